Background: an optimization exercise with open tools, aiming at small area. Do not read the settings as production practice. At most, simulation tests tie the RTL to the original design; equivalence was not proved. Order is by start time. A run may have started before the one above it ended, and the first run may already hold edits. The series may have gaps, and a smaller design here may also do less where the tests do not look. No functional check of the RTL was part of runs 1, 3 to 6, 8, 9 and 11. The clock port is modelled as an ideal driver; clocking choices that lean on that would not hold on a real chip.

### flow/config.mk
export PLATFORM = sky130hd
export DESIGN_NAME = top
export DESIGN_NICKNAME = top
export VERILOG_FILES = /design/flow/design.v
export SDC_FILE = /design/flow/constraint.sdc
export NUM_CORES = 4
export LEC_CHECK = 0
export CAP_MARGIN = 20
export CORE_MARGIN = 2
export CORE_UTILIZATION = 40
export SLEW_MARGIN = 20
### flow/constraint.sdc
create_clock -name core_clock -period 11.0 [get_ports {clk}]
set_input_delay 2.2000 -clock core_clock [delete_from_list [all_inputs] [get_ports {clk}]]
set_output_delay 2.2000 -clock core_clock [all_outputs]
set_load 0.01 [all_outputs]
### flow/design.v
module delay#(
    parameter VAL_DLY = 1000000  
)(
    input clk,      
    input rst,      
    input btn,      
    output reg delay_en  
);
reg [19:0] delay;  
always @(posedge clk or posedge rst) begin
    if (rst) begin
        delay <= 0;
        delay_en <= 0;
    end else begin
        if (btn) begin
            if (delay >= VAL_DLY) begin
                delay <= 0;
                delay_en <= 1;  
            end else begin
                delay <= delay + 1;
                delay_en <= 0;  
            end
        end else begin
            delay <= 0;
            delay_en <= 0;
        end
    end
end
endmodule
module vga_controller
#(
    parameter H_RES = 1920,
    parameter H_FRONT_PORCH = 88,
    parameter H_SYNC_PULSE = 44,
    parameter H_BACK_PORCH = 148,
    parameter V_RES = 1080,
    parameter V_FRONT_PORCH = 4,
    parameter V_SYNC_PULSE = 5,
    parameter V_BACK_PORCH = 36
)
(
    input clk,
    input rst,
    output video_on,
    output hsync,
    output vsync,
    output reg [11:0] h_count,
    output reg [11:0] v_count
);
    localparam H_FRAME = H_RES + H_FRONT_PORCH + H_SYNC_PULSE + H_BACK_PORCH - 1;
    localparam V_FRAME = V_RES + V_FRONT_PORCH + V_SYNC_PULSE + V_BACK_PORCH - 1;
always @(posedge clk or posedge rst) begin
if (rst)                 h_count <= 12'b0;    else
if (h_count == H_FRAME)  h_count <= 12'b0;    else
                         h_count <= h_count + 1;
    end
always @(posedge clk or posedge rst) begin
  if (rst) v_count <= 12'b0;  else 
  if (h_count == H_FRAME)     begin
  if (v_count == V_FRAME)  v_count <= 12'b0;else
                           v_count <= v_count + 1;
  end
end
    assign hsync    = ((h_count >= (H_RES + H_FRONT_PORCH)) && (h_count <  (H_RES + H_FRONT_PORCH + H_SYNC_PULSE)));
    assign vsync    = ((v_count >= (V_RES + V_FRONT_PORCH)) &&(v_count <  (V_RES + V_FRONT_PORCH + V_SYNC_PULSE)));
    assign video_on = (h_count < H_RES) && (v_count < V_RES);
endmodule
module rectangle#(
    parameter RC_H1 = 0,                
    parameter RC_H2 = 0,                
    parameter RC_V1 = 0,                
    parameter RC_V2 = 0,                
    parameter [11:0] COLOR = 12'h000    
)(
    input clk            ,                         
    input rst            ,  
    input video_on       ,  
    input btnU           ,  
    input btnD           ,  
    input [11:0] h_count ,  
    input [11:0] v_count ,  
    output reg [11:0] rgb,  
    output pe_u          ,  
    output pe_d          ,  
    output  [11:0] current_rc_h1,  
    output  [11:0] current_rc_h2,  
    output  [11:0] current_rc_v1,  
    output  [11:0] current_rc_v2   
);
localparam signed OFFSET = 10  ;  
logic signed [11:0] offset_ver1;  
logic reg_pe_r                 ;  
logic reg_pe_u                 ;  
logic delay_up                 ;  
logic delay_down               ;  
    assign pe_u = 1'b0;  
    assign pe_d = 1'b0;
    assign current_rc_h1 = RC_H1;  
    assign current_rc_h2 = RC_H2;
    assign current_rc_v1 = RC_V1 + offset_ver1;
    assign current_rc_v2 = RC_V2 + offset_ver1;
always @(posedge clk or posedge rst) begin
    if (rst)  rgb <= 12'h000;   else 
    if (((h_count >= current_rc_h1) && (h_count <=  current_rc_h2)) && ((v_count >= current_rc_v1) && (v_count <= current_rc_v2)))
        rgb <= video_on ? COLOR : 12'h000; else
        rgb <= 12'h000 ;
end
always @(posedge clk or posedge rst ) begin
    if(rst) offset_ver1 <= 12'b0;  else  
    if (delay_down) begin 
    if ((RC_V2 + offset_ver1 + OFFSET) <= 1079) offset_ver1 <= offset_ver1 + OFFSET; 
    end else
    if (delay_up) begin 
    if ((RC_V1 + offset_ver1 - OFFSET) >= 0)    offset_ver1 <= offset_ver1 - OFFSET;   
        end
    end
delay #(
.VAL_DLY(50000)              
    )delay_i_u(
        .clk      (clk      ),
        .rst      (rst      ),
        .btn      (btnU     ),
        .delay_en (delay_up )
                            );
delay #(
.VAL_DLY(50000)      
        )delay_i_d(
        .clk     (clk        ),
        .rst     (rst        ),
        .btn     (btnD       ),
        .delay_en(delay_down )
        );
endmodule
module circle#
(
    parameter P_H          = 0 ,  
    parameter P_V          = 0 ,  
    parameter radius       = 0 ,  
    parameter [11:0] COLOR = 12'hFFF        
)(
    input  clk           ,                            
    input  rst           ,                            
    input  video_on      ,  
    input [11:0] rc0_h1,  
    input [11:0] rc0_h2,  
    input [11:0] rc0_v1,  
    input [11:0] rc0_v2,  
    input [11:0] rc1_h1,  
    input [11:0] rc1_h2,  
    input [11:0] rc1_v1,  
    input [11:0] rc1_v2,  
    input [11:0] h_count,  
    input [11:0] v_count,  
    output reg [11:0] rgb                   
);
    localparam SCREEN_WIDTH  = 1920  ;  
    localparam SCREEN_LENGTH = 1080  ;
    logic [11:0] h_pos               ;  
    logic [11:0] v_pos               ;  
    logic [20:0] dh, dv              ;  
    logic [20:0] distance            ;  
    logic [20:0] p_radius            ;  
    logic        dir_right           ;  
    logic        move_tick           ;  
    logic        dir_down            ; 
    logic rec_hit_dect               ;
    logic rec_hit_dect_left;  
    logic rec_hit_dect_right;  
    logic any_rec_hit_dect;  
    assign p_radius = radius * radius;  
    assign dh = h_count - h_pos      ;  
    assign dv = v_count - v_pos      ;  
    assign distance = dh*dh + dv*dv  ;  
   assign rec_hit_dect_left  = ((h_pos + radius >= rc0_h1) && (h_pos - radius <= rc0_h2) &&
                                 (v_pos + radius >= rc0_v1) && (v_pos - radius <= rc0_v2));
    assign rec_hit_dect_right = ((h_pos + radius >= rc1_h1) && (h_pos - radius <= rc1_h2) &&
                                 (v_pos + radius >= rc1_v1) && (v_pos - radius <= rc1_v2));
    assign any_rec_hit_dect = rec_hit_dect_left || rec_hit_dect_right;
delay #(
.VAL_DLY(5000)              
        )delay_i_u(
        .clk    (clk      ),
        .rst    (rst      ),
        .btn    (1'b1     ),
       .delay_en(move_tick)
        );
    always @(posedge clk or posedge rst) begin
        if (rst) begin
            h_pos <= P_H/2;
            dir_right <= 1;
        end else if (any_rec_hit_dect) begin
            h_pos <= P_H/2;
            dir_right <= 1;
        end else if (move_tick) begin
            if (dir_right) begin
                if (h_pos + radius + 1 >= SCREEN_WIDTH) dir_right <= 0;    else      
                                                            h_pos <= h_pos + 1;
            end else begin
                if (h_pos <= radius + 1)  dir_right <= 1; else
                                              h_pos <= h_pos - 1;
            end
        end
    end
       always @(posedge clk or posedge rst) begin
        if (rst) begin
            v_pos <= P_V/2;
            dir_down <= 1;
        end else if (any_rec_hit_dect) begin
            v_pos <= P_V/2;
            dir_down <= 1;
        end else if (move_tick) begin
            if (dir_down) begin
                if (v_pos + radius + 1 >= SCREEN_LENGTH) dir_down<= 0;    else      
                                                          v_pos <= v_pos + 1;
            end else begin
                if (v_pos <= radius + 1)  dir_down <= 1; else
                                             v_pos <= v_pos - 1;
            end
        end
    end
    always@(posedge clk or posedge rst) begin
        if (rst)rgb <= 12'h000;else
        if (distance <= p_radius) rgb <= video_on ? COLOR : 12'h000;  else      
                                  rgb <= 12'h000;      
    end
endmodule
module top(
    input  clk           ,
    input  rst           ,
    input btnU           ,
    input btnD           ,
    input btnL           ,
    input btnR           ,
    output       Hsync   ,
    output       Vsync   ,
    output [3:0] vgaRed  ,
    output [3:0] vgaGreen,
    output [3:0] vgaBlue 
);
logic [19:0]delay    ;
logic [11:0]rgb      ;
logic [11:0]h_count  ;
logic [11:0]v_count  ;
logic [11:0]rgb_tr   ;
logic [11:0]rgb_rc   ;
logic [11:0]rgb_rc0  ;
logic [11:0]rgb_rc1  ;
logic [11:0]rgb_rc2  ;
logic [11:0]rgb_rc3  ;
logic [11:0]rgb_pre  ;
logic [11:0]rgb_circ ;
logic [3:0]red       ;
logic [3:0]green     ;
logic [3:0]blue      ;
logic clk_148Mhz     ;
logic video_on       ;
logic [11:0] left_rc_h1;
logic [11:0] left_rc_h2; 
logic [11:0] left_rc_v1; 
logic [11:0] left_rc_v2;
logic [11:0] right_rc_h1;
logic [11:0] right_rc_h2; 
logic [11:0] right_rc_v1; 
logic [11:0] right_rc_v2; 
assign vgaRed  = rgb[11:8]       ;
assign vgaGreen= rgb[7:4]        ;
assign vgaBlue = rgb[3:0]        ;
assign rgb_pre = (rgb_rc1 != 12'h000) ? rgb_rc1 :
                 (rgb_rc0 != 12'h000) ? rgb_rc0 :
                 (rgb_tr  != 12'h000) ? rgb_tr  :
                 (rgb_circ!= 12'h000) ? rgb_circ:
                 12'hF00; 
assign rgb = video_on ? rgb_pre : 12'h000;
assign clk_148Mhz = clk;
assign rgb_tr     = 12'h000;  
vga_controller vga_ctrl(
        .clk     (clk_148Mhz  ) ,
        .rst     (rst         ) ,
        .video_on(video_on    ) ,
        .hsync   (Hsync       ) ,
        .vsync   (Vsync       ) ,
        .h_count (h_count     ) ,
        .v_count (v_count     )
        );
circle#
(
        .P_H      (959       ) ,
        .P_V      (540       ) ,
        .radius   (60        ) ,
        .COLOR    (12'hFFF   )
) color_i  (
        .clk     (clk_148Mhz) ,
        .rst     (rst       ) ,
        .video_on(video_on  ) ,
        .h_count (h_count   ) ,
        .v_count (v_count   ) ,
        .rc0_h1       (left_rc_h1),  
        .rc0_h2     (left_rc_h2),  
        .rc0_v1     (left_rc_v1),  
        .rc0_v2     (left_rc_v2),  
        .rc1_h1     (right_rc_h1),  
        .rc1_h2     (right_rc_h2),  
        .rc1_v1     (right_rc_v1),  
        .rc1_v2     (right_rc_v2),  
        .rgb       (rgb_circ  )
);
rectangle #(
        .RC_H1 (100),  
        .RC_H2 (200),  
        .RC_V1 (0  ),  
        .RC_V2 (250),  
        .COLOR  (12'hFFF)   
) rectangle_left_i (
        .clk      (clk_148Mhz),
        .rst      (rst       ),
        .video_on (video_on  ),
        .h_count  (h_count   ),
        .v_count  (v_count   ), 
        .rgb      (rgb_rc0   ),
        .btnU     (btnU      ),
        .btnD     (btnR      ),
        .current_rc_h1 (left_rc_h1),  
        .current_rc_h2 (left_rc_h2),
        .current_rc_v1 (left_rc_v1),
        .current_rc_v2 (left_rc_v2)
);
rectangle #(
        .RC_H1  (1700   ),       
        .RC_H2  (1800   ),       
        .RC_V1  (0      ),        
        .RC_V2  (250    ),       
        .COLOR  (12'hFFF) 
) rectangle_right_i (
        .clk      (clk_148Mhz),
        .rst      (rst       ),
        .video_on (video_on  ),
        .h_count  (h_count   ),
        .v_count  (v_count   ),
        .rgb      (rgb_rc1   ),
        .btnU     (btnL      ),
        .btnD     (btnD      ),
        .current_rc_h1 (right_rc_h1),  
        .current_rc_h2 (right_rc_h2),
        .current_rc_v1 (right_rc_v1),
        .current_rc_v2 (right_rc_v2)
);
endmodule
### flow/run.sh
#!/bin/bash
# synth_recipe.tcl (not shown) runs the flow's synth.tcl, then flattens the netlist and writes it again
# the make line also repeats each setting of config.mk as NAME=value (left out here)
make -C /OpenROAD-flow-scripts/flow DESIGN_CONFIG=/design/flow/config.mk WORK_HOME=/design/flow/orfs CLKGATE_MAP_FILE= SYNTH_SCRIPT=/design/flow/synth_recipe.tcl finish
==> summary.txt, run 1 <==
Cts repair resizes = 0
Fillcell total = 6194
CTS max path bufs = 2
Routed vias/inst = 5.189
Post-synth top area cell = fa_1
Startpoint types = flip-flop
Number of synthesized register bits = 180
Worst path max stage delay = 0.85 ns
RSZ-0062 raised after global routing = false
Most used cell, CP = fa_1
FMAX = 100.6 MHz
Seq/Total Area, Yosys = 17.78%
Async set-reset flop share out of synthesis = 100.0%
Distinct cells, synth = 90
Cell Count, Final, Fillers Out = 3687
WL/cell = 16.68 µm
Post-synth EDFFs = 0
YS warnings = 6
Clock slew seen by the registers of the worst setup and hold paths = 0.09 ns
Worst slew pin tran = 0.9849 ns
Syn Area/Cell = 9.032 µm²
Most frequent cells in the layout = 508 x inv_1, 315 x ha_1, 291 x fa_1, 272 x nor2_1, 166 x dfrtp_1
Die area = 65620 µm²
# hold bufs at CTS = 0
Slowest cell on the critical path = fa_1
Overall routed net length = 61490 µm
Synth top area share = 22.90%
# Max-Cap Violations = 0
Worst slew margin = 33.87%
Ant diodes = 0
Initial Util = 40.39%
Gpl congestion = 0.9143
DRT antenna net count = 0
Status = complete, no violations
Pre-CTS WS = 1.112 ns
Htree depth = 4
Later-pin clock latency in the skew report = 0.47 ns
First-pass GRT wire length = 101500 µm
Setup Skew = 0.02128 ns
Setup TNS = 0 ns
Tot GR Track Use = 19.17%
Postcts setup bufs = 0
Final setup violation count = 0
PnR worst setup slack = 1.060 ns
Minimum clock period = 9.940 ns
Largest net degree at the start of global routing = 96
Die width = 256.2 µm
Row Count = 92
CP arrival = 10.31 ns
# port buffers = 19
Vias = 19130
Std-Cell Core Area = 62970 µm²
Layout net count = 3441
Final hold vios = 0
Top cells by area in the synthesized netlist = fa_1 23%, dfrtp_1 16%, ha_1 15%, inv_1 7.5%, xnor2_1 5.2%
Initial antenna violation count = 2
CP Max Fanout = 16
Post-Syn Area = 25430 µm²
Total I/O pin count = 20
CTS tree = yes
Detailed Place HPWL = 50730 µm
Clock root cell = clkbuf_16
Fraction of layout cells with a size suffix above 1 = 3.661%
CP endpoint kind = flip-flop
Prevailing post-synth register cell = dfrtp_1
Synthesis-to-finish area growth = 6.784%
Final period utilization = 90.37%
Commonest non-fill, non-tap cell in the layout = inv_1
Worst Setup Path Type = reg2reg
Grt ovf = 0
Vertical die dimension = 256.2 µm
Sink Count = 180
HP Class = reg2reg
Vias in the first global route = 19830
CTS Buf Count = 17
Worst path required time = 11.37 ns
Cells after DPL = 3656
Slew Limit Fails = 0
Synth Instances = 2816
1st-pass router iterations = 5
Remaining DRCs = 0
Starting DRC count in detailed routing = 1089
-- synthesized netlist by cell type (20+ instances only) --
cell	n
xor2_1	72
a21oi_1	106
o21a_1	21
inv_1	509
ha_1	315
nor2b_1	38
clkbuf_1	40
nand4_1	31
nand2_1	146
and3_1	28
o21ai_0	64
nand2b_1	43
nor2_1	272
nor3_1	38
a31oi_1	20
dfrtp_1	166
fa_1	291
xnor2_1	151
mux2i_1	30
nand3_1	81
a21o_1	47
nor4_1	24
-- per-stage QoR --
stage               util, %  instance area [µm²]  hold WS [ns]
finish                43.13                27160        0.5112
global route          43.13                27160        0.5380
CTS                   43.12                27150        0.5118
detailed placement    42.23                26590        0.4955
global placement      42.23                26590        0.4745
floorplan                 -                25520        0.4623
-- kinds of logic (layout without fill, tap and decap cells) --
logic type / Yosys count / in the layout / share of synthesized area, %
fa+ha+maj: 606 / 606 / 38.40
flops: 180 / 180 / 17.78
other cells: 1 / 23 / 0.01474
mux: 33 / 33 / 1.313
simple gates: 779 / 779 / 14.84
compound gates: 408 / 408 / 10.84
buf+inv: 583 / 586 / 8.919
xor+xnor: 226 / 226 / 7.895
-- flip-flops by register name, summed over array words and instances, names as in the netlist --
signal and cells:
rectangle_left_i.delay_i_d.delay 20, rectangle_right_i.delay_i_u.delay 20, rectangle_left_i.delay_i_u.delay_en 1, color_i.dir_down 1, color_i.v_pos 12, color_i.h_pos 12
rectangle_right_i.delay_i_d.delay 20, color_i.rgb 1, rectangle_left_i.delay_i_u.delay 20, color_i.delay_i_u.delay_en 1, rectangle_left_i.offset_ver1 11, rectangle_right_i.delay_i_u.delay_en 1
vga_ctrl.h_count 12, color_i.delay_i_u.delay 20, rectangle_left_i.rgb 1, rectangle_right_i.offset_ver1 11, rectangle_left_i.delay_i_d.delay_en 1, rectangle_right_i.delay_i_d.delay_en 1
color_i.dir_right 1, rectangle_right_i.rgb 1, vga_ctrl.v_count 12
-- per-layer routing --
layer	share of wire, %	vias to the layer above	track usage (%)
met5	0	-	0
met4	2.7	0	5.832
met3	3.4	83	2.189
met2	49	327	33.30
met1	45	9504	25.00
li1	-	9219	-
-- final timing paths --
kind,start,end,slack (ns),cells after the start
max in group asynchronous,rst,rectangle_right_i.offset_ver1[5],7.39,3
worst min register to register,rectangle_left_i.delay_i_u.delay[15],rectangle_left_i.delay_i_u.delay[15],0.51,2
worst max register to register,color_i.h_pos[2],color_i.rgb[10],1.06,32
worst min-delay path,rectangle_left_i.delay_i_u.delay[15],rectangle_left_i.delay_i_u.delay[15],0.51,2
worst max-delay path,color_i.h_pos[2],color_i.rgb[10],1.06,32
min in group asynchronous,rst,rectangle_left_i.delay_i_u.delay[13],2.29,2
-- critical path, delay by kind of cell (launching register included) --
kind	cells	cell delay, ns
adder cells (fa/ha/maj)	10	5.14
AND/OR/NAND/NOR	5	1.31
AO/OA/AOI/OAI	10	1.69
flip-flops	1	0.71
buffers and inverters	6	0.60
XOR/XNOR	1	0.37
-- layout make-up --
class                      instances  area (µm²)  share of cell area [%]
multi-input combinational       2075       18740                   68.99
tap                              846        1059                   3.897
inverter                         518        1949                   7.177
sequential                       180        4522                   16.65
timing repair buffer              37       329.1                   1.212
clock inverter                    12       120.1                  0.4423
clock buffer                      19       442.9                   1.631
Power of run 1 is left out: the tool's default activity adds up to more than one toggle a clock period on the data nets, which glitch-free logic cannot reach.
==> inputs of run 2 (changes only) <==
==> flow/design.v (replaced) <==
module delay #(
    parameter int N = 16,
    parameter [N-1:0] TAPS = '0,
    parameter [N-1:0] R    = '0,
    parameter [N-1:0] W    = '0,
    parameter [N-1:0] MASK = '1    
)(
    input  clk,
    input  rst,
    input  btn,
    output delay_en
);
    reg [N-1:0] s;
    assign delay_en = ((s & MASK) == (W & MASK));
    wire fb = (^(s & TAPS)) ^ delay_en;
    always @(posedge clk or posedge rst) begin
        if (rst)       s <= R;
        else if (!btn) s <= R;
        else           s <= {s[N-2:0], fb};
    end
endmodule
module rca #(parameter int N = 8) (
    input  [N-1:0] a,
    input  [N-1:0] b,
    input          ci,
    output [N-1:0] s,
    output         co
);
    wire [N:0] c;
    assign c[0] = ci;
    genvar i;
    for (i = 0; i < N; i++) begin : g
        assign s[i]   = a[i] ^ b[i] ^ c[i];
        assign c[i+1] = (a[i] & b[i]) | (c[i] & (a[i] ^ b[i]));
    end
    assign co = c[N];
endmodule
module inc #(parameter int N = 8) (
    input  [N-1:0] a,
    input          ci,
    output [N-1:0] s
);
    wire [N:0] c;
    assign c[0] = ci;
    genvar i;
    for (i = 0; i < N; i++) begin : g
        assign s[i]   = a[i] ^ c[i];
        assign c[i+1] = a[i] & c[i];
    end
endmodule
module vga_controller (
    input clk,
    input rst,
    output video_on,
    output hsync,
    output vsync,
    output reg [11:0] h_count,
    output reg [10:0] v_count
);
    wire [11:0] h = h_count;
    wire [10:0] v = v_count;
    wire h_end = h[11] & h[7] & h[4] & h[2] & h[1] & h[0];           
    wire v_end = v[10] & v[6] & v[5] & v[2];                         
    wire [11:0] h_inc;
    wire [10:0] v_inc;
    inc #(12) hi (.a(h), .ci(1'b1), .s(h_inc));
    inc #(11) vi (.a(v), .ci(1'b1), .s(v_inc));
    always @(posedge clk or posedge rst) begin
        if (rst)        h_count <= 12'd0;
        else if (h_end) h_count <= 12'd0;
        else            h_count <= h_inc;
    end
    always @(posedge clk or posedge rst) begin
        if (rst)        v_count <= 11'd0;
        else if (h_end) v_count <= v_end ? 11'd0 : v_inc;
    end
    assign hsync = (h[10] & h[9] & h[8] & h[7] & h[6] & (h[5] | (h[4] & h[3]))) |
                   (h[11] & ~(h[8] | h[7] | h[6] | h[5] | h[4] | h[3] | h[2]));
    assign vsync = v[10] & ((~v[6] & v[5] & v[4] & v[3] & v[2]) |
                            (v[6] & ~(v[5] | v[4] | v[3] | v[2] | v[1] | v[0])));
    assign video_on = ~h[11] & ~(h[10] & h[9] & h[8] & h[7]) &
                      (~v[10] | (~v[6] & ~(v[5] & v[4] & v[3])));
endmodule
module rectangle (
    input clk,
    input rst,
    input btnU,
    input btnD,
    output reg [8:0] pos
);
    wire up, down;
    wire at_bot = pos[8] & pos[7] & pos[4] & pos[3] & pos[1];    
    wire at_top = (pos == 9'd0);
    wire en_d = down & ~at_bot;
    wire en_u = ~down & up & ~at_top;
    wire [8:0] nxt;
    rca #(9) add (.a(pos), .b({{6{en_u}}, en_d, en_u, en_d | en_u}), .ci(1'b0),
                  .s(nxt), .co());
    always @(posedge clk or posedge rst) begin
        if (rst) pos <= 9'd0;
        else     pos <= nxt;
    end
    delay #(.N(16), .TAPS(16'hD008), .R(16'hC01C), .W(16'h401C), .MASK(16'hFFEF))
        delay_i_u (.clk(clk), .rst(rst), .btn(btnU), .delay_en(up));
    delay #(.N(16), .TAPS(16'hD008), .R(16'hC01C), .W(16'h401C), .MASK(16'hFFEF))
        delay_i_d (.clk(clk), .rst(rst), .btn(btnD), .delay_en(down));
endmodule
module circle (
    input clk,
    input rst,
    input  [8:0] pos_l,        
    input  [8:0] pos_r,
    output reg [10:0] nhp,
    output reg [9:0]  nvp
);
    reg dir_right, dir_down;
    wire move_tick;
    wire [10:0] hp = ~nhp;
    wire [9:0]  vp = ~nvp;
    wire [8:0] pc = hp[10] ? pos_r : pos_l;
    wire in_h = (hp <= 11'd260) || (hp >= 11'd1640);
    wire [9:0] f_hi;
    wire f_co;
    rca #(9) fadd (.a(pc), .b(nvp[9:1]), .ci(1'b0), .s(f_hi[8:0]), .co(f_co));
    assign f_hi[9] = f_co;
    wire [10:0] f = {f_hi, nvp[0]};
    wire hit = in_h && (f >= 11'd713) && (f <= 11'd1083);
    delay #(.N(13), .TAPS(13'h100D), .R(13'h11F9), .W(13'h01F9), .MASK(13'h1EF7))
        delay_i_u (.clk(clk), .rst(rst), .btn(1'b1), .delay_en(move_tick));
    wire h_max = hp[10] & hp[9] & hp[8] & hp[6] & hp[1] & hp[0];
    wire h_min = ~(hp[10] | hp[9] | hp[8] | hp[7] | hp[6] | hp[1]);
    wire v_max = vp[9] & vp[8] & vp[7] & vp[6] & vp[5] & vp[4] & vp[3] & vp[1] & vp[0];
    wire v_min = ~(vp[9] | vp[8] | vp[7] | vp[6] | vp[1]);
    wire en_h = move_tick & ~(dir_right ? h_max : h_min);
    wire en_v = move_tick & ~(dir_down ? v_max : v_min);
    wire [10:0] nhp_m;
    wire [9:0]  nvp_m;
    rca #(11) hadd (.a(nhp), .b({{10{en_h & dir_right}}, en_h}), .ci(1'b0), .s(nhp_m), .co());
    rca #(10) vadd (.a(nvp), .b({{9{en_v & dir_down}}, en_v}), .ci(1'b0), .s(nvp_m), .co());
    always @(posedge clk or posedge rst) begin
        if (rst) begin
            nhp <= ~11'd479;
            dir_right <= 1'b1;
            nvp <= ~10'd270;
            dir_down <= 1'b1;
        end else if (hit) begin
            nhp <= ~11'd479;
            dir_right <= 1'b1;
            nvp <= ~10'd270;
            dir_down <= 1'b1;
        end else begin
            nhp <= nhp_m;
            nvp <= nvp_m;
            if (move_tick) begin
                if (dir_right ? h_max : h_min) dir_right <= ~dir_right;
                if (dir_down ? v_max : v_min) dir_down <= ~dir_down;
            end
        end
    end
endmodule
module circle_hit (
    input  [11:0] h,
    input  [10:0] v,
    input  [10:0] nhp,
    input  [9:0]  nvp,
    output hit
);
    wire t0 = ~(h[0] ^ nhp[0]);
    wire t1 = h[0] | nhp[0];
    wire t2 = h[1] ^ nhp[1] ^ t1;
    wire t3 = (h[1] & nhp[1]) | (t1 & (h[1] ^ nhp[1]));
    wire t4 = h[2] ^ nhp[2] ^ t3;
    wire t5 = (h[2] & nhp[2]) | (t3 & (h[2] ^ nhp[2]));
    wire t6 = h[3] ^ nhp[3] ^ t5;
    wire t7 = (h[3] & nhp[3]) | (t5 & (h[3] ^ nhp[3]));
    wire t8 = h[4] ^ nhp[4] ^ t7;
    wire t9 = (h[4] & nhp[4]) | (t7 & (h[4] ^ nhp[4]));
    wire t10 = h[5] ^ nhp[5] ^ t9;
    wire t11 = (h[5] & nhp[5]) | (t9 & (h[5] ^ nhp[5]));
    wire t12 = h[6] ^ nhp[6] ^ t11;
    wire t13 = (h[6] & nhp[6]) | (t11 & (h[6] ^ nhp[6]));
    wire t14 = h[7] ^ nhp[7] ^ t13;
    wire t15 = (h[7] & nhp[7]) | (t13 & (h[7] ^ nhp[7]));
    wire t16 = h[8] ^ nhp[8] ^ t15;
    wire t17 = (h[8] & nhp[8]) | (t15 & (h[8] ^ nhp[8]));
    wire t18 = h[9] ^ nhp[9] ^ t17;
    wire t19 = (h[9] & nhp[9]) | (t17 & (h[9] ^ nhp[9]));
    wire t20 = h[10] ^ nhp[10] ^ t19;
    wire t21 = (h[10] & nhp[10]) | (t19 & (h[10] ^ nhp[10]));
    wire t22 = ~(h[11] ^ t21);
    wire t23 = t0 ^ t22;
    wire t24 = t23 ^ t22;
    wire t25 = t23 & t22;
    wire t26 = t2 ^ t22;
    wire t27 = t26 ^ t25;
    wire t28 = t26 & t25;
    wire t29 = t4 ^ t22;
    wire t30 = t29 ^ t28;
    wire t31 = t29 & t28;
    wire t32 = t6 ^ t22;
    wire t33 = t32 ^ t31;
    wire t34 = t32 & t31;
    wire t35 = t8 ^ t22;
    wire t36 = t35 ^ t34;
    wire t37 = t35 & t34;
    wire t38 = t10 ^ t22;
    wire t39 = t38 ^ t37;
    wire t40 = t38 & t37;
    wire t41 = t12 ^ t22;
    wire t42 = t41 ^ t40;
    wire t43 = t41 & t40;
    wire t44 = t14 ^ t22;
    wire t45 = t44 ^ t43;
    wire t46 = t44 & t43;
    wire t47 = t16 ^ t22;
    wire t48 = t47 ^ t46;
    wire t49 = t47 & t46;
    wire t50 = t18 ^ t22;
    wire t51 = t50 ^ t49;
    wire t52 = t50 & t49;
    wire t53 = t20 ^ t22;
    wire t54 = t53 ^ t52;
    wire t55 = ~(v[0] ^ nvp[0]);
    wire t56 = v[0] | nvp[0];
    wire t57 = v[1] ^ nvp[1] ^ t56;
    wire t58 = (v[1] & nvp[1]) | (t56 & (v[1] ^ nvp[1]));
    wire t59 = v[2] ^ nvp[2] ^ t58;
    wire t60 = (v[2] & nvp[2]) | (t58 & (v[2] ^ nvp[2]));
    wire t61 = v[3] ^ nvp[3] ^ t60;
    wire t62 = (v[3] & nvp[3]) | (t60 & (v[3] ^ nvp[3]));
    wire t63 = v[4] ^ nvp[4] ^ t62;
    wire t64 = (v[4] & nvp[4]) | (t62 & (v[4] ^ nvp[4]));
    wire t65 = v[5] ^ nvp[5] ^ t64;
    wire t66 = (v[5] & nvp[5]) | (t64 & (v[5] ^ nvp[5]));
    wire t67 = v[6] ^ nvp[6] ^ t66;
    wire t68 = (v[6] & nvp[6]) | (t66 & (v[6] ^ nvp[6]));
    wire t69 = v[7] ^ nvp[7] ^ t68;
    wire t70 = (v[7] & nvp[7]) | (t68 & (v[7] ^ nvp[7]));
    wire t71 = v[8] ^ nvp[8] ^ t70;
    wire t72 = (v[8] & nvp[8]) | (t70 & (v[8] ^ nvp[8]));
    wire t73 = v[9] ^ nvp[9] ^ t72;
    wire t74 = (v[9] & nvp[9]) | (t72 & (v[9] ^ nvp[9]));
    wire t75 = ~(v[10] ^ t74);
    wire t76 = t55 ^ t75;
    wire t77 = t76 ^ t75;
    wire t78 = t76 & t75;
    wire t79 = t57 ^ t75;
    wire t80 = t79 ^ t78;
    wire t81 = t79 & t78;
    wire t82 = t59 ^ t75;
    wire t83 = t82 ^ t81;
    wire t84 = t82 & t81;
    wire t85 = t61 ^ t75;
    wire t86 = t85 ^ t84;
    wire t87 = t85 & t84;
    wire t88 = t63 ^ t75;
    wire t89 = t88 ^ t87;
    wire t90 = t88 & t87;
    wire t91 = t65 ^ t75;
    wire t92 = t91 ^ t90;
    wire t93 = t91 & t90;
    wire t94 = t67 ^ t75;
    wire t95 = t94 ^ t93;
    wire t96 = t94 & t93;
    wire t97 = t69 ^ t75;
    wire t98 = t97 ^ t96;
    wire t99 = t97 & t96;
    wire t100 = t71 ^ t75;
    wire t101 = t100 ^ t99;
    wire t102 = t100 & t99;
    wire t103 = t73 ^ t75;
    wire t104 = t103 ^ t102;
    wire t105 = t27 & ~t24;
    wire t106 = t27 & t24;
    wire t107 = t30 & ~t27;
    wire t108 = t30 & t27;
    wire t109 = t33 & ~t30;
    wire t110 = t33 & t30;
    wire t111 = t36 & ~t33;
    wire t112 = t36 & t33;
    wire t113 = t39 & ~t36;
    wire t114 = t39 & t36;
    wire t115 = t42 & ~t39;
    wire t116 = t42 & t39;
    wire t117 = t45 & ~t42;
    wire t118 = t45 & t42;
    wire t119 = t48 & ~t45;
    wire t120 = t48 & t45;
    wire t121 = t51 & ~t48;
    wire t122 = t51 & t48;
    wire t123 = t54 & ~t51;
    wire t124 = t24 & t30;
    wire t125 = t24 & t33;
    wire t126 = t24 & t36;
    wire t127 = t24 & t39;
    wire t128 = t24 & t42;
    wire t129 = t24 & t45;
    wire t130 = t24 & t48;
    wire t131 = t24 & t51;
    wire t132 = t24 & t54;
    wire t133 = t27 & t33;
    wire t134 = t27 & t36;
    wire t135 = t27 & t39;
    wire t136 = t27 & t42;
    wire t137 = t27 & t45;
    wire t138 = t27 & t48;
    wire t139 = t27 & t51;
    wire t140 = t27 & t54;
    wire t141 = t30 & t36;
    wire t142 = t30 & t39;
    wire t143 = t30 & t42;
    wire t144 = t30 & t45;
    wire t145 = t30 & t48;
    wire t146 = t30 & t51;
    wire t147 = t30 & t54;
    wire t148 = t33 & t39;
    wire t149 = t33 & t42;
    wire t150 = t33 & t45;
    wire t151 = t33 & t48;
    wire t152 = t33 & t51;
    wire t153 = t33 & t54;
    wire t154 = t36 & t42;
    wire t155 = t36 & t45;
    wire t156 = t36 & t48;
    wire t157 = t36 & t51;
    wire t158 = t36 & t54;
    wire t159 = t39 & t45;
    wire t160 = t39 & t48;
    wire t161 = t39 & t51;
    wire t162 = t39 & t54;
    wire t163 = t42 & t48;
    wire t164 = t42 & t51;
    wire t165 = t42 & t54;
    wire t166 = t45 & t51;
    wire t167 = t45 & t54;
    wire t168 = t48 & t54;
    wire t169 = t80 & ~t77;
    wire t170 = t80 & t77;
    wire t171 = t83 & ~t80;
    wire t172 = t83 & t80;
    wire t173 = t86 & ~t83;
    wire t174 = t86 & t83;
    wire t175 = t89 & ~t86;
    wire t176 = t89 & t86;
    wire t177 = t92 & ~t89;
    wire t178 = t92 & t89;
    wire t179 = t95 & ~t92;
    wire t180 = t95 & t92;
    wire t181 = t98 & ~t95;
    wire t182 = t98 & t95;
    wire t183 = t101 & ~t98;
    wire t184 = t101 & t98;
    wire t185 = t104 & ~t101;
    wire t186 = t104 & t101;
    wire t187 = t77 & t83;
    wire t188 = t77 & t86;
    wire t189 = t77 & t89;
    wire t190 = t77 & t92;
    wire t191 = t77 & t95;
    wire t192 = t77 & t98;
    wire t193 = t77 & t101;
    wire t194 = t77 & t104;
    wire t195 = t80 & t86;
    wire t196 = t80 & t89;
    wire t197 = t80 & t92;
    wire t198 = t80 & t95;
    wire t199 = t80 & t98;
    wire t200 = t80 & t101;
    wire t201 = t80 & t104;
    wire t202 = t83 & t89;
    wire t203 = t83 & t92;
    wire t204 = t83 & t95;
    wire t205 = t83 & t98;
    wire t206 = t83 & t101;
    wire t207 = t83 & t104;
    wire t208 = t86 & t92;
    wire t209 = t86 & t95;
    wire t210 = t86 & t98;
    wire t211 = t86 & t101;
    wire t212 = t86 & t104;
    wire t213 = t89 & t95;
    wire t214 = t89 & t98;
    wire t215 = t89 & t101;
    wire t216 = t89 & t104;
    wire t217 = t92 & t98;
    wire t218 = t92 & t101;
    wire t219 = t92 & t104;
    wire t220 = t95 & t101;
    wire t221 = t95 & t104;
    wire t222 = t98 & t104;
    wire t223 = t112 ^ t130;
    wire t224 = t112 & t130;
    wire t225 = t113 ^ t131 ^ t138;
    wire t226 = (t113 & t131) | (t138 & (t113 ^ t131));
    wire t227 = t114 ^ t132 ^ t139;
    wire t228 = (t114 & t132) | (t139 & (t114 ^ t132));
    wire t229 = t145 ^ t150;
    wire t230 = t145 & t150;
    wire t231 = t115 ^ t140 ^ t146;
    wire t232 = (t115 & t140) | (t146 & (t115 ^ t140));
    wire t233 = t116 ^ t147;
    wire t234 = t116 & t147;
    wire t235 = t110 ^ t128 ^ t135;
    wire t236 = (t110 & t128) | (t135 & (t110 ^ t128));
    wire t237 = t111 ^ t129 ^ t136;
    wire t238 = (t111 & t129) | (t136 & (t111 ^ t129));
    wire t239 = t142 ^ t175;
    wire t240 = t142 & t175;
    wire t241 = t223 ^ t137 ^ t143;
    wire t242 = (t223 & t137) | (t143 & (t223 ^ t137));
    wire t243 = t148 ^ t176 ^ t193;
    wire t244 = (t148 & t176) | (t193 & (t148 ^ t176));
    wire t245 = t199 ^ t204;
    wire t246 = t199 & t204;
    wire t247 = t225 ^ t144 ^ t149;
    wire t248 = (t225 & t144) | (t149 & (t225 ^ t144));
    wire t249 = t177 ^ t194 ^ t200;
    wire t250 = (t177 & t194) | (t200 & (t177 ^ t194));
    wire t251 = t205 ^ t209 ^ t224;
    wire t252 = (t205 & t209) | (t224 & (t205 ^ t209));
    wire t253 = t227 ^ t229 ^ t154;
    wire t254 = (t227 & t229) | (t154 & (t227 ^ t229));
    wire t255 = t178 ^ t201 ^ t206;
    wire t256 = (t178 & t201) | (t206 & (t178 ^ t201));
    wire t257 = t210 ^ t213 ^ t226;
    wire t258 = (t210 & t213) | (t226 & (t210 ^ t213));
    wire t259 = t231 ^ t151 ^ t155;
    wire t260 = (t231 & t151) | (t155 & (t231 ^ t151));
    wire t261 = t179 ^ t207 ^ t211;
    wire t262 = (t179 & t207) | (t211 & (t179 ^ t207));
    wire t263 = t214 ^ t228 ^ t230;
    wire t264 = (t214 & t228) | (t230 & (t214 ^ t228));
    wire t265 = t233 ^ t152 ^ t156;
    wire t266 = (t233 & t152) | (t156 & (t233 ^ t152));
    wire t267 = t159 ^ t180 ^ t212;
    wire t268 = (t159 & t180) | (t212 & (t159 ^ t180));
    wire t269 = t215 ^ t217 ^ t232;
    wire t270 = (t215 & t217) | (t232 & (t215 ^ t217));
    wire t271 = t117 ^ t153 ^ t157;
    wire t272 = (t117 & t153) | (t157 & (t117 ^ t153));
    wire t273 = t160 ^ t181 ^ t216;
    wire t274 = (t160 & t181) | (t216 & (t160 ^ t181));
    wire t275 = t218 ^ t234;
    wire t276 = t218 & t234;
    wire t277 = t118 ^ t158 ^ t161;
    wire t278 = (t118 & t158) | (t161 & (t118 ^ t158));
    wire t279 = t163 ^ t182 ^ t219;
    wire t280 = (t163 & t182) | (t219 & (t163 ^ t182));
    wire t281 = t119 ^ t162;
    wire t282 = t119 & t162;
    wire t283 = t108 ^ t126 ^ t133;
    wire t284 = (t108 & t126) | (t133 & (t108 ^ t126));
    wire t285 = t109 ^ t127 ^ t134;
    wire t286 = (t109 & t127) | (t134 & (t109 ^ t127));
    wire t287 = t173 ^ t190;
    wire t288 = t173 & t190;
    wire t289 = t235 ^ t141 ^ t174;
    wire t290 = (t235 & t141) | (t174 & (t235 ^ t141));
    wire t291 = t191 ^ t197 ^ t202;
    wire t292 = (t191 & t197) | (t202 & (t191 ^ t197));
    wire t293 = t237 ^ t239 ^ t192;
    wire t294 = (t237 & t239) | (t192 & (t237 ^ t239));
    wire t295 = t198 ^ t203 ^ t236;
    wire t296 = (t198 & t203) | (t236 & (t198 ^ t203));
    wire t297 = t241 ^ t243 ^ t245;
    wire t298 = (t241 & t243) | (t245 & (t241 ^ t243));
    wire t299 = t208 ^ t238 ^ t240;
    wire t300 = (t208 & t238) | (t240 & (t208 ^ t238));
    wire t301 = t247 ^ t249 ^ t251;
    wire t302 = (t247 & t249) | (t251 & (t247 ^ t249));
    wire t303 = t242 ^ t244 ^ t246;
    wire t304 = (t242 & t244) | (t246 & (t242 ^ t244));
    wire t305 = t253 ^ t255 ^ t257;
    wire t306 = (t253 & t255) | (t257 & (t253 ^ t255));
    wire t307 = t248 ^ t250 ^ t252;
    wire t308 = (t248 & t250) | (t252 & (t248 ^ t250));
    wire t309 = t259 ^ t261 ^ t263;
    wire t310 = (t259 & t261) | (t263 & (t259 ^ t261));
    wire t311 = t254 ^ t256 ^ t258;
    wire t312 = (t254 & t256) | (t258 & (t254 ^ t256));
    wire t313 = t265 ^ t267 ^ t269;
    wire t314 = (t265 & t267) | (t269 & (t265 ^ t267));
    wire t315 = t260 ^ t262 ^ t264;
    wire t316 = (t260 & t262) | (t264 & (t260 ^ t262));
    wire t317 = t271 ^ t273 ^ t275;
    wire t318 = (t271 & t273) | (t275 & (t271 ^ t273));
    wire t319 = t266 ^ t268 ^ t270;
    wire t320 = (t266 & t268) | (t270 & (t266 ^ t268));
    wire t321 = t277 ^ t279 ^ t220;
    wire t322 = (t277 & t279) | (t220 & (t277 ^ t279));
    wire t323 = t272 ^ t274 ^ t276;
    wire t324 = (t272 & t274) | (t276 & (t272 ^ t274));
    wire t325 = t281 ^ t164 ^ t183;
    wire t326 = (t281 & t164) | (t183 & (t281 ^ t164));
    wire t327 = t221 ^ t278 ^ t280;
    wire t328 = (t221 & t278) | (t280 & (t221 ^ t278));
    wire t329 = t120 ^ t165 ^ t166;
    wire t330 = (t120 & t165) | (t166 & (t120 ^ t165));
    wire t331 = t184 ^ t222 ^ t282;
    wire t332 = (t184 & t222) | (t282 & (t184 ^ t222));
    wire t333 = t121 ^ t167;
    wire t334 = t121 & t167;
    wire t335 = t106 ^ t124;
    wire t336 = t106 & t124;
    wire t337 = t107 ^ t125 ^ t171;
    wire t338 = (t107 & t125) | (t171 & (t107 ^ t125));
    wire t339 = t283 ^ t172 ^ t189;
    wire t340 = (t283 & t172) | (t189 & (t283 ^ t172));
    wire t341 = t285 ^ t287 ^ t196;
    wire t342 = (t285 & t287) | (t196 & (t285 ^ t287));
    wire t343 = t289 ^ t291 ^ t286;
    wire t344 = (t289 & t291) | (t286 & (t289 ^ t291));
    wire t345 = t293 ^ t295 ^ t290;
    wire t346 = (t293 & t295) | (t290 & (t293 ^ t295));
    wire t347 = t297 ^ t299 ^ t294;
    wire t348 = (t297 & t299) | (t294 & (t297 ^ t299));
    wire t349 = t301 ^ t303 ^ t298;
    wire t350 = (t301 & t303) | (t298 & (t301 ^ t303));
    wire t351 = t305 ^ t307 ^ t302;
    wire t352 = (t305 & t307) | (t302 & (t305 ^ t307));
    wire t353 = t309 ^ t311 ^ t306;
    wire t354 = (t309 & t311) | (t306 & (t309 ^ t311));
    wire t355 = t313 ^ t315 ^ t310;
    wire t356 = (t313 & t315) | (t310 & (t313 ^ t315));
    wire t357 = t317 ^ t319 ^ t314;
    wire t358 = (t317 & t319) | (t314 & (t317 ^ t319));
    wire t359 = t321 ^ t323 ^ t318;
    wire t360 = (t321 & t323) | (t318 & (t321 ^ t323));
    wire t361 = t325 ^ t327 ^ t322;
    wire t362 = (t325 & t327) | (t322 & (t325 ^ t327));
    wire t363 = t329 ^ t331 ^ t326;
    wire t364 = (t329 & t331) | (t326 & (t329 ^ t331));
    wire t365 = t333 ^ t185 ^ t330;
    wire t366 = (t333 & t185) | (t330 & (t333 ^ t185));
    wire t367 = t122 ^ t168 ^ t186;
    wire t368 = (t122 & t168) | (t186 & (t122 ^ t168));
    wire t369 = t335 ^ t170;
    wire t370 = t335 & t170;
    wire t371 = t337 ^ t188 ^ t336;
    wire t372 = (t337 & t188) | (t336 & (t337 ^ t188));
    wire t373 = t339 ^ t195 ^ t338;
    wire t374 = (t339 & t195) | (t338 & (t339 ^ t195));
    wire t375 = t341 ^ t284 ^ t340;
    wire t376 = (t341 & t284) | (t340 & (t341 ^ t284));
    wire t377 = t343 ^ t288 ^ t342;
    wire t378 = (t343 & t288) | (t342 & (t343 ^ t288));
    wire t379 = t345 ^ t292 ^ t344;
    wire t380 = (t345 & t292) | (t344 & (t345 ^ t292));
    wire t381 = t347 ^ t296 ^ t346;
    wire t382 = (t347 & t296) | (t346 & (t347 ^ t296));
    wire t383 = t349 ^ t300 ^ t348;
    wire t384 = (t349 & t300) | (t348 & (t349 ^ t300));
    wire t385 = t351 ^ t304 ^ t350;
    wire t386 = (t351 & t304) | (t350 & (t351 ^ t304));
    wire t387 = t353 ^ t308 ^ t352;
    wire t388 = (t353 & t308) | (t352 & (t353 ^ t308));
    wire t389 = t355 ^ t312 ^ t354;
    wire t390 = (t355 & t312) | (t354 & (t355 ^ t312));
    wire t391 = t357 ^ t316 ^ t356;
    wire t392 = (t357 & t316) | (t356 & (t357 ^ t316));
    wire t393 = t359 ^ t320 ^ t358;
    wire t394 = (t359 & t320) | (t358 & (t359 ^ t320));
    wire t395 = t361 ^ t324 ^ t360;
    wire t396 = (t361 & t324) | (t360 & (t361 ^ t324));
    wire t397 = t363 ^ t328 ^ t362;
    wire t398 = (t363 & t328) | (t362 & (t363 ^ t328));
    wire t399 = t365 ^ t332 ^ t364;
    wire t400 = (t365 & t332) | (t364 & (t365 ^ t332));
    wire t401 = t367 ^ t334 ^ t366;
    wire t402 = (t367 & t334) | (t366 & (t367 ^ t334));
    wire t403 = t123 ^ t368;
    wire t404 = t123 & t368;
    wire t405 = t24 ^ t77;
    wire t406 = t24 & t77;
    wire t407 = t105 ^ t169;
    wire t408 = t105 & t169;
    wire t409 = t369 ^ t187 ^ t408;
    wire t410 = (t369 & t187) | (t408 & (t369 ^ t187));
    wire t411 = t371 ^ t370 ^ t410;
    wire t412 = (t371 & t370) | (t410 & (t371 ^ t370));
    wire t413 = t373 ^ t372 ^ t412;
    wire t414 = (t373 & t372) | (t412 & (t373 ^ t372));
    wire t415 = t375 ^ t374 ^ t414;
    wire t416 = (t375 & t374) | (t414 & (t375 ^ t374));
    wire t417 = t377 ^ t376 ^ t416;
    wire t418 = (t377 & t376) | (t416 & (t377 ^ t376));
    wire t419 = t379 ^ t378 ^ t418;
    wire t420 = (t379 & t378) | (t418 & (t379 ^ t378));
    wire t421 = t381 ^ t380 ^ t420;
    wire t422 = (t381 & t380) | (t420 & (t381 ^ t380));
    wire t423 = t383 ^ t382 ^ t422;
    wire t424 = (t383 & t382) | (t422 & (t383 ^ t382));
    wire t425 = t385 ^ t384 ^ t424;
    wire t426 = (t385 & t384) | (t424 & (t385 ^ t384));
    wire t427 = t387 ^ t386 ^ t426;
    wire t428 = (t387 & t386) | (t426 & (t387 ^ t386));
    wire t429 = t389 ^ t388 ^ t428;
    wire t430 = (t389 & t388) | (t428 & (t389 ^ t388));
    wire t431 = t391 ^ t390 ^ t430;
    wire t432 = (t391 & t390) | (t430 & (t391 ^ t390));
    wire t433 = t393 ^ t392 ^ t432;
    wire t434 = (t393 & t392) | (t432 & (t393 ^ t392));
    wire t435 = t395 ^ t394 ^ t434;
    wire t436 = (t395 & t394) | (t434 & (t395 ^ t394));
    wire t437 = t397 ^ t396 ^ t436;
    wire t438 = (t397 & t396) | (t436 & (t397 ^ t396));
    wire t439 = t399 ^ t398 ^ t438;
    wire t440 = (t399 & t398) | (t438 & (t399 ^ t398));
    wire t441 = t401 ^ t400 ^ t440;
    wire t442 = (t401 & t400) | (t440 & (t401 ^ t400));
    wire t443 = t403 ^ t402 ^ t442;
    wire [20:0] s = {t443, t441, t439, t437, t435, t433, t431, t429, t427, t425, t423, t421, t419, t417, t415, t413, t411, t409, t407, t406, t405};
    assign hit = ~(|s[20:12]) &
                 ~(s[11] & s[10] & s[9] & ((|s[8:5]) | (s[4] & (|s[3:0]))));
endmodule
module top(
    input  clk     ,
    input  rst     ,
    input  btnU    ,
    input  btnD    ,
    input  btnL    ,
    input  btnR    ,
    output       Hsync   ,
    output       Vsync   ,
    output [3:0] vgaRed  ,
    output [3:0] vgaGreen,
    output [3:0] vgaBlue
);
    wire [11:0] h_count;
    wire [10:0] v_count;
    wire video_on;
    wire [8:0] pos_l, pos_r;
    wire [10:0] nhp;
    wire [9:0]  nvp;
    wire circ;
    reg  white;    
    vga_controller vga_ctrl (
        .clk(clk), .rst(rst), .video_on(video_on), .hsync(Hsync), .vsync(Vsync),
        .h_count(h_count), .v_count(v_count));
    rectangle rectangle_left_i  (.clk(clk), .rst(rst), .btnU(btnU), .btnD(btnR), .pos(pos_l));
    rectangle rectangle_right_i (.clk(clk), .rst(rst), .btnU(btnL), .btnD(btnD), .pos(pos_r));
    circle color_i (.clk(clk), .rst(rst), .pos_l(pos_l), .pos_r(pos_r), .nhp(nhp), .nvp(nvp));
    circle_hit circle_hit_i (.h(h_count), .v(v_count), .nhp(nhp), .nvp(nvp), .hit(circ));
    wire [11:0] h = h_count;
    wire in_l = (h >= 12'd100) && (h <= 12'd200);
    wire in_r = (h >= 12'd1700) && (h <= 12'd1800);
    wire [8:0] pr = h[10] ? pos_r : pos_l;
    wire [9:0] dq;
    wire nb;
    rca #(10) dsub (.a(v_count[10:1]), .b({1'b1, ~pr}), .ci(1'b1), .s(dq), .co(nb));
    wire rows = nb & ((dq < 10'd125) | ((dq == 10'd125) & ~v_count[0]));
    wire rect = (in_l | in_r) & rows;
    always @(posedge clk or posedge rst) begin
        if (rst) white <= 1'b0;
        else     white <= video_on & (rect | circ);
    end
    assign vgaRed   = {4{video_on}};
    assign vgaGreen = {4{video_on & white}};
    assign vgaBlue  = {4{video_on & white}};
endmodule
==> run 2 against run 1 <==
  * Now fails the layout checks on setup timing
  * Critical path type unchanged
  * Synthesized area down 56%
  * Wire length decreased by 65%
  * Critical endpoint is now white
  * Setup slack worse by 2.9 ns
==> summary.txt, run 2 <==
Status = failed layout checks (was complete, no violations)
SO Viols = setup timing
# Max-Cap Violations = 0 (unchanged)
Detailed Place HPWL = 17300 µm (was 50730 µm)
Crit. Startpoint = vga_ctrl.h_count[0] (was color_i.h_pos[2])
Worst R2R Path Depth = 54 (was 32)
CP endpoint kind = flip-flop (unchanged)
Worst slew pin tran = 0.8934 ns (was 0.9849 ns)
Grt ovf = 0 (unchanged)
Clock root cell = clkbuf_16 (unchanged)
Worst Setup Path Type = reg2reg (unchanged)
Worst R2R Start = vga_ctrl.h_count[0] (was color_i.h_pos[2])
Reg-to-Reg End = white (was color_i.rgb[10])
WL/cell = 14.47 µm (was 16.68 µm)
Synth Instances = 1011 (was 2816)
FMAX = 77.79 MHz (was 100.6 MHz)
Die area = 29380 µm² (was 65620 µm²)
YS warnings = 6 (unchanged)
Worst path max stage delay = 0.53 ns (was 0.85 ns)
RSZ-0062 raised after global routing = true (was false)
CP arrival = 13.16 ns (was 10.31 ns)
Initial antenna violation count = 0 (was 2)
Worst Hold End = color_i.delay_i_u.s[5] (was rectangle_left_i.delay_i_u.delay[15])
# port buffers = 19 (unchanged)
Minimum clock period = 12.85 ns (was 9.940 ns)
Commonest non-fill, non-tap cell in the layout = inv_1 (unchanged)
Synthesis-to-finish area growth = 17.34% (was 6.784%)
Vias in the first global route = 7664 (was 19830)
Later-pin clock latency in the skew report = 0.42 ns (was 0.47 ns)
1st-pass router iterations = 4 (was 5)
CTS tree = yes (unchanged)
Ant diodes = 0 (unchanged)
Worst slew margin = 40.44% (was 33.87%)
Layout net count = 1315 (was 3441)
Std-Cell Core Area = 27710 µm² (was 62970 µm²)
Vias = 6890 (was 19130)
Post-synth EDFFs = 0 (unchanged)
Tot GR Track Use = 16.44% (was 19.17%)
PnR worst setup slack = -1.854 ns (was 1.060 ns)
Remaining DRCs = 0 (unchanged)
Initial Util = 40.46% (was 40.39%)
Vertical die dimension = 171.4 µm (was 256.2 µm)
Syn Area/Cell = 11.09 µm² (was 9.032 µm²)
Clock slew seen by the registers of the worst setup and hold paths = 0.07 ns (was 0.09 ns)
Routed vias/inst = 4.655 (was 5.189)
HP Class = reg2reg (unchanged)
Final setup violation count = 1 (was 0)
Distinct cells, synth = 55 (was 90)
Fraction of layout cells with a size suffix above 1 = 20.51% (was 3.661%)
Min-delay src = color_i.delay_i_u.s[4] (was rectangle_left_i.delay_i_u.delay[15])
DRT antenna net count = 0 (unchanged)
R2r setup slk = -1.85 ns (was 1.06 ns)
Top cells by area in the synthesized netlist = fa_1 29%, dfrtp_1 23%, dfstp_2 9.1%, ha_1 6.5%, inv_1 5.6% (was fa_1 23%, dfrtp_1 16%, ha_1 15%, inv_1 7.5%, xnor2_1 5.2%)
CP Max Fanout = 5 (was 16)
Final period utilization = 116.9% (was 90.37%)
Startpoint types = flip-flop (unchanged)
Most frequent cell after synthesis = inv_1 (unchanged)
Finished Cell Area = 13150 µm² (was 27160 µm²)
Most frequent cells after synthesis = 168 x inv_1, 162 x fa_1, 103 x dfrtp_1 (was 509 x inv_1, 315 x ha_1, 291 x fa_1)
Htree depth = 4 (unchanged)
CTS Buf Count = 17 (unchanged)
Number of synthesized register bits = 142 (was 180)
Hold path depth = 0 (was 2)
Overall routed net length = 21420 µm (was 61490 µm)
Synth top area share = 28.94% (was 22.90%)
Total I/O pin count = 20 (unchanged)
Post-synth top area cell = fa_1 (unchanged)
Async set-reset flop share out of synthesis = 100.0% (unchanged)
Setup TNS = -1.854 ns (was 0 ns)
Die width = 171.4 µm (was 256.2 µm)
Most used cell, CP = fa_2 (was fa_1)
Prevailing post-synth register cell = dfrtp_1 (unchanged)
CTS max path bufs = 2 (unchanged)
Most frequent cells in the layout = 161 x inv_1, 134 x fa_1, 103 x dfrtp_1, 85 x and2_1, 83 x buf_4 (was 508 x inv_1, 315 x ha_1, 291 x fa_1, 272 x nor2_1, 166 x dfrtp_1)
Seq/Total Area, Yosys = 32.14% (was 17.78%)
Final hold vios = 0 (unchanged)
Row Count = 61 (was 92)
WP buf/inv = 11 (was 6)
Gpl congestion = 0.7894 (was 0.9143)
Slowest cell on the critical path = fa_1 (unchanged)
First-pass GRT wire length = 37880 µm (was 101500 µm)
Critical path's top delay family = adder cells (unchanged)
Post-DP Area = 12530 µm² (was 26590 µm²)
Setup Skew = 0.01248 ns (was 0.02128 ns)
Slew Limit Fails = 0 (unchanged)
Starting DRC count in detailed routing = 313 (was 1089)
Largest net degree at the start of global routing = 73 (was 96)
Worst path required time = 11.30 ns (was 11.37 ns)
Post-Syn Area = 11210 µm² (was 25430 µm²)
Levels on crit path = 54 (was 32)
Sink Count = 142 (was 180)
## run 2: changes by cell type after synthesis, moves of 75 or more
cell | previous run | this run
and2_1 | 11 | 86
xnor2_1 | 151 | 35
ha_1 | 315 | 58
fa_1 | 291 | 162
nor2_1 | 272 | 13
a21oi_1 | 106 | 6
inv_1 | 509 | 168
## run 2: worst register-to-register path: cells and delay by family (launching register included)
kind / cells / cell delay (ns)
buffers and inverters: 11 / 0.58
adder cells (fa/ha/maj): 35 / 10.50
XOR/XNOR: 3 / 0.56
flip-flops: 1 / 0.34
AND/OR/NAND/NOR: 4 / 0.57
AO/OA/AOI/OAI: 1 / 0.16
## run 2: layout make-up
cell class                 count  area, µm²
clock buffer                  17      425.4
sequential                   142       3602
tap                          378      473.0
fill                        2546      14550
clock inverter                15      171.4
multi-input combinational    658       7030
timing repair buffer         102      813.3
inverter                     168      635.6
## run 2: metrics by stage
stage,std cells,worst slack (ns),util (%),hold slack (ns)
finish,1480,-1.854,47.47,0.3587
global route,1480,-2.383,47.47,0.3710
CTS,1480,-1.893,47.47,0.3617
detailed placement,1447,-1.973,45.22,0.3586
global placement,1447,-1.838,45.22,0.3517
floorplan,1011,-1.682,-,0.3466
## run 2: cell families (layout without fill, tap and decap cells)
logic type               Yosys count  count (layout)  share of synthesized area (%)
adder cells (fa/ha/maj)          220             220                          35.41
XOR/XNOR                          50              50                          4.075
AO/OA/AOI/OAI                     43              43                          2.445
buffers and inverters            211             302                          7.468
multiplexers                      19              19                          1.786
flip-flops                       142             142                          32.14
AND/OR/NAND/NOR                  326             326                          16.68
## run 2: layer usage
layer | GRT usage [%] | vias up | share of wire, %
met5 | 0 | - | 0
met4 | 3.906 | 0 | 1.2
met3 | 2.646 | 19 | 1.8
met2 | 27.52 | 70 | 49
met1 | 22.51 | 3516 | 48
li1 | - | 3285 | -
## run 2: worst max-delay path by stage
| stage | end |
|---|---|
| final | white |
| after global routing | white |
| after CTS | white |
| after detailed placement | white |
| after global placement | white |
| after floorplan | white |
## run 2: timing repair
item | 4_1_cts | 5_1_grt
hold buffers | 0 | 0
hold endpoints to repair | 0 | 0
pin swaps | 1 | 0
buffers inserted | 1 | 0
setup endpoints to repair | 1 | 1
gates resized for setup | 2 | 0
Power of run 2 is left out for the same reason.
==> inputs of run 3 (changes only) <==
==> flow/design.v (replaced) <==
module delay #(
    parameter int N = 16,
    parameter [N-1:0] TAPS = '0,
    parameter [N-1:0] R    = '0,
    parameter [N-1:0] W    = '0,
    parameter [N-1:0] MASK = '1,   
    parameter [N-1:0] P    = '0    
)(
    input  clk,
    input  rst,
    input  btn,
    output delay_en
);
    reg [N-1:0] q;
    wire [N-1:0] s = q ^ P;
    assign delay_en = ((s & MASK) == (W & MASK));
    wire fb = (^(s & TAPS)) ^ delay_en;
    always @(posedge clk or posedge rst) begin
        if (rst)       q <= R ^ P;
        else if (!btn) q <= R ^ P;
        else           q <= {s[N-2:0], fb} ^ P;
    end
endmodule
module rca #(parameter int N = 8) (
    input  [N-1:0] a,
    input  [N-1:0] b,
    input          ci,
    output [N-1:0] s,
    output         co
);
    wire [N:0] c;
    assign c[0] = ci;
    genvar i;
    for (i = 0; i < N; i++) begin : g
        assign s[i]   = a[i] ^ b[i] ^ c[i];
        assign c[i+1] = (a[i] & b[i]) | (c[i] & (a[i] ^ b[i]));
    end
    assign co = c[N];
endmodule
module inc #(parameter int N = 8) (
    input  [N-1:0] a,
    input          ci,
    output [N-1:0] s
);
    wire [N:0] c;
    assign c[0] = ci;
    genvar i;
    for (i = 0; i < N; i++) begin : g
        assign s[i]   = a[i] ^ c[i];
        assign c[i+1] = a[i] & c[i];
    end
endmodule
module vga_controller (
    input clk,
    input rst,
    output video_on,
    output hsync,
    output vsync,
    output reg [11:0] h_count,
    output reg [10:0] v_count
);
    wire [11:0] h = h_count;
    wire [10:0] v = v_count;
    wire h_end = h[11] & h[7] & h[4] & h[2] & h[1] & h[0];           
    wire v_end = v[10] & v[6] & v[5] & v[2];                         
    wire [11:0] h_inc;
    wire [10:0] v_inc;
    inc #(12) hi (.a(h), .ci(1'b1), .s(h_inc));
    inc #(11) vi (.a(v), .ci(1'b1), .s(v_inc));
    always @(posedge clk or posedge rst) begin
        if (rst)        h_count <= 12'd0;
        else if (h_end) h_count <= 12'd0;
        else            h_count <= h_inc;
    end
    always @(posedge clk or posedge rst) begin
        if (rst)        v_count <= 11'd0;
        else if (h_end) v_count <= v_end ? 11'd0 : v_inc;
    end
    assign hsync = (h[10] & h[9] & h[8] & h[7] & h[6] & (h[5] | (h[4] & h[3]))) |
                   (h[11] & ~(h[8] | h[7] | h[6] | h[5] | h[4] | h[3] | h[2]));
    assign vsync = v[10] & ((~v[6] & v[5] & v[4] & v[3] & v[2]) |
                            (v[6] & ~(v[5] | v[4] | v[3] | v[2] | v[1] | v[0])));
    assign video_on = ~h[11] & ~(h[10] & h[9] & h[8] & h[7]) &
                      (~v[10] | (~v[6] & ~(v[5] & v[4] & v[3])));
endmodule
module rectangle (
    input clk,
    input rst,
    input btnU,
    input btnD,
    output reg [8:0] pos
);
    wire up, down;
    wire at_bot = pos[8] & pos[7] & pos[4] & pos[3] & pos[1];    
    wire at_top = (pos == 9'd0);
    wire en_d = down & ~at_bot;
    wire en_u = ~down & up & ~at_top;
    wire [8:0] nxt;
    rca #(9) add (.a(pos), .b({{6{en_u}}, en_d, en_u, en_d | en_u}), .ci(1'b0),
                  .s(nxt), .co());
    always @(posedge clk or posedge rst) begin
        if (rst) pos <= 9'd0;
        else     pos <= nxt;
    end
    delay #(.N(16), .TAPS(16'hD008), .R(16'hC01C), .W(16'h401C), .MASK(16'hFFEF), .P(16'h5555))
        delay_i_u (.clk(clk), .rst(rst), .btn(btnU), .delay_en(up));
    delay #(.N(16), .TAPS(16'hD008), .R(16'hC01C), .W(16'h401C), .MASK(16'hFFEF), .P(16'h5555))
        delay_i_d (.clk(clk), .rst(rst), .btn(btnD), .delay_en(down));
endmodule
module circle (
    input clk,
    input rst,
    input  [8:0] pos_l,        
    input  [8:0] pos_r,
    output reg [10:0] nhp,
    output reg [9:0]  nvp
);
    reg dir_right, dir_down;
    wire move_tick;
    wire [10:0] hp = ~nhp;
    wire [9:0]  vp = ~nvp;
    wire [8:0] pc = hp[10] ? pos_r : pos_l;
    wire in_h = (hp <= 11'd260) || (hp >= 11'd1640);
    wire [9:0] f_hi;
    wire f_co;
    rca #(9) fadd (.a(pc), .b(nvp[9:1]), .ci(1'b0), .s(f_hi[8:0]), .co(f_co));
    assign f_hi[9] = f_co;
    wire [10:0] f = {f_hi, nvp[0]};
    wire hit = in_h && (f >= 11'd713) && (f <= 11'd1083);
    delay #(.N(13), .TAPS(13'h100D), .R(13'h11F9), .W(13'h01F9), .MASK(13'h1EF7))
        delay_i_u (.clk(clk), .rst(rst), .btn(1'b1), .delay_en(move_tick));
    wire h_max = hp[10] & hp[9] & hp[8] & hp[6] & hp[1] & hp[0];
    wire h_min = ~(hp[10] | hp[9] | hp[8] | hp[7] | hp[6] | hp[1]);
    wire v_max = vp[9] & vp[8] & vp[7] & vp[6] & vp[5] & vp[4] & vp[3] & vp[1] & vp[0];
    wire v_min = ~(vp[9] | vp[8] | vp[7] | vp[6] | vp[1]);
    wire en_h = move_tick & ~(dir_right ? h_max : h_min);
    wire en_v = move_tick & ~(dir_down ? v_max : v_min);
    wire [10:0] nhp_m;
    wire [9:0]  nvp_m;
    rca #(11) hadd (.a(nhp), .b({{10{en_h & dir_right}}, en_h}), .ci(1'b0), .s(nhp_m), .co());
    rca #(10) vadd (.a(nvp), .b({{9{en_v & dir_down}}, en_v}), .ci(1'b0), .s(nvp_m), .co());
    always @(posedge clk or posedge rst) begin
        if (rst) begin
            nhp <= ~11'd479;
            dir_right <= 1'b1;
            nvp <= ~10'd270;
            dir_down <= 1'b1;
        end else if (hit) begin
            nhp <= ~11'd479;
            dir_right <= 1'b1;
            nvp <= ~10'd270;
            dir_down <= 1'b1;
        end else begin
            nhp <= nhp_m;
            nvp <= nvp_m;
            if (move_tick) begin
                if (dir_right ? h_max : h_min) dir_right <= ~dir_right;
                if (dir_down ? v_max : v_min) dir_down <= ~dir_down;
            end
        end
    end
endmodule
module circle_hit (
    input  [11:0] h,
    input  [10:0] v,
    input  [10:0] nhp,
    input  [9:0]  nvp,
    output hit
);
    wire t0 = ~(h[0] ^ nhp[0]);
    wire t1 = h[0] | nhp[0];
    wire t2 = h[1] ^ nhp[1] ^ t1;
    wire t3 = (h[1] & nhp[1]) | (t1 & (h[1] ^ nhp[1]));
    wire t4 = h[2] ^ nhp[2] ^ t3;
    wire t5 = (h[2] & nhp[2]) | (t3 & (h[2] ^ nhp[2]));
    wire t6 = h[3] ^ nhp[3] ^ t5;
    wire t7 = (h[3] & nhp[3]) | (t5 & (h[3] ^ nhp[3]));
    wire t8 = h[4] ^ nhp[4] ^ t7;
    wire t9 = (h[4] & nhp[4]) | (t7 & (h[4] ^ nhp[4]));
    wire t10 = h[5] ^ nhp[5] ^ t9;
    wire t11 = (h[5] & nhp[5]) | (t9 & (h[5] ^ nhp[5]));
    wire t12 = h[6] ^ nhp[6] ^ t11;
    wire t13 = (h[6] & nhp[6]) | (t11 & (h[6] ^ nhp[6]));
    wire t14 = h[7] ^ nhp[7] ^ t13;
    wire t15 = (h[7] & nhp[7]) | (t13 & (h[7] ^ nhp[7]));
    wire t16 = h[8] ^ nhp[8] ^ t15;
    wire t17 = (h[8] & nhp[8]) | (t15 & (h[8] ^ nhp[8]));
    wire t18 = h[9] ^ nhp[9] ^ t17;
    wire t19 = (h[9] & nhp[9]) | (t17 & (h[9] ^ nhp[9]));
    wire t20 = h[10] ^ nhp[10] ^ t19;
    wire t21 = (h[10] & nhp[10]) | (t19 & (h[10] ^ nhp[10]));
    wire t22 = ~(h[11] ^ t21);
    wire t23 = ~(v[0] ^ nvp[0]);
    wire t24 = v[0] | nvp[0];
    wire t25 = v[1] ^ nvp[1] ^ t24;
    wire t26 = (v[1] & nvp[1]) | (t24 & (v[1] ^ nvp[1]));
    wire t27 = v[2] ^ nvp[2] ^ t26;
    wire t28 = (v[2] & nvp[2]) | (t26 & (v[2] ^ nvp[2]));
    wire t29 = v[3] ^ nvp[3] ^ t28;
    wire t30 = (v[3] & nvp[3]) | (t28 & (v[3] ^ nvp[3]));
    wire t31 = v[4] ^ nvp[4] ^ t30;
    wire t32 = (v[4] & nvp[4]) | (t30 & (v[4] ^ nvp[4]));
    wire t33 = v[5] ^ nvp[5] ^ t32;
    wire t34 = (v[5] & nvp[5]) | (t32 & (v[5] ^ nvp[5]));
    wire t35 = v[6] ^ nvp[6] ^ t34;
    wire t36 = (v[6] & nvp[6]) | (t34 & (v[6] ^ nvp[6]));
    wire t37 = v[7] ^ nvp[7] ^ t36;
    wire t38 = (v[7] & nvp[7]) | (t36 & (v[7] ^ nvp[7]));
    wire t39 = v[8] ^ nvp[8] ^ t38;
    wire t40 = (v[8] & nvp[8]) | (t38 & (v[8] ^ nvp[8]));
    wire t41 = v[9] ^ nvp[9] ^ t40;
    wire t42 = (v[9] & nvp[9]) | (t40 & (v[9] ^ nvp[9]));
    wire t43 = ~(v[10] ^ t42);
    wire t44 = t2 & ~t0;
    wire t45 = t2 & t0;
    wire t46 = t4 & ~t2;
    wire t47 = t4 & t2;
    wire t48 = t6 & ~t4;
    wire t49 = t6 & t4;
    wire t50 = t8 & ~t6;
    wire t51 = t8 & t6;
    wire t52 = t10 & ~t8;
    wire t53 = t10 & t8;
    wire t54 = t12 & ~t10;
    wire t55 = t12 & t10;
    wire t56 = t14 & ~t12;
    wire t57 = t14 & t12;
    wire t58 = t16 & ~t14;
    wire t59 = t16 & t14;
    wire t60 = t18 & ~t16;
    wire t61 = t18 & t16;
    wire t62 = t20 & ~t18;
    wire t63 = t0 & t4;
    wire t64 = t0 & t6;
    wire t65 = t0 & t8;
    wire t66 = t0 & t10;
    wire t67 = t0 & t12;
    wire t68 = t0 & t14;
    wire t69 = t0 & t16;
    wire t70 = t0 & t18;
    wire t71 = t0 & t20;
    wire t72 = t2 & t6;
    wire t73 = t2 & t8;
    wire t74 = t2 & t10;
    wire t75 = t2 & t12;
    wire t76 = t2 & t14;
    wire t77 = t2 & t16;
    wire t78 = t2 & t18;
    wire t79 = t2 & t20;
    wire t80 = t4 & t8;
    wire t81 = t4 & t10;
    wire t82 = t4 & t12;
    wire t83 = t4 & t14;
    wire t84 = t4 & t16;
    wire t85 = t4 & t18;
    wire t86 = t4 & t20;
    wire t87 = t6 & t10;
    wire t88 = t6 & t12;
    wire t89 = t6 & t14;
    wire t90 = t6 & t16;
    wire t91 = t6 & t18;
    wire t92 = t6 & t20;
    wire t93 = t8 & t12;
    wire t94 = t8 & t14;
    wire t95 = t8 & t16;
    wire t96 = t8 & t18;
    wire t97 = t8 & t20;
    wire t98 = t10 & t14;
    wire t99 = t10 & t16;
    wire t100 = t10 & t18;
    wire t101 = t10 & t20;
    wire t102 = t12 & t16;
    wire t103 = t12 & t18;
    wire t104 = t12 & t20;
    wire t105 = t14 & t18;
    wire t106 = t14 & t20;
    wire t107 = t16 & t20;
    wire t108 = t22 & t0;
    wire t109 = t22 & ~t0;
    wire t110 = t22 & ~t2;
    wire t111 = t22 & ~t4;
    wire t112 = t22 & ~t6;
    wire t113 = t22 & ~t8;
    wire t114 = t22 & ~t10;
    wire t115 = t22 & ~t12;
    wire t116 = t22 & ~t14;
    wire t117 = t22 & ~t16;
    wire t118 = t25 & ~t23;
    wire t119 = t25 & t23;
    wire t120 = t27 & ~t25;
    wire t121 = t27 & t25;
    wire t122 = t29 & ~t27;
    wire t123 = t29 & t27;
    wire t124 = t31 & ~t29;
    wire t125 = t31 & t29;
    wire t126 = t33 & ~t31;
    wire t127 = t33 & t31;
    wire t128 = t35 & ~t33;
    wire t129 = t35 & t33;
    wire t130 = t37 & ~t35;
    wire t131 = t37 & t35;
    wire t132 = t39 & ~t37;
    wire t133 = t39 & t37;
    wire t134 = t41 & ~t39;
    wire t135 = t41 & t39;
    wire t136 = t23 & t27;
    wire t137 = t23 & t29;
    wire t138 = t23 & t31;
    wire t139 = t23 & t33;
    wire t140 = t23 & t35;
    wire t141 = t23 & t37;
    wire t142 = t23 & t39;
    wire t143 = t23 & t41;
    wire t144 = t25 & t29;
    wire t145 = t25 & t31;
    wire t146 = t25 & t33;
    wire t147 = t25 & t35;
    wire t148 = t25 & t37;
    wire t149 = t25 & t39;
    wire t150 = t25 & t41;
    wire t151 = t27 & t31;
    wire t152 = t27 & t33;
    wire t153 = t27 & t35;
    wire t154 = t27 & t37;
    wire t155 = t27 & t39;
    wire t156 = t27 & t41;
    wire t157 = t29 & t33;
    wire t158 = t29 & t35;
    wire t159 = t29 & t37;
    wire t160 = t29 & t39;
    wire t161 = t29 & t41;
    wire t162 = t31 & t35;
    wire t163 = t31 & t37;
    wire t164 = t31 & t39;
    wire t165 = t31 & t41;
    wire t166 = t33 & t37;
    wire t167 = t33 & t39;
    wire t168 = t33 & t41;
    wire t169 = t35 & t39;
    wire t170 = t35 & t41;
    wire t171 = t37 & t41;
    wire t172 = t43 & t23;
    wire t173 = t43 & ~t23;
    wire t174 = t43 & ~t25;
    wire t175 = t43 & ~t27;
    wire t176 = t43 & ~t29;
    wire t177 = t43 & ~t31;
    wire t178 = t43 & ~t33;
    wire t179 = t43 & ~t35;
    wire t180 = t43 & ~t37;
    wire t181 = t43 & ~t39;
    wire t182 = t43 & t41;
    wire t183 = t51 ^ t69;
    wire t184 = t51 & t69;
    wire t185 = t52 ^ t70 ^ t77;
    wire t186 = (t52 & t70) | (t77 & (t52 ^ t70));
    wire t187 = t53 ^ t71 ^ t78;
    wire t188 = (t53 & t71) | (t78 & (t53 ^ t71));
    wire t189 = t84 ^ t89 ^ t93;
    wire t190 = (t84 & t89) | (t93 & (t84 ^ t89));
    wire t191 = t54 ^ t79 ^ t85;
    wire t192 = (t54 & t79) | (t85 & (t54 ^ t79));
    wire t193 = t90 ^ t94 ^ t108;
    wire t194 = (t90 & t94) | (t108 & (t90 ^ t94));
    wire t195 = t128 ^ t156;
    wire t196 = t128 & t156;
    wire t197 = t55 ^ t86 ^ t91;
    wire t198 = (t55 & t86) | (t91 & (t55 ^ t86));
    wire t199 = t95 ^ t98 ^ t109;
    wire t200 = (t95 & t98) | (t109 & (t95 ^ t98));
    wire t201 = t110 ^ t129 ^ t161;
    wire t202 = (t110 & t129) | (t161 & (t110 ^ t129));
    wire t203 = t56 ^ t92 ^ t96;
    wire t204 = (t56 & t92) | (t96 & (t56 ^ t92));
    wire t205 = t99 ^ t111;
    wire t206 = t99 & t111;
    wire t207 = t57 ^ t97 ^ t100;
    wire t208 = (t57 & t97) | (t100 & (t57 ^ t97));
    wire t209 = t49 ^ t67 ^ t74;
    wire t210 = (t49 & t67) | (t74 & (t49 ^ t67));
    wire t211 = t50 ^ t68 ^ t75;
    wire t212 = (t50 & t68) | (t75 & (t50 ^ t68));
    wire t213 = t81 ^ t124;
    wire t214 = t81 & t124;
    wire t215 = t183 ^ t76 ^ t82;
    wire t216 = (t183 & t76) | (t82 & (t183 ^ t76));
    wire t217 = t87 ^ t125 ^ t142;
    wire t218 = (t87 & t125) | (t142 & (t87 ^ t125));
    wire t219 = t148 ^ t153;
    wire t220 = t148 & t153;
    wire t221 = t185 ^ t83 ^ t88;
    wire t222 = (t185 & t83) | (t88 & (t185 ^ t83));
    wire t223 = t126 ^ t143 ^ t149;
    wire t224 = (t126 & t143) | (t149 & (t126 ^ t143));
    wire t225 = t154 ^ t158 ^ t184;
    wire t226 = (t154 & t158) | (t184 & (t154 ^ t158));
    wire t227 = t187 ^ t189 ^ t127;
    wire t228 = (t187 & t189) | (t127 & (t187 ^ t189));
    wire t229 = t150 ^ t155 ^ t159;
    wire t230 = (t150 & t155) | (t159 & (t150 ^ t155));
    wire t231 = t162 ^ t172 ^ t186;
    wire t232 = (t162 & t172) | (t186 & (t162 ^ t172));
    wire t233 = t191 ^ t193 ^ t195;
    wire t234 = (t191 & t193) | (t195 & (t191 ^ t193));
    wire t235 = t160 ^ t163 ^ t173;
    wire t236 = (t160 & t163) | (t173 & (t160 ^ t163));
    wire t237 = t174 ^ t188 ^ t190;
    wire t238 = (t174 & t188) | (t190 & (t174 ^ t188));
    wire t239 = t197 ^ t199 ^ t201;
    wire t240 = (t197 & t199) | (t201 & (t197 ^ t199));
    wire t241 = t164 ^ t166 ^ t175;
    wire t242 = (t164 & t166) | (t175 & (t164 ^ t166));
    wire t243 = t192 ^ t194 ^ t196;
    wire t244 = (t192 & t194) | (t196 & (t192 ^ t194));
    wire t245 = t203 ^ t205 ^ t130;
    wire t246 = (t203 & t205) | (t130 & (t203 ^ t205));
    wire t247 = t165 ^ t167 ^ t176;
    wire t248 = (t165 & t167) | (t176 & (t165 ^ t167));
    wire t249 = t198 ^ t200 ^ t202;
    wire t250 = (t198 & t200) | (t202 & (t198 ^ t200));
    wire t251 = t207 ^ t102 ^ t112;
    wire t252 = (t207 & t102) | (t112 & (t207 ^ t102));
    wire t253 = t131 ^ t168 ^ t169;
    wire t254 = (t131 & t168) | (t169 & (t131 ^ t168));
    wire t255 = t177 ^ t204 ^ t206;
    wire t256 = (t177 & t204) | (t206 & (t177 ^ t204));
    wire t257 = t58 ^ t101 ^ t103;
    wire t258 = (t58 & t101) | (t103 & (t58 ^ t101));
    wire t259 = t113 ^ t132 ^ t170;
    wire t260 = (t113 & t132) | (t170 & (t113 ^ t132));
    wire t261 = t178 ^ t208;
    wire t262 = t178 & t208;
    wire t263 = t59 ^ t104 ^ t105;
    wire t264 = (t59 & t104) | (t105 & (t59 ^ t104));
    wire t265 = t114 ^ t133 ^ t171;
    wire t266 = (t114 & t133) | (t171 & (t114 ^ t133));
    wire t267 = t60 ^ t106;
    wire t268 = t60 & t106;
    wire t269 = t47 ^ t65 ^ t72;
    wire t270 = (t47 & t65) | (t72 & (t47 ^ t65));
    wire t271 = t48 ^ t66 ^ t73;
    wire t272 = (t48 & t66) | (t73 & (t48 ^ t66));
    wire t273 = t122 ^ t139;
    wire t274 = t122 & t139;
    wire t275 = t209 ^ t80 ^ t123;
    wire t276 = (t209 & t80) | (t123 & (t209 ^ t80));
    wire t277 = t140 ^ t146 ^ t151;
    wire t278 = (t140 & t146) | (t151 & (t140 ^ t146));
    wire t279 = t211 ^ t213 ^ t141;
    wire t280 = (t211 & t213) | (t141 & (t211 ^ t213));
    wire t281 = t147 ^ t152 ^ t210;
    wire t282 = (t147 & t152) | (t210 & (t147 ^ t152));
    wire t283 = t215 ^ t217 ^ t219;
    wire t284 = (t215 & t217) | (t219 & (t215 ^ t217));
    wire t285 = t157 ^ t212 ^ t214;
    wire t286 = (t157 & t212) | (t214 & (t157 ^ t212));
    wire t287 = t221 ^ t223 ^ t225;
    wire t288 = (t221 & t223) | (t225 & (t221 ^ t223));
    wire t289 = t216 ^ t218 ^ t220;
    wire t290 = (t216 & t218) | (t220 & (t216 ^ t218));
    wire t291 = t227 ^ t229 ^ t231;
    wire t292 = (t227 & t229) | (t231 & (t227 ^ t229));
    wire t293 = t222 ^ t224 ^ t226;
    wire t294 = (t222 & t224) | (t226 & (t222 ^ t224));
    wire t295 = t233 ^ t235 ^ t237;
    wire t296 = (t233 & t235) | (t237 & (t233 ^ t235));
    wire t297 = t228 ^ t230 ^ t232;
    wire t298 = (t228 & t230) | (t232 & (t228 ^ t230));
    wire t299 = t239 ^ t241 ^ t243;
    wire t300 = (t239 & t241) | (t243 & (t239 ^ t241));
    wire t301 = t234 ^ t236 ^ t238;
    wire t302 = (t234 & t236) | (t238 & (t234 ^ t236));
    wire t303 = t245 ^ t247 ^ t249;
    wire t304 = (t245 & t247) | (t249 & (t245 ^ t247));
    wire t305 = t240 ^ t242 ^ t244;
    wire t306 = (t240 & t242) | (t244 & (t240 ^ t242));
    wire t307 = t251 ^ t253 ^ t255;
    wire t308 = (t251 & t253) | (t255 & (t251 ^ t253));
    wire t309 = t246 ^ t248 ^ t250;
    wire t310 = (t246 & t248) | (t250 & (t246 ^ t248));
    wire t311 = t257 ^ t259 ^ t261;
    wire t312 = (t257 & t259) | (t261 & (t257 ^ t259));
    wire t313 = t252 ^ t254 ^ t256;
    wire t314 = (t252 & t254) | (t256 & (t252 ^ t254));
    wire t315 = t263 ^ t265 ^ t179;
    wire t316 = (t263 & t265) | (t179 & (t263 ^ t265));
    wire t317 = t258 ^ t260 ^ t262;
    wire t318 = (t258 & t260) | (t262 & (t258 ^ t260));
    wire t319 = t267 ^ t115 ^ t134;
    wire t320 = (t267 & t115) | (t134 & (t267 ^ t115));
    wire t321 = t180 ^ t264 ^ t266;
    wire t322 = (t180 & t264) | (t266 & (t180 ^ t264));
    wire t323 = t61 ^ t107 ^ t116;
    wire t324 = (t61 & t107) | (t116 & (t61 ^ t107));
    wire t325 = t135 ^ t181 ^ t268;
    wire t326 = (t135 & t181) | (t268 & (t135 ^ t181));
    wire t327 = t62 ^ t117;
    wire t328 = t62 & t117;
    wire t329 = t45 ^ t63;
    wire t330 = t45 & t63;
    wire t331 = t46 ^ t64 ^ t120;
    wire t332 = (t46 & t64) | (t120 & (t46 ^ t64));
    wire t333 = t269 ^ t121 ^ t138;
    wire t334 = (t269 & t121) | (t138 & (t269 ^ t121));
    wire t335 = t271 ^ t273 ^ t145;
    wire t336 = (t271 & t273) | (t145 & (t271 ^ t273));
    wire t337 = t275 ^ t277 ^ t272;
    wire t338 = (t275 & t277) | (t272 & (t275 ^ t277));
    wire t339 = t279 ^ t281 ^ t276;
    wire t340 = (t279 & t281) | (t276 & (t279 ^ t281));
    wire t341 = t283 ^ t285 ^ t280;
    wire t342 = (t283 & t285) | (t280 & (t283 ^ t285));
    wire t343 = t287 ^ t289 ^ t284;
    wire t344 = (t287 & t289) | (t284 & (t287 ^ t289));
    wire t345 = t291 ^ t293 ^ t288;
    wire t346 = (t291 & t293) | (t288 & (t291 ^ t293));
    wire t347 = t295 ^ t297 ^ t292;
    wire t348 = (t295 & t297) | (t292 & (t295 ^ t297));
    wire t349 = t299 ^ t301 ^ t296;
    wire t350 = (t299 & t301) | (t296 & (t299 ^ t301));
    wire t351 = t303 ^ t305 ^ t300;
    wire t352 = (t303 & t305) | (t300 & (t303 ^ t305));
    wire t353 = t307 ^ t309 ^ t304;
    wire t354 = (t307 & t309) | (t304 & (t307 ^ t309));
    wire t355 = t311 ^ t313 ^ t308;
    wire t356 = (t311 & t313) | (t308 & (t311 ^ t313));
    wire t357 = t315 ^ t317 ^ t312;
    wire t358 = (t315 & t317) | (t312 & (t315 ^ t317));
    wire t359 = t319 ^ t321 ^ t316;
    wire t360 = (t319 & t321) | (t316 & (t319 ^ t321));
    wire t361 = t323 ^ t325 ^ t320;
    wire t362 = (t323 & t325) | (t320 & (t323 ^ t325));
    wire t363 = t327 ^ t182 ^ t324;
    wire t364 = (t327 & t182) | (t324 & (t327 ^ t182));
    wire t365 = t329 ^ t119;
    wire t366 = t329 & t119;
    wire t367 = t331 ^ t137 ^ t330;
    wire t368 = (t331 & t137) | (t330 & (t331 ^ t137));
    wire t369 = t333 ^ t144 ^ t332;
    wire t370 = (t333 & t144) | (t332 & (t333 ^ t144));
    wire t371 = t335 ^ t270 ^ t334;
    wire t372 = (t335 & t270) | (t334 & (t335 ^ t270));
    wire t373 = t337 ^ t274 ^ t336;
    wire t374 = (t337 & t274) | (t336 & (t337 ^ t274));
    wire t375 = t339 ^ t278 ^ t338;
    wire t376 = (t339 & t278) | (t338 & (t339 ^ t278));
    wire t377 = t341 ^ t282 ^ t340;
    wire t378 = (t341 & t282) | (t340 & (t341 ^ t282));
    wire t379 = t343 ^ t286 ^ t342;
    wire t380 = (t343 & t286) | (t342 & (t343 ^ t286));
    wire t381 = t345 ^ t290 ^ t344;
    wire t382 = (t345 & t290) | (t344 & (t345 ^ t290));
    wire t383 = t347 ^ t294 ^ t346;
    wire t384 = (t347 & t294) | (t346 & (t347 ^ t294));
    wire t385 = t349 ^ t298 ^ t348;
    wire t386 = (t349 & t298) | (t348 & (t349 ^ t298));
    wire t387 = t351 ^ t302 ^ t350;
    wire t388 = (t351 & t302) | (t350 & (t351 ^ t302));
    wire t389 = t353 ^ t306 ^ t352;
    wire t390 = (t353 & t306) | (t352 & (t353 ^ t306));
    wire t391 = t355 ^ t310 ^ t354;
    wire t392 = (t355 & t310) | (t354 & (t355 ^ t310));
    wire t393 = t357 ^ t314 ^ t356;
    wire t394 = (t357 & t314) | (t356 & (t357 ^ t314));
    wire t395 = t359 ^ t318 ^ t358;
    wire t396 = (t359 & t318) | (t358 & (t359 ^ t318));
    wire t397 = t361 ^ t322 ^ t360;
    wire t398 = (t361 & t322) | (t360 & (t361 ^ t322));
    wire t399 = t363 ^ t326 ^ t362;
    wire t400 = (t363 & t326) | (t362 & (t363 ^ t326));
    wire t401 = t0 ^ t23;
    wire t402 = t0 & t23;
    wire t403 = t44 ^ t118;
    wire t404 = t44 & t118;
    wire t405 = t365 ^ t136 ^ t404;
    wire t406 = (t365 & t136) | (t404 & (t365 ^ t136));
    wire t407 = t367 ^ t366 ^ t406;
    wire t408 = (t367 & t366) | (t406 & (t367 ^ t366));
    wire t409 = t369 ^ t368 ^ t408;
    wire t410 = (t369 & t368) | (t408 & (t369 ^ t368));
    wire t411 = t371 ^ t370 ^ t410;
    wire t412 = (t371 & t370) | (t410 & (t371 ^ t370));
    wire t413 = t373 ^ t372 ^ t412;
    wire t414 = (t373 & t372) | (t412 & (t373 ^ t372));
    wire t415 = t375 ^ t374 ^ t414;
    wire t416 = (t375 & t374) | (t414 & (t375 ^ t374));
    wire t417 = t377 ^ t376 ^ t416;
    wire t418 = (t377 & t376) | (t416 & (t377 ^ t376));
    wire t419 = t379 ^ t378 ^ t418;
    wire t420 = (t379 & t378) | (t418 & (t379 ^ t378));
    wire t421 = t381 ^ t380 ^ t420;
    wire t422 = (t381 & t380) | (t420 & (t381 ^ t380));
    wire t423 = t383 ^ t382;
    wire t424 = t383 | t382;
    wire t425 = t385 ^ t384;
    wire t426 = t385 | t384;
    wire t427 = t387 ^ t386;
    wire t428 = t387 | t386;
    wire t429 = t389 ^ t388;
    wire t430 = t389 | t388;
    wire t431 = t391 ^ t390;
    wire t432 = t391 | t390;
    wire t433 = t393 ^ t392;
    wire t434 = t393 | t392;
    wire t435 = t395 ^ t394;
    wire t436 = t395 | t394;
    wire t437 = t397 ^ t396;
    wire t438 = t397 | t396;
    wire t439 = t399 ^ t398;
    wire t440 = t399 | t398;
    wire [11:0] s = {t421, t419, t417, t415, t413, t411, t409, t407, t405, t403, t402, t401};
    wire high_zero = ~(t423 ^ t422) &
                     ~(t425 ^ t424) &
                     ~(t427 ^ t426) &
                     ~(t429 ^ t428) &
                     ~(t431 ^ t430) &
                     ~(t433 ^ t432) &
                     ~(t435 ^ t434) &
                     ~(t437 ^ t436) &
                     ~(t439 ^ t438);
    assign hit = high_zero &
                 ~(s[11] & s[10] & s[9] & ((|s[8:5]) | (s[4] & (|s[3:0]))));
endmodule
module top(
    input  clk     ,
    input  rst     ,
    input  btnU    ,
    input  btnD    ,
    input  btnL    ,
    input  btnR    ,
    output       Hsync   ,
    output       Vsync   ,
    output [3:0] vgaRed  ,
    output [3:0] vgaGreen,
    output [3:0] vgaBlue
);
    wire [11:0] h_count;
    wire [10:0] v_count;
    wire video_on;
    wire [8:0] pos_l, pos_r;
    wire [10:0] nhp;
    wire [9:0]  nvp;
    wire circ;
    reg  white;    
    vga_controller vga_ctrl (
        .clk(clk), .rst(rst), .video_on(video_on), .hsync(Hsync), .vsync(Vsync),
        .h_count(h_count), .v_count(v_count));
    rectangle rectangle_left_i  (.clk(clk), .rst(rst), .btnU(btnU), .btnD(btnR), .pos(pos_l));
    rectangle rectangle_right_i (.clk(clk), .rst(rst), .btnU(btnL), .btnD(btnD), .pos(pos_r));
    circle color_i (.clk(clk), .rst(rst), .pos_l(pos_l), .pos_r(pos_r), .nhp(nhp), .nvp(nvp));
    circle_hit circle_hit_i (.h(h_count), .v(v_count), .nhp(nhp), .nvp(nvp), .hit(circ));
    wire [11:0] h = h_count;
    wire in_l = (h >= 12'd100) && (h <= 12'd200);
    wire in_r = (h >= 12'd1700) && (h <= 12'd1800);
    wire [8:0] pr = h[10] ? pos_r : pos_l;
    wire [9:0] dq;
    wire nb;
    rca #(10) dsub (.a(v_count[10:1]), .b({1'b1, ~pr}), .ci(1'b1), .s(dq), .co(nb));
    wire rows = nb & ((dq < 10'd125) | ((dq == 10'd125) & ~v_count[0]));
    wire rect = (in_l | in_r) & rows;
    always @(posedge clk or posedge rst) begin
        if (rst) white <= 1'b0;
        else     white <= video_on & (rect | circ);
    end
    assign vgaRed   = {4{video_on}};
    assign vgaGreen = {4{video_on & white}};
    assign vgaBlue  = {4{video_on & white}};
endmodule
==> run 3 against run 2 <==
  * Now clean on timing, DRC and antenna
  * Maximum frequency rose by 38%
  * Setup slack improved by 3.5 ns
  * Critical path type unchanged
  * Wire length rose by 0.15%
  * Design area fell by 5.8%
  * Final cell count fell by 4.0%
  * Global-route usage fell by 0.23 points
  * First-iteration DRC count fell by 4.2%
  * Register-to-register slack improved by 3.5 ns
  * Clock skew fell by 0.0010 ns
  * Sequential share of layout area rose by 1.8 points
==> summary.txt, run 3 <==
Worst slew pin tran = 1.089 ns (was 0.8934 ns)
Synth Area in Adders = 35.50% (was 35.41%)
Final hold vios = 0 (unchanged)
Pre-CTS WS = 1.647 ns (was -1.973 ns)
Clock slew seen by the registers of the worst setup and hold paths = 0.07 ns (about the same)
Synth Instances = 1034 (was 1011)
Busiest grt layer = met2 (unchanged)
CTS max path bufs = 2 (unchanged)
Clock root cell = clkbuf_16 (unchanged)
Routed vias/inst = 4.716 (was 4.655)
DRT antenna net count = 0 (unchanged)
Post-synth EDFFs = 0 (unchanged)
Vias in the first global route = 7316 (was 7664)
Std-Cell Core Area = 27780 µm² (was 27710 µm²)
Minimum clock period = 9.317 ns (was 12.85 ns)
# port buffers = 19 (unchanged)
First-pass GRT wire length = 37490 µm (was 37880 µm)
Vertical die dimension = 172.2 µm (was 171.4 µm)
WL/cell = 15.09 µm (was 14.47 µm)
# hold bufs at CTS = 0 (unchanged)
Slowest cell on the critical path = fa_1 (unchanged)
Most used cell, CP = fa_1 (was fa_2)
Number of synthesized register bits = 142 (unchanged)
Setup Skew = 0.01146 ns (was 0.01248 ns)
CP arrival = 9.67 ns (was 13.16 ns)
Die area = 29640 µm² (was 29380 µm²)
Setup TNS = 0 ns (was -1.854 ns)
Syn Area/Cell = 10.94 µm² (was 11.09 µm²)
Worst Setup Path Type = reg2reg (unchanged)
Grt ovf = 0 (unchanged)
Htree depth = 4 (unchanged)
Most frequent cells in the layout = 181 x inv_1, 170 x fa_1, 95 x dfrtp_1, 79 x nor2b_1, 60 x nand2_1 (was 161 x inv_1, 134 x fa_1, 103 x dfrtp_1, 85 x and2_1, 83 x buf_4)
Gpl congestion = 0.8012 (was 0.7894)
Slew Limit Fails = 0 (unchanged)
Row Count = 61 (unchanged)
Worst path required time = 11.35 ns (was 11.30 ns)
PnR worst setup slack = 1.683 ns (was -1.854 ns)
Post-synth top area cell = fa_1 (unchanged)
Mux share of post-synthesis cell area = 1.770% (was 1.786%)
Layout net count = 1255 (was 1315)
Vias = 6702 (was 6890)
CTS tree = yes (unchanged)
Initial antenna violation count = 0 (unchanged)
Cts repair resizes = 0 (was 2)
Status = complete, no violations (was failed layout checks)
Synth top area share = 30.08% (was 28.94%)
Ant diodes = 0 (unchanged)
Largest net degree at the start of global routing = 87 (was 73)
GRT met3 Usage = 2.449% (was 2.646%)
Met1 usage = 23.41% (was 22.51%)
Synth Area in Compound Gates = 2.400% (was 2.445%)
Post-Syn Area = 11310 µm² (was 11210 µm²)
YS warnings = 6 (unchanged)
Startpoint types = flip-flop (unchanged)
HP Class = reg2reg (unchanged)
Final setup violation count = 0 (was 1)
Most frequent cell after synthesis = inv_1 (unchanged)
Fraction of layout cells with a size suffix above 1 = 12.27% (was 20.51%)
Most frequent cells after synthesis = 182 x inv_1, 170 x fa_1, 95 x dfrtp_1 (was 168 x inv_1, 162 x fa_1, 103 x dfrtp_1)
Top cells by area in the synthesized netlist = fa_1 30%, dfrtp_1 21%, dfstp_2 11%, inv_1 6.0%, ha_1 5.4% (was fa_1 29%, dfrtp_1 23%, dfstp_2 9.1%, ha_1 6.5%, inv_1 5.6%)
Initial Util = 40.72% (was 40.46%)
# Max-Cap Violations = 0 (unchanged)
Worst path max stage delay = 0.77 ns (was 0.53 ns)
CP endpoint kind = flip-flop (unchanged)
Overall routed net length = 21450 µm (was 21420 µm)
Die width = 172.2 µm (was 171.4 µm)
Worst slew margin = 26.82% (was 40.44%)
FMAX = 107.3 MHz (was 77.79 MHz)
CP Max Fanout = 10 (was 5)
Distinct cells, synth = 54 (was 55)
Remaining DRCs = 0 (unchanged)
Sequential Area = 3612 µm² (was 3602 µm²)
Fillcell total = 2637 (was 2546)
Commonest non-fill, non-tap cell in the layout = inv_1 (unchanged)
Synthesis-to-finish area growth = 9.522% (was 17.34%)
Total I/O pin count = 20 (unchanged)
Largest family of logic cells by synthesized area = adder cells (unchanged)
Sink Count = 142 (unchanged)
Starting DRC count in detailed routing = 300 (was 313)
Post-synthesis xor/xnor area fraction = 3.329% (was 4.075%)
RSZ-0062 raised after global routing = false (was true)
Final period utilization = 84.70% (was 116.9%)
Synth Area in Simple Gates = 17.22% (was 16.68%)
1st-pass router iterations = 4 (unchanged)
Tot GR Track Use = 16.21% (was 16.44%)
Footprint of the multi-input gates = 6817 µm² (was 7030 µm²)
Detailed Place HPWL = 16660 µm (was 17300 µm)
CTS Buf Count = 17 (unchanged)
GR Util met2 = 26.16% (was 27.52%)
Seq/Total Area, Yosys = 31.93% (was 32.14%)
Later-pin clock latency in the skew report = 0.42 ns (about the same)
Postcts setup bufs = 0 (was 1)
Prevailing post-synth register cell = dfrtp_1 (unchanged)
Async set-reset flop share out of synthesis = 100.0% (unchanged)
## run 3: layer usage
metal / vias to the layer above / wire length, µm
met5: - / 0
met4: 0 / 233
met3: 23 / 561
met2: 80 / 10170
met1: 3445 / 10490
li1: 3154 / -
## run 3: worst paths after layout
path	start	to	slack, ns	depth (start not counted)
min in group asynchronous	rst	rectangle_left_i.delay_i_d.q[4]	2.31	2
worst max-delay path	vga_ctrl.h_count[0]	white	1.68	29
max in group asynchronous	rst	color_i.delay_i_u.q[1]	7.43	3
worst min register to register	color_i.delay_i_u.q[4]	color_i.delay_i_u.q[5]	0.36	0
worst max register to register	vga_ctrl.h_count[0]	white	1.68	29
worst min-delay path	color_i.delay_i_u.q[4]	color_i.delay_i_u.q[5]	0.36	0
## run 3: cell families after synthesis
logic type / Yosys count
AND/OR/NAND/NOR: 344
buffers and inverters: 225
adder cells (fa/ha/maj): 219
flip-flops: 142
XOR/XNOR: 43
AO/OA/AOI/OAI: 42
multiplexers: 19
## run 3: final cells by class
type                       instances  area share (%)
clock inverter                    14           1.323
inverter                         182           5.554
sequential                       142           29.15
timing repair buffer              20           1.595
tap                              378           3.817
clock buffer                      18           3.544
multi-input combinational        667           55.01
## run 3: critical path, delay by kind of cell, from the launching register on
kind / cells / cell delay (ns)
and+or+nand+nor: 3 / 0.54
DFF: 1 / 0.39
adders and majority gates: 17 / 7.52
xor gates and xnor gates: 1 / 0.17
AOI/OAI and AO/OA: 1 / 0.16
buffers and inverters: 7 / 0.47
## run 3: per-stage QoR
step	cells	hold WS, ns	area, µm²	util [%]
2_1_floorplan	1034	0.3474	11310	-
3_3_place_gp	1389	0.3571	11790	42.43
3_5_place_dp	1389	0.3572	11790	42.43
4_1_cts	1421	0.3606	12390	44.60
5_1_grt	1421	0.3652	12390	44.60
6_report	1421	0.3619	12390	44.60
Power of run 3 is not shown: the default activity estimate is doubtful for this run.
==> inputs of run 4 (changes only) <==
--- a/flow/config.mk
+++ b/flow/config.mk
@@ -9,3 +9,3 @@
 export CORE_MARGIN = 2
-export CORE_UTILIZATION = 40
+export CORE_UTILIZATION = 75
 export SLEW_MARGIN = 20
==> run 4 against run 3 <==
  * Utilization is 38 points higher
  * Non-clock buffer count up 1
  * Synthesized cell count unchanged
  * Maximum frequency grew 0.19%
  * Highest routed layer unchanged
  * Register-to-register slack improved by 0.02 ns
  * Die area down 46%
==> summary.txt, run 4 <==
PnR worst setup slack = 1.700 ns (was 1.683 ns)
Synthesis-to-finish area growth = 7.244% (was 9.522%)
GRT met3 Usage = 5.778% (was 2.449%)
Final period utilization = 84.54% (was 84.70%)
GR Util met2 = 49.75% (was 26.16%)
CTS Buf Count = 17 (unchanged)
Postcts setup bufs = 0 (unchanged)
Setup TNS = 0 ns (unchanged)
# port buffers = 19 (unchanged)
Detailed Place HPWL = 16070 µm (was 16660 µm)
Initial Util = 77.26% (was 40.72%)
Async set-reset flop share out of synthesis = 100.0% (unchanged)
Most frequent cells after synthesis = 182 x inv_1, 170 x fa_1, 95 x dfrtp_1 (unchanged)
Layout net count = 1256 (was 1255)
Fraction of layout cells with a size suffix above 1 = 12.26% (was 12.27%)
Worst path max stage delay = 0.54 ns (was 0.77 ns)
WL/cell = 17.99 µm (was 15.09 µm)
R2r setup slk = 1.70 ns (was 1.68 ns)
1st-pass router iterations = 5 (was 4)
Fillcell total = 820 (was 2637)
Most frequent cells in the layout = 181 x inv_1, 170 x fa_1, 95 x dfrtp_1, 79 x nor2b_1, 60 x nand2_1 (unchanged)
Minimum clock period = 9.300 ns (was 9.317 ns)
Die area = 16080 µm² (was 29640 µm²)
Gpl congestion = 0.8168 (was 0.8012)
Worst slew pin tran = 1.019 ns (was 1.089 ns)
Grt ovf = 0 (unchanged)
Final hold vios = 0 (unchanged)
Most frequent cell after synthesis = inv_1 (unchanged)
Number of synthesized register bits = 142 (unchanged)
CP endpoint kind = flip-flop (unchanged)
Post-synth top area cell = fa_1 (unchanged)
Seq/Total Area, Yosys = 31.93% (unchanged)
Finished Cell Area = 12130 µm² (was 12390 µm²)
# Max-Cap Violations = 0 (unchanged)
YS warnings = 6 (unchanged)
Vias in the first global route = 7644 (was 7316)
Syn Area/Cell = 10.94 µm² (unchanged)
Starting DRC count in detailed routing = 496 (was 300)
Setup Skew = 0.02341 ns (was 0.01146 ns)
Vertical die dimension = 126.8 µm (was 172.2 µm)
Post-DP Area = 11550 µm² (was 11790 µm²)
CTS tree = yes (unchanged)
Initial antenna violation count = 0 (unchanged)
Post-Syn Area = 11310 µm² (unchanged)
Ant diodes = 0 (unchanged)
Busiest grt layer = met2 (unchanged)
CP Max Fanout = 10 (unchanged)
Std-Cell Core Area = 14640 µm² (was 27780 µm²)
CP arrival = 9.65 ns (was 9.67 ns)
Htree depth = 4 (unchanged)
Top cells by area in the synthesized netlist = fa_1 30%, dfrtp_1 21%, dfstp_2 11%, inv_1 6.0%, ha_1 5.4% (unchanged)
Overall routed net length = 22090 µm (was 21450 µm)
Startpoint types = flip-flop (unchanged)
Worst Setup Path Type = reg2reg (unchanged)
Clock slew seen by the registers of the worst setup and hold paths = 0.07 ns (about the same)
DRT antenna net count = 0 (unchanged)
Synth top area share = 30.08% (unchanged)
Slowest cell on the critical path = xor2_1 (was fa_1)
Die width = 126.8 µm (was 172.2 µm)
Slew Limit Fails = 0 (unchanged)
First-pass GRT wire length = 38270 µm (was 37490 µm)
Pre-CTS WS = 1.676 ns (was 1.647 ns)
Largest net degree at the start of global routing = 77 (was 87)
Row Count = 44 (was 61)
Most used cell, CP = fa_1 (unchanged)
Synth Instances = 1034 (unchanged)
# hold bufs at CTS = 0 (unchanged)
Status = complete, no violations (unchanged)
Worst path required time = 11.35 ns (about the same)
Vias = 6969 (was 6702)
HP Class = reg2reg (unchanged)
Tot GR Track Use = 30.89% (was 16.21%)
Routed vias/inst = 5.675 (was 4.716)
Later-pin clock latency in the skew report = 0.43 ns (was 0.42 ns)
Remaining DRCs = 0 (unchanged)
Post-synth EDFFs = 0 (unchanged)
Distinct cells, synth = 54 (unchanged)
Cts repair resizes = 0 (unchanged)
RSZ-0062 raised after global routing = false (unchanged)
Met1 usage = 43.60% (was 23.41%)
Commonest non-fill, non-tap cell in the layout = inv_1 (unchanged)
CTS max path bufs = 2 (unchanged)
Clock root cell = clkbuf_16 (unchanged)
Sink Count = 142 (unchanged)
Final setup violation count = 0 (unchanged)
Total I/O pin count = 20 (unchanged)
Hold Slack = 0.3684 ns (was 0.3619 ns)
FMAX = 107.5 MHz (was 107.3 MHz)
Prevailing post-synth register cell = dfrtp_1 (unchanged)
Worst slew margin = 31.58% (was 26.82%)
[run 4: cell counts after synthesis]
No cell type changed its count.
[run 4: worst max-delay path, delay by kind of cell, from the launching register on]
kind,cells,cell delay [ns]
xor gates and xnor gates,2,0.67
buffers and inverters,8,0.55
and+or+nand+nor,3,0.65
adders and majority gates,17,6.85
AOI/OAI and AO/OA,1,0.16
DFF,1,0.39
[run 4: worst paths after layout]
kind	end	from	depth (start not counted)
setup / recovery	white	vga_ctrl.h_count[0]	31
hold / removal	color_i.delay_i_u.q[6]	color_i.delay_i_u.q[5]	0
setup reg to reg	white	vga_ctrl.h_count[0]	31
hold reg to reg	color_i.delay_i_u.q[6]	color_i.delay_i_u.q[5]	0
max in group asynchronous	white	rst	3
min in group asynchronous	rectangle_left_i.delay_i_d.q[5]	rst	2
[run 4: cell families (layout without fill, tap and decap cells)]
group           Yosys count  count (layout)  share of synthesized area (%)
compound gates           42              42                          2.400
buf+inv                 225             235                          7.852
fa+ha+maj               219             219                          35.50
simple gates            344             344                          17.22
flops                   142             142                          31.93
mux                      19              19                          1.770
xor+xnor                 43              43                          3.329
[run 4: through the flow]
| stage | utilization, % | instances |
|---|---|---|
| 2_1_floorplan | - | 1034 |
| 3_3_place_gp | 78.86 | 1196 |
| 3_5_place_dp | 78.86 | 1196 |
| 4_1_cts | 82.85 | 1228 |
| 5_1_grt | 82.85 | 1228 |
| 6_report | 82.85 | 1228 |
[run 4: cell type report]
| class | count | area, µm² | area share, % |
|---|---|---|---|
| clock buffers | 18 | 439.2 | 3.620 |
| clock inverters | 14 | 145.1 | 1.196 |
| inverters | 182 | 688.2 | 5.672 |
| multi-input cells | 667 | 6813 | 56.15 |
| flip-flops and latches | 142 | 3612 | 29.77 |
| well taps | 184 | 230.2 | 1.897 |
| repair buffers | 21 | 205.2 | 1.691 |
[run 4: metal layers]
metal / part of all wire [%] / wire length, µm
met1: 43 / 9554
met2: 50 / 11060
met3: 4.4 / 968
met4: 2.3 / 508
met5: 0 / 0
Power of run 4 is not shown: the default activity estimate is doubtful for this run.
==> inputs of run 5 (changes only) <==
--- a/flow/config.mk
+++ b/flow/config.mk
@@ -9,3 +9,4 @@
 export CORE_MARGIN = 2
-export CORE_UTILIZATION = 75
+export CORE_UTILIZATION = 40
+export CTS_BUF_LIST = sky130_fd_sc_hd__clkbuf_8
 export SLEW_MARGIN = 20
==> run 5 against run 4 <==
  * Utilization fell by 39 points
  * Maximum frequency is essentially flat
  * Wire length shrank 2.8%
  * Critical endpoint unchanged
  * Largest cell class unchanged
==> summary.txt, run 5 <==
Status = complete, no violations (unchanged)
Worst slew pin tran = 1.077 ns (was 1.019 ns)
CP endpoint kind = flip-flop (unchanged)
RSZ-0062 raised after global routing = false (unchanged)
Minimum clock period = 9.302 ns (was 9.300 ns)
FMAX = 107.5 MHz (about the same)
Htree depth = 4 (unchanged)
Top cells by area in the synthesized netlist = fa_1 30%, dfrtp_1 21%, dfstp_2 11%, inv_1 6.0%, ha_1 5.4% (unchanged)
Critical path's top delay family = adder cells (unchanged)
Clock slew seen by the registers of the worst setup and hold paths = 0.10 ns (was 0.07 ns)
Worst slew margin = 27.65% (was 31.58%)
Post-synth top area cell = fa_1 (unchanged)
Overall routed net length = 21470 µm (was 22090 µm)
Vias = 6721 (was 6969)
Setup Skew = 0.01644 ns (was 0.02341 ns)
Most used cell, CP = fa_1 (unchanged)
DRT antenna net count = 0 (unchanged)
Distinct cells, synth = 54 (unchanged)
Commonest non-fill, non-tap cell in the layout = inv_1 (unchanged)
Layout net count = 1255 (was 1256)
Vertical die dimension = 172.2 µm (was 126.8 µm)
CP arrival = 9.70 ns (was 9.65 ns)
Async set-reset flop share out of synthesis = 100.0% (unchanged)
Post-Syn Area = 11310 µm² (unchanged)
Prevailing post-synth register cell = dfrtp_1 (unchanged)
Initial antenna violation count = 0 (unchanged)
PnR worst setup slack = 1.698 ns (was 1.700 ns)
Fraction of layout cells with a size suffix above 1 = 12.27% (was 12.26%)
Synthesis-to-finish area growth = 7.830% (was 7.244%)
Final period utilization = 84.56% (was 84.54%)
Setup TNS = 0 ns (unchanged)
Pre-CTS WS = 1.647 ns (was 1.676 ns)
Clock root cell = clkbuf_8 (was clkbuf_16)
Number of synthesized register bits = 142 (unchanged)
Sink Count = 142 (unchanged)
Gpl congestion = 0.8012 (was 0.8168)
Std-Cell Core Area = 27780 µm² (was 14640 µm²)
Remaining DRCs = 0 (unchanged)
# Max-Cap Violations = 0 (unchanged)
CTS max path bufs = 2 (unchanged)
Later-pin clock latency in the skew report = 0.46 ns (was 0.43 ns)
Worst Setup Path Type = reg2reg (unchanged)
Worst path required time = 11.40 ns (was 11.35 ns)
Die area = 29640 µm² (was 16080 µm²)
Worst path max stage delay = 0.78 ns (was 0.54 ns)
Most frequent cell after synthesis = inv_1 (unchanged)
Grt ovf = 0 (unchanged)
Postcts setup bufs = 0 (unchanged)
Detailed Place HPWL = 16660 µm (was 16070 µm)
Starting DRC count in detailed routing = 283 (was 496)
Most frequent cells in the layout = 181 x inv_1, 170 x fa_1, 95 x dfrtp_1, 79 x nor2b_1, 60 x nand2_1 (unchanged)
Syn Area/Cell = 10.94 µm² (unchanged)
1st-pass router iterations = 6 (was 5)
Largest net degree at the start of global routing = 87 (was 77)
YS warnings = 6 (unchanged)
WL/cell = 15.11 µm (was 17.99 µm)
Synth Instances = 1034 (unchanged)
WP buf/inv = 7 (was 8)
Seq/Total Area, Yosys = 31.93% (unchanged)
Slowest cell on the critical path = fa_1 (was xor2_1)
Slew Limit Fails = 0 (unchanged)
# port buffers = 19 (unchanged)
Row Count = 61 (was 44)
Post-synth EDFFs = 0 (unchanged)
CTS Buf Count = 17 (unchanged)
Final setup violation count = 0 (unchanged)
Initial Util = 40.72% (was 77.26%)
CTS tree = yes (unchanged)
CP Max Fanout = 10 (unchanged)
Ant diodes = 0 (unchanged)
Vias in the first global route = 7284 (was 7644)
Total I/O pin count = 20 (unchanged)
First-pass GRT wire length = 37500 µm (was 38270 µm)
Tot GR Track Use = 16.27% (was 30.89%)
HP Class = reg2reg (unchanged)
Die width = 172.2 µm (was 126.8 µm)
Synth top area share = 30.08% (unchanged)
# hold bufs at CTS = 0 (unchanged)
Cts repair resizes = 0 (unchanged)
Final hold vios = 0 (unchanged)
Routed vias/inst = 4.730 (was 5.675)
Startpoint types = flip-flop (unchanged)
Most frequent cells after synthesis = 182 x inv_1, 170 x fa_1, 95 x dfrtp_1 (unchanged)
run 5: area by class of cell:
type / count / area (µm²)
Tap cell: 378 / 473.0
Clock inverter: 14 / 163.9
Sequential cell: 142 / 3612
Multi-Input combinational cell: 667 / 6817
Clock buffer: 18 / 247.7
Timing Repair Buffer: 20 / 197.7
Inverter: 182 / 688.2
Fill cell: 2656 / 15580
run 5: routing by layer:
layer,vias up,track usage [%],share of wire (%)
met1,3458,23.40,49
li1,3152,-,-
met3,22,2.312,2.5
met2,89,26.10,47
met4,0,4.165,1.3
met5,-,0,0
run 5: logic make-up (layout without fill, tap and decap cells):
logic type	after synthesis	in the layout	share of synthesized area, %
multiplexers	19	19	1.770
buffers and inverters	225	234	7.852
AO/OA/AOI/OAI	42	42	2.400
flip-flops	142	142	31.93
XOR/XNOR	43	43	3.329
adder cells (fa/ha/maj)	219	219	35.50
AND/OR/NAND/NOR	344	344	17.22
run 5: through the flow:
step                      cell area (µm²)  util [%]  std cells  hold WS (ns)
after floorplan                     11310         -       1034        0.3474
after global placement              11790     42.43       1389        0.3571
after detailed placement            11790     42.43       1389        0.3572
after CTS                           12200     43.91       1421        0.3604
after global routing                12200     43.91       1421        0.3678
final                               12200     43.91       1421        0.3603
run 5: path summary, 6_finish.rpt:
kind | startpoint | end | slack (ns) | cells after the start
worst max register to register | vga_ctrl.h_count[0] | white | 1.70 | 29
worst min register to register | color_i.delay_i_u.q[4] | color_i.delay_i_u.q[5] | 0.36 | 0
min in group asynchronous | rst | rectangle_left_i.delay_i_d.q[4] | 2.25 | 2
worst min-delay path | color_i.delay_i_u.q[4] | color_i.delay_i_u.q[5] | 0.36 | 0
worst max-delay path | vga_ctrl.h_count[0] | white | 1.70 | 29
max in group asynchronous | rst | color_i.delay_i_u.q[2] | 7.49 | 3
Power of run 5 is not shown: the default activity estimate is doubtful for this run.
==> inputs of run 6 (changes only) <==
--- a/flow/config.mk
+++ b/flow/config.mk
@@ -9,4 +9,6 @@
 export CORE_MARGIN = 2
-export CORE_UTILIZATION = 40
-export CTS_BUF_LIST = sky130_fd_sc_hd__clkbuf_8
+export CORE_UTILIZATION = 70
+export CTS_BUF_LIST = sky130_fd_sc_hd__clkbuf_4 sky130_fd_sc_hd__clkbuf_8
+export CTS_CLUSTER_DIAMETER = 500
+export CTS_CLUSTER_SIZE = 100
 export SLEW_MARGIN = 20
==> run 6 against run 5 <==
  * First-iteration DRC count is 46% higher
  * Final cell count is 11% lower
  * Synthesized area unchanged
  * Sequential share of layout area up 0.48 points
  * Synthesized cell count unchanged
  * Non-clock buffer count grew 1
  * Setup slack lost 0.047 ns
  * Worst hold slack better by 0.0097 ns
  * Count of clock-buffer cells in the layout unchanged
  * Clock skew grew 0.0013 ns
  * Critical path depth increased by 1
  * Die area shrank 42%
  * Highest routed layer unchanged
==> summary.txt, run 6 <==
Row Count = 46 (was 61)
Fraction of layout cells with a size suffix above 1 = 12.26% (was 12.27%)
Commonest non-fill, non-tap cell in the layout = inv_1 (unchanged)
Synth top area share = 30.08% (unchanged)
CTS Buf Count = 17 (unchanged)
Pre-CTS WS = 1.588 ns (was 1.647 ns)
Worst R2R Start = vga_ctrl.h_count[0] (unchanged)
First-pass GRT wire length = 36810 µm (was 37500 µm)
Distinct cells, synth = 54 (unchanged)
Setup Skew = 0.01775 ns (was 0.01644 ns)
Worst slew pin tran = 0.9965 ns (was 1.077 ns)
Most frequent cells after synthesis = 182 x inv_1, 170 x fa_1, 95 x dfrtp_1 (unchanged)
Initial antenna violation count = 0 (unchanged)
Status = complete, no violations (unchanged)
# hold bufs at CTS = 0 (unchanged)
Die width = 131.1 µm (was 172.2 µm)
Most used cell, CP = fa_1 (unchanged)
Grt ovf = 0 (unchanged)
FMAX = 107.0 MHz (was 107.5 MHz)
Hold path depth = 0 (unchanged)
Hold Slack = 0.3700 ns (was 0.3603 ns)
Met1 usage = 39.14% (was 23.40%)
Post-synth EDFFs = 0 (unchanged)
Worst slew margin = 33.05% (was 27.65%)
CTS max path bufs = 2 (unchanged)
Worst path required time = 11.38 ns (was 11.40 ns)
Die area = 17200 µm² (was 29640 µm²)
Async set-reset flop share out of synthesis = 100.0% (unchanged)
Tot GR Track Use = 27.25% (was 16.27%)
Slowest cell on the critical path = xor2_1 (was fa_1)
Top cells by area in the synthesized netlist = fa_1 30%, dfrtp_1 21%, dfstp_2 11%, inv_1 6.0%, ha_1 5.4% (unchanged)
WL/cell = 16.75 µm (was 15.11 µm)
Clock slew seen by the registers of the worst setup and hold paths = 0.09 ns (was 0.10 ns)
Gpl congestion = 0.8558 (was 0.8012)
Final hold vios = 0 (unchanged)
Cts repair resizes = 0 (unchanged)
Vias = 6801 (was 6721)
GRT met3 Usage = 4.090% (was 2.312%)
Syn Area/Cell = 10.94 µm² (unchanged)
CP endpoint kind = flip-flop (unchanged)
Layout net count = 1256 (was 1255)
Starting DRC count in detailed routing = 412 (was 283)
RSZ-0062 raised after global routing = false (unchanged)
CP arrival = 9.73 ns (was 9.70 ns)
PnR worst setup slack = 1.651 ns (was 1.698 ns)
Initial Util = 71.48% (was 40.72%)
Overall routed net length = 21110 µm (was 21470 µm)
Critical path's top delay family = adder cells (unchanged)
Total I/O pin count = 20 (unchanged)
# Max-Cap Violations = 0 (unchanged)
Routed vias/inst = 5.398 (was 4.730)
Worst Hold End = color_i.delay_i_u.q[7] (was color_i.delay_i_u.q[5])
Remaining DRCs = 0 (unchanged)
Htree depth = 4 (unchanged)
Later-pin clock latency in the skew report = 0.45 ns (was 0.46 ns)
CP Max Fanout = 10 (unchanged)
GR Util met2 = 44.30% (was 26.10%)
Prevailing post-synth register cell = dfrtp_1 (unchanged)
Detailed Place HPWL = 16120 µm (was 16660 µm)
Reg-to-Reg End = white (unchanged)
Post-Syn Area = 11310 µm² (unchanged)
Clock root cell = clkbuf_8 (unchanged)
Startpoint types = flip-flop (unchanged)
Worst R2R Path Depth = 30 (was 29)
Core Util, Final = 75.86% (was 43.91%)
# port buffers = 19 (unchanged)
Vias in the first global route = 7340 (was 7284)
Slew Limit Fails = 0 (unchanged)
Most frequent cell after synthesis = inv_1 (unchanged)
Largest net degree at the start of global routing = 90 (was 87)
DRT antenna net count = 0 (unchanged)
Seq/Total Area, Yosys = 31.93% (unchanged)
Final period utilization = 84.99% (was 84.56%)
Setup TNS = 0 ns (unchanged)
Worst path max stage delay = 0.55 ns (was 0.78 ns)
WP buf/inv = 7 (unchanged)
HP Class = reg2reg (unchanged)
Most frequent cells in the layout = 181 x inv_1, 170 x fa_1, 95 x dfrtp_1, 79 x nor2b_1, 60 x nand2_1 (unchanged)
Synth Instances = 1034 (unchanged)
Ant diodes = 0 (unchanged)
Synthesis-to-finish area growth = 6.127% (was 7.830%)
Final setup violation count = 0 (unchanged)
Busiest grt layer = met2 (unchanged)
Min-delay src = color_i.delay_i_u.q[6] (was color_i.delay_i_u.q[4])
Number of synthesized register bits = 142 (unchanged)
CTS tree = yes (unchanged)
Sink Count = 142 (unchanged)
Minimum clock period = 9.349 ns (was 9.302 ns)
Vertical die dimension = 131.1 µm (was 172.2 µm)
Worst Setup Path Type = reg2reg (unchanged)
Postcts setup bufs = 0 (unchanged)
YS warnings = 6 (unchanged)
1st-pass router iterations = 5 (was 6)
R2r setup slk = 1.65 ns (was 1.70 ns)
Std-Cell Core Area = 15830 µm² (was 27780 µm²)
Post-synth top area cell = fa_1 (unchanged)
run 6: final cells by class:
type	instances	area [µm²]
inverters	182	688.2
multi-input cells	667	6813
fillers	1074	3821
repair buffers	21	205.2
flip-flops and latches	142	3612
well taps	216	270.3
clock buffers	18	247.7
clock inverters	14	170.2
run 6: per-layer routing:
metal | wire [µm] | up-vias
li1 | - | 3144
met1 | 9868 | 3507
met2 | 10210 | 124
met3 | 670 | 26
met4 | 363 | 0
met5 | 0 | -
run 6: cells by family (layout without fill, tap and decap cells):
family	Yosys count	after routing	share of synthesized area, %
AO/OA/AOI/OAI	42	42	2.400
XOR/XNOR	43	43	3.329
adder cells (fa/ha/maj)	219	219	35.50
buffers and inverters	225	235	7.852
flip-flops	142	142	31.93
multiplexers	19	19	1.770
AND/OR/NAND/NOR	344	344	17.22
run 6: how the worst max path moves through the flow:
| stage | from | endpoint | slack, ns | depth (start not counted) |
|---|---|---|---|---|
| after floorplan | vga_ctrl.h_count[0] | white | 2.04 | 30 |
| after detailed placement | vga_ctrl.h_count[0] | white | 1.59 | 30 |
| after global placement | color_i.nhp[0] | white | 1.82 | 30 |
| final | vga_ctrl.h_count[0] | white | 1.65 | 30 |
| after CTS | vga_ctrl.h_count[0] | white | 1.58 | 30 |
| after global routing | color_i.nhp[0] | white | 1.18 | 31 |
run 6: per-stage QoR:
step	cells	area (µm²)
finish	1260	12010
global route	1260	12010
CTS	1260	12010
detailed placement	1228	11590
global placement	1228	11590
floorplan	1034	11310
run 6: worst register-to-register path, delay by kind of cell, from the launching register on:
family / cells / cell delay [ns]
compound gates: 1 / 0.16
xor+xnor: 2 / 0.68
fa+ha+maj: 17 / 7.03
buf+inv: 7 / 0.48
flops: 1 / 0.40
simple gates: 3 / 0.55
Power of run 6 is not shown: the default activity estimate is doubtful for this run.
==> inputs of run 7 (changes only) <==
==> flow/design.v (replaced) <==
module fa (input a, input b, input c, output s, output co);
    assign s  = a ^ b ^ c;
    assign co = (a & b) | (c & (a ^ b));
endmodule
module ha (input a, input b, output s, output co);
    assign s  = a ^ b;
    assign co = a & b;
endmodule
module delay (
    input  clk,
    input  rst,
    input  btn,
    output delay_en
);
    localparam [15:0] TAPS = 16'hD008, R = 16'hC01C, W = 16'h401C,
                      MASK = 16'hFFEF, P = 16'h5555;
    reg  [15:0] q;
    wire [15:0] s = q ^ P;
    assign delay_en = ((s & MASK) == (W & MASK));
    wire fb = (^(s & TAPS)) ^ delay_en;
    always @(posedge clk or posedge rst) begin
        if (rst)       q <= R ^ P;
        else if (!btn) q <= R ^ P;
        else           q <= {s[14:0], fb} ^ P;
    end
endmodule
module ball_tick (
    input  clk,
    input  rst,
    output tick
);
    localparam [12:0] TAPS = 13'h100D, R = 13'h11F9, W = 13'h01F9, MASK = 13'h1EF7;
    reg [12:0] s;
    assign tick = ((s & MASK) == (W & MASK));
    wire fb = (^(s & TAPS)) ^ tick;
    always @(posedge clk or posedge rst) begin
        if (rst) s <= R;
        else     s <= {s[11:0], fb};
    end
endmodule
module vga_controller (
    input clk,
    input rst,
    output video_on,
    output hsync,
    output vsync,
    output reg [11:0] h_count,
    output reg [10:0] v_count
);
    wire [11:0] h = h_count;
    wire [10:0] v = v_count;
    wire h_end = h[11] & h[7] & h[4] & h[2] & h[1] & h[0];           
    wire v_end = v[10] & v[6] & v[5] & v[2];                         
    wire [11:0] hs, hc;
    assign hs[0] = ~h[0];
    assign hc[0] = h[0];
    wire [10:0] vs, vc;
    ha v0 (.a(v[0]), .b(h_end), .s(vs[0]), .co(vc[0]));
    genvar i;
    for (i = 1; i < 12; i++) begin : hinc
        ha u (.a(h[i]), .b(hc[i-1]), .s(hs[i]), .co(hc[i]));
    end
    for (i = 1; i < 11; i++) begin : vinc
        ha u (.a(v[i]), .b(vc[i-1]), .s(vs[i]), .co(vc[i]));
    end
    always @(posedge clk or posedge rst) begin
        if (rst)        h_count <= 12'd0;
        else if (h_end) h_count <= 12'd0;
        else            h_count <= hs;
    end
    always @(posedge clk or posedge rst) begin
        if (rst)                 v_count <= 11'd0;
        else if (h_end & v_end)  v_count <= 11'd0;
        else                     v_count <= vs;
    end
    assign hsync = (h[10] & h[9] & h[8] & h[7] & h[6] & (h[5] | (h[4] & h[3]))) |
                   (h[11] & ~(h[8] | h[7] | h[6] | h[5] | h[4] | h[3] | h[2]));
    assign vsync = v[10] & ((~v[6] & v[5] & v[4] & v[3] & v[2]) |
                            (v[6] & ~(v[5] | v[4] | v[3] | v[2] | v[1] | v[0])));
    assign video_on = ~h[11] & ~(h[10] & h[9] & h[8] & h[7]) &
                      (~v[10] | (~v[6] & ~(v[5] & v[4] & v[3])));
endmodule
module rectangle (
    input clk,
    input rst,
    input btnU,
    input btnD,
    output reg [8:0] pos
);
    wire up, down;
    wire at_bot = pos[8] & pos[7] & pos[4] & pos[3] & pos[1];    
    wire at_top = ~|pos;
    wire en_d = down & ~at_bot;
    wire en_u = ~down & up & ~at_top;
    wire en = en_d | en_u;
    wire [8:0] s, c;
    ha a0 (.a(pos[0]), .b(en),   .s(s[0]), .co(c[0]));
    fa a1 (.a(pos[1]), .b(en_u), .c(c[0]), .s(s[1]), .co(c[1]));
    fa a2 (.a(pos[2]), .b(en_d), .c(c[1]), .s(s[2]), .co(c[2]));
    genvar i;
    for (i = 3; i < 8; i++) begin : add
        fa u (.a(pos[i]), .b(en_u), .c(c[i-1]), .s(s[i]), .co(c[i]));
    end
    assign s[8] = pos[8] ^ en_u ^ c[7];
    always @(posedge clk or posedge rst) begin
        if (rst) pos <= 9'd0;
        else     pos <= s;
    end
    delay delay_i_u (.clk(clk), .rst(rst), .btn(btnU), .delay_en(up));
    delay delay_i_d (.clk(clk), .rst(rst), .btn(btnD), .delay_en(down));
endmodule
module circle (
    input clk,
    input rst,
    input  [8:0] pos_l,        
    input  [8:0] pos_r,
    output reg [10:0] nhp,
    output reg [9:0]  nvp
);
    reg dir_right, dir_down;
    wire move_tick;
    wire [10:0] hp = ~nhp;
    wire [9:0]  vp = ~nvp;
    genvar i;
    wire [8:0] pc = hp[10] ? pos_r : pos_l;
    wire in_h = (hp <= 11'd260) || (hp >= 11'd1640);
    wire [8:0] fs, fc;
    ha f0 (.a(pc[0]), .b(nvp[1]), .s(fs[0]), .co(fc[0]));
    for (i = 1; i < 9; i++) begin : fadd
        fa u (.a(pc[i]), .b(nvp[i+1]), .c(fc[i-1]), .s(fs[i]), .co(fc[i]));
    end
    wire [10:0] f = {fc[8], fs, nvp[0]};
    wire hit = in_h && (f >= 11'd713) && (f <= 11'd1083);
    ball_tick delay_i_u (.clk(clk), .rst(rst), .tick(move_tick));
    wire h_max = hp[10] & hp[9] & hp[8] & hp[6] & hp[1] & hp[0];
    wire h_min = ~(hp[10] | hp[9] | hp[8] | hp[7] | hp[6] | hp[1]);
    wire v_max = vp[9] & vp[8] & vp[7] & vp[6] & vp[5] & vp[4] & vp[3] & vp[1] & vp[0];
    wire v_min = ~(vp[9] | vp[8] | vp[7] | vp[6] | vp[1]);
    wire h_turn = dir_right ? h_max : h_min;
    wire v_turn = dir_down ? v_max : v_min;
    wire en_h = move_tick & ~h_turn;
    wire en_v = move_tick & ~v_turn;
    wire dm_h = en_h & dir_right;
    wire dm_v = en_v & dir_down;
    wire [10:0] hs, hc;
    wire [9:0]  vs, vc;
    ha h0 (.a(nhp[0]), .b(en_h), .s(hs[0]), .co(hc[0]));
    ha v0 (.a(nvp[0]), .b(en_v), .s(vs[0]), .co(vc[0]));
    for (i = 1; i < 10; i++) begin : hadd
        fa u (.a(nhp[i]), .b(dm_h), .c(hc[i-1]), .s(hs[i]), .co(hc[i]));
    end
    assign hs[10] = nhp[10] ^ dm_h ^ hc[9];
    for (i = 1; i < 9; i++) begin : vadd
        fa u (.a(nvp[i]), .b(dm_v), .c(vc[i-1]), .s(vs[i]), .co(vc[i]));
    end
    assign vs[9] = nvp[9] ^ dm_v ^ vc[8];
    always @(posedge clk or posedge rst) begin
        if (rst) begin
            nhp <= ~11'd479;
            dir_right <= 1'b1;
            nvp <= ~10'd270;
            dir_down <= 1'b1;
        end else if (hit) begin
            nhp <= ~11'd479;
            dir_right <= 1'b1;
            nvp <= ~10'd270;
            dir_down <= 1'b1;
        end else begin
            nhp <= hs;
            nvp <= vs;
            if (move_tick & h_turn) dir_right <= ~dir_right;
            if (move_tick & v_turn) dir_down <= ~dir_down;
        end
    end
endmodule
module circle_hit (
    input  [11:0] h,
    input  [10:0] v,
    input  [10:0] nhp,
    input  [9:0]  nvp,
    output hit
);
    wire t3, t4, t5, t6, t7, t8, t9, t10;
    wire t11, t12, t13, t14, t15, t16, t17, t18;
    wire t19, t20, t21, t22, t26, t27, t28, t29;
    wire t30, t31, t32, t33, t34, t35, t36, t37;
    wire t38, t39, t40, t41, t42, t43, t188, t189;
    wire t190, t191, t192, t193, t194, t195, t196, t197;
    wire t200, t201, t202, t203, t204, t205, t206, t207;
    wire t210, t211, t212, t213, t214, t215, t218, t219;
    wire t220, t221, t224, t225, t226, t227, t229, t230;
    wire t231, t232, t233, t234, t235, t236, t237, t238;
    wire t239, t240, t242, t243, t244, t245, t246, t247;
    wire t249, t250, t251, t252, t253, t254, t256, t257;
    wire t258, t259, t260, t261, t263, t264, t265, t266;
    wire t267, t268, t271, t272, t273, t274, t277, t278;
    wire t279, t280, t283, t284, t285, t286, t287, t288;
    wire t290, t291, t292, t293, t294, t295, t296, t297;
    wire t299, t300, t301, t302, t303, t304, t305, t306;
    wire t307, t308, t309, t310, t311, t312, t313, t314;
    wire t315, t316, t317, t318, t319, t320, t321, t322;
    wire t324, t325, t326, t327, t329, t330, t331, t332;
    wire t334, t335, t336, t337, t339, t340, t345, t346;
    wire t347, t348, t349, t350, t351, t352, t353, t354;
    wire t355, t356, t357, t358, t359, t360, t361, t362;
    wire t363, t364, t365, t366, t367, t368, t369, t370;
    wire t371, t372, t373, t374, t375, t376, t377, t378;
    wire t382, t383, t384, t385, t387, t388, t390, t391;
    wire t392, t393, t395, t396, t398, t399, t400, t401;
    wire t402, t403, t404, t405, t406, t407, t408, t409;
    wire t410, t411, t412, t413, t414, t415, t416, t417;
    wire t419, t420, t425, t426, t428, t429, t431, t432;
    wire t433, t434, t435, t436, t437, t438, t439, t440;
    wire t441, t442, t443, t444;
    wire t1 = ~(h[0] ^ nhp[0]);
    wire t2 = h[0] | nhp[0];
    wire t23 = ~(h[11] ^ t22);
    wire t24 = ~(v[0] ^ nvp[0]);
    wire t25 = v[0] | nvp[0];
    wire t44 = ~(v[10] ^ t43);
    wire t45 = ~t1;
    wire t46 = ~(t3 & ~t1);
    wire t47 = ~(t3 & t1);
    wire t48 = ~(t5 & ~t3);
    wire t49 = ~(t5 & t3);
    wire t50 = ~(t7 & ~t5);
    wire t51 = ~(t7 & t5);
    wire t52 = ~(t9 & ~t7);
    wire t53 = ~(t9 & t7);
    wire t54 = ~(t11 & ~t9);
    wire t55 = ~(t11 & t9);
    wire t56 = ~(t13 & ~t11);
    wire t57 = ~(t13 & t11);
    wire t58 = ~(t15 & ~t13);
    wire t59 = ~(t15 & t13);
    wire t60 = ~(t17 & ~t15);
    wire t61 = ~(t17 & t15);
    wire t62 = ~(t19 & ~t17);
    wire t63 = ~(t19 & t17);
    wire t64 = ~(t21 & ~t19);
    wire t65 = ~(t1 & t5);
    wire t66 = ~(t1 & t7);
    wire t67 = ~(t1 & t9);
    wire t68 = ~(t1 & t11);
    wire t69 = ~(t1 & t13);
    wire t70 = ~(t1 & t15);
    wire t71 = ~(t1 & t17);
    wire t72 = ~(t1 & t19);
    wire t73 = ~(t1 & t21);
    wire t74 = ~(t3 & t7);
    wire t75 = ~(t3 & t9);
    wire t76 = ~(t3 & t11);
    wire t77 = ~(t3 & t13);
    wire t78 = ~(t3 & t15);
    wire t79 = ~(t3 & t17);
    wire t80 = ~(t3 & t19);
    wire t81 = ~(t3 & t21);
    wire t82 = ~(t5 & t9);
    wire t83 = ~(t5 & t11);
    wire t84 = ~(t5 & t13);
    wire t85 = ~(t5 & t15);
    wire t86 = ~(t5 & t17);
    wire t87 = ~(t5 & t19);
    wire t88 = ~(t5 & t21);
    wire t89 = ~(t7 & t11);
    wire t90 = ~(t7 & t13);
    wire t91 = ~(t7 & t15);
    wire t92 = ~(t7 & t17);
    wire t93 = ~(t7 & t19);
    wire t94 = ~(t7 & t21);
    wire t95 = ~(t9 & t13);
    wire t96 = ~(t9 & t15);
    wire t97 = ~(t9 & t17);
    wire t98 = ~(t9 & t19);
    wire t99 = ~(t9 & t21);
    wire t100 = ~(t11 & t15);
    wire t101 = ~(t11 & t17);
    wire t102 = ~(t11 & t19);
    wire t103 = ~(t11 & t21);
    wire t104 = ~(t13 & t17);
    wire t105 = ~(t13 & t19);
    wire t106 = ~(t13 & t21);
    wire t107 = ~(t15 & t19);
    wire t108 = ~(t15 & t21);
    wire t109 = ~(t17 & t21);
    wire t110 = ~(t23 & t1);
    wire t111 = ~(t23 & ~t1);
    wire t112 = ~(t23 & ~t3);
    wire t113 = ~(t23 & ~t5);
    wire t114 = ~(t23 & ~t7);
    wire t115 = ~(t23 & ~t9);
    wire t116 = ~(t23 & ~t11);
    wire t117 = ~(t23 & ~t13);
    wire t118 = ~(t23 & ~t15);
    wire t119 = ~(t23 & ~t17);
    wire t120 = ~t24;
    wire t121 = ~(t26 & ~t24);
    wire t122 = ~(t26 & t24);
    wire t123 = ~(t28 & ~t26);
    wire t124 = ~(t28 & t26);
    wire t125 = ~(t30 & ~t28);
    wire t126 = ~(t30 & t28);
    wire t127 = ~(t32 & ~t30);
    wire t128 = ~(t32 & t30);
    wire t129 = ~(t34 & ~t32);
    wire t130 = ~(t34 & t32);
    wire t131 = ~(t36 & ~t34);
    wire t132 = ~(t36 & t34);
    wire t133 = ~(t38 & ~t36);
    wire t134 = ~(t38 & t36);
    wire t135 = ~(t40 & ~t38);
    wire t136 = ~(t40 & t38);
    wire t137 = ~(t42 & ~t40);
    wire t138 = ~(t42 & t40);
    wire t139 = ~(t24 & t28);
    wire t140 = ~(t24 & t30);
    wire t141 = ~(t24 & t32);
    wire t142 = ~(t24 & t34);
    wire t143 = ~(t24 & t36);
    wire t144 = ~(t24 & t38);
    wire t145 = ~(t24 & t40);
    wire t146 = ~(t24 & t42);
    wire t147 = ~(t26 & t30);
    wire t148 = ~(t26 & t32);
    wire t149 = ~(t26 & t34);
    wire t150 = ~(t26 & t36);
    wire t151 = ~(t26 & t38);
    wire t152 = ~(t26 & t40);
    wire t153 = ~(t26 & t42);
    wire t154 = ~(t28 & t32);
    wire t155 = ~(t28 & t34);
    wire t156 = ~(t28 & t36);
    wire t157 = ~(t28 & t38);
    wire t158 = ~(t28 & t40);
    wire t159 = ~(t28 & t42);
    wire t160 = ~(t30 & t34);
    wire t161 = ~(t30 & t36);
    wire t162 = ~(t30 & t38);
    wire t163 = ~(t30 & t40);
    wire t164 = ~(t30 & t42);
    wire t165 = ~(t32 & t36);
    wire t166 = ~(t32 & t38);
    wire t167 = ~(t32 & t40);
    wire t168 = ~(t32 & t42);
    wire t169 = ~(t34 & t38);
    wire t170 = ~(t34 & t40);
    wire t171 = ~(t34 & t42);
    wire t172 = ~(t36 & t40);
    wire t173 = ~(t36 & t42);
    wire t174 = ~(t38 & t42);
    wire t175 = ~(t44 & t24);
    wire t176 = ~(t44 & ~t24);
    wire t177 = ~(t44 & ~t26);
    wire t178 = ~(t44 & ~t28);
    wire t179 = ~(t44 & ~t30);
    wire t180 = ~(t44 & ~t32);
    wire t181 = ~(t44 & ~t34);
    wire t182 = ~(t44 & ~t36);
    wire t183 = ~(t44 & ~t38);
    wire t184 = ~(t44 & ~t40);
    wire t185 = ~(t44 & t42);
    wire t186 = t53 ^ t71;
    wire t187 = ~(t53 | t71);
    wire t198 = t131 ^ t159;
    wire t199 = ~(t131 | t159);
    wire t208 = t101 ^ t113;
    wire t209 = ~(t101 | t113);
    wire t216 = t83 ^ t127;
    wire t217 = ~(t83 | t127);
    wire t222 = t156 ^ t160;
    wire t223 = ~(t156 | t160);
    wire t228 = ~t187;
    wire t241 = ~t198;
    wire t248 = ~t199;
    wire t255 = ~t208;
    wire t262 = ~t209;
    wire t269 = t181 ^ t211;
    wire t270 = ~(t181 | t211);
    wire t275 = t62 ^ t108;
    wire t276 = ~(t62 | t108);
    wire t281 = t125 ^ t142;
    wire t282 = ~(t125 | t142);
    wire t289 = ~t216;
    wire t298 = ~t223;
    wire t323 = ~t269;
    wire t328 = ~t270;
    wire t333 = ~t275;
    wire t338 = ~t276;
    wire t341 = t64 ^ t119;
    wire t342 = ~(t64 | t119);
    wire t343 = t47 ^ t65;
    wire t344 = ~(t47 | t65);
    wire t379 = t122 ^ t139;
    wire t380 = ~(t122 | t139);
    wire t381 = ~t344;
    wire t386 = ~t281;
    wire t389 = ~t282;
    wire t394 = ~t292;
    wire t397 = ~t293;
    wire t418 = ~t341;
    wire t421 = t45 ^ t120;
    wire t422 = ~(t45 | t120);
    wire t423 = t46 ^ t121;
    wire t424 = ~(t46 | t121);
    wire t427 = ~t382;
    wire t430 = ~t429;
    fa u_t3 (.a(h[1]), .b(nhp[1]), .c(t2), .s(t3), .co(t4));
    fa u_t5 (.a(h[2]), .b(nhp[2]), .c(t4), .s(t5), .co(t6));
    fa u_t7 (.a(h[3]), .b(nhp[3]), .c(t6), .s(t7), .co(t8));
    fa u_t9 (.a(h[4]), .b(nhp[4]), .c(t8), .s(t9), .co(t10));
    fa u_t11 (.a(h[5]), .b(nhp[5]), .c(t10), .s(t11), .co(t12));
    fa u_t13 (.a(h[6]), .b(nhp[6]), .c(t12), .s(t13), .co(t14));
    fa u_t15 (.a(h[7]), .b(nhp[7]), .c(t14), .s(t15), .co(t16));
    fa u_t17 (.a(h[8]), .b(nhp[8]), .c(t16), .s(t17), .co(t18));
    fa u_t19 (.a(h[9]), .b(nhp[9]), .c(t18), .s(t19), .co(t20));
    fa u_t21 (.a(h[10]), .b(nhp[10]), .c(t20), .s(t21), .co(t22));
    fa u_t26 (.a(v[1]), .b(nvp[1]), .c(t25), .s(t26), .co(t27));
    fa u_t28 (.a(v[2]), .b(nvp[2]), .c(t27), .s(t28), .co(t29));
    fa u_t30 (.a(v[3]), .b(nvp[3]), .c(t29), .s(t30), .co(t31));
    fa u_t32 (.a(v[4]), .b(nvp[4]), .c(t31), .s(t32), .co(t33));
    fa u_t34 (.a(v[5]), .b(nvp[5]), .c(t33), .s(t34), .co(t35));
    fa u_t36 (.a(v[6]), .b(nvp[6]), .c(t35), .s(t36), .co(t37));
    fa u_t38 (.a(v[7]), .b(nvp[7]), .c(t37), .s(t38), .co(t39));
    fa u_t40 (.a(v[8]), .b(nvp[8]), .c(t39), .s(t40), .co(t41));
    fa u_t42 (.a(v[9]), .b(nvp[9]), .c(t41), .s(t42), .co(t43));
    fa u_t188 (.a(t54), .b(t72), .c(t79), .s(t188), .co(t189));
    fa u_t190 (.a(t55), .b(t73), .c(t80), .s(t190), .co(t191));
    fa u_t192 (.a(t86), .b(t91), .c(t95), .s(t192), .co(t193));
    fa u_t194 (.a(t56), .b(t81), .c(t87), .s(t194), .co(t195));
    fa u_t196 (.a(t92), .b(t96), .c(t110), .s(t196), .co(t197));
    fa u_t200 (.a(t57), .b(t88), .c(t93), .s(t200), .co(t201));
    fa u_t202 (.a(t97), .b(t100), .c(t111), .s(t202), .co(t203));
    fa u_t204 (.a(t112), .b(t132), .c(t164), .s(t204), .co(t205));
    fa u_t206 (.a(t58), .b(t94), .c(t98), .s(t206), .co(t207));
    fa u_t210 (.a(t59), .b(t99), .c(t102), .s(t210), .co(t211));
    fa u_t212 (.a(t51), .b(t69), .c(t76), .s(t212), .co(t213));
    fa u_t214 (.a(t52), .b(t70), .c(t77), .s(t214), .co(t215));
    fa u_t218 (.a(t78), .b(t84), .c(t89), .s(t218), .co(t219));
    fa u_t220 (.a(t128), .b(t145), .c(t151), .s(t220), .co(t221));
    fa u_t224 (.a(t188), .b(t85), .c(t90), .s(t224), .co(t225));
    fa u_t226 (.a(t129), .b(t146), .c(t152), .s(t226), .co(t227));
    fa u_t229 (.a(t157), .b(t161), .c(t228), .s(t229), .co(t230));
    fa u_t231 (.a(t190), .b(t192), .c(t130), .s(t231), .co(t232));
    fa u_t233 (.a(t153), .b(t158), .c(t162), .s(t233), .co(t234));
    fa u_t235 (.a(t165), .b(t175), .c(t189), .s(t235), .co(t236));
    fa u_t237 (.a(t194), .b(t196), .c(t163), .s(t237), .co(t238));
    fa u_t239 (.a(t166), .b(t176), .c(t177), .s(t239), .co(t240));
    fa u_t242 (.a(t191), .b(t193), .c(t241), .s(t242), .co(t243));
    fa u_t244 (.a(t200), .b(t202), .c(t204), .s(t244), .co(t245));
    fa u_t246 (.a(t167), .b(t169), .c(t178), .s(t246), .co(t247));
    fa u_t249 (.a(t195), .b(t197), .c(t248), .s(t249), .co(t250));
    fa u_t251 (.a(t206), .b(t133), .c(t168), .s(t251), .co(t252));
    fa u_t253 (.a(t170), .b(t179), .c(t201), .s(t253), .co(t254));
    fa u_t256 (.a(t203), .b(t205), .c(t255), .s(t256), .co(t257));
    fa u_t258 (.a(t210), .b(t104), .c(t114), .s(t258), .co(t259));
    fa u_t260 (.a(t134), .b(t171), .c(t172), .s(t260), .co(t261));
    fa u_t263 (.a(t180), .b(t207), .c(t262), .s(t263), .co(t264));
    fa u_t265 (.a(t60), .b(t103), .c(t105), .s(t265), .co(t266));
    fa u_t267 (.a(t115), .b(t135), .c(t173), .s(t267), .co(t268));
    fa u_t271 (.a(t61), .b(t106), .c(t107), .s(t271), .co(t272));
    fa u_t273 (.a(t116), .b(t136), .c(t174), .s(t273), .co(t274));
    fa u_t277 (.a(t49), .b(t67), .c(t74), .s(t277), .co(t278));
    fa u_t279 (.a(t50), .b(t68), .c(t75), .s(t279), .co(t280));
    fa u_t283 (.a(t212), .b(t82), .c(t126), .s(t283), .co(t284));
    fa u_t285 (.a(t143), .b(t149), .c(t154), .s(t285), .co(t286));
    fa u_t287 (.a(t214), .b(t144), .c(t150), .s(t287), .co(t288));
    fa u_t290 (.a(t155), .b(t213), .c(t289), .s(t290), .co(t291));
    fa u_t292 (.a(t222), .b(t186), .c(t217), .s(t292), .co(t293));
    fa u_t294 (.a(t218), .b(t220), .c(t215), .s(t294), .co(t295));
    fa u_t296 (.a(t224), .b(t226), .c(t229), .s(t296), .co(t297));
    fa u_t299 (.a(t219), .b(t221), .c(t298), .s(t299), .co(t300));
    fa u_t301 (.a(t231), .b(t233), .c(t235), .s(t301), .co(t302));
    fa u_t303 (.a(t225), .b(t227), .c(t230), .s(t303), .co(t304));
    fa u_t305 (.a(t237), .b(t239), .c(t242), .s(t305), .co(t306));
    fa u_t307 (.a(t232), .b(t234), .c(t236), .s(t307), .co(t308));
    fa u_t309 (.a(t244), .b(t246), .c(t249), .s(t309), .co(t310));
    fa u_t311 (.a(t238), .b(t240), .c(t243), .s(t311), .co(t312));
    fa u_t313 (.a(t251), .b(t253), .c(t256), .s(t313), .co(t314));
    fa u_t315 (.a(t245), .b(t247), .c(t250), .s(t315), .co(t316));
    fa u_t317 (.a(t258), .b(t260), .c(t263), .s(t317), .co(t318));
    fa u_t319 (.a(t252), .b(t254), .c(t257), .s(t319), .co(t320));
    fa u_t321 (.a(t265), .b(t267), .c(t259), .s(t321), .co(t322));
    fa u_t324 (.a(t261), .b(t264), .c(t323), .s(t324), .co(t325));
    fa u_t326 (.a(t271), .b(t273), .c(t182), .s(t326), .co(t327));
    fa u_t329 (.a(t266), .b(t268), .c(t328), .s(t329), .co(t330));
    fa u_t331 (.a(t117), .b(t137), .c(t183), .s(t331), .co(t332));
    fa u_t334 (.a(t272), .b(t274), .c(t333), .s(t334), .co(t335));
    fa u_t336 (.a(t63), .b(t109), .c(t118), .s(t336), .co(t337));
    fa u_t339 (.a(t138), .b(t184), .c(t338), .s(t339), .co(t340));
    fa u_t345 (.a(t48), .b(t66), .c(t123), .s(t345), .co(t346));
    fa u_t347 (.a(t277), .b(t124), .c(t141), .s(t347), .co(t348));
    fa u_t349 (.a(t279), .b(t148), .c(t278), .s(t349), .co(t350));
    fa u_t351 (.a(t283), .b(t285), .c(t280), .s(t351), .co(t352));
    fa u_t353 (.a(t287), .b(t290), .c(t284), .s(t353), .co(t354));
    fa u_t355 (.a(t294), .b(t288), .c(t291), .s(t355), .co(t356));
    fa u_t357 (.a(t296), .b(t299), .c(t295), .s(t357), .co(t358));
    fa u_t359 (.a(t301), .b(t303), .c(t297), .s(t359), .co(t360));
    fa u_t361 (.a(t305), .b(t307), .c(t302), .s(t361), .co(t362));
    fa u_t363 (.a(t309), .b(t311), .c(t306), .s(t363), .co(t364));
    fa u_t365 (.a(t313), .b(t315), .c(t310), .s(t365), .co(t366));
    fa u_t367 (.a(t317), .b(t319), .c(t314), .s(t367), .co(t368));
    fa u_t369 (.a(t321), .b(t324), .c(t318), .s(t369), .co(t370));
    fa u_t371 (.a(t326), .b(t329), .c(t322), .s(t371), .co(t372));
    fa u_t373 (.a(t331), .b(t334), .c(t327), .s(t373), .co(t374));
    fa u_t375 (.a(t336), .b(t339), .c(t332), .s(t375), .co(t376));
    fa u_t377 (.a(t185), .b(t337), .c(t340), .s(t377), .co(t378));
    fa u_t382 (.a(t345), .b(t140), .c(t381), .s(t382), .co(t383));
    fa u_t384 (.a(t347), .b(t147), .c(t346), .s(t384), .co(t385));
    fa u_t387 (.a(t349), .b(t348), .c(t386), .s(t387), .co(t388));
    fa u_t390 (.a(t351), .b(t350), .c(t389), .s(t390), .co(t391));
    fa u_t392 (.a(t353), .b(t286), .c(t352), .s(t392), .co(t393));
    fa u_t395 (.a(t355), .b(t354), .c(t394), .s(t395), .co(t396));
    fa u_t398 (.a(t357), .b(t356), .c(t397), .s(t398), .co(t399));
    fa u_t400 (.a(t359), .b(t300), .c(t358), .s(t400), .co(t401));
    fa u_t402 (.a(t361), .b(t304), .c(t360), .s(t402), .co(t403));
    fa u_t404 (.a(t363), .b(t308), .c(t362), .s(t404), .co(t405));
    fa u_t406 (.a(t365), .b(t312), .c(t364), .s(t406), .co(t407));
    fa u_t408 (.a(t367), .b(t316), .c(t366), .s(t408), .co(t409));
    fa u_t410 (.a(t369), .b(t320), .c(t368), .s(t410), .co(t411));
    fa u_t412 (.a(t371), .b(t325), .c(t370), .s(t412), .co(t413));
    fa u_t414 (.a(t373), .b(t330), .c(t372), .s(t414), .co(t415));
    fa u_t416 (.a(t375), .b(t335), .c(t374), .s(t416), .co(t417));
    fa u_t419 (.a(t377), .b(t376), .c(t418), .s(t419), .co(t420));
    fa u_t425 (.a(t379), .b(t343), .c(t424), .s(t425), .co(t426));
    fa u_t428 (.a(t427), .b(t380), .c(t426), .s(t428), .co(t429));
    fa u_t431 (.a(t384), .b(t383), .c(t430), .s(t431), .co(t432));
    fa u_t433 (.a(t387), .b(t385), .c(t432), .s(t433), .co(t434));
    fa u_t435 (.a(t390), .b(t388), .c(t434), .s(t435), .co(t436));
    fa u_t437 (.a(t392), .b(t391), .c(t436), .s(t437), .co(t438));
    fa u_t439 (.a(t395), .b(t393), .c(t438), .s(t439), .co(t440));
    fa u_t441 (.a(t398), .b(t396), .c(t440), .s(t441), .co(t442));
    fa u_t443 (.a(t400), .b(t399), .c(t442), .s(t443), .co(t444));
    wire [11:0] s = {~t443, ~t441, ~t439, ~t437, ~t435, ~t433, ~t431, t428, t425, t423, t422, t421};
    wire high_zero = ~((~t402 ^ ~t401) ^ ~t444) &
        ~((~t404 ^ ~t403) ^ (~t402 | ~t401)) &
        ~((~t406 ^ ~t405) ^ (~t404 | ~t403)) &
        ~((~t408 ^ ~t407) ^ (~t406 | ~t405)) &
        ~((~t410 ^ ~t409) ^ (~t408 | ~t407)) &
        ~((~t412 ^ ~t411) ^ (~t410 | ~t409)) &
        ~((~t414 ^ ~t413) ^ (~t412 | ~t411)) &
        ~((~t416 ^ ~t415) ^ (~t414 | ~t413)) &
        ~((~t419 ^ ~t417) ^ (~t416 | ~t415));
    assign hit = high_zero &
                 ~(s[11] & s[10] & s[9] & ((|s[8:5]) | (s[4] & (|s[3:0]))));
endmodule
module top(
    input  clk     ,
    input  rst     ,
    input  btnU    ,
    input  btnD    ,
    input  btnL    ,
    input  btnR    ,
    output       Hsync   ,
    output       Vsync   ,
    output [3:0] vgaRed  ,
    output [3:0] vgaGreen,
    output [3:0] vgaBlue
);
    wire [11:0] h_count;
    wire [10:0] v_count;
    wire video_on;
    wire [8:0] pos_l, pos_r;
    wire [10:0] nhp;
    wire [9:0]  nvp;
    wire circ;
    reg  white;    
    vga_controller vga_ctrl (
        .clk(clk), .rst(rst), .video_on(video_on), .hsync(Hsync), .vsync(Vsync),
        .h_count(h_count), .v_count(v_count));
    rectangle rectangle_left_i  (.clk(clk), .rst(rst), .btnU(btnU), .btnD(btnR), .pos(pos_l));
    rectangle rectangle_right_i (.clk(clk), .rst(rst), .btnU(btnL), .btnD(btnD), .pos(pos_r));
    circle color_i (.clk(clk), .rst(rst), .pos_l(pos_l), .pos_r(pos_r), .nhp(nhp), .nvp(nvp));
    circle_hit circle_hit_i (.h(h_count), .v(v_count), .nhp(nhp), .nvp(nvp), .hit(circ));
    wire [11:0] h = h_count;
    wire [10:0] v = v_count;
    wire in_l = (h >= 12'd100) && (h <= 12'd200);
    wire in_r = (h >= 12'd1700) && (h <= 12'd1800);
    wire [8:0] npr = ~(h[10] ? pos_r : pos_l);
    wire [9:0] dq, dc;
    assign dq[0] = ~(v[1] ^ npr[0]);
    assign dc[0] = v[1] | npr[0];
    genvar i;
    for (i = 1; i < 9; i++) begin : dsub
        fa u (.a(v[i+1]), .b(npr[i]), .c(dc[i-1]), .s(dq[i]), .co(dc[i]));
    end
    assign dq[9] = ~(v[10] ^ dc[8]);
    assign dc[9] = v[10] | dc[8];
    wire rows = dc[9] & ((dq < 10'd125) | ((dq == 10'd125) & ~v[0]));
    wire rect = (in_l | in_r) & rows;
    always @(posedge clk or posedge rst) begin
        if (rst) white <= 1'b0;
        else     white <= video_on & (rect | circ);
    end
    assign vgaRed   = {4{video_on}};
    assign vgaGreen = {4{video_on & white}};
    assign vgaBlue  = {4{video_on & white}};
endmodule
--- a/flow/config.mk
+++ b/flow/config.mk
@@ -9,6 +9,5 @@
 export CORE_MARGIN = 2
-export CORE_UTILIZATION = 70
-export CTS_BUF_LIST = sky130_fd_sc_hd__clkbuf_4 sky130_fd_sc_hd__clkbuf_8
-export CTS_CLUSTER_DIAMETER = 500
-export CTS_CLUSTER_SIZE = 100
+export CORE_UTILIZATION = 40
+export CTS_BUF_LIST = sky130_fd_sc_hd__clkbuf_8
 export SLEW_MARGIN = 20
+export SYNTH_HIERARCHICAL = 1
==> run 7 against run 6 <==
  * Still clean on timing, DRC and antenna
  * First-iteration DRC count decreased by 17%
  * Synthesized area decreased by 2.9%
  * Maximum frequency increased by 2.5%
  * Final cell count decreased by 1.0%
  * Utilization decreased by 32 points
  * Register-to-register slack improved by 0.23 ns
  * Count of clock-buffer cells in the layout unchanged
  * Clock skew decreased by 0.0083 ns
  * Non-clock buffer count increased by 3
  * Design area decreased by 1.4%
  * Critical path depth decreased by 5
  * Critical endpoint unchanged
==> summary.txt, run 7 <==
R2r setup slk = 1.88 ns (was 1.65 ns)
Initial Util = 40.77% (was 71.48%)
Minimum clock period = 9.118 ns (was 9.349 ns)
Synth Area in Simple Gates = 17.17% (was 17.22%)
1st-pass router iterations = 4 (was 5)
Top cells by area in the synthesized netlist = fa_1 32%, dfrtp_1 22%, dfstp_2 11%, ha_1 5.8%, nor2b_1 4.6% (was fa_1 30%, dfrtp_1 21%, dfstp_2 11%, inv_1 6.0%, ha_1 5.4%)
Seq/Total Area, Yosys = 32.87% (was 31.93%)
RSZ-0062 raised after global routing = false (unchanged)
Final setup violation count = 0 (unchanged)
Layout net count = 1123 (was 1256)
Post-Syn Area = 10990 µm² (was 11310 µm²)
Worst slew pin tran = 0.9148 ns (was 0.9965 ns)
Largest net degree at the start of global routing = 24 (was 90)
First-pass GRT wire length = 37000 µm (was 36810 µm)
CP arrival = 9.50 ns (was 9.73 ns)
Initial antenna violation count = 0 (unchanged)
Row Count = 60 (was 46)
Fraction of layout cells with a size suffix above 1 = 13.25% (was 12.26%)
Syn Area/Cell = 12.30 µm² (was 10.94 µm²)
Reg-to-Reg End = white (unchanged)
Worst path required time = 11.39 ns (was 11.38 ns)
Later-pin clock latency in the skew report = 0.44 ns (was 0.45 ns)
Synth top area share = 31.52% (was 30.08%)
Most frequent cells in the layout = 173 x fa_1, 124 x nand2_1, 95 x dfrtp_1, 80 x nor2b_1, 51 x ha_1 (was 181 x inv_1, 170 x fa_1, 95 x dfrtp_1, 79 x nor2b_1, 60 x nand2_1)
Starting DRC count in detailed routing = 341 (was 412)
Total I/O pin count = 20 (unchanged)
Tot GR Track Use = 16.47% (was 27.25%)
Remaining DRCs = 0 (unchanged)
YS warnings = 12 (was 6)
Async set-reset flop share out of synthesis = 100.0% (unchanged)
Die width = 169.7 µm (was 131.1 µm)
WL/cell = 17.18 µm (was 16.75 µm)
Grt ovf = 0 (unchanged)
Distinct cells, synth = 75 (was 54)
Core Util, Final = 43.93% (was 75.86%)
Number of synthesized register bits = 142 (unchanged)
Post-synth EDFFs = 0 (unchanged)
Prevailing post-synth register cell = dfrtp_1 (unchanged)
CTS max path bufs = 2 (unchanged)
Slew Limit Fails = 0 (unchanged)
Detailed Place HPWL = 16300 µm (was 16120 µm)
Vias in the first global route = 6939 (was 7340)
Startpoint types = flip-flop (unchanged)
Gpl congestion = 0.8143 (was 0.8558)
Htree depth = 4 (unchanged)
FMAX = 109.7 MHz (was 107.0 MHz)
Post-synthesis xor/xnor area fraction = 2.619% (was 3.329%)
DRT antenna net count = 0 (unchanged)
Final hold vios = 0 (unchanged)
Final period utilization = 82.89% (was 84.99%)
Largest family of logic cells by synthesized area = adder cells (unchanged)
Vias = 6411 (was 6801)
HP Class = reg2reg (unchanged)
Clock slew seen by the registers of the worst setup and hold paths = 0.08 ns (was 0.09 ns)
Setup Skew = 0.009404 ns (was 0.01775 ns)
# port buffers = 19 (unchanged)
Mux share of post-synthesis cell area = 1.754% (was 1.770%)
Worst R2R Path Depth = 25 (was 30)
Cts repair resizes = 0 (unchanged)
Worst R2R Start = vga_ctrl.h_count[0] (unchanged)
Hold Slack = 0.3704 ns (was 0.3700 ns)
# Max-Cap Violations = 0 (unchanged)
Status = complete, no violations (unchanged)
Synth Instances = 893 (was 1034)
Synth Area in Adders = 37.33% (was 35.50%)
# hold bufs at CTS = 0 (unchanged)
CP Max Fanout = 10 (unchanged)
CP endpoint kind = flip-flop (unchanged)
Synthesis-to-finish area growth = 7.754% (was 6.127%)
Crit. Startpoint = vga_ctrl.h_count[0] (unchanged)
Crit path to = white (unchanged)
Finished Cell Area = 11840 µm² (was 12010 µm²)
Vertical die dimension = 169.7 µm (was 131.1 µm)
Overall routed net length = 21430 µm (was 21110 µm)
CTS Buf Count = 17 (unchanged)
Postcts setup bufs = 0 (unchanged)
Setup TNS = 0 ns (unchanged)
Clock root cell = clkbuf_8 (unchanged)
Worst Setup Path Type = reg2reg (unchanged)
Commonest non-fill, non-tap cell in the layout = fa_1 (was inv_1)
Most frequent cells after synthesis = 173 x fa_1, 124 x nand2_1, 95 x dfrtp_1 (was 182 x inv_1, 170 x fa_1, 95 x dfrtp_1)
Std-Cell Core Area = 26950 µm² (was 15830 µm²)
Ant diodes = 0 (unchanged)
Routed vias/inst = 5.141 (was 5.398)
CTS tree = yes (unchanged)
Worst slew margin = 38.95% (was 33.05%)
Die area = 28810 µm² (was 17200 µm²)
Post-DP Area = 11410 µm² (was 11590 µm²)
Sink Count = 142 (unchanged)
Most frequent cell after synthesis = fa_1 (was inv_1)
Synth Area in Compound Gates = 4.532% (was 2.400%)
Post-synth top area cell = fa_1 (unchanged)
run 7: how the worst min path moves through the flow:
stage	start	end	slack (ns)	cells past startpoint
after floorplan	color_i.delay_i_u.s[1]	color_i.delay_i_u.s[2]	0.35	0
after global placement	color_i.delay_i_u.s[1]	color_i.delay_i_u.s[2]	0.35	0
after detailed placement	color_i.delay_i_u.s[6]	color_i.delay_i_u.s[7]	0.36	0
after CTS	color_i.delay_i_u.s[7]	color_i.delay_i_u.s[8]	0.37	0
after global routing	color_i.delay_i_u.s[7]	color_i.delay_i_u.s[8]	0.38	0
final	color_i.delay_i_u.s[6]	color_i.delay_i_u.s[7]	0.37	0
run 7: cell families after synthesis:
group / count (synthesis)
mux: 18
fa+ha+maj: 224
flops: 142
compound gates: 64
buf+inv: 90
xor+xnor: 32
simple gates: 323
run 7: final cells by class:
| type | instances | area (µm²) |
|---|---|---|
| clock inverters | 14 | 182.7 |
| flip-flops and latches | 142 | 3612 |
| repair buffers | 24 | 227.7 |
| clock buffers | 18 | 247.7 |
| multi-input cells | 661 | 6967 |
| fillers | 2550 | 15110 |
| inverters | 47 | 176.4 |
| well taps | 341 | 426.7 |
run 7: worst max-delay path: stages, from the launching register on:
cell	delay [ns]
dfrtp_1	0.44
inv_1	0.08
ha_1	0.13
inv_1	0.05
fa_1	0.38
fa_1	0.40
fa_1	0.39
fa_1	0.39
fa_1	0.39
fa_1	0.39
fa_1	0.39
fa_1	0.39
fa_1	0.39
fa_1	0.41
xnor2_2	0.36
or2b_1	0.29
fa_1	0.56
fa_1	0.45
fa_1	0.52
fa_1	0.52
fa_1	0.49
ha_1	0.29
xor2_1	0.17
nand4_1	0.12
nor4_2	0.50
a32o_2	0.19
run 7: modules after synthesis, one instance, submodules excluded:
module	cell area, µm²	copies in the design
circle_hit	1292	1
circle	1201	1
vga_controller	852.1	1
delay	588.1	4
ball_tick	430.4	1
top	392.9	1
rectangle	332.8	2
fa	20.02	173
ha	12.51	27
run 7: per-stage QoR:
| stage | setup slack, ns | cells |
|---|---|---|
| after floorplan | 2.164 | 893 |
| after global placement | 2.002 | 1215 |
| after detailed placement | 1.892 | 1215 |
| after CTS | 1.858 | 1247 |
| after global routing | 1.501 | 1247 |
| final | 1.882 | 1247 |
run 7: metal layers:
layer | share of wire (%) | vias up | GRT usage [%]
met5 | 0 | - | 0
li1 | - | 2904 | -
met1 | 48 | 3392 | 23.60
met3 | 3.3 | 11 | 2.355
met2 | 48 | 104 | 26.58
met4 | 0.95 | 0 | 4.088
Power of run 7 is not shown: the default activity estimate is doubtful for this run.
==> inputs of run 8 (changes only) <==
--- a/flow/design.v
+++ b/flow/design.v
@@ -10,3 +10,3 @@
     input  clk,
-    input  rst,
+    input  rst_seen,
     input  btn,
@@ -15,11 +15,11 @@
     localparam [15:0] TAPS = 16'hD008, R = 16'hC01C, W = 16'h401C,
-                      MASK = 16'hFFEF, P = 16'h5555;
+                      MASK = 16'hFFEF, P = 16'h5555, S1 = 16'h8039;
     reg  [15:0] q;
     wire [15:0] s = q ^ P;
-    assign delay_en = ((s & MASK) == (W & MASK));
+    assign delay_en = ~rst_seen & ((s & MASK) == (W & MASK));
     wire fb = (^(s & TAPS)) ^ delay_en;
-    always @(posedge clk or posedge rst) begin
-        if (rst)       q <= R ^ P;
-        else if (!btn) q <= R ^ P;
-        else           q <= {s[14:0], fb} ^ P;
+    always @(posedge clk) begin
+        if (!btn)          q <= R ^ P;
+        else if (rst_seen) q <= S1 ^ P;
+        else               q <= {s[14:0], fb} ^ P;
     end
@@ -65,11 +65,12 @@
     end
+    wire v_wrap = h_end & v_end;
     always @(posedge clk or posedge rst) begin
-        if (rst)        h_count <= 12'd0;
-        else if (h_end) h_count <= 12'd0;
-        else            h_count <= hs;
+        if (rst) h_count <= 12'd0;
+        else     h_count <= {hs[11] & ~h_end, hs[10:8], hs[7] & ~h_end, hs[6:5],
+                             hs[4:3] & ~{2{h_end}}, hs[2:0]};
     end
     always @(posedge clk or posedge rst) begin
-        if (rst)                 v_count <= 11'd0;
-        else if (h_end & v_end)  v_count <= 11'd0;
-        else                     v_count <= vs;
+        if (rst) v_count <= 11'd0;
+        else     v_count <= {vs[10] & ~v_wrap, vs[9:7], vs[6:5] & ~{2{v_wrap}}, vs[4:3],
+                             vs[2] & ~v_wrap, vs[1], vs[0] & ~v_wrap};
     end
@@ -85,2 +86,3 @@
     input rst,
+    input rst_seen,
     input btnU,
@@ -108,4 +110,4 @@
     end
-    delay delay_i_u (.clk(clk), .rst(rst), .btn(btnU), .delay_en(up));
-    delay delay_i_d (.clk(clk), .rst(rst), .btn(btnD), .delay_en(down));
+    delay delay_i_u (.clk(clk), .rst_seen(rst_seen), .btn(btnU), .delay_en(up));
+    delay delay_i_d (.clk(clk), .rst_seen(rst_seen), .btn(btnD), .delay_en(down));
 endmodule
@@ -569,4 +571,9 @@
         .h_count(h_count), .v_count(v_count));
-    rectangle rectangle_left_i  (.clk(clk), .rst(rst), .btnU(btnU), .btnD(btnR), .pos(pos_l));
-    rectangle rectangle_right_i (.clk(clk), .rst(rst), .btnU(btnL), .btnD(btnD), .pos(pos_r));
+    reg rst_seen;
+    always @(posedge clk or posedge rst) begin
+        if (rst) rst_seen <= 1'b1;
+        else     rst_seen <= 1'b0;
+    end
+    rectangle rectangle_left_i  (.clk(clk), .rst(rst), .rst_seen(rst_seen), .btnU(btnU), .btnD(btnR), .pos(pos_l));
+    rectangle rectangle_right_i (.clk(clk), .rst(rst), .rst_seen(rst_seen), .btnU(btnL), .btnD(btnD), .pos(pos_r));
     circle color_i (.clk(clk), .rst(rst), .pos_l(pos_l), .pos_r(pos_r), .nhp(nhp), .nvp(nvp));
==> flow/flow/run.sh (new file) <==
#!/bin/bash
# The standard layout (standard.sh: ORFS synthesis to finish) with
# two layout choices passed to ORFS's own variables:
# - clock tree: clkbuf_8 buffers and no dummy loads at the leaves
# - port buffers: buf_1
# Everything else (synthesis, floorplan, power grid, taps, placement,
# routing) is standard.sh unchanged.
set -e
export CTS_ARGS="-sink_clustering_enable -repair_clock_nets -buf_list sky130_fd_sc_hd__clkbuf_8 -dont_use_dummy_load"
export BUFFER_PORTS_ARGS="-buffer_cell sky130_fd_sc_hd__buf_1"
bash standard.sh > standard.log 2>&1
==> flow/standard.sh (new file) <==
#!/bin/bash
# synth_recipe.tcl (not shown) runs the flow's synth.tcl, then flattens the netlist and writes it again
# the make line also repeats each setting of config.mk as NAME=value (left out here)
make -C /OpenROAD-flow-scripts/flow DESIGN_CONFIG=/design/flow/config.mk WORK_HOME=/design/flow/orfs CLKGATE_MAP_FILE= SYNTH_SCRIPT=/design/flow/synth_recipe.tcl "${@:-finish}"
removed: flow/run.sh
==> run 8 against run 7 <==
  * Still clean
  * Design area is 6.0% lower
  * Via count shrank 1.3%
  * Register-to-register slack worse by 0.06 ns
  * Worst hold slack worse by 0.023 ns
  * Die area shrank 3.5%
  * Global-route usage is 0.25 points lower
  * Non-clock buffer count fell by 3
  * Sequential share of layout area is 1.0 points lower
  * Maximum frequency decreased by 0.69%
==> summary.txt, run 8 <==
Postcts setup bufs = 0 (unchanged)
DRT antenna net count = 0 (unchanged)
WP buf/inv = 2 (unchanged)
# hold bufs at CTS = 0 (unchanged)
CP endpoint kind = flip-flop (unchanged)
Die width = 166.8 µm (was 169.7 µm)
YS warnings = 12 (unchanged)
Post-synth top area cell = fa_1 (unchanged)
Critical path's top delay family = adder cells (unchanged)
CTS tree = yes (unchanged)
Total I/O pin count = 20 (unchanged)
Prevailing post-synth register cell = dfxtp_1 (was dfrtp_1)
Footprint of the multi-input gates = 6929 µm² (was 6967 µm²)
Synth Instances = 884 (was 893)
Layout net count = 1117 (was 1123)
Grt ovf = 0 (unchanged)
Die area = 27810 µm² (was 28810 µm²)
Vias in the first global route = 6867 (was 6939)
Starting DRC count in detailed routing = 381 (was 341)
Most used cell, CP = fa_1 (unchanged)
Synthesis-to-finish area growth = 5.019% (was 7.754%)
First-pass GRT wire length = 35650 µm (was 37000 µm)
FMAX = 108.9 MHz (was 109.7 MHz)
Slowest cell on the critical path = fa_1 (unchanged)
Vertical die dimension = 166.8 µm (was 169.7 µm)
Gpl congestion = 0.7865 (was 0.8143)
Async set-reset flop share out of synthesis = 55.24% (was 100.0%)
Top cells by area in the synthesized netlist = fa_1 33%, dfrtp_1 14%, dfxtp_1 12%, ha_1 6.0%, dfstp_2 5.0% (was fa_1 32%, dfrtp_1 22%, dfstp_2 11%, ha_1 5.8%, nor2b_1 4.6%)
Worst path max stage delay = 0.55 ns (was 0.56 ns)
Number of synthesized register bits = 143 (was 142)
Remaining DRCs = 0 (unchanged)
HP Class = reg2reg (unchanged)
Setup TNS = 0 ns (unchanged)
Htree depth = 4 (unchanged)
Largest net degree at the start of global routing = 24 (unchanged)
Most frequent cells after synthesis = 173 x fa_1, 128 x nand2_1, 64 x dfxtp_1 (was 173 x fa_1, 124 x nand2_1, 95 x dfrtp_1)
Minimum clock period = 9.181 ns (was 9.118 ns)
Fillcell total = 2493 (was 2550)
Cts repair resizes = 0 (unchanged)
Later-pin clock latency in the skew report = 0.45 ns (was 0.44 ns)
# port buffers = 19 (unchanged)
Status = complete, no violations (unchanged)
Worst slew pin tran = 0.9360 ns (was 0.9148 ns)
Detailed Place HPWL = 16480 µm (was 16300 µm)
Distinct cells, synth = 78 (was 75)
Seq/Total Area, Yosys = 30.98% (was 32.87%)
Sequential Area = 3283 µm² (was 3612 µm²)
Overall routed net length = 21260 µm (was 21430 µm)
Row Count = 59 (was 60)
Synth top area share = 32.68% (was 31.52%)
Most frequent cell after synthesis = fa_1 (unchanged)
Worst Setup Path Type = reg2reg (unchanged)
Post-synth EDFFs = 0 (unchanged)
Routed vias/inst = 5.189 (was 5.141)
CTS max path bufs = 2 (unchanged)
CP arrival = 9.53 ns (was 9.50 ns)
Slew Limit Fails = 0 (unchanged)
Clock root cell = clkbuf_8 (unchanged)
# Max-Cap Violations = 0 (unchanged)
Setup Skew = 0.03653 ns (was 0.009404 ns)
Tot GR Track Use = 16.22% (was 16.47%)
Syn Area/Cell = 11.99 µm² (was 12.30 µm²)
Commonest non-fill, non-tap cell in the layout = fa_1 (unchanged)
Final hold vios = 0 (unchanged)
WL/cell = 17.43 µm (was 17.18 µm)
Initial antenna violation count = 0 (unchanged)
Sink Count = 143 (was 142)
Ant diodes = 0 (unchanged)
CP Max Fanout = 10 (unchanged)
Initial Util = 40.66% (was 40.77%)
RSZ-0062 raised after global routing = false (unchanged)
CTS Buf Count = 17 (unchanged)
Post-Syn Area = 10600 µm² (was 10990 µm²)
Worst path required time = 11.35 ns (was 11.39 ns)
Vias = 6330 (was 6411)
Std-Cell Core Area = 26060 µm² (was 26950 µm²)
Final period utilization = 83.46% (was 82.89%)
Startpoint types = flip-flop (unchanged)
Final setup violation count = 0 (unchanged)
Worst slew margin = 37.53% (was 38.95%)
Clock slew seen by the registers of the worst setup and hold paths = 0.09 ns (was 0.08 ns)
Most frequent cells in the layout = 173 x fa_1, 128 x nand2_1, 64 x dfxtp_1, 59 x dfrtp_1, 51 x ha_1 (was 173 x fa_1, 124 x nand2_1, 95 x dfrtp_1, 80 x nor2b_1, 51 x ha_1)
Fraction of layout cells with a size suffix above 1 = 9.266% (was 13.25%)
1st-pass router iterations = 4 (unchanged)
## run 8: changes by cell type after synthesis, sizes merged, moves of 12 or more
cell / before / now
dfstp: 47 / 20
nor2: 9 / 33
dfxtp: 0 / 64
dfrtp: 95 / 59
nor2b: 80 / 35
a21boi: 12 / 24
## run 8: cell type report
| type | instances | share of cell area [%] |
|---|---|---|
| inverter | 47 | 1.585 |
| clock buffer | 17 | 2.103 |
| tap | 335 | 3.767 |
| multi-input combinational | 657 | 62.27 |
| timing repair buffer | 21 | 0.7758 |
| sequential | 143 | 29.50 |
## run 8: worst paths after layout
check / from / endpoint / slack [ns] / cells past startpoint
min: color_i.delay_i_u.s[5] / color_i.delay_i_u.s[6] / 0.35 / 0
max in group asynchronous: rst / color_i.nvp[2] / 8.21 / 2
min reg2reg: color_i.delay_i_u.s[5] / color_i.delay_i_u.s[6] / 0.35 / 0
max reg2reg: vga_ctrl.h_count[0] / white / 1.82 / 25
max: vga_ctrl.h_count[0] / white / 1.82 / 25
min in group asynchronous: rst / white / 1.88 / 2
## run 8: logic make-up (layout without fill, tap and decap cells)
kind of cell / after synthesis / count (layout) / share of synthesized area, %
compound gates: 76 / 76 / 5.833
xor+xnor: 32 / 32 / 2.716
fa+ha+maj: 224 / 224 / 38.71
buf+inv: 84 / 85 / 3.625
flops: 143 / 143 / 30.98
mux: 18 / 18 / 1.818
other cells: 1 / 1 / 0.03539
simple gates: 306 / 306 / 16.28
## run 8: per-module statistics from Yosys (local to each module, per instance)
module	flops+latches	times used	cell area [µm²]	cells
circle_hit	0	1	1292	227
fa	0	173	20.02	1
rectangle	9	2	332.8	26
ha	0	27	12.51	1
vga_controller	23	1	770.7	53
delay	16	4	503.0	43
circle	23	1	1201	105
top	2	1	422.9	52
ball_tick	13	1	430.4	23
## run 8: stage by stage
stage | std cells | setup WS [ns] | hold WS [ns] | util, % | instance area (µm²)
after floorplan | 884 | 2.164 | 0.3470 | - | 10600
after global routing | 1220 | 1.467 | 0.3456 | 42.70 | 11130
final | 1220 | 1.819 | 0.3472 | 42.70 | 11130
after CTS | 1220 | 1.848 | 0.3424 | 42.70 | 11130
after detailed placement | 1203 | 1.878 | 0.3584 | 41.81 | 10890
after global placement | 1203 | 1.997 | 0.3537 | 41.81 | 10890
## run 8: metal layers
layer | vias up | wire [µm] | GRT usage [%] | part of all wire [%]
li1 | 2902 | - | - | -
met1 | 3316 | 9958 | 22.57 | 47
met2 | 93 | 10320 | 26.68 | 49
met3 | 19 | 665 | 2.210 | 3.1
met4 | 0 | 318 | 4.760 | 1.5
met5 | - | 0 | 0 | 0
Power of run 8 is not shown: the default activity estimate is doubtful for this run.
==> inputs of run 9 (changes only) <==
--- a/flow/flow/run.sh
+++ b/flow/flow/run.sh
@@ -8,3 +8,3 @@
 set -e
-export CTS_ARGS="-sink_clustering_enable -repair_clock_nets -buf_list sky130_fd_sc_hd__clkbuf_8 -dont_use_dummy_load"
+export CTS_ARGS="-sink_clustering_enable -repair_clock_nets -buf_list \"sky130_fd_sc_hd__clkbuf_4 sky130_fd_sc_hd__clkbuf_8\" -sink_clustering_size 30 -sink_clustering_max_diameter 100 -dont_use_dummy_load"
 export BUFFER_PORTS_ARGS="-buffer_cell sky130_fd_sc_hd__buf_1"
==> run 9 against run 8 <==
  * First-iteration DRC count unchanged
  * Design area stayed put
  * Global-route usage unchanged
  * Non-clock buffer count unchanged
  * Highest routed layer unchanged
  * Flip-flop and latch count stayed put
  * Maximum frequency unchanged
  * Clock skew is the same
  * Final cell count unchanged
  * Critical endpoint unchanged
  * Count of clock-buffer cells in the layout unchanged
  * Synthesized cell count unchanged
  * Register-to-register slack about the same
==> summary.txt, run 9 <==
Slowest cell on the critical path = fa_1 (unchanged)
Vias in the first global route = 6867 (unchanged)
# Max-Cap Violations = 0 (unchanged)
Slew Limit Fails = 0 (unchanged)
Most frequent cells after synthesis = 173 x fa_1, 128 x nand2_1, 64 x dfxtp_1 (unchanged)
Initial antenna violation count = 0 (unchanged)
Worst path required time = 11.35 ns (about the same)
WP buf/inv = 2 (unchanged)
First-pass GRT wire length = 35650 µm (unchanged)
# port buffers = 19 (unchanged)
Synthesis-to-finish area growth = 5.019% (unchanged)
Remaining DRCs = 0 (unchanged)
Layout net count = 1117 (unchanged)
Distinct cells, synth = 78 (unchanged)
CP arrival = 9.53 ns (about the same)
Detailed Place HPWL = 16480 µm (unchanged)
Sink Count = 143 (unchanged)
Fraction of layout cells with a size suffix above 1 = 9.266% (unchanged)
RSZ-0062 raised after global routing = false (unchanged)
1st-pass router iterations = 4 (unchanged)
Worst path max stage delay = 0.55 ns (about the same)
Worst slew margin = 37.53% (unchanged)
Cts repair resizes = 0 (unchanged)
Minimum clock period = 9.181 ns (unchanged)
Routed vias/inst = 5.189 (unchanged)
Post-synth EDFFs = 0 (unchanged)
CP endpoint kind = flip-flop (unchanged)
Final period utilization = 83.46% (unchanged)
Synth Area in Simple Gates = 16.28% (unchanged)
Die area = 27810 µm² (unchanged)
Critical path's top delay family = adder cells (unchanged)
Setup Skew = 0.03653 ns (unchanged)
# hold bufs at CTS = 0 (unchanged)
Core Util, Final = 42.70% (unchanged)
Vias = 6330 (unchanged)
Grt ovf = 0 (unchanged)
Std-Cell Core Area = 26060 µm² (unchanged)
PnR worst setup slack = 1.819 ns (unchanged)
Row Count = 59 (unchanged)
Tot GR Track Use = 16.22% (unchanged)
Synth Area in Adders = 38.71% (unchanged)
YS warnings = 12 (unchanged)
Ant diodes = 0 (unchanged)
Htree depth = 4 (unchanged)
Startpoint types = flip-flop (unchanged)
Most frequent cell after synthesis = fa_1 (unchanged)
Cell Count, Final, Fillers Out = 1220 (unchanged)
WL/cell = 17.43 µm (unchanged)
Most frequent cells in the layout = 173 x fa_1, 128 x nand2_1, 64 x dfxtp_1, 59 x dfrtp_1, 51 x ha_1 (unchanged)
Worst Setup Path Type = reg2reg (unchanged)
Vertical die dimension = 166.8 µm (unchanged)
Postcts setup bufs = 0 (unchanged)
CP Max Fanout = 10 (unchanged)
Syn Area/Cell = 11.99 µm² (unchanged)
Setup TNS = 0 ns (unchanged)
Most used cell, CP = fa_1 (unchanged)
Prevailing post-synth register cell = dfxtp_1 (unchanged)
Clock root cell = clkbuf_8 (unchanged)
Post-synthesis xor/xnor area fraction = 2.716% (unchanged)
Die width = 166.8 µm (unchanged)
Initial Util = 40.66% (unchanged)
Largest family of logic cells by synthesized area = adder cells (unchanged)
Pre-CTS WS = 1.878 ns (unchanged)
Top cells by area in the synthesized netlist = fa_1 33%, dfrtp_1 14%, dfxtp_1 12%, ha_1 6.0%, dfstp_2 5.0% (unchanged)
Commonest non-fill, non-tap cell in the layout = fa_1 (unchanged)
Number of synthesized register bits = 143 (unchanged)
CTS tree = yes (unchanged)
Post-Syn Area = 10600 µm² (unchanged)
Worst slew pin tran = 0.9360 ns (unchanged)
Post-synth top area cell = fa_1 (unchanged)
CTS Buf Count = 17 (unchanged)
Gpl congestion = 0.7865 (unchanged)
Synth top area share = 32.68% (unchanged)
Synth Area in Compound Gates = 5.833% (unchanged)
Overall routed net length = 21260 µm (unchanged)
FMAX = 108.9 MHz (unchanged)
Later-pin clock latency in the skew report = 0.45 ns (about the same)
Final setup violation count = 0 (unchanged)
Async set-reset flop share out of synthesis = 55.24% (unchanged)
Starting DRC count in detailed routing = 381 (unchanged)
HP Class = reg2reg (unchanged)
Cells after DPL = 1203 (unchanged)
Seq/Total Area, Yosys = 30.98% (unchanged)
Final hold vios = 0 (unchanged)
Total I/O pin count = 20 (unchanged)
DRT antenna net count = 0 (unchanged)
Status = complete, no violations (unchanged)
Clock slew seen by the registers of the worst setup and hold paths = 0.09 ns (about the same)
Mux share of post-synthesis cell area = 1.818% (unchanged)
Largest net degree at the start of global routing = 24 (unchanged)
Synth Instances = 884 (unchanged)
CTS max path bufs = 2 (unchanged)
==> run 9: cell counts in the layout (fill, tap and decap cells not counted) <==
No cell type changed its count.
==> run 9: final timing paths <==
check / startpoint / to / slack (ns) / depth (start not counted)
setup / recovery: vga_ctrl.h_count[0] / white / 1.82 / 25
setup reg to reg: vga_ctrl.h_count[0] / white / 1.82 / 25
min in group asynchronous: rst / white / 1.88 / 2
max in group asynchronous: rst / color_i.nvp[2] / 8.21 / 2
hold reg to reg: color_i.delay_i_u.s[5] / color_i.delay_i_u.s[6] / 0.35 / 0
hold / removal: color_i.delay_i_u.s[5] / color_i.delay_i_u.s[6] / 0.35 / 0
==> run 9: final cells by class <==
cell class / count / area, µm²
repair buffers: 21 / 86.33
clock buffers: 17 / 234.0
well taps: 335 / 419.2
multi-input cells: 657 / 6929
fillers: 2493 / 14930
flip-flops and latches: 143 / 3283
inverters: 47 / 176.4
==> run 9: cells by family after synthesis <==
group	Yosys count
AND/OR/NAND/NOR	306
flip-flops	143
multiplexers	18
XOR/XNOR	32
other	1
buffers and inverters	84
adder cells (fa/ha/maj)	224
AO/OA/AOI/OAI	76
==> run 9: per-module statistics from Yosys (local to each module, per instance), excerpt <==
module,cells,copies in the design
ball_tick,23,1
circle,105,1
circle_hit,227,1
delay,43,4
fa,1,173
rectangle,26,2
top,52,1
vga_controller,53,1
==> run 9: layer usage <==
metal / vias to the layer above / global-route usage, % / routed length [µm]
li1: 2902 / - / -
met1: 3316 / 22.57 / 9958
met2: 93 / 26.68 / 10320
met3: 19 / 2.210 / 665
met4: 0 / 4.760 / 318
met5: - / 0 / 0
==> run 9: stage by stage <==
stage	hold WS, ns	area [µm²]
4_1_cts	0.3424	11130
6_report	0.3472	11130
3_5_place_dp	0.3584	10890
2_1_floorplan	0.3470	10600
5_1_grt	0.3456	11130
3_3_place_gp	0.3537	10890
Power of run 9 is not shown: the default activity estimate is doubtful for this run.
==> inputs of run 10 (changes only) <==
--- a/flow/design.v
+++ b/flow/design.v
@@ -188,30 +188,33 @@
     wire t30, t31, t32, t33, t34, t35, t36, t37;
-    wire t38, t39, t40, t41, t42, t43, t188, t189;
-    wire t190, t191, t192, t193, t194, t195, t196, t197;
-    wire t200, t201, t202, t203, t204, t205, t206, t207;
-    wire t210, t211, t212, t213, t214, t215, t218, t219;
-    wire t220, t221, t224, t225, t226, t227, t229, t230;
-    wire t231, t232, t233, t234, t235, t236, t237, t238;
-    wire t239, t240, t242, t243, t244, t245, t246, t247;
-    wire t249, t250, t251, t252, t253, t254, t256, t257;
-    wire t258, t259, t260, t261, t263, t264, t265, t266;
-    wire t267, t268, t271, t272, t273, t274, t277, t278;
-    wire t279, t280, t283, t284, t285, t286, t287, t288;
-    wire t290, t291, t292, t293, t294, t295, t296, t297;
-    wire t299, t300, t301, t302, t303, t304, t305, t306;
-    wire t307, t308, t309, t310, t311, t312, t313, t314;
-    wire t315, t316, t317, t318, t319, t320, t321, t322;
-    wire t324, t325, t326, t327, t329, t330, t331, t332;
-    wire t334, t335, t336, t337, t339, t340, t345, t346;
-    wire t347, t348, t349, t350, t351, t352, t353, t354;
-    wire t355, t356, t357, t358, t359, t360, t361, t362;
-    wire t363, t364, t365, t366, t367, t368, t369, t370;
-    wire t371, t372, t373, t374, t375, t376, t377, t378;
-    wire t382, t383, t384, t385, t387, t388, t390, t391;
-    wire t392, t393, t395, t396, t398, t399, t400, t401;
-    wire t402, t403, t404, t405, t406, t407, t408, t409;
-    wire t410, t411, t412, t413, t414, t415, t416, t417;
-    wire t419, t420, t425, t426, t428, t429, t431, t432;
-    wire t433, t434, t435, t436, t437, t438, t439, t440;
-    wire t441, t442, t443, t444;
+    wire t38, t39, t40, t41, t42, t43, t186, t187;
+    wire t188, t189, t190, t191, t192, t193, t194, t195;
+    wire t196, t197, t198, t199, t200, t201, t202, t203;
+    wire t204, t205, t206, t207, t208, t209, t210, t211;
+    wire t212, t213, t214, t215, t216, t217, t218, t219;
+    wire t220, t221, t222, t223, t224, t225, t226, t227;
+    wire t229, t230, t231, t232, t233, t234, t235, t236;
+    wire t237, t238, t239, t240, t242, t243, t244, t245;
+    wire t246, t247, t249, t250, t251, t252, t253, t254;
+    wire t256, t257, t258, t259, t260, t261, t263, t264;
+    wire t265, t266, t267, t268, t270, t271, t272, t273;
+    wire t274, t275, t276, t277, t278, t279, t280, t281;
+    wire t282, t283, t284, t285, t286, t287, t288, t289;
+    wire t291, t292, t293, t294, t296, t297, t298, t299;
+    wire t301, t302, t303, t304, t305, t306, t307, t308;
+    wire t309, t310, t311, t312, t313, t314, t315, t316;
+    wire t317, t318, t319, t320, t321, t322, t323, t324;
+    wire t326, t327, t328, t329, t331, t332, t333, t334;
+    wire t336, t337, t338, t339, t341, t342, t343, t344;
+    wire t345, t346, t347, t348, t349, t350, t351, t352;
+    wire t353, t354, t355, t356, t357, t358, t359, t360;
+    wire t361, t362, t363, t364, t365, t366, t367, t368;
+    wire t369, t370, t371, t372, t373, t374, t375, t376;
+    wire t377, t378, t379, t380, t381, t382, t384, t385;
+    wire t386, t387, t389, t390, t392, t393, t394, t395;
+    wire t397, t398, t400, t401, t402, t403, t404, t405;
+    wire t406, t407, t408, t409, t410, t411, t412, t413;
+    wire t414, t415, t416, t417, t418, t419, t421, t422;
+    wire t425, t426, t427, t428, t429, t430, t432, t433;
+    wire t435, t436, t437, t438, t439, t440, t441, t442;
+    wire t443, t444, t445, t446, t447, t448;
     wire t1 = ~(h[0] ^ nhp[0]);
@@ -223,4 +226,4 @@
     wire t45 = ~t1;
-    wire t46 = ~(t3 & ~t1);
-    wire t47 = ~(t3 & t1);
+    wire t46 = t3 & ~t1;
+    wire t47 = t3 & t1;
     wire t48 = ~(t5 & ~t3);
@@ -230,3 +233,3 @@
     wire t52 = ~(t9 & ~t7);
-    wire t53 = ~(t9 & t7);
+    wire t53 = t9 & t7;
     wire t54 = ~(t11 & ~t9);
@@ -239,6 +242,6 @@
     wire t61 = ~(t17 & t15);
-    wire t62 = ~(t19 & ~t17);
+    wire t62 = t19 & ~t17;
     wire t63 = ~(t19 & t17);
-    wire t64 = ~(t21 & ~t19);
-    wire t65 = ~(t1 & t5);
+    wire t64 = t21 & ~t19;
+    wire t65 = t1 & t5;
     wire t66 = ~(t1 & t7);
@@ -248,3 +251,3 @@
     wire t70 = ~(t1 & t15);
-    wire t71 = ~(t1 & t17);
+    wire t71 = t1 & t17;
     wire t72 = ~(t1 & t19);
@@ -260,3 +263,3 @@
     wire t82 = ~(t5 & t9);
-    wire t83 = ~(t5 & t11);
+    wire t83 = t5 & t11;
     wire t84 = ~(t5 & t13);
@@ -278,3 +281,3 @@
     wire t100 = ~(t11 & t15);
-    wire t101 = ~(t11 & t17);
+    wire t101 = t11 & t17;
     wire t102 = ~(t11 & t19);
@@ -285,3 +288,3 @@
     wire t107 = ~(t15 & t19);
-    wire t108 = ~(t15 & t21);
+    wire t108 = t15 & t21;
     wire t109 = ~(t17 & t21);
@@ -290,3 +293,3 @@
     wire t112 = ~(t23 & ~t3);
-    wire t113 = ~(t23 & ~t5);
+    wire t113 = t23 & ~t5;
     wire t114 = ~(t23 & ~t7);
@@ -296,11 +299,11 @@
     wire t118 = ~(t23 & ~t15);
-    wire t119 = ~(t23 & ~t17);
+    wire t119 = t23 & ~t17;
     wire t120 = ~t24;
-    wire t121 = ~(t26 & ~t24);
-    wire t122 = ~(t26 & t24);
+    wire t121 = t26 & ~t24;
+    wire t122 = t26 & t24;
     wire t123 = ~(t28 & ~t26);
     wire t124 = ~(t28 & t26);
-    wire t125 = ~(t30 & ~t28);
+    wire t125 = t30 & ~t28;
     wire t126 = ~(t30 & t28);
-    wire t127 = ~(t32 & ~t30);
+    wire t127 = t32 & ~t30;
     wire t128 = ~(t32 & t30);
@@ -308,3 +311,3 @@
     wire t130 = ~(t34 & t32);
-    wire t131 = ~(t36 & ~t34);
+    wire t131 = t36 & ~t34;
     wire t132 = ~(t36 & t34);
@@ -316,6 +319,6 @@
     wire t138 = ~(t42 & t40);
-    wire t139 = ~(t24 & t28);
+    wire t139 = t24 & t28;
     wire t140 = ~(t24 & t30);
     wire t141 = ~(t24 & t32);
-    wire t142 = ~(t24 & t34);
+    wire t142 = t24 & t34;
     wire t143 = ~(t24 & t36);
@@ -333,6 +336,6 @@
     wire t155 = ~(t28 & t34);
-    wire t156 = ~(t28 & t36);
+    wire t156 = t28 & t36;
     wire t157 = ~(t28 & t38);
     wire t158 = ~(t28 & t40);
-    wire t159 = ~(t28 & t42);
+    wire t159 = t28 & t42;
     wire t160 = ~(t30 & t34);
@@ -358,3 +361,3 @@
     wire t180 = ~(t44 & ~t32);
-    wire t181 = ~(t44 & ~t34);
+    wire t181 = t44 & ~t34;
     wire t182 = ~(t44 & ~t36);
@@ -363,12 +366,2 @@
     wire t185 = ~(t44 & t42);
-    wire t186 = t53 ^ t71;
-    wire t187 = ~(t53 | t71);
-    wire t198 = t131 ^ t159;
-    wire t199 = ~(t131 | t159);
-    wire t208 = t101 ^ t113;
-    wire t209 = ~(t101 | t113);
-    wire t216 = t83 ^ t127;
-    wire t217 = ~(t83 | t127);
-    wire t222 = t156 ^ t160;
-    wire t223 = ~(t156 | t160);
     wire t228 = ~t187;
@@ -378,32 +371,20 @@
     wire t262 = ~t209;
-    wire t269 = t181 ^ t211;
-    wire t270 = ~(t181 | t211);
-    wire t275 = t62 ^ t108;
-    wire t276 = ~(t62 | t108);
-    wire t281 = t125 ^ t142;
-    wire t282 = ~(t125 | t142);
-    wire t289 = ~t216;
-    wire t298 = ~t223;
-    wire t323 = ~t269;
-    wire t328 = ~t270;
-    wire t333 = ~t275;
-    wire t338 = ~t276;
-    wire t341 = t64 ^ t119;
-    wire t342 = ~(t64 | t119);
-    wire t343 = t47 ^ t65;
-    wire t344 = ~(t47 | t65);
-    wire t379 = t122 ^ t139;
-    wire t380 = ~(t122 | t139);
-    wire t381 = ~t344;
-    wire t386 = ~t281;
-    wire t389 = ~t282;
-    wire t394 = ~t292;
-    wire t397 = ~t293;
-    wire t418 = ~t341;
-    wire t421 = t45 ^ t120;
-    wire t422 = ~(t45 | t120);
-    wire t423 = t46 ^ t121;
-    wire t424 = ~(t46 | t121);
-    wire t427 = ~t382;
-    wire t430 = ~t429;
+    wire t269 = ~t211;
+    wire t290 = ~t216;
+    wire t295 = ~t215;
+    wire t300 = ~t223;
+    wire t325 = ~t270;
+    wire t330 = ~t271;
+    wire t335 = ~t276;
+    wire t340 = ~t277;
+    wire t383 = ~t346;
+    wire t388 = ~t282;
+    wire t391 = ~t283;
+    wire t396 = ~t296;
+    wire t399 = ~t297;
+    wire t420 = ~t343;
+    wire t423 = ~t45;
+    wire t424 = ~t120;
+    wire t431 = ~t384;
+    wire t434 = ~t433;
     fa u_t3 (.a(h[1]), .b(nhp[1]), .c(t2), .s(t3), .co(t4));
@@ -427,2 +408,3 @@
     fa u_t42 (.a(v[9]), .b(nvp[9]), .c(t41), .s(t42), .co(t43));
+    ha u_t186 (.a(t53), .b(t71), .s(t186), .co(t187));
     fa u_t188 (.a(t54), .b(t72), .c(t79), .s(t188), .co(t189));
@@ -432,2 +414,3 @@
     fa u_t196 (.a(t92), .b(t96), .c(t110), .s(t196), .co(t197));
+    ha u_t198 (.a(t131), .b(t159), .s(t198), .co(t199));
     fa u_t200 (.a(t57), .b(t88), .c(t93), .s(t200), .co(t201));
@@ -436,2 +419,3 @@
     fa u_t206 (.a(t58), .b(t94), .c(t98), .s(t206), .co(t207));
+    ha u_t208 (.a(t101), .b(t113), .s(t208), .co(t209));
     fa u_t210 (.a(t59), .b(t99), .c(t102), .s(t210), .co(t211));
@@ -439,4 +423,6 @@
     fa u_t214 (.a(t52), .b(t70), .c(t77), .s(t214), .co(t215));
+    ha u_t216 (.a(t83), .b(t127), .s(t216), .co(t217));
     fa u_t218 (.a(t78), .b(t84), .c(t89), .s(t218), .co(t219));
     fa u_t220 (.a(t128), .b(t145), .c(t151), .s(t220), .co(t221));
+    ha u_t222 (.a(t186), .b(t156), .s(t222), .co(t223));
     fa u_t224 (.a(t188), .b(t85), .c(t90), .s(t224), .co(t225));
@@ -461,78 +447,85 @@
     fa u_t267 (.a(t115), .b(t135), .c(t173), .s(t267), .co(t268));
-    fa u_t271 (.a(t61), .b(t106), .c(t107), .s(t271), .co(t272));
-    fa u_t273 (.a(t116), .b(t136), .c(t174), .s(t273), .co(t274));
-    fa u_t277 (.a(t49), .b(t67), .c(t74), .s(t277), .co(t278));
-    fa u_t279 (.a(t50), .b(t68), .c(t75), .s(t279), .co(t280));
-    fa u_t283 (.a(t212), .b(t82), .c(t126), .s(t283), .co(t284));
-    fa u_t285 (.a(t143), .b(t149), .c(t154), .s(t285), .co(t286));
-    fa u_t287 (.a(t214), .b(t144), .c(t150), .s(t287), .co(t288));
-    fa u_t290 (.a(t155), .b(t213), .c(t289), .s(t290), .co(t291));
-    fa u_t292 (.a(t222), .b(t186), .c(t217), .s(t292), .co(t293));
-    fa u_t294 (.a(t218), .b(t220), .c(t215), .s(t294), .co(t295));
-    fa u_t296 (.a(t224), .b(t226), .c(t229), .s(t296), .co(t297));
-    fa u_t299 (.a(t219), .b(t221), .c(t298), .s(t299), .co(t300));
-    fa u_t301 (.a(t231), .b(t233), .c(t235), .s(t301), .co(t302));
-    fa u_t303 (.a(t225), .b(t227), .c(t230), .s(t303), .co(t304));
-    fa u_t305 (.a(t237), .b(t239), .c(t242), .s(t305), .co(t306));
-    fa u_t307 (.a(t232), .b(t234), .c(t236), .s(t307), .co(t308));
-    fa u_t309 (.a(t244), .b(t246), .c(t249), .s(t309), .co(t310));
-    fa u_t311 (.a(t238), .b(t240), .c(t243), .s(t311), .co(t312));
-    fa u_t313 (.a(t251), .b(t253), .c(t256), .s(t313), .co(t314));
-    fa u_t315 (.a(t245), .b(t247), .c(t250), .s(t315), .co(t316));
-    fa u_t317 (.a(t258), .b(t260), .c(t263), .s(t317), .co(t318));
-    fa u_t319 (.a(t252), .b(t254), .c(t257), .s(t319), .co(t320));
-    fa u_t321 (.a(t265), .b(t267), .c(t259), .s(t321), .co(t322));
-    fa u_t324 (.a(t261), .b(t264), .c(t323), .s(t324), .co(t325));
-    fa u_t326 (.a(t271), .b(t273), .c(t182), .s(t326), .co(t327));
-    fa u_t329 (.a(t266), .b(t268), .c(t328), .s(t329), .co(t330));
-    fa u_t331 (.a(t117), .b(t137), .c(t183), .s(t331), .co(t332));
-    fa u_t334 (.a(t272), .b(t274), .c(t333), .s(t334), .co(t335));
-    fa u_t336 (.a(t63), .b(t109), .c(t118), .s(t336), .co(t337));
-    fa u_t339 (.a(t138), .b(t184), .c(t338), .s(t339), .co(t340));
-    fa u_t345 (.a(t48), .b(t66), .c(t123), .s(t345), .co(t346));
-    fa u_t347 (.a(t277), .b(t124), .c(t141), .s(t347), .co(t348));
-    fa u_t349 (.a(t279), .b(t148), .c(t278), .s(t349), .co(t350));
-    fa u_t351 (.a(t283), .b(t285), .c(t280), .s(t351), .co(t352));
-    fa u_t353 (.a(t287), .b(t290), .c(t284), .s(t353), .co(t354));
-    fa u_t355 (.a(t294), .b(t288), .c(t291), .s(t355), .co(t356));
-    fa u_t357 (.a(t296), .b(t299), .c(t295), .s(t357), .co(t358));
-    fa u_t359 (.a(t301), .b(t303), .c(t297), .s(t359), .co(t360));
-    fa u_t361 (.a(t305), .b(t307), .c(t302), .s(t361), .co(t362));
-    fa u_t363 (.a(t309), .b(t311), .c(t306), .s(t363), .co(t364));
-    fa u_t365 (.a(t313), .b(t315), .c(t310), .s(t365), .co(t366));
-    fa u_t367 (.a(t317), .b(t319), .c(t314), .s(t367), .co(t368));
-    fa u_t369 (.a(t321), .b(t324), .c(t318), .s(t369), .co(t370));
-    fa u_t371 (.a(t326), .b(t329), .c(t322), .s(t371), .co(t372));
-    fa u_t373 (.a(t331), .b(t334), .c(t327), .s(t373), .co(t374));
-    fa u_t375 (.a(t336), .b(t339), .c(t332), .s(t375), .co(t376));
-    fa u_t377 (.a(t185), .b(t337), .c(t340), .s(t377), .co(t378));
-    fa u_t382 (.a(t345), .b(t140), .c(t381), .s(t382), .co(t383));
-    fa u_t384 (.a(t347), .b(t147), .c(t346), .s(t384), .co(t385));
-    fa u_t387 (.a(t349), .b(t348), .c(t386), .s(t387), .co(t388));
-    fa u_t390 (.a(t351), .b(t350), .c(t389), .s(t390), .co(t391));
-    fa u_t392 (.a(t353), .b(t286), .c(t352), .s(t392), .co(t393));
-    fa u_t395 (.a(t355), .b(t354), .c(t394), .s(t395), .co(t396));
-    fa u_t398 (.a(t357), .b(t356), .c(t397), .s(t398), .co(t399));
-    fa u_t400 (.a(t359), .b(t300), .c(t358), .s(t400), .co(t401));
-    fa u_t402 (.a(t361), .b(t304), .c(t360), .s(t402), .co(t403));
-    fa u_t404 (.a(t363), .b(t308), .c(t362), .s(t404), .co(t405));
-    fa u_t406 (.a(t365), .b(t312), .c(t364), .s(t406), .co(t407));
-    fa u_t408 (.a(t367), .b(t316), .c(t366), .s(t408), .co(t409));
-    fa u_t410 (.a(t369), .b(t320), .c(t368), .s(t410), .co(t411));
-    fa u_t412 (.a(t371), .b(t325), .c(t370), .s(t412), .co(t413));
-    fa u_t414 (.a(t373), .b(t330), .c(t372), .s(t414), .co(t415));
-    fa u_t416 (.a(t375), .b(t335), .c(t374), .s(t416), .co(t417));
-    fa u_t419 (.a(t377), .b(t376), .c(t418), .s(t419), .co(t420));
-    fa u_t425 (.a(t379), .b(t343), .c(t424), .s(t425), .co(t426));
-    fa u_t428 (.a(t427), .b(t380), .c(t426), .s(t428), .co(t429));
-    fa u_t431 (.a(t384), .b(t383), .c(t430), .s(t431), .co(t432));
-    fa u_t433 (.a(t387), .b(t385), .c(t432), .s(t433), .co(t434));
-    fa u_t435 (.a(t390), .b(t388), .c(t434), .s(t435), .co(t436));
-    fa u_t437 (.a(t392), .b(t391), .c(t436), .s(t437), .co(t438));
-    fa u_t439 (.a(t395), .b(t393), .c(t438), .s(t439), .co(t440));
-    fa u_t441 (.a(t398), .b(t396), .c(t440), .s(t441), .co(t442));
-    fa u_t443 (.a(t400), .b(t399), .c(t442), .s(t443), .co(t444));
-    wire [11:0] s = {~t443, ~t441, ~t439, ~t437, ~t435, ~t433, ~t431, t428, t425, t423, t422, t421};
-    wire high_zero = ~((~t402 ^ ~t401) ^ ~t444) &
-        ~((~t404 ^ ~t403) ^ (~t402 | ~t401)) &
+    ha u_t270 (.a(t181), .b(t269), .s(t270), .co(t271));
+    fa u_t272 (.a(t61), .b(t106), .c(t107), .s(t272), .co(t273));
+    fa u_t274 (.a(t116), .b(t136), .c(t174), .s(t274), .co(t275));
+    ha u_t276 (.a(t62), .b(t108), .s(t276), .co(t277));
+    fa u_t278 (.a(t49), .b(t67), .c(t74), .s(t278), .co(t279));
+    fa u_t280 (.a(t50), .b(t68), .c(t75), .s(t280), .co(t281));
+    ha u_t282 (.a(t125), .b(t142), .s(t282), .co(t283));
+    fa u_t284 (.a(t212), .b(t82), .c(t126), .s(t284), .co(t285));
+    fa u_t286 (.a(t143), .b(t149), .c(t154), .s(t286), .co(t287));
+    fa u_t288 (.a(t214), .b(t144), .c(t150), .s(t288), .co(t289));
+    fa u_t291 (.a(t155), .b(t213), .c(t290), .s(t291), .co(t292));
+    fa u_t293 (.a(t218), .b(t220), .c(t160), .s(t293), .co(t294));
+    fa u_t296 (.a(t222), .b(t217), .c(t295), .s(t296), .co(t297));
+    fa u_t298 (.a(t224), .b(t226), .c(t229), .s(t298), .co(t299));
+    fa u_t301 (.a(t219), .b(t221), .c(t300), .s(t301), .co(t302));
+    fa u_t303 (.a(t231), .b(t233), .c(t235), .s(t303), .co(t304));
+    fa u_t305 (.a(t225), .b(t227), .c(t230), .s(t305), .co(t306));
+    fa u_t307 (.a(t237), .b(t239), .c(t242), .s(t307), .co(t308));
+    fa u_t309 (.a(t232), .b(t234), .c(t236), .s(t309), .co(t310));
+    fa u_t311 (.a(t244), .b(t246), .c(t249), .s(t311), .co(t312));
+    fa u_t313 (.a(t238), .b(t240), .c(t243), .s(t313), .co(t314));
+    fa u_t315 (.a(t251), .b(t253), .c(t256), .s(t315), .co(t316));
+    fa u_t317 (.a(t245), .b(t247), .c(t250), .s(t317), .co(t318));
+    fa u_t319 (.a(t258), .b(t260), .c(t263), .s(t319), .co(t320));
+    fa u_t321 (.a(t252), .b(t254), .c(t257), .s(t321), .co(t322));
+    fa u_t323 (.a(t265), .b(t267), .c(t259), .s(t323), .co(t324));
+    fa u_t326 (.a(t261), .b(t264), .c(t325), .s(t326), .co(t327));
+    fa u_t328 (.a(t272), .b(t274), .c(t182), .s(t328), .co(t329));
+    fa u_t331 (.a(t266), .b(t268), .c(t330), .s(t331), .co(t332));
+    fa u_t333 (.a(t117), .b(t137), .c(t183), .s(t333), .co(t334));
+    fa u_t336 (.a(t273), .b(t275), .c(t335), .s(t336), .co(t337));
+    fa u_t338 (.a(t63), .b(t109), .c(t118), .s(t338), .co(t339));
+    fa u_t341 (.a(t138), .b(t184), .c(t340), .s(t341), .co(t342));
+    ha u_t343 (.a(t64), .b(t119), .s(t343), .co(t344));
+    ha u_t345 (.a(t47), .b(t65), .s(t345), .co(t346));
+    fa u_t347 (.a(t48), .b(t66), .c(t123), .s(t347), .co(t348));
+    fa u_t349 (.a(t278), .b(t124), .c(t141), .s(t349), .co(t350));
+    fa u_t351 (.a(t280), .b(t148), .c(t279), .s(t351), .co(t352));
+    fa u_t353 (.a(t284), .b(t286), .c(t281), .s(t353), .co(t354));
+    fa u_t355 (.a(t288), .b(t291), .c(t285), .s(t355), .co(t356));
+    fa u_t357 (.a(t293), .b(t289), .c(t292), .s(t357), .co(t358));
+    fa u_t359 (.a(t298), .b(t301), .c(t294), .s(t359), .co(t360));
+    fa u_t361 (.a(t303), .b(t305), .c(t299), .s(t361), .co(t362));
+    fa u_t363 (.a(t307), .b(t309), .c(t304), .s(t363), .co(t364));
+    fa u_t365 (.a(t311), .b(t313), .c(t308), .s(t365), .co(t366));
+    fa u_t367 (.a(t315), .b(t317), .c(t312), .s(t367), .co(t368));
+    fa u_t369 (.a(t319), .b(t321), .c(t316), .s(t369), .co(t370));
+    fa u_t371 (.a(t323), .b(t326), .c(t320), .s(t371), .co(t372));
+    fa u_t373 (.a(t328), .b(t331), .c(t324), .s(t373), .co(t374));
+    fa u_t375 (.a(t333), .b(t336), .c(t329), .s(t375), .co(t376));
+    fa u_t377 (.a(t338), .b(t341), .c(t334), .s(t377), .co(t378));
+    fa u_t379 (.a(t185), .b(t339), .c(t342), .s(t379), .co(t380));
+    ha u_t381 (.a(t345), .b(t122), .s(t381), .co(t382));
+    fa u_t384 (.a(t347), .b(t140), .c(t383), .s(t384), .co(t385));
+    fa u_t386 (.a(t349), .b(t147), .c(t348), .s(t386), .co(t387));
+    fa u_t389 (.a(t351), .b(t350), .c(t388), .s(t389), .co(t390));
+    fa u_t392 (.a(t353), .b(t352), .c(t391), .s(t392), .co(t393));
+    fa u_t394 (.a(t355), .b(t287), .c(t354), .s(t394), .co(t395));
+    fa u_t397 (.a(t357), .b(t356), .c(t396), .s(t397), .co(t398));
+    fa u_t400 (.a(t359), .b(t358), .c(t399), .s(t400), .co(t401));
+    fa u_t402 (.a(t361), .b(t302), .c(t360), .s(t402), .co(t403));
+    fa u_t404 (.a(t363), .b(t306), .c(t362), .s(t404), .co(t405));
+    fa u_t406 (.a(t365), .b(t310), .c(t364), .s(t406), .co(t407));
+    fa u_t408 (.a(t367), .b(t314), .c(t366), .s(t408), .co(t409));
+    fa u_t410 (.a(t369), .b(t318), .c(t368), .s(t410), .co(t411));
+    fa u_t412 (.a(t371), .b(t322), .c(t370), .s(t412), .co(t413));
+    fa u_t414 (.a(t373), .b(t327), .c(t372), .s(t414), .co(t415));
+    fa u_t416 (.a(t375), .b(t332), .c(t374), .s(t416), .co(t417));
+    fa u_t418 (.a(t377), .b(t337), .c(t376), .s(t418), .co(t419));
+    fa u_t421 (.a(t379), .b(t378), .c(t420), .s(t421), .co(t422));
+    ha u_t425 (.a(t423), .b(t424), .s(t425), .co(t426));
+    ha u_t427 (.a(t46), .b(t121), .s(t427), .co(t428));
+    fa u_t429 (.a(t381), .b(t139), .c(t428), .s(t429), .co(t430));
+    fa u_t432 (.a(t431), .b(t382), .c(t430), .s(t432), .co(t433));
+    fa u_t435 (.a(t386), .b(t385), .c(t434), .s(t435), .co(t436));
+    fa u_t437 (.a(t389), .b(t387), .c(t436), .s(t437), .co(t438));
+    fa u_t439 (.a(t392), .b(t390), .c(t438), .s(t439), .co(t440));
+    fa u_t441 (.a(t394), .b(t393), .c(t440), .s(t441), .co(t442));
+    fa u_t443 (.a(t397), .b(t395), .c(t442), .s(t443), .co(t444));
+    fa u_t445 (.a(t400), .b(t398), .c(t444), .s(t445), .co(t446));
+    fa u_t447 (.a(t402), .b(t401), .c(t446), .s(t447), .co(t448));
+    wire [11:0] s = {~t447, ~t445, ~t443, ~t441, ~t439, ~t437, ~t435, t432, t429, t427, t426, t425};
+    wire high_zero = ~((~t404 ^ ~t403) ^ ~t448) &
         ~((~t406 ^ ~t405) ^ (~t404 | ~t403)) &
@@ -543,3 +536,4 @@
         ~((~t416 ^ ~t415) ^ (~t414 | ~t413)) &
-        ~((~t419 ^ ~t417) ^ (~t416 | ~t415));
+        ~((~t418 ^ ~t417) ^ (~t416 | ~t415)) &
+        ~((~t421 ^ ~t419) ^ (~t418 | ~t417));
     assign hit = high_zero &
==> flow/flow/run.sh (replaced) <==
#!/bin/bash
# The standard layout (standard.sh: ORFS synthesis to finish) with
# three layout choices:
# - after synthesis, combinational cells that ABC sized above drive 1 are
#   set back to drive 1 (flow/downsize.tcl); the flow's repair steps size
#   up again wherever slew, capacitance or timing need it
# - clock tree: clkbuf_8 buffers and no dummy loads at the leaves
# - port buffers: buf_1
# Synthesis, floorplan, power grid, taps, placement and routing are
# standard.sh unchanged. Each tool's output goes to a log file here.
set -e
export CTS_ARGS="-sink_clustering_enable -repair_clock_nets -buf_list sky130_fd_sc_hd__clkbuf_8 -dont_use_dummy_load"
export BUFFER_PORTS_ARGS="-buffer_cell sky130_fd_sc_hd__buf_1"
bash standard.sh synth > synth.log 2>&1
DS_ODB=orfs/results/$FLOW_PLATFORM/top/base/1_synth.odb \
  openroad -no_init -exit flow/downsize.tcl > downsize.log 2>&1
bash standard.sh > standard.log 2>&1
==> flow/flow/downsize.tcl (new file) <==
# Swaps every combinational cell that synthesis sized above drive 1 for the
# same function at drive 1 (or 0), where the platform has one that is not
# don't-use. Timing repair later in the flow sizes cells up where needed.
set odb $::env(DS_ODB)
read_db $odb
set db [ord::get_db]
set block [ord::get_db_block]
set dont_use [list]
if {[info exists ::env(DONT_USE_CELLS)]} { set dont_use $::env(DONT_USE_CELLS) }
# never pick the platform's special-purpose cells
set n 0
foreach inst [$block getInsts] {
  set m [$inst getMaster]
  set name [$m getName]
  if {![regexp {^(sky130_fd_sc_hd__)([a-z0-9]+)_([0-9]+)$} $name -> pre base drv]} { continue }
  if {$drv <= 1} { continue }
  if {[regexp {lpflow|probe} $base]} { continue }
  if {[regexp {^(df|sdf|dl|edf|sedf|clk|buf|fa|ha|fah|conb|tap|fill|decap|diode)} $base]} { continue }
  foreach d {1 0} {
    set cand "${pre}${base}_${d}"
    if {[lsearch -exact $dont_use $cand] >= 0} { continue }
    set nm [$db findMaster $cand]
    if {$nm != "NULL" && $nm != ""} {
      $inst swapMaster $nm
      incr n
      break
    }
  }
}
puts "downsized $n cells"
write_db $odb
--- a/flow/config.mk
+++ b/flow/config.mk
@@ -10,3 +10,2 @@
 export CORE_UTILIZATION = 40
-export CTS_BUF_LIST = sky130_fd_sc_hd__clkbuf_8
 export SLEW_MARGIN = 20
==> run 10 against run 9 <==
  * Maximum frequency grew 0.73%
  * Critical path type unchanged
  * Register-to-register slack improved by 0.07 ns
  * Wire length down 0.92%
  * Sequential share of layout area is 0.48 points higher
  * Still clean
==> summary.txt, run 10 <==
Worst slew margin = 37.75% (was 37.53%)
Commonest non-fill, non-tap cell in the layout = fa_1 (unchanged)
Pre-CTS WS = 1.856 ns (was 1.878 ns)
Synthesis-to-finish area growth = 5.243% (was 5.019%)
Postcts setup bufs = 0 (unchanged)
Detailed Place HPWL = 16430 µm (was 16480 µm)
Later-pin clock latency in the skew report = 0.44 ns (was 0.45 ns)
Tot GR Track Use = 16.91% (was 16.22%)
Worst Hold End = rectangle_right_i.delay_i_d.q[8] (was color_i.delay_i_u.s[6])
CP Max Fanout = 10 (unchanged)
# Max-Cap Violations = 0 (unchanged)
Clock root cell = clkbuf_8 (unchanged)
Cell Count, Final, Fillers Out = 1224 (was 1220)
Std-Cell Core Area = 25760 µm² (was 26060 µm²)
YS warnings = 12 (unchanged)
CTS tree = yes (unchanged)
WL/cell = 17.21 µm (was 17.43 µm)
Ant diodes = 0 (unchanged)
Cts repair resizes = 0 (unchanged)
Core Util, Final = 42.51% (was 42.70%)
FMAX = 109.7 MHz (was 108.9 MHz)
Sink Count = 143 (unchanged)
# port buffers = 19 (unchanged)
Startpoint types = flip-flop (unchanged)
Hold path depth = 1 (was 0)
Grt ovf = 0 (unchanged)
Overall routed net length = 21070 µm (was 21260 µm)
First-pass GRT wire length = 35490 µm (was 35650 µm)
HP Class = reg2reg (unchanged)
CP endpoint kind = flip-flop (unchanged)
Row Count = 59 (unchanged)
Worst R2R Path Depth = 25 (unchanged)
DRT antenna net count = 0 (unchanged)
Status = complete, no violations (unchanged)
Fraction of layout cells with a size suffix above 1 = 4.499% (was 9.266%)
RSZ-0062 raised after global routing = false (unchanged)
Gpl congestion = 0.7873 (was 0.7865)
1st-pass router iterations = 4 (unchanged)
Final period utilization = 82.86% (was 83.46%)
CTS Buf Count = 17 (unchanged)
Die width = 165.3 µm (was 166.8 µm)
Die area = 27320 µm² (was 27810 µm²)
Worst R2R Start = vga_ctrl.h_count[0] (unchanged)
Vias in the first global route = 6829 (was 6867)
Setup TNS = 0 ns (unchanged)
Total I/O pin count = 20 (unchanged)
Synth Instances = 887 (was 884)
Post-Syn Area = 10410 µm² (was 10600 µm²)
Syn Area/Cell = 11.73 µm² (was 11.99 µm²)
Final hold vios = 0 (unchanged)
PnR worst setup slack = 1.886 ns (was 1.819 ns)
Most frequent cells in the layout = 173 x fa_1, 129 x nand2_1, 64 x dfxtp_1, 59 x dfrtp_1, 52 x ha_1 (was 173 x fa_1, 128 x nand2_1, 64 x dfxtp_1, 59 x dfrtp_1, 51 x ha_1)
Largest net degree at the start of global routing = 24 (unchanged)
# hold bufs at CTS = 0 (unchanged)
Clock slew seen by the registers of the worst setup and hold paths = 0.09 ns (about the same)
Vias = 6296 (was 6330)
Setup Skew = 0.03560 ns (was 0.03653 ns)
Initial antenna violation count = 0 (unchanged)
Htree depth = 4 (unchanged)
Minimum clock period = 9.114 ns (was 9.181 ns)
Fillcell total = 2443 (was 2493)
CTS max path bufs = 2 (unchanged)
Slew Limit Fails = 0 (unchanged)
Worst path required time = 11.35 ns (about the same)
Vertical die dimension = 165.3 µm (was 166.8 µm)
Final setup violation count = 0 (unchanged)
Layout net count = 1122 (was 1117)
Worst slew pin tran = 0.9252 ns (was 0.9360 ns)
CP arrival = 9.46 ns (was 9.53 ns)
Min-delay src = rectangle_right_i.delay_i_d.q[7] (was color_i.delay_i_u.s[5])
Routed vias/inst = 5.144 (was 5.189)
Remaining DRCs = 0 (unchanged)
Cells after DPL = 1207 (was 1203)
Starting DRC count in detailed routing = 378 (was 381)
R2r setup slk = 1.89 ns (was 1.82 ns)
Initial Util = 40.39% (was 40.66%)
Reg-to-Reg End = white (unchanged)
Worst Setup Path Type = reg2reg (unchanged)
[run 10: cell type report]
cell class / instances / area, µm² / area share, %
clock buffers: 17 / 234.0 / 2.136
inverters: 49 / 183.9 / 1.679
multi-input cells: 658 / 6738 / 61.52
flip-flops and latches: 143 / 3283 / 29.98
well taps: 335 / 419.2 / 3.827
repair buffers: 22 / 93.84 / 0.8568
[run 10: routing by layer]
layer  vias up  track usage, %  part of all wire [%]
li1       2907               -                     -
met1      3292           23.74                    47
met2        79           27.78                    49
met3        18           2.547                   2.5
met4         0           4.075                   1.3
met5         -               0                     0
[run 10: how the worst max path moves through the flow]
| stage | slack (ns) | start | to |
|---|---|---|---|
| floorplan | 2.26 | vga_ctrl.h_count[0] | white |
| global route | 1.45 | vga_ctrl.h_count[0] | white |
| CTS | 1.83 | vga_ctrl.h_count[0] | white |
| detailed placement | 1.86 | vga_ctrl.h_count[0] | white |
| finish | 1.89 | vga_ctrl.h_count[0] | white |
| global placement | 2.02 | vga_ctrl.h_count[0] | white |
[run 10: stage by stage]
stage	area, µm²	hold slack (ns)
6_report	10950	0.3672
5_1_grt	10950	0.3773
4_1_cts	10950	0.3615
3_5_place_dp	10720	0.3539
3_3_place_gp	10720	0.3547
2_1_floorplan	10410	0.3474
[run 10: critical path, stage by stage (launching register included)]
cell	delay, ns
dfrtp_1	0.42
inv_1	0.07
ha_1	0.13
inv_1	0.05
fa_1	0.37
fa_1	0.39
fa_1	0.39
fa_1	0.39
fa_1	0.39
fa_1	0.39
fa_1	0.40
fa_1	0.40
fa_1	0.39
fa_1	0.38
xnor2_1	0.64
nand2b_1	0.17
fa_1	0.59
fa_1	0.44
fa_1	0.51
fa_1	0.52
fa_1	0.49
ha_1	0.30
xor2_1	0.15
nand4_1	0.11
nor3_1	0.38
a32o_1	0.20
Power of run 10 is not shown: the default activity estimate is doubtful for this run.
==> inputs of run 11 (changes only) <==
--- a/flow/design.v
+++ b/flow/design.v
@@ -116,2 +116,3 @@
     input rst,
+    input rst_seen,
     input  [8:0] pos_l,        
@@ -158,9 +159,4 @@
     assign vs[9] = nvp[9] ^ dm_v ^ vc[8];
-    always @(posedge clk or posedge rst) begin
-        if (rst) begin
-            nhp <= ~11'd479;
-            dir_right <= 1'b1;
-            nvp <= ~10'd270;
-            dir_down <= 1'b1;
-        end else if (hit) begin
+    always @(posedge clk) begin
+        if (hit | rst_seen) begin
             nhp <= ~11'd479;
@@ -195,26 +191,26 @@
     wire t229, t230, t231, t232, t233, t234, t235, t236;
-    wire t237, t238, t239, t240, t242, t243, t244, t245;
-    wire t246, t247, t249, t250, t251, t252, t253, t254;
-    wire t256, t257, t258, t259, t260, t261, t263, t264;
-    wire t265, t266, t267, t268, t270, t271, t272, t273;
-    wire t274, t275, t276, t277, t278, t279, t280, t281;
-    wire t282, t283, t284, t285, t286, t287, t288, t289;
-    wire t291, t292, t293, t294, t296, t297, t298, t299;
-    wire t301, t302, t303, t304, t305, t306, t307, t308;
-    wire t309, t310, t311, t312, t313, t314, t315, t316;
-    wire t317, t318, t319, t320, t321, t322, t323, t324;
-    wire t326, t327, t328, t329, t331, t332, t333, t334;
-    wire t336, t337, t338, t339, t341, t342, t343, t344;
-    wire t345, t346, t347, t348, t349, t350, t351, t352;
-    wire t353, t354, t355, t356, t357, t358, t359, t360;
-    wire t361, t362, t363, t364, t365, t366, t367, t368;
-    wire t369, t370, t371, t372, t373, t374, t375, t376;
-    wire t377, t378, t379, t380, t381, t382, t384, t385;
-    wire t386, t387, t389, t390, t392, t393, t394, t395;
-    wire t397, t398, t400, t401, t402, t403, t404, t405;
-    wire t406, t407, t408, t409, t410, t411, t412, t413;
-    wire t414, t415, t416, t417, t418, t419, t421, t422;
-    wire t425, t426, t427, t428, t429, t430, t432, t433;
-    wire t435, t436, t437, t438, t439, t440, t441, t442;
-    wire t443, t444, t445, t446, t447, t448;
+    wire t237, t238, t239, t240, t241, t242, t243, t244;
+    wire t245, t246, t247, t248, t249, t250, t251, t252;
+    wire t253, t254, t255, t256, t257, t258, t259, t260;
+    wire t261, t262, t263, t264, t265, t266, t267, t268;
+    wire t269, t270, t271, t272, t273, t274, t275, t276;
+    wire t277, t278, t279, t280, t281, t282, t283, t284;
+    wire t286, t287, t288, t289, t291, t292, t293, t294;
+    wire t296, t297, t298, t299, t300, t301, t302, t303;
+    wire t304, t305, t306, t307, t308, t309, t310, t311;
+    wire t312, t313, t314, t315, t316, t317, t318, t319;
+    wire t320, t321, t322, t323, t324, t325, t326, t327;
+    wire t328, t329, t330, t331, t332, t333, t334, t335;
+    wire t336, t337, t338, t339, t340, t341, t342, t343;
+    wire t344, t345, t346, t347, t348, t349, t350, t351;
+    wire t352, t353, t354, t355, t356, t357, t358, t359;
+    wire t360, t361, t362, t363, t364, t365, t366, t367;
+    wire t368, t369, t370, t371, t372, t373, t375, t376;
+    wire t377, t378, t380, t381, t383, t384, t385, t386;
+    wire t388, t389, t391, t392, t393, t394, t395, t396;
+    wire t397, t398, t399, t400, t401, t402, t403, t404;
+    wire t405, t406, t407, t408, t409, t410, t411, t412;
+    wire t415, t416, t417, t418, t419, t420, t422, t423;
+    wire t425, t426, t427, t428, t429, t430, t431, t432;
+    wire t433, t434, t435, t436, t437, t438;
     wire t1 = ~(h[0] ^ nhp[0]);
@@ -242,5 +238,5 @@
     wire t61 = ~(t17 & t15);
-    wire t62 = t19 & ~t17;
+    wire t62 = ~(t19 & ~t17);
     wire t63 = ~(t19 & t17);
-    wire t64 = t21 & ~t19;
+    wire t64 = ~(t21 & ~t19);
     wire t65 = t1 & t5;
@@ -281,3 +277,3 @@
     wire t100 = ~(t11 & t15);
-    wire t101 = t11 & t17;
+    wire t101 = ~(t11 & t17);
     wire t102 = ~(t11 & t19);
@@ -288,3 +284,3 @@
     wire t107 = ~(t15 & t19);
-    wire t108 = t15 & t21;
+    wire t108 = ~(t15 & t21);
     wire t109 = ~(t17 & t21);
@@ -293,3 +289,3 @@
     wire t112 = ~(t23 & ~t3);
-    wire t113 = t23 & ~t5;
+    wire t113 = ~(t23 & ~t5);
     wire t114 = ~(t23 & ~t7);
@@ -299,3 +295,3 @@
     wire t118 = ~(t23 & ~t15);
-    wire t119 = t23 & ~t17;
+    wire t119 = ~(t23 & ~t17);
     wire t120 = ~t24;
@@ -311,3 +307,3 @@
     wire t130 = ~(t34 & t32);
-    wire t131 = t36 & ~t34;
+    wire t131 = ~(t36 & ~t34);
     wire t132 = ~(t36 & t34);
@@ -339,3 +335,3 @@
     wire t158 = ~(t28 & t40);
-    wire t159 = t28 & t42;
+    wire t159 = ~(t28 & t42);
     wire t160 = ~(t30 & t34);
@@ -361,3 +357,3 @@
     wire t180 = ~(t44 & ~t32);
-    wire t181 = t44 & ~t34;
+    wire t181 = ~(t44 & ~t34);
     wire t182 = ~(t44 & ~t36);
@@ -367,24 +363,14 @@
     wire t228 = ~t187;
-    wire t241 = ~t198;
-    wire t248 = ~t199;
-    wire t255 = ~t208;
-    wire t262 = ~t209;
-    wire t269 = ~t211;
-    wire t290 = ~t216;
-    wire t295 = ~t215;
-    wire t300 = ~t223;
-    wire t325 = ~t270;
-    wire t330 = ~t271;
-    wire t335 = ~t276;
-    wire t340 = ~t277;
-    wire t383 = ~t346;
-    wire t388 = ~t282;
-    wire t391 = ~t283;
-    wire t396 = ~t296;
-    wire t399 = ~t297;
-    wire t420 = ~t343;
-    wire t423 = ~t45;
-    wire t424 = ~t120;
-    wire t431 = ~t384;
-    wire t434 = ~t433;
+    wire t285 = ~t216;
+    wire t290 = ~t215;
+    wire t295 = ~t223;
+    wire t374 = ~t337;
+    wire t379 = ~t277;
+    wire t382 = ~t278;
+    wire t387 = ~t291;
+    wire t390 = ~t292;
+    wire t413 = ~t45;
+    wire t414 = ~t120;
+    wire t421 = ~t375;
+    wire t424 = ~t423;
     fa u_t3 (.a(h[1]), .b(nhp[1]), .c(t2), .s(t3), .co(t4));
@@ -433,107 +419,107 @@
     fa u_t235 (.a(t165), .b(t175), .c(t189), .s(t235), .co(t236));
-    fa u_t237 (.a(t194), .b(t196), .c(t163), .s(t237), .co(t238));
-    fa u_t239 (.a(t166), .b(t176), .c(t177), .s(t239), .co(t240));
-    fa u_t242 (.a(t191), .b(t193), .c(t241), .s(t242), .co(t243));
-    fa u_t244 (.a(t200), .b(t202), .c(t204), .s(t244), .co(t245));
-    fa u_t246 (.a(t167), .b(t169), .c(t178), .s(t246), .co(t247));
-    fa u_t249 (.a(t195), .b(t197), .c(t248), .s(t249), .co(t250));
-    fa u_t251 (.a(t206), .b(t133), .c(t168), .s(t251), .co(t252));
-    fa u_t253 (.a(t170), .b(t179), .c(t201), .s(t253), .co(t254));
-    fa u_t256 (.a(t203), .b(t205), .c(t255), .s(t256), .co(t257));
-    fa u_t258 (.a(t210), .b(t104), .c(t114), .s(t258), .co(t259));
-    fa u_t260 (.a(t134), .b(t171), .c(t172), .s(t260), .co(t261));
-    fa u_t263 (.a(t180), .b(t207), .c(t262), .s(t263), .co(t264));
-    fa u_t265 (.a(t60), .b(t103), .c(t105), .s(t265), .co(t266));
-    fa u_t267 (.a(t115), .b(t135), .c(t173), .s(t267), .co(t268));
-    ha u_t270 (.a(t181), .b(t269), .s(t270), .co(t271));
-    fa u_t272 (.a(t61), .b(t106), .c(t107), .s(t272), .co(t273));
-    fa u_t274 (.a(t116), .b(t136), .c(t174), .s(t274), .co(t275));
-    ha u_t276 (.a(t62), .b(t108), .s(t276), .co(t277));
-    fa u_t278 (.a(t49), .b(t67), .c(t74), .s(t278), .co(t279));
-    fa u_t280 (.a(t50), .b(t68), .c(t75), .s(t280), .co(t281));
-    ha u_t282 (.a(t125), .b(t142), .s(t282), .co(t283));
-    fa u_t284 (.a(t212), .b(t82), .c(t126), .s(t284), .co(t285));
-    fa u_t286 (.a(t143), .b(t149), .c(t154), .s(t286), .co(t287));
-    fa u_t288 (.a(t214), .b(t144), .c(t150), .s(t288), .co(t289));
-    fa u_t291 (.a(t155), .b(t213), .c(t290), .s(t291), .co(t292));
-    fa u_t293 (.a(t218), .b(t220), .c(t160), .s(t293), .co(t294));
-    fa u_t296 (.a(t222), .b(t217), .c(t295), .s(t296), .co(t297));
-    fa u_t298 (.a(t224), .b(t226), .c(t229), .s(t298), .co(t299));
-    fa u_t301 (.a(t219), .b(t221), .c(t300), .s(t301), .co(t302));
-    fa u_t303 (.a(t231), .b(t233), .c(t235), .s(t303), .co(t304));
-    fa u_t305 (.a(t225), .b(t227), .c(t230), .s(t305), .co(t306));
-    fa u_t307 (.a(t237), .b(t239), .c(t242), .s(t307), .co(t308));
-    fa u_t309 (.a(t232), .b(t234), .c(t236), .s(t309), .co(t310));
-    fa u_t311 (.a(t244), .b(t246), .c(t249), .s(t311), .co(t312));
-    fa u_t313 (.a(t238), .b(t240), .c(t243), .s(t313), .co(t314));
-    fa u_t315 (.a(t251), .b(t253), .c(t256), .s(t315), .co(t316));
-    fa u_t317 (.a(t245), .b(t247), .c(t250), .s(t317), .co(t318));
-    fa u_t319 (.a(t258), .b(t260), .c(t263), .s(t319), .co(t320));
-    fa u_t321 (.a(t252), .b(t254), .c(t257), .s(t321), .co(t322));
-    fa u_t323 (.a(t265), .b(t267), .c(t259), .s(t323), .co(t324));
-    fa u_t326 (.a(t261), .b(t264), .c(t325), .s(t326), .co(t327));
-    fa u_t328 (.a(t272), .b(t274), .c(t182), .s(t328), .co(t329));
-    fa u_t331 (.a(t266), .b(t268), .c(t330), .s(t331), .co(t332));
-    fa u_t333 (.a(t117), .b(t137), .c(t183), .s(t333), .co(t334));
-    fa u_t336 (.a(t273), .b(t275), .c(t335), .s(t336), .co(t337));
-    fa u_t338 (.a(t63), .b(t109), .c(t118), .s(t338), .co(t339));
-    fa u_t341 (.a(t138), .b(t184), .c(t340), .s(t341), .co(t342));
-    ha u_t343 (.a(t64), .b(t119), .s(t343), .co(t344));
-    ha u_t345 (.a(t47), .b(t65), .s(t345), .co(t346));
-    fa u_t347 (.a(t48), .b(t66), .c(t123), .s(t347), .co(t348));
-    fa u_t349 (.a(t278), .b(t124), .c(t141), .s(t349), .co(t350));
-    fa u_t351 (.a(t280), .b(t148), .c(t279), .s(t351), .co(t352));
-    fa u_t353 (.a(t284), .b(t286), .c(t281), .s(t353), .co(t354));
-    fa u_t355 (.a(t288), .b(t291), .c(t285), .s(t355), .co(t356));
-    fa u_t357 (.a(t293), .b(t289), .c(t292), .s(t357), .co(t358));
-    fa u_t359 (.a(t298), .b(t301), .c(t294), .s(t359), .co(t360));
-    fa u_t361 (.a(t303), .b(t305), .c(t299), .s(t361), .co(t362));
-    fa u_t363 (.a(t307), .b(t309), .c(t304), .s(t363), .co(t364));
-    fa u_t365 (.a(t311), .b(t313), .c(t308), .s(t365), .co(t366));
-    fa u_t367 (.a(t315), .b(t317), .c(t312), .s(t367), .co(t368));
-    fa u_t369 (.a(t319), .b(t321), .c(t316), .s(t369), .co(t370));
-    fa u_t371 (.a(t323), .b(t326), .c(t320), .s(t371), .co(t372));
-    fa u_t373 (.a(t328), .b(t331), .c(t324), .s(t373), .co(t374));
-    fa u_t375 (.a(t333), .b(t336), .c(t329), .s(t375), .co(t376));
-    fa u_t377 (.a(t338), .b(t341), .c(t334), .s(t377), .co(t378));
-    fa u_t379 (.a(t185), .b(t339), .c(t342), .s(t379), .co(t380));
-    ha u_t381 (.a(t345), .b(t122), .s(t381), .co(t382));
-    fa u_t384 (.a(t347), .b(t140), .c(t383), .s(t384), .co(t385));
-    fa u_t386 (.a(t349), .b(t147), .c(t348), .s(t386), .co(t387));
-    fa u_t389 (.a(t351), .b(t350), .c(t388), .s(t389), .co(t390));
-    fa u_t392 (.a(t353), .b(t352), .c(t391), .s(t392), .co(t393));
-    fa u_t394 (.a(t355), .b(t287), .c(t354), .s(t394), .co(t395));
-    fa u_t397 (.a(t357), .b(t356), .c(t396), .s(t397), .co(t398));
-    fa u_t400 (.a(t359), .b(t358), .c(t399), .s(t400), .co(t401));
-    fa u_t402 (.a(t361), .b(t302), .c(t360), .s(t402), .co(t403));
-    fa u_t404 (.a(t363), .b(t306), .c(t362), .s(t404), .co(t405));
-    fa u_t406 (.a(t365), .b(t310), .c(t364), .s(t406), .co(t407));
-    fa u_t408 (.a(t367), .b(t314), .c(t366), .s(t408), .co(t409));
-    fa u_t410 (.a(t369), .b(t318), .c(t368), .s(t410), .co(t411));
-    fa u_t412 (.a(t371), .b(t322), .c(t370), .s(t412), .co(t413));
-    fa u_t414 (.a(t373), .b(t327), .c(t372), .s(t414), .co(t415));
-    fa u_t416 (.a(t375), .b(t332), .c(t374), .s(t416), .co(t417));
-    fa u_t418 (.a(t377), .b(t337), .c(t376), .s(t418), .co(t419));
-    fa u_t421 (.a(t379), .b(t378), .c(t420), .s(t421), .co(t422));
-    ha u_t425 (.a(t423), .b(t424), .s(t425), .co(t426));
-    ha u_t427 (.a(t46), .b(t121), .s(t427), .co(t428));
-    fa u_t429 (.a(t381), .b(t139), .c(t428), .s(t429), .co(t430));
-    fa u_t432 (.a(t431), .b(t382), .c(t430), .s(t432), .co(t433));
-    fa u_t435 (.a(t386), .b(t385), .c(t434), .s(t435), .co(t436));
-    fa u_t437 (.a(t389), .b(t387), .c(t436), .s(t437), .co(t438));
-    fa u_t439 (.a(t392), .b(t390), .c(t438), .s(t439), .co(t440));
-    fa u_t441 (.a(t394), .b(t393), .c(t440), .s(t441), .co(t442));
-    fa u_t443 (.a(t397), .b(t395), .c(t442), .s(t443), .co(t444));
-    fa u_t445 (.a(t400), .b(t398), .c(t444), .s(t445), .co(t446));
-    fa u_t447 (.a(t402), .b(t401), .c(t446), .s(t447), .co(t448));
-    wire [11:0] s = {~t447, ~t445, ~t443, ~t441, ~t439, ~t437, ~t435, t432, t429, t427, t426, t425};
-    wire high_zero = ~((~t404 ^ ~t403) ^ ~t448) &
-        ~((~t406 ^ ~t405) ^ (~t404 | ~t403)) &
-        ~((~t408 ^ ~t407) ^ (~t406 | ~t405)) &
-        ~((~t410 ^ ~t409) ^ (~t408 | ~t407)) &
-        ~((~t412 ^ ~t411) ^ (~t410 | ~t409)) &
-        ~((~t414 ^ ~t413) ^ (~t412 | ~t411)) &
-        ~((~t416 ^ ~t415) ^ (~t414 | ~t413)) &
-        ~((~t418 ^ ~t417) ^ (~t416 | ~t415)) &
-        ~((~t421 ^ ~t419) ^ (~t418 | ~t417));
+    fa u_t237 (.a(t194), .b(t196), .c(t198), .s(t237), .co(t238));
+    fa u_t239 (.a(t163), .b(t166), .c(t176), .s(t239), .co(t240));
+    fa u_t241 (.a(t177), .b(t191), .c(t193), .s(t241), .co(t242));
+    fa u_t243 (.a(t200), .b(t202), .c(t204), .s(t243), .co(t244));
+    fa u_t245 (.a(t167), .b(t169), .c(t178), .s(t245), .co(t246));
+    fa u_t247 (.a(t195), .b(t197), .c(t199), .s(t247), .co(t248));
+    fa u_t249 (.a(t206), .b(t208), .c(t133), .s(t249), .co(t250));
+    fa u_t251 (.a(t168), .b(t170), .c(t179), .s(t251), .co(t252));
+    fa u_t253 (.a(t201), .b(t203), .c(t205), .s(t253), .co(t254));
+    fa u_t255 (.a(t210), .b(t104), .c(t114), .s(t255), .co(t256));
+    fa u_t257 (.a(t134), .b(t171), .c(t172), .s(t257), .co(t258));
+    fa u_t259 (.a(t180), .b(t207), .c(t209), .s(t259), .co(t260));
+    fa u_t261 (.a(t60), .b(t103), .c(t105), .s(t261), .co(t262));
+    fa u_t263 (.a(t115), .b(t135), .c(t173), .s(t263), .co(t264));
+    ha u_t265 (.a(t181), .b(t211), .s(t265), .co(t266));
+    fa u_t267 (.a(t61), .b(t106), .c(t107), .s(t267), .co(t268));
+    fa u_t269 (.a(t116), .b(t136), .c(t174), .s(t269), .co(t270));
+    ha u_t271 (.a(t62), .b(t108), .s(t271), .co(t272));
+    fa u_t273 (.a(t49), .b(t67), .c(t74), .s(t273), .co(t274));
+    fa u_t275 (.a(t50), .b(t68), .c(t75), .s(t275), .co(t276));
+    ha u_t277 (.a(t125), .b(t142), .s(t277), .co(t278));
+    fa u_t279 (.a(t212), .b(t82), .c(t126), .s(t279), .co(t280));
+    fa u_t281 (.a(t143), .b(t149), .c(t154), .s(t281), .co(t282));
+    fa u_t283 (.a(t214), .b(t144), .c(t150), .s(t283), .co(t284));
+    fa u_t286 (.a(t155), .b(t213), .c(t285), .s(t286), .co(t287));
+    fa u_t288 (.a(t218), .b(t220), .c(t160), .s(t288), .co(t289));
+    fa u_t291 (.a(t222), .b(t217), .c(t290), .s(t291), .co(t292));
+    fa u_t293 (.a(t224), .b(t226), .c(t229), .s(t293), .co(t294));
+    fa u_t296 (.a(t219), .b(t221), .c(t295), .s(t296), .co(t297));
+    fa u_t298 (.a(t231), .b(t233), .c(t235), .s(t298), .co(t299));
+    fa u_t300 (.a(t225), .b(t227), .c(t230), .s(t300), .co(t301));
+    fa u_t302 (.a(t237), .b(t239), .c(t241), .s(t302), .co(t303));
+    fa u_t304 (.a(t232), .b(t234), .c(t236), .s(t304), .co(t305));
+    fa u_t306 (.a(t243), .b(t245), .c(t247), .s(t306), .co(t307));
+    fa u_t308 (.a(t238), .b(t240), .c(t242), .s(t308), .co(t309));
+    fa u_t310 (.a(t249), .b(t251), .c(t253), .s(t310), .co(t311));
+    fa u_t312 (.a(t244), .b(t246), .c(t248), .s(t312), .co(t313));
+    fa u_t314 (.a(t255), .b(t257), .c(t259), .s(t314), .co(t315));
+    fa u_t316 (.a(t250), .b(t252), .c(t254), .s(t316), .co(t317));
+    fa u_t318 (.a(t261), .b(t263), .c(t265), .s(t318), .co(t319));
+    fa u_t320 (.a(t256), .b(t258), .c(t260), .s(t320), .co(t321));
+    fa u_t322 (.a(t267), .b(t269), .c(t182), .s(t322), .co(t323));
+    fa u_t324 (.a(t262), .b(t264), .c(t266), .s(t324), .co(t325));
+    fa u_t326 (.a(t271), .b(t117), .c(t137), .s(t326), .co(t327));
+    fa u_t328 (.a(t183), .b(t268), .c(t270), .s(t328), .co(t329));
+    fa u_t330 (.a(t63), .b(t109), .c(t118), .s(t330), .co(t331));
+    fa u_t332 (.a(t138), .b(t184), .c(t272), .s(t332), .co(t333));
+    ha u_t334 (.a(t64), .b(t119), .s(t334), .co(t335));
+    ha u_t336 (.a(t47), .b(t65), .s(t336), .co(t337));
+    fa u_t338 (.a(t48), .b(t66), .c(t123), .s(t338), .co(t339));
+    fa u_t340 (.a(t273), .b(t124), .c(t141), .s(t340), .co(t341));
+    fa u_t342 (.a(t275), .b(t148), .c(t274), .s(t342), .co(t343));
+    fa u_t344 (.a(t279), .b(t281), .c(t276), .s(t344), .co(t345));
+    fa u_t346 (.a(t283), .b(t286), .c(t280), .s(t346), .co(t347));
+    fa u_t348 (.a(t288), .b(t284), .c(t287), .s(t348), .co(t349));
+    fa u_t350 (.a(t293), .b(t296), .c(t289), .s(t350), .co(t351));
+    fa u_t352 (.a(t298), .b(t300), .c(t294), .s(t352), .co(t353));
+    fa u_t354 (.a(t302), .b(t304), .c(t299), .s(t354), .co(t355));
+    fa u_t356 (.a(t306), .b(t308), .c(t303), .s(t356), .co(t357));
+    fa u_t358 (.a(t310), .b(t312), .c(t307), .s(t358), .co(t359));
+    fa u_t360 (.a(t314), .b(t316), .c(t311), .s(t360), .co(t361));
+    fa u_t362 (.a(t318), .b(t320), .c(t315), .s(t362), .co(t363));
+    fa u_t364 (.a(t322), .b(t324), .c(t319), .s(t364), .co(t365));
+    fa u_t366 (.a(t326), .b(t328), .c(t323), .s(t366), .co(t367));
+    fa u_t368 (.a(t330), .b(t332), .c(t327), .s(t368), .co(t369));
+    fa u_t370 (.a(t334), .b(t185), .c(t331), .s(t370), .co(t371));
+    ha u_t372 (.a(t336), .b(t122), .s(t372), .co(t373));
+    fa u_t375 (.a(t338), .b(t140), .c(t374), .s(t375), .co(t376));
+    fa u_t377 (.a(t340), .b(t147), .c(t339), .s(t377), .co(t378));
+    fa u_t380 (.a(t342), .b(t341), .c(t379), .s(t380), .co(t381));
+    fa u_t383 (.a(t344), .b(t343), .c(t382), .s(t383), .co(t384));
+    fa u_t385 (.a(t346), .b(t282), .c(t345), .s(t385), .co(t386));
+    fa u_t388 (.a(t348), .b(t347), .c(t387), .s(t388), .co(t389));
+    fa u_t391 (.a(t350), .b(t349), .c(t390), .s(t391), .co(t392));
+    fa u_t393 (.a(t352), .b(t297), .c(t351), .s(t393), .co(t394));
+    fa u_t395 (.a(t354), .b(t301), .c(t353), .s(t395), .co(t396));
+    fa u_t397 (.a(t356), .b(t305), .c(t355), .s(t397), .co(t398));
+    fa u_t399 (.a(t358), .b(t309), .c(t357), .s(t399), .co(t400));
+    fa u_t401 (.a(t360), .b(t313), .c(t359), .s(t401), .co(t402));
+    fa u_t403 (.a(t362), .b(t317), .c(t361), .s(t403), .co(t404));
+    fa u_t405 (.a(t364), .b(t321), .c(t363), .s(t405), .co(t406));
+    fa u_t407 (.a(t366), .b(t325), .c(t365), .s(t407), .co(t408));
+    fa u_t409 (.a(t368), .b(t329), .c(t367), .s(t409), .co(t410));
+    fa u_t411 (.a(t370), .b(t333), .c(t369), .s(t411), .co(t412));
+    ha u_t415 (.a(t413), .b(t414), .s(t415), .co(t416));
+    ha u_t417 (.a(t46), .b(t121), .s(t417), .co(t418));
+    fa u_t419 (.a(t372), .b(t139), .c(t418), .s(t419), .co(t420));
+    fa u_t422 (.a(t421), .b(t373), .c(t420), .s(t422), .co(t423));
+    fa u_t425 (.a(t377), .b(t376), .c(t424), .s(t425), .co(t426));
+    fa u_t427 (.a(t380), .b(t378), .c(t426), .s(t427), .co(t428));
+    fa u_t429 (.a(t383), .b(t381), .c(t428), .s(t429), .co(t430));
+    fa u_t431 (.a(t385), .b(t384), .c(t430), .s(t431), .co(t432));
+    fa u_t433 (.a(t388), .b(t386), .c(t432), .s(t433), .co(t434));
+    fa u_t435 (.a(t391), .b(t389), .c(t434), .s(t435), .co(t436));
+    fa u_t437 (.a(t393), .b(t392), .c(t436), .s(t437), .co(t438));
+    wire [11:0] s = {~t437, ~t435, ~t433, ~t431, ~t429, ~t427, ~t425, t422, t419, t417, t416, t415};
+    wire high_zero = ~(~(~t395 ^ ~t394) ^ ~t438) &
+        ~((~t397 ^ ~t396) ^ (~t395 & ~t394)) &
+        ~(~(~t399 ^ ~t398) ^ (~t397 | ~t396)) &
+        ~((~t401 ^ ~t400) ^ (~t399 & ~t398)) &
+        ~(~(~t403 ^ ~t402) ^ (~t401 | ~t400)) &
+        ~((~t405 ^ ~t404) ^ (~t403 & ~t402)) &
+        ~(~(~t407 ^ ~t406) ^ (~t405 | ~t404)) &
+        ~((~t409 ^ ~t408) ^ (~t407 & ~t406)) &
+        ~(~(~t411 ^ ~t410) ^ (~t409 | ~t408));
     assign hit = high_zero &
@@ -572,3 +558,3 @@
     rectangle rectangle_right_i (.clk(clk), .rst(rst), .rst_seen(rst_seen), .btnU(btnL), .btnD(btnD), .pos(pos_r));
-    circle color_i (.clk(clk), .rst(rst), .pos_l(pos_l), .pos_r(pos_r), .nhp(nhp), .nvp(nvp));
+    circle color_i (.clk(clk), .rst(rst), .rst_seen(rst_seen), .pos_l(pos_l), .pos_r(pos_r), .nhp(nhp), .nvp(nvp));
     circle_hit circle_hit_i (.h(h_count), .v(v_count), .nhp(nhp), .nvp(nvp), .hit(circ));
@@ -592,3 +578,3 @@
         if (rst) white <= 1'b0;
-        else     white <= video_on & (rect | circ);
+        else     white <= ~rst_seen & video_on & (rect | circ);
     end
--- a/flow/flow/run.sh
+++ b/flow/flow/run.sh
@@ -11,3 +11,3 @@
 set -e
-export CTS_ARGS="-sink_clustering_enable -repair_clock_nets -buf_list sky130_fd_sc_hd__clkbuf_8 -dont_use_dummy_load"
+export CTS_ARGS="-repair_clock_nets -buf_list sky130_fd_sc_hd__clkbuf_8 -dont_use_dummy_load"
 export BUFFER_PORTS_ARGS="-buffer_cell sky130_fd_sc_hd__buf_1"
==> run 11 against run 10 <==
  * Register-to-register slack worse by 0.16 ns
  * Global-route usage decreased by 0.17 points
  * Utilization is 0.46 points higher
  * Clock skew decreased by 0.011 ns
  * Final cell count fell by 0.49%
  * First-iteration DRC count is 26% lower
  * Worst hold slack got worse by 0.00080 ns
  * Highest routed layer unchanged
==> summary.txt, run 11 <==
Worst slew pin tran = 0.9177 ns (was 0.9252 ns)
Critical path's top delay family = adder cells (unchanged)
Syn Area/Cell = 11.59 µm² (was 11.73 µm²)
FMAX = 107.9 MHz (was 109.7 MHz)
Vias = 6158 (was 6296)
Detailed Place HPWL = 16050 µm (was 16430 µm)
Later-pin clock latency in the skew report = 0.44 ns (about the same)
Pre-CTS WS = 1.729 ns (was 1.856 ns)
Die width = 164.2 µm (was 165.3 µm)
Layout net count = 1121 (was 1122)
Largest net degree at the start of global routing = 24 (unchanged)
Fraction of layout cells with a size suffix above 1 = 3.378% (was 4.499%)
Sequential Area = 3154 µm² (was 3283 µm²)
WL/cell = 16.65 µm (was 17.21 µm)
CTS max path bufs = 2 (unchanged)
Slew Limit Fails = 0 (unchanged)
WP buf/inv = 2 (unchanged)
PnR worst setup slack = 1.729 ns (was 1.886 ns)
Ant diodes = 0 (unchanged)
CP endpoint kind = flip-flop (unchanged)
Die area = 26970 µm² (was 27320 µm²)
Worst path required time = 11.32 ns (was 11.35 ns)
1st-pass router iterations = 4 (unchanged)
Clock root cell = clkbuf_8 (unchanged)
Total I/O pin count = 20 (unchanged)
DRT antenna net count = 0 (unchanged)
Hold path depth = 0 (was 1)
CTS tree = yes (unchanged)
Final hold vios = 0 (unchanged)
Fillcell total = 2366 (was 2443)
# Max-Cap Violations = 0 (unchanged)
Clock slew seen by the registers of the worst setup and hold paths = 0.08 ns (was 0.09 ns)
Postcts setup bufs = 0 (unchanged)
Synth Instances = 886 (was 887)
Final setup violation count = 0 (unchanged)
Final period utilization = 84.28% (was 82.86%)
Tot GR Track Use = 16.74% (was 16.91%)
Most frequent cells in the layout = 173 x fa_1, 133 x nand2_1, 87 x dfxtp_1, 52 x ha_1, 47 x dfrtp_1 (was 173 x fa_1, 129 x nand2_1, 64 x dfxtp_1, 59 x dfrtp_1, 52 x ha_1)
Gpl congestion = 0.7782 (was 0.7873)
Minimum clock period = 9.271 ns (was 9.114 ns)
Row Count = 58 (was 59)
Post-DP Area = 10570 µm² (was 10720 µm²)
Footprint of the multi-input gates = 6759 µm² (was 6738 µm²)
First-pass GRT wire length = 34910 µm (was 35490 µm)
Worst R2R Path Depth = 26 (was 25)
Levels on crit path = 26 (was 25)
Std-Cell Core Area = 25180 µm² (was 25760 µm²)
Htree depth = 4 (unchanged)
Overall routed net length = 20280 µm (was 21070 µm)
Grt ovf = 0 (unchanged)
# hold bufs at CTS = 0 (unchanged)
Cts repair resizes = 0 (unchanged)
Vias in the first global route = 6673 (was 6829)
HP Class = reg2reg (unchanged)
Worst path max stage delay = 0.67 ns (was 0.64 ns)
Slowest cell on the critical path = xnor2_1 (unchanged)
Worst slew margin = 38.25% (was 37.75%)
Starting DRC count in detailed routing = 281 (was 378)
Startpoint types = flip-flop (unchanged)
Post-Syn Area = 10270 µm² (was 10410 µm²)
Worst Setup Path Type = reg2reg (unchanged)
Finished Cell Area = 10820 µm² (was 10950 µm²)
Commonest non-fill, non-tap cell in the layout = fa_1 (unchanged)
CTS Buf Count = 17 (unchanged)
Synthesis-to-finish area growth = 5.348% (was 5.243%)
Vertical die dimension = 164.2 µm (was 165.3 µm)
Routed vias/inst = 5.056 (was 5.144)
Status = complete, no violations (unchanged)
R2r setup slk = 1.73 ns (was 1.89 ns)
Initial Util = 40.78% (was 40.39%)
Initial antenna violation count = 0 (unchanged)
# port buffers = 19 (unchanged)
RSZ-0062 raised after global routing = false (unchanged)
Remaining DRCs = 0 (unchanged)
YS warnings = 12 (unchanged)
CP arrival = 9.59 ns (was 9.46 ns)
Sink Count = 143 (unchanged)
Setup TNS = 0 ns (unchanged)
Setup Skew = 0.02482 ns (was 0.03560 ns)
Most used cell, CP = fa_1 (unchanged)
CP Max Fanout = 10 (unchanged)
run 11: cell type report:
type,count,area share (%)
Timing Repair Buffer,22,0.8674
Sequential cell,143,29.15
Clock buffer,17,2.163
Tap cell,330,3.816
Multi-Input combinational cell,662,62.47
Inverter,44,1.527
run 11: worst paths after layout:
path                                   startpoint                     end
max                           vga_ctrl.h_count[0]                   white
min                        color_i.delay_i_u.s[5]  color_i.delay_i_u.s[6]
max reg2reg                   vga_ctrl.h_count[0]                   white
min reg2reg                color_i.delay_i_u.s[5]  color_i.delay_i_u.s[6]
max in group asynchronous                     rst     vga_ctrl.v_count[0]
min in group asynchronous                     rst                   white
run 11: metrics by stage:
stage / util (%) / instances / hold WS, ns
after floorplan: - / 886 / 0.3474
after global placement: 41.99 / 1201 / 0.3542
after detailed placement: 41.99 / 1201 / 0.3557
after CTS: 42.92 / 1218 / 0.3683
after global routing: 42.96 / 1218 / 0.3681
final: 42.96 / 1218 / 0.3664
run 11: per-layer routing:
layer	up-vias	routed length, µm	global-route usage [%]
met4	0	243	3.788
met2	73	9890	27.56
met5	-	0	0
met3	19	594	2.778
li1	2915	-	-
met1	3151	9554	23.27
Power of run 11 is not shown: the default activity estimate is doubtful for this run.
==> inputs of run 12 (changes only) <==
==> flow/design.v (replaced) <==
module fa (input a, input b, input c, output s, output co);
    assign s  = a ^ b ^ c;
    assign co = (a & b) | (c & (a ^ b));
endmodule
module ha (input a, input b, output s, output co);
    assign s  = a ^ b;
    assign co = a & b;
endmodule
module delay (
    input  clk,
    input  rst_seen,
    input  btn,
    output delay_en
);
    localparam [15:0] TAPS = 16'hD008, R = 16'hC01C, W = 16'h401C,
                      MASK = 16'hFFEF, P = 16'h5555, S1 = 16'h8039;
    reg  [15:0] q;
    wire [15:0] s = q ^ P;
    assign delay_en = ~rst_seen & ((s & MASK) == (W & MASK));
    wire fb = (^(s & TAPS)) ^ delay_en;
    always @(posedge clk) begin
        if (!btn)          q <= R ^ P;
        else if (rst_seen) q <= S1 ^ P;
        else               q <= {s[14:0], fb} ^ P;
    end
endmodule
module ball_tick (
    input  clk,
    input  rst,
    output tick
);
    localparam [12:0] TAPS = 13'h100D, R = 13'h11F9, W = 13'h01F9, MASK = 13'h1EF7;
    reg [12:0] s;
    assign tick = ((s & MASK) == (W & MASK));
    wire fb = (^(s & TAPS)) ^ tick;
    always @(posedge clk or posedge rst) begin
        if (rst) s <= R;
        else     s <= {s[11:0], fb};
    end
endmodule
module vga_controller (
    input clk,
    input rst,
    output video_on,
    output hsync,
    output vsync,
    output reg [11:0] h_count,
    output reg [10:0] v_count
);
    wire [11:0] h = h_count;
    wire [10:0] v = v_count;
    wire h_end = h[11] & h[7] & h[4] & h[2] & h[1] & h[0];           
    wire v_end = v[10] & v[6] & v[5] & v[2];                         
    wire [11:0] hs, hc;
    assign hs[0] = ~h[0];
    assign hc[0] = h[0];
    wire [10:0] vs, vc;
    ha v0 (.a(v[0]), .b(h_end), .s(vs[0]), .co(vc[0]));
    genvar i;
    for (i = 1; i < 12; i++) begin : hinc
        ha u (.a(h[i]), .b(hc[i-1]), .s(hs[i]), .co(hc[i]));
    end
    for (i = 1; i < 11; i++) begin : vinc
        ha u (.a(v[i]), .b(vc[i-1]), .s(vs[i]), .co(vc[i]));
    end
    wire v_wrap = h_end & v_end;
    always @(posedge clk or posedge rst) begin
        if (rst) h_count <= 12'd0;
        else     h_count <= {hs[11] & ~h_end, hs[10:8], hs[7] & ~h_end, hs[6:5],
                             hs[4:3] & ~{2{h_end}}, hs[2:0]};
    end
    always @(posedge clk or posedge rst) begin
        if (rst) v_count <= 11'd0;
        else     v_count <= {vs[10] & ~v_wrap, vs[9:7], vs[6:5] & ~{2{v_wrap}}, vs[4:3],
                             vs[2] & ~v_wrap, vs[1], vs[0] & ~v_wrap};
    end
    assign hsync = (h[10] & h[9] & h[8] & h[7] & h[6] & (h[5] | (h[4] & h[3]))) |
                   (h[11] & ~(h[8] | h[7] | h[6] | h[5] | h[4] | h[3] | h[2]));
    assign vsync = v[10] & ((~v[6] & v[5] & v[4] & v[3] & v[2]) |
                            (v[6] & ~(v[5] | v[4] | v[3] | v[2] | v[1] | v[0])));
    assign video_on = ~h[11] & ~(h[10] & h[9] & h[8] & h[7]) &
                      (~v[10] | (~v[6] & ~(v[5] & v[4] & v[3])));
endmodule
module rectangle (
    input clk,
    input rst,
    input rst_seen,
    input btnU,
    input btnD,
    output reg [8:0] pos
);
    wire up, down;
    wire at_bot = pos[8] & pos[7] & pos[4] & pos[3] & pos[1];    
    wire at_top = ~|pos;
    wire en_d = down & ~at_bot;
    wire en_u = ~down & up & ~at_top;
    wire en = en_d | en_u;
    wire [8:0] s, c;
    ha a0 (.a(pos[0]), .b(en),   .s(s[0]), .co(c[0]));
    fa a1 (.a(pos[1]), .b(en_u), .c(c[0]), .s(s[1]), .co(c[1]));
    fa a2 (.a(pos[2]), .b(en_d), .c(c[1]), .s(s[2]), .co(c[2]));
    genvar i;
    for (i = 3; i < 8; i++) begin : add
        fa u (.a(pos[i]), .b(en_u), .c(c[i-1]), .s(s[i]), .co(c[i]));
    end
    assign s[8] = pos[8] ^ en_u ^ c[7];
    always @(posedge clk or posedge rst) begin
        if (rst) pos <= 9'd0;
        else     pos <= s;
    end
    delay delay_i_u (.clk(clk), .rst_seen(rst_seen), .btn(btnU), .delay_en(up));
    delay delay_i_d (.clk(clk), .rst_seen(rst_seen), .btn(btnD), .delay_en(down));
endmodule
module circle (
    input clk,
    input rst,
    input rst_seen,
    input  [8:0] pos_l,        
    input  [8:0] pos_r,
    output reg [10:0] nhp,
    output reg [9:0]  nvp
);
    reg dir_right, dir_down;
    wire move_tick;
    wire [10:0] hp = ~nhp;
    wire [9:0]  vp = ~nvp;
    genvar i;
    wire [8:0] pc = hp[10] ? pos_r : pos_l;
    wire in_h = (hp <= 11'd260) || (hp >= 11'd1640);
    wire [8:0] fs, fc;
    ha f0 (.a(pc[0]), .b(nvp[1]), .s(fs[0]), .co(fc[0]));
    for (i = 1; i < 9; i++) begin : fadd
        fa u (.a(pc[i]), .b(nvp[i+1]), .c(fc[i-1]), .s(fs[i]), .co(fc[i]));
    end
    wire [10:0] f = {fc[8], fs, nvp[0]};
    wire hit = in_h && (f >= 11'd713) && (f <= 11'd1083);
    ball_tick delay_i_u (.clk(clk), .rst(rst), .tick(move_tick));
    wire h_max = hp[10] & hp[9] & hp[8] & hp[6] & hp[1] & hp[0];
    wire h_min = ~(hp[10] | hp[9] | hp[8] | hp[7] | hp[6] | hp[1]);
    wire v_max = vp[9] & vp[8] & vp[7] & vp[6] & vp[5] & vp[4] & vp[3] & vp[1] & vp[0];
    wire v_min = ~(vp[9] | vp[8] | vp[7] | vp[6] | vp[1]);
    wire h_turn = dir_right ? h_max : h_min;
    wire v_turn = dir_down ? v_max : v_min;
    wire en_h = move_tick & ~h_turn;
    wire en_v = move_tick & ~v_turn;
    wire dm_h = en_h & dir_right;
    wire dm_v = en_v & dir_down;
    wire [10:0] hs, hc;
    wire [9:0]  vs, vc;
    ha h0 (.a(nhp[0]), .b(en_h), .s(hs[0]), .co(hc[0]));
    ha v0 (.a(nvp[0]), .b(en_v), .s(vs[0]), .co(vc[0]));
    for (i = 1; i < 10; i++) begin : hadd
        fa u (.a(nhp[i]), .b(dm_h), .c(hc[i-1]), .s(hs[i]), .co(hc[i]));
    end
    assign hs[10] = nhp[10] ^ dm_h ^ hc[9];
    for (i = 1; i < 9; i++) begin : vadd
        fa u (.a(nvp[i]), .b(dm_v), .c(vc[i-1]), .s(vs[i]), .co(vc[i]));
    end
    assign vs[9] = nvp[9] ^ dm_v ^ vc[8];
    always @(posedge clk) begin
        if (hit | rst_seen) begin
            nhp <= ~11'd479;
            dir_right <= 1'b1;
            nvp <= ~10'd270;
            dir_down <= 1'b1;
        end else begin
            nhp <= hs;
            nvp <= vs;
            if (move_tick & h_turn) dir_right <= ~dir_right;
            if (move_tick & v_turn) dir_down <= ~dir_down;
        end
    end
endmodule
module circle_hit (
    input  [11:0] h,
    input  [10:0] v,
    input  [10:0] nhp,
    input  [9:0]  nvp,
    output hit
);
    wire t3, t4, t5, t6, t7, t8, t9, t10;
    wire t11, t12, t13, t14, t15, t16, t17, t18;
    wire t19, t20, t21, t22, t26, t27, t28, t29;
    wire t30, t31, t32, t33, t34, t35, t36, t37;
    wire t38, t39, t40, t41, t42, t43, t185, t186;
    wire t187, t188, t189, t190, t191, t192, t193, t194;
    wire t195, t196, t197, t198, t199, t200, t201, t202;
    wire t203, t204, t205, t206, t207, t208, t209, t210;
    wire t211, t212, t213, t214, t215, t216, t217, t218;
    wire t219, t220, t221, t222, t223, t224, t225, t226;
    wire t228, t229, t230, t231, t232, t233, t234, t235;
    wire t236, t237, t238, t239, t240, t241, t242, t243;
    wire t244, t245, t246, t247, t248, t249, t250, t251;
    wire t252, t253, t254, t255, t256, t257, t258, t259;
    wire t260, t261, t262, t263, t264, t265, t266, t267;
    wire t268, t269, t270, t271, t272, t273, t274, t275;
    wire t276, t277, t278, t279, t280, t281, t282, t283;
    wire t285, t286, t287, t288, t290, t291, t292, t293;
    wire t295, t296, t297, t298, t299, t300, t301, t302;
    wire t303, t304, t305, t306, t307, t308, t309, t310;
    wire t311, t312, t313, t314, t315, t316, t317, t318;
    wire t319, t320, t321, t322, t323, t324, t325, t326;
    wire t328, t329, t330, t331, t333, t334, t335, t336;
    wire t337, t338, t339, t340, t341, t342, t343, t344;
    wire t345, t346, t347, t348, t349, t350, t351, t352;
    wire t353, t354, t355, t356, t357, t358, t359, t360;
    wire t361, t362, t363, t364, t365, t366, t367, t368;
    wire t369, t370, t371, t372, t373, t374, t376, t377;
    wire t378, t379, t381, t382, t384, t385, t386, t387;
    wire t389, t390, t392, t393, t394, t395, t396, t397;
    wire t398, t399, t400, t401, t402, t403, t404, t405;
    wire t406, t407, t408, t409, t410, t411, t413, t414;
    wire t417, t418, t419, t420, t421, t422, t424, t425;
    wire t427, t428, t429, t430, t431, t432, t433, t434;
    wire t435, t436, t437, t438, t439, t440;
    wire t1 = ~(h[0] ^ nhp[0]);
    wire t2 = h[0] | nhp[0];
    wire t23 = ~(h[11] ^ t22);
    wire t24 = ~(v[0] ^ nvp[0]);
    wire t25 = v[0] | nvp[0];
    wire t44 = ~(v[10] ^ t43);
    wire t45 = ~t1;
    wire t46 = t3 & ~t1;
    wire t47 = t3 & t1;
    wire t48 = ~(t5 & ~t3);
    wire t49 = ~(t5 & t3);
    wire t50 = ~(t7 & ~t5);
    wire t51 = ~(t7 & t5);
    wire t52 = ~(t9 & ~t7);
    wire t53 = t9 & t7;
    wire t54 = ~(t11 & ~t9);
    wire t55 = ~(t11 & t9);
    wire t56 = ~(t13 & ~t11);
    wire t57 = ~(t13 & t11);
    wire t58 = ~(t15 & ~t13);
    wire t59 = ~(t15 & t13);
    wire t60 = ~(t17 & ~t15);
    wire t61 = ~(t17 & t15);
    wire t62 = t19 & ~t17;
    wire t63 = ~(t19 & t17);
    wire t64 = t21 & ~t19;
    wire t65 = t1 & t5;
    wire t66 = ~(t1 & t7);
    wire t67 = ~(t1 & t9);
    wire t68 = ~(t1 & t11);
    wire t69 = ~(t1 & t13);
    wire t70 = ~(t1 & t15);
    wire t71 = t1 & t17;
    wire t72 = ~(t1 & t19);
    wire t73 = ~(t1 & t21);
    wire t74 = ~(t3 & t7);
    wire t75 = ~(t3 & t9);
    wire t76 = ~(t3 & t11);
    wire t77 = ~(t3 & t13);
    wire t78 = ~(t3 & t15);
    wire t79 = ~(t3 & t17);
    wire t80 = ~(t3 & t19);
    wire t81 = ~(t3 & t21);
    wire t82 = ~(t5 & t9);
    wire t83 = t5 & t11;
    wire t84 = ~(t5 & t13);
    wire t85 = ~(t5 & t15);
    wire t86 = ~(t5 & t17);
    wire t87 = ~(t5 & t19);
    wire t88 = ~(t5 & t21);
    wire t89 = ~(t7 & t11);
    wire t90 = ~(t7 & t13);
    wire t91 = ~(t7 & t15);
    wire t92 = ~(t7 & t17);
    wire t93 = ~(t7 & t19);
    wire t94 = ~(t7 & t21);
    wire t95 = ~(t9 & t13);
    wire t96 = ~(t9 & t15);
    wire t97 = ~(t9 & t17);
    wire t98 = ~(t9 & t19);
    wire t99 = ~(t9 & t21);
    wire t100 = ~(t11 & t15);
    wire t101 = ~(t11 & t17);
    wire t102 = ~(t11 & t19);
    wire t103 = ~(t11 & t21);
    wire t104 = ~(t13 & t17);
    wire t105 = ~(t13 & t19);
    wire t106 = ~(t13 & t21);
    wire t107 = ~(t15 & t19);
    wire t108 = ~(t15 & t21);
    wire t109 = ~(t17 & t21);
    wire t110 = t23 & t1;
    wire t111 = t23 & t3;
    wire t112 = t23 & t5;
    wire t113 = t23 & t7;
    wire t114 = t23 & t9;
    wire t115 = t23 & t11;
    wire t116 = ~(t23 & t13);
    wire t117 = t23 & t15;
    wire t118 = ~(t23 & t17);
    wire t119 = ~t24;
    wire t120 = t26 & ~t24;
    wire t121 = t26 & t24;
    wire t122 = ~(t28 & ~t26);
    wire t123 = ~(t28 & t26);
    wire t124 = t30 & ~t28;
    wire t125 = ~(t30 & t28);
    wire t126 = t32 & ~t30;
    wire t127 = ~(t32 & t30);
    wire t128 = ~(t34 & ~t32);
    wire t129 = ~(t34 & t32);
    wire t130 = ~(t36 & ~t34);
    wire t131 = ~(t36 & t34);
    wire t132 = ~(t38 & ~t36);
    wire t133 = ~(t38 & t36);
    wire t134 = ~(t40 & ~t38);
    wire t135 = ~(t40 & t38);
    wire t136 = ~(t42 & ~t40);
    wire t137 = ~(t42 & t40);
    wire t138 = t24 & t28;
    wire t139 = ~(t24 & t30);
    wire t140 = ~(t24 & t32);
    wire t141 = t24 & t34;
    wire t142 = ~(t24 & t36);
    wire t143 = ~(t24 & t38);
    wire t144 = ~(t24 & t40);
    wire t145 = ~(t24 & t42);
    wire t146 = ~(t26 & t30);
    wire t147 = ~(t26 & t32);
    wire t148 = ~(t26 & t34);
    wire t149 = ~(t26 & t36);
    wire t150 = ~(t26 & t38);
    wire t151 = ~(t26 & t40);
    wire t152 = ~(t26 & t42);
    wire t153 = ~(t28 & t32);
    wire t154 = ~(t28 & t34);
    wire t155 = t28 & t36;
    wire t156 = ~(t28 & t38);
    wire t157 = ~(t28 & t40);
    wire t158 = ~(t28 & t42);
    wire t159 = ~(t30 & t34);
    wire t160 = ~(t30 & t36);
    wire t161 = ~(t30 & t38);
    wire t162 = ~(t30 & t40);
    wire t163 = ~(t30 & t42);
    wire t164 = ~(t32 & t36);
    wire t165 = ~(t32 & t38);
    wire t166 = ~(t32 & t40);
    wire t167 = ~(t32 & t42);
    wire t168 = ~(t34 & t38);
    wire t169 = ~(t34 & t40);
    wire t170 = ~(t34 & t42);
    wire t171 = ~(t36 & t40);
    wire t172 = ~(t36 & t42);
    wire t173 = ~(t38 & t42);
    wire t174 = ~(t44 & t24);
    wire t175 = ~(t44 & ~t24);
    wire t176 = ~(t44 & ~t26);
    wire t177 = ~(t44 & ~t28);
    wire t178 = ~(t44 & ~t30);
    wire t179 = ~(t44 & ~t32);
    wire t180 = ~(t44 & ~t34);
    wire t181 = ~(t44 & ~t36);
    wire t182 = ~(t44 & ~t38);
    wire t183 = ~(t44 & ~t40);
    wire t184 = ~(t44 & t42);
    wire t227 = ~t186;
    wire t284 = ~t215;
    wire t289 = ~t214;
    wire t294 = ~t222;
    wire t327 = ~t270;
    wire t332 = ~t271;
    wire t375 = ~t338;
    wire t380 = ~t276;
    wire t383 = ~t277;
    wire t388 = ~t290;
    wire t391 = ~t291;
    wire t412 = ~t335;
    wire t415 = ~t45;
    wire t416 = ~t119;
    wire t423 = ~t376;
    wire t426 = ~t425;
    fa u_t3 (.a(h[1]), .b(nhp[1]), .c(t2), .s(t3), .co(t4));
    fa u_t5 (.a(h[2]), .b(nhp[2]), .c(t4), .s(t5), .co(t6));
    fa u_t7 (.a(h[3]), .b(nhp[3]), .c(t6), .s(t7), .co(t8));
    fa u_t9 (.a(h[4]), .b(nhp[4]), .c(t8), .s(t9), .co(t10));
    fa u_t11 (.a(h[5]), .b(nhp[5]), .c(t10), .s(t11), .co(t12));
    fa u_t13 (.a(h[6]), .b(nhp[6]), .c(t12), .s(t13), .co(t14));
    fa u_t15 (.a(h[7]), .b(nhp[7]), .c(t14), .s(t15), .co(t16));
    fa u_t17 (.a(h[8]), .b(nhp[8]), .c(t16), .s(t17), .co(t18));
    fa u_t19 (.a(h[9]), .b(nhp[9]), .c(t18), .s(t19), .co(t20));
    fa u_t21 (.a(h[10]), .b(nhp[10]), .c(t20), .s(t21), .co(t22));
    fa u_t26 (.a(v[1]), .b(nvp[1]), .c(t25), .s(t26), .co(t27));
    fa u_t28 (.a(v[2]), .b(nvp[2]), .c(t27), .s(t28), .co(t29));
    fa u_t30 (.a(v[3]), .b(nvp[3]), .c(t29), .s(t30), .co(t31));
    fa u_t32 (.a(v[4]), .b(nvp[4]), .c(t31), .s(t32), .co(t33));
    fa u_t34 (.a(v[5]), .b(nvp[5]), .c(t33), .s(t34), .co(t35));
    fa u_t36 (.a(v[6]), .b(nvp[6]), .c(t35), .s(t36), .co(t37));
    fa u_t38 (.a(v[7]), .b(nvp[7]), .c(t37), .s(t38), .co(t39));
    fa u_t40 (.a(v[8]), .b(nvp[8]), .c(t39), .s(t40), .co(t41));
    fa u_t42 (.a(v[9]), .b(nvp[9]), .c(t41), .s(t42), .co(t43));
    ha u_t185 (.a(t53), .b(t71), .s(t185), .co(t186));
    fa u_t187 (.a(t54), .b(t72), .c(t79), .s(t187), .co(t188));
    fa u_t189 (.a(t55), .b(t73), .c(t80), .s(t189), .co(t190));
    fa u_t191 (.a(t86), .b(t91), .c(t95), .s(t191), .co(t192));
    fa u_t193 (.a(t110), .b(t56), .c(t81), .s(t193), .co(t194));
    fa u_t195 (.a(t87), .b(t92), .c(t96), .s(t195), .co(t196));
    ha u_t197 (.a(t130), .b(t158), .s(t197), .co(t198));
    fa u_t199 (.a(t111), .b(t57), .c(t88), .s(t199), .co(t200));
    fa u_t201 (.a(t93), .b(t97), .c(t100), .s(t201), .co(t202));
    ha u_t203 (.a(t131), .b(t163), .s(t203), .co(t204));
    fa u_t205 (.a(t112), .b(t58), .c(t94), .s(t205), .co(t206));
    ha u_t207 (.a(t98), .b(t101), .s(t207), .co(t208));
    fa u_t209 (.a(t113), .b(t59), .c(t99), .s(t209), .co(t210));
    fa u_t211 (.a(t51), .b(t69), .c(t76), .s(t211), .co(t212));
    fa u_t213 (.a(t52), .b(t70), .c(t77), .s(t213), .co(t214));
    ha u_t215 (.a(t83), .b(t126), .s(t215), .co(t216));
    fa u_t217 (.a(t78), .b(t84), .c(t89), .s(t217), .co(t218));
    fa u_t219 (.a(t127), .b(t144), .c(t150), .s(t219), .co(t220));
    ha u_t221 (.a(t185), .b(t155), .s(t221), .co(t222));
    fa u_t223 (.a(t187), .b(t85), .c(t90), .s(t223), .co(t224));
    fa u_t225 (.a(t128), .b(t145), .c(t151), .s(t225), .co(t226));
    fa u_t228 (.a(t156), .b(t160), .c(t227), .s(t228), .co(t229));
    fa u_t230 (.a(t189), .b(t191), .c(t129), .s(t230), .co(t231));
    fa u_t232 (.a(t152), .b(t157), .c(t161), .s(t232), .co(t233));
    fa u_t234 (.a(t164), .b(t174), .c(t188), .s(t234), .co(t235));
    fa u_t236 (.a(t193), .b(t195), .c(t197), .s(t236), .co(t237));
    fa u_t238 (.a(t162), .b(t165), .c(t175), .s(t238), .co(t239));
    fa u_t240 (.a(t176), .b(t190), .c(t192), .s(t240), .co(t241));
    fa u_t242 (.a(t199), .b(t201), .c(t203), .s(t242), .co(t243));
    fa u_t244 (.a(t166), .b(t168), .c(t177), .s(t244), .co(t245));
    fa u_t246 (.a(t194), .b(t196), .c(t198), .s(t246), .co(t247));
    fa u_t248 (.a(t205), .b(t207), .c(t132), .s(t248), .co(t249));
    fa u_t250 (.a(t167), .b(t169), .c(t178), .s(t250), .co(t251));
    fa u_t252 (.a(t200), .b(t202), .c(t204), .s(t252), .co(t253));
    fa u_t254 (.a(t209), .b(t102), .c(t104), .s(t254), .co(t255));
    fa u_t256 (.a(t133), .b(t170), .c(t171), .s(t256), .co(t257));
    fa u_t258 (.a(t179), .b(t206), .c(t208), .s(t258), .co(t259));
    fa u_t260 (.a(t114), .b(t60), .c(t103), .s(t260), .co(t261));
    fa u_t262 (.a(t105), .b(t134), .c(t172), .s(t262), .co(t263));
    ha u_t264 (.a(t180), .b(t210), .s(t264), .co(t265));
    fa u_t266 (.a(t115), .b(t61), .c(t106), .s(t266), .co(t267));
    fa u_t268 (.a(t107), .b(t135), .c(t173), .s(t268), .co(t269));
    ha u_t270 (.a(t116), .b(t62), .s(t270), .co(t271));
    fa u_t272 (.a(t49), .b(t67), .c(t74), .s(t272), .co(t273));
    fa u_t274 (.a(t50), .b(t68), .c(t75), .s(t274), .co(t275));
    ha u_t276 (.a(t124), .b(t141), .s(t276), .co(t277));
    fa u_t278 (.a(t211), .b(t82), .c(t125), .s(t278), .co(t279));
    fa u_t280 (.a(t142), .b(t148), .c(t153), .s(t280), .co(t281));
    fa u_t282 (.a(t213), .b(t143), .c(t149), .s(t282), .co(t283));
    fa u_t285 (.a(t154), .b(t212), .c(t284), .s(t285), .co(t286));
    fa u_t287 (.a(t217), .b(t219), .c(t159), .s(t287), .co(t288));
    fa u_t290 (.a(t221), .b(t216), .c(t289), .s(t290), .co(t291));
    fa u_t292 (.a(t223), .b(t225), .c(t228), .s(t292), .co(t293));
    fa u_t295 (.a(t218), .b(t220), .c(t294), .s(t295), .co(t296));
    fa u_t297 (.a(t230), .b(t232), .c(t234), .s(t297), .co(t298));
    fa u_t299 (.a(t224), .b(t226), .c(t229), .s(t299), .co(t300));
    fa u_t301 (.a(t236), .b(t238), .c(t240), .s(t301), .co(t302));
    fa u_t303 (.a(t231), .b(t233), .c(t235), .s(t303), .co(t304));
    fa u_t305 (.a(t242), .b(t244), .c(t246), .s(t305), .co(t306));
    fa u_t307 (.a(t237), .b(t239), .c(t241), .s(t307), .co(t308));
    fa u_t309 (.a(t248), .b(t250), .c(t252), .s(t309), .co(t310));
    fa u_t311 (.a(t243), .b(t245), .c(t247), .s(t311), .co(t312));
    fa u_t313 (.a(t254), .b(t256), .c(t258), .s(t313), .co(t314));
    fa u_t315 (.a(t249), .b(t251), .c(t253), .s(t315), .co(t316));
    fa u_t317 (.a(t260), .b(t262), .c(t264), .s(t317), .co(t318));
    fa u_t319 (.a(t255), .b(t257), .c(t259), .s(t319), .co(t320));
    fa u_t321 (.a(t266), .b(t268), .c(t181), .s(t321), .co(t322));
    fa u_t323 (.a(t261), .b(t263), .c(t265), .s(t323), .co(t324));
    fa u_t325 (.a(t108), .b(t136), .c(t182), .s(t325), .co(t326));
    fa u_t328 (.a(t267), .b(t269), .c(t327), .s(t328), .co(t329));
    fa u_t330 (.a(t117), .b(t63), .c(t109), .s(t330), .co(t331));
    fa u_t333 (.a(t137), .b(t183), .c(t332), .s(t333), .co(t334));
    ha u_t335 (.a(t118), .b(t64), .s(t335), .co(t336));
    ha u_t337 (.a(t47), .b(t65), .s(t337), .co(t338));
    fa u_t339 (.a(t48), .b(t66), .c(t122), .s(t339), .co(t340));
    fa u_t341 (.a(t272), .b(t123), .c(t140), .s(t341), .co(t342));
    fa u_t343 (.a(t274), .b(t147), .c(t273), .s(t343), .co(t344));
    fa u_t345 (.a(t278), .b(t280), .c(t275), .s(t345), .co(t346));
    fa u_t347 (.a(t282), .b(t285), .c(t279), .s(t347), .co(t348));
    fa u_t349 (.a(t287), .b(t283), .c(t286), .s(t349), .co(t350));
    fa u_t351 (.a(t292), .b(t295), .c(t288), .s(t351), .co(t352));
    fa u_t353 (.a(t297), .b(t299), .c(t293), .s(t353), .co(t354));
    fa u_t355 (.a(t301), .b(t303), .c(t298), .s(t355), .co(t356));
    fa u_t357 (.a(t305), .b(t307), .c(t302), .s(t357), .co(t358));
    fa u_t359 (.a(t309), .b(t311), .c(t306), .s(t359), .co(t360));
    fa u_t361 (.a(t313), .b(t315), .c(t310), .s(t361), .co(t362));
    fa u_t363 (.a(t317), .b(t319), .c(t314), .s(t363), .co(t364));
    fa u_t365 (.a(t321), .b(t323), .c(t318), .s(t365), .co(t366));
    fa u_t367 (.a(t325), .b(t328), .c(t322), .s(t367), .co(t368));
    fa u_t369 (.a(t330), .b(t333), .c(t326), .s(t369), .co(t370));
    fa u_t371 (.a(t184), .b(t331), .c(t334), .s(t371), .co(t372));
    ha u_t373 (.a(t337), .b(t121), .s(t373), .co(t374));
    fa u_t376 (.a(t339), .b(t139), .c(t375), .s(t376), .co(t377));
    fa u_t378 (.a(t341), .b(t146), .c(t340), .s(t378), .co(t379));
    fa u_t381 (.a(t343), .b(t342), .c(t380), .s(t381), .co(t382));
    fa u_t384 (.a(t345), .b(t344), .c(t383), .s(t384), .co(t385));
    fa u_t386 (.a(t347), .b(t281), .c(t346), .s(t386), .co(t387));
    fa u_t389 (.a(t349), .b(t348), .c(t388), .s(t389), .co(t390));
    fa u_t392 (.a(t351), .b(t350), .c(t391), .s(t392), .co(t393));
    fa u_t394 (.a(t353), .b(t296), .c(t352), .s(t394), .co(t395));
    fa u_t396 (.a(t355), .b(t300), .c(t354), .s(t396), .co(t397));
    fa u_t398 (.a(t357), .b(t304), .c(t356), .s(t398), .co(t399));
    fa u_t400 (.a(t359), .b(t308), .c(t358), .s(t400), .co(t401));
    fa u_t402 (.a(t361), .b(t312), .c(t360), .s(t402), .co(t403));
    fa u_t404 (.a(t363), .b(t316), .c(t362), .s(t404), .co(t405));
    fa u_t406 (.a(t365), .b(t320), .c(t364), .s(t406), .co(t407));
    fa u_t408 (.a(t367), .b(t324), .c(t366), .s(t408), .co(t409));
    fa u_t410 (.a(t369), .b(t329), .c(t368), .s(t410), .co(t411));
    fa u_t413 (.a(t371), .b(t370), .c(t412), .s(t413), .co(t414));
    ha u_t417 (.a(t415), .b(t416), .s(t417), .co(t418));
    ha u_t419 (.a(t46), .b(t120), .s(t419), .co(t420));
    fa u_t421 (.a(t373), .b(t138), .c(t420), .s(t421), .co(t422));
    fa u_t424 (.a(t423), .b(t374), .c(t422), .s(t424), .co(t425));
    fa u_t427 (.a(t378), .b(t377), .c(t426), .s(t427), .co(t428));
    fa u_t429 (.a(t381), .b(t379), .c(t428), .s(t429), .co(t430));
    fa u_t431 (.a(t384), .b(t382), .c(t430), .s(t431), .co(t432));
    fa u_t433 (.a(t386), .b(t385), .c(t432), .s(t433), .co(t434));
    fa u_t435 (.a(t389), .b(t387), .c(t434), .s(t435), .co(t436));
    fa u_t437 (.a(t392), .b(t390), .c(t436), .s(t437), .co(t438));
    fa u_t439 (.a(t394), .b(t393), .c(t438), .s(t439), .co(t440));
    wire [11:0] s = {~t439, ~t437, ~t435, ~t433, ~t431, ~t429, ~t427, t424, t421, t419, t418, t417};
    wire high_zero = ~((~t396 ^ ~t395) ^ ~t440) &
        ~(~(~t398 ^ ~t397) ^ (~t396 | ~t395)) &
        ~(~(~t400 ^ ~t399) ^ (~t398 & ~t397)) &
        ~((~t402 ^ ~t401) ^ (~t400 & ~t399)) &
        ~(~(~t404 ^ ~t403) ^ (~t402 | ~t401)) &
        ~((~t406 ^ ~t405) ^ (~t404 & ~t403)) &
        ~((~t408 ^ ~t407) ^ (~t406 | ~t405)) &
        ~((~t410 ^ ~t409) ^ (~t408 | ~t407)) &
        ~((~t413 ^ ~t411) ^ (~t410 | ~t409));
    assign hit = high_zero &
                 ~(s[11] & s[10] & s[9] & ((|s[8:5]) | (s[4] & (|s[3:0]))));
endmodule
module top(
    input  clk     ,
    input  rst     ,
    input  btnU    ,
    input  btnD    ,
    input  btnL    ,
    input  btnR    ,
    output       Hsync   ,
    output       Vsync   ,
    output [3:0] vgaRed  ,
    output [3:0] vgaGreen,
    output [3:0] vgaBlue
);
    wire [11:0] h_count;
    wire [10:0] v_count;
    wire video_on;
    wire [8:0] pos_l, pos_r;
    wire [10:0] nhp;
    wire [9:0]  nvp;
    wire circ;
    reg  white;    
    vga_controller vga_ctrl (
        .clk(clk), .rst(rst), .video_on(video_on), .hsync(Hsync), .vsync(Vsync),
        .h_count(h_count), .v_count(v_count));
    reg rst_seen;
    always @(posedge clk or posedge rst) begin
        if (rst) rst_seen <= 1'b1;
        else     rst_seen <= 1'b0;
    end
    rectangle rectangle_left_i  (.clk(clk), .rst(rst), .rst_seen(rst_seen), .btnU(btnU), .btnD(btnR), .pos(pos_l));
    rectangle rectangle_right_i (.clk(clk), .rst(rst), .rst_seen(rst_seen), .btnU(btnL), .btnD(btnD), .pos(pos_r));
    circle color_i (.clk(clk), .rst(rst), .rst_seen(rst_seen), .pos_l(pos_l), .pos_r(pos_r), .nhp(nhp), .nvp(nvp));
    circle_hit circle_hit_i (.h(h_count), .v(v_count), .nhp(nhp), .nvp(nvp), .hit(circ));
    wire [11:0] h = h_count;
    wire [10:0] v = v_count;
    wire in_l = (h >= 12'd100) && (h <= 12'd200);
    wire in_r = (h >= 12'd1700) && (h <= 12'd1800);
    wire [8:0] npr = ~(h[10] ? pos_r : pos_l);
    wire [9:0] dq, dc;
    assign dq[0] = ~(v[1] ^ npr[0]);
    assign dc[0] = v[1] | npr[0];
    genvar i;
    for (i = 1; i < 9; i++) begin : dsub
        fa u (.a(v[i+1]), .b(npr[i]), .c(dc[i-1]), .s(dq[i]), .co(dc[i]));
    end
    assign dq[9] = ~(v[10] ^ dc[8]);
    assign dc[9] = v[10] | dc[8];
    wire rows = dc[9] & ((dq < 10'd125) | ((dq == 10'd125) & ~v[0]));
    wire rect = (in_l | in_r) & rows;
    always @(posedge clk or posedge rst) begin
        if (rst) white <= 1'b0;
        else     white <= ~rst_seen & video_on & (rect | circ);
    end
    assign vgaRed   = {4{video_on}};
    assign vgaGreen = {4{video_on & white}};
    assign vgaBlue  = {4{video_on & white}};
endmodule
--- a/flow/flow/run.sh
+++ b/flow/flow/run.sh
@@ -11,3 +11,3 @@
 set -e
-export CTS_ARGS="-repair_clock_nets -buf_list sky130_fd_sc_hd__clkbuf_8 -dont_use_dummy_load"
+export CTS_ARGS="-sink_clustering_enable -repair_clock_nets -buf_list sky130_fd_sc_hd__clkbuf_8 -dont_use_dummy_load"
 export BUFFER_PORTS_ARGS="-buffer_cell sky130_fd_sc_hd__buf_1"
==> run 12 against run 11 <==
  * Still clean
  * First-iteration DRC count up 8.5%
  * Flip-flop and latch count unchanged
  * Global-route usage down 0.24 points
  * Die area down 0.15%
  * Sequential share of layout area about the same
  * Setup slack better by 0.17 ns
  * Critical path depth up 2
  * Design area about the same
  * Count of clock-buffer cells in the layout unchanged
  * Utilization about the same
  * Critical path type unchanged
==> summary.txt, run 12 <==
Status = complete, no violations (unchanged)
Syn Area/Cell = 11.55 µm² (was 11.59 µm²)
Worst path max stage delay = 0.54 ns (was 0.67 ns)
Setup Skew = 0.03779 ns (was 0.02482 ns)
Die width = 164.1 µm (was 164.2 µm)
Final setup violation count = 0 (unchanged)
Initial antenna violation count = 0 (unchanged)
Clock root cell = clkbuf_8 (unchanged)
WL/cell = 16.58 µm (was 16.65 µm)
Hold Slack = 0.3489 ns (was 0.3664 ns)
Final period utilization = 82.75% (was 84.28%)
WP buf/inv = 3 (was 2)
Later-pin clock latency in the skew report = 0.45 ns (was 0.44 ns)
CP Max Fanout = 9 (was 10)
Met3 wire length = 629 µm (was 594 µm)
Gpl congestion = 0.7972 (was 0.7782)
Worst slew pin tran = 0.9214 ns (was 0.9177 ns)
Row Count = 58 (unchanged)
First-pass GRT wire length = 34510 µm (was 34910 µm)
Layout net count = 1127 (was 1121)
FMAX = 109.9 MHz (was 107.9 MHz)
Routed vias/inst = 5.145 (was 5.056)
Remaining DRCs = 0 (unchanged)
Post-Syn Area = 10250 µm² (was 10270 µm²)
Initial Util = 40.72% (was 40.78%)
Worst slew margin = 38.01% (was 38.25%)
Reg-to-Reg End = white (unchanged)
Detailed Place HPWL = 15990 µm (was 16050 µm)
Worst path required time = 11.31 ns (was 11.32 ns)
Levels on crit path = 28 (was 26)
Synthesis-to-finish area growth = 5.588% (was 5.348%)
RSZ-0062 raised after global routing = false (unchanged)
Starting DRC count in detailed routing = 305 (was 281)
Sink Count = 143 (unchanged)
Fraction of layout cells with a size suffix above 1 = 3.803% (was 3.378%)
Tot GR Track Use = 16.50% (was 16.74%)
Grt ovf = 0 (unchanged)
Critical path's top delay family = adder cells (unchanged)
Final hold vios = 0 (unchanged)
CP endpoint kind = flip-flop (unchanged)
Metal2 WL = 10090 µm (was 9890 µm)
Vertical die dimension = 164.1 µm (was 164.2 µm)
Finished Cell Area = 10830 µm² (was 10820 µm²)
Clock slew seen by the registers of the worst setup and hold paths = 0.08 ns (about the same)
Minimum clock period = 9.103 ns (was 9.271 ns)
Most used cell, CP = fa_1 (unchanged)
Htree depth = 4 (unchanged)
CTS max path bufs = 2 (unchanged)
1st-pass router iterations = 5 (was 4)
# hold bufs at CTS = 0 (unchanged)
Crit. Startpoint = vga_ctrl.h_count[0] (unchanged)
Highest Signal Layer = met4 (unchanged)
# port buffers = 19 (unchanged)
Vias in the first global route = 6788 (was 6673)
Ant diodes = 0 (unchanged)
Slowest cell on the critical path = xnor2_1 (unchanged)
Postcts setup bufs = 0 (unchanged)
R2r setup slk = 1.90 ns (was 1.73 ns)
Metal-1 WL = 9324 µm (was 9554 µm)
Post-DP Area = 10590 µm² (was 10570 µm²)
Startpoint types = flip-flop (unchanged)
Largest net degree at the start of global routing = 24 (unchanged)
Synth Instances = 888 (was 886)
CTS Buf Count = 17 (unchanged)
# Max-Cap Violations = 0 (unchanged)
Worst R2R Start = vga_ctrl.h_count[0] (unchanged)
Most frequent cells in the layout = 172 x fa_1, 133 x nand2_1, 87 x dfxtp_1, 53 x ha_1, 47 x dfrtp_1 (was 173 x fa_1, 133 x nand2_1, 87 x dfxtp_1, 52 x ha_1, 47 x dfrtp_1)
DRT antenna net count = 0 (unchanged)
Hold path depth = 0 (unchanged)
Worst R2R Path Depth = 28 (was 26)
Worst Hold End = color_i.delay_i_u.s[8] (was color_i.delay_i_u.s[6])
Core Util, Final = 43.00% (was 42.96%)
Cts repair resizes = 0 (unchanged)
Overall routed net length = 20290 µm (was 20280 µm)
Worst Setup Path Type = reg2reg (unchanged)
Die area = 26930 µm² (was 26970 µm²)
CTS tree = yes (unchanged)
CP arrival = 9.41 ns (was 9.59 ns)
Min-delay src = color_i.delay_i_u.s[7] (was color_i.delay_i_u.s[5])
Std-Cell Core Area = 25180 µm² (unchanged)
Setup TNS = 0 ns (unchanged)
Fillcell total = 2374 (was 2366)
YS warnings = 12 (unchanged)
Total I/O pin count = 20 (unchanged)
Commonest non-fill, non-tap cell in the layout = fa_1 (unchanged)
Slew Limit Fails = 0 (unchanged)
HP Class = reg2reg (unchanged)
Vias = 6297 (was 6158)
-- run 12: worst max path at each step --
stage	end	slack [ns]
finish	white	1.90
global route	white	1.38
CTS	white	1.85
detailed placement	white	1.87
global placement	white	2.00
floorplan	white	2.33
-- run 12: layout make-up --
class / count / area [µm²] / area share (%)
clock buffer: 17 / 234.0 / 2.161
inverter: 45 / 168.9 / 1.560
multi-input combinational: 663 / 6734 / 62.19
sequential: 143 / 3154 / 29.13
tap: 330 / 412.9 / 3.813
timing repair buffer: 26 / 123.9 / 1.144
-- run 12: per-stage QoR --
stage,worst slack [ns],cells
floorplan,2.328,888
global placement,2.000,1207
detailed placement,1.874,1207
CTS,1.848,1224
global route,1.384,1224
finish,1.897,1224
-- run 12: per-layer routing --
| metal | vias up | GRT usage, % |
|---|---|---|
| li1 | 2916 | - |
| met1 | 3255 | 22.66 |
| met2 | 107 | 27.16 |
| met3 | 19 | 2.626 |
| met4 | 0 | 4.625 |
| met5 | - | 0 |
-- run 12: worst reg2reg max path: cells and delay by family (launching register included) --
family,cells,cell delay (ns)
adder cells (fa/ha/maj),17,6.78
AND/OR/NAND/NOR,5,0.88
XOR/XNOR,2,0.67
flip-flops,1,0.42
buffers and inverters,3,0.16
AO/OA/AOI/OAI,1,0.07
Power of run 12 is not shown: the default activity estimate is doubtful for this run.
==> inputs of run 13 (changes only) <==
--- a/flow/config.mk
+++ b/flow/config.mk
@@ -7,6 +7,6 @@
 export LEC_CHECK = 0
-export CAP_MARGIN = 20
+export CAP_MARGIN = 0
 export CORE_MARGIN = 2
 export CORE_UTILIZATION = 40
-export SLEW_MARGIN = 20
+export SLEW_MARGIN = 0
 export SYNTH_HIERARCHICAL = 1
==> run 13 against run 12 <==
  * Design area unchanged
  * Wire length unchanged
  * Global-route usage is the same
  * Highest routed layer unchanged
==> summary.txt, run 13 <==
Vias = 6297 (unchanged)
Postcts setup bufs = 0 (unchanged)
Final setup violation count = 0 (unchanged)
Worst slew margin = 38.01% (unchanged)
# Max-Cap Violations = 0 (unchanged)
Vertical die dimension = 164.1 µm (unchanged)
Die width = 164.1 µm (unchanged)
Initial antenna violation count = 0 (unchanged)
Cells after DPL = 1207 (unchanged)
CP endpoint kind = flip-flop (unchanged)
Worst path max stage delay = 0.54 ns (about the same)
Overall routed net length = 20290 µm (unchanged)
Synth Instances = 888 (unchanged)
Worst Setup Path Type = reg2reg (unchanged)
Vias in the first global route = 6788 (unchanged)
CTS Buf Count = 17 (unchanged)
Std-Cell Core Area = 25180 µm² (unchanged)
Most frequent cells in the layout = 172 x fa_1, 133 x nand2_1, 87 x dfxtp_1, 53 x ha_1, 47 x dfrtp_1 (unchanged)
# port buffers = 19 (unchanged)
FMAX = 109.9 MHz (unchanged)
CTS max path bufs = 2 (unchanged)
Startpoint types = flip-flop (unchanged)
DRT antenna net count = 0 (unchanged)
Core Util, Final = 43.00% (unchanged)
Remaining DRCs = 0 (unchanged)
RSZ-0062 raised after global routing = false (unchanged)
YS warnings = 12 (unchanged)
# hold bufs at CTS = 0 (unchanged)
Grt ovf = 0 (unchanged)
Gpl congestion = 0.7972 (unchanged)
Crit. Startpoint = vga_ctrl.h_count[0] (unchanged)
Slew Limit Fails = 0 (unchanged)
Commonest non-fill, non-tap cell in the layout = fa_1 (unchanged)
Final hold vios = 0 (unchanged)
Tot GR Track Use = 16.50% (unchanged)
CTS tree = yes (unchanged)
Layout net count = 1127 (unchanged)
Clock slew seen by the registers of the worst setup and hold paths = 0.08 ns (about the same)
PnR worst setup slack = 1.897 ns (unchanged)
Minimum clock period = 9.103 ns (unchanged)
Largest net degree at the start of global routing = 24 (unchanged)
Total I/O pin count = 20 (unchanged)
Post-Syn Area = 10250 µm² (unchanged)
Worst R2R Start = vga_ctrl.h_count[0] (unchanged)
Starting DRC count in detailed routing = 305 (unchanged)
HP Class = reg2reg (unchanged)
Die area = 26930 µm² (unchanged)
Row Count = 58 (unchanged)
Htree depth = 4 (unchanged)
First-pass GRT wire length = 34510 µm (unchanged)
Worst path required time = 11.31 ns (about the same)
Pre-CTS WS = 1.874 ns (unchanged)
Clock root cell = clkbuf_8 (unchanged)
Ant diodes = 0 (unchanged)
1st-pass router iterations = 5 (unchanged)
Min-delay src = color_i.delay_i_u.s[7] (unchanged)
Cell Count, Final, Fillers Out = 1224 (unchanged)
Later-pin clock latency in the skew report = 0.45 ns (about the same)
Setup TNS = 0 ns (unchanged)
Most used cell, CP = fa_1 (unchanged)
Worst slew pin tran = 0.9214 ns (unchanged)
Synthesis-to-finish area growth = 5.588% (unchanged)
Syn Area/Cell = 11.55 µm² (unchanged)
Final period utilization = 82.75% (unchanged)
Cts repair resizes = 0 (unchanged)
Status = complete, no violations (unchanged)
Detailed Place HPWL = 15990 µm (unchanged)
Initial Util = 40.72% (unchanged)
Fraction of layout cells with a size suffix above 1 = 3.803% (unchanged)
Slowest cell on the critical path = xnor2_1 (unchanged)
CP Max Fanout = 9 (unchanged)
CP arrival = 9.41 ns (about the same)
Sink Count = 143 (unchanged)
WL/cell = 16.58 µm (unchanged)
Setup Skew = 0.03779 ns (unchanged)
Routed vias/inst = 5.145 (unchanged)
[run 13: final cells by class]
type	count	area [µm²]
fillers	2374	14350
multi-input cells	663	6734
flip-flops and latches	143	3154
well taps	330	412.9
clock buffers	17	234.0
inverters	45	168.9
repair buffers	26	123.9
[run 13: worst max-delay path, delay by kind of cell (launching register included)]
kind	cells	cell delay [ns]
buf+inv	3	0.16
xor+xnor	2	0.67
compound gates	1	0.07
simple gates	5	0.88
fa+ha+maj	17	6.78
flops	1	0.42
[run 13: path summary, 6_finish.rpt]
| kind | end | slack, ns | depth (start not counted) |
|---|---|---|---|
| setup / recovery | white | 1.90 | 28 |
| hold / removal | color_i.delay_i_u.s[8] | 0.35 | 0 |
| setup reg to reg | white | 1.90 | 28 |
| hold reg to reg | color_i.delay_i_u.s[8] | 0.35 | 0 |
| max in group asynchronous | vga_ctrl.h_count[11] | 8.35 | 2 |
| min in group asynchronous | white | 1.77 | 2 |
[run 13: stage by stage]
step	instance area, µm²	hold slack, ns
after detailed placement	10590	0.3584
after global routing	10830	0.3520
after CTS	10830	0.3513
final	10830	0.3489
after floorplan	10250	0.3474
after global placement	10590	0.3552
[run 13: routing by layer]
| metal | global-route usage [%] | up-vias | part of all wire, % |
|---|---|---|---|
| li1 | - | 2916 | - |
| met1 | 22.66 | 3255 | 46 |
| met2 | 27.16 | 107 | 50 |
| met3 | 2.626 | 19 | 3.1 |
| met4 | 4.625 | 0 | 1.2 |
| met5 | 0 | - | 0 |
Power of run 13 is not shown: the default activity estimate is doubtful for this run.
==> inputs of run 14 (changes only) <==
--- a/flow/flow/run.sh
+++ b/flow/flow/run.sh
@@ -11,3 +11,3 @@
 set -e
-export CTS_ARGS="-sink_clustering_enable -repair_clock_nets -buf_list sky130_fd_sc_hd__clkbuf_8 -dont_use_dummy_load"
+export CTS_ARGS="-sink_clustering_enable -sink_clustering_size 24 -sink_clustering_max_diameter 80 -sink_clustering_levels 1 -sink_clustering_buffer sky130_fd_sc_hd__clkbuf_8 -repair_clock_nets -buf_list sky130_fd_sc_hd__clkbuf_8 -dont_use_dummy_load"
 export BUFFER_PORTS_ARGS="-buffer_cell sky130_fd_sc_hd__buf_1"
==> run 14 against run 13 <==
  * Still clean on timing, DRC and antenna
  * Critical path type unchanged
  * Synthesized cell count is the same
  * Utilization is the same
  * Register-to-register slack is essentially flat
  * Via count is the same
  * Global-route usage is the same
  * Flip-flop and latch count is the same
  * Non-clock buffer count is the same
  * Clock skew is the same
  * Count of clock-buffer cells in the layout is the same
==> summary.txt, run 14 <==
Tot GR Track Use = 16.50% (unchanged)
Remaining DRCs = 0 (unchanged)
Setup Skew = 0.03779 ns (unchanged)
Fillcell total = 2374 (unchanged)
Setup TNS = 0 ns (unchanged)
Vias in the first global route = 6788 (unchanged)
Die width = 164.1 µm (unchanged)
WP buf/inv = 3 (unchanged)
First-pass GRT wire length = 34510 µm (unchanged)
Worst path required time = 11.31 ns (about the same)
Layout net count = 1127 (unchanged)
# port buffers = 19 (unchanged)
Fraction of layout cells with a size suffix above 1 = 3.803% (unchanged)
Worst path max stage delay = 0.54 ns (about the same)
Final hold vios = 0 (unchanged)
HP Class = reg2reg (unchanged)
Detailed Place HPWL = 15990 µm (unchanged)
Footprint of the multi-input gates = 6734 µm² (unchanged)
Gpl congestion = 0.7972 (unchanged)
CTS max path bufs = 2 (unchanged)
Minimum clock period = 9.103 ns (unchanged)
Sequential Area = 3154 µm² (unchanged)
CP Max Fanout = 9 (unchanged)
RSZ-0062 raised after global routing = false (unchanged)
1st-pass router iterations = 5 (unchanged)
Row Count = 58 (unchanged)
Vias = 6297 (unchanged)
Sink Count = 143 (unchanged)
Commonest non-fill, non-tap cell in the layout = fa_1 (unchanged)
Worst slew margin = 38.01% (unchanged)
Final period utilization = 82.75% (unchanged)
WL/cell = 16.58 µm (unchanged)
Slowest cell on the critical path = xnor2_1 (unchanged)
Routed vias/inst = 5.145 (unchanged)
Ant diodes = 0 (unchanged)
Synth Instances = 888 (unchanged)
Starting DRC count in detailed routing = 305 (unchanged)
Cts repair resizes = 0 (unchanged)
CP endpoint kind = flip-flop (unchanged)
Status = complete, no violations (unchanged)
Most frequent cells in the layout = 172 x fa_1, 133 x nand2_1, 87 x dfxtp_1, 53 x ha_1, 47 x dfrtp_1 (unchanged)
Hold Slack = 0.3489 ns (unchanged)
Largest net degree at the start of global routing = 24 (unchanged)
Syn Area/Cell = 11.55 µm² (unchanged)
CTS tree = yes (unchanged)
Worst Setup Path Type = reg2reg (unchanged)
Critical path's top delay family = adder cells (unchanged)
FMAX = 109.9 MHz (unchanged)
Clock root cell = clkbuf_8 (unchanged)
Post-Syn Area = 10250 µm² (unchanged)
Grt ovf = 0 (unchanged)
Htree depth = 4 (unchanged)
Cells after DPL = 1207 (unchanged)
Initial Util = 40.72% (unchanged)
Worst slew pin tran = 0.9214 ns (unchanged)
Clock slew seen by the registers of the worst setup and hold paths = 0.08 ns (about the same)
Slew Limit Fails = 0 (unchanged)
Cell Count, Final, Fillers Out = 1224 (unchanged)
Initial antenna violation count = 0 (unchanged)
Startpoint types = flip-flop (unchanged)
DRT antenna net count = 0 (unchanged)
Synthesis-to-finish area growth = 5.588% (unchanged)
Final setup violation count = 0 (unchanged)
# Max-Cap Violations = 0 (unchanged)
Std-Cell Core Area = 25180 µm² (unchanged)
CTS Buf Count = 17 (unchanged)
Total I/O pin count = 20 (unchanged)
Core Util, Final = 43.00% (unchanged)
CP arrival = 9.41 ns (about the same)
Most used cell, CP = fa_1 (unchanged)
# hold bufs at CTS = 0 (unchanged)
Later-pin clock latency in the skew report = 0.45 ns (about the same)
YS warnings = 12 (unchanged)
Overall routed net length = 20290 µm (unchanged)
Postcts setup bufs = 0 (unchanged)
Die area = 26930 µm² (unchanged)
Vertical die dimension = 164.1 µm (unchanged)
==> run 14: worst paths after layout <==
| path | from | endpoint | slack, ns | cells past startpoint |
|---|---|---|---|---|
| setup / recovery | vga_ctrl.h_count[0] | white | 1.90 | 28 |
| hold / removal | color_i.delay_i_u.s[7] | color_i.delay_i_u.s[8] | 0.35 | 0 |
| setup reg to reg | vga_ctrl.h_count[0] | white | 1.90 | 28 |
| hold reg to reg | color_i.delay_i_u.s[7] | color_i.delay_i_u.s[8] | 0.35 | 0 |
| max in group asynchronous | rst | vga_ctrl.h_count[11] | 8.35 | 2 |
| min in group asynchronous | rst | white | 1.77 | 2 |
==> run 14: stage by stage <==
stage	setup slack (ns)	cell area (µm²)
after floorplan	2.328	10250
after global placement	2.000	10590
after detailed placement	1.874	10590
after CTS	1.848	10830
after global routing	1.384	10830
final	1.897	10830
==> run 14: layout make-up <==
cell class                 instances  share of cell area, %
sequential                       143                  29.13
timing repair buffer              26                  1.144
multi-input combinational        663                  62.19
tap                              330                  3.813
clock buffer                      17                  2.161
inverter                          45                  1.560
==> run 14: routing by layer <==
| layer | global-route usage, % | part of all wire [%] | vias to the layer above |
|---|---|---|---|
| met5 | 0 | 0 | - |
| met4 | 4.625 | 1.2 | 0 |
| met3 | 2.626 | 3.1 | 19 |
| met2 | 27.16 | 50 | 107 |
| met1 | 22.66 | 46 | 3255 |
| li1 | - | - | 2916 |
Power of run 14 is not shown: the default activity estimate is doubtful for this run.
==> inputs of run 15 (changes only) <==
--- a/flow/design.v
+++ b/flow/design.v
@@ -14,4 +14,4 @@
 );
-    localparam [15:0] TAPS = 16'hD008, R = 16'hC01C, W = 16'h401C,
-                      MASK = 16'hFFEF, P = 16'h5555, S1 = 16'h8039;
+    localparam [15:0] TAPS = 16'h8040, R = 16'hE166, W = 16'h6166,
+                      MASK = 16'hEFDF, P = 16'h5555, S1 = 16'hC2CC;
     reg  [15:0] q;
@@ -31,3 +31,3 @@
 );
-    localparam [12:0] TAPS = 13'h100D, R = 13'h11F9, W = 13'h01F9, MASK = 13'h1EF7;
+    localparam [12:0] TAPS = 13'h1004, R = 13'h0C40, W = 13'h1C40, MASK = 13'h1FF9;
     reg [12:0] s;
--- a/flow/flow/run.sh
+++ b/flow/flow/run.sh
@@ -11,3 +11,3 @@
 set -e
-export CTS_ARGS="-sink_clustering_enable -sink_clustering_size 24 -sink_clustering_max_diameter 80 -sink_clustering_levels 1 -sink_clustering_buffer sky130_fd_sc_hd__clkbuf_8 -repair_clock_nets -buf_list sky130_fd_sc_hd__clkbuf_8 -dont_use_dummy_load"
+export CTS_ARGS="-sink_clustering_enable -repair_clock_nets -buf_list sky130_fd_sc_hd__clkbuf_8 -dont_use_dummy_load"
 export BUFFER_PORTS_ARGS="-buffer_cell sky130_fd_sc_hd__buf_1"
--- a/flow/config.mk
+++ b/flow/config.mk
@@ -7,6 +7,6 @@
 export LEC_CHECK = 0
-export CAP_MARGIN = 0
+export CAP_MARGIN = 20
 export CORE_MARGIN = 2
 export CORE_UTILIZATION = 40
-export SLEW_MARGIN = 0
+export SLEW_MARGIN = 20
 export SYNTH_HIERARCHICAL = 1
==> run 15 against run 14 <==
  * Final cell count fell by 0.57%
  * Synthesized cell count fell by 0.68%
  * Worst hold slack got worse by 0.0046 ns
  * Register-to-register slack improved by 0.03 ns
  * Utilization fell by 0.23 points
  * Critical path depth did not move
  * Maximum frequency rose by 0.30%
  * Critical path type unchanged
  * Wire length fell by 1.3%
  * Die area fell by 0.78%
  * Setup slack improved by 0.027 ns
  * Sequential share of layout area rose by 0.19 points
  * Via count fell by 1.7%
==> summary.txt, run 15 <==
Worst slew pin tran = 0.9361 ns (was 0.9214 ns)
Commonest non-fill, non-tap cell in the layout = fa_1 (unchanged)
Setup Skew = 0.02922 ns (was 0.03779 ns)
Worst path required time = 11.31 ns (about the same)
CTS Buf Count = 17 (unchanged)
Vias = 6191 (was 6297)
Clock root cell = clkbuf_8 (unchanged)
Gpl congestion = 0.8023 (was 0.7972)
1st-pass router iterations = 5 (unchanged)
Slowest cell on the critical path = fa_1 (was xnor2_1)
Footprint of the multi-input gates = 6654 µm² (was 6734 µm²)
Postcts setup bufs = 0 (unchanged)
Overall routed net length = 20040 µm (was 20290 µm)
CP endpoint kind = flip-flop (unchanged)
Synth Instances = 882 (was 888)
YS warnings = 12 (unchanged)
Routed vias/inst = 5.087 (was 5.145)
Layout net count = 1120 (was 1127)
Largest net degree at the start of global routing = 29 (was 24)
Tot GR Track Use = 16.66% (was 16.50%)
Status = complete, no violations (unchanged)
RSZ-0062 raised after global routing = false (unchanged)
Startpoint types = flip-flop (unchanged)
Later-pin clock latency in the skew report = 0.44 ns (was 0.45 ns)
Post-Syn Area = 10170 µm² (was 10250 µm²)
Htree depth = 4 (unchanged)
Final period utilization = 82.51% (was 82.75%)
CTS max path bufs = 2 (unchanged)
Worst path max stage delay = 0.54 ns (about the same)
FMAX = 110.2 MHz (was 109.9 MHz)
Most used cell, CP = fa_1 (unchanged)
Clock slew seen by the registers of the worst setup and hold paths = 0.09 ns (was 0.08 ns)
Sink Count = 143 (unchanged)
Slew Limit Fails = 0 (unchanged)
Minimum clock period = 9.076 ns (was 9.103 ns)
Initial antenna violation count = 0 (unchanged)
Worst slew margin = 37.02% (was 38.01%)
WP buf/inv = 3 (unchanged)
Syn Area/Cell = 11.53 µm² (was 11.55 µm²)
Fraction of layout cells with a size suffix above 1 = 3.157% (was 3.803%)
Vertical die dimension = 163.5 µm (was 164.1 µm)
First-pass GRT wire length = 34680 µm (was 34510 µm)
CTS tree = yes (unchanged)
Grt ovf = 0 (unchanged)
Starting DRC count in detailed routing = 296 (was 305)
# hold bufs at CTS = 0 (unchanged)
Row Count = 58 (unchanged)
Final hold vios = 0 (unchanged)
# Max-Cap Violations = 0 (unchanged)
Fillcell total = 2422 (was 2374)
Worst Setup Path Type = reg2reg (unchanged)
DRT antenna net count = 0 (unchanged)
Synthesis-to-finish area growth = 5.560% (was 5.588%)
Final setup violation count = 0 (unchanged)
HP Class = reg2reg (unchanged)
CP arrival = 9.38 ns (was 9.41 ns)
Sequential Area = 3148 µm² (was 3154 µm²)
CP Max Fanout = 9 (unchanged)
Die width = 163.5 µm (was 164.1 µm)
Ant diodes = 0 (unchanged)
Initial Util = 40.51% (was 40.72%)
Most frequent cells in the layout = 172 x fa_1, 125 x nand2_1, 87 x dfxtp_1, 53 x ha_1, 52 x dfrtp_1 (was 172 x fa_1, 133 x nand2_1, 87 x dfxtp_1, 53 x ha_1, 47 x dfrtp_1)
Std-Cell Core Area = 25110 µm² (was 25180 µm²)
Total I/O pin count = 20 (unchanged)
Setup TNS = 0 ns (unchanged)
Critical path's top delay family = adder cells (unchanged)
# port buffers = 19 (unchanged)
Detailed Place HPWL = 15820 µm (was 15990 µm)
WL/cell = 16.46 µm (was 16.58 µm)
Die area = 26720 µm² (was 26930 µm²)
Cts repair resizes = 0 (unchanged)
Vias in the first global route = 6770 (was 6788)
Remaining DRCs = 0 (unchanged)
run 15: worst register-to-register path, delay by kind of cell (launching register included):
family / cells / cell delay (ns)
DFF: 1 / 0.42
adders and majority gates: 17 / 6.80
xor gates and xnor gates: 2 / 0.63
and+or+nand+nor: 5 / 0.89
buffers and inverters: 3 / 0.15
AOI/OAI and AO/OA: 1 / 0.07
run 15: final timing paths:
kind | startpoint | endpoint | slack, ns | depth (start not counted)
min | color_i.delay_i_u.s[10] | color_i.delay_i_u.s[11] | 0.34 | 0
min in group asynchronous | rst | white | 1.80 | 2
max | vga_ctrl.h_count[0] | white | 1.92 | 28
max reg2reg | vga_ctrl.h_count[0] | white | 1.92 | 28
min reg2reg | color_i.delay_i_u.s[10] | color_i.delay_i_u.s[11] | 0.34 | 0
max in group asynchronous | rst | vga_ctrl.h_count[6] | 8.27 | 2
run 15: cell type report:
| type | instances | share of cell area (%) |
|---|---|---|
| repair buffers | 25 | 1.084 |
| flip-flops and latches | 143 | 29.32 |
| clock buffers | 17 | 2.179 |
| inverters | 46 | 1.608 |
| multi-input cells | 656 | 61.97 |
| well taps | 330 | 3.845 |
run 15: routing by layer:
layer | up-vias | track usage (%) | wire length (µm)
met5 | - | 0 | 0
met4 | 0 | 4.346 | 302
met3 | 18 | 2.285 | 559
met2 | 90 | 28.12 | 10090
met1 | 3175 | 22.69 | 9084
li1 | 2908 | - | -
run 15: through the flow:
| step | instances | util (%) | setup slack [ns] | hold WS, ns | cell area, µm² |
|---|---|---|---|---|---|
| floorplan | 882 | - | 2.328 | 0.3312 | 10170 |
| global placement | 1200 | 41.83 | 2.027 | 0.3355 | 10500 |
| detailed placement | 1200 | 41.83 | 1.858 | 0.3458 | 10500 |
| CTS | 1217 | 42.76 | 1.858 | 0.3454 | 10740 |
| global route | 1217 | 42.76 | 1.404 | 0.3500 | 10740 |
| finish | 1217 | 42.76 | 1.924 | 0.3443 | 10740 |
Power of run 15 is not shown: the default activity estimate is doubtful for this run.
==> inputs of run 16 (changes only) <==
--- a/flow/config.mk
+++ b/flow/config.mk
@@ -9,3 +9,4 @@
 export CORE_MARGIN = 2
-export CORE_UTILIZATION = 40
+export CORE_UTILIZATION = 75
+export PLACE_DENSITY = 0.85
 export SLEW_MARGIN = 20
==> run 16 against run 15 <==
  * Critical endpoint unchanged
  * Wire length grew 4.1%
  * Largest cell class unchanged
  * Via count grew 6.6%
  * Register-to-register slack gained 0.04 ns
==> summary.txt, run 16 <==
Htree depth = 4 (unchanged)
CP Max Fanout = 9 (unchanged)
Worst path required time = 11.33 ns (was 11.31 ns)
Routed vias/inst = 6.234 (was 5.087)
Synth Instances = 882 (unchanged)
Ant diodes = 0 (unchanged)
Remaining DRCs = 0 (unchanged)
Footprint of the multi-input gates = 6669 µm² (was 6654 µm²)
Core Util, Final = 79.52% (was 42.76%)
YS warnings = 12 (unchanged)
Startpoint types = flip-flop (unchanged)
Die area = 14510 µm² (was 26720 µm²)
Finished Cell Area = 10530 µm² (was 10740 µm²)
# hold bufs at CTS = 0 (unchanged)
Starting DRC count in detailed routing = 424 (was 296)
Total I/O pin count = 20 (unchanged)
CTS tree = yes (unchanged)
Cts repair resizes = 0 (unchanged)
Vias in the first global route = 7549 (was 6770)
Row Count = 42 (was 58)
# port buffers = 19 (unchanged)
Initial antenna violation count = 1 (was 0)
Final period utilization = 82.16% (was 82.51%)
Layout net count = 1116 (was 1120)
RSZ-0062 raised after global routing = false (unchanged)
Clock root cell = clkbuf_8 (unchanged)
# Max-Cap Violations = 0 (unchanged)
Die width = 120.5 µm (was 163.5 µm)
CTS max path bufs = 2 (unchanged)
FMAX = 110.6 MHz (was 110.2 MHz)
Fillcell total = 800 (was 2422)
Postcts setup bufs = 0 (unchanged)
Sink Count = 143 (unchanged)
CP arrival = 9.37 ns (was 9.38 ns)
Tot GR Track Use = 32.51% (was 16.66%)
Commonest non-fill, non-tap cell in the layout = fa_1 (unchanged)
WL/cell = 19.69 µm (was 16.46 µm)
Sequential Area = 3148 µm² (unchanged)
Slew Limit Fails = 0 (unchanged)
Clock slew seen by the registers of the worst setup and hold paths = 0.08 ns (was 0.09 ns)
Final hold vios = 0 (unchanged)
Slowest cell on the critical path = fa_1 (unchanged)
Worst path max stage delay = 0.54 ns (about the same)
Post-Syn Area = 10170 µm² (unchanged)
Most used cell, CP = fa_1 (unchanged)
Detailed Place HPWL = 16190 µm (was 15820 µm)
Status = complete, no violations (unchanged)
Std-Cell Core Area = 13240 µm² (was 25110 µm²)
Vertical die dimension = 120.5 µm (was 163.5 µm)
Minimum clock period = 9.038 ns (was 9.076 ns)
Synthesis-to-finish area growth = 3.518% (was 5.560%)
1st-pass router iterations = 8 (was 5)
Final setup violation count = 0 (unchanged)
Grt ovf = 0 (unchanged)
Setup TNS = 0 ns (unchanged)
Most frequent cells in the layout = 172 x fa_1, 125 x nand2_1, 87 x dfxtp_1, 53 x ha_1, 52 x dfrtp_1 (unchanged)
Worst Setup Path Type = reg2reg (unchanged)
Largest net degree at the start of global routing = 29 (unchanged)
Post-DP Area = 10280 µm² (was 10500 µm²)
CTS Buf Count = 17 (unchanged)
Later-pin clock latency in the skew report = 0.45 ns (was 0.44 ns)
HP Class = reg2reg (unchanged)
Overall routed net length = 20850 µm (was 20040 µm)
Initial Util = 76.81% (was 40.51%)
First-pass GRT wire length = 36290 µm (was 34680 µm)
Gpl congestion = 0.8716 (was 0.8023)
CP endpoint kind = flip-flop (unchanged)
Worst slew pin tran = 0.9149 ns (was 0.9361 ns)
Vias = 6602 (was 6191)
Setup Skew = 0.03017 ns (was 0.02922 ns)
Fraction of layout cells with a size suffix above 1 = 2.831% (was 3.157%)
Worst slew margin = 38.44% (was 37.02%)
DRT antenna net count = 0 (unchanged)
Syn Area/Cell = 11.53 µm² (unchanged)
run 16: cell type report:
cell class | count | area share [%]
Clock buffer | 17 | 2.222
Inverter | 46 | 1.640
Multi-Input combinational cell | 656 | 63.33
Sequential cell | 143 | 29.90
Tap cell | 176 | 2.091
Timing Repair Buffer | 21 | 0.8199
run 16: final timing paths:
| kind | from | endpoint | slack [ns] | cells past startpoint |
|---|---|---|---|---|
| max reg2reg | vga_ctrl.h_count[0] | white | 1.96 | 28 |
| min reg2reg | color_i.delay_i_u.s[1] | color_i.delay_i_u.s[2] | 0.36 | 0 |
| max | vga_ctrl.h_count[0] | white | 1.96 | 28 |
| min in group asynchronous | rst | white | 1.79 | 2 |
| min | color_i.delay_i_u.s[1] | color_i.delay_i_u.s[2] | 0.36 | 0 |
| max in group asynchronous | rst | vga_ctrl.h_count[10] | 8.32 | 2 |
run 16: worst max-delay path: cells and delay by family (launching register included):
kind                     cells  cell delay, ns
buffers and inverters        3            0.15
flip-flops                   1            0.43
AND/OR/NAND/NOR              5            0.89
XOR/XNOR                     2            0.58
AO/OA/AOI/OAI                1            0.07
adder cells (fa/ha/maj)     17            6.80
run 16: layer usage:
layer | global-route usage, % | vias to the layer above | share of wire [%]
met1 | 41.07 | 3469 | 40
li1 | - | 2895 | -
met2 | 55.86 | 182 | 53
met5 | 0 | - | 0.062
met3 | 6.368 | 54 | 4.0
met4 | 12.57 | 2 | 2.7
run 16: through the flow:
stage                     std cells  hold WS (ns)  worst slack [ns]
after floorplan                 882        0.3312             2.328
after global placement         1042        0.3434             2.072
final                          1059        0.3621             1.962
after CTS                      1059        0.3642             1.938
after detailed placement       1042        0.3412             1.963
after global routing           1059        0.3708             1.424
Power of run 16 is not shown: the default activity estimate is doubtful for this run.
==> inputs of run 17 (changes only) <==
--- a/flow/config.mk
+++ b/flow/config.mk
@@ -9,4 +9,4 @@
 export CORE_MARGIN = 2
-export CORE_UTILIZATION = 75
-export PLACE_DENSITY = 0.85
+export CORE_UTILIZATION = 55
+export PLACE_DENSITY = 0.65
 export SLEW_MARGIN = 20
==> run 17 against run 16 <==
  * Sequential share of layout area down 0.20 points
  * Utilization fell by 21 points
  * Worst hold slack got worse by 0.0015 ns
  * Count of clock-buffer cells in the layout unchanged
  * Final cell count is 5.1% higher
  * Via count shrank 3.3%
  * Non-clock buffer count rose by 1
  * Die area up 35%
  * Critical path type unchanged
  * Critical endpoint unchanged
  * Highest routed layer is now met4
==> summary.txt, run 17 <==
Synth Instances = 882 (unchanged)
Most frequent cells in the layout = 172 x fa_1, 125 x nand2_1, 87 x dfxtp_1, 53 x ha_1, 52 x dfrtp_1 (unchanged)
Slew Limit Fails = 0 (unchanged)
Final hold vios = 0 (unchanged)
Synthesis-to-finish area growth = 4.207% (was 3.518%)
CTS tree = yes (unchanged)
Worst slew pin tran = 0.9290 ns (was 0.9149 ns)
Postcts setup bufs = 0 (unchanged)
# port buffers = 19 (unchanged)
Fraction of layout cells with a size suffix above 1 = 2.828% (was 2.831%)
# Max-Cap Violations = 0 (unchanged)
Largest net degree at the start of global routing = 29 (unchanged)
CTS Buf Count = 17 (unchanged)
Routed vias/inst = 5.737 (was 6.234)
Grt ovf = 0 (unchanged)
Die width = 140.0 µm (was 120.5 µm)
Total I/O pin count = 20 (unchanged)
CP Max Fanout = 9 (unchanged)
Final period utilization = 85.01% (was 82.16%)
Post-Syn Area = 10170 µm² (unchanged)
1st-pass router iterations = 5 (was 8)
Worst path required time = 11.30 ns (was 11.33 ns)
FMAX = 106.9 MHz (was 110.6 MHz)
Worst Setup Path Type = reg2reg (unchanged)
Detailed Place HPWL = 16350 µm (was 16190 µm)
Most used cell, CP = fa_1 (unchanged)
Clock root cell = clkbuf_8 (unchanged)
Setup TNS = 0 ns (unchanged)
Slowest cell on the critical path = xnor2_1 (was fa_1)
Htree depth = 4 (unchanged)
Remaining DRCs = 0 (unchanged)
Startpoint types = flip-flop (unchanged)
WL/cell = 18.68 µm (was 19.69 µm)
DRT antenna net count = 0 (unchanged)
Ant diodes = 0 (unchanged)
Commonest non-fill, non-tap cell in the layout = fa_1 (unchanged)
Row Count = 49 (was 42)
Later-pin clock latency in the skew report = 0.44 ns (was 0.45 ns)
Final setup violation count = 0 (unchanged)
HP Class = reg2reg (unchanged)
RSZ-0062 raised after global routing = false (unchanged)
# hold bufs at CTS = 0 (unchanged)
Sink Count = 143 (unchanged)
CP endpoint kind = flip-flop (unchanged)
Cts repair resizes = 0 (unchanged)
Layout net count = 1117 (was 1116)
Gpl congestion = 0.8553 (was 0.8716)
Vias = 6385 (was 6602)
Tot GR Track Use = 23.26% (was 32.51%)
Setup Skew = 0.02186 ns (was 0.03017 ns)
Clock slew seen by the registers of the worst setup and hold paths = 0.08 ns (about the same)
Vertical die dimension = 140.0 µm (was 120.5 µm)
YS warnings = 12 (unchanged)
Starting DRC count in detailed routing = 348 (was 424)
Overall routed net length = 20790 µm (was 20850 µm)
First-pass GRT wire length = 35890 µm (was 36290 µm)
Vias in the first global route = 7095 (was 7549)
Minimum clock period = 9.352 ns (was 9.038 ns)
Worst path max stage delay = 0.57 ns (was 0.54 ns)
CTS max path bufs = 2 (unchanged)
CP arrival = 9.65 ns (was 9.37 ns)
Syn Area/Cell = 11.53 µm² (unchanged)
Initial antenna violation count = 0 (was 1)
Die area = 19600 µm² (was 14510 µm²)
Std-Cell Core Area = 18020 µm² (was 13240 µm²)
Initial Util = 56.43% (was 76.81%)
Worst slew margin = 38.00% (was 38.44%)
Status = complete, no violations (unchanged)
run 17: final timing paths:
| kind | startpoint | end | slack, ns | cells past startpoint |
|---|---|---|---|---|
| worst max-delay path | vga_ctrl.h_count[0] | white | 1.65 | 28 |
| min in group asynchronous | rst | white | 1.84 | 2 |
| max in group asynchronous | rst | vga_ctrl.v_count[4] | 8.24 | 2 |
| worst min register to register | color_i.delay_i_u.s[1] | color_i.delay_i_u.s[2] | 0.36 | 0 |
| worst min-delay path | color_i.delay_i_u.s[1] | color_i.delay_i_u.s[2] | 0.36 | 0 |
| worst max register to register | vga_ctrl.h_count[0] | white | 1.65 | 28 |
run 17: through the flow:
step           instances  utilization [%]  cell area (µm²)  setup WS [ns]  hold WS (ns)
2_1_floorplan        882                -            10170          2.328        0.3312
3_3_place_gp        1096            57.45            10350          2.015        0.3409
3_5_place_dp        1096            57.45            10350          1.703        0.3394
4_1_cts             1113            58.75            10590          1.657        0.3583
5_1_grt             1113            58.81            10600          1.198        0.3588
6_report            1113            58.81            10600          1.648        0.3605
run 17: metal layers:
metal	global-route usage (%)	wire length (µm)
met1	31.13	9056
met2	39.64	10700
met3	3.897	714
met4	6.526	317
met5	0	0
run 17: cell type report:
| type | count | area [µm²] |
|---|---|---|
| well taps | 229 | 286.5 |
| multi-input cells | 656 | 6665 |
| clock buffers | 17 | 234.0 |
| inverters | 46 | 172.7 |
| repair buffers | 22 | 93.84 |
| flip-flops and latches | 143 | 3148 |
| fillers | 1501 | 7425 |
run 17: critical path, delay by kind of cell, from the launching register on:
| kind | cells | cell delay (ns) |
|---|---|---|
| buffers and inverters | 3 | 0.15 |
| AND/OR/NAND/NOR | 5 | 0.99 |
| adder cells (fa/ha/maj) | 17 | 6.85 |
| AO/OA/AOI/OAI | 1 | 0.08 |
| flip-flops | 1 | 0.43 |
| XOR/XNOR | 2 | 0.69 |
Power of run 17 is not shown: the default activity estimate is doubtful for this run.
==> inputs of run 18 (changes only) <==
--- a/flow/config.mk
+++ b/flow/config.mk
@@ -9,4 +9,4 @@
 export CORE_MARGIN = 2
-export CORE_UTILIZATION = 55
-export PLACE_DENSITY = 0.65
+export CORE_UTILIZATION = 65
+export PLACE_DENSITY = 0.75
 export SLEW_MARGIN = 20
==> run 18 against run 17 <==
  * Register-to-register slack better by 0.095 ns
  * Critical path type unchanged
  * Sequential share of layout area is 0.095 points higher
  * Synthesized cell count stayed put
  * Flip-flop and latch count stayed put
  * Die area is 15% lower
  * Highest routed layer unchanged
==> summary.txt, run 18 <==
Tot GR Track Use = 27.39% (was 23.26%)
DRT antenna net count = 0 (unchanged)
Min-delay src = color_i.delay_i_u.s[1] (unchanged)
Total I/O pin count = 20 (unchanged)
Minimum clock period = 9.256 ns (was 9.352 ns)
Gpl congestion = 0.8683 (was 0.8553)
Most used cell, CP = fa_1 (unchanged)
Slew Limit Fails = 0 (unchanged)
Slowest cell on the critical path = fa_1 (was xnor2_1)
Largest net degree at the start of global routing = 29 (unchanged)
Most frequent cells in the layout = 172 x fa_1, 125 x nand2_1, 87 x dfxtp_1, 53 x ha_1, 52 x dfrtp_1 (unchanged)
Final period utilization = 84.15% (was 85.01%)
Postcts setup bufs = 0 (unchanged)
Cts repair resizes = 0 (unchanged)
Syn Area/Cell = 11.53 µm² (unchanged)
Startpoint types = flip-flop (unchanged)
Worst R2R Start = vga_ctrl.h_count[0] (unchanged)
Fraction of layout cells with a size suffix above 1 = 2.828% (unchanged)
Critical path's top delay family = adder cells (unchanged)
PnR worst setup slack = 1.744 ns (was 1.648 ns)
RSZ-0062 raised after global routing = false (unchanged)
Initial antenna violation count = 0 (unchanged)
Pre-CTS WS = 1.778 ns (was 1.703 ns)
Status = complete, no violations (unchanged)
Final setup violation count = 0 (unchanged)
Worst path required time = 11.31 ns (was 11.30 ns)
Overall routed net length = 20090 µm (was 20790 µm)
Worst Setup Path Type = reg2reg (unchanged)
CP arrival = 9.57 ns (was 9.65 ns)
# port buffers = 19 (unchanged)
Die width = 129.1 µm (was 140.0 µm)
Synthesis-to-finish area growth = 3.875% (was 4.207%)
Synth Instances = 882 (unchanged)
CTS max path bufs = 2 (unchanged)
Htree depth = 4 (unchanged)
Setup Skew = 0.02589 ns (was 0.02186 ns)
First-pass GRT wire length = 35180 µm (was 35890 µm)
HP Class = reg2reg (unchanged)
CTS Buf Count = 17 (unchanged)
Clock root cell = clkbuf_8 (unchanged)
Initial Util = 66.67% (was 56.43%)
Finished Cell Area = 10570 µm² (was 10600 µm²)
Worst slew margin = 29.90% (was 38.00%)
Die area = 16670 µm² (was 19600 µm²)
WL/cell = 18.34 µm (was 18.68 µm)
Sink Count = 143 (unchanged)
Clock slew seen by the registers of the worst setup and hold paths = 0.07 ns (was 0.08 ns)
Vertical die dimension = 129.1 µm (was 140.0 µm)
Post-DP Area = 10330 µm² (was 10350 µm²)
Ant diodes = 0 (unchanged)
# Max-Cap Violations = 0 (unchanged)
1st-pass router iterations = 4 (was 5)
Row Count = 45 (was 49)
FMAX = 108.0 MHz (was 106.9 MHz)
CP Max Fanout = 9 (unchanged)
Vias = 6388 (was 6385)
Crit. Startpoint = vga_ctrl.h_count[0] (unchanged)
Final hold vios = 0 (unchanged)
Worst slew pin tran = 1.044 ns (was 0.9290 ns)
CP endpoint kind = flip-flop (unchanged)
Later-pin clock latency in the skew report = 0.44 ns (about the same)
# hold bufs at CTS = 0 (unchanged)
Layout net count = 1117 (unchanged)
Commonest non-fill, non-tap cell in the layout = fa_1 (unchanged)
Detailed Place HPWL = 15810 µm (was 16350 µm)
Setup TNS = 0 ns (unchanged)
Vias in the first global route = 7149 (was 7095)
Grt ovf = 0 (unchanged)
Std-Cell Core Area = 15260 µm² (was 18020 µm²)
WP buf/inv = 3 (unchanged)
Fillcell total = 1138 (was 1501)
Worst path max stage delay = 0.55 ns (was 0.57 ns)
Routed vias/inst = 5.834 (was 5.737)
CTS tree = yes (unchanged)
Post-Syn Area = 10170 µm² (unchanged)
Remaining DRCs = 0 (unchanged)
Starting DRC count in detailed routing = 298 (was 348)
YS warnings = 12 (unchanged)
## run 18: cell types whose count changed in the layout (fill, tap and decap cells not counted)
cell	delta
a311oi_2	+1
a311oi_4	-1
## run 18: worst paths after layout
| kind | to | slack [ns] | cells past startpoint |
|---|---|---|---|
| max | white | 1.74 | 28 |
| max reg2reg | white | 1.74 | 28 |
| min reg2reg | color_i.delay_i_u.s[2] | 0.35 | 0 |
| min | color_i.delay_i_u.s[2] | 0.35 | 0 |
| max in group asynchronous | vga_ctrl.v_count[10] | 8.31 | 2 |
| min in group asynchronous | white | 1.81 | 2 |
## run 18: cell type report
class / count / area (µm²) / area share [%]
Clock buffer: 17 / 234.0 / 2.214
Inverter: 46 / 172.7 / 1.634
Multi-Input combinational cell: 656 / 6654 / 62.97
Sequential cell: 143 / 3148 / 29.79
Tap cell: 211 / 264.0 / 2.499
Timing Repair Buffer: 22 / 93.84 / 0.8881
## run 18: routing by layer
metal  vias up  share of wire, %  GRT usage (%)  routed length (µm)
met4         0               1.5          8.440                 306
li1       2908                 -              -                   -
met2       167                53          47.52               10600
met5         -                 0              0                   0
met3        26               3.9          3.799                 774
met1      3287                42          36.25                8406
## run 18: worst reg2reg max path: cells and delay by family, from the launching register on
family	cells	cell delay (ns)
AOI/OAI and AO/OA	1	0.07
xor gates and xnor gates	2	0.64
and+or+nand+nor	5	0.94
buffers and inverters	3	0.16
adders and majority gates	17	6.92
DFF	1	0.42
## run 18: metrics by stage
step | hold slack [ns] | std cells | util [%]
2_1_floorplan | 0.3312 | 882 | -
3_3_place_gp | 0.3371 | 1078 | 67.72
3_5_place_dp | 0.3562 | 1078 | 67.72
4_1_cts | 0.3574 | 1095 | 69.25
5_1_grt | 0.3608 | 1095 | 69.25
6_report | 0.3507 | 1095 | 69.25
Power of run 18 is not shown: the default activity estimate is doubtful for this run.
==> inputs of run 19 (changes only) <==
--- a/flow/flow/run.sh
+++ b/flow/flow/run.sh
@@ -2,3 +2,3 @@
 # The standard layout (standard.sh: ORFS synthesis to finish) with
-# three layout choices:
+# these layout choices:
 # - after synthesis, combinational cells that ABC sized above drive 1 are
@@ -6,3 +6,4 @@
 #   up again wherever slew, capacitance or timing need it
-# - clock tree: clkbuf_8 buffers and no dummy loads at the leaves
+# - clock tree: ORFS's CTS step run through flow/cts.py, with clkbuf_8
+#   buffers, no dummy loads at the leaves and up to 30 sinks per H-tree leaf
 # - port buffers: buf_1
@@ -13,2 +14,3 @@
 export BUFFER_PORTS_ARGS="-buffer_cell sky130_fd_sc_hd__buf_1"
+export CTS_MAX_LEAF_SINKS=30
 bash standard.sh synth > synth.log 2>&1
@@ -16,2 +18,4 @@
   openroad -no_init -exit flow/downsize.tcl > downsize.log 2>&1
+bash standard.sh place > place.log 2>&1
+bash standard.sh run RUN_SCRIPT=$PWD/flow/cts.py RUN_LOG_NAME_STEM=4_1_cts > cts.log 2>&1
 bash standard.sh > standard.log 2>&1
==> flow/flow/cts.py (new file) <==
# Runs ORFS's own CTS step (scripts/cts.tcl, with CTS_ARGS from run.sh)
# after raising TritonCTS's limit on sinks per H-tree leaf from its default
# of 15, which has no Tcl option: with about 140 flip-flops the H-tree then
# stops one level earlier (8 leaf buffers instead of 16).
import os
from openroad import Design, Tech

tech = Tech()
design = Design(tech)
parms = design.getTritonCts().getParms()
parms.setNumMaxLeafSinks(int(os.environ.get("CTS_MAX_LEAF_SINKS", "30")))
print("CTS max leaf sinks:", parms.getNumMaxLeafSinks())
design.evalTclString("source $::env(SCRIPTS_DIR)/cts.tcl")
--- a/flow/config.mk
+++ b/flow/config.mk
@@ -9,4 +9,4 @@
 export CORE_MARGIN = 2
-export CORE_UTILIZATION = 65
-export PLACE_DENSITY = 0.75
+export CORE_UTILIZATION = 75
+export PLACE_DENSITY = 0.85
 export SLEW_MARGIN = 20
==> run 19 against run 18 <==
  * Still clean on timing, DRC and antenna
  * Register-to-register slack gained 0.20 ns
  * Final cell count decreased by 4.0%
  * Worst hold slack better by 0.018 ns
  * Sequential share of layout area grew 0.42 points
  * Clock skew rose by 0.00076 ns
  * Largest cell class unchanged
  * Highest routed layer is now met5
==> summary.txt, run 19 <==
Worst path max stage delay = 0.54 ns (was 0.55 ns)
# Max-Cap Violations = 0 (unchanged)
Core Util, Final = 78.68% (was 69.25%)
CTS max path bufs = 2 (unchanged)
Vias in the first global route = 7467 (was 7149)
Fillcell total = 804 (was 1138)
Clock root cell = clkbuf_8 (unchanged)
Worst slew margin = 38.40% (was 29.90%)
Startpoint types = flip-flop (unchanged)
Final hold vios = 0 (unchanged)
CP Max Fanout = 9 (unchanged)
HP Class = reg2reg (unchanged)
Largest net degree at the start of global routing = 29 (unchanged)
Minimum clock period = 9.054 ns (was 9.256 ns)
DRT antenna net count = 0 (unchanged)
FMAX = 110.5 MHz (was 108.0 MHz)
1st-pass router iterations = 5 (was 4)
Worst path required time = 11.27 ns (was 11.31 ns)
Syn Area/Cell = 11.53 µm² (unchanged)
Cell Count, Final, Fillers Out = 1051 (was 1095)
Pre-CTS WS = 1.963 ns (was 1.778 ns)
Most frequent cells in the layout = 172 x fa_1, 125 x nand2_1, 87 x dfxtp_1, 53 x ha_1, 52 x dfrtp_1 (unchanged)
Die width = 120.5 µm (was 129.1 µm)
Setup Skew = 0.02665 ns (was 0.02589 ns)
Total I/O pin count = 20 (unchanged)
# hold bufs at CTS = 0 (unchanged)
Later-pin clock latency in the skew report = 0.41 ns (was 0.44 ns)
PnR worst setup slack = 1.946 ns (was 1.744 ns)
Final period utilization = 82.31% (was 84.15%)
Row Count = 42 (was 45)
Status = complete, no violations (unchanged)
CTS tree = yes (unchanged)
Synthesis-to-finish area growth = 2.435% (was 3.875%)
Remaining DRCs = 0 (unchanged)
Overall routed net length = 20680 µm (was 20090 µm)
Post-Syn Area = 10170 µm² (unchanged)
CP endpoint kind = flip-flop (unchanged)
Slowest cell on the critical path = fa_1 (unchanged)
Worst R2R Path Depth = 28 (unchanged)
# port buffers = 19 (unchanged)
Commonest non-fill, non-tap cell in the layout = fa_1 (unchanged)
Most used cell, CP = fa_1 (unchanged)
Grt ovf = 0 (unchanged)
RSZ-0062 raised after global routing = false (unchanged)
Starting DRC count in detailed routing = 403 (was 298)
Hold path depth = 0 (unchanged)
Min-delay src = color_i.delay_i_u.s[1] (unchanged)
CTS Buf Count = 9 (was 17)
Ant diodes = 0 (unchanged)
Detailed Place HPWL = 16190 µm (was 15810 µm)
WL/cell = 19.67 µm (was 18.34 µm)
Crit. Startpoint = vga_ctrl.h_count[0] (unchanged)
Sequential Area = 3148 µm² (unchanged)
Sink Count = 143 (unchanged)
Initial Util = 76.81% (was 66.67%)
Layout net count = 1108 (was 1117)
Worst slew pin tran = 0.9156 ns (was 1.044 ns)
Vertical die dimension = 120.5 µm (was 129.1 µm)
Vias = 6506 (was 6388)
Worst Setup Path Type = reg2reg (unchanged)
Initial antenna violation count = 1 (was 0)
Footprint of the multi-input gates = 6669 µm² (was 6654 µm²)
Std-Cell Core Area = 13240 µm² (was 15260 µm²)
Setup TNS = 0 ns (unchanged)
CP arrival = 9.33 ns (was 9.57 ns)
Die area = 14510 µm² (was 16670 µm²)
Routed vias/inst = 6.190 (was 5.834)
YS warnings = 12 (unchanged)
Gpl congestion = 0.8716 (was 0.8683)
First-pass GRT wire length = 35880 µm (was 35180 µm)
Synth Instances = 882 (unchanged)
Fraction of layout cells with a size suffix above 1 = 1.943% (was 2.828%)
Cts repair resizes = 0 (unchanged)
Tot GR Track Use = 31.93% (was 27.39%)
Htree depth = 3 (was 4)
Cells after DPL = 1042 (was 1078)
Final setup violation count = 0 (unchanged)
Clock slew seen by the registers of the worst setup and hold paths = 0.12 ns (was 0.07 ns)
Postcts setup bufs = 0 (unchanged)
Worst R2R Start = vga_ctrl.h_count[0] (unchanged)
Slew Limit Fails = 0 (unchanged)
-- run 19: cell type report --
class | count | area share, %
inverter | 46 | 1.657
multi-input combinational | 656 | 64.00
timing repair buffer | 21 | 0.8285
tap | 176 | 2.113
clock buffer | 9 | 1.189
sequential | 143 | 30.21
-- run 19: path summary, 6_finish.rpt --
kind | end | slack, ns
worst min-delay path | color_i.delay_i_u.s[2] | 0.37
worst max register to register | white | 1.95
max in group asynchronous | vga_ctrl.h_count[8] | 8.29
worst max-delay path | white | 1.95
min in group asynchronous | white | 1.84
worst min register to register | color_i.delay_i_u.s[2] | 0.37
-- run 19: per-layer routing --
| metal | vias to the layer above | GRT usage [%] | share of wire [%] |
|---|---|---|---|
| met2 | 191 | 54.41 | 53 |
| met5 | - | 0 | 0.063 |
| li1 | 2879 | - | - |
| met3 | 55 | 4.717 | 4.0 |
| met4 | 2 | 13.44 | 2.8 |
| met1 | 3379 | 41.38 | 41 |
-- run 19: critical path, delay by kind of cell, from the launching register on --
kind | cells | cell delay (ns)
XOR/XNOR | 2 | 0.58
AO/OA/AOI/OAI | 1 | 0.07
adder cells (fa/ha/maj) | 17 | 6.81
buffers and inverters | 3 | 0.15
AND/OR/NAND/NOR | 5 | 0.88
flip-flops | 1 | 0.45
-- run 19: per-stage QoR --
stage / cell area [µm²] / hold slack (ns)
floorplan: 10170 / 0.3312
finish: 10420 / 0.3685
detailed placement: 10280 / 0.3412
global route: 10420 / 0.3811
global placement: 10280 / 0.3434
Power of run 19 is not shown: the default activity estimate is doubtful for this run.
==> inputs of run 20 (changes only) <==
--- a/flow/flow/run.sh
+++ b/flow/flow/run.sh
@@ -12,3 +12,3 @@
 set -e
-export CTS_ARGS="-sink_clustering_enable -repair_clock_nets -buf_list sky130_fd_sc_hd__clkbuf_8 -dont_use_dummy_load"
+export CTS_ARGS="-sink_clustering_enable -repair_clock_nets -root_buf sky130_fd_sc_hd__clkbuf_16 -tree_buf sky130_fd_sc_hd__clkbuf_8 -buf_list sky130_fd_sc_hd__clkbuf_8 -dont_use_dummy_load"
 export BUFFER_PORTS_ARGS="-buffer_cell sky130_fd_sc_hd__buf_1"
==> run 20 against run 19 <==
  * Still clean on timing, DRC and antenna
  * Count of clock-buffer cells in the layout unchanged
  * Setup slack better by 0.0075 ns
  * Synthesized area unchanged
  * Flip-flop and latch count unchanged
  * Critical path depth unchanged
  * Via count up 1.1%
  * Die area unchanged
  * Utilization up 0.77 points
  * Final cell count unchanged
  * Clock skew down 0.0053 ns
  * Register-to-register slack about the same
  * Global-route usage up 0.23 points
  * Highest routed layer unchanged
==> summary.txt, run 20 <==
Status = complete, no violations (unchanged)
CTS max path bufs = 2 (unchanged)
Initial antenna violation count = 1 (unchanged)
Worst Setup Path Type = reg2reg (unchanged)
DRT antenna net count = 0 (unchanged)
Slew Limit Fails = 0 (unchanged)
Layout net count = 1108 (unchanged)
Synth Instances = 882 (unchanged)
Routed vias/inst = 6.258 (was 6.190)
Final hold vios = 0 (unchanged)
Die area = 14510 µm² (unchanged)
Postcts setup bufs = 0 (unchanged)
Synthesis-to-finish area growth = 3.431% (was 2.435%)
CP Max Fanout = 9 (unchanged)
Largest net degree at the start of global routing = 29 (unchanged)
Most frequent cells in the layout = 172 x fa_1, 125 x nand2_1, 87 x dfxtp_1, 53 x ha_1, 52 x dfrtp_1 (unchanged)
Vertical die dimension = 120.5 µm (unchanged)
Sink Count = 143 (unchanged)
CTS Buf Count = 9 (unchanged)
Sequential Area = 3148 µm² (unchanged)
Minimum clock period = 9.046 ns (was 9.054 ns)
Fillcell total = 794 (was 804)
Worst path required time = 11.24 ns (was 11.27 ns)
Tot GR Track Use = 32.16% (was 31.93%)
Total I/O pin count = 20 (unchanged)
Commonest non-fill, non-tap cell in the layout = fa_1 (unchanged)
Slowest cell on the critical path = fa_1 (unchanged)
Vias in the first global route = 7445 (was 7467)
RSZ-0062 raised after global routing = false (unchanged)
Clock slew seen by the registers of the worst setup and hold paths = 0.09 ns (was 0.12 ns)
Later-pin clock latency in the skew report = 0.37 ns (was 0.41 ns)
R2r setup slk = 1.95 ns (about the same)
Footprint of the multi-input gates = 6669 µm² (unchanged)
Post-Syn Area = 10170 µm² (unchanged)
CP endpoint kind = flip-flop (unchanged)
Initial Util = 76.81% (unchanged)
Vias = 6577 (was 6506)
Critical path's top delay family = adder cells (unchanged)
Setup Skew = 0.02138 ns (was 0.02665 ns)
Worst slew margin = 40.46% (was 38.40%)
Setup TNS = 0 ns (unchanged)
Std-Cell Core Area = 13240 µm² (unchanged)
Worst path max stage delay = 0.54 ns (about the same)
HP Class = reg2reg (unchanged)
Remaining DRCs = 0 (unchanged)
Ant diodes = 0 (unchanged)
Clock root cell = clkbuf_16 (was clkbuf_8)
Syn Area/Cell = 11.53 µm² (unchanged)
# hold bufs at CTS = 0 (unchanged)
WP buf/inv = 3 (unchanged)
CTS tree = yes (unchanged)
Starting DRC count in detailed routing = 452 (was 403)
FMAX = 110.5 MHz (about the same)
# port buffers = 19 (unchanged)
1st-pass router iterations = 5 (unchanged)
CP arrival = 9.28 ns (was 9.33 ns)
Worst slew pin tran = 0.8849 ns (was 0.9156 ns)
Gpl congestion = 0.8716 (unchanged)
YS warnings = 12 (unchanged)
First-pass GRT wire length = 36080 µm (was 35880 µm)
# Max-Cap Violations = 0 (unchanged)
Detailed Place HPWL = 16190 µm (unchanged)
WL/cell = 19.83 µm (was 19.67 µm)
Row Count = 42 (unchanged)
Final setup violation count = 0 (unchanged)
Overall routed net length = 20850 µm (was 20680 µm)
Htree depth = 3 (unchanged)
Final period utilization = 82.24% (was 82.31%)
Startpoint types = flip-flop (unchanged)
Die width = 120.5 µm (unchanged)
Cts repair resizes = 0 (unchanged)
Fraction of layout cells with a size suffix above 1 = 1.943% (unchanged)
Grt ovf = 0 (unchanged)
Most used cell, CP = fa_1 (unchanged)
## run 20: worst reg2reg max path: cells and delay by family, from the launching register on
family / cells / cell delay (ns)
adders and majority gates: 17 / 6.81
and+or+nand+nor: 5 / 0.88
xor gates and xnor gates: 2 / 0.58
AOI/OAI and AO/OA: 1 / 0.07
buffers and inverters: 3 / 0.15
DFF: 1 / 0.43
## run 20: path summary, 6_finish.rpt
check                                         end  depth (start not counted)                    from
min in group asynchronous                   white                          2                     rst
hold / removal             color_i.delay_i_u.s[2]                          0  color_i.delay_i_u.s[1]
setup reg to reg                            white                         28     vga_ctrl.h_count[0]
hold reg to reg            color_i.delay_i_u.s[2]                          0  color_i.delay_i_u.s[1]
setup / recovery                            white                         28     vga_ctrl.h_count[0]
max in group asynchronous     vga_ctrl.h_count[8]                          2                     rst
## run 20: stage by stage
step	cell area [µm²]	cells	setup slack, ns	util [%]	hold WS, ns
final	10520	1051	1.954	79.45	0.3598
after global routing	10520	1051	1.427	79.45	0.3712
after detailed placement	10280	1042	1.963	77.66	0.3412
after global placement	10280	1042	2.072	77.64	0.3434
after floorplan	10170	882	2.328	-	0.3312
## run 20: layer usage
| metal | vias to the layer above | track usage, % | routed length, µm |
|---|---|---|---|
| met1 | 3417 | 41.49 | 8259 |
| met2 | 218 | 55.44 | 10990 |
| met4 | 2 | 12.65 | 650 |
| met3 | 58 | 4.764 | 934 |
| li1 | 2882 | - | - |
| met5 | - | 0 | 13 |
## run 20: layout make-up
cell class | instances | share of cell area, %
well taps | 176 | 2.093
repair buffers | 21 | 0.8206
flip-flops and latches | 143 | 29.92
multi-input cells | 656 | 63.38
clock buffers | 9 | 2.141
inverters | 46 | 1.641
Power of run 20 is not shown: the default activity estimate is doubtful for this run.
==> inputs of run 21 (changes only) <==
--- a/flow/config.mk
+++ b/flow/config.mk
@@ -9,4 +9,4 @@
 export CORE_MARGIN = 2
-export CORE_UTILIZATION = 75
-export PLACE_DENSITY = 0.85
+export CORE_UTILIZATION = 65
+export PLACE_DENSITY = 0.75
 export SLEW_MARGIN = 20
==> run 21 against run 20 <==
  * Still clean
  * Via count shrank 3.8%
  * Critical path depth unchanged
  * Die area grew 15%
  * Final cell count up 3.4%
  * Synthesized cell count stayed put
  * Critical path type unchanged
  * Critical endpoint unchanged
  * Largest cell class unchanged
  * Highest routed layer is now met4
==> summary.txt, run 21 <==
Worst path required time = 11.24 ns (about the same)
Hold path depth = 0 (unchanged)
Postcts setup bufs = 0 (unchanged)
Tot GR Track Use = 27.10% (was 32.16%)
Slew Limit Fails = 0 (unchanged)
Minimum clock period = 9.235 ns (was 9.046 ns)
Vertical die dimension = 129.1 µm (was 120.5 µm)
Final hold vios = 0 (unchanged)
Slowest cell on the critical path = fa_1 (unchanged)
Detailed Place HPWL = 15810 µm (was 16190 µm)
WL/cell = 18.42 µm (was 19.83 µm)
Largest net degree at the start of global routing = 29 (unchanged)
CP Max Fanout = 9 (unchanged)
DRT antenna net count = 0 (unchanged)
Die area = 16670 µm² (was 14510 µm²)
Syn Area/Cell = 11.53 µm² (unchanged)
# port buffers = 19 (unchanged)
Status = complete, no violations (unchanged)
Htree depth = 3 (unchanged)
Vias = 6328 (was 6577)
Gpl congestion = 0.8683 (was 0.8716)
Layout net count = 1109 (was 1108)
Initial Util = 66.67% (was 76.81%)
Sink Count = 143 (unchanged)
Fraction of layout cells with a size suffix above 1 = 1.941% (was 1.943%)
CTS max path bufs = 2 (unchanged)
Synthesis-to-finish area growth = 3.788% (was 3.431%)
Final setup violation count = 0 (unchanged)
Worst slew margin = 30.71% (was 40.46%)
# hold bufs at CTS = 0 (unchanged)
Ant diodes = 0 (unchanged)
Later-pin clock latency in the skew report = 0.36 ns (was 0.37 ns)
CTS Buf Count = 9 (unchanged)
CP arrival = 9.48 ns (was 9.28 ns)
Final period utilization = 83.95% (was 82.24%)
RSZ-0062 raised after global routing = false (unchanged)
Total I/O pin count = 20 (unchanged)
Setup Skew = 0.01942 ns (was 0.02138 ns)
Clock slew seen by the registers of the worst setup and hold paths = 0.09 ns (about the same)
Overall routed net length = 20020 µm (was 20850 µm)
Cts repair resizes = 0 (unchanged)
Remaining DRCs = 0 (unchanged)
CTS tree = yes (unchanged)
Worst slew pin tran = 1.032 ns (was 0.8849 ns)
Worst path max stage delay = 0.55 ns (was 0.54 ns)
Most frequent cells in the layout = 172 x fa_1, 125 x nand2_1, 87 x dfxtp_1, 53 x ha_1, 52 x dfrtp_1 (unchanged)
Most used cell, CP = fa_1 (unchanged)
Synth Instances = 882 (unchanged)
1st-pass router iterations = 5 (unchanged)
Initial antenna violation count = 0 (was 1)
Clock root cell = clkbuf_16 (unchanged)
Commonest non-fill, non-tap cell in the layout = fa_1 (unchanged)
Vias in the first global route = 7048 (was 7445)
# Max-Cap Violations = 0 (unchanged)
Die width = 129.1 µm (was 120.5 µm)
Startpoint types = flip-flop (unchanged)
Row Count = 45 (was 42)
Routed vias/inst = 5.822 (was 6.258)
Setup TNS = 0 ns (unchanged)
First-pass GRT wire length = 34950 µm (was 36080 µm)
Starting DRC count in detailed routing = 328 (was 452)
YS warnings = 12 (unchanged)
CP endpoint kind = flip-flop (unchanged)
FMAX = 108.3 MHz (was 110.5 MHz)
HP Class = reg2reg (unchanged)
Grt ovf = 0 (unchanged)
Post-Syn Area = 10170 µm² (unchanged)
Worst R2R Path Depth = 28 (unchanged)
Std-Cell Core Area = 15260 µm² (was 13240 µm²)
Worst Setup Path Type = reg2reg (unchanged)
-- run 21: changes by cell type in the layout (fill, tap and decap cells not counted), sizes merged --
cell  before  now
buf       21   22
-- run 21: worst paths after layout --
kind,slack [ns],end,from
min,0.35,color_i.delay_i_u.s[2],color_i.delay_i_u.s[1]
min reg2reg,0.35,color_i.delay_i_u.s[2],color_i.delay_i_u.s[1]
max reg2reg,1.77,white,vga_ctrl.h_count[0]
max,1.77,white,vga_ctrl.h_count[0]
min in group asynchronous,1.87,white,rst
max in group asynchronous,8.25,vga_ctrl.h_count[5],rst
-- run 21: cell type report --
type                    count  area, µm²
clock buffers               9      225.2
fillers                  1141       4701
inverters                  46      172.7
multi-input cells         656       6654
flip-flops and latches    143       3148
well taps                 211      264.0
repair buffers             22      93.84
-- run 21: critical path, delay by kind of cell (launching register included) --
| kind | cells | cell delay [ns] |
|---|---|---|
| xor gates and xnor gates | 2 | 0.63 |
| adders and majority gates | 17 | 6.90 |
| AOI/OAI and AO/OA | 1 | 0.07 |
| and+or+nand+nor | 5 | 0.94 |
| DFF | 1 | 0.42 |
| buffers and inverters | 3 | 0.16 |
-- run 21: per-stage QoR --
step	instances	worst slack, ns	cell area [µm²]	utilization (%)	hold WS, ns
3_3_place_gp	1078	2.058	10330	67.72	0.3371
2_1_floorplan	882	2.328	10170	-	0.3312
6_report	1087	1.765	10560	69.19	0.3471
5_1_grt	1087	1.300	10560	69.19	0.3553
3_5_place_dp	1078	1.778	10330	67.72	0.3562
-- run 21: layer usage --
layer  track usage, %  share of wire, %  vias to the layer above
met4            7.353               1.5                        0
met1            36.44                42                     3282
met5                0                 0                        -
met2            47.43                53                      135
met3            3.014               3.4                       21
li1                 -                 -                     2890
Power of run 21 is not shown: the default activity estimate is doubtful for this run.
==> inputs of run 22 (changes only) <==
--- a/flow/flow/run.sh
+++ b/flow/flow/run.sh
@@ -15,2 +15,3 @@
 export CTS_MAX_LEAF_SINKS=30
+export POST_CTS_TCL=$PWD/flow/post_cts.tcl
 bash standard.sh synth > synth.log 2>&1
==> flow/flow/post_cts.tcl (new file) <==
estimate_parasitics -placement
set small_cell [get_lib_cells sky130_fd_sc_hd__clkbuf_8]
set big_cell [get_lib_cells sky130_fd_sc_hd__clkbuf_16]
proc worst_load_slew {inst} {
  set worst 0.0
  foreach opin [get_pins -of_objects $inst -filter "direction==output"] {
    foreach p [get_pins -of_objects [get_nets -of_objects $opin] -filter "direction==input"] {
      set s [get_property $p slew_max]
      if {$s > $worst} { set worst $s }
    }
  }
  return $worst
}
set clk_port_net [get_nets -of_objects [get_ports clk]]
foreach inst [get_cells *] {
  if {[get_property $inst ref_name] ne "sky130_fd_sc_hd__clkbuf_16"} { continue }
  set ipin [get_pins -of_objects $inst -filter "direction==input"]
  if {[get_full_name [get_nets -of_objects $ipin]] eq [get_full_name $clk_port_net]} { continue }
  replace_cell $inst $small_cell
  estimate_parasitics -placement
  set s [worst_load_slew $inst]
  if {$s > 0.100} {
    replace_cell $inst $big_cell
    estimate_parasitics -placement
    puts "post_cts: [get_full_name $inst] stays clkbuf_16 (clkbuf_8 slew $s)"
  } else {
    puts "post_cts: [get_full_name $inst] -> clkbuf_8 (slew $s)"
  }
}
detailed_placement
check_placement -verbose
==> run 22 against run 21 <==
  * The flow now stops in clock tree synthesis
  * Synthesized area unchanged
  * Synthesized cell count unchanged
==> summary.txt, run 22 <==
Status = stopped before the end (was complete, no violations)
Fail Step = clock tree synthesis
Tool error = [ERROR STA-0100] unsupported object type Port.
# port buffers = 19 (unchanged)
Row Count = 45 (unchanged)
Detailed Place HPWL = 15810 µm (unchanged)
Post-Syn Area = 10170 µm² (unchanged)
Initial Util = 66.67% (unchanged)
Synth Instances = 882 (unchanged)
Syn Area/Cell = 11.53 µm² (unchanged)
Gpl congestion = 0.8683 (unchanged)
Total I/O pin count = 20 (unchanged)
Vertical die dimension = 129.1 µm (unchanged)
Die width = 129.1 µm (unchanged)
YS warnings = 12 (unchanged)
run 22: stage by stage:
step | std cells | setup WS (ns) | hold slack (ns) | util, % | area (µm²)
2_1_floorplan | 882 | 2.328 | 0.3312 | - | 10170
3_3_place_gp | 1078 | 2.058 | 0.3371 | 67.72 | 10330
3_5_place_dp | 1078 | 1.778 | 0.3562 | 67.72 | 10330
run 22: how the worst min path moves through the flow:
stage	to	startpoint	slack, ns
floorplan	color_i.delay_i_u.s[2]	color_i.delay_i_u.s[1]	0.33
detailed placement	color_i.delay_i_u.s[11]	color_i.delay_i_u.s[10]	0.36
global placement	color_i.delay_i_u.s[2]	color_i.delay_i_u.s[1]	0.34
==> inputs of run 23 (changes only) <==
--- a/flow/config.mk
+++ b/flow/config.mk
@@ -9,4 +9,4 @@
 export CORE_MARGIN = 2
-export CORE_UTILIZATION = 65
-export PLACE_DENSITY = 0.75
+export CORE_UTILIZATION = 75
+export PLACE_DENSITY = 0.85
 export SLEW_MARGIN = 20
==> run 23 against run 22 <==
  * The run again fails in clock tree synthesis
  * Synthesized cell count is the same
  * Synthesized area is the same
==> summary.txt, run 23 <==
Detailed Place HPWL = 16190 µm (was 15810 µm)
Initial Util = 76.81% (was 66.67%)
Vertical die dimension = 120.5 µm (was 129.1 µm)
Tool error = [ERROR STA-0100] unsupported object type Port. (unchanged)
Status = stopped before the end (unchanged)
Row Count = 42 (was 45)
Gpl congestion = 0.8716 (was 0.8683)
Die width = 120.5 µm (was 129.1 µm)
YS warnings = 12 (unchanged)
Fail Step = clock tree synthesis (unchanged)
Post-DP Area = 10280 µm² (was 10330 µm²)
Synth Instances = 882 (unchanged)
Post-Syn Area = 10170 µm² (unchanged)
# port buffers = 19 (unchanged)
Total I/O pin count = 20 (unchanged)
Syn Area/Cell = 11.53 µm² (unchanged)
[run 23: per-stage QoR]
step | setup WS (ns) | util [%] | hold WS, ns | cells
global placement | 2.072 | 77.64 | 0.3434 | 1042
detailed placement | 1.963 | 77.66 | 0.3412 | 1042
floorplan | 2.328 | - | 0.3312 | 882
[run 23: worst max-delay path by stage]
stage                                   start  endpoint  slack [ns]  depth (start not counted)
after floorplan           vga_ctrl.h_count[0]     white        2.33                         28
after detailed placement  vga_ctrl.h_count[0]     white        1.96                         28
after global placement    vga_ctrl.h_count[0]     white        2.07                         28
==> inputs of run 24 (changes only) <==
--- a/flow/flow/post_cts.tcl
+++ b/flow/flow/post_cts.tcl
@@ -13,3 +13,2 @@
 }
-set clk_port_net [get_nets -of_objects [get_ports clk]]
 foreach inst [get_cells *] {
@@ -17,3 +16,3 @@
   set ipin [get_pins -of_objects $inst -filter "direction==input"]
-  if {[get_full_name [get_nets -of_objects $ipin]] eq [get_full_name $clk_port_net]} { continue }
+  if {[get_full_name [get_nets -of_objects $ipin]] eq "clk"} { continue }
   replace_cell $inst $small_cell
--- a/flow/config.mk
+++ b/flow/config.mk
@@ -9,4 +9,4 @@
 export CORE_MARGIN = 2
-export CORE_UTILIZATION = 75
-export PLACE_DENSITY = 0.85
+export CORE_UTILIZATION = 65
+export PLACE_DENSITY = 0.75
 export SLEW_MARGIN = 20
==> run 24 against run 23 <==
  * The run now finishes clean
  * Synthesized area unchanged
  * Synthesized cell count unchanged
==> summary.txt, run 24 <==
Status = complete, no violations (was stopped before the end)
Post-DP Area = 10330 µm² (was 10280 µm²)
Setup TNS = 0 ns
Ant diodes = 0
Met3 wire length = 561 µm
1st-pass router iterations = 5
Highest Signal Layer = met4
Die width = 129.1 µm (was 120.5 µm)
CTS tree = yes
Routed vias/inst = 5.808
Fillcell total = 1149
Most frequent cells in the layout = 172 x fa_1, 125 x nand2_1, 87 x dfxtp_1, 53 x ha_1, 52 x dfrtp_1
DRT antenna net count = 0
Detailed Place HPWL = 15810 µm (was 16190 µm)
Die area = 16670 µm²
Metal-1 WL = 8574 µm
Fraction of layout cells with a size suffix above 1 = 1.941%
# port buffers = 19 (unchanged)
Row Count = 45 (was 42)
RSZ-0062 raised after global routing = false
Remaining DRCs = 0
Setup Skew = 0.01493 ns
Largest net degree at the start of global routing = 29
CP endpoint kind = flip-flop
CP Max Fanout = 9
Worst slew pin tran = 1.040 ns
Final setup violation count = 0
Gpl congestion = 0.8683 (was 0.8716)
Final period utilization = 84.19%
Clock slew seen by the registers of the worst setup and hold paths = 0.09 ns
Overall routed net length = 20030 µm
Later-pin clock latency in the skew report = 0.35 ns
Commonest non-fill, non-tap cell in the layout = fa_1
YS warnings = 12 (unchanged)
FMAX = 108.0 MHz
Worst path required time = 11.25 ns
Grt ovf = 0
Vertical die dimension = 129.1 µm (was 120.5 µm)
HP Class = reg2reg
Synth Instances = 882 (unchanged)
CP arrival = 9.51 ns
First-pass GRT wire length = 34980 µm
Synthesis-to-finish area growth = 3.346%
# Max-Cap Violations = 0
Hold Slack = 0.3682 ns
Post-Syn Area = 10170 µm² (unchanged)
Tot GR Track Use = 27.10%
Total I/O pin count = 20 (unchanged)
Initial Util = 66.67% (was 76.81%)
Initial antenna violation count = 0
Finished Cell Area = 10510 µm²
Final hold vios = 0
Vias in the first global route = 7061
Worst slew margin = 30.15%
Vias = 6313
Slew Limit Fails = 0
Std-Cell Core Area = 15260 µm²
Core Util, Final = 68.90%
Most used cell, CP = fa_1
R2r setup slk = 1.74 ns
Slowest cell on the critical path = fa_1
Syn Area/Cell = 11.53 µm² (unchanged)
Worst Setup Path Type = reg2reg
Layout net count = 1109
WL/cell = 18.43 µm
Sink Count = 143
Metal2 WL = 10600 µm
Worst path max stage delay = 0.55 ns
Startpoint types = flip-flop
Minimum clock period = 9.261 ns
Starting DRC count in detailed routing = 321
[run 24: metal layers]
layer | vias to the layer above | global-route usage [%]
met2 | 122 | 47.43
met5 | - | 0
met3 | 22 | 3.014
li1 | 2888 | -
met4 | 0 | 7.545
met1 | 3281 | 36.35
[run 24: worst max-delay path: cells and delay by family (launching register included)]
kind	cells	cell delay (ns)
compound gates	1	0.07
simple gates	5	0.93
fa+ha+maj	17	6.90
flops	1	0.43
xor+xnor	2	0.65
buf+inv	3	0.16
[run 24: final timing paths]
check	from	to	depth (start not counted)
min in group asynchronous	rst	white	2
max	vga_ctrl.h_count[0]	white	28
min reg2reg	color_i.delay_i_u.s[10]	color_i.delay_i_u.s[11]	0
min	color_i.delay_i_u.s[10]	color_i.delay_i_u.s[11]	0
max reg2reg	vga_ctrl.h_count[0]	white	28
max in group asynchronous	rst	vga_ctrl.v_count[9]	2
[run 24: stage by stage]
step                setup slack [ns]  instances
floorplan                      2.328        882
global placement               2.058       1078
detailed placement             1.778       1078
global route                   1.294       1087
finish                         1.739       1087
[run 24: layout make-up]
| class | count | area, µm² | share of cell area, % |
|---|---|---|---|
| Inverter | 46 | 172.7 | 1.642 |
| Timing Repair Buffer | 22 | 93.84 | 0.8926 |
| Multi-Input combinational cell | 656 | 6654 | 63.29 |
| Tap cell | 211 | 264.0 | 2.511 |
| Sequential cell | 143 | 3148 | 29.95 |
| Clock buffer | 9 | 180.2 | 1.714 |
Power of run 24 is not shown: the default activity estimate is doubtful for this run.
==> inputs of run 25 (changes only) <==
--- a/flow/config.mk
+++ b/flow/config.mk
@@ -9,4 +9,4 @@
 export CORE_MARGIN = 2
-export CORE_UTILIZATION = 65
-export PLACE_DENSITY = 0.75
+export CORE_UTILIZATION = 75
+export PLACE_DENSITY = 0.85
 export SLEW_MARGIN = 20
==> run 25 against run 24 <==
  * Die area is 13% lower
  * Maximum frequency increased by 2.7%
  * Highest routed layer is now met5
  * Design area fell by 0.24%
  * Largest cell class unchanged
  * Critical endpoint unchanged
  * Still clean on timing, DRC and antenna
==> summary.txt, run 25 <==
Std-Cell Core Area = 13240 µm² (was 15260 µm²)
Pre-CTS WS = 1.963 ns (was 1.778 ns)
Fillcell total = 800 (was 1149)
Most used cell, CP = fa_1 (unchanged)
Final setup violation count = 0 (unchanged)
Detailed Place HPWL = 16190 µm (was 15810 µm)
Synthesis-to-finish area growth = 3.100% (was 3.346%)
Commonest non-fill, non-tap cell in the layout = fa_1 (unchanged)
Final period utilization = 82.01% (was 84.19%)
Slowest cell on the critical path = fa_1 (unchanged)
Minimum clock period = 9.021 ns (was 9.261 ns)
Min-delay src = color_i.delay_i_u.s[1] (was color_i.delay_i_u.s[10])
RSZ-0062 raised after global routing = false (unchanged)
Initial Util = 76.81% (was 66.67%)
Tot GR Track Use = 32.16% (was 27.10%)
Post-Syn Area = 10170 µm² (unchanged)
HP Class = reg2reg (unchanged)
Worst slew margin = 39.71% (was 30.15%)
Status = complete, no violations (unchanged)
Remaining DRCs = 0 (unchanged)
Routed vias/inst = 6.237 (was 5.808)
WL/cell = 19.92 µm (was 18.43 µm)
Overall routed net length = 20930 µm (was 20030 µm)
CTS tree = yes (unchanged)
R2r setup slk = 1.98 ns (was 1.74 ns)
Worst R2R Path Depth = 28 (unchanged)
# Max-Cap Violations = 0 (unchanged)
Later-pin clock latency in the skew report = 0.36 ns (was 0.35 ns)
CP Max Fanout = 9 (unchanged)
Layout net count = 1108 (was 1109)
Levels on crit path = 28 (unchanged)
Setup Skew = 0.01633 ns (was 0.01493 ns)
DRT antenna net count = 0 (unchanged)
Setup TNS = 0 ns (unchanged)
Synth Instances = 882 (unchanged)
Initial antenna violation count = 1 (was 0)
Fraction of layout cells with a size suffix above 1 = 1.943% (was 1.941%)
Vias = 6555 (was 6313)
Worst slew pin tran = 0.8961 ns (was 1.040 ns)
Startpoint types = flip-flop (unchanged)
Hold path depth = 0 (unchanged)
FMAX = 110.8 MHz (was 108.0 MHz)
Total I/O pin count = 20 (unchanged)
Worst Hold End = color_i.delay_i_u.s[2] (was color_i.delay_i_u.s[11])
WP buf/inv = 3 (unchanged)
First-pass GRT wire length = 36060 µm (was 34980 µm)
Worst path required time = 11.24 ns (was 11.25 ns)
Worst R2R Start = vga_ctrl.h_count[0] (unchanged)
Final hold vios = 0 (unchanged)
Row Count = 42 (was 45)
Reg-to-Reg End = white (unchanged)
Sink Count = 143 (unchanged)
Die area = 14510 µm² (was 16670 µm²)
Starting DRC count in detailed routing = 375 (was 321)
1st-pass router iterations = 6 (was 5)
Grt ovf = 0 (unchanged)
PnR worst setup slack = 1.979 ns (was 1.739 ns)
Syn Area/Cell = 11.53 µm² (unchanged)
YS warnings = 12 (unchanged)
Vias in the first global route = 7451 (was 7061)
Most frequent cells in the layout = 172 x fa_1, 125 x nand2_1, 87 x dfxtp_1, 53 x ha_1, 52 x dfrtp_1 (unchanged)
# port buffers = 19 (unchanged)
Worst path max stage delay = 0.54 ns (was 0.55 ns)
CP endpoint kind = flip-flop (unchanged)
Clock slew seen by the registers of the worst setup and hold paths = 0.09 ns (about the same)
Slew Limit Fails = 0 (unchanged)
Largest net degree at the start of global routing = 29 (unchanged)
CP arrival = 9.26 ns (was 9.51 ns)
Gpl congestion = 0.8716 (was 0.8683)
Ant diodes = 0 (unchanged)
Core Util, Final = 79.20% (was 68.90%)
Worst Setup Path Type = reg2reg (unchanged)
Die width = 120.5 µm (was 129.1 µm)
Vertical die dimension = 120.5 µm (was 129.1 µm)
Critical path's top delay family = adder cells (unchanged)
-- run 25: layer usage --
layer,track usage (%),routed length (µm)
met5,0,13
met2,55.12,10960
met1,41.56,8373
met3,4.764,910
met4,13.15,675
-- run 25: through the flow --
stage | area [µm²] | hold WS, ns | instances
2_1_floorplan | 10170 | 0.3312 | 882
3_3_place_gp | 10280 | 0.3434 | 1042
3_5_place_dp | 10280 | 0.3412 | 1042
5_1_grt | 10490 | 0.3712 | 1051
6_report | 10490 | 0.3598 | 1051
-- run 25: how the worst max path moves through the flow --
stage,start,slack [ns],end
after floorplan,vga_ctrl.h_count[0],2.33,white
after detailed placement,vga_ctrl.h_count[0],1.96,white
final,vga_ctrl.h_count[0],1.98,white
after global placement,vga_ctrl.h_count[0],2.07,white
after global routing,vga_ctrl.h_count[0],1.45,white
-- run 25: cell type report --
type,count,area [µm²],share of cell area [%]
clock buffer,9,191.4,1.825
inverter,46,172.7,1.646
sequential,143,3148,30.02
tap,176,220.2,2.100
multi-input combinational,656,6669,63.59
timing repair buffer,21,86.33,0.8232
-- run 25: worst reg2reg max path, delay by kind of cell, from the launching register on --
| family | cells | cell delay [ns] |
|---|---|---|
| DFF | 1 | 0.43 |
| xor gates and xnor gates | 2 | 0.58 |
| AOI/OAI and AO/OA | 1 | 0.07 |
| adders and majority gates | 17 | 6.81 |
| and+or+nand+nor | 5 | 0.88 |
| buffers and inverters | 3 | 0.15 |
Power of run 25 is not shown: the default activity estimate is doubtful for this run.
==> inputs of run 26 (changes only) <==
==> flow/flow/run.sh (replaced) <==
#!/bin/bash
# The standard layout (standard.sh: ORFS's make targets) with these
# layout choices:
# - after synthesis, combinational cells that ABC sized above drive 1 are
#   set back to drive 1 (flow/downsize.tcl); the flow's repair steps size
#   up again wherever slew, capacitance or timing need it
# - clock tree: ORFS's CTS step, run through flow/cts.py to allow up to 30
#   sinks per H-tree leaf (8 leaves instead of 16), with clkbuf_16 buffers
#   and no dummy loads; flow/post_cts.tcl then sets each leaf buffer to
#   clkbuf_8 where the estimated clock slew at its flip-flops stays low
# - port buffers: buf_1
# Synthesis, floorplan, power grid, taps, placement and routing are
# standard.sh unchanged. Each tool's output goes to a log file here.
set -e
export CTS_ARGS="-sink_clustering_enable -repair_clock_nets -root_buf sky130_fd_sc_hd__clkbuf_16 -buf_list sky130_fd_sc_hd__clkbuf_16 -dont_use_dummy_load"
export CTS_MAX_LEAF_SINKS=30
export POST_CTS_TCL=$PWD/flow/post_cts.tcl
export BUFFER_PORTS_ARGS="-buffer_cell sky130_fd_sc_hd__buf_1"
bash standard.sh synth > synth.log 2>&1
DS_ODB=orfs/results/$FLOW_PLATFORM/top/base/1_synth.odb \
  openroad -no_init -exit flow/downsize.tcl > downsize.log 2>&1
bash standard.sh place > place.log 2>&1
bash standard.sh run RUN_SCRIPT=$PWD/flow/cts.py RUN_LOG_NAME_STEM=4_1_cts > cts.log 2>&1
bash standard.sh > standard.log 2>&1
==> flow/flow/cts.py (replaced) <==
# Runs ORFS's own CTS step (scripts/cts.tcl, with CTS_ARGS and POST_CTS_TCL
# from run.sh) after raising TritonCTS's limit on sinks per H-tree leaf from
# its default of 15, which has no Tcl option: with about 140 flip-flops the
# H-tree then stops one level earlier (8 leaf buffers instead of 16).
import os
from openroad import Design, Tech

tech = Tech()
design = Design(tech)
parms = design.getTritonCts().getParms()
parms.setNumMaxLeafSinks(int(os.environ.get("CTS_MAX_LEAF_SINKS", "30")))
print("CTS max leaf sinks:", parms.getNumMaxLeafSinks())
design.evalTclString("source $::env(SCRIPTS_DIR)/cts.tcl")
--- a/flow/config.mk
+++ b/flow/config.mk
@@ -9,4 +9,4 @@
 export CORE_MARGIN = 2
-export CORE_UTILIZATION = 75
-export PLACE_DENSITY = 0.85
+export CORE_UTILIZATION = 65
+export PLACE_DENSITY = 0.75
 export SLEW_MARGIN = 20
==> run 26 against run 25 <==
  * Synthesized area did not move
  * Die area rose by 15%
  * First-iteration DRC count is 14% lower
  * Utilization shrank 10 points
  * Register-to-register slack got worse by 0.24 ns
  * Clock skew shrank 0.0014 ns
  * Still clean on timing, DRC and antenna
  * Critical path depth stayed put
  * Maximum frequency is 2.6% lower
  * Flip-flop and latch count unchanged
  * Via count down 3.7%
  * Largest cell class unchanged
  * Non-clock buffer count up 1
  * Sequential share of layout area down 0.071 points
==> summary.txt, run 26 <==
# Max-Cap Violations = 0 (unchanged)
Std-Cell Core Area = 15260 µm² (was 13240 µm²)
Syn Area/Cell = 11.53 µm² (unchanged)
RSZ-0062 raised after global routing = false (unchanged)
WL/cell = 18.43 µm (was 19.92 µm)
Vertical die dimension = 129.1 µm (was 120.5 µm)
Sink Count = 143 (unchanged)
Final setup violation count = 0 (unchanged)
Overall routed net length = 20030 µm (was 20930 µm)
Worst path max stage delay = 0.55 ns (was 0.54 ns)
CP endpoint kind = flip-flop (unchanged)
Vias = 6313 (was 6555)
Clock slew seen by the registers of the worst setup and hold paths = 0.09 ns (about the same)
Starting DRC count in detailed routing = 321 (was 375)
Synthesis-to-finish area growth = 3.346% (was 3.100%)
PnR worst setup slack = 1.739 ns (was 1.979 ns)
Final hold vios = 0 (unchanged)
Tot GR Track Use = 27.10% (was 32.16%)
Min-delay src = color_i.delay_i_u.s[10] (was color_i.delay_i_u.s[1])
Die area = 16670 µm² (was 14510 µm²)
Most used cell, CP = fa_1 (unchanged)
CTS tree = yes (unchanged)
Most frequent cells in the layout = 172 x fa_1, 125 x nand2_1, 87 x dfxtp_1, 53 x ha_1, 52 x dfrtp_1 (unchanged)
Ant diodes = 0 (unchanged)
1st-pass router iterations = 5 (was 6)
Fraction of layout cells with a size suffix above 1 = 1.941% (was 1.943%)
Gpl congestion = 0.8683 (was 0.8716)
Synth Instances = 882 (unchanged)
Total I/O pin count = 20 (unchanged)
Layout net count = 1109 (was 1108)
# port buffers = 19 (unchanged)
Post-Syn Area = 10170 µm² (unchanged)
Fillcell total = 1149 (was 800)
Vias in the first global route = 7061 (was 7451)
First-pass GRT wire length = 34980 µm (was 36060 µm)
Initial Util = 66.67% (was 76.81%)
Routed vias/inst = 5.808 (was 6.237)
Status = complete, no violations (unchanged)
Startpoint types = flip-flop (unchanged)
Remaining DRCs = 0 (unchanged)
Minimum clock period = 9.261 ns (was 9.021 ns)
Pre-CTS WS = 1.778 ns (was 1.963 ns)
Worst slew margin = 30.15% (was 39.71%)
Worst path required time = 11.25 ns (was 11.24 ns)
Detailed Place HPWL = 15810 µm (was 16190 µm)
YS warnings = 12 (unchanged)
DRT antenna net count = 0 (unchanged)
Crit. Startpoint = vga_ctrl.h_count[0] (unchanged)
Worst slew pin tran = 1.040 ns (was 0.8961 ns)
Setup TNS = 0 ns (unchanged)
HP Class = reg2reg (unchanged)
Slowest cell on the critical path = fa_1 (unchanged)
CP Max Fanout = 9 (unchanged)
Setup Skew = 0.01493 ns (was 0.01633 ns)
Grt ovf = 0 (unchanged)
Largest net degree at the start of global routing = 29 (unchanged)
Worst Setup Path Type = reg2reg (unchanged)
Slew Limit Fails = 0 (unchanged)
CP arrival = 9.51 ns (was 9.26 ns)
Final period utilization = 84.19% (was 82.01%)
Die width = 129.1 µm (was 120.5 µm)
Initial antenna violation count = 0 (was 1)
FMAX = 108.0 MHz (was 110.8 MHz)
Later-pin clock latency in the skew report = 0.35 ns (was 0.36 ns)
Worst R2R Start = vga_ctrl.h_count[0] (unchanged)
Commonest non-fill, non-tap cell in the layout = fa_1 (unchanged)
Cells after DPL = 1078 (was 1042)
Cell Count, Final, Fillers Out = 1087 (was 1051)
Row Count = 45 (was 42)
==> run 26: final timing paths <==
| kind | to | slack (ns) | depth (start not counted) |
|---|---|---|---|
| min in group asynchronous | white | 1.86 | 2 |
| min | color_i.delay_i_u.s[11] | 0.37 | 0 |
| max | white | 1.74 | 28 |
| min reg2reg | color_i.delay_i_u.s[11] | 0.37 | 0 |
| max in group asynchronous | vga_ctrl.v_count[9] | 8.26 | 2 |
| max reg2reg | white | 1.74 | 28 |
==> run 26: area by class of cell <==
cell class / count / area, µm² / share of cell area [%]
Inverter: 46 / 172.7 / 1.642
Multi-Input combinational cell: 656 / 6654 / 63.29
Sequential cell: 143 / 3148 / 29.95
Clock buffer: 9 / 180.2 / 1.714
Tap cell: 211 / 264.0 / 2.511
Timing Repair Buffer: 22 / 93.84 / 0.8926
==> run 26: metrics by stage <==
stage	utilization, %	area, µm²	hold slack [ns]
3_5_place_dp	67.72	10330	0.3562
5_1_grt	68.90	10510	0.3771
6_report	68.90	10510	0.3682
2_1_floorplan	-	10170	0.3312
3_3_place_gp	67.72	10330	0.3371
==> run 26: per-layer routing <==
metal / wire (µm) / global-route usage [%] / share of wire (%) / up-vias
li1: - / - / - / 2888
met1: 8574 / 36.35 / 43 / 3281
met2: 10600 / 47.43 / 53 / 122
met3: 561 / 3.014 / 2.8 / 22
met4: 299 / 7.545 / 1.5 / 0
met5: 0 / 0 / 0 / -
==> run 26: worst max-delay path: cells and delay by family, from the launching register on <==
| family | cells | cell delay, ns |
|---|---|---|
| flops | 1 | 0.43 |
| fa+ha+maj | 17 | 6.90 |
| simple gates | 5 | 0.93 |
| xor+xnor | 2 | 0.65 |
| buf+inv | 3 | 0.16 |
| compound gates | 1 | 0.07 |
Power of run 26 is not shown: the default activity estimate is doubtful for this run.
==> inputs of run 27 (changes only) <==
--- a/flow/flow/post_cts.tcl
+++ b/flow/flow/post_cts.tcl
@@ -20,3 +20,3 @@
   set s [worst_load_slew $inst]
-  if {$s > 0.100} {
+  if {$s > 0.120} {
     replace_cell $inst $big_cell
==> run 27 against run 26 <==
  * Still clean on timing, DRC and antenna
  * Count of clock-buffer cells in the layout is the same
  * Flip-flop and latch count unchanged
  * Wire length is essentially flat
  * Utilization down 0.074 points
  * Non-clock buffer count did not move
  * Worst hold slack about the same
  * Maximum frequency barely moved
==> summary.txt, run 27 <==
# Max-Cap Violations = 0 (unchanged)
YS warnings = 12 (unchanged)
CP arrival = 9.50 ns (was 9.51 ns)
Die area = 16670 µm² (unchanged)
CTS tree = yes (unchanged)
First-pass GRT wire length = 35010 µm (was 34980 µm)
Minimum clock period = 9.257 ns (was 9.261 ns)
Std-Cell Core Area = 15260 µm² (unchanged)
Remaining DRCs = 0 (unchanged)
GR Util met2 = 47.40% (was 47.43%)
Total I/O pin count = 20 (unchanged)
Fillcell total = 1151 (was 1149)
Finished Cell Area = 10500 µm² (was 10510 µm²)
Syn Area/Cell = 11.53 µm² (unchanged)
Initial antenna violation count = 0 (unchanged)
Post-DP Area = 10330 µm² (unchanged)
Overall routed net length = 20030 µm (about the same)
Final setup violation count = 0 (unchanged)
Sink Count = 143 (unchanged)
CP Max Fanout = 9 (unchanged)
Vertical die dimension = 129.1 µm (unchanged)
Vias in the first global route = 7058 (was 7061)
WP buf/inv = 3 (unchanged)
Most frequent cells in the layout = 172 x fa_1, 125 x nand2_1, 87 x dfxtp_1, 53 x ha_1, 52 x dfrtp_1 (unchanged)
Grt ovf = 0 (unchanged)
Footprint of the multi-input gates = 6654 µm² (unchanged)
FMAX = 108.0 MHz (about the same)
Status = complete, no violations (unchanged)
Setup TNS = 0 ns (unchanged)
Later-pin clock latency in the skew report = 0.35 ns (about the same)
Clock slew seen by the registers of the worst setup and hold paths = 0.09 ns (about the same)
Sequential Area = 3148 µm² (unchanged)
GRT met3 Usage = 3.014% (unchanged)
Fraction of layout cells with a size suffix above 1 = 1.941% (unchanged)
# port buffers = 19 (unchanged)
Most used cell, CP = fa_1 (unchanged)
Routed vias/inst = 5.791 (was 5.808)
Tot GR Track Use = 27.12% (was 27.10%)
RSZ-0062 raised after global routing = false (unchanged)
Final hold vios = 0 (unchanged)
DRT antenna net count = 0 (unchanged)
Vias = 6295 (was 6313)
Layout net count = 1109 (unchanged)
Final period utilization = 84.15% (was 84.19%)
Commonest non-fill, non-tap cell in the layout = fa_1 (unchanged)
Worst slew pin tran = 0.9957 ns (was 1.040 ns)
Startpoint types = flip-flop (unchanged)
Die width = 129.1 µm (unchanged)
CP endpoint kind = flip-flop (unchanged)
1st-pass router iterations = 7 (was 5)
Post-Syn Area = 10170 µm² (unchanged)
Slowest cell on the critical path = fa_1 (unchanged)
Row Count = 45 (unchanged)
Slew Limit Fails = 0 (unchanged)
Largest net degree at the start of global routing = 29 (unchanged)
WL/cell = 18.43 µm (about the same)
Detailed Place HPWL = 15810 µm (unchanged)
Setup Skew = 0.01413 ns (was 0.01493 ns)
Gpl congestion = 0.8683 (unchanged)
HP Class = reg2reg (unchanged)
Synthesis-to-finish area growth = 3.235% (was 3.346%)
Worst slew margin = 33.14% (was 30.15%)
Busiest grt layer = met2 (unchanged)
Worst path required time = 11.24 ns (was 11.25 ns)
Synth Instances = 882 (unchanged)
Ant diodes = 0 (unchanged)
Worst Setup Path Type = reg2reg (unchanged)
Met1 usage = 36.44% (was 36.35%)
Critical path's top delay family = adder cells (unchanged)
Worst path max stage delay = 0.55 ns (about the same)
Starting DRC count in detailed routing = 333 (was 321)
Initial Util = 66.67% (unchanged)
[run 27: cell types whose count changed in the layout (fill, tap and decap cells not counted)]
cell,previous run,this run
clkbuf_8,4,5
clkbuf_16,5,4
[run 27: worst paths after layout]
path | start | end | slack, ns | cells past startpoint
worst max-delay path | vga_ctrl.h_count[0] | white | 1.74 | 28
worst min-delay path | color_i.delay_i_u.s[10] | color_i.delay_i_u.s[11] | 0.37 | 0
worst max register to register | vga_ctrl.h_count[0] | white | 1.74 | 28
worst min register to register | color_i.delay_i_u.s[10] | color_i.delay_i_u.s[11] | 0.37 | 0
max in group asynchronous | rst | vga_ctrl.h_count[5] | 8.25 | 2
min in group asynchronous | rst | white | 1.87 | 2
[run 27: layout make-up]
type | count | area share [%]
Multi-Input combinational cell | 656 | 63.36
Sequential cell | 143 | 29.98
Tap cell | 211 | 2.514
Inverter | 46 | 1.644
Clock buffer | 9 | 1.608
Timing Repair Buffer | 22 | 0.8936
[run 27: layer usage]
metal	wire [µm]	part of all wire, %	vias up
li1	-	-	2887
met2	10640	53	145
met3	661	3.3	18
met1	8477	42	3245
met5	0	0	-
met4	248	1.2	0
[run 27: stage by stage]
stage | setup WS [ns] | util (%) | hold WS (ns) | instances
2_1_floorplan | 2.328 | - | 0.3312 | 882
3_3_place_gp | 2.058 | 67.72 | 0.3371 | 1078
3_5_place_dp | 1.778 | 67.72 | 0.3562 | 1078
5_1_grt | 1.294 | 68.82 | 0.3771 | 1087
6_report | 1.743 | 68.82 | 0.3682 | 1087
Power of run 27 is not shown: the default activity estimate is doubtful for this run.
==> inputs of run 28 (changes only) <==
--- a/flow/flow/post_cts.tcl
+++ b/flow/flow/post_cts.tcl
@@ -20,3 +20,3 @@
   set s [worst_load_slew $inst]
-  if {$s > 0.120} {
+  if {$s > 0.110} {
     replace_cell $inst $big_cell
==> run 28 against run 27 <==
  * Wire length unchanged
  * Register-to-register slack about the same
  * Critical path depth unchanged
  * Synthesized area unchanged
  * Global-route usage unchanged
  * Non-clock buffer count stayed put
  * Via count unchanged
  * Die area did not move
==> summary.txt, run 28 <==
RSZ-0062 raised after global routing = false (unchanged)
Worst path required time = 11.24 ns (about the same)
Commonest non-fill, non-tap cell in the layout = fa_1 (unchanged)
Critical path's top delay family = adder cells (unchanged)
Layout net count = 1109 (unchanged)
Most used cell, CP = fa_1 (unchanged)
DRT antenna net count = 0 (unchanged)
Vertical die dimension = 129.1 µm (unchanged)
Detailed Place HPWL = 15810 µm (unchanged)
# port buffers = 19 (unchanged)
Worst path max stage delay = 0.55 ns (about the same)
Vias in the first global route = 7058 (unchanged)
CP endpoint kind = flip-flop (unchanged)
Synth Instances = 882 (unchanged)
Setup TNS = 0 ns (unchanged)
Overall routed net length = 20030 µm (unchanged)
CP arrival = 9.50 ns (about the same)
Clock slew seen by the registers of the worst setup and hold paths = 0.09 ns (about the same)
Routed vias/inst = 5.791 (unchanged)
Post-Syn Area = 10170 µm² (unchanged)
Grt ovf = 0 (unchanged)
Ant diodes = 0 (unchanged)
Std-Cell Core Area = 15260 µm² (unchanged)
Fraction of layout cells with a size suffix above 1 = 1.941% (unchanged)
Total I/O pin count = 20 (unchanged)
WP buf/inv = 3 (unchanged)
Syn Area/Cell = 11.53 µm² (unchanged)
Gpl congestion = 0.8683 (unchanged)
Starting DRC count in detailed routing = 333 (unchanged)
Status = complete, no violations (unchanged)
Final hold vios = 0 (unchanged)
Footprint of the multi-input gates = 6654 µm² (unchanged)
Initial antenna violation count = 0 (unchanged)
FMAX = 108.0 MHz (unchanged)
# Max-Cap Violations = 0 (unchanged)
CP Max Fanout = 9 (unchanged)
Sink Count = 143 (unchanged)
1st-pass router iterations = 7 (unchanged)
Synthesis-to-finish area growth = 3.235% (unchanged)
Vias = 6295 (unchanged)
Largest net degree at the start of global routing = 29 (unchanged)
CTS tree = yes (unchanged)
Startpoint types = flip-flop (unchanged)
Tot GR Track Use = 27.12% (unchanged)
Worst slew pin tran = 0.9957 ns (unchanged)
Minimum clock period = 9.257 ns (unchanged)
Final setup violation count = 0 (unchanged)
YS warnings = 12 (unchanged)
Remaining DRCs = 0 (unchanged)
WL/cell = 18.43 µm (unchanged)
Die width = 129.1 µm (unchanged)
Die area = 16670 µm² (unchanged)
Most frequent cells in the layout = 172 x fa_1, 125 x nand2_1, 87 x dfxtp_1, 53 x ha_1, 52 x dfrtp_1 (unchanged)
Sequential Area = 3148 µm² (unchanged)
First-pass GRT wire length = 35010 µm (unchanged)
Slew Limit Fails = 0 (unchanged)
Setup Skew = 0.01413 ns (unchanged)
Row Count = 45 (unchanged)
HP Class = reg2reg (unchanged)
Later-pin clock latency in the skew report = 0.35 ns (about the same)
Final period utilization = 84.15% (unchanged)
Worst Setup Path Type = reg2reg (unchanged)
Worst slew margin = 33.14% (unchanged)
Initial Util = 66.67% (unchanged)
Fillcell total = 1151 (unchanged)
Slowest cell on the critical path = fa_1 (unchanged)
[run 28: layout make-up]
class	instances	share of cell area, %
Multi-Input combinational cell	656	63.36
Clock buffer	9	1.608
Tap cell	211	2.514
Timing Repair Buffer	22	0.8936
Inverter	46	1.644
Sequential cell	143	29.98
[run 28: path summary, 6_finish.rpt]
path / slack (ns) / start / end / cells past startpoint
worst min-delay path: 0.37 / color_i.delay_i_u.s[10] / color_i.delay_i_u.s[11] / 0
worst min register to register: 0.37 / color_i.delay_i_u.s[10] / color_i.delay_i_u.s[11] / 0
worst max register to register: 1.74 / vga_ctrl.h_count[0] / white / 28
worst max-delay path: 1.74 / vga_ctrl.h_count[0] / white / 28
min in group asynchronous: 1.87 / rst / white / 2
max in group asynchronous: 8.25 / rst / vga_ctrl.h_count[5] / 2
[run 28: per-stage QoR]
stage	worst slack (ns)	util (%)	area (µm²)	hold WS, ns	std cells
finish	1.743	68.82	10500	0.3682	1087
global route	1.294	68.82	10500	0.3771	1087
detailed placement	1.778	67.72	10330	0.3562	1078
global placement	2.058	67.72	10330	0.3371	1078
floorplan	2.328	-	10170	0.3312	882
[run 28: routing by layer]
metal	global-route usage [%]	vias up	wire, µm
li1	-	2887	-
met1	36.44	3245	8477
met2	47.40	145	10640
met3	3.014	18	661
met4	7.545	0	248
met5	0	-	0
Power of run 28 is not shown: the default activity estimate is doubtful for this run.

[re-timing with driven ports]
The results above use ideal ports. As a check the final layouts listed here were re-extracted and re-timed, cells and wires unchanged.
Step 1, drivers: a clkbuf_16 drives clk and a buf_2 each remaining input, both assumed.
Step 2 adds t to the input delays and takes it off the output delays; t is the mean of the earliest and latest rising clock arrival at the registers after step 1. Input paths then give back, and output paths get back, about the clock's delay inside the block.
Slacks: ideal / step 1 / step 2; pairs: ideal / step 1.
run	t, ns	slack for setup (ns)	hold WS [ns]
run 1	0.510	1.060 / 1.060 / 1.060	0.511 / 0.511 / 0.511
run 2	0.460	-1.854 / -1.854 / -1.854	0.359 / 0.359 / 0.359
run 3	0.460	1.683 / 1.683 / 1.683	0.362 / 0.362 / 0.362
run 4	0.471	1.700 / 1.700 / 1.700	0.368 / 0.368 / 0.368
run 5	0.487	1.698 / 1.698 / 1.698	0.360 / 0.360 / 0.360
run 6	0.480	1.651 / 1.651 / 1.651	0.370 / 0.370 / 0.370
run 7	0.484	1.882 / 1.882 / 1.882	0.370 / 0.370 / 0.370
run 8	0.471	1.819 / 1.819 / 1.819	0.347 / 0.347 / 0.347
run 9	0.471	1.819 / 1.819 / 1.819	0.347 / 0.347 / 0.347
run 10	0.465	1.886 / 1.886 / 1.886	0.367 / 0.367 / 0.367
run 11	0.468	1.729 / 1.729 / 1.729	0.366 / 0.366 / 0.366
run 12	0.466	1.897 / 1.897 / 1.897	0.349 / 0.349 / 0.349
run 13	0.466	1.897 / 1.897 / 1.897	0.349 / 0.349 / 0.349
run 14	0.466	1.897 / 1.897 / 1.897	0.349 / 0.349 / 0.349
run 15	0.460	1.924 / 1.924 / 1.924	0.344 / 0.344 / 0.344
run 16	0.476	1.962 / 1.962 / 1.962	0.362 / 0.362 / 0.362
run 17	0.467	1.648 / 1.648 / 1.648	0.361 / 0.361 / 0.361
run 18	0.467	1.744 / 1.744 / 1.744	0.351 / 0.351 / 0.351
run 19	0.430	1.946 / 1.946 / 1.946	0.369 / 0.369 / 0.369
run 20	0.398	1.954 / 1.954 / 1.954	0.360 / 0.360 / 0.360
run 21	0.397	1.765 / 1.765 / 1.765	0.347 / 0.347 / 0.347
run 24	0.386	1.739 / 1.739 / 1.739	0.368 / 0.368 / 0.368
run 25	0.390	1.979 / 1.979 / 1.979	0.360 / 0.360 / 0.360
run 26	0.386	1.739 / 1.739 / 1.739	0.368 / 0.368 / 0.368
run 27	0.383	1.743 / 1.743 / 1.743	0.368 / 0.368 / 0.368
run 28	0.383	1.743 / 1.743 / 1.743	0.368 / 0.368 / 0.368
